From an optimization exercise on the open Yosys and OpenROAD flow, aimed at small area and a short achievable clock period; shortcuts taken in it are not production practice. RTL that was checked went through simulation tests only; none was proved equivalent to the original. Order is by start time. A run may have started before the one above it ended, and the first run may already hold edits. The series may have gaps, and a smaller design here may also do less where the tests do not look. Only the layout flow was run in runs 3 to 7, 9, 10, 12, 13, 16 to 20, 26, 30 and 32; the RTL was not checked for function there.

==> design/flow/design.v <==
module BusMux2_1(out,data0,data1,select);
	output [15:0] out;
	input  [15:0] data0,data1;
	input select;
	reg [15:0] out;
always @ (select or data0 or data1)
        case (select)
                1'b0:  out <= data0;
                1'b1:  out <= data1;
                default: out <= data1; 
        endcase 
endmodule   
module shifter(dataout,datain,shift);
	output [15:0] dataout;
	input [15:0] datain;
	input [3:0] shift;
	assign dataout = datain >> shift;
endmodule
module CLA ( s, co, a, b, ci );
input ci;
input [15:0] a, b;
output [15:0] s;
output co;
reg [15:0] carrychain;
integer i;
wire [15:0] p = a ^ b;
wire [15:0] g = a & b;
wire [15+1:0] shiftedcarry = {carrychain, ci};
wire [15:0] s = p ^ shiftedcarry[15:0];
wire co = shiftedcarry[15+1];
always @ (a or b or ci or g or p)
begin
        carrychain[0] = g[0] | (p[0] & ci);
        for ( i = 1; i <= 15; i = i + 1)
                carrychain[i] = g[i] | (p[i] & carrychain[i-1]);
end
endmodule
module complement (dataout, datain, enable);
        output [15:0] dataout;
        input  [15:0] datain;
        input  enable;
        reg [15:0] Co, dataout, Enable;
        reg Cin;
        integer i,j;
always @ (enable)
        begin
        for(j=0;j<15+1;j=j+1)
                Enable[j] = enable;
        end
        wire [15:0] A = datain ^ Enable;
        always @ (enable)
                begin
                case (enable)
                        1'b0:  Cin = 1'b0;
                        1'b1:  Cin = 1'b1;
                        default:  Cin = 1'b1;
                endcase
                end
always @ (A or Cin )
        begin
           dataout[0] = A[0] ^ Cin;
           Co[0] = A[0] & Cin;
                for(i = 1; i <=15; i = i + 1)
                   begin
                        dataout[i] = A[i] ^ Co[i-1];
                        Co[i] = A[i] & Co[i-1];
                   end
        end
endmodule  
module Adder (S, sign, Asign, A, B, AS);
        output [15:0] S;
        output sign;
        input [15:0] A,B;
        input Asign,AS;
        wire [15:0] Atemp,Btemp,Btemp1,Stemp;
        reg [15:0] CIN;
        wire Y_1,Y_2,Y_3,Y_4;
        assign Y_1 = (~AS) & Asign;
        BusMux2_1 MUX_0 (Atemp,A,B,Y_1);  
        BusMux2_1 MUX_1 (Btemp,B,A,Y_1);
        assign Y_2 = Asign ^ AS;
        integer i;
always @ (Y_2)
        begin
                for(i=0;i<15+1;i=i+1)
                CIN[i] <= Y_2;
        end
        assign Btemp1 = Btemp ^ CIN;
        CLA Add (Stemp,Y_3,Atemp,Btemp1,Y_2);  
        assign Y_4 = (~Y_3) & (Asign ^ AS);
        complement Compl (S,Stemp,Y_4);   
        assign sign = (~Y_3 & AS) | (~Y_3 & Asign) | (AS & Asign);
endmodule  
module MEM (iteration, tanangle ) ;
    output [15:0] tanangle ;
    input [3:0] iteration ;
reg [15:0] tanangle ;
always @ (iteration)
  case (iteration)
    4'b0000: tanangle <= 16'b00101101_00000000 ;  
    4'b0001: tanangle <= 16'b00011010_10010001 ;  
    4'b0010: tanangle <= 16'b00001110_00001001 ;  
    4'b0011: tanangle <= 16'b00000111_00100000 ;  
    4'b0100: tanangle <= 16'b00000011_10010100 ;  
    4'b0101: tanangle <= 16'b00000001_11001010 ;  
    4'b0110: tanangle <= 16'b00000000_11100101 ;  
    4'b0111: tanangle <= 16'b00000000_01110011 ;  
    4'b1000: tanangle <= 16'b00000000_00111001 ;  
    4'b1001: tanangle <= 16'b00000000_00011101 ;  
    4'b1010: tanangle <= 16'b00000000_00001110 ;  
    4'b1011: tanangle <= 16'b00000000_00000111 ;  
    4'b1100: tanangle <= 16'b00000000_00000100 ;  
    4'b1101: tanangle <= 16'b00000000_00000010 ;  
    4'b1110: tanangle <= 16'b00000000_00000001 ;  
    4'b1111: tanangle <= 16'b00000000_00000000 ;  
   endcase
endmodule 
module cordic(CosX,SinX,theta,Sign,clock,reset);
	output [15+1:0] CosX,SinX;
	input [15:0] theta;
	input  Sign,clock,reset;
	reg AngleCin,Xsign,Ysign;
	reg [15:0] X,Y,Angle;
	reg [3:0] iteration;
	wire [15:0] tanangle;
	wire [15:0] BS1,BS2;
	wire [15:0] SumX,SumY,SumAngle;
	wire CarryX,CarryY,AngleCout;
MEM pla ( iteration, tanangle ) ;
        shifter SH1(BS1,Y,iteration); 
        Adder AddX(SumX,CarryX,Xsign,X,BS1,~AngleCin ^ Ysign);  
        shifter SH2(BS2,X,iteration);
        Adder AddY(SumY,CarryY,Ysign,Y,BS2,AngleCin ^ Xsign);
        Adder Add0(SumAngle,AngleCout,AngleCin,Angle,tanangle,~AngleCin);
        assign CosX={CarryX,SumX};
        assign SinX={CarryY,SumY};
	always @ (posedge clock)
		if (reset)
			begin
			iteration<=0;
			Angle <= theta ;
			X<=16'b1001101101110100;              
			Y<=16'b0000000000000000;
			Xsign<=0;
			Ysign<=0;
			AngleCin <= Sign ;
			end
		else
			begin
                        iteration <= iteration + 1;
                        Angle <= SumAngle;
                        X <= SumX;
                        Y <= SumY;
                        Xsign <= CarryX;
                        Ysign <= CarryY;
                        AngleCin <= AngleCout;
                        end
endmodule  
==> design/flow/run.sh <==
#!/bin/bash
# synth_recipe.tcl (not shown) runs the flow's synth.tcl, then flattens the netlist and writes it again
# the make line also repeats each setting of config.mk as NAME=value (left out here)
make -C /OpenROAD-flow-scripts/flow DESIGN_CONFIG=/design/flow/config.mk WORK_HOME=/design/flow/orfs CLKGATE_MAP_FILE= SYNTH_SCRIPT=/design/flow/synth_recipe.tcl finish
==> design/flow/config.mk <==
export PLATFORM = sky130hd
export DESIGN_NAME = cordic
export DESIGN_NICKNAME = cordic
export VERILOG_FILES = /design/flow/design.v
export SDC_FILE = /design/flow/constraint.sdc
export NUM_CORES = 4
export LEC_CHECK = 0
export CAP_MARGIN = 20
export CORE_MARGIN = 2
export CORE_UTILIZATION = 40
export SETUP_SLACK_MARGIN = 0.5
export SLEW_MARGIN = 20
==> design/flow/constraint.sdc <==
create_clock -name core_clock -period 15.0 [get_ports {clock}]
set_input_delay 3.0000 -clock core_clock [delete_from_list [all_inputs] [get_ports {clock}]]
set_output_delay 3.0000 -clock core_clock [all_outputs]
set_load 0.01 [all_outputs]
==> results of run 1 <==
layout make-up:
type	instances	area (sq um)	area share, %
repair buffers	141	1227	14.10
well taps	225	281.5	3.233
inverters	17	63.81	0.7329
flip-flops and latches	69	1395	16.02
multi-input cells	565	5451	62.61
clock buffers	11	252.7	2.903
clock inverters	5	35.03	0.4024
layer usage:
metal,up-vias,GRT usage [%]
li1,2672,-
met1,2769,25.95
met2,119,37.88
met3,27,4.362
met4,0,7.928
met5,-,0
stage by stage:
stage / setup WS, ns / utilization, %
finish: 0.8571 / 50.69
global route: 0.4841 / 50.69
CTS: 0.5172 / 50.24
detailed placement: -0.4156 / 47.75
global placement: -0.1679 / 47.75
floorplan: 0.4947 / -
layout by cell type, fill, tap and decap left out, types with 13 or more instances in the layout:
master	count
a21oi_1	22
buf_4	82
clkdlybuf4s50_1	47
dfxtp_1	64
fa_1	14
fa_2	28
ha_1	54
inv_1	13
mux2_2	36
mux2i_1	63
mux4_2	22
nand2_1	47
nor2_1	24
nor2b_1	34
nor3_1	13
o21ai_0	18
xnor2_1	62
xor2_1	23
kinds of logic after synthesis:
kind of cell,Yosys count
xor gates and xnor gates,85
buffers and inverters,71
adders and majority gates,98
muxes,126
AOI/OAI and AO/OA,89
and+or+nand+nor,167
DFF,69
sequential cells by signal, indices dropped and copies added, names as in the netlist:
name / flops
Y: 16
iteration: 4
Angle: 16
Add0.MUX_0.data1: 14
Xsign: 1
Ysign: 1
AngleCin: 1
X: 16
what timing repair did:
item	CTS	global route
setup buffers	1	1
cloned	0	0
pin swaps	4	14
endpoints found under the setup margin	13	7
gates resized for setup	56	19
hold endpoints to repair	0	0
final timing paths:
check | from | end | slack, ns | cells after the start
worst min-delay path | Ysign$_SDFF_PP0_ | Ysign$_SDFF_PP0_ | 0.71 | 3
worst min register to register | Ysign$_SDFF_PP0_ | Ysign$_SDFF_PP0_ | 0.71 | 3
worst max register to register | AngleCin$_DFF_P_ | Angle[15]$_DFF_P_ | 3.92 | 38
worst max-delay path | iteration[1]$_SDFF_PP0_ | CosX[15] | 0.86 | 41
critical path: cells and delay by family (launching register included):
kind	cells	cell delay (ns)
AOI/OAI and AO/OA	1	0.16
xor gates and xnor gates	3	0.49
adders and majority gates	29	8.35
buffers and inverters	3	0.40
DFF	1	0.37
muxes	3	0.80
and+or+nand+nor	2	0.22
==> summary.txt, run 1 <==
Clock network
  • Root buffer cell: clkbuf_16
  • Skew-Pair Late Insertion Delay: 0.35 ns
  • Clock-pin slew reported for the worst setup and hold paths after clock tree synthesis: 0.06 ns
  • CTS tree: done
  • Number of H-tree branching levels: 3
  • Total CTS buffers: 9
  • Hold-fix buffer count after cts: 0
  • TritonCTS sink count: 69
  • Clock buffer depth: 2

Synth
  • Number of nets in the synthesized netlist: 822
  • Ranking of synthesized cells by area: dfxtp_1 20%, fa_1 12%, ha_1 10%
  • Adder and majority gate portion of the synthesized area: 22.07%
  • Number of library cell types mapped by synthesis: 52
  • Syn_area_per_cell: 9.907 sq um
  • Share of the synthesized netlist area taken by xor and xnor gates: 10.66%
  • Compound-Gate Fraction of Synth Area: 8.062%
  • Yosys reg bits: 69
  • Fraction of post-synthesis cell area in the top cell type by area: 19.78%
  • Proportion of synthesized flip-flops having asynchronous set or reset: 0%
  • Main combinational cell family by area after synthesis: multiplexers
  • Cell area after synthesis: 6984 sq um
  • Top flip-flop cell by instance count after synthesis: dfxtp_1
  • Cell with the most instances after synthesis: dfxtp_1
  • Leading post-synthesis cells by instance count: 69 x dfxtp_1, 68 x mux2i_1, 62 x xnor2_1, 56 x ha_1, 47 x nand2_1
  • EDFF count, synth: 0
  • Cells after Synth: 705
  • Sequential-to-total area share from yosys stat: 19.78%
  • Dominant cell type by area after synthesis: dfxtp_1
  • Synth Area in Simple Gates: 12.15%
  • Proportion of synthesized area in mux cells: 22.64%
  • Total of warnings raised by yosys: 6

Worst setup path
  • Required time reported for the critical path endpoint: 12.00 ns
  • CP max FO: 17
  • Worst Setup Path Type: register to output pin
  • Nature of the critical path startpoint: register
  • Biggest cell delay along the critical path: 0.51 ns
  • Critical-path top delay cell: mux4_2
  • Arrival time worst endpoint: 11.14 ns
  • Type of destination of the critical path: output pin

Route
  • Via count: 5587
  • Top Metal Used: met4
  • Iteration count of the initial detailed-routing pass: 5
  • Vias per cell: 5.409
  • Met3 wire len: 793 um
  • Length of routed wiring on met1: 8326 um
  • Initial DRC Count: 382
  • DRC violations left: 0
  • Met2 layer wire length in the routed design: 9546 um
  • Final wirelength: 19130 um
  • Routed len/inst: 18.52 um
  • Post-route ant nets: 0

Outcome
  • Result of the run: no timing/DRC/antenna violations

Final layout
  • Ratio of cells with drive above 1 in the final layout: 28.84%
  • Area overhead of the layout relative to synthesis: 24.67%
  • Design area: 8707 sq um
  • Fillers: 1568
  • Antenna Cells: 0
  • Number of standard cells in the layout, taps in and fillers out: 1033
  • Final nets: 920

Worst hold path
  • Worst hold path class: register to register

Timing
  • Worst Hold Slack: 0.7093 ns
  • Part of the cycle the worst path needs: 94.29%
  • Setup repair after global routing missed its margin: no
  • Worst Skew: 0.009951 ns
  • Count of endpoints failing hold in the final timing report: 0
  • Number of endpoints failing setup at the final stage: 0
  • Shortest period the worst path allows: 14.14 ns
  • Slew at the pin with the worst max-slew slack: 0.6621 ns
  • Worst slew margin relative to its limit: 55.86%
  • Fmax: 70.71 MHz
  • Setup Total Neg Slack: 0 ns
  • Max-slew violation count: 0

Global routing
  • Vias in the first global route: 5846
  • Largest net degree at the start of global routing: 61
  • Congestion Overflow GR: 0
  • Global-route wire length before repair: 30660 um
  • Number of antenna violations at the first check in global routing: 0
  • GRT Overall Usage: 21.55%

Place
  • Post-detailed-placement cell area: 8202 sq um
  • Post-detail-place hpwl: 15070 um
  • Weighted congestion reported at the end of routability-driven placement: 0.9199
  • Count of buffers from port buffering: 52
  • Count of placed standard cells including taps: 1015

Run
  • MaxCap Viol Count: 0

Floorplanning
  • Floorplan core area: 17180 sq um
  • Die X-Extent: 136.1 um
  • Starting Density: 40.66%
  • Die footprint: 18530 sq um
  • Height of the die: 136.1 um
  • Row count: 48
  • Number of ports placed on the die boundary: 53
Power of run 1 is not shown: default switching activity piles up to over one toggle a cycle in this logic, so the estimate is an artifact.
==> run 2, diff against run 1 <==
==> design/flow/design.v (replaced) <==
module cordic(CosX,SinX,theta,Sign,clock,reset);
	output [16:0] CosX,SinX;
	input  [15:0] theta;
	input  Sign,clock,reset;
	reg [15:0] X;
	reg [16:0] Y;
	reg [14:0] Z;
	reg [3:0]  iteration;
	wire zs = Z[14];           
	reg [13:0] atan;
	always @* case (iteration)
		4'd0:  atan = 14'd11520; 4'd1:  atan = 14'd6801;
		4'd2:  atan = 14'd3593;  4'd3:  atan = 14'd1824;
		4'd4:  atan = 14'd916;   4'd5:  atan = 14'd458;
		4'd6:  atan = 14'd229;   4'd7:  atan = 14'd115;
		4'd8:  atan = 14'd57;    4'd9:  atan = 14'd29;
		4'd10: atan = 14'd14;    4'd11: atan = 14'd7;
		4'd12: atan = 14'd4;     4'd13: atan = 14'd2;
		4'd14: atan = 14'd1;     default: atan = 14'd0;
	endcase
	wire [32:0] yext = {{16{Y[16]}}, Y} >> iteration;
	wire [16:0] ysh = yext[16:0];
	wire [15:0] ylow = Y[15:0] & ~(16'hFFFF << iteration);
	wire yc = Y[16] & (|ylow);
	wire [15:0] xsh = X >> iteration;
	wire cx = yc ^ ~zs;
	wire cz = ~zs;
	wire [15:0] SumX = X + (ysh[15:0] ^ {16{~zs}}) + cx;
	wire [16:0] SumY = Y + ({1'b0, xsh} ^ {17{zs}}) + zs;
	wire [14:0] SumZ = Z + ({1'b0, atan} ^ {15{~zs}}) + cz;
	wire [14:0] Z0 = (theta[14:0] ^ {15{Sign}}) + (Sign ? 15'd11521 : -15'd11520);
	always @(posedge clock)
		if (reset) begin
			iteration <= 4'd1;
			X <= 16'h9B74;
			Y <= Sign ? -17'h09B74 : 17'h09B74;
			Z <= Z0;
		end else begin
			iteration <= iteration + 4'd1;
			X <= SumX;
			Y <= SumY;
			Z <= SumZ;
		end
	wire [15:0] ymag = (Y[15:0] ^ {16{Y[16]}}) + Y[16];
	assign CosX = {1'b0, X};
	assign SinX = {Y[16], ymag};
endmodule
==> run 2 against run 1 <==
  * Synthesized area is 4.7% higher
  * Register-to-register slack better by 6.2 ns
  * Utilization down 4.7 points
  * Global-route usage decreased by 2.3 points
  * Cell area shrank 5.1%
  * First-iteration DRC count rose by 20%
  * Still clean on timing, DRC and antenna
==> summary.txt, run 2 <==
Outcome
  • Result of the run: no timing/DRC/antenna violations

Synth
  • Ranking of synthesized cells by area: dfxtp_1 18%, ha_1 10%, xnor2_1 9.1%
  • Cell area after synthesis: 7316 sq um (+4.7%)
  • Number of nets in the synthesized netlist: 1045 (+27%)
  • Fraction of post-synthesis cell area in the top cell type by area: 18.06% (-1.7 points)
  • Leading post-synthesis cells by instance count: 96 x nand2_1, 82 x nor2_1, 76 x xnor2_1, 72 x o21ai_0, 70 x a21oi_1
  • Cells after Synth: 961 (+36%)
  • Sequential-to-total area share from yosys stat: 18.06% (-1.7 points)
  • Top flip-flop cell by instance count after synthesis: dfxtp_1
  • Proportion of synthesized flip-flops having asynchronous set or reset: 0% (unchanged)
  • Total of warnings raised by yosys: 1 (-5)
  • Number of library cell types mapped by synthesis: 70 (+35%)
  • Dominant cell type by area after synthesis: dfxtp_1
  • EDFF count, synth: 0 (unchanged)
  • Yosys reg bits: 66 (-4.3%)
  • Syn_area_per_cell: 7.613 sq um (-23%)
  • Cell with the most instances after synthesis: nand2_1

Route
  • Initial DRC Count: 459 (+20%)
  • Via count: 6766 (+21%)
  • Iteration count of the initial detailed-routing pass: 5 (unchanged)
  • Post-route ant nets: 0 (unchanged)
  • Final wirelength: 18920 um (-1.1%)
  • Routed len/inst: 15.73 um (-15%)
  • Vias per cell: 5.624 (+4.0%)
  • DRC violations left: 0 (unchanged)

Worst setup path
  • CP max FO: 30 (+13)
  • Worst Setup Path Type: register to output pin
  • Type of destination of the critical path: output pin
  • Source of the critical timing path: Y[16]$_DFF_P_
  • Required time reported for the critical path endpoint: 12.00 ns (about the same)
  • Worst R2R Start: iteration[1]$_SDFF_PP0_
  • Arrival time worst endpoint: 3.44 ns (-7.70 ns)
  • Worst path most repeated cell: ha_1
  • Critical-path top delay cell: dfxtp_1
  • Biggest cell delay along the critical path: 0.67 ns (+0.16 ns)
  • Nature of the critical path startpoint: register
  • Cell-by-cell trace of the critical path: buf_4 -> ha_1 -> ha_1 -> nand3_1 -> a21o_1 -> o21ai_0 -> o2bb2ai_1 -> xnor2_1 -> clkdlybuf4s50_1

Timing
  • Shortest period the worst path allows: 6.441 ns (-7.702 ns)
  • Worst Skew: 0.009473 ns (-0.0004788 ns)
  • Setup Total Neg Slack: 0 ns (unchanged)
  • Count of endpoints failing hold in the final timing report: 0 (unchanged)
  • Worst Hold Slack: 0.5649 ns (-0.1444 ns)
  • Fmax: 155.3 MHz (+120%)
  • Setup repair after global routing missed its margin: no
  • Part of the cycle the worst path needs: 42.94% (-51 points)
  • Max-slew violation count: 0 (unchanged)
  • Worst slew margin relative to its limit: 32.05% (-24 points)
  • Slew at the pin with the worst max-slew slack: 1.018 ns (+0.3561 ns)
  • Number of endpoints failing setup at the final stage: 0 (unchanged)

Place
  • Post-detail-place hpwl: 13660 um (-9.3%)
  • Count of placed standard cells including taps: 1187 (+17%)
  • Count of buffers from port buffering: 50 (-3.8%)
  • Weighted congestion reported at the end of routability-driven placement: 0.8580 (-6.7%)

Run
  • MaxCap Viol Count: 0 (unchanged)

Final layout
  • Largest Register: Y
  • Ratio of cells with drive above 1 in the final layout: 5.441% (-23 points)
  • Commonest cells after routing, fill and taps aside: 96 x nand2_1, 82 x nor2_1, 76 x xnor2_1
  • Most common cell after layout, fill and taps aside: nand2_1
  • Number of standard cells in the layout, taps in and fillers out: 1203 (+16%)
  • Area overhead of the layout relative to synthesis: 12.98%
  • Antenna Cells: 0 (unchanged)
  • Final nets: 1053 (+14%)
  • Largest register FFs: 17
  • Largest registers: Y: 17 flops, X: 16 flops, Z: 15 flops

Global routing
  • Vias in the first global route: 6257 (+7.0%)
  • GRT Overall Usage: 19.27% (-2.3 points)
  • Largest net degree at the start of global routing: 52 (-15%)
  • Number of antenna violations at the first check in global routing: 0 (unchanged)
  • Congestion Overflow GR: 0 (unchanged)
  • Global-route wire length before repair: 30840 um (+0.61%)

Clock network
  • Number of H-tree branching levels: 3 (unchanged)
  • Clock buffer depth: 2 (unchanged)
  • Root buffer cell: clkbuf_16
  • Hold-fix buffer count after cts: 0 (unchanged)
  • Skew-Pair Late Insertion Delay: 0.34 ns (about the same)
  • Post-CTS Setup Bufs: 0 (-1)
  • Clock-pin slew reported for the worst setup and hold paths after clock tree synthesis: 0.06 ns (about the same)
  • Cells resized by post-CTS repair: 0 (-100%)
  • CTS tree: done
  • TritonCTS sink count: 66 (-4.3%)
  • Total CTS buffers: 9 (unchanged)

Worst hold path
  • Worst hold path class: register to register
  • Worst min-delay path startpoint: Z[0]$_DFF_P_

Floorplanning
  • Starting Density: 40.73% (+0.064 points)
  • Die footprint: 19390 sq um (+4.6%)
  • Row count: 49 (+2.1%)
  • Floorplan core area: 17960 sq um (+4.6%)
  • Die X-Extent: 139.2 um (+2.3%)
  • Height of the die: 139.2 um (+2.3%)
  • Number of ports placed on the die boundary: 53 (unchanged)
==> run 2: cell types whose count changed in the layout (fill, tap and decap cells not counted), moves of 25 or more <==
| cell | delta |
|---|---|
| mux2_2 | -29 |
| nor2_1 | +58 |
| inv_1 | +25 |
| buf_4 | -73 |
| o21ai_0 | +54 |
| a21oi_1 | +48 |
| nand2_1 | +49 |
| fa_2 | -28 |
==> run 2: final timing paths <==
check	to	slack (ns)	cells after the start
min reg2reg	Z[0]$_DFF_P_	0.56	2
max reg2reg	X[15]$_SDFF_PP1_	10.07	16
max	SinX[14]	8.56	9
min	Z[0]$_DFF_P_	0.56	2
==> run 2: per-layer routing <==
layer	part of all wire (%)	GRT usage (%)	vias to the layer above
met5	0	0	-
met3	3.4	3.476	27
met1	48	25.23	3159
li1	-	-	3435
met4	2.0	5.369	0
met2	47	32.61	145
==> run 2: cells by family after synthesis <==
logic type	synth area share (%)
fa+ha+maj	11.53
mux	9.509
buf+inv	5.507
compound gates	23.62
xor+xnor	14.25
simple gates	17.48
other cells	0.05126
flops	18.06
==> run 2: critical path: cells and delay by family (launching register included) <==
| kind | cells | cell delay [ns] |
|---|---|---|
| buffers and inverters | 2 | 0.94 |
| flip-flops | 1 | 0.67 |
| AO/OA/AOI/OAI | 3 | 0.53 |
| AND/OR/NAND/NOR | 1 | 0.18 |
| adder cells (fa/ha/maj) | 2 | 0.63 |
| XOR/XNOR | 1 | 0.13 |
==> run 2: stage by stage <==
step           area (sq um)  utilization (%)  setup WS [ns]
6_report               8265            46.01          8.559
4_1_cts                8265            46.01          8.517
3_3_place_gp           7915            44.06          8.546
5_1_grt                8265            46.01          8.304
2_1_floorplan          7316                -          9.713
3_5_place_dp           7915            44.06          8.529
==> run 2: layout make-up <==
class	instances	area [sq um]
Clock buffer	10	239.0
Clock inverter	6	111.4
Fill cell	1829	9698
Inverter	40	150.1
Multi-Input combinational cell	793	5592
Sequential cell	66	1324
Tap cell	229	286.5
Timing Repair Buffer	59	563.0
Power of run 2 is not shown: the default activity estimate is doubtful for this run.
==> run 3, diff against run 2 <==
==> design/flow/design.v (replaced) <==
module cordic(CosX,SinX,theta,Sign,clock,reset);
	output [16:0] CosX,SinX;
	input  [15:0] theta;
	input  Sign,clock,reset;
	reg [15:0] X;
	reg [16:0] Y;
	reg [14:0] Z;
	reg        zsr;            
	reg [3:0]  iteration;
	wire zs = zsr;
	wire [14:0] zop =
		(iteration == 4'd1)  ? (Z[14] ? 15'd4720 : (zs ? -15'd4719 : -15'd18321)) :
		(iteration == 4'd2)  ? (zs ? 15'd3593 : -15'd3593) :
		(iteration == 4'd3)  ? (zs ? 15'd1824 : -15'd1824) :
		(iteration == 4'd4)  ? (zs ? 15'd916  : -15'd916)  :
		(iteration == 4'd5)  ? (zs ? 15'd458  : -15'd458)  :
		(iteration == 4'd6)  ? (zs ? 15'd229  : -15'd229)  :
		(iteration == 4'd7)  ? (zs ? 15'd115  : -15'd115)  :
		(iteration == 4'd8)  ? (zs ? 15'd57   : -15'd57)   :
		(iteration == 4'd9)  ? (zs ? 15'd29   : -15'd29)   :
		(iteration == 4'd10) ? (zs ? 15'd14   : -15'd14)   :
		(iteration == 4'd11) ? (zs ? 15'd7    : -15'd7)    :
		(iteration == 4'd12) ? (zs ? 15'd4    : -15'd4)    :
		(iteration == 4'd13) ? (zs ? 15'd2    : -15'd2)    :
		(iteration == 4'd14) ? (zs ? 15'd1    : -15'd1)    : 15'd0;
	wire [16:0] yx = Y ^ {17{~zs}};
	wire [32:0] yext = {{16{yx[16]}}, yx} >> iteration;
	wire [15:0] yop = yext[15:0];
	wire [15:0] xx = X ^ {16{zs}};
	wire [32:0] xext = {{17{zs}}, xx} >> iteration;
	wire [16:0] xop = xext[16:0];
	wire [15:0] ylow = Y[15:0] & ~(16'hFFFF << iteration);
	wire yc = Y[16] & (|ylow);
	wire cx = yc ^ ~zs;
	wire cy = zs;
	wire [15:0] SumX = X + yop + cx;
	wire [16:0] SumY = Y + xop + cy;
	wire [14:0] SumZ = Z + zop;
	always @(posedge clock)
		if (reset) begin
			iteration <= 4'd1;
			X <= 16'h9B74;
			Y <= Sign ? 17'h1648C : 17'h09B74;
			Z <= {Sign, theta[13:0] ^ {14{Sign}}};
			zsr <= ~Sign & (theta != 16'h2D00);
		end else begin
			iteration <= iteration + 4'd1;
			X <= SumX;
			Y <= SumY;
			Z <= SumZ;
			zsr <= SumZ[14];
		end
	wire [15:0] ymag = (Y[15:0] ^ {16{Y[16]}}) + Y[16];
	assign CosX = {1'b0, X};
	assign SinX = {Y[16], ymag};
endmodule
==> run 3 against run 2 <==
  * Final cell count shrank 2.4%
  * Sequential share of layout area shrank 2.2 points
  * Clock-buffer cell count shrank 5
  * Cell area shrank 6.4%
  * Critical path depth is the same
  * Register-to-register slack lost 0.55 ns
  * Synthesized area shrank 4.2%
  * Routed wire length grew 5.4%
  * Flip-flop and latch count shrank 13
  * Global-route usage grew 2.8 points
  * Hold slack gained 0.051 ns
==> summary.txt, run 3 <==
Place
  • Count of placed standard cells including taps: 1166 (-1.8%)
  • Post-detailed-placement cell area: 7594 sq um (-4.1%)
  • Count of buffers from port buffering: 51 (+2.0%)
  • Post-detail-place hpwl: 14360 um (+5.1%)
  • Weighted congestion reported at the end of routability-driven placement: 0.9159 (+6.7%)

Clock network
  • Hold-fix buffer count after cts: 0 (unchanged)
  • Root buffer cell: clkbuf_16
  • Clock buffer depth: 2 (unchanged)
  • Clock-pin slew reported for the worst setup and hold paths after clock tree synthesis: 0.08 ns (+0.02 ns)
  • Skew-Pair Late Insertion Delay: 0.31 ns (-0.03 ns)
  • Number of H-tree branching levels: 2 (-1)
  • Post-CTS Setup Bufs: 0 (unchanged)
  • Cells resized by post-CTS repair: 0 (unchanged)
  • CTS tree: done
  • Total CTS buffers: 5 (-4)
  • TritonCTS sink count: 53 (-20%)

Synth
  • Number of nets in the synthesized netlist: 1024 (-2.0%)
  • Yosys reg bits: 53 (-20%)
  • Cell with the most instances after synthesis: a21oi_1
  • Compound-Gate Fraction of Synth Area: 26.99% (+3.4 points)
  • Leading post-synthesis cells by instance count: 91 x a21oi_1, 89 x nand2_1, 85 x nor2_1, 78 x o21ai_0, 68 x xnor2_1
  • Cells after Synth: 950 (-1.1%)
  • Adder and majority gate portion of the synthesized area: 10.35% (-1.2 points)
  • Proportion of synthesized flip-flops having asynchronous set or reset: 0% (unchanged)
  • Syn_area_per_cell: 7.379 sq um (-3.1%)
  • Top flip-flop cell by instance count after synthesis: dfxtp_1
  • Ranking of synthesized cells by area: dfxtp_1 15%, ha_1 8.9%, xnor2_1 8.5%
  • Number of library cell types mapped by synthesis: 66 (-5.7%)
  • Fraction of post-synthesis cell area in the top cell type by area: 15.13% (-2.9 points)
  • Synth Area in Simple Gates: 19.19% (+1.7 points)
  • Total of warnings raised by yosys: 1 (unchanged)
  • Cell area after synthesis: 7010 sq um (-4.2%)
  • EDFF count, synth: 0 (unchanged)
  • Sequential-to-total area share from yosys stat: 15.13% (-2.9 points)
  • Proportion of synthesized area in mux cells: 9.977% (+0.47 points)
  • Share of the synthesized netlist area taken by xor and xnor gates: 12.74% (-1.5 points)
  • Main combinational cell family by area after synthesis: compound AO/OA/AOI/OAI gates
  • Dominant cell type by area after synthesis: dfxtp_1

Worst hold path
  • Worst min-delay path startpoint: Z[0]$_DFF_P_
  • Worst hold path class: register to register

Floorplanning
  • Starting Density: 40.67% (-0.054 points)
  • Die X-Extent: 136.4 um (-2.1%)
  • Floorplan core area: 17240 sq um (-4.0%)
  • Number of ports placed on the die boundary: 53 (unchanged)
  • Row count: 48 (-2.0%)
  • Die footprint: 18600 sq um (-4.1%)
  • Height of the die: 136.4 um (-2.1%)

Worst setup path
  • End of the worst register-to-register path: X[14]$_SDFF_PP0_
  • Worst R2R Start: iteration[1]$_SDFF_PP0_
  • Slack of the worst reg-to-reg path: 9.52 ns (-0.55 ns)
  • CP max FO: 41 (+37%)
  • Required time reported for the critical path endpoint: 12.00 ns (about the same)
  • Nature of the critical path startpoint: register
  • Endpoint of the worst setup timing path: SinX[15]
  • Source of the critical timing path: Y[16]$_DFF_P_
  • Worst Setup Path Type: register to output pin
  • Worst-case reg-to-reg path depth: 18 (+2)
  • Type of destination of the critical path: output pin
  • Arrival time worst endpoint: 3.15 ns (-0.29 ns)

Timing
  • Shortest period the worst path allows: 6.147 ns (-0.2941 ns)
  • Slew at the pin with the worst max-slew slack: 1.047 ns (+0.02888 ns)
  • Worst Skew: 0.01116 ns (+0.001691 ns)
  • Part of the cycle the worst path needs: 40.98% (-2.0 points)
  • Count of endpoints failing hold in the final timing report: 0 (unchanged)
  • Max-slew violation count: 0 (unchanged)
  • Worst slew margin relative to its limit: 30.20% (-1.9 points)
  • Setup Total Neg Slack: 0 ns (unchanged)
  • Number of endpoints failing setup at the final stage: 0 (unchanged)
  • Fmax: 162.7 MHz (+4.8%)
  • Setup repair after global routing missed its margin: no

Global routing
  • Congestion Overflow GR: 0 (unchanged)
  • Largest net degree at the start of global routing: 65 (+25%)
  • Global-route wire length before repair: 32830 um (+6.4%)
  • GRT Overall Usage: 22.11% (+2.8 points)
  • Vias in the first global route: 6258 (+0.016%)
  • Number of antenna violations at the first check in global routing: 0 (unchanged)

Final layout
  • Number of standard cells in the layout, taps in and fillers out: 1174 (-2.4%)
  • Largest Register: Y
  • Most common cell after layout, fill and taps aside: a21oi_1
  • Commonest cells after routing, fill and taps aside: 91 x a21oi_1, 89 x nand2_1, 85 x nor2_1
  • Area overhead of the layout relative to synthesis: 10.41%
  • Ratio of cells with drive above 1 in the final layout: 5.163% (-0.28 points)
  • Antenna Cells: 0 (unchanged)
  • Largest register FFs: 17 (unchanged)
  • Largest registers: Y: 17 flops, X: 16 flops, Z: 15 flops
  • Final nets: 1022 (-2.9%)
  • Design area: 7740 sq um (-6.4%)

Route
  • Iteration count of the initial detailed-routing pass: 6 (+1)
  • Vias per cell: 5.894 (+4.8%)
  • DRC violations left: 0 (unchanged)
  • Routed len/inst: 16.99 um (+8.0%)
  • Initial DRC Count: 600 (+31%)
  • Final wirelength: 19950 um (+5.4%)
  • Post-route ant nets: 0 (unchanged)
  • Via count: 6920 (+2.3%)

Run
  • MaxCap Viol Count: 0 (unchanged)

Outcome
  • Result of the run: no timing/DRC/antenna violations
==> run 3: cell count changes after synthesis, moves of 9 or more <==
cell	change
a21oi_1	+21
dfxtp_1	-13
ha_1	-11
inv_1	-11
mux2i_1	-15
mux4_2	+10
nor3_1	+10
xor2_1	-9
==> run 3: worst min path at each step <==
| stage | slack (ns) | cells past startpoint | end |
|---|---|---|---|
| floorplan | 0.56 | 3 | Z[0]$_DFF_P_ |
| global placement | 0.58 | 3 | Z[0]$_DFF_P_ |
| detailed placement | 0.59 | 3 | Z[0]$_DFF_P_ |
| CTS | 0.61 | 3 | Z[0]$_DFF_P_ |
| global route | 0.63 | 3 | Z[0]$_DFF_P_ |
| finish | 0.62 | 3 | Z[0]$_DFF_P_ |
==> run 3: stage by stage <==
stage                     utilization [%]  hold slack [ns]  setup WS (ns)
after floorplan                         -           0.5627          9.556
after global placement              44.05           0.5757          9.241
after detailed placement            44.05           0.5889          9.189
after CTS                           44.90           0.6082          8.850
after global routing                44.90           0.6289          8.611
final                               44.90           0.6160          8.853
==> run 3: metal layers <==
layer | GRT usage (%) | wire length [um] | up-vias
li1 | - | - | 3425
met1 | 31.64 | 9499 | 3239
met2 | 35.15 | 9078 | 231
met3 | 2.424 | 1011 | 25
met4 | 6.076 | 356 | 0
met5 | 0 | 0 | -
==> run 3: area by class of cell <==
class | instances | area, sq um
Fill cell | 1776 | 9497
Multi-Input combinational cell | 798 | 5559
Sequential cell | 53 | 1067
Inverter | 30 | 112.6
Tap cell | 225 | 281.5
Clock buffer | 5 | 125.1
Clock inverter | 3 | 21.27
Timing Repair Buffer | 60 | 573.1
==> run 3: logic make-up after synthesis <==
family	after synthesis
other cells	1
mux	47
xor+xnor	102
compound gates	305
fa+ha+maj	55
buf+inv	99
flops	53
simple gates	288
==> run 3: worst max-delay path, stage by stage (launching register included) <==
cell and delay [ns]:
dfxtp_1 0.31, buf_4 0.39, or3b_2 0.50, o21ai_0 0.22, nand4_1 0.20, nor2_1 0.22
a21oi_1 0.09, o22ai_1 0.19, xnor2_1 0.15, clkdlybuf4s50_1 0.55
Power of run 3 is not shown: the default activity estimate is doubtful for this run.
==> run 4, diff against run 3 <==
--- a/design/flow/config.mk
+++ b/design/flow/config.mk
@@ -5,8 +5,10 @@
 export SDC_FILE = /design/flow/constraint.sdc
 export NUM_CORES = 4
 export LEC_CHECK = 0
+export ABC_AREA = 1
 export CAP_MARGIN = 20
 export CORE_MARGIN = 2
-export CORE_UTILIZATION = 40
+export CORE_UTILIZATION = 60
+export CTS_BUF_LIST = sky130_fd_sc_hd__clkbuf_8
 export SETUP_SLACK_MARGIN = 0.5
 export SLEW_MARGIN = 20
==> run 4 against run 3 <==
  * Via count decreased by 0.32%
  * Flip-flop and latch count is the same
  * Routed wire length is 7.3% lower
  * Critical path depth increased by 1
  * Final cell count rose by 2.6%
  * Critical endpoint is now SinX[14]
  * Synthesized cell count is 9.7% higher
  * Clock skew decreased by 0.0052 ns
  * Register-to-register slack better by 0.21 ns
  * Synthesized area shrank 5.9%
  * Highest routed layer unchanged
  * Cell area down 6.5%
  * Hold slack worse by 0.0086 ns
  * Die area is 36% lower
  * Largest cell class unchanged
==> summary.txt, run 4 <==
Final layout
  • Most common cell after layout, fill and taps aside: nand2_1
  • Ratio of cells with drive above 1 in the final layout: 4.695% (-0.47 points)
  • Largest register FFs: 17 (unchanged)
  • Largest registers: Y: 17 flops, X: 16 flops, Z: 15 flops
  • Post-layout utilization of the core: 67.09% (+22 points)
  • Number of standard cells in the layout, taps in and fillers out: 1205 (+2.6%)
  • Largest Register: Y
  • Area overhead of the layout relative to synthesis: 9.810%
  • Fillers: 1037 (-42%)
  • Final nets: 1138 (+11%)
  • Antenna Cells: 0 (unchanged)
  • Commonest cells after routing, fill and taps aside: 230 x nand2_1, 119 x inv_1, 119 x o21ai_0

Place
  • Count of buffers from port buffering: 51 (unchanged)
  • Count of placed standard cells including taps: 1197 (+2.7%)
  • Weighted congestion reported at the end of routability-driven placement: 0.9408 (+2.7%)
  • Post-detail-place hpwl: 14230 um (-0.89%)

Clock network
  • Clock-pin slew reported for the worst setup and hold paths after clock tree synthesis: 0.11 ns (+0.03 ns)
  • Cells resized by post-CTS repair: 0 (unchanged)
  • TritonCTS sink count: 53 (unchanged)
  • Hold-fix buffer count after cts: 0 (unchanged)
  • Root buffer cell: clkbuf_8
  • Total CTS buffers: 5 (unchanged)
  • CTS tree: done
  • Skew-Pair Late Insertion Delay: 0.34 ns (+0.03 ns)
  • Clock buffer depth: 2 (unchanged)
  • Post-CTS Setup Bufs: 0 (unchanged)
  • Number of H-tree branching levels: 2 (unchanged)

Floorplanning
  • Floorplan core area: 10790 sq um (-37%)
  • Die X-Extent: 108.8 um (-20%)
  • Die footprint: 11840 sq um (-36%)
  • Height of the die: 108.8 um (-20%)
  • Number of ports placed on the die boundary: 53 (unchanged)
  • Row count: 38 (-21%)
  • Starting Density: 61.09% (+20 points)

Synth
  • Total of warnings raised by yosys: 1 (unchanged)
  • Proportion of synthesized flip-flops having asynchronous set or reset: 0% (unchanged)
  • Cells after Synth: 1042 (+9.7%)
  • Dominant cell type by area after synthesis: dfxtp_1
  • Cell area after synthesis: 6594 sq um (-5.9%)
  • Number of library cell types mapped by synthesis: 55 (-17%)
  • Leading post-synthesis cells by instance count: 230 x nand2_1, 119 x inv_1, 119 x o21ai_0, 82 x a21oi_1, 71 x nor2_1
  • Syn_area_per_cell: 6.328 sq um (-14%)
  • Fraction of post-synthesis cell area in the top cell type by area: 16.09% (+0.96 points)
  • EDFF count, synth: 0 (unchanged)
  • Cell with the most instances after synthesis: nand2_1
  • Number of nets in the synthesized netlist: 1116 (+9.0%)
  • Ranking of synthesized cells by area: dfxtp_1 16%, nand2_1 13%, ha_1 9.5%
  • Top flip-flop cell by instance count after synthesis: dfxtp_1
  • Sequential-to-total area share from yosys stat: 16.09% (+0.96 points)
  • Yosys reg bits: 53 (unchanged)

Worst setup path
  • Slack of the worst reg-to-reg path: 9.73 ns (+0.21 ns)
  • Nature of the critical path startpoint: register
  • Arrival time worst endpoint: 3.49 ns (+0.34 ns)
  • Required time reported for the critical path endpoint: 12.00 ns (about the same)
  • Worst Setup Path Type: register to output pin
  • CP max FO: 21 (-49%)
  • Type of destination of the critical path: output pin

Timing
  • Max-slew violation count: 0 (unchanged)
  • Worst Skew: 0.005917 ns (-0.005247 ns)
  • Setup repair after global routing missed its margin: no
  • Worst slew margin relative to its limit: 33.09% (+2.9 points)
  • Fmax: 154.0 MHz (-5.3%)
  • Count of endpoints failing hold in the final timing report: 0 (unchanged)
  • Number of endpoints failing setup at the final stage: 0 (unchanged)
  • Shortest period the worst path allows: 6.492 ns (+0.3453 ns)
  • Setup Total Neg Slack: 0 ns (unchanged)
  • Slew at the pin with the worst max-slew slack: 1.002 ns (-0.04472 ns)
  • Part of the cycle the worst path needs: 43.28% (+2.3 points)

Route
  • Routed len/inst: 15.34 um (-9.7%)
  • Initial DRC Count: 607 (+1.2%)
  • Post-route ant nets: 0 (unchanged)
  • Vias per cell: 5.724 (-2.9%)
  • DRC violations left: 0 (unchanged)
  • Final wirelength: 18490 um (-7.3%)
  • Via count: 6898 (-0.32%)
  • Iteration count of the initial detailed-routing pass: 7 (+1)

Worst hold path
  • Worst hold path class: register to register

Run
  • MaxCap Viol Count: 0 (unchanged)

Global routing
  • GRT Overall Usage: 32.31% (+10 points)
  • Largest net degree at the start of global routing: 53 (-18%)
  • Congestion Overflow GR: 0 (unchanged)
  • Vias in the first global route: 6049 (-3.3%)
  • Number of antenna violations at the first check in global routing: 0 (unchanged)
  • Global-route wire length before repair: 30090 um (-8.3%)

Outcome
  • Result of the run: no timing/DRC/antenna violations
==> run 4: cell count changes after synthesis, moves of 15 or more <==
cell	change
o21ai_0	+41
nand2_1	+141
nor2b_1	-18
inv_1	+92
clkbuf_1	-20
mux4_2	-18
o21a_1	-15
xnor2_1	-27
mux2i_1	-21
nand3_1	+25
==> run 4: cell families after synthesis <==
kind of cell             after synthesis  synth area share, %
adder cells (fa/ha/maj)               55                11.01
flip-flops                            53                16.09
buffers and inverters                169                10.28
AO/OA/AOI/OAI                        279                24.29
multiplexers                           5               0.7590
XOR/XNOR                              83                11.14
other                                  1              0.05687
AND/OR/NAND/NOR                      397                26.38
==> run 4: path summary, 6_finish.rpt <==
kind | cells after the start | endpoint | from
setup / recovery | 10 | SinX[14] | Y[16]$_DFF_P_
hold / removal | 3 | Z[0]$_DFF_P_ | Z[0]$_DFF_P_
setup reg to reg | 26 | zsr$_DFF_P_ | iteration[1]$_SDFF_PP0_
hold reg to reg | 3 | Z[0]$_DFF_P_ | Z[0]$_DFF_P_
==> run 4: cell type report <==
type	instances	area [sq um]	share of cell area (%)
clock buffers	5	68.82	0.9504
multi-input cells	820	4855	67.05
well taps	140	175.2	2.419
inverters	126	473.0	6.532
repair buffers	58	563.0	7.776
clock inverters	3	43.79	0.6048
flip-flops and latches	53	1062	14.67
==> run 4: worst max-delay path, stage by stage, from the launching register on <==
cell and delay, ns:
dfxtp_1 1.00, ha_1 0.31, ha_1 0.18, nand2_1 0.11, nor4_4 0.26, nand2_1 0.15
nor2_1 0.13, nand3b_1 0.15, nor3_2 0.16, xor2_1 0.15, clkdlybuf4s50_1 0.54
==> run 4: metrics by stage <==
step           worst slack (ns)  area [sq um]  hold slack, ns
2_1_floorplan             10.11          6594          0.5562
3_3_place_gp              8.546          7128          0.5670
3_5_place_dp              8.401          7128          0.5840
4_1_cts                   8.538          7241          0.6119
5_1_grt                   8.218          7241          0.6601
6_report                  8.508          7241          0.6073
==> run 4: per-layer routing <==
metal | track usage, % | part of all wire [%] | vias to the layer above
met5 | 0 | 0 | -
met4 | 11.72 | 2.9 | 0
met3 | 5.260 | 7.0 | 38
met2 | 49.02 | 43 | 270
met1 | 45.99 | 47 | 3051
li1 | - | - | 3539
Power of run 4 is not shown: the default activity estimate is doubtful for this run.
==> run 5, diff against run 4 <==
--- a/design/flow/design.v
+++ b/design/flow/design.v
@@ -8,6 +8,7 @@
 	reg        zsr;            
 	reg [3:0]  iteration;
 	wire zs = zsr;
+	wire last = (iteration == 4'd15);
 	wire [14:0] zop =
 		(iteration == 4'd1)  ? (Z[14] ? 15'd4720 : (zs ? -15'd4719 : -15'd18321)) :
 		(iteration == 4'd2)  ? (zs ? 15'd3593 : -15'd3593) :
@@ -23,34 +24,38 @@
 		(iteration == 4'd12) ? (zs ? 15'd4    : -15'd4)    :
 		(iteration == 4'd13) ? (zs ? 15'd2    : -15'd2)    :
 		(iteration == 4'd14) ? (zs ? 15'd1    : -15'd1)    : 15'd0;
+	wire b = X[15];
+	wire ysame = &(Y[15:0] ~^ {16{Y[16]}});      
+	wire neg = last & (Y[16] ^ (ysame & b & (Y[16] ^ zs)));
 	wire [16:0] yx = Y ^ {17{~zs}};
 	wire [32:0] yext = {{16{yx[16]}}, yx} >> iteration;
 	wire [15:0] yop = yext[15:0];
 	wire [15:0] xx = X ^ {16{zs}};
 	wire [32:0] xext = {{17{zs}}, xx} >> iteration;
-	wire [16:0] xop = xext[16:0];
+	wire [16:0] xop = neg ? {15'd0, zs & b, ~b} : xext[16:0];
 	wire [15:0] ylow = Y[15:0] & ~(16'hFFFF << iteration);
 	wire yc = Y[16] & (|ylow);
 	wire cx = yc ^ ~zs;
-	wire cy = zs;
+	wire cy = zs & ~neg;
+	wire [16:0] ya = Y ^ {17{neg}};
 	wire [15:0] SumX = X + yop + cx;
-	wire [16:0] SumY = Y + xop + cy;
+	wire [16:0] SumY = ya + xop + cy;
 	wire [14:0] SumZ = Z + zop;
+	wire t45 = theta[13] & theta[11] & theta[10] & theta[8];
 	always @(posedge clock)
 		if (reset) begin
 			iteration <= 4'd1;
 			X <= 16'h9B74;
 			Y <= Sign ? 17'h1648C : 17'h09B74;
 			Z <= {Sign, theta[13:0] ^ {14{Sign}}};
-			zsr <= ~Sign & (theta != 16'h2D00);
+			zsr <= ~Sign & ~t45;
 		end else begin
 			iteration <= iteration + 4'd1;
 			X <= SumX;
-			Y <= SumY;
+			Y <= {SumY[16] | neg, SumY[15:0]};
 			Z <= SumZ;
 			zsr <= SumZ[14];
 		end
-	wire [15:0] ymag = (Y[15:0] ^ {16{Y[16]}}) + Y[16];
 	assign CosX = {1'b0, X};
-	assign SinX = {Y[16], ymag};
+	assign SinX = Y;
 endmodule
==> design/flow/flow/run.sh (new file) <==
#!/bin/bash
set -euo pipefail
sed -e "s/SETUP_SLACK_MARGIN=[0-9.]*/SETUP_SLACK_MARGIN=9.5 'BUFFER_PORTS_ARGS=-buffer_cell sky130_fd_sc_hd__buf_2'/" standard.sh > my_standard.sh
bash my_standard.sh > flow_make.log 2>&1
==> design/flow/standard.sh (new file) <==
#!/bin/bash
# synth_recipe.tcl (not shown) runs the flow's synth.tcl, then flattens the netlist and writes it again
# the make line also repeats each setting of config.mk as NAME=value (left out here)
make -C /OpenROAD-flow-scripts/flow DESIGN_CONFIG=/design/flow/config.mk WORK_HOME=/design/flow/orfs CLKGATE_MAP_FILE= SYNTH_SCRIPT=/design/flow/synth_recipe.tcl "${@:-finish}"
removed: design/flow/run.sh
==> run 5 against run 4 <==
  * Register-to-register slack gained 0.32 ns
  * Flip-flop and latch count is the same
  * Synthesized area shrank 3.6%
  * Via count shrank 3.8%
  * Routed wire length shrank 4.0%
  * Hold slack lost 0.011 ns
  * Synthesized cell count shrank 3.9%
  * Critical path depth grew 17
  * Utilization shrank 2.1 points
  * Sequential share of layout area grew 1.2 points
  * Cell area shrank 7.4%
  * Highest routed layer unchanged
==> summary.txt, run 5 <==
Worst setup path
  • Biggest cell delay along the critical path: 0.53 ns (-0.47 ns)
  • Source of the critical timing path: iteration[1]$_SDFF_PP0_
  • Type of destination of the critical path: register
  • Total buffers and inverters traversed by the critical path: 5 (+4)
  • Worst R2R Start: iteration[1]$_SDFF_PP0_
  • Nature of the critical path startpoint: register
  • Worst path most repeated cell: nand2_1
  • Critical-path top delay cell: clkinvlp_4
  • CP max FO: 35 (+67%)
  • Arrival time worst endpoint: 5.21 ns (+1.72 ns)
  • Largest delay share family, worst path: compound AO/OA/AOI/OAI gates
  • Worst Setup Path Type: register to register
  • Required time reported for the critical path endpoint: 15.26 ns (+3.26 ns)

Synth
  • Cell area after synthesis: 6354 sq um (-3.6%)
  • Syn_area_per_cell: 6.347 sq um (+0.30%)
  • Number of library cell types mapped by synthesis: 52 (-5.5%)
  • Cell with the most instances after synthesis: nand2_1
  • Ranking of synthesized cells by area: dfxtp_1 17%, nand2_1 13%, ha_1 9.8%
  • Dominant cell type by area after synthesis: dfxtp_1
  • Sequential-to-total area share from yosys stat: 16.70% (+0.61 points)
  • Proportion of synthesized flip-flops having asynchronous set or reset: 0% (unchanged)
  • Cells after Synth: 1001 (-3.9%)
  • Fraction of post-synthesis cell area in the top cell type by area: 16.70% (+0.61 points)
  • EDFF count, synth: 0 (unchanged)
  • Top flip-flop cell by instance count after synthesis: dfxtp_1
  • Yosys reg bits: 53 (unchanged)
  • Total of warnings raised by yosys: 1 (unchanged)
  • Leading post-synthesis cells by instance count: 227 x nand2_1, 107 x o21ai_0, 104 x inv_1, 85 x a21oi_1, 64 x nor2_1
  • Number of nets in the synthesized netlist: 1075 (-3.7%)

Floorplanning
  • Floorplan core area: 10320 sq um (-4.3%)
  • Starting Density: 61.54% (+0.45 points)
  • Die footprint: 11430 sq um (-3.5%)
  • Die X-Extent: 106.9 um (-1.8%)
  • Number of ports placed on the die boundary: 53 (unchanged)
  • Row count: 37 (-2.6%)
  • Height of the die: 106.9 um (-1.8%)

Clock network
  • CTS tree: done
  • Root buffer cell: clkbuf_8
  • Total CTS buffers: 5 (unchanged)
  • Number of H-tree branching levels: 2 (unchanged)
  • TritonCTS sink count: 53 (unchanged)
  • Post-CTS Setup Bufs: 0 (unchanged)
  • Skew-Pair Late Insertion Delay: 0.36 ns (+0.02 ns)
  • Clock-pin slew reported for the worst setup and hold paths after clock tree synthesis: 0.12 ns (about the same)
  • Clock buffer depth: 2 (unchanged)

Final layout
  • Largest register FFs: 17 (unchanged)
  • Commonest cells after routing, fill and taps aside: 227 x nand2_1, 107 x o21ai_0, 103 x inv_1
  • Most common cell after layout, fill and taps aside: nand2_1
  • Antenna Cells: 0 (unchanged)
  • Largest Register: Y
  • Number of standard cells in the layout, taps in and fillers out: 1156 (-4.1%)
  • Largest registers: Y: 17 flops, X: 16 flops, Z: 15 flops
  • Ratio of cells with drive above 1 in the final layout: 10.49% (+5.8 points)
  • Area overhead of the layout relative to synthesis: 5.553%
  • Final nets: 1093 (-4.0%)

Route
  • Routed len/inst: 15.35 um (about the same)
  • Met3 wire len: 1197 um (-7.3%)
  • Vias per cell: 5.741 (+0.29%)
  • Post-route ant nets: 0 (unchanged)
  • Length of routed wiring on met1: 8459 um (-3.5%)
  • Iteration count of the initial detailed-routing pass: 5 (-2)
  • Via count: 6637 (-3.8%)
  • DRC violations left: 0 (unchanged)
  • Met2 layer wire length in the routed design: 7798 um (-1.0%)
  • Final wirelength: 17740 um (-4.0%)
  • Initial DRC Count: 610 (+0.49%)
  • Top Metal Used: met4

Global routing
  • GRT Overall Usage: 31.96% (-0.35 points)
  • Congestion Overflow GR: 0 (unchanged)
  • Number of antenna violations at the first check in global routing: 0 (unchanged)
  • Largest net degree at the start of global routing: 51 (-3.8%)
  • Vias in the first global route: 5848 (-3.3%)
  • Global-route wire length before repair: 29120 um (-3.2%)

Timing
  • Max-slew violation count: 0 (unchanged)
  • Worst slew margin relative to its limit: 27.53% (-5.6 points)
  • Count of endpoints failing hold in the final timing report: 0 (unchanged)
  • Number of endpoints failing setup at the final stage: 0 (unchanged)
  • Setup repair after global routing missed its margin: no
  • Worst Skew: 0.007338 ns (+0.001421 ns)
  • Slew at the pin with the worst max-slew slack: 1.086 ns (+0.08332 ns)
  • Fmax: 202.1 MHz (+31%)
  • Part of the cycle the worst path needs: 32.99% (-10 points)
  • Setup Total Neg Slack: 0 ns (unchanged)
  • Shortest period the worst path allows: 4.948 ns (-1.544 ns)

Outcome
  • Result of the run: no timing/DRC/antenna violations

Run
  • MaxCap Viol Count: 0 (unchanged)

Place
  • Weighted congestion reported at the end of routability-driven placement: 0.9491 (+0.88%)
  • Post-detail-place hpwl: 13180 um (-7.4%)
  • Count of buffers from port buffering: 49 (-3.9%)
  • Count of placed standard cells including taps: 1148 (-4.1%)

Worst hold path
  • Worst min-delay path startpoint: Z[0]$_DFF_P_
  • Worst hold path class: register to register
-- run 5: kinds of logic after synthesis --
logic type	Yosys count	share of synthesized area, %
buffers and inverters	161	10.38
adders and majority gates	55	11.42
muxes	6	0.9453
xor gates and xnor gates	72	10.04
AOI/OAI and AO/OA	274	24.50
DFF	53	16.70
and+or+nand+nor	379	25.96
other	1	0.05902
-- run 5: final cells by class --
type | instances | area (sq um)
flip-flops and latches | 53 | 1062
fillers | 1026 | 3617
repair buffers | 53 | 275.3
multi-input cells | 787 | 4636
well taps | 136 | 170.2
inverters | 119 | 450.4
clock buffers | 5 | 68.82
clock inverters | 3 | 43.79
-- run 5: metrics by stage --
step                hold slack (ns)  area (sq um)  utilization (%)  worst slack, ns
floorplan                    0.5563          6354                -            10.69
global placement             0.5699          6588            63.81            9.705
detailed placement           0.5727          6588            63.81            9.711
CTS                          0.6007          6700            64.90            9.970
global route                 0.6533          6706            64.96            9.625
finish                       0.5959          6706            64.96            10.05
-- run 5: routing by layer --
| metal | track usage, % | up-vias |
|---|---|---|
| met5 | 0 | - |
| li1 | - | 3398 |
| met4 | 8.442 | 0 |
| met1 | 45.85 | 2982 |
| met3 | 4.438 | 26 |
| met2 | 50.23 | 231 |
-- run 5: repair_timing --
item                                    4_1_cts  5_1_grt
resized for setup                             0        1
endpoints found under the setup margin        0        1
hold buffers                                  0        0
-- run 5: worst paths after layout --
check,endpoint,slack [ns],depth (start not counted)
setup / recovery,Z[12]$_DFF_P_,10.05,27
hold / removal,Z[0]$_DFF_P_,0.60,3
setup reg to reg,Z[12]$_DFF_P_,10.05,27
hold reg to reg,Z[0]$_DFF_P_,0.60,3
-- run 5: worst min-delay path, delay by kind of cell, from the launching register on --
| kind | cells | cell delay [ns] |
|---|---|---|
| AO/OA/AOI/OAI | 1 | 0.07 |
| adder cells (fa/ha/maj) | 1 | 0.12 |
| flip-flops | 1 | 0.33 |
| AND/OR/NAND/NOR | 1 | 0.05 |
Power of run 5 is not shown: the default activity estimate is doubtful for this run.
==> run 6, diff against run 5 <==
==> design/flow/flow/run.sh (replaced) <==
#!/bin/bash
set -euo pipefail
sed -e "s/SETUP_SLACK_MARGIN=[0-9.]*/SETUP_SLACK_MARGIN=10.5 'BUFFER_PORTS_ARGS=-buffer_cell sky130_fd_sc_hd__buf_2'/" standard.sh > my_standard.sh
bash my_standard.sh > flow_make.log 2>&1
==> run 6 against run 5 <==
  * Sequential share of layout area decreased by 0.23 points
  * Critical endpoint is now Y[16]$_DFF_P_
  * Largest cell class unchanged
  * Flip-flop and latch count unchanged
  * Via count increased by 1.6%
==> summary.txt, run 6 <==
Worst setup path
  • End of the worst register-to-register path: Z[12]$_DFF_P_
  • Worst R2R Start: iteration[2]$_SDFF_PP0_
  • Arrival time worst endpoint: 4.55 ns (-0.66 ns)
  • Worst Setup Path Type: input port to register
  • Nature of the critical path startpoint: input port
  • CP max FO: 28 (-20%)
  • Endpoint of the worst setup timing path: Y[16]$_DFF_P_
  • Required time reported for the critical path endpoint: 15.27 ns (about the same)
  • Slack of the worst reg-to-reg path: 10.79 ns (+0.74 ns)
  • Type of destination of the critical path: register
  • Worst-case reg-to-reg path depth: 24 (-11%)
  • Source of the critical timing path: reset

Global routing
  • GR met1 Demand/Resource: 46.67% (+0.82 points)
  • Vias in the first global route: 5942 (+1.6%)
  • Global-route wire length before repair: 29710 um (+2.0%)
  • Largest net degree at the start of global routing: 51 (unchanged)
  • Busiest layer in global routing: met2
  • GRT Overall Usage: 32.62% (+0.67 points)
  • Met3 routing resource usage after global routing: 4.681% (+0.24 points)
  • Number of antenna violations at the first check in global routing: 0 (unchanged)
  • Congestion Overflow GR: 0 (unchanged)
  • Met2 Resource Use GR: 51.27% (+1.0 points)

Timing
  • Max-slew violation count: 0 (unchanged)
  • Part of the cycle the worst path needs: 28.55% (-4.4 points)
  • Setup repair after global routing missed its margin: no
  • Worst slew margin relative to its limit: 47.42% (+20 points)
  • Slew at the pin with the worst max-slew slack: 0.7869 ns (-0.2988 ns)
  • Setup Total Neg Slack: 0 ns (unchanged)
  • Worst Skew: 0.01235 ns (+0.005012 ns)
  • Shortest period the worst path allows: 4.283 ns (-0.6655 ns)
  • Fmax: 233.5 MHz (+16%)
  • Count of endpoints failing hold in the final timing report: 0 (unchanged)
  • Number of endpoints failing setup at the final stage: 0 (unchanged)

Place
  • Count of buffers from port buffering: 49 (unchanged)
  • Weighted congestion reported at the end of routability-driven placement: 0.9491 (unchanged)
  • Post-detail-place hpwl: 13180 um (unchanged)

Synth
  • Ranking of synthesized cells by area: dfxtp_1 17%, nand2_1 13%, ha_1 9.8%
  • Total of warnings raised by yosys: 1 (unchanged)
  • Number of nets in the synthesized netlist: 1075 (unchanged)
  • Yosys reg bits: 53 (unchanged)
  • Cells after Synth: 1001 (unchanged)
  • Leading post-synthesis cells by instance count: 227 x nand2_1, 107 x o21ai_0, 104 x inv_1, 85 x a21oi_1, 64 x nor2_1
  • Fraction of post-synthesis cell area in the top cell type by area: 16.70% (unchanged)
  • EDFF count, synth: 0 (unchanged)
  • Dominant cell type by area after synthesis: dfxtp_1
  • Proportion of synthesized flip-flops having asynchronous set or reset: 0% (unchanged)
  • Sequential-to-total area share from yosys stat: 16.70% (unchanged)
  • Syn_area_per_cell: 6.347 sq um (unchanged)
  • Cell area after synthesis: 6354 sq um (unchanged)
  • Cell with the most instances after synthesis: nand2_1
  • Number of library cell types mapped by synthesis: 52 (unchanged)
  • Top flip-flop cell by instance count after synthesis: dfxtp_1

Route
  • Via count: 6740 (+1.6%)
  • Iteration count of the initial detailed-routing pass: 5 (unchanged)
  • Post-route ant nets: 0 (unchanged)
  • Vias per cell: 5.790 (+0.85%)
  • DRC violations left: 0 (unchanged)
  • Routed len/inst: 15.60 um (+1.6%)
  • Initial DRC Count: 591 (-3.1%)
  • Final wirelength: 18160 um (+2.3%)

Final layout
  • Final nets: 1101 (+0.73%)
  • Antenna Cells: 0 (unchanged)
  • Largest registers: Y: 17 flops, X: 16 flops, Z: 15 flops
  • Sequential cell area: 1069 sq um (+0.59%)
  • Area taken by multi-input logic gates: 4684 sq um (+1.1%)
  • Fillers: 1007 (-1.9%)
  • Most common cell after layout, fill and taps aside: nand2_1
  • Commonest cells after routing, fill and taps aside: 227 x nand2_1, 104 x o21ai_0, 101 x inv_1
  • Area overhead of the layout relative to synthesis: 7.739%
  • Ratio of cells with drive above 1 in the final layout: 12.35% (+1.9 points)
  • Largest register FFs: 17 (unchanged)
  • Largest Register: Y

Floorplanning
  • Height of the die: 106.9 um (unchanged)
  • Die footprint: 11430 sq um (unchanged)
  • Row count: 37 (unchanged)
  • Starting Density: 61.54% (unchanged)
  • Floorplan core area: 10320 sq um (unchanged)
  • Number of ports placed on the die boundary: 53 (unchanged)
  • Die X-Extent: 106.9 um (unchanged)

Outcome
  • Result of the run: no timing/DRC/antenna violations

Clock network
  • Root buffer cell: clkbuf_8
  • Number of H-tree branching levels: 2 (unchanged)
  • CTS tree: done
  • Skew-Pair Late Insertion Delay: 0.36 ns (about the same)
  • TritonCTS sink count: 53 (unchanged)
  • Clock buffer depth: 2 (unchanged)
  • Total CTS buffers: 5 (unchanged)
  • Clock-pin slew reported for the worst setup and hold paths after clock tree synthesis: 0.12 ns (about the same)

Run
  • MaxCap Viol Count: 0 (unchanged)

Worst hold path
  • Worst hold path class: register to register
[run 6: cell counts after synthesis]
Identical to the previous run, type by type.
[run 6: worst max-delay path, cell delays in order]
cell and delay (ns):
buf_2 0.50, clkinv_1 0.27, nor2_4 0.37, inv_1 0.25
nand2_1 0.12, inv_1 0.04
[run 6: routing by layer]
metal / vias up / routed length, um
li1: 3420 / -
met1: 3024 / 8554
met2: 260 / 7954
met3: 36 / 1299
met4: 0 / 348
met5: - / 0
[run 6: final cells by class]
cell class                 count  share of cell area (%)
sequential                    53                   15.61
timing repair inverter         2                  0.1828
clock buffer                   5                   1.005
clock inverter                 3                  0.6397
tap                          136                   2.486
inverter                     119                   6.726
timing repair buffer          58                   4.917
multi-input combinational    788                   68.43
[run 6: stage by stage]
step / util [%] / instance area, sq um / worst slack, ns / hold slack, ns / instances
after global routing: 66.31 / 6845 / 10.51 / 0.6534 / 1164
final: 66.31 / 6845 / 10.72 / 0.5968 / 1164
after global placement: 63.81 / 6588 / 9.705 / 0.5699 / 1148
after CTS: 65.64 / 6777 / 10.42 / 0.6007 / 1163
after floorplan: - / 6354 / 10.69 / 0.5563 / 1001
after detailed placement: 63.81 / 6588 / 9.711 / 0.5727 / 1148
[run 6: repair_timing]
| action | 4_1_cts | 5_1_grt |
|---|---|---|
| endpoints found under the hold margin | 0 | 0 |
| resized for setup | 8 | 22 |
| hold buffers | 0 | 0 |
| gates cloned | 2 | 1 |
| setup endpoints to repair | 32 | 15 |
| setup buffers | 5 | 0 |
| pin swaps | 0 | 1 |
[run 6: cells by family (layout without fill, tap and decap cells)]
logic type	Yosys count	count (layout)	synth area share [%]
flops	53	53	16.70
fa+ha+maj	55	55	11.42
buf+inv	161	187	10.38
other cells	1	1	0.05902
simple gates	379	380	25.96
compound gates	274	274	24.50
xor+xnor	72	72	10.04
mux	6	6	0.9453
[run 6: how the worst min path moves through the flow]
stage	startpoint	endpoint	slack, ns	depth (start not counted)
floorplan	Z[0]$_DFF_P_	Z[0]$_DFF_P_	0.56	3
global placement	Z[0]$_DFF_P_	Z[0]$_DFF_P_	0.57	3
detailed placement	Z[0]$_DFF_P_	Z[0]$_DFF_P_	0.57	3
CTS	Z[0]$_DFF_P_	Z[0]$_DFF_P_	0.60	3
global route	Z[0]$_DFF_P_	Z[0]$_DFF_P_	0.65	3
finish	Z[0]$_DFF_P_	Z[0]$_DFF_P_	0.60	3
Power of run 6 is not shown: the default activity estimate is doubtful for this run.
==> run 7, diff against run 6 <==
--- a/design/flow/design.v
+++ b/design/flow/design.v
@@ -38,9 +38,9 @@
 	wire cx = yc ^ ~zs;
 	wire cy = zs & ~neg;
 	wire [16:0] ya = Y ^ {17{neg}};
-	wire [15:0] SumX = X + yop + cx;
-	wire [16:0] SumY = ya + xop + cy;
-	wire [14:0] SumZ = Z + zop;
+	wire [15:0] SumX; addx ax(.a(X), .b(yop), .ci(cx), .s(SumX));
+	wire [16:0] SumY; addy ay(.a(ya), .b(xop), .ci(cy), .s(SumY));
+	wire [14:0] SumZ; addz az(.a(Z), .b(zop), .ci(1'b0), .s(SumZ));
 	wire t45 = theta[13] & theta[11] & theta[10] & theta[8];
 	always @(posedge clock)
 		if (reset) begin
@@ -59,3 +59,153 @@
 	assign CosX = {1'b0, X};
 	assign SinX = Y;
 endmodule
+module addx(input [15:0] a, input [15:0] b, input ci, output [15:0] s);
+  wire [15:0] p = a ^ b;
+  wire [15:0] g = a & b;
+  wire g0c = g[0] | (p[0] & ci);
+  wire gn1 = g[1] | (p[1] & g0c);
+  wire gn2 = g[3] | (p[3] & g[2]);
+  wire pn2 = p[3] & p[2];
+  wire gn3 = g[5] | (p[5] & g[4]);
+  wire pn3 = p[5] & p[4];
+  wire gn4 = g[7] | (p[7] & g[6]);
+  wire pn4 = p[7] & p[6];
+  wire gn5 = g[9] | (p[9] & g[8]);
+  wire pn5 = p[9] & p[8];
+  wire gn6 = g[11] | (p[11] & g[10]);
+  wire pn6 = p[11] & p[10];
+  wire gn7 = g[13] | (p[13] & g[12]);
+  wire pn7 = p[13] & p[12];
+  wire gn8 = g[15] | (p[15] & g[14]);
+  wire pn8 = p[15] & p[14];
+  wire gn9 = g[2] | (p[2] & gn1);
+  wire gn10 = gn2 | (pn2 & gn1);
+  wire gn11 = g[6] | (p[6] & gn3);
+  wire pn11 = p[6] & pn3;
+  wire gn12 = gn4 | (pn4 & gn3);
+  wire pn12 = pn4 & pn3;
+  wire gn13 = g[10] | (p[10] & gn5);
+  wire pn13 = p[10] & pn5;
+  wire gn14 = gn6 | (pn6 & gn5);
+  wire pn14 = pn6 & pn5;
+  wire gn15 = g[14] | (p[14] & gn7);
+  wire pn15 = p[14] & pn7;
+  wire gn16 = gn8 | (pn8 & gn7);
+  wire pn16 = pn8 & pn7;
+  wire gn17 = g[4] | (p[4] & gn10);
+  wire gn18 = gn3 | (pn3 & gn10);
+  wire gn19 = gn11 | (pn11 & gn10);
+  wire gn20 = gn12 | (pn12 & gn10);
+  wire gn21 = g[12] | (p[12] & gn14);
+  wire pn21 = p[12] & pn14;
+  wire gn22 = gn7 | (pn7 & gn14);
+  wire pn22 = pn7 & pn14;
+  wire gn23 = gn15 | (pn15 & gn14);
+  wire pn23 = pn15 & pn14;
+  wire gn24 = gn16 | (pn16 & gn14);
+  wire pn24 = pn16 & pn14;
+  wire gn25 = g[8] | (p[8] & gn20);
+  wire gn26 = gn5 | (pn5 & gn20);
+  wire gn27 = gn13 | (pn13 & gn20);
+  wire gn28 = gn14 | (pn14 & gn20);
+  wire gn29 = gn21 | (pn21 & gn20);
+  wire gn30 = gn22 | (pn22 & gn20);
+  wire gn31 = gn23 | (pn23 & gn20);
+  wire gn32 = gn24 | (pn24 & gn20);
+  wire [15:0] c = {gn31, gn30, gn29, gn28, gn27, gn26, gn25, gn20, gn19, gn18, gn17, gn10, gn9, gn1, g0c, ci};
+  assign s = p ^ c;
+endmodule
+module addy(input [16:0] a, input [16:0] b, input ci, output [16:0] s);
+  wire [16:0] p = a ^ b;
+  wire [16:0] g = a & b;
+  wire g0c = g[0] | (p[0] & ci);
+  wire gn1 = g[1] | (p[1] & g0c);
+  wire gn2 = g[3] | (p[3] & g[2]);
+  wire pn2 = p[3] & p[2];
+  wire gn3 = g[5] | (p[5] & g[4]);
+  wire pn3 = p[5] & p[4];
+  wire gn4 = g[7] | (p[7] & g[6]);
+  wire pn4 = p[7] & p[6];
+  wire gn5 = g[9] | (p[9] & g[8]);
+  wire pn5 = p[9] & p[8];
+  wire gn6 = g[11] | (p[11] & g[10]);
+  wire pn6 = p[11] & p[10];
+  wire gn7 = g[13] | (p[13] & g[12]);
+  wire pn7 = p[13] & p[12];
+  wire gn8 = g[15] | (p[15] & g[14]);
+  wire pn8 = p[15] & p[14];
+  wire gn9 = g[2] | (p[2] & gn1);
+  wire gn10 = gn2 | (pn2 & gn1);
+  wire gn11 = g[6] | (p[6] & gn3);
+  wire pn11 = p[6] & pn3;
+  wire gn12 = gn4 | (pn4 & gn3);
+  wire pn12 = pn4 & pn3;
+  wire gn13 = g[10] | (p[10] & gn5);
+  wire pn13 = p[10] & pn5;
+  wire gn14 = gn6 | (pn6 & gn5);
+  wire pn14 = pn6 & pn5;
+  wire gn15 = g[14] | (p[14] & gn7);
+  wire pn15 = p[14] & pn7;
+  wire gn16 = gn8 | (pn8 & gn7);
+  wire pn16 = pn8 & pn7;
+  wire gn17 = g[4] | (p[4] & gn10);
+  wire gn18 = gn3 | (pn3 & gn10);
+  wire gn19 = gn11 | (pn11 & gn10);
+  wire gn20 = gn12 | (pn12 & gn10);
+  wire gn21 = g[12] | (p[12] & gn14);
+  wire pn21 = p[12] & pn14;
+  wire gn22 = gn7 | (pn7 & gn14);
+  wire pn22 = pn7 & pn14;
+  wire gn23 = gn15 | (pn15 & gn14);
+  wire pn23 = pn15 & pn14;
+  wire gn24 = gn16 | (pn16 & gn14);
+  wire pn24 = pn16 & pn14;
+  wire gn25 = g[8] | (p[8] & gn20);
+  wire gn26 = gn5 | (pn5 & gn20);
+  wire gn27 = gn13 | (pn13 & gn20);
+  wire gn28 = gn14 | (pn14 & gn20);
+  wire gn29 = gn21 | (pn21 & gn20);
+  wire gn30 = gn22 | (pn22 & gn20);
+  wire gn31 = gn23 | (pn23 & gn20);
+  wire gn32 = gn24 | (pn24 & gn20);
+  wire gn33 = g[16] | (p[16] & gn32);
+  wire [16:0] c = {gn32, gn31, gn30, gn29, gn28, gn27, gn26, gn25, gn20, gn19, gn18, gn17, gn10, gn9, gn1, g0c, ci};
+  assign s = p ^ c;
+endmodule
+module addz(input [14:0] a, input [14:0] b, input ci, output [14:0] s);
+  wire [14:0] p = a ^ b;
+  wire [14:0] g = a & b;
+  wire g0c = g[0] | (p[0] & ci);
+  wire gn1 = g[1] | (p[1] & g0c);
+  wire gn2 = g[3] | (p[3] & g[2]);
+  wire pn2 = p[3] & p[2];
+  wire gn3 = g[5] | (p[5] & g[4]);
+  wire pn3 = p[5] & p[4];
+  wire gn4 = g[7] | (p[7] & g[6]);
+  wire pn4 = p[7] & p[6];
+  wire gn5 = g[9] | (p[9] & g[8]);
+  wire pn5 = p[9] & p[8];
+  wire gn6 = g[11] | (p[11] & g[10]);
+  wire pn6 = p[11] & p[10];
+  wire gn7 = g[13] | (p[13] & g[12]);
+  wire pn7 = p[13] & p[12];
+  wire gn8 = gn2 | (pn2 & gn1);
+  wire gn9 = gn4 | (pn4 & gn3);
+  wire pn9 = pn4 & pn3;
+  wire gn10 = gn6 | (pn6 & gn5);
+  wire pn10 = pn6 & pn5;
+  wire gn11 = gn9 | (pn9 & gn8);
+  wire gn12 = gn10 | (pn10 & gn11);
+  wire gn13 = gn3 | (pn3 & gn8);
+  wire gn14 = gn5 | (pn5 & gn11);
+  wire gn15 = gn7 | (pn7 & gn12);
+  wire gn16 = g[2] | (p[2] & gn1);
+  wire gn17 = g[4] | (p[4] & gn8);
+  wire gn18 = g[6] | (p[6] & gn13);
+  wire gn19 = g[8] | (p[8] & gn11);
+  wire gn20 = g[10] | (p[10] & gn14);
+  wire gn21 = g[12] | (p[12] & gn12);
+  wire gn22 = g[14] | (p[14] & gn15);
+  wire [14:0] c = {gn15, gn21, gn12, gn20, gn14, gn19, gn11, gn18, gn13, gn17, gn8, gn16, gn1, g0c, ci};
+  assign s = p ^ c;
+endmodule
==> design/flow/flow/run.sh (replaced) <==
#!/bin/bash
# The standard layout (standard.sh), with repair_timing aiming for a
# setup margin of 10.9 ns and buf_2 port buffers. make's output goes to
# flow_make.log here; each ORFS step logs under orfs/logs.
set -euo pipefail
sed -e "s/SETUP_SLACK_MARGIN=[0-9.]*/SETUP_SLACK_MARGIN=10.9 'BUFFER_PORTS_ARGS=-buffer_cell sky130_fd_sc_hd__buf_2'/" standard.sh > my_standard.sh
bash my_standard.sh > flow_make.log 2>&1
==> run 7 against run 6 <==
  * Clock skew down 0.0039 ns
  * Synthesized cell count down 6.4%
  * Critical path depth up 13
  * Still clean on timing, DRC and antenna
  * Via count down 0.53%
  * Final cell count down 1.6%
  * Flip-flop and latch count unchanged
  * Register-to-register slack better by 0.13 ns
  * Global-route usage up 0.53 points
  * Highest routed layer unchanged
==> summary.txt, run 7 <==
Outcome
  • Result of the run: no timing/DRC/antenna violations

Global routing
  • Met3 routing resource usage after global routing: 3.679% (-1.0 points)
  • GRT Overall Usage: 33.15% (+0.53 points)
  • Number of antenna violations at the first check in global routing: 0 (unchanged)
  • GR met1 Demand/Resource: 47.17% (+0.49 points)
  • Vias in the first global route: 6118 (+3.0%)
  • Global-route wire length before repair: 29900 um (+0.63%)
  • Busiest layer in global routing: met2
  • Congestion Overflow GR: 0 (unchanged)
  • Met2 Resource Use GR: 53.55% (+2.3 points)
  • Largest net degree at the start of global routing: 37 (-27%)

Route
  • Final wirelength: 19160 um (+5.5%)
  • Initial DRC Count: 723 (+22%)
  • Vias per cell: 5.855 (+1.1%)
  • Iteration count of the initial detailed-routing pass: 5 (unchanged)
  • DRC violations left: 0 (unchanged)
  • Via count: 6704 (-0.53%)
  • Post-route ant nets: 0 (unchanged)
  • Routed len/inst: 16.73 um (+7.3%)

Synth
  • Cell area after synthesis: 6237 sq um (-1.8%)
  • Dominant cell type by area after synthesis: dfxtp_1
  • Number of nets in the synthesized netlist: 1019 (-5.2%)
  • Fraction of post-synthesis cell area in the top cell type by area: 17.01% (+0.31 points)
  • Cells after Synth: 937 (-6.4%)
  • Number of library cell types mapped by synthesis: 52 (unchanged)
  • Sequential-to-total area share from yosys stat: 17.01% (+0.31 points)
  • Top flip-flop cell by instance count after synthesis: dfxtp_1
  • Yosys reg bits: 53 (unchanged)
  • Syn_area_per_cell: 6.657 sq um (+4.9%)
  • Cell with the most instances after synthesis: nand2_1
  • Ranking of synthesized cells by area: dfxtp_1 17%, nand2_1 13%, ha_1 9.2%
  • Leading post-synthesis cells by instance count: 209 x nand2_1, 123 x inv_1, 88 x o21ai_0, 61 x a21oi_1, 53 x dfxtp_1
  • Proportion of synthesized flip-flops having asynchronous set or reset: 0% (unchanged)
  • EDFF count, synth: 0 (unchanged)
  • Total of warnings raised by yosys: 1 (unchanged)

Timing
  • Worst slew margin relative to its limit: 62.13% (+15 points)
  • Shortest period the worst path allows: 4.082 ns (-0.2002 ns)
  • Worst Skew: 0.008495 ns (-0.003855 ns)
  • Count of endpoints failing hold in the final timing report: 0 (unchanged)
  • Part of the cycle the worst path needs: 27.22% (-1.3 points)
  • Setup Total Neg Slack: 0 ns (unchanged)
  • Setup repair after global routing missed its margin: yes
  • Slew at the pin with the worst max-slew slack: 0.5622 ns (-0.2247 ns)
  • Number of endpoints failing setup at the final stage: 0 (unchanged)
  • Max-slew violation count: 0 (unchanged)
  • Fmax: 245.0 MHz (+4.9%)

Clock network
  • CTS tree: done
  • Number of H-tree branching levels: 2 (unchanged)
  • Skew-Pair Late Insertion Delay: 0.32 ns (-0.04 ns)
  • Hold-fix buffer count after cts: 0 (unchanged)
  • TritonCTS sink count: 53 (unchanged)
  • Total CTS buffers: 5 (unchanged)
  • Clock buffer depth: 2 (unchanged)
  • Clock-pin slew reported for the worst setup and hold paths after clock tree synthesis: 0.10 ns (-0.02 ns)
  • Root buffer cell: clkbuf_8

Floorplanning
  • Die footprint: 11230 sq um (-1.8%)
  • Floorplan core area: 10180 sq um (-1.3%)
  • Height of the die: 106.0 um (-0.89%)
  • Row count: 37 (unchanged)
  • Die X-Extent: 106.0 um (-0.89%)
  • Starting Density: 61.24% (-0.30 points)
  • Number of ports placed on the die boundary: 53 (unchanged)

Final layout
  • Final nets: 1091 (-0.91%)
  • Area taken by multi-input logic gates: 4707 sq um (+0.48%)
  • Most common cell after layout, fill and taps aside: nand2_1
  • Largest register FFs: 17 (unchanged)
  • Antenna Cells: 0 (unchanged)
  • Design area: 7408 sq um (+8.2%)
  • Sequential cell area: 1080 sq um (+1.1%)
  • Area overhead of the layout relative to synthesis: 18.78%
  • Largest Register: Y
  • Fillers: 850 (-16%)
  • Largest registers: Y: 17 flops, X: 16 flops, Z: 15 flops
  • Ratio of cells with drive above 1 in the final layout: 22.50% (+10 points)
  • Commonest cells after routing, fill and taps aside: 200 x nand2_1, 113 x inv_1, 71 x o21ai_0

Worst setup path
  • Type of destination of the critical path: register
  • Worst-case reg-to-reg path depth: 19 (-21%)
  • End of the worst register-to-register path: X[8]$_SDFF_PP1_
  • Required time reported for the critical path endpoint: 15.22 ns (-0.05 ns)
  • Arrival time worst endpoint: 4.30 ns (-0.25 ns)
  • Worst Setup Path Type: register to register
  • Nature of the critical path startpoint: register
  • CP max FO: 5 (-82%)
  • Slack of the worst reg-to-reg path: 10.92 ns (+0.13 ns)
  • Worst R2R Start: iteration[0]$_SDFF_PP1_

Worst hold path
  • WHS Endpoint: Z[0]$_DFF_P_
  • Min-Delay Path Depth: 3 (unchanged)
  • Worst hold path class: register to register
  • Worst min-delay path startpoint: Z[0]$_DFF_P_

Run
  • MaxCap Viol Count: 0 (unchanged)

Place
  • Post-detailed-placement cell area: 6461 sq um (-1.9%)
  • Count of buffers from port buffering: 49 (unchanged)
  • Weighted congestion reported at the end of routability-driven placement: 0.9313 (-1.9%)
  • Post-detail-place hpwl: 13050 um (-0.97%)
run 7: cell count changes in the layout (fill, tap and decap cells not counted), moves of 6 or more:
cell / delta
a21oi_1: -26
buf_4: +37
fa_1: +8
ha_1: -6
inv_1: +12
nand2_1: -27
nand2_2: +11
nor2_1: -18
nor2_2: +8
o21ai_0: -33
xor2_1: -6
run 7: cells by family (layout without fill, tap and decap cells):
kind of cell               Yosys count  count (layout)  synth area share, %
DFF                                 53              53                17.01
xor gates and xnor gates            66              66                9.268
and+or+nand+nor                    355             356                25.60
adders and majority gates           63              63                14.68
buffers and inverters              173             244                11.82
other                                1               1              0.06012
muxes                                7               7                1.123
AOI/OAI and AO/OA                  219             219                20.44
run 7: repair_timing:
action,CTS,global route
gates cloned,5,1
setup buffers,23,23
pin swaps,7,28
setup endpoints to repair,45,29
gates resized for setup,39,83
run 7: worst max path at each step:
stage / from / endpoint / slack [ns] / depth (start not counted)
after floorplan: iteration[0]$_SDFF_PP1_ / X[8]$_SDFF_PP1_ / 10.91 / 21
after global placement: reset / Y[16]$_DFF_P_ / 9.23 / 6
after detailed placement: reset / Y[16]$_DFF_P_ / 9.19 / 6
after CTS: zsr$_DFF_P_ / Y[8]$_DFF_P_ / 10.90 / 25
after global routing: iteration[1]$_SDFF_PP0_ / X[8]$_SDFF_PP1_ / 10.78 / 20
final: iteration[0]$_SDFF_PP1_ / X[8]$_SDFF_PP1_ / 10.92 / 19
run 7: metal layers:
layer  vias to the layer above  part of all wire (%)
li1                       3235                     -
met1                      3095                    44
met2                       333                    45
met3                        41                   8.8
met4                         0                   2.1
met5                         -                     0
run 7: critical path, cell delays in order, from the launching register on:
cell	delay, ns
dfxtp_4	0.37
buf_12	0.14
buf_4	0.15
ha_4	0.16
nand2_2	0.08
o22ai_2	0.09
o41ai_2	0.38
a31oi_2	0.20
xor2_2	0.22
fa_2	0.38
fa_2	0.42
nor2_2	0.12
a211oi_2	0.06
o21ai_1	0.20
nand2_1	0.11
nand2_2	0.09
nand2_2	0.07
nand2_4	0.08
fa_1	0.38
or2_2	0.28
run 7: final cells by class:
| cell class | count | area share [%] |
|---|---|---|
| multi-input cells | 712 | 63.54 |
| well taps | 136 | 2.297 |
| repair buffers | 103 | 10.78 |
| clock inverters | 1 | 0.1013 |
| flip-flops and latches | 53 | 14.58 |
| repair inverters | 2 | 0.1689 |
| inverters | 132 | 7.431 |
| clock buffers | 6 | 1.115 |
run 7: per-stage QoR:
| step | cells | utilization [%] | setup WS (ns) | hold WS, ns |
|---|---|---|---|---|
| after floorplan | 937 | - | 10.91 | 0.5562 |
| after global placement | 1086 | 63.44 | 9.234 | 0.5668 |
| after detailed placement | 1086 | 63.44 | 9.194 | 0.5845 |
| after CTS | 1121 | 68.32 | 10.90 | 0.6074 |
| after global routing | 1145 | 72.74 | 10.78 | 0.6474 |
| final | 1145 | 72.74 | 10.92 | 0.6035 |
Power of run 7 is not shown: the default activity estimate is doubtful for this run.
==> run 8, diff against run 7 <==
--- a/design/flow/design.v
+++ b/design/flow/design.v
@@ -78,41 +78,29 @@
   wire pn7 = p[13] & p[12];
   wire gn8 = g[15] | (p[15] & g[14]);
   wire pn8 = p[15] & p[14];
-  wire gn9 = g[2] | (p[2] & gn1);
-  wire gn10 = gn2 | (pn2 & gn1);
-  wire gn11 = g[6] | (p[6] & gn3);
-  wire pn11 = p[6] & pn3;
-  wire gn12 = gn4 | (pn4 & gn3);
-  wire pn12 = pn4 & pn3;
-  wire gn13 = g[10] | (p[10] & gn5);
-  wire pn13 = p[10] & pn5;
-  wire gn14 = gn6 | (pn6 & gn5);
-  wire pn14 = pn6 & pn5;
-  wire gn15 = g[14] | (p[14] & gn7);
-  wire pn15 = p[14] & pn7;
-  wire gn16 = gn8 | (pn8 & gn7);
-  wire pn16 = pn8 & pn7;
-  wire gn17 = g[4] | (p[4] & gn10);
-  wire gn18 = gn3 | (pn3 & gn10);
-  wire gn19 = gn11 | (pn11 & gn10);
-  wire gn20 = gn12 | (pn12 & gn10);
-  wire gn21 = g[12] | (p[12] & gn14);
-  wire pn21 = p[12] & pn14;
-  wire gn22 = gn7 | (pn7 & gn14);
-  wire pn22 = pn7 & pn14;
-  wire gn23 = gn15 | (pn15 & gn14);
-  wire pn23 = pn15 & pn14;
-  wire gn24 = gn16 | (pn16 & gn14);
-  wire pn24 = pn16 & pn14;
-  wire gn25 = g[8] | (p[8] & gn20);
-  wire gn26 = gn5 | (pn5 & gn20);
-  wire gn27 = gn13 | (pn13 & gn20);
-  wire gn28 = gn14 | (pn14 & gn20);
-  wire gn29 = gn21 | (pn21 & gn20);
-  wire gn30 = gn22 | (pn22 & gn20);
-  wire gn31 = gn23 | (pn23 & gn20);
-  wire gn32 = gn24 | (pn24 & gn20);
-  wire [15:0] c = {gn31, gn30, gn29, gn28, gn27, gn26, gn25, gn20, gn19, gn18, gn17, gn10, gn9, gn1, g0c, ci};
+  wire gn9 = gn2 | (pn2 & gn1);
+  wire gn10 = gn4 | (pn4 & gn3);
+  wire pn10 = pn4 & pn3;
+  wire gn11 = gn6 | (pn6 & gn5);
+  wire pn11 = pn6 & pn5;
+  wire gn12 = gn8 | (pn8 & gn7);
+  wire pn12 = pn8 & pn7;
+  wire gn13 = gn10 | (pn10 & gn9);
+  wire gn14 = gn12 | (pn12 & gn11);
+  wire pn14 = pn12 & pn11;
+  wire gn15 = gn14 | (pn14 & gn13);
+  wire gn16 = gn11 | (pn11 & gn13);
+  wire gn17 = gn3 | (pn3 & gn9);
+  wire gn18 = gn5 | (pn5 & gn13);
+  wire gn19 = gn7 | (pn7 & gn16);
+  wire gn20 = g[2] | (p[2] & gn1);
+  wire gn21 = g[4] | (p[4] & gn9);
+  wire gn22 = g[6] | (p[6] & gn17);
+  wire gn23 = g[8] | (p[8] & gn13);
+  wire gn24 = g[10] | (p[10] & gn18);
+  wire gn25 = g[12] | (p[12] & gn16);
+  wire gn26 = g[14] | (p[14] & gn19);
+  wire [15:0] c = {gn26, gn19, gn25, gn16, gn24, gn18, gn23, gn13, gn22, gn17, gn21, gn9, gn20, gn1, g0c, ci};
   assign s = p ^ c;
 endmodule
 module addy(input [16:0] a, input [16:0] b, input ci, output [16:0] s);
@@ -134,42 +122,30 @@
   wire pn7 = p[13] & p[12];
   wire gn8 = g[15] | (p[15] & g[14]);
   wire pn8 = p[15] & p[14];
-  wire gn9 = g[2] | (p[2] & gn1);
-  wire gn10 = gn2 | (pn2 & gn1);
-  wire gn11 = g[6] | (p[6] & gn3);
-  wire pn11 = p[6] & pn3;
-  wire gn12 = gn4 | (pn4 & gn3);
-  wire pn12 = pn4 & pn3;
-  wire gn13 = g[10] | (p[10] & gn5);
-  wire pn13 = p[10] & pn5;
-  wire gn14 = gn6 | (pn6 & gn5);
-  wire pn14 = pn6 & pn5;
-  wire gn15 = g[14] | (p[14] & gn7);
-  wire pn15 = p[14] & pn7;
-  wire gn16 = gn8 | (pn8 & gn7);
-  wire pn16 = pn8 & pn7;
-  wire gn17 = g[4] | (p[4] & gn10);
-  wire gn18 = gn3 | (pn3 & gn10);
-  wire gn19 = gn11 | (pn11 & gn10);
-  wire gn20 = gn12 | (pn12 & gn10);
-  wire gn21 = g[12] | (p[12] & gn14);
-  wire pn21 = p[12] & pn14;
-  wire gn22 = gn7 | (pn7 & gn14);
-  wire pn22 = pn7 & pn14;
-  wire gn23 = gn15 | (pn15 & gn14);
-  wire pn23 = pn15 & pn14;
-  wire gn24 = gn16 | (pn16 & gn14);
-  wire pn24 = pn16 & pn14;
-  wire gn25 = g[8] | (p[8] & gn20);
-  wire gn26 = gn5 | (pn5 & gn20);
-  wire gn27 = gn13 | (pn13 & gn20);
-  wire gn28 = gn14 | (pn14 & gn20);
-  wire gn29 = gn21 | (pn21 & gn20);
-  wire gn30 = gn22 | (pn22 & gn20);
-  wire gn31 = gn23 | (pn23 & gn20);
-  wire gn32 = gn24 | (pn24 & gn20);
-  wire gn33 = g[16] | (p[16] & gn32);
-  wire [16:0] c = {gn32, gn31, gn30, gn29, gn28, gn27, gn26, gn25, gn20, gn19, gn18, gn17, gn10, gn9, gn1, g0c, ci};
+  wire gn9 = gn2 | (pn2 & gn1);
+  wire gn10 = gn4 | (pn4 & gn3);
+  wire pn10 = pn4 & pn3;
+  wire gn11 = gn6 | (pn6 & gn5);
+  wire pn11 = pn6 & pn5;
+  wire gn12 = gn8 | (pn8 & gn7);
+  wire pn12 = pn8 & pn7;
+  wire gn13 = gn10 | (pn10 & gn9);
+  wire gn14 = gn12 | (pn12 & gn11);
+  wire pn14 = pn12 & pn11;
+  wire gn15 = gn14 | (pn14 & gn13);
+  wire gn16 = gn11 | (pn11 & gn13);
+  wire gn17 = gn3 | (pn3 & gn9);
+  wire gn18 = gn5 | (pn5 & gn13);
+  wire gn19 = gn7 | (pn7 & gn16);
+  wire gn20 = g[2] | (p[2] & gn1);
+  wire gn21 = g[4] | (p[4] & gn9);
+  wire gn22 = g[6] | (p[6] & gn17);
+  wire gn23 = g[8] | (p[8] & gn13);
+  wire gn24 = g[10] | (p[10] & gn18);
+  wire gn25 = g[12] | (p[12] & gn16);
+  wire gn26 = g[14] | (p[14] & gn19);
+  wire gn27 = g[16] | (p[16] & gn15);
+  wire [16:0] c = {gn15, gn26, gn19, gn25, gn16, gn24, gn18, gn23, gn13, gn22, gn17, gn21, gn9, gn20, gn1, g0c, ci};
   assign s = p ^ c;
 endmodule
 module addz(input [14:0] a, input [14:0] b, input ci, output [14:0] s);
==> run 8 against run 7 <==
  * Still clean
  * Non-clock buffer count shrank 31
  * Setup slack better by 0.042 ns
  * Sequential share of layout area increased by 0.61 points
  * Final cell count shrank 3.3%
  * Clock-buffer cell count down 1
  * Synthesized cell count down 0.21%
  * Flip-flop and latch count did not move
  * Cell area down 3.2%
  * Register-to-register slack better by 0.10 ns
  * Routed wire length down 3.6%
  * Largest cell class unchanged
  * Highest routed layer unchanged
==> summary.txt, run 8 <==
Outcome
  • Result of the run: no timing/DRC/antenna violations

Place
  • Weighted congestion reported at the end of routability-driven placement: 0.9958 (+6.9%)
  • Worst setup timing slack at the placement stage: 9.242 ns (+0.04806 ns)
  • Post-detail-place hpwl: 13130 um (+0.62%)
  • Count of buffers from port buffering: 49 (unchanged)

Route
  • Initial DRC Count: 630 (-13%)
  • Via count: 6436 (-4.0%)
  • Post-route ant nets: 0 (unchanged)
  • DRC violations left: 0 (unchanged)
  • Final wirelength: 18470 um (-3.6%)
  • Routed len/inst: 16.69 um (-0.28%)
  • Vias per cell: 5.814 (-0.70%)
  • Iteration count of the initial detailed-routing pass: 6 (+1)

Synth
  • Leading post-synthesis cells by instance count: 220 x nand2_1, 114 x inv_1, 90 x o21ai_0, 58 x nor2_1, 53 x dfxtp_1
  • Number of library cell types mapped by synthesis: 48 (-7.7%)
  • Cell with the most instances after synthesis: nand2_1
  • Total of warnings raised by yosys: 1 (unchanged)
  • Cell area after synthesis: 6316 sq um (+1.3%)
  • EDFF count, synth: 0 (unchanged)
  • Dominant cell type by area after synthesis: dfxtp_1
  • Ranking of synthesized cells by area: dfxtp_1 17%, nand2_1 13%, ha_1 8.9%
  • Top flip-flop cell by instance count after synthesis: dfxtp_1
  • Sequential-to-total area share from yosys stat: 16.80% (-0.21 points)
  • Proportion of synthesized flip-flops having asynchronous set or reset: 0% (unchanged)
  • Number of nets in the synthesized netlist: 1024 (+0.49%)
  • Yosys reg bits: 53 (unchanged)
  • Cells after Synth: 935 (-0.21%)
  • Fraction of post-synthesis cell area in the top cell type by area: 16.80% (-0.21 points)
  • Syn_area_per_cell: 6.755 sq um (+1.5%)

Floorplanning
  • Number of ports placed on the die boundary: 53 (unchanged)
  • Floorplan core area: 10280 sq um (+0.91%)
  • Row count: 37 (unchanged)
  • Die footprint: 11360 sq um (+1.2%)
  • Die X-Extent: 106.6 um (+0.61%)
  • Height of the die: 106.6 um (+0.61%)
  • Starting Density: 61.46% (+0.22 points)

Worst setup path
  • Cell count along the critical path: 1 (-18)
  • Cell-by-cell trace of the critical path: buf_2
  • Nature of the critical path startpoint: register
  • Required time reported for the critical path endpoint: 12.00 ns (-3.22 ns)
  • Worst Setup Path Type: register to output pin
  • Type of destination of the critical path: output pin
  • Worst-case reg-to-reg path depth: 23 (+4)
  • Largest delay share family, worst path: flip-flops
  • Critical-path top delay cell: dfxtp_1
  • Total buffers and inverters traversed by the critical path: 1 (-1)
  • Arrival time worst endpoint: 1.04 ns (-3.26 ns)
  • CP max FO: 5 (unchanged)
  • Biggest cell delay along the critical path: 0.51 ns (+0.09 ns)

Timing
  • Count of endpoints failing hold in the final timing report: 0 (unchanged)
  • Shortest period the worst path allows: 4.040 ns (-0.04200 ns)
  • Fmax: 247.5 MHz (+1.0%)
  • Part of the cycle the worst path needs: 26.94% (-0.28 points)
  • Worst Hold Slack: 0.6127 ns (+0.009162 ns)
  • Setup slack after layout: 10.96 ns (+0.04200 ns)
  • Setup repair after global routing missed its margin: yes
  • Worst slew margin relative to its limit: 64.10% (+2.0 points)
  • Max-slew violation count: 0 (unchanged)
  • Slew at the pin with the worst max-slew slack: 0.5379 ns (-0.02430 ns)
  • Worst Skew: 0.01220 ns (+0.003704 ns)
  • Number of endpoints failing setup at the final stage: 0 (unchanged)
  • Setup Total Neg Slack: 0 ns (unchanged)

Global routing
  • GRT Overall Usage: 32.72% (-0.43 points)
  • Largest net degree at the start of global routing: 38 (+2.7%)
  • Congestion Overflow GR: 0 (unchanged)
  • Vias in the first global route: 5946 (-2.8%)
  • Global-route wire length before repair: 29800 um (-0.32%)
  • Number of antenna violations at the first check in global routing: 0 (unchanged)

Final layout
  • Area overhead of the layout relative to synthesis: 13.51%
  • Final nets: 1059 (-2.9%)
  • Largest register FFs: 17 (unchanged)
  • Most common cell after layout, fill and taps aside: nand2_1
  • Antenna Cells: 0 (unchanged)
  • Ratio of cells with drive above 1 in the final layout: 16.68% (-5.8 points)
  • Largest registers: Y: 17 flops, X: 16 flops, Z: 15 flops
  • Largest Register: Y
  • Commonest cells after routing, fill and taps aside: 215 x nand2_1, 112 x inv_1, 81 x o21ai_0
  • Post-layout utilization of the core: 69.76% (-3.0 points)

Clock network
  • TritonCTS sink count: 53 (unchanged)
  • Clock-pin slew reported for the worst setup and hold paths after clock tree synthesis: 0.11 ns (about the same)
  • Clock buffer depth: 2 (unchanged)
  • Skew-Pair Late Insertion Delay: 0.34 ns (+0.02 ns)
  • Root buffer cell: clkbuf_8
  • Hold-fix buffer count after cts: 0 (unchanged)
  • CTS tree: done
  • Number of H-tree branching levels: 2 (unchanged)
  • Total CTS buffers: 5 (unchanged)

Run
  • MaxCap Viol Count: 0 (unchanged)

Worst hold path
  • Min-Delay Path Depth: 3 (unchanged)
  • Worst hold path class: register to register
## run 8: tightest hold or removal path, delay by kind of cell (launching register included)
family	cells	cell delay [ns]
flip-flops	1	0.33
adder cells (fa/ha/maj)	1	0.12
AO/OA/AOI/OAI	1	0.08
AND/OR/NAND/NOR	1	0.05
## run 8: final cells by class
cell class                 count  area (sq um)
multi-input combinational    714          4722
timing repair buffer          72         576.8
tap                          136         170.2
sequential                    53          1089
fill                         945          3108
clock inverter                 3         26.28
clock buffer                   5         68.82
inverter                     124         516.7
## run 8: what timing repair did
action,CTS,global route
setup buffers,9,6
resized for setup,41,53
pin swaps,6,18
endpoints found under the setup margin,49,24
cloned,3,1
## run 8: path summary, 6_finish.rpt
path / to / startpoint / slack, ns
hold reg to reg: Z[0]$_DFF_P_ / Z[0]$_DFF_P_ / 0.61
hold / removal: Z[0]$_DFF_P_ / Z[0]$_DFF_P_ / 0.61
setup / recovery: SinX[15] / Y[15]$_DFF_P_ / 10.96
setup reg to reg: X[15]$_SDFF_PP1_ / iteration[1]$_SDFF_PP0_ / 11.02
## run 8: per-layer routing
layer / vias up / routed length (um) / GRT usage [%] / part of all wire, %
met4: 0 / 434 / 9.740 / 2.3
met1: 2992 / 8234 / 47.34 / 45
met2: 282 / 8367 / 51.36 / 45
met3: 33 / 1435 / 3.647 / 7.8
met5: - / 0 / 0 / 0
li1: 3129 / - / - / -
## run 8: through the flow
step / area, sq um / cells
after global placement: 6505 / 1080
after global routing: 7169 / 1107
after CTS: 6909 / 1100
final: 7169 / 1107
after floorplan: 6329 / 935
after detailed placement: 6505 / 1080
## run 8: cells by family (layout without fill, tap and decap cells)
logic type	after synthesis	after routing	share of synthesized area, %
AOI/OAI and AO/OA	208	208	18.80
xor gates and xnor gates	73	73	10.60
adders and majority gates	70	70	16.84
buffers and inverters	169	204	11.81
DFF	53	53	16.80
muxes	5	5	0.7924
other	1	1	0.05937
and+or+nand+nor	356	357	24.31
Power of run 8 is not shown: the default activity estimate is doubtful for this run.
==> run 9, diff against run 8 <==
--- a/design/flow/design.v
+++ b/design/flow/design.v
@@ -4,26 +4,27 @@
 	input  Sign,clock,reset;
 	reg [15:0] X;
 	reg [16:0] Y;
-	reg [14:0] Z;
+	reg [13:0] Z;
+	reg        S1;             
 	reg        zsr;            
 	reg [3:0]  iteration;
 	wire zs = zsr;
 	wire last = (iteration == 4'd15);
-	wire [14:0] zop =
-		(iteration == 4'd1)  ? (Z[14] ? 15'd4720 : (zs ? -15'd4719 : -15'd18321)) :
-		(iteration == 4'd2)  ? (zs ? 15'd3593 : -15'd3593) :
-		(iteration == 4'd3)  ? (zs ? 15'd1824 : -15'd1824) :
-		(iteration == 4'd4)  ? (zs ? 15'd916  : -15'd916)  :
-		(iteration == 4'd5)  ? (zs ? 15'd458  : -15'd458)  :
-		(iteration == 4'd6)  ? (zs ? 15'd229  : -15'd229)  :
-		(iteration == 4'd7)  ? (zs ? 15'd115  : -15'd115)  :
-		(iteration == 4'd8)  ? (zs ? 15'd57   : -15'd57)   :
-		(iteration == 4'd9)  ? (zs ? 15'd29   : -15'd29)   :
-		(iteration == 4'd10) ? (zs ? 15'd14   : -15'd14)   :
-		(iteration == 4'd11) ? (zs ? 15'd7    : -15'd7)    :
-		(iteration == 4'd12) ? (zs ? 15'd4    : -15'd4)    :
-		(iteration == 4'd13) ? (zs ? 15'd2    : -15'd2)    :
-		(iteration == 4'd14) ? (zs ? 15'd1    : -15'd1)    : 15'd0;
+	wire [13:0] zop =
+		(iteration == 4'd1)  ? (S1 ? 14'd4720 : (zs ? -14'd4719 : 14'd14447)) :
+		(iteration == 4'd2)  ? (zs ? 14'd3593 : -14'd3593) :
+		(iteration == 4'd3)  ? (zs ? 14'd1824 : -14'd1824) :
+		(iteration == 4'd4)  ? (zs ? 14'd916  : -14'd916)  :
+		(iteration == 4'd5)  ? (zs ? 14'd458  : -14'd458)  :
+		(iteration == 4'd6)  ? (zs ? 14'd229  : -14'd229)  :
+		(iteration == 4'd7)  ? (zs ? 14'd115  : -14'd115)  :
+		(iteration == 4'd8)  ? (zs ? 14'd57   : -14'd57)   :
+		(iteration == 4'd9)  ? (zs ? 14'd29   : -14'd29)   :
+		(iteration == 4'd10) ? (zs ? 14'd14   : -14'd14)   :
+		(iteration == 4'd11) ? (zs ? 14'd7    : -14'd7)    :
+		(iteration == 4'd12) ? (zs ? 14'd4    : -14'd4)    :
+		(iteration == 4'd13) ? (zs ? 14'd2    : -14'd2)    :
+		(iteration == 4'd14) ? (zs ? 14'd1    : -14'd1)    : 14'd0;
 	wire b = X[15];
 	wire ysame = &(Y[15:0] ~^ {16{Y[16]}});      
 	wire neg = last & (Y[16] ^ (ysame & b & (Y[16] ^ zs)));
@@ -40,21 +41,23 @@
 	wire [16:0] ya = Y ^ {17{neg}};
 	wire [15:0] SumX; addx ax(.a(X), .b(yop), .ci(cx), .s(SumX));
 	wire [16:0] SumY; addy ay(.a(ya), .b(xop), .ci(cy), .s(SumY));
-	wire [14:0] SumZ; addz az(.a(Z), .b(zop), .ci(1'b0), .s(SumZ));
+	wire [13:0] SumZ; addz az(.a(Z), .b(zop), .ci(1'b0), .s(SumZ));
 	wire t45 = theta[13] & theta[11] & theta[10] & theta[8];
 	always @(posedge clock)
 		if (reset) begin
 			iteration <= 4'd1;
 			X <= 16'h9B74;
 			Y <= Sign ? 17'h1648C : 17'h09B74;
-			Z <= {Sign, theta[13:0] ^ {14{Sign}}};
+			Z <= theta[13:0] ^ {14{Sign}};
+			S1 <= Sign;
 			zsr <= ~Sign & ~t45;
 		end else begin
 			iteration <= iteration + 4'd1;
 			X <= SumX;
 			Y <= {SumY[16] | neg, SumY[15:0]};
 			Z <= SumZ;
-			zsr <= SumZ[14];
+			S1 <= 1'b0;
+			zsr <= SumZ[13];
 		end
 	assign CosX = {1'b0, X};
 	assign SinX = Y;
@@ -148,9 +151,9 @@
   wire [16:0] c = {gn15, gn26, gn19, gn25, gn16, gn24, gn18, gn23, gn13, gn22, gn17, gn21, gn9, gn20, gn1, g0c, ci};
   assign s = p ^ c;
 endmodule
-module addz(input [14:0] a, input [14:0] b, input ci, output [14:0] s);
-  wire [14:0] p = a ^ b;
-  wire [14:0] g = a & b;
+module addz(input [13:0] a, input [13:0] b, input ci, output [13:0] s);
+  wire [13:0] p = a ^ b;
+  wire [13:0] g = a & b;
   wire g0c = g[0] | (p[0] & ci);
   wire gn1 = g[1] | (p[1] & g0c);
   wire gn2 = g[3] | (p[3] & g[2]);
@@ -181,7 +184,6 @@
   wire gn19 = g[8] | (p[8] & gn11);
   wire gn20 = g[10] | (p[10] & gn14);
   wire gn21 = g[12] | (p[12] & gn12);
-  wire gn22 = g[14] | (p[14] & gn15);
-  wire [14:0] c = {gn15, gn21, gn12, gn20, gn14, gn19, gn11, gn18, gn13, gn17, gn8, gn16, gn1, g0c, ci};
+  wire [13:0] c = {gn21, gn12, gn20, gn14, gn19, gn11, gn18, gn13, gn17, gn8, gn16, gn1, g0c, ci};
   assign s = p ^ c;
 endmodule
==> run 9 against run 8 <==
  * Die area fell by 2.6%
  * Critical path type is now register to register
  * Setup slack got worse by 0.26 ns
  * Critical path depth up 22
  * Still clean on timing, DRC and antenna
  * Critical endpoint is now X[15]$_SDFF_PP1_
  * Hold slack got worse by 0.040 ns
  * Final cell count rose by 1.4%
  * First-iteration DRC count increased by 30%
  * Synthesized area shrank 2.7%
  * Non-clock buffer count is 43 higher
==> summary.txt, run 9 <==
Route
  • Post-route ant nets: 0 (unchanged)
  • Routed len/inst: 17.85 um (+7.0%)
  • Initial DRC Count: 821 (+30%)
  • Via count: 6664 (+3.5%)
  • Vias per cell: 5.934 (+2.1%)
  • Iteration count of the initial detailed-routing pass: 5 (-1)
  • DRC violations left: 0 (unchanged)
  • Final wirelength: 20050 um (+8.5%)

Synth
  • Leading post-synthesis cells by instance count: 193 x nand2_1, 116 x inv_1, 104 x o21ai_0, 58 x nor2_1, 54 x xor2_1
  • Main combinational cell family by area after synthesis: simple AND/OR/NAND/NOR gates
  • Syn_area_per_cell: 6.760 sq um (about the same)
  • Number of library cell types mapped by synthesis: 50 (+4.2%)
  • Cell with the most instances after synthesis: nand2_1
  • Total of warnings raised by yosys: 1 (unchanged)
  • Ranking of synthesized cells by area: dfxtp_1 17%, nand2_1 12%, ha_1 8.8%
  • Synth Area in Simple Gates: 22.58% (-1.7 points)
  • Proportion of synthesized flip-flops having asynchronous set or reset: 0% (unchanged)
  • Cell area after synthesis: 6145 sq um (-2.7%)
  • Yosys reg bits: 53 (unchanged)
  • Number of nets in the synthesized netlist: 996 (-2.7%)
  • Sequential-to-total area share from yosys stat: 17.27% (+0.47 points)
  • Adder and majority gate portion of the synthesized area: 16.90% (+0.062 points)
  • Compound-Gate Fraction of Synth Area: 20.53% (+1.7 points)
  • Dominant cell type by area after synthesis: dfxtp_1
  • Share of the synthesized netlist area taken by xor and xnor gates: 10.26% (-0.34 points)
  • EDFF count, synth: 0 (unchanged)
  • Proportion of synthesized area in mux cells: 0.6516% (-0.14 points)
  • Top flip-flop cell by instance count after synthesis: dfxtp_1
  • Cells after Synth: 909 (-2.8%)
  • Fraction of post-synthesis cell area in the top cell type by area: 17.27% (+0.47 points)

Floorplanning
  • Number of ports placed on the die boundary: 53 (unchanged)
  • Die X-Extent: 105.2 um (-1.3%)
  • Starting Density: 62.29% (+0.83 points)
  • Row count: 36 (-2.7%)
  • Floorplan core area: 9864 sq um (-4.0%)
  • Height of the die: 105.2 um (-1.3%)
  • Die footprint: 11070 sq um (-2.6%)

Worst hold path
  • Worst hold path class: register to register

Global routing
  • GRT Overall Usage: 35.67% (+3.0 points)
  • Global-route wire length before repair: 31680 um (+6.3%)
  • Vias in the first global route: 6196 (+4.2%)
  • Congestion Overflow GR: 0 (unchanged)
  • Largest net degree at the start of global routing: 36 (-5.3%)
  • Number of antenna violations at the first check in global routing: 0 (unchanged)

Clock network
  • CTS tree: done
  • TritonCTS sink count: 53 (unchanged)
  • Root buffer cell: clkbuf_8
  • Total CTS buffers: 5 (unchanged)
  • Clock buffer depth: 2 (unchanged)
  • Hold-fix buffer count after cts: 0 (unchanged)
  • Number of H-tree branching levels: 2 (unchanged)
  • Clock-pin slew reported for the worst setup and hold paths after clock tree synthesis: 0.11 ns (about the same)
  • Skew-Pair Late Insertion Delay: 0.33 ns (about the same)

Final layout
  • Largest Register: Y
  • Fillers: 777 (-18%)
  • Largest register FFs: 17 (unchanged)
  • Most common cell after layout, fill and taps aside: nand2_1
  • Final nets: 1076 (+1.6%)
  • Antenna Cells: 0 (unchanged)
  • Ratio of cells with drive above 1 in the final layout: 26.77% (+10 points)
  • Area overhead of the layout relative to synthesis: 23.84%
  • Largest registers: Y: 17 flops, X: 16 flops, Z: 14 flops
  • Commonest cells after routing, fill and taps aside: 181 x nand2_1, 103 x inv_1, 80 x o21ai_0

Timing
  • Slew at the pin with the worst max-slew slack: 0.5187 ns (-0.01914 ns)
  • Worst slew margin relative to its limit: 65.23% (+1.1 points)
  • Worst Hold Slack: 0.5725 ns (-0.04017 ns)
  • Shortest period the worst path allows: 4.299 ns (+0.2586 ns)
  • Setup repair after global routing missed its margin: yes
  • Setup Total Neg Slack: 0 ns (unchanged)
  • Setup slack after layout: 10.70 ns (-0.2586 ns)
  • Count of endpoints failing hold in the final timing report: 0 (unchanged)
  • Worst Skew: 0.01167 ns (-0.0005251 ns)
  • Part of the cycle the worst path needs: 28.66% (+1.7 points)
  • Max-slew violation count: 0 (unchanged)
  • Number of endpoints failing setup at the final stage: 0 (unchanged)
  • Fmax: 232.6 MHz (-6.0%)

Worst setup path
  • Total buffers and inverters traversed by the critical path: 2 (+1)
  • Nature of the critical path startpoint: register
  • Critical-path top delay cell: fa_2
  • CP max FO: 4 (-1)
  • Type of destination of the critical path: register
  • Required time reported for the critical path endpoint: 15.21 ns (+3.21 ns)
  • Cell-by-cell trace of the critical path: buf_12 -> ha_4 -> nor2_4 -> buf_6 -> nor2_2 -> nor2_2 -> a31oi_2 -> o41ai_4 -> xor2_1 -> fa_2 -> fa_2 -> o21ai_4 -> a31oi_4 -> nor2_1 -> o21ai_1 -> nand2_1 -> a21boi_2 -> nor2_2 -> a211oi_2 -> fa_2 -> xnor2_2 -> a21oi_1 -> o21ai_1
  • Biggest cell delay along the critical path: 0.43 ns (-0.08 ns)
  • Largest delay share family, worst path: adder cells
  • Arrival time worst endpoint: 4.51 ns (+3.47 ns)
  • Worst Setup Path Type: register to register

Place
  • Post-detail-place hpwl: 12950 um (-1.4%)
  • Weighted congestion reported at the end of routability-driven placement: 0.9650 (-3.1%)
  • Count of buffers from port buffering: 49 (unchanged)
  • Worst setup timing slack at the placement stage: 9.370 ns (+0.1284 ns)

Run
  • MaxCap Viol Count: 0 (unchanged)

Outcome
  • Result of the run: no timing/DRC/antenna violations
==> run 9: through the flow <==
stage | util [%] | cells | instance area, sq um
finish | 77.14 | 1123 | 7610
global route | 77.14 | 1123 | 7610
CTS | 73.28 | 1106 | 7228
detailed placement | 64.89 | 1051 | 6401
global placement | 64.89 | 1051 | 6401
floorplan | - | 909 | 6251
==> run 9: worst paths after layout <==
| path | end | startpoint | cells after the start | slack (ns) |
|---|---|---|---|---|
| hold reg to reg | iteration[2]$_SDFF_PP0_ | iteration[2]$_SDFF_PP0_ | 2 | 0.57 |
| hold / removal | iteration[2]$_SDFF_PP0_ | iteration[2]$_SDFF_PP0_ | 2 | 0.57 |
| setup reg to reg | X[15]$_SDFF_PP1_ | iteration[0]$_SDFF_PP1_ | 23 | 10.70 |
| setup / recovery | X[15]$_SDFF_PP1_ | iteration[0]$_SDFF_PP1_ | 23 | 10.70 |
==> run 9: final cells by class <==
class / instances / area [sq um] / area share (%)
Multi-Input combinational cell: 686 / 4772 / 62.71
Sequential cell: 53 / 1096 / 14.40
Timing Repair Buffer: 115 / 942.2 / 12.38
Inverter: 125 / 519.2 / 6.823
Tap cell: 133 / 166.4 / 2.187
Clock buffer: 5 / 68.82 / 0.9043
Clock inverter: 3 / 26.28 / 0.3453
Timing Repair inverter: 3 / 18.77 / 0.2466
==> run 9: kinds of logic (layout without fill, tap and decap cells) <==
group / count (synthesis) / count (layout)
adder cells (fa/ha/maj): 68 / 68
other: 1 / 1
AO/OA/AOI/OAI: 218 / 218
buffers and inverters: 170 / 251
AND/OR/NAND/NOR: 323 / 323
XOR/XNOR: 72 / 72
multiplexers: 4 / 4
flip-flops: 53 / 53
==> run 9: timing repair <==
item / in CTS / in global routing
gates cloned: 8 / 0
gates resized for setup: 76 / 82
setup endpoints to repair: 46 / 19
pin swaps: 27 / 51
setup buffers: 39 / 17
hold endpoints to repair: 0 / 0
==> run 9: worst min-delay path, cell delays in order, from the launching register on <==
cell	delay, ns
dfxtp_4	0.41
nand2_1	0.08
a21oi_1	0.06
==> run 9: metal layers <==
layer  GRT usage (%)  wire length (um)
met1           48.94              8254
met2           57.37              9215
met3           4.928              1877
met4           12.10               704
met5               0                 0
Power of run 9 is not shown: the default activity estimate is doubtful for this run.
==> run 10, diff against run 9 <==
--- a/design/flow/design.v
+++ b/design/flow/design.v
@@ -7,37 +7,38 @@
 	reg [13:0] Z;
 	reg        S1;             
 	reg        zsr;            
-	reg [3:0]  iteration;
+	reg [3:0]  sh;             
 	wire zs = zsr;
-	wire last = (iteration == 4'd15);
+	wire last = (sh == 4'd14);
 	wire [13:0] zop =
-		(iteration == 4'd1)  ? (S1 ? 14'd4720 : (zs ? -14'd4719 : 14'd14447)) :
-		(iteration == 4'd2)  ? (zs ? 14'd3593 : -14'd3593) :
-		(iteration == 4'd3)  ? (zs ? 14'd1824 : -14'd1824) :
-		(iteration == 4'd4)  ? (zs ? 14'd916  : -14'd916)  :
-		(iteration == 4'd5)  ? (zs ? 14'd458  : -14'd458)  :
-		(iteration == 4'd6)  ? (zs ? 14'd229  : -14'd229)  :
-		(iteration == 4'd7)  ? (zs ? 14'd115  : -14'd115)  :
-		(iteration == 4'd8)  ? (zs ? 14'd57   : -14'd57)   :
-		(iteration == 4'd9)  ? (zs ? 14'd29   : -14'd29)   :
-		(iteration == 4'd10) ? (zs ? 14'd14   : -14'd14)   :
-		(iteration == 4'd11) ? (zs ? 14'd7    : -14'd7)    :
-		(iteration == 4'd12) ? (zs ? 14'd4    : -14'd4)    :
-		(iteration == 4'd13) ? (zs ? 14'd2    : -14'd2)    :
-		(iteration == 4'd14) ? (zs ? 14'd1    : -14'd1)    : 14'd0;
+		(sh == 4'd0)  ? (S1 ? 14'd4720 : (zs ? -14'd4719 : 14'd14447)) :
+		(sh == 4'd1)  ? (zs ? 14'd3593 : -14'd3593) :
+		(sh == 4'd2)  ? (zs ? 14'd1824 : -14'd1824) :
+		(sh == 4'd3)  ? (zs ? 14'd916  : -14'd916)  :
+		(sh == 4'd4)  ? (zs ? 14'd458  : -14'd458)  :
+		(sh == 4'd5)  ? (zs ? 14'd229  : -14'd229)  :
+		(sh == 4'd6)  ? (zs ? 14'd115  : -14'd115)  :
+		(sh == 4'd7)  ? (zs ? 14'd57   : -14'd57)   :
+		(sh == 4'd8)  ? (zs ? 14'd29   : -14'd29)   :
+		(sh == 4'd9) ? (zs ? 14'd14   : -14'd14)   :
+		(sh == 4'd10) ? (zs ? 14'd7    : -14'd7)    :
+		(sh == 4'd11) ? (zs ? 14'd4    : -14'd4)    :
+		(sh == 4'd12) ? (zs ? 14'd2    : -14'd2)    :
+		(sh == 4'd13) ? (zs ? 14'd1    : -14'd1)    : 14'd0;
 	wire b = X[15];
 	wire ysame = &(Y[15:0] ~^ {16{Y[16]}});      
 	wire neg = last & (Y[16] ^ (ysame & b & (Y[16] ^ zs)));
 	wire [16:0] yx = Y ^ {17{~zs}};
-	wire [32:0] yext = {{16{yx[16]}}, yx} >> iteration;
+	wire [32:0] yext = {{17{yx[16]}}, yx[16:1]} >> sh;
 	wire [15:0] yop = yext[15:0];
 	wire [15:0] xx = X ^ {16{zs}};
-	wire [32:0] xext = {{17{zs}}, xx} >> iteration;
-	wire [16:0] xop = neg ? {15'd0, zs & b, ~b} : xext[16:0];
-	wire [15:0] ylow = Y[15:0] & ~(16'hFFFF << iteration);
+	wire fillx = zs & ~neg;
+	wire [32:0] xext = {{18{fillx}}, xx[15:1] ^ {neg, 14'd0}} >> sh;
+	wire [16:0] xop = xext[16:0];
+	wire [15:0] ylow = Y[15:0] & ~(16'hFFFE << sh);
 	wire yc = Y[16] & (|ylow);
 	wire cx = yc ^ ~zs;
-	wire cy = zs & ~neg;
+	wire cy = zs;
 	wire [16:0] ya = Y ^ {17{neg}};
 	wire [15:0] SumX; addx ax(.a(X), .b(yop), .ci(cx), .s(SumX));
 	wire [16:0] SumY; addy ay(.a(ya), .b(xop), .ci(cy), .s(SumY));
@@ -45,14 +46,14 @@
 	wire t45 = theta[13] & theta[11] & theta[10] & theta[8];
 	always @(posedge clock)
 		if (reset) begin
-			iteration <= 4'd1;
+			sh <= 4'd0;
 			X <= 16'h9B74;
 			Y <= Sign ? 17'h1648C : 17'h09B74;
 			Z <= theta[13:0] ^ {14{Sign}};
 			S1 <= Sign;
 			zsr <= ~Sign & ~t45;
 		end else begin
-			iteration <= iteration + 4'd1;
+			sh <= sh + 4'd1;
 			X <= SumX;
 			Y <= {SumY[16] | neg, SumY[15:0]};
 			Z <= SumZ;
==> run 10 against run 9 <==
  * Flip-flop and latch count did not move
  * Clock-buffer cell count unchanged
  * Final cell count grew 1.4%
  * Largest cell class unchanged
==> summary.txt, run 10 <==
Outcome
  • Result of the run: no timing/DRC/antenna violations

Timing
  • Setup repair after global routing missed its margin: yes
  • Part of the cycle the worst path needs: 27.96% (-0.70 points)
  • Shortest period the worst path allows: 4.194 ns (-0.1047 ns)
  • Worst Skew: 0.01005 ns (-0.001629 ns)
  • Count of endpoints failing hold in the final timing report: 0 (unchanged)
  • Setup Total Neg Slack: 0 ns (unchanged)
  • Slew at the pin with the worst max-slew slack: 0.5642 ns (+0.04550 ns)
  • Max-slew violation count: 0 (unchanged)
  • Fmax: 238.4 MHz (+2.5%)
  • Number of endpoints failing setup at the final stage: 0 (unchanged)
  • Worst slew margin relative to its limit: 62.10% (-3.1 points)

Worst setup path
  • Biggest cell delay along the critical path: 0.41 ns (-0.02 ns)
  • Worst Setup Path Type: register to register
  • Critical-path top delay cell: dfxtp_4
  • Type of destination of the critical path: register
  • Nature of the critical path startpoint: register
  • Required time reported for the critical path endpoint: 15.24 ns (+0.03 ns)
  • CP max FO: 4 (unchanged)
  • Worst path most repeated cell: nand2_1
  • Arrival time worst endpoint: 4.43 ns (-0.08 ns)

Clock network
  • Clock-pin slew reported for the worst setup and hold paths after clock tree synthesis: 0.12 ns (about the same)
  • Clock buffer depth: 2 (unchanged)
  • TritonCTS sink count: 53 (unchanged)
  • Skew-Pair Late Insertion Delay: 0.34 ns (about the same)
  • CTS tree: done
  • Root buffer cell: clkbuf_8
  • Total CTS buffers: 5 (unchanged)
  • Number of H-tree branching levels: 2 (unchanged)
  • Hold-fix buffer count after cts: 0 (unchanged)

Floorplanning
  • Height of the die: 104.4 um (-0.75%)
  • Starting Density: 61.89% (-0.40 points)
  • Die footprint: 10900 sq um (-1.5%)
  • Number of ports placed on the die boundary: 53 (unchanged)
  • Floorplan core area: 9774 sq um (-0.91%)
  • Row count: 36 (unchanged)
  • Die X-Extent: 104.4 um (-0.75%)

Final layout
  • Fillers: 744 (-4.2%)
  • Final nets: 1091 (+1.4%)
  • Commonest cells after routing, fill and taps aside: 201 x nand2_1, 113 x inv_1, 64 x o21ai_0
  • Largest register FFs: 17 (unchanged)
  • Largest Register: Y
  • Ratio of cells with drive above 1 in the final layout: 28.23% (+1.5 points)
  • Most common cell after layout, fill and taps aside: nand2_1
  • Antenna Cells: 0 (unchanged)
  • Largest registers: Y: 17 flops, X: 16 flops, Z: 14 flops
  • Area overhead of the layout relative to synthesis: 26.27%
  • Area taken by multi-input logic gates: 4707 sq um (-1.4%)
  • Sequential cell area: 1136 sq um (+3.7%)

Global routing
  • GRT Overall Usage: 35.49% (-0.18 points)
  • Vias in the first global route: 6453 (+4.1%)
  • Largest net degree at the start of global routing: 38 (+5.6%)
  • Global-route wire length before repair: 31080 um (-1.9%)
  • Congestion Overflow GR: 0 (unchanged)
  • Number of antenna violations at the first check in global routing: 0 (unchanged)

Place
  • Count of buffers from port buffering: 49 (unchanged)
  • Post-detail-place hpwl: 12770 um (-1.4%)
  • Weighted congestion reported at the end of routability-driven placement: 0.9548 (-1.1%)

Route
  • Routed len/inst: 18.03 um (+0.99%)
  • DRC violations left: 0 (unchanged)
  • Initial DRC Count: 541 (-34%)
  • Iteration count of the initial detailed-routing pass: 5 (unchanged)
  • Via count: 6752 (+1.3%)
  • Post-route ant nets: 0 (unchanged)
  • Vias per cell: 5.928 (-0.10%)
  • Final wirelength: 20540 um (+2.4%)

Synth
  • Dominant cell type by area after synthesis: dfxtp_1
  • Cell area after synthesis: 6050 sq um (-1.5%)
  • Ranking of synthesized cells by area: dfxtp_1 18%, nand2_1 13%, ha_1 8.7%
  • Cells after Synth: 911 (+0.22%)
  • EDFF count, synth: 0 (unchanged)
  • Yosys reg bits: 53 (unchanged)
  • Syn_area_per_cell: 6.641 sq um (-1.8%)
  • Top flip-flop cell by instance count after synthesis: dfxtp_1
  • Leading post-synthesis cells by instance count: 210 x nand2_1, 121 x inv_1, 80 x o21ai_0, 66 x nor2_1, 59 x a21oi_1
  • Fraction of post-synthesis cell area in the top cell type by area: 17.54% (+0.27 points)
  • Proportion of synthesized flip-flops having asynchronous set or reset: 0% (unchanged)
  • Total of warnings raised by yosys: 1 (unchanged)
  • Number of library cell types mapped by synthesis: 51 (+2.0%)
  • Cell with the most instances after synthesis: nand2_1
  • Sequential-to-total area share from yosys stat: 17.54% (+0.27 points)
  • Number of nets in the synthesized netlist: 997 (+0.10%)

Run
  • MaxCap Viol Count: 0 (unchanged)

Worst hold path
  • Worst hold path class: register to register
-- run 10: worst paths after layout --
| check | startpoint | end | slack [ns] | cells past startpoint |
|---|---|---|---|---|
| max reg2reg | sh[0]$_SDFF_PP0_ | Z[13]$_DFF_P_ | 10.81 | 26 |
| max | sh[0]$_SDFF_PP0_ | Z[13]$_DFF_P_ | 10.81 | 26 |
| min | Z[0]$_DFF_P_ | Z[0]$_DFF_P_ | 0.61 | 3 |
| min reg2reg | Z[0]$_DFF_P_ | Z[0]$_DFF_P_ | 0.61 | 3 |
-- run 10: timing repair --
| action | in CTS | in global routing |
|---|---|---|
| setup buffers | 38 | 32 |
| cloned | 4 | 1 |
| pin swaps | 28 | 41 |
| resized for setup | 85 | 72 |
| setup endpoints to repair | 44 | 23 |
-- run 10: critical path: cells and delay by family (launching register included) --
kind                       cells  cell delay [ns]
buffers and inverters          3             0.31
DFF                            1             0.41
adders and majority gates      3             0.87
AOI/OAI and AO/OA             10             1.58
and+or+nand+nor                9             0.76
xor gates and xnor gates       1             0.16
-- run 10: kinds of logic after synthesis --
family | after synthesis | share of synthesized area [%]
and+or+nand+nor | 354 | 25.34
adders and majority gates | 67 | 16.96
other | 1 | 0.06199
buffers and inverters | 173 | 11.91
AOI/OAI and AO/OA | 202 | 19.32
xor gates and xnor gates | 59 | 8.542
DFF | 53 | 17.54
muxes | 2 | 0.3309
-- run 10: layout make-up --
class	count	area share, %
tap	133	2.179
timing repair inverter	2	0.2129
clock buffer	5	0.9009
sequential	53	14.87
timing repair buffer	125	12.69
inverter	133	7.142
clock inverter	3	0.3767
multi-input combinational	685	61.62
-- run 10: routing by layer --
| metal | track usage [%] | wire length, um |
|---|---|---|
| met3 | 5.827 | 1622 |
| met5 | 0 | 0 |
| met1 | 46.09 | 8657 |
| met2 | 59.06 | 9636 |
| met4 | 13.32 | 619 |
-- run 10: per-stage QoR --
| stage | setup WS [ns] | instances | hold WS [ns] | area (sq um) | utilization (%) |
|---|---|---|---|---|---|
| after floorplan | 10.90 | 911 | 0.5562 | 6192 | - |
| after global placement | 9.490 | 1056 | 0.5712 | 6359 | 65.05 |
| after detailed placement | 9.373 | 1056 | 0.5775 | 6359 | 65.05 |
| after CTS | 10.88 | 1106 | 0.6065 | 7119 | 72.84 |
| after global routing | 10.62 | 1139 | 0.6551 | 7639 | 78.15 |
| final | 10.81 | 1139 | 0.6085 | 7639 | 78.15 |
Power of run 10 is not shown: the default activity estimate is doubtful for this run.
==> run 11, diff against run 10 <==
--- a/design/flow/design.v
+++ b/design/flow/design.v
@@ -10,21 +10,17 @@
 	reg [3:0]  sh;             
 	wire zs = zsr;
 	wire last = (sh == 4'd14);
-	wire [13:0] zop =
-		(sh == 4'd0)  ? (S1 ? 14'd4720 : (zs ? -14'd4719 : 14'd14447)) :
-		(sh == 4'd1)  ? (zs ? 14'd3593 : -14'd3593) :
-		(sh == 4'd2)  ? (zs ? 14'd1824 : -14'd1824) :
-		(sh == 4'd3)  ? (zs ? 14'd916  : -14'd916)  :
-		(sh == 4'd4)  ? (zs ? 14'd458  : -14'd458)  :
-		(sh == 4'd5)  ? (zs ? 14'd229  : -14'd229)  :
-		(sh == 4'd6)  ? (zs ? 14'd115  : -14'd115)  :
-		(sh == 4'd7)  ? (zs ? 14'd57   : -14'd57)   :
-		(sh == 4'd8)  ? (zs ? 14'd29   : -14'd29)   :
-		(sh == 4'd9) ? (zs ? 14'd14   : -14'd14)   :
-		(sh == 4'd10) ? (zs ? 14'd7    : -14'd7)    :
-		(sh == 4'd11) ? (zs ? 14'd4    : -14'd4)    :
-		(sh == 4'd12) ? (zs ? 14'd2    : -14'd2)    :
-		(sh == 4'd13) ? (zs ? 14'd1    : -14'd1)    : 14'd0;
+	wire [13:0] atan =
+		(sh == 4'd1)  ? 14'd3593 : (sh == 4'd2)  ? 14'd1824 :
+		(sh == 4'd3)  ? 14'd916  : (sh == 4'd4)  ? 14'd458  :
+		(sh == 4'd5)  ? 14'd229  : (sh == 4'd6)  ? 14'd115  :
+		(sh == 4'd7)  ? 14'd57   : (sh == 4'd8)  ? 14'd29   :
+		(sh == 4'd9)  ? 14'd14   : (sh == 4'd10) ? 14'd7    :
+		(sh == 4'd11) ? 14'd4    : (sh == 4'd12) ? 14'd2    :
+		(sh == 4'd13) ? 14'd1    : 14'd0;
+	wire first = (sh == 4'd0);
+	wire [13:0] zop = first ? (S1 ? 14'd4720 : (zs ? -14'd4719 : 14'd14447)) : (atan ^ {14{~zs}});
+	wire zci = ~first & ~zs;
 	wire b = X[15];
 	wire ysame = &(Y[15:0] ~^ {16{Y[16]}});      
 	wire neg = last & (Y[16] ^ (ysame & b & (Y[16] ^ zs)));
@@ -42,7 +38,7 @@
 	wire [16:0] ya = Y ^ {17{neg}};
 	wire [15:0] SumX; addx ax(.a(X), .b(yop), .ci(cx), .s(SumX));
 	wire [16:0] SumY; addy ay(.a(ya), .b(xop), .ci(cy), .s(SumY));
-	wire [13:0] SumZ; addz az(.a(Z), .b(zop), .ci(1'b0), .s(SumZ));
+	wire [13:0] SumZ; addz az(.a(Z), .b(zop), .ci(zci), .s(SumZ));
 	wire t45 = theta[13] & theta[11] & theta[10] & theta[8];
 	always @(posedge clock)
 		if (reset) begin
==> run 11 against run 10 <==
  * Synthesized area down 4.6%
  * Clock-buffer cell count unchanged
  * Routed wire length down 6.4%
  * Global-route usage up 1.1 points
  * Die area down 4.4%
  * First-iteration DRC count up 23%
  * Fmax down 3.6%
  * Register-to-register slack worse by 0.15 ns
  * Utilization down 2.3 points
  * Non-clock buffer count down 14
  * Sequential share of layout area up 1.1 points
  * Critical path type unchanged
  * Critical endpoint unchanged
  * Highest routed layer unchanged
==> summary.txt, run 11 <==
Final layout
  • Largest register FFs: 17 (unchanged)
  • Largest Register: Y
  • Area overhead of the layout relative to synthesis: 22.02%
  • Largest registers: Y: 17 flops, X: 16 flops, Z: 14 flops
  • Commonest cells after routing, fill and taps aside: 172 x nand2_1, 94 x inv_1, 63 x nor2_1
  • Ratio of cells with drive above 1 in the final layout: 25.78% (-2.4 points)
  • Antenna Cells: 0 (unchanged)
  • Most common cell after layout, fill and taps aside: nand2_1
  • Final nets: 1012 (-7.2%)

Synth
  • Adder and majority gate portion of the synthesized area: 17.90% (+0.94 points)
  • Fraction of post-synthesis cell area in the top cell type by area: 18.38% (+0.84 points)
  • Yosys reg bits: 53 (unchanged)
  • Main combinational cell family by area after synthesis: simple AND/OR/NAND/NOR gates
  • Number of library cell types mapped by synthesis: 52 (+2.0%)
  • Dominant cell type by area after synthesis: dfxtp_1
  • Synth Area in Simple Gates: 22.82% (-2.5 points)
  • Compound-Gate Fraction of Synth Area: 19.53% (+0.21 points)
  • Proportion of synthesized area in mux cells: 1.040% (+0.71 points)
  • Top flip-flop cell by instance count after synthesis: dfxtp_1
  • Total of warnings raised by yosys: 1 (unchanged)
  • Ranking of synthesized cells by area: dfxtp_1 18%, nand2_1 12%, fa_1 9.0%
  • Leading post-synthesis cells by instance count: 181 x nand2_1, 107 x inv_1, 74 x nor2_1, 67 x o21ai_0, 53 x dfxtp_1
  • Syn_area_per_cell: 6.848 sq um (+3.1%)
  • Cells after Synth: 843 (-7.5%)
  • Sequential-to-total area share from yosys stat: 18.38% (+0.84 points)
  • Cell area after synthesis: 5773 sq um (-4.6%)
  • Share of the synthesized netlist area taken by xor and xnor gates: 8.951% (+0.41 points)
  • Number of nets in the synthesized netlist: 929 (-6.8%)
  • EDFF count, synth: 0 (unchanged)
  • Cell with the most instances after synthesis: nand2_1
  • Proportion of synthesized flip-flops having asynchronous set or reset: 0% (unchanged)

Timing
  • Shortest period the worst path allows: 4.349 ns (+0.1548 ns)
  • Fmax: 229.9 MHz (-3.6%)
  • Slew at the pin with the worst max-slew slack: 0.5056 ns (-0.05866 ns)
  • Count of endpoints failing hold in the final timing report: 0 (unchanged)
  • Part of the cycle the worst path needs: 28.99% (+1.0 points)
  • Setup repair after global routing missed its margin: yes
  • Worst slew margin relative to its limit: 65.94% (+3.8 points)
  • Number of endpoints failing setup at the final stage: 0 (unchanged)
  • Max-slew violation count: 0 (unchanged)
  • Worst Skew: 0.01639 ns (+0.006349 ns)
  • Setup Total Neg Slack: 0 ns (unchanged)

Place
  • Post-detail-place hpwl: 12230 um (-4.2%)
  • Count of buffers from port buffering: 49 (unchanged)
  • Weighted congestion reported at the end of routability-driven placement: 0.9411 (-1.4%)

Global routing
  • Global-route wire length before repair: 29400 um (-5.4%)
  • Vias in the first global route: 5827 (-9.7%)
  • Largest net degree at the start of global routing: 42 (+11%)
  • Number of antenna violations at the first check in global routing: 0 (unchanged)
  • GRT Overall Usage: 36.60% (+1.1 points)
  • Congestion Overflow GR: 0 (unchanged)

Floorplanning
  • Starting Density: 62.18% (+0.29 points)
  • Number of ports placed on the die boundary: 53 (unchanged)
  • Height of the die: 102.1 um (-2.2%)
  • Die X-Extent: 102.1 um (-2.2%)
  • Die footprint: 10420 sq um (-4.4%)
  • Row count: 35 (-2.8%)
  • Floorplan core area: 9284 sq um (-5.0%)

Outcome
  • Result of the run: no timing/DRC/antenna violations

Clock network
  • Total CTS buffers: 5 (unchanged)
  • CTS tree: done
  • Hold-fix buffer count after cts: 0 (unchanged)
  • Clock-pin slew reported for the worst setup and hold paths after clock tree synthesis: 0.12 ns (about the same)
  • TritonCTS sink count: 53 (unchanged)
  • Number of H-tree branching levels: 2 (unchanged)
  • Skew-Pair Late Insertion Delay: 0.33 ns (about the same)
  • Clock buffer depth: 2 (unchanged)
  • Root buffer cell: clkbuf_8

Route
  • Routed len/inst: 18.20 um (+0.94%)
  • Final wirelength: 19220 um (-6.4%)
  • Iteration count of the initial detailed-routing pass: 7 (+2)
  • DRC violations left: 0 (unchanged)
  • Vias per cell: 5.946 (+0.30%)
  • Via count: 6279 (-7.0%)
  • Initial DRC Count: 668 (+23%)
  • Post-route ant nets: 0 (unchanged)

Worst setup path
  • Nature of the critical path startpoint: register
  • Type of destination of the critical path: register
  • Arrival time worst endpoint: 4.56 ns (+0.13 ns)
  • CP max FO: 4 (unchanged)
  • Required time reported for the critical path endpoint: 15.21 ns (-0.03 ns)
  • Worst Setup Path Type: register to register

Run
  • MaxCap Viol Count: 0 (unchanged)

Worst hold path
  • Worst hold path class: register to register
==> run 11: cells by family (layout without fill, tap and decap cells) <==
| logic type | count (synthesis) | count (layout) |
|---|---|---|
| adder cells (fa/ha/maj) | 67 | 67 |
| AND/OR/NAND/NOR | 310 | 311 |
| multiplexers | 6 | 6 |
| AO/OA/AOI/OAI | 190 | 190 |
| flip-flops | 53 | 53 |
| XOR/XNOR | 59 | 59 |
| other | 1 | 1 |
| buffers and inverters | 157 | 240 |
==> run 11: cell type report <==
type	instances	area, sq um
clock inverters	3	21.27
repair buffers	111	765.7
multi-input cells	634	4404
repair inverters	2	16.27
flip-flops and latches	53	1124
fillers	723	2240
inverters	119	483.0
well taps	129	161.4
clock buffers	5	68.82
==> run 11: worst max-delay path: stages (launching register included) <==
cell      delay [ns]
dfxtp_4         0.42
buf_4           0.14
ha_2            0.20
inv_2           0.07
nor2_1          0.27
nor2_2          0.10
nand4_1         0.11
nand2_2         0.08
a211oi_2        0.24
fa_2            0.22
inv_1           0.05
fa_2            0.37
inv_2           0.08
a31oi_4         0.09
o311a_1         0.40
o21a_1          0.19
o21bai_1        0.18
a21oi_2         0.10
fa_2            0.36
xor2_1          0.18
nand3b_1        0.18
nand3_2         0.08
o211ai_1        0.10
==> run 11: path summary, 6_finish.rpt <==
path / start / end / slack (ns) / cells after the start
worst max register to register: sh[1]$_SDFF_PP0_ / Z[13]$_DFF_P_ / 10.65 / 22
worst min register to register: sh[0]$_SDFF_PP0_ / sh[0]$_SDFF_PP0_ / 0.67 / 2
worst min-delay path: sh[0]$_SDFF_PP0_ / sh[0]$_SDFF_PP0_ / 0.67 / 2
worst max-delay path: sh[1]$_SDFF_PP0_ / Z[13]$_DFF_P_ / 10.65 / 22
==> run 11: timing repair <==
item                                    in CTS  in global routing
setup buffers                               52                  8
resized for setup                          108                 22
cloned                                       3                  1
endpoints found under the setup margin      47                 20
pin swaps                                   38                 25
==> run 11: through the flow <==
step | setup WS (ns) | area (sq um) | util [%] | hold slack (ns) | instances
6_report | 10.65 | 7044 | 75.88 | 0.6696 | 1056
5_1_grt | 10.44 | 7044 | 75.88 | 0.6854 | 1056
4_1_cts | 10.73 | 6872 | 74.02 | 0.6688 | 1047
3_5_place_dp | 8.990 | 6021 | 64.85 | 0.6619 | 984
3_3_place_gp | 9.042 | 6021 | 64.85 | 0.6066 | 984
2_1_floorplan | 10.86 | 5839 | - | 0.5939 | 843
==> run 11: metal layers <==
layer | GRT usage (%) | vias to the layer above | routed length (um)
met1 | 47.15 | 2897 | 7547
li1 | - | 2926 | -
met3 | 5.198 | 82 | 1846
met2 | 62.50 | 374 | 9062
met5 | 0 | - | 0
met4 | 13.33 | 0 | 765
Power of run 11 is not shown: the default activity estimate is doubtful for this run.
==> run 12, diff against run 11 <==
==> design/flow/design.v (replaced) <==
module cordic(CosX,SinX,theta,Sign,clock,reset);
	output [16:0] CosX,SinX;
	input  [15:0] theta;
	input  Sign,clock,reset;
	reg [15:0] X;
	reg [16:0] Y;
	reg [13:0] Z;
	reg        S1;             
	reg        zsr;            
	reg [3:0]  sh;             
	wire zs = zsr;
	wire last = (sh == 4'd14);
	wire [13:0] atan =
		(sh == 4'd1)  ? 14'd3593 : (sh == 4'd2)  ? 14'd1824 :
		(sh == 4'd3)  ? 14'd916  : (sh == 4'd4)  ? 14'd458  :
		(sh == 4'd5)  ? 14'd229  : (sh == 4'd6)  ? 14'd115  :
		(sh == 4'd7)  ? 14'd57   : (sh == 4'd8)  ? 14'd29   :
		(sh == 4'd9)  ? 14'd14   : (sh == 4'd10) ? 14'd7    :
		(sh == 4'd11) ? 14'd4    : (sh == 4'd12) ? 14'd2    :
		(sh == 4'd13) ? 14'd1    : 14'd0;
	wire first = (sh == 4'd0);
	wire [13:0] zop = first ? (S1 ? 14'd4720 : (zs ? -14'd4719 : 14'd14447)) : (atan ^ {14{~zs}});
	wire zci = ~first & ~zs;
	wire b = X[15];
	wire ysame = &(Y[15:0] ~^ {16{Y[16]}});      
	wire neg = last & (Y[16] ^ (ysame & b & (Y[16] ^ zs)));
	wire [16:0] yx = Y ^ {17{~zs}};
	wire [32:0] yext = {{17{yx[16]}}, yx[16:1]} >> sh;
	wire [15:0] yop = yext[15:0];
	wire [15:0] xx = X ^ {16{zs}};
	wire fillx = zs & ~neg;
	wire [32:0] xext = {{18{fillx}}, xx[15:1] ^ {neg, 14'd0}} >> sh;
	wire [16:0] xop = xext[16:0];
	wire [15:0] ylow = Y[15:0] & ~(16'hFFFE << sh);
	wire yc = Y[16] & (|ylow);
	wire cx = yc ^ ~zs;
	wire cy = zs;
	wire [16:0] ya = Y ^ {17{neg}};
	wire [15:0] SumX; addx ax(.a(X), .b(yop), .ci(cx), .s(SumX));
	wire [16:0] SumY; addy ay(.a(ya), .b(xop), .ci(cy), .s(SumY));
	wire [13:0] SumZ; addz az(.a(Z), .b(zop), .ci(zci), .s(SumZ));
	wire t45 = theta[13] & theta[11] & theta[10] & theta[8];
	always @(posedge clock)
		if (reset) begin
			sh <= 4'd0;
			X <= 16'h9B74;
			Y <= Sign ? 17'h1648C : 17'h09B74;
			Z <= theta[13:0] ^ {14{Sign}};
			S1 <= Sign;
			zsr <= ~Sign & ~t45;
		end else begin
			sh <= sh + 4'd1;
			X <= SumX;
			Y <= {SumY[16] | neg, SumY[15:0]};
			Z <= SumZ;
			S1 <= 1'b0;
			zsr <= SumZ[13];
		end
	assign CosX = {1'b0, X};
	assign SinX = Y;
endmodule
module addx(input [15:0] a, input [15:0] b, input ci, output [15:0] s);
  wire [15:0] p = a ^ b;
  wire [15:0] g = a & b;
  wire [16:0] c;
  assign c[0] = ci;
  assign c[1] = g[0] | (p[0] & c[0]);
  assign c[2] = g[1] | (p[1] & c[1]);
  assign c[3] = g[2] | (p[2] & c[2]);
  assign c[4] = g[3] | (p[3] & c[3]);
  assign c[5] = g[4] | (p[4] & c[4]);
  assign c[6] = g[5] | (p[5] & c[5]);
  assign c[7] = g[6] | (p[6] & c[6]);
  assign c[8] = g[7] | (p[7] & c[7]);
  assign c[9] = g[8] | (p[8] & c[8]);
  assign c[10] = g[9] | (p[9] & c[9]);
  assign c[11] = g[10] | (p[10] & c[10]);
  assign c[12] = g[11] | (p[11] & c[11]);
  assign c[13] = g[12] | (p[12] & c[12]);
  assign c[14] = g[13] | (p[13] & c[13]);
  assign c[15] = g[14] | (p[14] & c[14]);
  assign c[16] = g[15] | (p[15] & c[15]);
  assign s = p ^ c[15:0];
endmodule
module addy(input [16:0] a, input [16:0] b, input ci, output [16:0] s);
  wire [16:0] p = a ^ b;
  wire [16:0] g = a & b;
  wire [17:0] c;
  assign c[0] = ci;
  assign c[1] = g[0] | (p[0] & c[0]);
  assign c[2] = g[1] | (p[1] & c[1]);
  assign c[3] = g[2] | (p[2] & c[2]);
  assign c[4] = g[3] | (p[3] & c[3]);
  assign c[5] = g[4] | (p[4] & c[4]);
  assign c[6] = g[5] | (p[5] & c[5]);
  assign c[7] = g[6] | (p[6] & c[6]);
  assign c[8] = g[7] | (p[7] & c[7]);
  assign c[9] = g[8] | (p[8] & c[8]);
  assign c[10] = g[9] | (p[9] & c[9]);
  assign c[11] = g[10] | (p[10] & c[10]);
  assign c[12] = g[11] | (p[11] & c[11]);
  assign c[13] = g[12] | (p[12] & c[12]);
  assign c[14] = g[13] | (p[13] & c[13]);
  assign c[15] = g[14] | (p[14] & c[14]);
  assign c[16] = g[15] | (p[15] & c[15]);
  assign c[17] = g[16] | (p[16] & c[16]);
  assign s = p ^ c[16:0];
endmodule
module addz(input [13:0] a, input [13:0] b, input ci, output [13:0] s);
  wire [13:0] p = a ^ b;
  wire [13:0] g = a & b;
  wire [14:0] c;
  assign c[0] = ci;
  assign c[1] = g[0] | (p[0] & c[0]);
  assign c[2] = g[1] | (p[1] & c[1]);
  assign c[3] = g[2] | (p[2] & c[2]);
  assign c[4] = g[3] | (p[3] & c[3]);
  assign c[5] = g[4] | (p[4] & c[4]);
  assign c[6] = g[5] | (p[5] & c[5]);
  assign c[7] = g[6] | (p[6] & c[6]);
  assign c[8] = g[7] | (p[7] & c[7]);
  assign c[9] = g[8] | (p[8] & c[8]);
  assign c[10] = g[9] | (p[9] & c[9]);
  assign c[11] = g[10] | (p[10] & c[10]);
  assign c[12] = g[11] | (p[11] & c[11]);
  assign c[13] = g[12] | (p[12] & c[12]);
  assign c[14] = g[13] | (p[13] & c[13]);
  assign s = p ^ c[13:0];
endmodule
==> design/flow/flow/run.sh (replaced) <==
#!/bin/bash
# The standard layout (standard.sh) with these changes:
# repair_timing aims for a setup margin of 10.9 ns, ports get buf_2
# buffers, and Yosys maps no full or half adder cells (ADDER_MAP_FILE is
# empty, so ABC maps the adders as plain logic).
# make's output goes to flow_make.log here; each ORFS step logs under orfs/logs.
set -euo pipefail

sed -e "s|SETUP_SLACK_MARGIN=[0-9.]*|SETUP_SLACK_MARGIN=10.9 'BUFFER_PORTS_ARGS=-buffer_cell sky130_fd_sc_hd__buf_2' ADDER_MAP_FILE=|" standard.sh > my_standard.sh
bash my_standard.sh > flow_make.log 2>&1
==> run 12 against run 11 <==
  * The run now fails in global routing (5_1_grt)
  * Synthesized cell count is 7.0% higher
  * Synthesized area is 4.4% lower
==> summary.txt, run 12 <==
Synth
  • Cell area after synthesis: 5517 sq um (-4.4%)
  • Main combinational cell family by area after synthesis: simple AND/OR/NAND/NOR gates
  • Proportion of synthesized flip-flops having asynchronous set or reset: 0% (unchanged)
  • Yosys reg bits: 53 (unchanged)
  • Dominant cell type by area after synthesis: dfxtp_1
  • Cell with the most instances after synthesis: nand2_1
  • EDFF count, synth: 0 (unchanged)
  • Share of the synthesized netlist area taken by xor and xnor gates: 14.77% (+5.8 points)
  • Top flip-flop cell by instance count after synthesis: dfxtp_1
  • Adder and majority gate portion of the synthesized area: 0% (-18 points)
  • Synth Area in Simple Gates: 35.45% (+13 points)
  • Fraction of post-synthesis cell area in the top cell type by area: 19.23% (+0.85 points)
  • Leading post-synthesis cells by instance count: 258 x nand2_1, 88 x inv_1, 63 x nand3_1, 61 x nor2_1, 60 x o21ai_0
  • Number of library cell types mapped by synthesis: 53 (+1.9%)
  • Ranking of synthesized cells by area: dfxtp_1 19%, nand2_1 18%, xor2_1 8.1%
  • Cells after Synth: 902 (+7.0%)
  • Syn_area_per_cell: 6.116 sq um (-11%)
  • Sequential-to-total area share from yosys stat: 19.23% (+0.85 points)
  • Total of warnings raised by yosys: 1 (unchanged)
  • Number of nets in the synthesized netlist: 921 (-0.86%)
  • Proportion of synthesized area in mux cells: 1.270% (+0.23 points)
  • Compound-Gate Fraction of Synth Area: 17.62% (-1.9 points)

Timing
  • Worst EP post-GRT repair: Y[16]$_DFF_P_/D
  • Type of the worst endpoint after the last repair: sequential cell input

Outcome
  • Stage where the flow stopped: global routing (5_1_grt)
  • Error text reported by the tool: [ERROR GRT-0232] Routing congestion too high. Check the congestion heatmap in the GUI.
  • Result of the run: did not finish

Place
  • Count of buffers from port buffering: 49 (unchanged)
  • Post-detail-place hpwl: 11820 um (-3.4%)
  • Post-detailed-placement cell area: 5707 sq um (-5.2%)
  • Weighted congestion reported at the end of routability-driven placement: 1.010 (+7.3%)

Floorplanning
  • Height of the die: 99.89 um (-2.2%)
  • Row count: 34 (-2.9%)
  • Die X-Extent: 99.89 um (-2.2%)
  • Starting Density: 62.65% (+0.46 points)
  • Number of ports placed on the die boundary: 53 (unchanged)

Clock network
  • Clock buffer depth: 2 (unchanged)
  • Hold-fix buffer count after cts: 0 (unchanged)
  • TritonCTS sink count: 53 (unchanged)
  • Number of H-tree branching levels: 2 (unchanged)
  • Total CTS buffers: 5 (unchanged)
  • Root buffer cell: clkbuf_8

Global routing
  • Largest net degree at the start of global routing: 47
  • GRT Overall Usage: 74.02%
  • Congestion Overflow GR: 14
[run 12: worst max-delay path by stage]
stage               slack (ns)  cells after the start         from                to
CTS                      10.85                     41  zsr$_DFF_P_  X[15]$_SDFF_PP1_
floorplan                11.03                      6        reset       zsr$_DFF_P_
global placement          9.94                     44  zsr$_DFF_P_     Y[16]$_DFF_P_
detailed placement        9.79                     45  zsr$_DFF_P_     Y[16]$_DFF_P_
[run 12: metal layers]
metal / overflow / GRT usage, %
met5: 0 / 11.79
met4: 6 / 76.29
met3: 0 / 56.69
met2: 8 / 92.57
met1: 0 / 73.68
[run 12: cell families after synthesis]
logic type      Yosys count
simple gates            445
compound gates          161
flops                    53
mux                       7
other cells               1
buf+inv                 142
xor+xnor                 93
[run 12: through the flow]
stage	hold WS (ns)	util [%]	worst slack (ns)	instances
floorplan	0.6035	-	11.03	902
detailed placement	0.5534	64.81	9.790	1028
global placement	0.5307	64.81	9.939	1028
CTS	0.6638	85.25	10.85	1168
[run 12: what timing repair did]
action | 4_1_cts
pin swaps | 62
cloned | 9
resized for setup | 155
setup endpoints to repair | 34
buffers inserted | 123
==> run 13, diff against run 12 <==
==> design/flow/design.v (replaced) <==
module cordic(CosX,SinX,theta,Sign,clock,reset);
	output [16:0] CosX,SinX;
	input  [15:0] theta;
	input  Sign,clock,reset;
	reg [15:0] X;
	reg [16:0] Y;
	reg [13:0] Z;
	reg        S1;             
	reg        zsr;            
	reg [3:0]  sh;             
	wire zs = zsr;
	wire last = (sh == 4'd14);
	wire [13:0] atan =
		(sh == 4'd1)  ? 14'd3593 : (sh == 4'd2)  ? 14'd1824 :
		(sh == 4'd3)  ? 14'd916  : (sh == 4'd4)  ? 14'd458  :
		(sh == 4'd5)  ? 14'd229  : (sh == 4'd6)  ? 14'd115  :
		(sh == 4'd7)  ? 14'd57   : (sh == 4'd8)  ? 14'd29   :
		(sh == 4'd9)  ? 14'd14   : (sh == 4'd10) ? 14'd7    :
		(sh == 4'd11) ? 14'd4    : (sh == 4'd12) ? 14'd2    :
		(sh == 4'd13) ? 14'd1    : 14'd0;
	wire first = (sh == 4'd0);
	wire [13:0] zop = first ? (S1 ? 14'd4720 : (zs ? -14'd4719 : 14'd14447)) : (atan ^ {14{~zs}});
	wire zci = ~first & ~zs;
	wire b = X[15];
	wire ysame = &(Y[15:0] ~^ {16{Y[16]}});      
	wire neg = last & (Y[16] ^ (ysame & b & (Y[16] ^ zs)));
	wire [16:0] yx = Y ^ {17{~zs}};
	wire [32:0] yext = {{17{yx[16]}}, yx[16:1]} >> sh;
	wire [15:0] yop = yext[15:0];
	wire [15:0] xx = X ^ {16{zs}};
	wire fillx = zs & ~neg;
	wire [32:0] xext = {{18{fillx}}, xx[15:1] ^ {neg, 14'd0}} >> sh;
	wire [16:0] xop = xext[16:0];
	wire [15:0] ylow = Y[15:0] & ~(16'hFFFE << sh);
	wire yc = Y[16] & (|ylow);
	wire cx = yc ^ ~zs;
	wire cy = zs;
	wire [16:0] ya = Y ^ {17{neg}};
	wire [15:0] SumX; addx ax(.a(X), .b(yop), .ci(cx), .s(SumX));
	wire [16:0] SumY; addy ay(.a(ya), .b(xop), .ci(cy), .s(SumY));
	wire [13:0] SumZ; addz az(.a(Z), .b(zop), .ci(zci), .s(SumZ));
	wire t45 = theta[13] & theta[11] & theta[10] & theta[8];
	always @(posedge clock)
		if (reset) begin
			sh <= 4'd0;
			X <= 16'h9B74;
			Y <= Sign ? 17'h1648C : 17'h09B74;
			Z <= theta[13:0] ^ {14{Sign}};
			S1 <= Sign;
			zsr <= ~Sign & ~t45;
		end else begin
			sh <= sh + 4'd1;
			X <= SumX;
			Y <= {SumY[16] | neg, SumY[15:0]};
			Z <= SumZ;
			S1 <= 1'b0;
			zsr <= SumZ[13];
		end
	assign CosX = {1'b0, X};
	assign SinX = Y;
endmodule
module addx(input [15:0] a, input [15:0] b, input ci, output [15:0] s);
  wire [15:0] p = a ^ b;
  wire [15:0] g = a & b;
  wire g0c = g[0] | (p[0] & ci);
  wire gn1 = g[1] | (p[1] & g0c);
  wire gn2 = g[3] | (p[3] & g[2]);
  wire pn2 = p[3] & p[2];
  wire gn3 = g[5] | (p[5] & g[4]);
  wire pn3 = p[5] & p[4];
  wire gn4 = g[7] | (p[7] & g[6]);
  wire pn4 = p[7] & p[6];
  wire gn5 = g[9] | (p[9] & g[8]);
  wire pn5 = p[9] & p[8];
  wire gn6 = g[11] | (p[11] & g[10]);
  wire pn6 = p[11] & p[10];
  wire gn7 = g[13] | (p[13] & g[12]);
  wire pn7 = p[13] & p[12];
  wire gn8 = g[15] | (p[15] & g[14]);
  wire pn8 = p[15] & p[14];
  wire gn9 = g[2] | (p[2] & gn1);
  wire gn10 = gn2 | (pn2 & gn1);
  wire gn11 = g[6] | (p[6] & gn3);
  wire pn11 = p[6] & pn3;
  wire gn12 = gn4 | (pn4 & gn3);
  wire pn12 = pn4 & pn3;
  wire gn13 = g[10] | (p[10] & gn5);
  wire pn13 = p[10] & pn5;
  wire gn14 = gn6 | (pn6 & gn5);
  wire pn14 = pn6 & pn5;
  wire gn15 = g[14] | (p[14] & gn7);
  wire pn15 = p[14] & pn7;
  wire gn16 = gn8 | (pn8 & gn7);
  wire pn16 = pn8 & pn7;
  wire gn17 = g[4] | (p[4] & gn10);
  wire gn18 = gn3 | (pn3 & gn10);
  wire gn19 = gn11 | (pn11 & gn10);
  wire gn20 = gn12 | (pn12 & gn10);
  wire gn21 = g[12] | (p[12] & gn14);
  wire pn21 = p[12] & pn14;
  wire gn22 = gn7 | (pn7 & gn14);
  wire pn22 = pn7 & pn14;
  wire gn23 = gn15 | (pn15 & gn14);
  wire pn23 = pn15 & pn14;
  wire gn24 = gn16 | (pn16 & gn14);
  wire pn24 = pn16 & pn14;
  wire gn25 = g[8] | (p[8] & gn20);
  wire gn26 = gn5 | (pn5 & gn20);
  wire gn27 = gn13 | (pn13 & gn20);
  wire gn28 = gn14 | (pn14 & gn20);
  wire gn29 = gn21 | (pn21 & gn20);
  wire gn30 = gn22 | (pn22 & gn20);
  wire gn31 = gn23 | (pn23 & gn20);
  wire gn32 = gn24 | (pn24 & gn20);
  wire [15:0] c = {gn31, gn30, gn29, gn28, gn27, gn26, gn25, gn20, gn19, gn18, gn17, gn10, gn9, gn1, g0c, ci};
  assign s = p ^ c;
endmodule
module addy(input [16:0] a, input [16:0] b, input ci, output [16:0] s);
  wire [16:0] p = a ^ b;
  wire [16:0] g = a & b;
  wire g0c = g[0] | (p[0] & ci);
  wire gn1 = g[1] | (p[1] & g0c);
  wire gn2 = g[3] | (p[3] & g[2]);
  wire pn2 = p[3] & p[2];
  wire gn3 = g[5] | (p[5] & g[4]);
  wire pn3 = p[5] & p[4];
  wire gn4 = g[7] | (p[7] & g[6]);
  wire pn4 = p[7] & p[6];
  wire gn5 = g[9] | (p[9] & g[8]);
  wire pn5 = p[9] & p[8];
  wire gn6 = g[11] | (p[11] & g[10]);
  wire pn6 = p[11] & p[10];
  wire gn7 = g[13] | (p[13] & g[12]);
  wire pn7 = p[13] & p[12];
  wire gn8 = g[15] | (p[15] & g[14]);
  wire pn8 = p[15] & p[14];
  wire gn9 = g[2] | (p[2] & gn1);
  wire gn10 = gn2 | (pn2 & gn1);
  wire gn11 = g[6] | (p[6] & gn3);
  wire pn11 = p[6] & pn3;
  wire gn12 = gn4 | (pn4 & gn3);
  wire pn12 = pn4 & pn3;
  wire gn13 = g[10] | (p[10] & gn5);
  wire pn13 = p[10] & pn5;
  wire gn14 = gn6 | (pn6 & gn5);
  wire pn14 = pn6 & pn5;
  wire gn15 = g[14] | (p[14] & gn7);
  wire pn15 = p[14] & pn7;
  wire gn16 = gn8 | (pn8 & gn7);
  wire pn16 = pn8 & pn7;
  wire gn17 = g[4] | (p[4] & gn10);
  wire gn18 = gn3 | (pn3 & gn10);
  wire gn19 = gn11 | (pn11 & gn10);
  wire gn20 = gn12 | (pn12 & gn10);
  wire gn21 = g[12] | (p[12] & gn14);
  wire pn21 = p[12] & pn14;
  wire gn22 = gn7 | (pn7 & gn14);
  wire pn22 = pn7 & pn14;
  wire gn23 = gn15 | (pn15 & gn14);
  wire pn23 = pn15 & pn14;
  wire gn24 = gn16 | (pn16 & gn14);
  wire pn24 = pn16 & pn14;
  wire gn25 = g[8] | (p[8] & gn20);
  wire gn26 = gn5 | (pn5 & gn20);
  wire gn27 = gn13 | (pn13 & gn20);
  wire gn28 = gn14 | (pn14 & gn20);
  wire gn29 = gn21 | (pn21 & gn20);
  wire gn30 = gn22 | (pn22 & gn20);
  wire gn31 = gn23 | (pn23 & gn20);
  wire gn32 = gn24 | (pn24 & gn20);
  wire gn33 = g[16] | (p[16] & gn32);
  wire [16:0] c = {gn32, gn31, gn30, gn29, gn28, gn27, gn26, gn25, gn20, gn19, gn18, gn17, gn10, gn9, gn1, g0c, ci};
  assign s = p ^ c;
endmodule
module addz(input [13:0] a, input [13:0] b, input ci, output [13:0] s);
  wire [13:0] p = a ^ b;
  wire [13:0] g = a & b;
  wire g0c = g[0] | (p[0] & ci);
  wire gn1 = g[1] | (p[1] & g0c);
  wire gn2 = g[3] | (p[3] & g[2]);
  wire pn2 = p[3] & p[2];
  wire gn3 = g[5] | (p[5] & g[4]);
  wire pn3 = p[5] & p[4];
  wire gn4 = g[7] | (p[7] & g[6]);
  wire pn4 = p[7] & p[6];
  wire gn5 = g[9] | (p[9] & g[8]);
  wire pn5 = p[9] & p[8];
  wire gn6 = g[11] | (p[11] & g[10]);
  wire pn6 = p[11] & p[10];
  wire gn7 = g[13] | (p[13] & g[12]);
  wire pn7 = p[13] & p[12];
  wire gn8 = g[2] | (p[2] & gn1);
  wire gn9 = gn2 | (pn2 & gn1);
  wire gn10 = g[6] | (p[6] & gn3);
  wire pn10 = p[6] & pn3;
  wire gn11 = gn4 | (pn4 & gn3);
  wire pn11 = pn4 & pn3;
  wire gn12 = g[10] | (p[10] & gn5);
  wire pn12 = p[10] & pn5;
  wire gn13 = gn6 | (pn6 & gn5);
  wire pn13 = pn6 & pn5;
  wire gn14 = g[4] | (p[4] & gn9);
  wire gn15 = gn3 | (pn3 & gn9);
  wire gn16 = gn10 | (pn10 & gn9);
  wire gn17 = gn11 | (pn11 & gn9);
  wire gn18 = g[12] | (p[12] & gn13);
  wire pn18 = p[12] & pn13;
  wire gn19 = gn7 | (pn7 & gn13);
  wire pn19 = pn7 & pn13;
  wire gn20 = g[8] | (p[8] & gn17);
  wire gn21 = gn5 | (pn5 & gn17);
  wire gn22 = gn12 | (pn12 & gn17);
  wire gn23 = gn13 | (pn13 & gn17);
  wire gn24 = gn18 | (pn18 & gn17);
  wire gn25 = gn19 | (pn19 & gn17);
  wire [13:0] c = {gn24, gn23, gn22, gn21, gn20, gn17, gn16, gn15, gn14, gn9, gn8, gn1, g0c, ci};
  assign s = p ^ c;
endmodule
==> design/flow/flow/run.sh (replaced) <==
#!/bin/bash
# The standard layout (standard.sh) with these changes:
# repair_timing aims for a setup margin of 10.9 ns, ports get buf_2
# buffers, and Yosys maps no full or half adder cells (ADDER_MAP_FILE is
# empty, so ABC maps the adders as plain logic). ABC maps with
# flow/abc_area.script (a copy of ORFS's scripts folder is made here and
# only that file replaced).
# make's output goes to flow_make.log here; each ORFS step logs under orfs/logs.
set -euo pipefail
rm -rf scripts_copy
cp -r "$FLOW_HOME/scripts" scripts_copy
cp flow/abc_area.script scripts_copy/abc_area.script
sed -e "s|SETUP_SLACK_MARGIN=[0-9.]*|SETUP_SLACK_MARGIN=10.9 'BUFFER_PORTS_ARGS=-buffer_cell sky130_fd_sc_hd__buf_2' ADDER_MAP_FILE= SCRIPTS_DIR=$PWD/scripts_copy|" standard.sh > my_standard.sh
bash my_standard.sh > flow_make.log 2>&1
==> design/flow/flow/abc_area.script (new file) <==
strash
balance
rewrite
refactor
balance
rewrite
rewrite -z
balance
refactor -z
rewrite -z
balance
dch
map -a
topo
stime -c
buffer -c
upsize -c
dnsize -c
--- a/design/flow/config.mk
+++ b/design/flow/config.mk
@@ -8,7 +8,7 @@
 export ABC_AREA = 1
 export CAP_MARGIN = 20
 export CORE_MARGIN = 2
-export CORE_UTILIZATION = 60
+export CORE_UTILIZATION = 50
 export CTS_BUF_LIST = sky130_fd_sc_hd__clkbuf_8
 export SETUP_SLACK_MARGIN = 0.5
 export SLEW_MARGIN = 20
==> run 13 against run 12 <==
  * Now clean on timing, DRC and antenna
  * Synthesized cell count up 1.6%
  * Synthesized area down 1.0%
==> summary.txt, run 13 <==
Route
  • Initial DRC Count: 708
  • Final wirelength: 18670 um
  • Routed len/inst: 16.74 um
  • DRC violations left: 0
  • Top Metal Used: met5
  • Post-route ant nets: 0
  • Length of routed wiring on met1: 7993 um
  • Via count: 6429
  • Met3 wire len: 1624 um
  • Vias per cell: 5.766
  • Iteration count of the initial detailed-routing pass: 6
  • Met2 layer wire length in the routed design: 8349 um

Global routing
  • Congestion Overflow GR: 0
  • Vias in the first global route: 5650
  • Number of antenna violations at the first check in global routing: 0
  • Global-route wire length before repair: 28430 um
  • GRT Overall Usage: 31.07%
  • Largest net degree at the start of global routing: 36

Synth
  • Dominant cell type by area after synthesis: dfxtp_1
  • Leading post-synthesis cells by instance count: 198 x nand2_1, 135 x nor2_1, 97 x inv_1, 59 x xor2_1
  • EDFF count, synth: 0 (unchanged)
  • Ranking of synthesized cells by area: dfxtp_1 19%, nand2_1 14%, xor2_1 9.5%
  • Cell with the most instances after synthesis: nand2_1
  • Cells after Synth: 916 (+1.6%)
  • Number of nets in the synthesized netlist: 935 (+1.5%)
  • Sequential-to-total area share from yosys stat: 19.44% (+0.20 points)
  • Fraction of post-synthesis cell area in the top cell type by area: 19.44% (+0.20 points)
  • Top flip-flop cell by instance count after synthesis: dfxtp_1
  • Syn_area_per_cell: 5.960 sq um (-2.6%)
  • Number of library cell types mapped by synthesis: 55 (+3.8%)
  • Yosys reg bits: 53 (unchanged)
  • Cell area after synthesis: 5459 sq um (-1.0%)
  • Total of warnings raised by yosys: 1 (unchanged)
  • Proportion of synthesized flip-flops having asynchronous set or reset: 0% (unchanged)

Floorplanning
  • Row count: 38 (+12%)
  • Starting Density: 50.80% (-12 points)
  • Floorplan core area: 10750 sq um
  • Die X-Extent: 108.5 um (+8.6%)
  • Die footprint: 11770 sq um
  • Number of ports placed on the die boundary: 53 (unchanged)
  • Height of the die: 108.5 um (+8.6%)

Clock network
  • Number of H-tree branching levels: 2 (unchanged)
  • Clock-pin slew reported for the worst setup and hold paths after clock tree synthesis: 0.11 ns
  • Root buffer cell: clkbuf_8
  • CTS tree: done
  • Skew-Pair Late Insertion Delay: 0.35 ns
  • Total CTS buffers: 5 (unchanged)
  • Clock buffer depth: 2 (unchanged)
  • Hold-fix buffer count after cts: 0 (unchanged)
  • TritonCTS sink count: 53 (unchanged)

Final layout
  • Most common cell after layout, fill and taps aside: nand2_1
  • Design area: 6753 sq um
  • Largest register FFs: 17
  • Final nets: 993
  • Area taken by multi-input logic gates: 4190 sq um
  • Largest registers: Y: 17 flops, X: 16 flops, Z: 14 flops
  • Fillers: 1005
  • Commonest cells after routing, fill and taps aside: 194 x nand2_1, 120 x nor2_1, 94 x inv_1
  • Post-layout utilization of the core: 62.84%
  • Area overhead of the layout relative to synthesis: 23.70%
  • Largest Register: Y
  • Antenna Cells: 0
  • Sequential cell area: 1095 sq um
  • Ratio of cells with drive above 1 in the final layout: 23.28%

Worst setup path
  • Arrival time worst endpoint: 4.48 ns
  • Worst-case reg-to-reg path depth: 31
  • Worst Setup Path Type: register to register
  • Required time reported for the critical path endpoint: 15.25 ns
  • Nature of the critical path startpoint: register
  • Biggest cell delay along the critical path: 0.34 ns
  • End of the worst register-to-register path: X[15]$_SDFF_PP1_
  • Critical-path top delay cell: dfxtp_1
  • Type of destination of the critical path: register
  • Slack of the worst reg-to-reg path: 10.76 ns
  • CP max FO: 21
  • Largest delay share family, worst path: simple AND/OR/NAND/NOR gates
  • Worst R2R Start: sh[1]$_SDFF_PP0_
  • Worst path most repeated cell: nor2_4
  • Total buffers and inverters traversed by the critical path: 6

Place
  • Weighted congestion reported at the end of routability-driven placement: 0.9858 (-2.3%)
  • Count of buffers from port buffering: 49 (unchanged)
  • Post-detail-place hpwl: 12760 um (+8.0%)
  • Post-detailed-placement cell area: 5739 sq um (+0.57%)

Worst hold path
  • Worst hold path class: register to register
  • Worst min-delay path startpoint: sh[3]$_SDFF_PP0_
  • Min-Delay Path Depth: 2
  • WHS Endpoint: sh[3]$_SDFF_PP0_

Timing
  • Count of endpoints failing hold in the final timing report: 0
  • Number of endpoints failing setup at the final stage: 0
  • Shortest period the worst path allows: 4.235 ns
  • Max-slew violation count: 0
  • Setup Total Neg Slack: 0 ns
  • Worst Skew: 0.01031 ns
  • Setup repair after global routing missed its margin: yes
  • Part of the cycle the worst path needs: 28.24%
  • Fmax: 236.1 MHz

Outcome
  • Result of the run: no timing/DRC/antenna violations

Run
  • MaxCap Viol Count: 0
## run 13: changes by cell type after synthesis, sizes merged, moves of 15 or more
cell,delta
nor2,+81
a21oi,+19
nand3,-42
nand2,-86
o21ai,+15
xnor2,-18
a31oi,+15
## run 13: worst max-delay path by stage
stage	to	slack [ns]	depth (start not counted)	from
4_1_cts	X[15]$_SDFF_PP1_	10.90	32	zsr$_DFF_P_
3_5_place_dp	Z[2]$_DFF_P_	9.62	5	reset
3_3_place_gp	Z[10]$_DFF_P_	9.66	5	reset
6_report	X[15]$_SDFF_PP1_	10.76	31	sh[1]$_SDFF_PP0_
2_1_floorplan	Z[5]$_DFF_P_	10.97	5	Sign
5_1_grt	X[15]$_SDFF_PP1_	10.54	30	zsr$_DFF_P_
## run 13: per-layer routing
| metal | GRT usage [%] | vias to the layer above |
|---|---|---|
| met4 | 11.72 | 2 |
| li1 | - | 3107 |
| met2 | 48.97 | 324 |
| met1 | 41.08 | 2929 |
| met3 | 6.872 | 67 |
| met5 | 2.679 | - |
## run 13: stage by stage
step | instances | setup WS [ns] | hold WS (ns)
after floorplan | 916 | 10.97 | 0.5904
after global placement | 1072 | 9.661 | 0.5875
after detailed placement | 1072 | 9.623 | 0.6201
after CTS | 1101 | 10.90 | 0.6224
after global routing | 1115 | 10.54 | 0.6563
final | 1115 | 10.76 | 0.6265
## run 13: cell type report
cell class              instances  share of cell area (%)
clock buffers                   6                   1.223
clock inverters                 2                  0.5559
inverters                     114                   7.115
multi-input cells             711                   62.05
flip-flops and latches         53                   16.21
well taps                     140                   2.594
repair buffers                 87                   10.04
repair inverters                2                  0.2038
## run 13: kinds of logic (layout without fill, tap and decap cells)
| kind of cell | Yosys count | after routing | synth area share [%] |
|---|---|---|---|
| AND/OR/NAND/NOR | 412 | 412 | 32.07 |
| AO/OA/AOI/OAI | 212 | 212 | 23.01 |
| buffers and inverters | 152 | 211 | 11.21 |
| XOR/XNOR | 84 | 84 | 13.82 |
| flip-flops | 53 | 53 | 19.44 |
| adder cells (fa/ha/maj) | 2 | 2 | 0.3896 |
| other | 1 | 1 | 0.06869 |
## run 13: repair_timing
item	4_1_cts	5_1_grt
gates resized for setup	56	82
setup buffers	16	13
pin swaps	8	28
setup endpoints to repair	40	29
gates cloned	5	1
## run 13: worst min-delay path, cell delays in order, from the launching register on
cell	delay, ns
dfxtp_4	0.39
nor2_1	0.14
nor3_1	0.06
Power of run 13 is not shown: the default activity estimate is doubtful for this run.
==> run 14, diff against run 13 <==
==> design/flow/design.v: back to that of run 11 <==
==> design/flow/flow/run.sh (replaced) <==
#!/bin/bash
# The standard layout (standard.sh) with these changes:
# repair_timing aims for a setup margin of 10.9 ns, ports get buf_2
# buffers, and Yosys maps no full or half adder cells (ADDER_MAP_FILE is
# empty, so ABC maps the adders as plain logic).
# make's output goes to flow_make.log here; each ORFS step logs under orfs/logs.
set -euo pipefail

sed -e "s|SETUP_SLACK_MARGIN=[0-9.]*|SETUP_SLACK_MARGIN=10.9 'BUFFER_PORTS_ARGS=-buffer_cell sky130_fd_sc_hd__buf_2' ADDER_MAP_FILE=|" standard.sh > my_standard.sh
bash my_standard.sh > flow_make.log 2>&1
removed: design/flow/flow/abc_area.script
==> run 14 against run 13 <==
  * Still clean
  * Synthesized area grew 6.9%
  * Hold slack worse by 0.20 ns
  * Fmax grew 3.9%
  * Via count fell by 3.8%
  * Non-clock buffer count down 31
  * Global-route usage fell by 3.9 points
  * First-iteration DRC count decreased by 30%
  * Clock-buffer cell count shrank 1
  * Sequential share of layout area is 1.2 points higher
  * Utilization decreased by 8.2 points
  * Cell area decreased by 7.6%
  * Critical path type is now register to output pin
  * Highest routed layer is now met4
==> summary.txt, run 14 <==
Outcome
  • Result of the run: no timing/DRC/antenna violations

Synth
  • Yosys reg bits: 53 (unchanged)
  • Number of nets in the synthesized netlist: 1023 (+9.4%)
  • Cells after Synth: 1004 (+9.6%)
  • Number of library cell types mapped by synthesis: 55 (unchanged)
  • Leading post-synthesis cells by instance count: 290 x nand2_1, 116 x inv_1, 97 x nor2_1, 71 x o21ai_0, 57 x nand3_1
  • EDFF count, synth: 0 (unchanged)
  • Top flip-flop cell by instance count after synthesis: dfxtp_1
  • Dominant cell type by area after synthesis: nand2_1
  • Cell area after synthesis: 5838 sq um (+6.9%)
  • Ranking of synthesized cells by area: nand2_1 19%, dfxtp_1 18%, inv_1 7.5%
  • Sequential-to-total area share from yosys stat: 18.17% (-1.3 points)
  • Total of warnings raised by yosys: 1 (unchanged)
  • Cell with the most instances after synthesis: nand2_1
  • Fraction of post-synthesis cell area in the top cell type by area: 18.65% (-0.79 points)
  • Syn_area_per_cell: 5.815 sq um (-2.4%)
  • Proportion of synthesized flip-flops having asynchronous set or reset: 0% (unchanged)

Clock network
  • Root buffer cell: clkbuf_8
  • Total CTS buffers: 5 (unchanged)
  • TritonCTS sink count: 53 (unchanged)
  • Number of H-tree branching levels: 2 (unchanged)
  • CTS tree: done
  • Skew-Pair Late Insertion Delay: 0.35 ns (about the same)
  • Clock buffer depth: 2 (unchanged)
  • Hold-fix buffer count after cts: 0 (unchanged)
  • Clock-pin slew reported for the worst setup and hold paths after clock tree synthesis: 0.11 ns (about the same)

Worst setup path
  • Required time reported for the critical path endpoint: 12.00 ns (-3.25 ns)
  • Cell count along the critical path: 1 (-97%)
  • Worst Setup Path Type: register to output pin
  • Critical-path top delay cell: dfxtp_1
  • Largest delay share family, worst path: flip-flops
  • Biggest cell delay along the critical path: 0.54 ns (+0.20 ns)
  • Arrival time worst endpoint: 1.08 ns (-3.40 ns)
  • Slack of the worst reg-to-reg path: 11.25 ns (+0.49 ns)
  • Type of destination of the critical path: output pin
  • Total buffers and inverters traversed by the critical path: 1 (-5)
  • Cell-by-cell trace of the critical path: buf_2
  • Nature of the critical path startpoint: register
  • Worst-case reg-to-reg path depth: 25 (-19%)
  • CP max FO: 6 (-71%)

Floorplanning
  • Floorplan core area: 11420 sq um (+6.3%)
  • Starting Density: 51.13% (+0.33 points)
  • Row count: 39 (+2.6%)
  • Die footprint: 12560 sq um (+6.7%)
  • Height of the die: 112.1 um (+3.3%)
  • Die X-Extent: 112.1 um (+3.3%)
  • Number of ports placed on the die boundary: 53 (unchanged)

Final layout
  • Largest register FFs: 17 (unchanged)
  • Commonest cells after routing, fill and taps aside: 290 x nand2_1, 114 x inv_1, 96 x nor2_1
  • Most common cell after layout, fill and taps aside: nand2_1
  • Antenna Cells: 0 (unchanged)
  • Largest Register: Y
  • Final nets: 1048 (+5.5%)
  • Largest registers: Y: 17 flops, X: 16 flops, Z: 14 flops
  • Design area: 6240 sq um (-7.6%)
  • Number of standard cells in the layout, taps in and fillers out: 1173 (+5.2%)
  • Area overhead of the layout relative to synthesis: 6.879%
  • Ratio of cells with drive above 1 in the final layout: 14.76% (-8.5 points)

Timing
  • Worst Hold Slack: 0.4242 ns (-0.2024 ns)
  • Max-slew violation count: 0 (unchanged)
  • Shortest period the worst path allows: 4.077 ns (-0.1583 ns)
  • Part of the cycle the worst path needs: 27.18% (-1.1 points)
  • Count of endpoints failing hold in the final timing report: 0 (unchanged)
  • Slew at the pin with the worst max-slew slack: 0.6069 ns
  • Setup repair after global routing missed its margin: no
  • Worst Skew: 0.01173 ns (+0.001422 ns)
  • Number of endpoints failing setup at the final stage: 0 (unchanged)
  • Fmax: 245.3 MHz (+3.9%)
  • Setup Total Neg Slack: 0 ns (unchanged)
  • Worst slew margin relative to its limit: 59.50%

Route
  • DRC violations left: 0 (unchanged)
  • Iteration count of the initial detailed-routing pass: 5 (-1)
  • Vias per cell: 5.271 (-8.6%)
  • Initial DRC Count: 496 (-30%)
  • Final wirelength: 16810 um (-9.9%)
  • Routed len/inst: 14.33 um (-14%)
  • Via count: 6183 (-3.8%)
  • Post-route ant nets: 0 (unchanged)

Global routing
  • Vias in the first global route: 5564 (-1.5%)
  • Met2 Resource Use GR: 46.18% (-2.8 points)
  • Congestion Overflow GR: 0 (unchanged)
  • Met3 routing resource usage after global routing: 3.942% (-2.9 points)
  • Global-route wire length before repair: 27460 um (-3.4%)
  • Largest net degree at the start of global routing: 47 (+31%)
  • GRT Overall Usage: 27.15% (-3.9 points)
  • Number of antenna violations at the first check in global routing: 0 (unchanged)
  • Busiest layer in global routing: met2
  • GR met1 Demand/Resource: 36.63% (-4.5 points)

Worst hold path
  • Min-Delay Path Depth: 1 (-1)
  • Worst hold path class: register to register

Place
  • Count of placed standard cells including taps: 1161 (+8.3%)
  • Post-detail-place hpwl: 12540 um (-1.7%)
  • Count of buffers from port buffering: 49 (unchanged)
  • Post-detailed-placement cell area: 6061 sq um (+5.6%)
  • Weighted congestion reported at the end of routability-driven placement: 0.9205 (-6.6%)

Run
  • MaxCap Viol Count: 0 (unchanged)
run 14: cell count changes after synthesis, sizes merged, moves of 7 or more:
cell	previous run	this run
or2	7	20
nand3	23	66
o21ai	89	96
xor2	60	45
nor2	149	101
inv	113	126
nand2	201	312
a21oi	59	46
a31oi	16	2
o221ai	12	3
run 14: final cells by class:
type | instances | area (sq um)
multi-input cells | 785 | 4078
clock buffers | 5 | 68.82
clock inverters | 3 | 21.27
flip-flops and latches | 53 | 1085
fillers | 1233 | 5179
well taps | 143 | 178.9
repair buffers | 56 | 312.8
repair inverters | 1 | 5.005
inverters | 127 | 490.5
run 14: layer usage:
metal  wire (um)  up-vias  part of all wire (%)
li1            -     3262                     -
met1        8022     2746                    48
met2        7740      162                    46
met3         856       13                   5.1
met4         194        0                   1.2
met5           0        -                     0
run 14: per-stage QoR:
stage,worst slack (ns),utilization (%)
2_1_floorplan,11.05,-
3_3_place_gp,10.41,53.08
3_5_place_dp,10.41,53.08
4_1_cts,10.90,54.10
5_1_grt,10.90,54.65
6_report,10.92,54.65
run 14: kinds of logic after synthesis:
family,Yosys count,share of synthesized area (%)
multiplexers,6,1.029
XOR/XNOR,74,11.36
AO/OA/AOI/OAI,186,18.15
other,1,0.06423
AND/OR/NAND/NOR,517,38.90
flip-flops,53,18.17
buffers and inverters,167,12.32
run 14: final timing paths:
check | startpoint | to
worst min register to register | sh[0]$_SDFF_PP0_ | sh[0]$_SDFF_PP0_
worst max register to register | sh[3]$_SDFF_PP0_ | X[15]$_SDFF_PP1_
worst min-delay path | sh[0]$_SDFF_PP0_ | sh[0]$_SDFF_PP0_
worst max-delay path | Y[4]$_DFF_P_ | SinX[4]
run 14: timing repair:
item,CTS,global route
hold endpoints to repair,0,0
pin swaps,0,2
setup buffers,0,2
resized for setup,9,17
cloned,1,1
endpoints found under the setup margin,18,34
Power of run 14 is not shown: the default activity estimate is doubtful for this run.
==> run 15, diff against run 14 <==
==> design/flow/flow/run.sh (replaced) <==
#!/bin/bash
# The standard layout (standard.sh) with these changes:
# repair_timing aims for a setup margin of 11.2 ns, ports get buf_2
# buffers, and Yosys maps no full or half adder cells (ADDER_MAP_FILE is
# empty, so ABC maps the adders as plain logic).
# make's output goes to flow_make.log here; each ORFS step logs under orfs/logs.
set -euo pipefail

sed -e "s|SETUP_SLACK_MARGIN=[0-9.]*|SETUP_SLACK_MARGIN=11.2 'BUFFER_PORTS_ARGS=-buffer_cell sky130_fd_sc_hd__buf_2' ADDER_MAP_FILE=|" standard.sh > my_standard.sh
bash my_standard.sh > flow_make.log 2>&1
==> run 15 against run 14 <==
  * Via count up 2.1%
  * Critical endpoint is now SinX[1]
  * Clock-buffer cell count up 1
  * Critical path type unchanged
  * Die area unchanged
  * Clock skew up 0.0011 ns
  * Utilization up 5.8 points
  * Register-to-register slack better by 0.26 ns
  * Critical path depth unchanged
  * Largest cell class unchanged
==> summary.txt, run 15 <==
Worst setup path
  • CP max FO: 2 (-4)
  • Worst R2R Start: zsr$_DFF_P_
  • Required time reported for the critical path endpoint: 12.00 ns (about the same)
  • Total buffers and inverters traversed by the critical path: 1 (unchanged)
  • Biggest cell delay along the critical path: 0.37 ns (-0.17 ns)
  • Cell-by-cell trace of the critical path: buf_6
  • Source of the critical timing path: Y[1]$_SDFF_PP0_
  • Worst Setup Path Type: register to output pin
  • Nature of the critical path startpoint: register
  • Largest delay share family, worst path: flip-flops
  • Arrival time worst endpoint: 0.83 ns (-0.25 ns)
  • Critical-path top delay cell: dfxtp_4
  • Type of destination of the critical path: output pin
  • Slack of the worst reg-to-reg path: 11.51 ns (+0.26 ns)

Timing
  • Count of endpoints failing hold in the final timing report: 0 (unchanged)
  • Worst Skew: 0.01287 ns (+0.001138 ns)
  • Fmax: 260.8 MHz (+6.3%)
  • Part of the cycle the worst path needs: 25.56% (-1.6 points)
  • Shortest period the worst path allows: 3.835 ns (-0.2423 ns)
  • Setup repair after global routing missed its margin: yes
  • Worst slew margin relative to its limit: 59.47% (about the same)
  • Worst Hold Slack: 0.5465 ns (+0.1224 ns)
  • Number of endpoints failing setup at the final stage: 0 (unchanged)
  • Setup Total Neg Slack: 0 ns (unchanged)
  • Slew at the pin with the worst max-slew slack: 0.6072 ns (+0.0003484 ns)
  • Max-slew violation count: 0 (unchanged)

Final layout
  • Final nets: 1089 (+3.9%)
  • Fillers: 1181 (-4.2%)
  • Area overhead of the layout relative to synthesis: 18.13%
  • Ratio of cells with drive above 1 in the final layout: 20.17% (+5.4 points)
  • Most common cell after layout, fill and taps aside: nand2_1
  • Commonest cells after routing, fill and taps aside: 288 x nand2_1, 115 x inv_1, 96 x nor2_1
  • Largest registers: Y: 17 flops, X: 16 flops, Z: 14 flops
  • Antenna Cells: 0 (unchanged)
  • Largest Register: Y
  • Largest register FFs: 17 (unchanged)

Synth
  • Yosys reg bits: 53 (unchanged)
  • Ranking of synthesized cells by area: nand2_1 19%, dfxtp_1 18%, inv_1 7.5%
  • Top flip-flop cell by instance count after synthesis: dfxtp_1
  • Sequential-to-total area share from yosys stat: 18.17% (unchanged)
  • Cell with the most instances after synthesis: nand2_1
  • EDFF count, synth: 0 (unchanged)
  • Total of warnings raised by yosys: 1 (unchanged)
  • Cell area after synthesis: 5838 sq um (unchanged)
  • Dominant cell type by area after synthesis: nand2_1
  • Leading post-synthesis cells by instance count: 290 x nand2_1, 116 x inv_1, 97 x nor2_1, 71 x o21ai_0, 57 x nand3_1
  • Fraction of post-synthesis cell area in the top cell type by area: 18.65% (unchanged)
  • Proportion of synthesized flip-flops having asynchronous set or reset: 0% (unchanged)
  • Number of library cell types mapped by synthesis: 55 (unchanged)
  • Cells after Synth: 1004 (unchanged)
  • Syn_area_per_cell: 5.815 sq um (unchanged)
  • Number of nets in the synthesized netlist: 1023 (unchanged)

Route
  • Via count: 6313 (+2.1%)
  • Post-route ant nets: 0 (unchanged)
  • DRC violations left: 0 (unchanged)
  • Vias per cell: 5.200 (-1.3%)
  • Routed len/inst: 14.18 um (-1.1%)
  • Final wirelength: 17210 um (+2.4%)
  • Initial DRC Count: 476 (-4.0%)
  • Iteration count of the initial detailed-routing pass: 5 (unchanged)

Worst hold path
  • Worst hold path class: register to register
  • Worst min-delay path startpoint: sh[0]$_SDFF_PP0_

Floorplanning
  • Row count: 39 (unchanged)
  • Die footprint: 12560 sq um (unchanged)
  • Floorplan core area: 11420 sq um (unchanged)
  • Height of the die: 112.1 um (unchanged)
  • Starting Density: 51.13% (unchanged)
  • Die X-Extent: 112.1 um (unchanged)
  • Number of ports placed on the die boundary: 53 (unchanged)

Place
  • Weighted congestion reported at the end of routability-driven placement: 0.9046 (-1.7%)
  • Post-detail-place hpwl: 12470 um (-0.54%)
  • Count of buffers from port buffering: 49 (unchanged)

Clock network
  • Clock-pin slew reported for the worst setup and hold paths after clock tree synthesis: 0.11 ns (about the same)
  • Number of H-tree branching levels: 2 (unchanged)
  • Clock buffer depth: 2 (unchanged)
  • Root buffer cell: clkbuf_8
  • CTS tree: done
  • Total CTS buffers: 5 (unchanged)
  • Hold-fix buffer count after cts: 0 (unchanged)
  • TritonCTS sink count: 53 (unchanged)
  • Skew-Pair Late Insertion Delay: 0.34 ns (about the same)

Global routing
  • Global-route wire length before repair: 28280 um (+3.0%)
  • GRT Overall Usage: 27.84% (+0.69 points)
  • Congestion Overflow GR: 0 (unchanged)
  • Vias in the first global route: 5818 (+4.6%)
  • Largest net degree at the start of global routing: 47 (unchanged)
  • Number of antenna violations at the first check in global routing: 0 (unchanged)

Run
  • MaxCap Viol Count: 0 (unchanged)

Outcome
  • Result of the run: no timing/DRC/antenna violations
## run 15: cell counts after synthesis
No cell type changed its count.
## run 15: routing by layer
metal,global-route usage [%],routed length (um),vias up
li1,-,-,3341
met1,37.10,7903,2767
met2,47.15,7961,169
met3,3.942,915,36
met4,8.130,429,0
met5,0,0,-
## run 15: layout make-up
type	count	area, sq um	share of cell area, %
inverter	127	491.7	7.130
clock inverter	2	33.78	0.4898
multi-input combinational	785	4083	59.20
timing repair buffer	97	854.6	12.39
tap	143	178.9	2.594
timing repair inverter	1	5.005	0.07257
clock buffer	6	82.58	1.197
sequential	53	1167	16.93
## run 15: kinds of logic (layout without fill, tap and decap cells)
logic type	Yosys count	count (layout)	share of synthesized area [%]
AO/OA/AOI/OAI	186	186	18.15
XOR/XNOR	74	74	11.36
buffers and inverters	167	233	12.32
flip-flops	53	53	18.17
multiplexers	6	6	1.029
other	1	1	0.06423
AND/OR/NAND/NOR	517	518	38.90
## run 15: through the flow
step | setup WS [ns] | instance area (sq um) | std cells | util (%)
final | 11.17 | 6897 | 1214 | 60.40
after global routing | 11.14 | 6897 | 1214 | 60.40
after CTS | 11.16 | 6718 | 1203 | 58.83
after detailed placement | 10.48 | 6062 | 1161 | 53.09
after global placement | 10.49 | 6062 | 1161 | 53.09
after floorplan | 11.21 | 5844 | 1004 | -
## run 15: final timing paths
kind	to	cells past startpoint
setup / recovery	SinX[1]	1
hold / removal	sh[0]$_SDFF_PP0_	1
setup reg to reg	X[15]$_SDFF_PP1_	27
hold reg to reg	sh[0]$_SDFF_PP0_	1
## run 15: repair_timing
item	CTS	global route
resized for setup	90	20
endpoints found under the setup margin	68	60
pin swaps	0	2
setup buffers	33	10
cloned	1	1
Power of run 15 is not shown: the default activity estimate is doubtful for this run.
==> run 16, diff against run 15 <==
--- a/design/flow/design.v
+++ b/design/flow/design.v
@@ -5,7 +5,6 @@
 	reg [15:0] X;
 	reg [16:0] Y;
 	reg [13:0] Z;
-	reg        S1;             
 	reg        zsr;            
 	reg [3:0]  sh;             
 	wire zs = zsr;
@@ -19,7 +18,7 @@
 		(sh == 4'd11) ? 14'd4    : (sh == 4'd12) ? 14'd2    :
 		(sh == 4'd13) ? 14'd1    : 14'd0;
 	wire first = (sh == 4'd0);
-	wire [13:0] zop = first ? (S1 ? 14'd4720 : (zs ? -14'd4719 : 14'd14447)) : (atan ^ {14{~zs}});
+	wire [13:0] zop = first ? (Y[16] ? 14'd4720 : (zs ? -14'd4719 : 14'd14447)) : (atan ^ {14{~zs}});
 	wire zci = ~first & ~zs;
 	wire b = X[15];
 	wire ysame = &(Y[15:0] ~^ {16{Y[16]}});      
@@ -46,14 +45,12 @@
 			X <= 16'h9B74;
 			Y <= Sign ? 17'h1648C : 17'h09B74;
 			Z <= theta[13:0] ^ {14{Sign}};
-			S1 <= Sign;
 			zsr <= ~Sign & ~t45;
 		end else begin
 			sh <= sh + 4'd1;
 			X <= SumX;
 			Y <= {SumY[16] | neg, SumY[15:0]};
 			Z <= SumZ;
-			S1 <= 1'b0;
 			zsr <= SumZ[13];
 		end
 	assign CosX = {1'b0, X};
==> design/flow/flow/run.sh (replaced) <==
#!/bin/bash
# The standard layout (standard.sh) with these changes:
# repair_timing aims for a setup margin of 10.9 ns, ports get buf_2
# buffers, and Yosys maps no full or half adder cells (ADDER_MAP_FILE is
# empty, so ABC maps the adders as plain logic).
# make's output goes to flow_make.log here; each ORFS step logs under orfs/logs.
set -euo pipefail

sed -e "s|SETUP_SLACK_MARGIN=[0-9.]*|SETUP_SLACK_MARGIN=10.9 'BUFFER_PORTS_ARGS=-buffer_cell sky130_fd_sc_hd__buf_2' ADDER_MAP_FILE=|" standard.sh > my_standard.sh
bash my_standard.sh > flow_make.log 2>&1
==> run 16 against run 15 <==
  * Global-route usage down 0.099 points
  * Fmax decreased by 6.0%
  * Synthesized cell count shrank 2.8%
  * Still clean
  * Final cell count down 5.6%
==> summary.txt, run 16 <==
Floorplanning
  • Number of ports placed on the die boundary: 53 (unchanged)
  • Row count: 39 (unchanged)
  • Height of the die: 111.6 um (-0.45%)
  • Die X-Extent: 111.6 um (-0.45%)
  • Die footprint: 12440 sq um (-0.89%)
  • Floorplan core area: 11370 sq um (-0.43%)
  • Starting Density: 50.87% (-0.25 points)

Synth
  • Cell area after synthesis: 5784 sq um (-0.92%)
  • Top flip-flop cell by instance count after synthesis: dfxtp_1
  • EDFF count, synth: 0 (unchanged)
  • Cells after Synth: 976 (-2.8%)
  • Proportion of synthesized flip-flops having asynchronous set or reset: 0% (unchanged)
  • Number of nets in the synthesized netlist: 995 (-2.7%)
  • Syn_area_per_cell: 5.927 sq um (+1.9%)
  • Total of warnings raised by yosys: 1 (unchanged)
  • Sequential-to-total area share from yosys stat: 18.00% (-0.18 points)
  • Dominant cell type by area after synthesis: nand2_1
  • Number of library cell types mapped by synthesis: 54 (-1.8%)
  • Leading post-synthesis cells by instance count: 288 x nand2_1, 94 x inv_1, 86 x nor2_1, 71 x o21ai_0, 57 x nand3_1
  • Yosys reg bits: 52 (-1.9%)
  • Fraction of post-synthesis cell area in the top cell type by area: 18.69% (+0.044 points)
  • Ranking of synthesized cells by area: nand2_1 19%, dfxtp_1 18%, xor2_1 6.2%
  • Cell with the most instances after synthesis: nand2_1

Run
  • MaxCap Viol Count: 0 (unchanged)

Timing
  • Max-slew violation count: 0 (unchanged)
  • Fmax: 245.2 MHz (-6.0%)
  • Number of endpoints failing setup at the final stage: 0 (unchanged)
  • Shortest period the worst path allows: 4.078 ns (+0.2430 ns)
  • Setup repair after global routing missed its margin: no
  • Slew at the pin with the worst max-slew slack: 0.6985 ns (+0.09129 ns)
  • Setup Total Neg Slack: 0 ns (unchanged)
  • Worst Skew: 0.009075 ns (-0.003796 ns)
  • Part of the cycle the worst path needs: 27.18% (+1.6 points)
  • Count of endpoints failing hold in the final timing report: 0 (unchanged)
  • Worst slew margin relative to its limit: 52.84% (-6.6 points)

Clock network
  • Hold-fix buffer count after cts: 0 (unchanged)
  • TritonCTS sink count: 52 (-1.9%)
  • Clock-pin slew reported for the worst setup and hold paths after clock tree synthesis: 0.11 ns (about the same)
  • Clock buffer depth: 2 (unchanged)
  • Number of H-tree branching levels: 2 (unchanged)
  • Root buffer cell: clkbuf_8
  • CTS tree: done
  • Total CTS buffers: 5 (unchanged)
  • Skew-Pair Late Insertion Delay: 0.34 ns (about the same)

Global routing
  • Vias in the first global route: 5703 (-2.0%)
  • GRT Overall Usage: 27.74% (-0.099 points)
  • Congestion Overflow GR: 0 (unchanged)
  • Number of antenna violations at the first check in global routing: 0 (unchanged)
  • Largest net degree at the start of global routing: 52 (+11%)
  • Global-route wire length before repair: 28310 um (about the same)

Place
  • Count of buffers from port buffering: 49 (unchanged)
  • Post-detail-place hpwl: 12950 um (+3.9%)
  • Weighted congestion reported at the end of routability-driven placement: 0.9070 (+0.27%)

Final layout
  • Area overhead of the layout relative to synthesis: 7.419%
  • Fillers: 1192 (+0.93%)
  • Ratio of cells with drive above 1 in the final layout: 15.85% (-4.3 points)
  • Largest Register: Y
  • Largest register FFs: 17 (unchanged)
  • Final nets: 1021 (-6.2%)
  • Largest registers: Y: 17 flops, X: 16 flops, Z: 14 flops
  • Commonest cells after routing, fill and taps aside: 288 x nand2_1, 94 x inv_1, 85 x nor2_1
  • Antenna Cells: 0 (unchanged)
  • Most common cell after layout, fill and taps aside: nand2_1

Worst setup path
  • Type of destination of the critical path: output pin
  • Nature of the critical path startpoint: register
  • Total buffers and inverters traversed by the critical path: 1 (unchanged)
  • Cell-by-cell trace of the critical path: buf_2
  • Biggest cell delay along the critical path: 0.54 ns (+0.17 ns)
  • Worst Setup Path Type: register to output pin
  • Required time reported for the critical path endpoint: 12.00 ns (about the same)
  • Largest delay share family, worst path: flip-flops
  • Arrival time worst endpoint: 1.08 ns (+0.25 ns)
  • CP max FO: 6 (+4)
  • Critical-path top delay cell: dfxtp_1

Route
  • Post-route ant nets: 0 (unchanged)
  • Initial DRC Count: 437 (-8.2%)
  • DRC violations left: 0 (unchanged)
  • Iteration count of the initial detailed-routing pass: 5 (unchanged)
  • Via count: 6354 (+0.65%)
  • Vias per cell: 5.545 (+6.6%)
  • Final wirelength: 17450 um (+1.4%)
  • Routed len/inst: 15.23 um (+7.4%)

Outcome
  • Result of the run: no timing/DRC/antenna violations

Worst hold path
  • Worst hold path class: register to register
## run 16: cell types whose count changed in the layout (fill, tap and decap cells not counted), sizes merged, moves of 4 or more
cell	delta
o22ai	-4
a21oi	-9
nor2	-7
xor2	-4
buf	-40
a21o	+4
or2	-4
nand2	+4
inv	-16
o221ai	+5
## run 16: layer usage
layer | vias up | wire length [um] | track usage [%]
li1 | 3202 | - | -
met1 | 2881 | 8143 | 38.16
met2 | 231 | 7831 | 45.12
met3 | 40 | 1049 | 3.865
met4 | 0 | 425 | 8.807
met5 | - | 0 | 0
## run 16: final timing paths
| path | from | end | slack (ns) | cells after the start |
|---|---|---|---|---|
| max reg2reg | zsr$_DFF_P_ | X[15]$_SDFF_PP1_ | 11.33 | 28 |
| max | Y[9]$_DFF_P_ | SinX[9] | 10.92 | 1 |
| min | X[0]$_SDFF_PP0_ | X[0]$_SDFF_PP0_ | 0.63 | 3 |
| min reg2reg | X[0]$_SDFF_PP0_ | X[0]$_SDFF_PP0_ | 0.63 | 3 |
## run 16: logic make-up after synthesis
kind of cell / after synthesis / synth area share, %
xor+xnor: 73 / 11.18
buf+inv: 150 / 11.98
simple gates: 507 / 38.35
flops: 52 / 18.00
compound gates: 187 / 19.38
other cells: 1 / 0.06483
mux: 6 / 1.038
## run 16: worst reg2reg max path: cells and delay by family, from the launching register on
family | cells | cell delay, ns
buffers and inverters | 3 | 0.51
AND/OR/NAND/NOR | 17 | 1.60
flip-flops | 1 | 0.37
AO/OA/AOI/OAI | 7 | 0.96
XOR/XNOR | 1 | 0.14
## run 16: layout make-up
cell class                      count  area, sq um  area share [%]
Sequential cell                    52         1060           17.06
Multi-Input combinational cell    775         4086           65.77
Clock inverter                      2        11.26          0.1812
Tap cell                          143        178.9           2.880
Clock buffer                        6        82.58           1.329
Timing Repair Buffer               58        365.4           5.880
Inverter                          110        429.2           6.907
## run 16: stage by stage
stage	area (sq um)	hold slack (ns)	worst slack (ns)	instances	util [%]
after floorplan	5784	0.6057	11.02	976	-
after global placement	5969	0.5923	9.678	1132	52.50
after detailed placement	5969	0.6220	9.653	1132	52.50
after CTS	6088	0.6392	10.82	1140	53.55
after global routing	6213	0.6878	10.90	1146	54.65
final	6213	0.6304	10.92	1146	54.65
## run 16: repair_timing
action,in CTS,in global routing
pin swaps,0,1
endpoints found under the setup margin,29,35
resized for setup,8,19
gates cloned,0,2
endpoints found under the hold margin,0,0
setup buffers,0,4
Power of run 16 is not shown: the default activity estimate is doubtful for this run.
==> run 17, diff against run 16 <==
==> design/flow/flow/run.sh (replaced) <==
#!/bin/bash
# The standard layout (standard.sh) with these changes:
# repair_timing aims for a setup margin of 11.05 ns, ports get buf_2
# buffers, and Yosys maps no full or half adder cells (ADDER_MAP_FILE is
# empty, so ABC maps the adders as plain logic).
# make's output goes to flow_make.log here; each ORFS step logs under orfs/logs.
set -euo pipefail

sed -e "s|SETUP_SLACK_MARGIN=[0-9.]*|SETUP_SLACK_MARGIN=11.05 'BUFFER_PORTS_ARGS=-buffer_cell sky130_fd_sc_hd__buf_2' ADDER_MAP_FILE=|" standard.sh > my_standard.sh
bash my_standard.sh > flow_make.log 2>&1
==> run 17 against run 16 <==
  * Register-to-register slack improved by 0.09 ns
  * Die area is the same
  * Flip-flop and latch count unchanged
  * First-iteration DRC count is 32% higher
  * Critical endpoint is now CosX[14]
  * Highest routed layer unchanged
==> summary.txt, run 17 <==
Outcome
  • Result of the run: no timing/DRC/antenna violations

Worst setup path
  • Largest delay share family, worst path: flip-flops
  • End of the worst register-to-register path: X[15]$_SDFF_PP1_
  • Slack of the worst reg-to-reg path: 11.42 ns (+0.09 ns)
  • Nature of the critical path startpoint: register
  • Worst-case reg-to-reg path depth: 28 (unchanged)
  • Critical-path top delay cell: dfxtp_1
  • Worst Setup Path Type: register to output pin
  • Source of the critical timing path: X[14]$_SDFF_PP0_
  • Worst R2R Start: zsr$_DFF_P_
  • Total buffers and inverters traversed by the critical path: 1 (unchanged)
  • Type of destination of the critical path: output pin
  • Arrival time worst endpoint: 0.92 ns (-0.16 ns)
  • CP max FO: 4 (-2)
  • Biggest cell delay along the critical path: 0.42 ns (-0.12 ns)
  • Required time reported for the critical path endpoint: 12.00 ns (about the same)
  • Cell-by-cell trace of the critical path: buf_2

Floorplanning
  • Starting Density: 50.87% (unchanged)
  • Die X-Extent: 111.6 um (unchanged)
  • Row count: 39 (unchanged)
  • Die footprint: 12440 sq um (unchanged)
  • Number of ports placed on the die boundary: 53 (unchanged)
  • Floorplan core area: 11370 sq um (unchanged)
  • Height of the die: 111.6 um (unchanged)

Place
  • Count of buffers from port buffering: 49 (unchanged)
  • Post-detail-place hpwl: 13050 um (+0.74%)
  • Worst setup timing slack at the placement stage: 10.38 ns (+0.7301 ns)
  • Weighted congestion reported at the end of routability-driven placement: 0.9151 (+0.89%)
  • Post-detailed-placement cell area: 5984 sq um (+0.25%)

Final layout
  • Area taken by multi-input logic gates: 4093 sq um (+0.15%)
  • Sequential cell area: 1107 sq um (+4.5%)
  • Post-layout utilization of the core: 54.85% (+0.20 points)
  • Largest Register: Y
  • Ratio of cells with drive above 1 in the final layout: 17.10% (+1.2 points)
  • Fillers: 1187 (-0.42%)
  • Area overhead of the layout relative to synthesis: 7.809%
  • Design area: 6236 sq um (+0.36%)
  • Antenna Cells: 0 (unchanged)
  • Final nets: 1019 (-0.20%)
  • Commonest cells after routing, fill and taps aside: 286 x nand2_1, 94 x inv_1, 86 x nor2_1
  • Largest register FFs: 17 (unchanged)
  • Most common cell after layout, fill and taps aside: nand2_1
  • Largest registers: Y: 17 flops, X: 16 flops, Z: 14 flops

Synth
  • Cells after Synth: 976 (unchanged)
  • Number of nets in the synthesized netlist: 995 (unchanged)
  • Leading post-synthesis cells by instance count: 288 x nand2_1, 94 x inv_1, 86 x nor2_1, 71 x o21ai_0, 57 x nand3_1
  • Yosys reg bits: 52 (unchanged)
  • Cell area after synthesis: 5784 sq um (unchanged)
  • Sequential-to-total area share from yosys stat: 18.00% (unchanged)
  • Number of library cell types mapped by synthesis: 54 (unchanged)
  • EDFF count, synth: 0 (unchanged)
  • Ranking of synthesized cells by area: nand2_1 19%, dfxtp_1 18%, xor2_1 6.2%
  • Total of warnings raised by yosys: 1 (unchanged)
  • Top flip-flop cell by instance count after synthesis: dfxtp_1
  • Dominant cell type by area after synthesis: nand2_1
  • Cell with the most instances after synthesis: nand2_1
  • Fraction of post-synthesis cell area in the top cell type by area: 18.69% (unchanged)
  • Proportion of synthesized flip-flops having asynchronous set or reset: 0% (unchanged)
  • Syn_area_per_cell: 5.927 sq um (unchanged)

Clock network
  • Clock-pin slew reported for the worst setup and hold paths after clock tree synthesis: 0.10 ns (about the same)
  • Hold-fix buffer count after cts: 0 (unchanged)
  • Skew-Pair Late Insertion Delay: 0.34 ns (about the same)
  • Root buffer cell: clkbuf_8
  • Clock buffer depth: 2 (unchanged)
  • TritonCTS sink count: 52 (unchanged)
  • Post-CTS Setup Bufs: 0 (unchanged)
  • Total CTS buffers: 5 (unchanged)
  • CTS tree: done
  • Number of H-tree branching levels: 2 (unchanged)

Timing
  • Number of endpoints failing setup at the final stage: 0 (unchanged)
  • Worst Skew: 0.008901 ns (-0.0001747 ns)
  • Worst slew margin relative to its limit: 65.31% (+12 points)
  • Fmax: 255.3 MHz (+4.1%)
  • Part of the cycle the worst path needs: 26.11% (-1.1 points)
  • Setup Total Neg Slack: 0 ns (unchanged)
  • Shortest period the worst path allows: 3.917 ns (-0.1606 ns)
  • Setup repair after global routing missed its margin: no
  • Setup slack after layout: 11.08 ns (+0.1606 ns)
  • Max-slew violation count: 0 (unchanged)
  • Slew at the pin with the worst max-slew slack: 0.5149 ns (-0.1836 ns)
  • Count of endpoints failing hold in the final timing report: 0 (unchanged)

Route
  • Via count: 6347 (-0.11%)
  • Vias per cell: 5.553 (+0.15%)
  • Final wirelength: 17470 um (+0.14%)
  • DRC violations left: 0 (unchanged)
  • Post-route ant nets: 0 (unchanged)
  • Routed len/inst: 15.29 um (+0.40%)
  • Initial DRC Count: 578 (+32%)
  • Iteration count of the initial detailed-routing pass: 5 (unchanged)

Global routing
  • Busiest layer in global routing: met2
  • Largest net degree at the start of global routing: 52 (unchanged)
  • Met3 routing resource usage after global routing: 3.430% (-0.44 points)
  • Vias in the first global route: 5655 (-0.84%)
  • Congestion Overflow GR: 0 (unchanged)
  • Global-route wire length before repair: 27460 um (-3.0%)
  • GRT Overall Usage: 27.18% (-0.56 points)
  • Number of antenna violations at the first check in global routing: 0 (unchanged)
  • Met2 Resource Use GR: 46.38% (+1.3 points)
  • GR met1 Demand/Resource: 36.06% (-2.1 points)

Worst hold path
  • Worst min-delay path startpoint: X[0]$_SDFF_PP0_
  • Worst hold path class: register to register
  • Min-Delay Path Depth: 3 (unchanged)
  • WHS Endpoint: X[0]$_SDFF_PP0_

Run
  • MaxCap Viol Count: 0 (unchanged)
## run 17: cell counts after synthesis
No cell type changed its count.
## run 17: what timing repair did
item | 4_1_cts | 5_1_grt
cloned | 0 | 2
gates resized for setup | 28 | 31
endpoints found under the setup margin | 50 | 42
pin swaps | 0 | 1
## run 17: worst max path at each step
stage | cells after the start | end
after CTS | 1 | SinX[7]
final | 1 | CosX[14]
after floorplan | 6 | zsr$_DFF_P_
after global placement | 24 | Y[15]$_DFF_P_
after global routing | 28 | X[15]$_SDFF_PP1_
after detailed placement | 24 | Y[15]$_DFF_P_
## run 17: cell families after synthesis
kind of cell              after synthesis  synth area share, %
DFF                                    52                18.00
AOI/OAI and AO/OA                     187                19.38
muxes                                   6                1.038
xor gates and xnor gates               73                11.18
and+or+nand+nor                       507                38.35
buffers and inverters                 150                11.98
other                                   1              0.06483
## run 17: cell type report
| cell class | instances | area share (%) |
|---|---|---|
| inverter | 110 | 6.902 |
| timing repair buffer | 56 | 5.538 |
| tap | 143 | 2.869 |
| sequential | 52 | 17.76 |
| clock inverter | 2 | 0.2006 |
| multi-input combinational | 775 | 65.63 |
| clock buffer | 5 | 1.104 |
## run 17: worst register-to-register path, delay by kind of cell, from the launching register on
kind	cells	cell delay, ns
and+or+nand+nor	17	1.51
buffers and inverters	3	0.50
DFF	1	0.37
AOI/OAI and AO/OA	7	0.97
xor gates and xnor gates	1	0.15
## run 17: routing by layer
metal  routed length (um)  vias to the layer above
met1                 8038                     2913
met3                 1015                       27
li1                     -                     3201
met2                 8089                      206
met5                    0                        -
met4                  329                        0
## run 17: metrics by stage
stage                     hold WS [ns]  cells
after floorplan                 0.6057    976
after global placement          0.6109   1134
after detailed placement        0.6133   1134
after CTS                       0.6341   1141
after global routing            0.6690   1143
final                           0.6206   1143
Power of run 17 is not shown: the default activity estimate is doubtful for this run.
==> run 18, diff against run 17 <==
--- a/design/flow/design.v
+++ b/design/flow/design.v
@@ -3,9 +3,10 @@
 	input  [15:0] theta;
 	input  Sign,clock,reset;
 	reg [15:0] X;
-	reg [16:0] Y;
-	reg [13:0] Z;
+	reg [16:0] Y;              
+	reg [13:0] Z;              
 	reg        zsr;            
+	reg        S;              
 	reg [3:0]  sh;             
 	wire zs = zsr;
 	wire last = (sh == 4'd14);
@@ -18,11 +19,14 @@
 		(sh == 4'd11) ? 14'd4    : (sh == 4'd12) ? 14'd2    :
 		(sh == 4'd13) ? 14'd1    : 14'd0;
 	wire first = (sh == 4'd0);
-	wire [13:0] zop = first ? (Y[16] ? 14'd4720 : (zs ? -14'd4719 : 14'd14447)) : (atan ^ {14{~zs}});
-	wire zci = ~first & ~zs;
+	wire [13:0] zop = first ? (zs ? -14'd4720 : -14'd18322) : (atan ^ {14{~zs}});
+	wire zci = first ? ~S : ~zs;
 	wire b = X[15];
 	wire ysame = &(Y[15:0] ~^ {16{Y[16]}});      
-	wire neg = last & (Y[16] ^ (ysame & b & (Y[16] ^ zs)));
+	wire yneg = Y[16] ^ (ysame & b & (Y[16] ^ zs));
+	wire yzero = ysame & (Y[16] ? (b & ~zs) : ~b);
+	wire neg = last & yneg;
+	wire ssign = (yneg ^ S) & ~yzero;
 	wire [16:0] yx = Y ^ {17{~zs}};
 	wire [32:0] yext = {{17{yx[16]}}, yx[16:1]} >> sh;
 	wire [15:0] yop = yext[15:0];
@@ -43,13 +47,14 @@
 		if (reset) begin
 			sh <= 4'd0;
 			X <= 16'h9B74;
-			Y <= Sign ? 17'h1648C : 17'h09B74;
-			Z <= theta[13:0] ^ {14{Sign}};
-			zsr <= ~Sign & ~t45;
+			Y <= 17'h09B74;
+			Z <= theta[13:0];
+			zsr <= Sign | ~t45;
+			S <= Sign;
 		end else begin
 			sh <= sh + 4'd1;
 			X <= SumX;
-			Y <= {SumY[16] | neg, SumY[15:0]};
+			Y <= {last ? ssign : SumY[16], SumY[15:0]};
 			Z <= SumZ;
 			zsr <= SumZ[13];
 		end
==> design/flow/flow/run.sh (replaced) <==
#!/bin/bash
# The standard layout (standard.sh) with these changes:
# repair_timing aims for a setup margin of 11.12 ns, ports get buf_2
# buffers, and Yosys maps no full or half adder cells (ADDER_MAP_FILE is
# empty, so ABC maps the adders as plain logic).
# make's output goes to flow_make.log here; each ORFS step logs under orfs/logs.
set -euo pipefail

sed -e "s|SETUP_SLACK_MARGIN=[0-9.]*|SETUP_SLACK_MARGIN=11.12 'BUFFER_PORTS_ARGS=-buffer_cell sky130_fd_sc_hd__buf_2' ADDER_MAP_FILE=|" standard.sh > my_standard.sh
bash my_standard.sh > flow_make.log 2>&1
==> run 18 against run 17 <==
  * Flip-flop and latch count rose by 1
  * Critical path type unchanged
  * Routed wire length rose by 0.14%
  * Setup slack improved by 0.058 ns
==> summary.txt, run 18 <==
Route
  • Iteration count of the initial detailed-routing pass: 5 (unchanged)
  • Via count: 6255 (-1.4%)
  • Met2 layer wire length in the routed design: 8140 um (+0.63%)
  • Length of routed wiring on met1: 8124 um (+1.1%)
  • Top Metal Used: met4
  • Final wirelength: 17500 um (+0.14%)
  • Vias per cell: 5.301 (-4.5%)
  • Routed len/inst: 14.83 um (-3.0%)
  • Initial DRC Count: 586 (+1.4%)
  • DRC violations left: 0 (unchanged)
  • Post-route ant nets: 0 (unchanged)
  • Met3 wire len: 905 um (-11%)

Timing
  • Part of the cycle the worst path needs: 25.73% (-0.39 points)
  • Worst slew margin relative to its limit: 50.38% (-15 points)
  • Count of endpoints failing hold in the final timing report: 0 (unchanged)
  • Worst Skew: 0.01212 ns (+0.003224 ns)
  • Slew at the pin with the worst max-slew slack: 0.7416 ns (+0.2266 ns)
  • Fmax: 259.1 MHz (+1.5%)
  • Setup repair after global routing missed its margin: yes
  • Setup slack after layout: 11.14 ns (+0.05780 ns)
  • Shortest period the worst path allows: 3.859 ns (-0.05780 ns)
  • Setup Total Neg Slack: 0 ns (unchanged)
  • Number of endpoints failing setup at the final stage: 0 (unchanged)
  • Max-slew violation count: 0 (unchanged)

Synth
  • Fraction of post-synthesis cell area in the top cell type by area: 20.31% (+1.6 points)
  • Cell with the most instances after synthesis: nand2_1
  • Syn_area_per_cell: 5.822 sq um (-1.8%)
  • Number of nets in the synthesized netlist: 1003 (+0.80%)
  • Sequential-to-total area share from yosys stat: 18.69% (+0.70 points)
  • Top flip-flop cell by instance count after synthesis: dfxtp_1
  • Proportion of synthesized flip-flops having asynchronous set or reset: 0% (unchanged)
  • EDFF count, synth: 1 (+1)
  • Leading post-synthesis cells by instance count: 310 x nand2_1, 102 x inv_1, 80 x nor2_1, 74 x o21ai_0, 52 x dfxtp_1
  • Total of warnings raised by yosys: 2 (+1)
  • Dominant cell type by area after synthesis: nand2_1
  • Ranking of synthesized cells by area: nand2_1 20%, dfxtp_1 18%, inv_1 6.7%
  • Cells after Synth: 984 (+0.82%)
  • Number of library cell types mapped by synthesis: 53 (-1.9%)
  • Cell area after synthesis: 5729 sq um (-0.95%)
  • Yosys reg bits: 53 (+1.9%)

Worst setup path
  • Biggest cell delay along the critical path: 0.38 ns (-0.04 ns)
  • CP max FO: 3 (-1)
  • Slack of the worst reg-to-reg path: 11.42 ns (about the same)
  • Largest delay share family, worst path: flip-flops
  • Total buffers and inverters traversed by the critical path: 1 (unchanged)
  • End of the worst register-to-register path: X[15]$_SDFF_PP1_
  • Worst-case reg-to-reg path depth: 24 (-14%)
  • Critical-path top delay cell: dfxtp_1
  • Worst R2R Start: sh[3]$_SDFF_PP0_
  • Worst Setup Path Type: register to output pin
  • Cell-by-cell trace of the critical path: buf_2
  • Arrival time worst endpoint: 0.86 ns (-0.06 ns)
  • Nature of the critical path startpoint: register
  • Required time reported for the critical path endpoint: 12.00 ns (about the same)
  • Type of destination of the critical path: output pin

Final layout
  • Most common cell after layout, fill and taps aside: nand2_1
  • Final nets: 1055 (+3.5%)
  • Largest Register: Y
  • Largest register FFs: 17 (unchanged)
  • Ratio of cells with drive above 1 in the final layout: 19.96% (+2.9 points)
  • Area overhead of the layout relative to synthesis: 12.71%
  • Commonest cells after routing, fill and taps aside: 310 x nand2_1, 101 x inv_1, 79 x nor2_1
  • Post-layout utilization of the core: 57.04% (+2.2 points)
  • Largest registers: Y: 17 flops, X: 16 flops, Z: 14 flops
  • Antenna Cells: 0 (unchanged)

Global routing
  • Global-route wire length before repair: 27790 um (+1.2%)
  • GRT Overall Usage: 27.63% (+0.46 points)
  • Number of antenna violations at the first check in global routing: 0 (unchanged)
  • Vias in the first global route: 5669 (+0.25%)
  • Congestion Overflow GR: 0 (unchanged)
  • Largest net degree at the start of global routing: 51 (-1.9%)

Run
  • MaxCap Viol Count: 0 (unchanged)

Worst hold path
  • Min-Delay Path Depth: 3 (unchanged)
  • Worst min-delay path startpoint: X[14]$_SDFF_PP0_
  • WHS Endpoint: X[15]$_SDFF_PP1_
  • Worst hold path class: register to register

Floorplanning
  • Die footprint: 12330 sq um (-0.91%)
  • Row count: 39 (unchanged)
  • Floorplan core area: 11320 sq um (-0.43%)
  • Height of the die: 111.0 um (-0.46%)
  • Number of ports placed on the die boundary: 53 (unchanged)
  • Die X-Extent: 111.0 um (-0.46%)
  • Starting Density: 50.61% (-0.27 points)

Place
  • Weighted congestion reported at the end of routability-driven placement: 0.9141 (-0.11%)
  • Post-detail-place hpwl: 12600 um (-3.5%)
  • Count of buffers from port buffering: 49 (unchanged)
  • Worst setup timing slack at the placement stage: 10.26 ns (-0.1248 ns)

Clock network
  • Clock-pin slew reported for the worst setup and hold paths after clock tree synthesis: 0.11 ns (about the same)
  • Skew-Pair Late Insertion Delay: 0.34 ns (about the same)
  • TritonCTS sink count: 53 (+1.9%)
  • Total CTS buffers: 5 (unchanged)
  • CTS tree: done
  • Hold-fix buffer count after cts: 0 (unchanged)
  • Root buffer cell: clkbuf_8
  • Number of H-tree branching levels: 2 (unchanged)
  • Clock buffer depth: 2 (unchanged)

Outcome
  • Result of the run: no timing/DRC/antenna violations
-- run 18: how the worst max path moves through the flow --
stage	startpoint	to	cells past startpoint	slack, ns
2_1_floorplan	reset	Y[15]$_SDFF_PP1_	5	11.18
3_3_place_gp	reset	zsr$_DFF_P_	5	10.32
3_5_place_dp	reset	zsr$_DFF_P_	5	10.26
4_1_cts	Y[6]$_SDFF_PP1_	SinX[6]	1	11.12
5_1_grt	zsr$_DFF_P_	X[15]$_SDFF_PP1_	32	11.12
6_report	X[13]$_SDFF_PP0_	CosX[13]	1	11.14
-- run 18: final cells by class --
type | count | area, sq um
Fill cell | 1200 | 4863
Multi-Input combinational cell | 770 | 3986
Sequential cell | 53 | 1164
Timing Repair Buffer | 80 | 548.0
Inverter | 124 | 478.0
Tap cell | 143 | 178.9
Clock buffer | 5 | 68.82
Clock inverter | 3 | 18.77
Timing Repair inverter | 2 | 15.01
-- run 18: cell families after synthesis --
kind of cell | synth area share (%)
other cells | 0.06545
xor+xnor | 10.24
buf+inv | 11.90
compound gates | 18.50
simple gates | 39.90
flops | 18.69
mux | 0.6989
-- run 18: repair_timing --
item,in CTS,in global routing
buffers inserted,13,9
pin swaps,0,1
setup endpoints to repair,65,42
cloned,1,3
gates resized for setup,44,28
-- run 18: metal layers --
layer,global-route usage (%),up-vias
met5,0,-
met4,8.313,0
met3,3.007,22
met2,46.50,173
met1,37.42,2816
li1,-,3244
-- run 18: stage by stage --
| step | hold slack (ns) | instance area [sq um] | instances |
|---|---|---|---|
| 3_5_place_dp | 0.6088 | 5991 | 1146 |
| 5_1_grt | 0.6418 | 6457 | 1180 |
| 2_1_floorplan | 0.5743 | 5732 | 984 |
| 3_3_place_gp | 0.5996 | 5991 | 1146 |
| 6_report | 0.6106 | 6457 | 1180 |
| 4_1_cts | 0.6148 | 6262 | 1168 |
Power of run 18 is not shown: the default activity estimate is doubtful for this run.
==> run 19, diff against run 18 <==
==> design/flow/flow/run.sh (replaced) <==
#!/bin/bash
# The standard layout (standard.sh) with these changes:
# repair_timing aims for a setup margin of 11.05 ns, ports get buf_2
# buffers, and Yosys maps no full or half adder cells (ADDER_MAP_FILE is
# empty, so ABC maps the adders as plain logic).
# make's output goes to flow_make.log here; each ORFS step logs under orfs/logs.
set -euo pipefail

sed -e "s|SETUP_SLACK_MARGIN=[0-9.]*|SETUP_SLACK_MARGIN=11.05 'BUFFER_PORTS_ARGS=-buffer_cell sky130_fd_sc_hd__buf_2' ADDER_MAP_FILE=|" standard.sh > my_standard.sh
bash my_standard.sh > flow_make.log 2>&1
==> run 19 against run 18 <==
  * Still clean
  * Die area stayed put
  * Clock skew is 0.00062 ns lower
  * Hold slack better by 0.012 ns
==> summary.txt, run 19 <==
Global routing
  • GRT Overall Usage: 27.50% (-0.13 points)
  • Vias in the first global route: 5614 (-0.97%)
  • Number of antenna violations at the first check in global routing: 0 (unchanged)
  • Congestion Overflow GR: 0 (unchanged)
  • Largest net degree at the start of global routing: 51 (unchanged)
  • Global-route wire length before repair: 27820 um (+0.12%)

Final layout
  • Area overhead of the layout relative to synthesis: 9.194%
  • Commonest cells after routing, fill and taps aside: 310 x nand2_1, 101 x inv_1, 80 x nor2_1
  • Antenna Cells: 0 (unchanged)
  • Largest registers: Y: 17 flops, X: 16 flops, Z: 14 flops
  • Most common cell after layout, fill and taps aside: nand2_1
  • Design area: 6256 sq um (-3.1%)
  • Largest Register: Y
  • Post-layout utilization of the core: 55.26% (-1.8 points)
  • Area taken by multi-input logic gates: 3988 sq um (about the same)
  • Fillers: 1206 (+0.50%)
  • Sequential cell area: 1121 sq um (-3.7%)
  • Largest register FFs: 17 (unchanged)
  • Final nets: 1038 (-1.6%)
  • Ratio of cells with drive above 1 in the final layout: 17.55% (-2.4 points)

Synth
  • Cell area after synthesis: 5729 sq um (unchanged)
  • Sequential-to-total area share from yosys stat: 18.69% (unchanged)
  • Ranking of synthesized cells by area: nand2_1 20%, dfxtp_1 18%, inv_1 6.7%
  • Fraction of post-synthesis cell area in the top cell type by area: 20.31% (unchanged)
  • Leading post-synthesis cells by instance count: 310 x nand2_1, 102 x inv_1, 80 x nor2_1, 74 x o21ai_0, 52 x dfxtp_1
  • Proportion of synthesized flip-flops having asynchronous set or reset: 0% (unchanged)
  • Number of nets in the synthesized netlist: 1003 (unchanged)
  • EDFF count, synth: 1 (unchanged)
  • Yosys reg bits: 53 (unchanged)
  • Number of library cell types mapped by synthesis: 53 (unchanged)
  • Syn_area_per_cell: 5.822 sq um (unchanged)
  • Cell with the most instances after synthesis: nand2_1
  • Top flip-flop cell by instance count after synthesis: dfxtp_1
  • Dominant cell type by area after synthesis: nand2_1
  • Total of warnings raised by yosys: 2 (unchanged)
  • Cells after Synth: 984 (unchanged)

Route
  • Vias per cell: 5.312 (+0.21%)
  • Routed len/inst: 14.60 um (-1.5%)
  • Post-route ant nets: 0 (unchanged)
  • Via count: 6178 (-1.2%)
  • Iteration count of the initial detailed-routing pass: 5 (unchanged)
  • Final wirelength: 16980 um (-2.9%)
  • DRC violations left: 0 (unchanged)
  • Initial DRC Count: 531 (-9.4%)

Timing
  • Max-slew violation count: 0 (unchanged)
  • Count of endpoints failing hold in the final timing report: 0 (unchanged)
  • Worst slew margin relative to its limit: 49.89% (-0.49 points)
  • Setup repair after global routing missed its margin: no
  • Number of endpoints failing setup at the final stage: 0 (unchanged)
  • Shortest period the worst path allows: 3.919 ns (+0.06000 ns)
  • Worst Skew: 0.01151 ns (-0.0006180 ns)
  • Slew at the pin with the worst max-slew slack: 0.7488 ns (+0.007261 ns)
  • Setup Total Neg Slack: 0 ns (unchanged)
  • Fmax: 255.1 MHz (-1.5%)
  • Part of the cycle the worst path needs: 26.13% (+0.40 points)

Worst setup path
  • Type of destination of the critical path: output pin
  • Slack of the worst reg-to-reg path: 11.41 ns (about the same)
  • Cell-by-cell trace of the critical path: buf_2
  • End of the worst register-to-register path: X[15]$_SDFF_PP1_
  • Biggest cell delay along the critical path: 0.42 ns (+0.04 ns)
  • Required time reported for the critical path endpoint: 12.00 ns (about the same)
  • Nature of the critical path startpoint: register
  • Worst R2R Start: sh[3]$_SDFF_PP0_
  • CP max FO: 6 (+3)
  • Critical-path top delay cell: dfxtp_4
  • Arrival time worst endpoint: 0.92 ns (+0.06 ns)
  • Worst-case reg-to-reg path depth: 24 (unchanged)
  • Worst Setup Path Type: register to output pin
  • Total buffers and inverters traversed by the critical path: 1 (unchanged)
  • Largest delay share family, worst path: flip-flops

Worst hold path
  • Min-Delay Path Depth: 3 (unchanged)
  • Worst min-delay path startpoint: X[14]$_SDFF_PP0_
  • WHS Endpoint: X[15]$_SDFF_PP1_
  • Worst hold path class: register to register

Clock network
  • Clock buffer depth: 2 (unchanged)
  • Number of H-tree branching levels: 2 (unchanged)
  • Root buffer cell: clkbuf_8
  • Skew-Pair Late Insertion Delay: 0.34 ns (about the same)
  • Total CTS buffers: 5 (unchanged)
  • CTS tree: done
  • TritonCTS sink count: 53 (unchanged)
  • Clock-pin slew reported for the worst setup and hold paths after clock tree synthesis: 0.11 ns (about the same)

Place
  • Weighted congestion reported at the end of routability-driven placement: 0.9079 (-0.68%)
  • Post-detailed-placement cell area: 5991 sq um (unchanged)
  • Count of buffers from port buffering: 49 (unchanged)
  • Post-detail-place hpwl: 12640 um (+0.35%)

Floorplanning
  • Row count: 39 (unchanged)
  • Die X-Extent: 111.0 um (unchanged)
  • Starting Density: 50.61% (unchanged)
  • Number of ports placed on the die boundary: 53 (unchanged)
  • Floorplan core area: 11320 sq um (unchanged)
  • Die footprint: 12330 sq um (unchanged)
  • Height of the die: 111.0 um (unchanged)

Outcome
  • Result of the run: no timing/DRC/antenna violations

Run
  • MaxCap Viol Count: 0 (unchanged)
==> run 19: cell types whose count changed in the layout (fill, tap and decap cells not counted), moves of 2 or more <==
| cell | change |
|---|---|
| dfxtp_4 | -12 |
| buf_4 | -13 |
| dfxtp_1 | +10 |
| dfxtp_2 | +2 |
| buf_6 | -2 |
==> run 19: worst reg2reg max path, stage by stage, from the launching register on <==
cell and delay [ns]:
dfxtp_1 0.31, buf_4 0.24, nor2_1 0.64, inv_1 0.37, o22ai_1 0.24, o21bai_2 0.16
nor2_1 0.06, inv_1 0.07, nand2_1 0.07, inv_2 0.07, nand2_1 0.04, nand2_1 0.09
nand2_1 0.07, nand2_1 0.08, nand3_1 0.09, nand2_2 0.11, nand3_2 0.09, nand2_2 0.08
nand3_1 0.10, nand2_1 0.10, nand2_1 0.05, nand2_1 0.10, nand2_1 0.08, nand3b_1 0.08
nand3_1 0.07
==> run 19: what timing repair did <==
| item | 4_1_cts | 5_1_grt |
|---|---|---|
| gates resized for setup | 26 | 18 |
| setup endpoints to repair | 50 | 26 |
| pin swaps | 0 | 1 |
| hold buffers | 0 | 0 |
| buffers inserted | 1 | 6 |
| gates cloned | 0 | 2 |
==> run 19: cells by family (layout without fill, tap and decap cells) <==
family	Yosys count	count (layout)	share of synthesized area [%]
flip-flops	53	53	18.69
XOR/XNOR	67	67	10.24
other	1	1	0.06545
buffers and inverters	161	197	11.90
AO/OA/AOI/OAI	186	186	18.50
AND/OR/NAND/NOR	512	512	39.90
multiplexers	4	4	0.6989
==> run 19: worst max path at each step <==
stage	start	endpoint	slack [ns]	depth (start not counted)
3_3_place_gp	reset	zsr$_DFF_P_	10.34	5
3_5_place_dp	reset	Z[10]$_DFF_P_	10.27	5
2_1_floorplan	reset	Y[15]$_SDFF_PP1_	11.08	5
4_1_cts	Y[3]$_SDFF_PP0_	SinX[3]	11.06	1
5_1_grt	X[15]$_SDFF_PP1_	CosX[15]	11.05	1
6_report	Y[12]$_SDFF_PP1_	SinX[12]	11.08	1
==> run 19: layer usage <==
metal	track usage [%]	share of wire, %
met5	0	0
met1	38.58	48
met3	3.609	5.1
met2	45.77	46
met4	5.103	1.1
==> run 19: final cells by class <==
type / count / area share, %
Sequential cell: 53 / 17.92
Timing Repair Buffer: 64 / 6.360
Multi-Input combinational cell: 770 / 63.74
Clock inverter: 3 / 0.3000
Timing Repair inverter: 1 / 0.1200
Inverter: 124 / 7.600
Clock buffer: 5 / 1.100
Tap cell: 143 / 2.860
==> run 19: per-stage QoR <==
step | instances | setup slack (ns) | hold slack (ns)
6_report | 1163 | 11.08 | 0.6225
5_1_grt | 1163 | 11.05 | 0.6786
4_1_cts | 1155 | 11.06 | 0.6450
3_5_place_dp | 1146 | 10.27 | 0.6194
3_3_place_gp | 1146 | 10.34 | 0.6018
2_1_floorplan | 984 | 11.08 | 0.5743
Power of run 19 is not shown: the default activity estimate is doubtful for this run.
==> run 20, diff against run 19 <==
--- a/design/flow/design.v
+++ b/design/flow/design.v
@@ -22,7 +22,7 @@
 	wire [13:0] zop = first ? (zs ? -14'd4720 : -14'd18322) : (atan ^ {14{~zs}});
 	wire zci = first ? ~S : ~zs;
 	wire b = X[15];
-	wire ysame = &(Y[15:0] ~^ {16{Y[16]}});      
+	wire ysame = Y[16] ? &Y[2:0] : ~|Y[15:0];   
 	wire yneg = Y[16] ^ (ysame & b & (Y[16] ^ zs));
 	wire yzero = ysame & (Y[16] ? (b & ~zs) : ~b);
 	wire neg = last & yneg;
@@ -34,11 +34,11 @@
 	wire fillx = zs & ~neg;
 	wire [32:0] xext = {{18{fillx}}, xx[15:1] ^ {neg, 14'd0}} >> sh;
 	wire [16:0] xop = xext[16:0];
-	wire [15:0] ylow = Y[15:0] & ~(16'hFFFE << sh);
-	wire yc = Y[16] & (|ylow);
+	wire [5:0] ylow = Y[5:0] & ~(6'h3E << sh);
+	wire yc = Y[16] & ((sh >= 4'd6) | (|ylow));
 	wire cx = yc ^ ~zs;
 	wire cy = zs;
-	wire [16:0] ya = Y ^ {17{neg}};
+	wire [16:0] ya = {Y[16:3], Y[2:0] ^ {3{neg}}};
 	wire [15:0] SumX; addx ax(.a(X), .b(yop), .ci(cx), .s(SumX));
 	wire [16:0] SumY; addy ay(.a(ya), .b(xop), .ci(cy), .s(SumY));
 	wire [13:0] SumZ; addz az(.a(Z), .b(zop), .ci(zci), .s(SumZ));
@@ -54,7 +54,7 @@
 		end else begin
 			sh <= sh + 4'd1;
 			X <= SumX;
-			Y <= {last ? ssign : SumY[16], SumY[15:0]};
+			Y <= {last ? ssign : SumY[16], SumY[15:3] & {13{~neg}}, SumY[2:0]};
 			Z <= SumZ;
 			zsr <= SumZ[13];
 		end
==> run 20 against run 19 <==
  * Hold slack lost 0.0012 ns
  * Global-route usage grew 0.15 points
  * Critical path depth is the same
  * Final cell count shrank 5.8%
  * Routed wire length shrank 4.6%
  * Still clean on timing, DRC and antenna
  * Sequential share of layout area grew 0.69 points
  * Via count shrank 5.3%
  * Fmax grew 0.11%
  * First-iteration DRC count shrank 30%
  * Clock skew is essentially flat
  * Die area shrank 2.9%
==> summary.txt, run 20 <==
Final layout
  • Antenna Cells: 0 (unchanged)
  • Post-layout utilization of the core: 55.57% (+0.31 points)
  • Area taken by multi-input logic gates: 3859 sq um (-3.2%)
  • Area overhead of the layout relative to synthesis: 8.397%
  • Largest Register: Y
  • Commonest cells after routing, fill and taps aside: 266 x nand2_1, 93 x inv_1, 75 x o21ai_0, 75 x nor2_1, 59 x nand3_1
  • Largest registers: Y: 17 flops, X: 16 flops, Z: 14 flops
  • Sequential cell area: 1121 sq um (unchanged)
  • Final nets: 973 (-6.3%)
  • Most common cell after layout, fill and taps aside: nand2_1
  • Fillers: 1155 (-4.2%)
  • Largest register FFs: 17 (unchanged)
  • Ratio of cells with drive above 1 in the final layout: 19.90% (+2.3 points)

Worst setup path
  • Cell-by-cell trace of the critical path: buf_2
  • Worst Setup Path Type: register to output pin
  • Arrival time worst endpoint: 0.91 ns (about the same)
  • Nature of the critical path startpoint: register
  • Total buffers and inverters traversed by the critical path: 1 (unchanged)
  • Type of destination of the critical path: output pin
  • Biggest cell delay along the critical path: 0.43 ns (about the same)
  • Required time reported for the critical path endpoint: 12.00 ns (about the same)
  • Critical-path top delay cell: dfxtp_4
  • Largest delay share family, worst path: flip-flops
  • CP max FO: 7 (+1)

Floorplanning
  • Starting Density: 51.27% (+0.66 points)
  • Die footprint: 11970 sq um (-2.9%)
  • Number of ports placed on the die boundary: 53 (unchanged)
  • Floorplan core area: 10840 sq um (-4.2%)
  • Height of the die: 109.4 um (-1.5%)
  • Row count: 38 (-2.6%)
  • Die X-Extent: 109.4 um (-1.5%)

Synth
  • Top flip-flop cell by instance count after synthesis: dfxtp_1
  • Fraction of post-synthesis cell area in the top cell type by area: 18.73% (-1.6 points)
  • Ranking of synthesized cells by area: dfxtp_1 19%, nand2_1 18%, o21ai_0 6.8%
  • Cell area after synthesis: 5558 sq um (-3.0%)
  • Syn_area_per_cell: 6.008 sq um (+3.2%)
  • Dominant cell type by area after synthesis: dfxtp_1
  • Leading post-synthesis cells by instance count: 267 x nand2_1, 94 x inv_1, 76 x nor2_1, 75 x o21ai_0, 59 x nand3_1
  • Cell with the most instances after synthesis: nand2_1
  • Yosys reg bits: 53 (unchanged)
  • Number of library cell types mapped by synthesis: 61 (+15%)
  • Total of warnings raised by yosys: 2 (unchanged)
  • EDFF count, synth: 1 (unchanged)
  • Cells after Synth: 925 (-6.0%)
  • Number of nets in the synthesized netlist: 944 (-5.9%)
  • Proportion of synthesized flip-flops having asynchronous set or reset: 0% (unchanged)
  • Sequential-to-total area share from yosys stat: 19.27% (+0.58 points)

Global routing
  • Met2 Resource Use GR: 47.00% (+1.2 points)
  • Largest net degree at the start of global routing: 49 (-3.9%)
  • Number of antenna violations at the first check in global routing: 0 (unchanged)
  • GR met1 Demand/Resource: 35.18% (-3.4 points)
  • Congestion Overflow GR: 0 (unchanged)
  • Met3 routing resource usage after global routing: 4.149% (+0.54 points)
  • Vias in the first global route: 5317 (-5.3%)
  • GRT Overall Usage: 27.65% (+0.15 points)
  • Busiest layer in global routing: met2
  • Global-route wire length before repair: 25630 um (-7.9%)

Route
  • Iteration count of the initial detailed-routing pass: 5 (unchanged)
  • Routed len/inst: 14.80 um (+1.4%)
  • Final wirelength: 16210 um (-4.6%)
  • Vias per cell: 5.344 (+0.61%)
  • Initial DRC Count: 372 (-30%)
  • Via count: 5852 (-5.3%)
  • Post-route ant nets: 0 (unchanged)
  • DRC violations left: 0 (unchanged)

Timing
  • Part of the cycle the worst path needs: 26.10% (-0.030 points)
  • Count of endpoints failing hold in the final timing report: 0 (unchanged)
  • Max-slew violation count: 0 (unchanged)
  • Number of endpoints failing setup at the final stage: 0 (unchanged)
  • Worst Skew: 0.01124 ns (-0.0002692 ns)
  • Setup repair after global routing missed its margin: yes
  • Fmax: 255.4 MHz (+0.11%)
  • Setup Total Neg Slack: 0 ns (unchanged)
  • Slew at the pin with the worst max-slew slack: 0.6196 ns (-0.1292 ns)
  • Shortest period the worst path allows: 3.915 ns (-0.004500 ns)
  • Worst slew margin relative to its limit: 58.25% (+8.4 points)
  • Worst Hold Slack: 0.6213 ns (-0.001168 ns)

Place
  • Weighted congestion reported at the end of routability-driven placement: 0.9320 (+2.7%)
  • Count of buffers from port buffering: 49 (unchanged)
  • Post-detail-place hpwl: 12470 um (-1.4%)

Clock network
  • TritonCTS sink count: 53 (unchanged)
  • Number of H-tree branching levels: 2 (unchanged)
  • Total CTS buffers: 5 (unchanged)
  • Skew-Pair Late Insertion Delay: 0.34 ns (about the same)
  • Root buffer cell: clkbuf_8
  • Clock-pin slew reported for the worst setup and hold paths after clock tree synthesis: 0.11 ns (about the same)
  • CTS tree: done
  • Clock buffer depth: 2 (unchanged)

Outcome
  • Result of the run: no timing/DRC/antenna violations

Run
  • MaxCap Viol Count: 0 (unchanged)

Worst hold path
  • Worst hold path class: register to register
-- run 20: changes by cell type after synthesis, sizes merged, moves of 4 or more --
cell,delta
a21oi,-13
buf,+5
clkbuf,-6
inv,-14
mux2i,+5
nand2,-30
nand3,+10
nand3b,-4
o21ai,-4
o22ai,-4
xor2,-6
-- run 20: cells by family after synthesis --
logic type	synth area share, %
compound gates	17.65
xor+xnor	9.883
buf+inv	11.71
flops	19.27
simple gates	39.62
mux	1.621
fa+ha+maj	0.1801
other cells	0.06747
-- run 20: cell type report --
| type | instances | share of cell area, % |
|---|---|---|
| clock inverters | 2 | 0.5607 |
| inverters | 111 | 7.124 |
| well taps | 140 | 2.908 |
| clock buffers | 6 | 1.371 |
| multi-input cells | 724 | 64.05 |
| repair inverters | 1 | 0.08307 |
| repair buffers | 58 | 5.296 |
| flip-flops and latches | 53 | 18.61 |
-- run 20: repair_timing --
action / in CTS / in global routing
resized for setup: 25 / 19
cloned: 0 / 1
endpoints found under the setup margin: 54 / 31
hold buffers: 0 / 0
buffers inserted: 1 / 4
-- run 20: path summary, 6_finish.rpt --
path	from	end	slack, ns	cells past startpoint
worst max-delay path	Y[16]$_SDFF_PP0_	SinX[16]	11.09	1
worst min-delay path	X[14]$_SDFF_PP0_	X[15]$_SDFF_PP1_	0.62	3
worst min register to register	X[14]$_SDFF_PP0_	X[15]$_SDFF_PP1_	0.62	3
worst max register to register	sh[2]$_SDFF_PP0_	Z[13]$_DFF_P_	11.42	31
-- run 20: layer usage --
metal,up-vias,part of all wire [%]
li1,3023,-
met1,2650,46
met2,151,46
met3,28,5.1
met4,0,3.2
met5,-,0
-- run 20: stage by stage --
step / instance area (sq um) / cells / worst slack, ns
after floorplan: 5558 / 925 / 11.27
after global placement: 5776 / 1081 / 10.28
after detailed placement: 5776 / 1081 / 10.20
after CTS: 5941 / 1090 / 11.05
after global routing: 6025 / 1095 / 11.05
final: 6025 / 1095 / 11.09
Power of run 20 is not shown: the default activity estimate is doubtful for this run.
==> run 21, diff against run 20 <==
--- a/design/flow/design.v
+++ b/design/flow/design.v
@@ -34,8 +34,8 @@
 	wire fillx = zs & ~neg;
 	wire [32:0] xext = {{18{fillx}}, xx[15:1] ^ {neg, 14'd0}} >> sh;
 	wire [16:0] xop = xext[16:0];
-	wire [5:0] ylow = Y[5:0] & ~(6'h3E << sh);
-	wire yc = Y[16] & ((sh >= 4'd6) | (|ylow));
+	wire [15:0] ylow = Y[15:0] & ~(16'hFFFE << sh);
+	wire yc = Y[16] & (|ylow);
 	wire cx = yc ^ ~zs;
 	wire cy = zs;
 	wire [16:0] ya = {Y[16:3], Y[2:0] ^ {3{neg}}};
==> run 21 against run 20 <==
  * Largest cell class unchanged
  * Via count increased by 1.4%
  * Final cell count grew 1.9%
  * Highest routed layer unchanged
  * Fmax fell by 0.89%
  * Critical endpoint is now SinX[9]
==> summary.txt, run 21 <==
Outcome
  • Result of the run: no timing/DRC/antenna violations

Worst setup path
  • Biggest cell delay along the critical path: 0.44 ns (about the same)
  • Total buffers and inverters traversed by the critical path: 1 (unchanged)
  • Worst Setup Path Type: register to output pin
  • Type of destination of the critical path: output pin
  • Nature of the critical path startpoint: register
  • Arrival time worst endpoint: 0.95 ns (+0.04 ns)
  • Required time reported for the critical path endpoint: 12.00 ns (about the same)
  • CP max FO: 6 (-1)
  • Largest delay share family, worst path: flip-flops
  • Critical-path top delay cell: dfxtp_2
  • Cell-by-cell trace of the critical path: buf_2

Synth
  • Leading post-synthesis cells by instance count: 301 x nand2_1, 85 x inv_1, 84 x nor2_1, 55 x nand3_1, 52 x dfxtp_1
  • Fraction of post-synthesis cell area in the top cell type by area: 20.24% (+1.5 points)
  • Ranking of synthesized cells by area: nand2_1 20%, dfxtp_1 19%, inv_1 5.7%
  • Top flip-flop cell by instance count after synthesis: dfxtp_1
  • Yosys reg bits: 53 (unchanged)
  • EDFF count, synth: 1 (unchanged)
  • Syn_area_per_cell: 5.863 sq um (-2.4%)
  • Sequential-to-total area share from yosys stat: 19.19% (-0.082 points)
  • Total of warnings raised by yosys: 2 (unchanged)
  • Cell with the most instances after synthesis: nand2_1
  • Proportion of synthesized flip-flops having asynchronous set or reset: 0% (unchanged)
  • Cells after Synth: 952 (+2.9%)
  • Cell area after synthesis: 5582 sq um (+0.43%)
  • Number of nets in the synthesized netlist: 971 (+2.9%)
  • Number of library cell types mapped by synthesis: 56 (-8.2%)
  • Dominant cell type by area after synthesis: nand2_1

Route
  • Iteration count of the initial detailed-routing pass: 5 (unchanged)
  • Final wirelength: 16090 um (-0.73%)
  • Vias per cell: 5.315 (-0.54%)
  • Routed len/inst: 14.42 um (-2.6%)
  • Via count: 5932 (+1.4%)
  • Post-route ant nets: 0 (unchanged)
  • DRC violations left: 0 (unchanged)
  • Initial DRC Count: 317 (-15%)

Final layout
  • Ratio of cells with drive above 1 in the final layout: 18.55% (-1.4 points)
  • Largest Register: Y
  • Final nets: 994 (+2.2%)
  • Largest register FFs: 17 (unchanged)
  • Fillers: 1164 (+0.78%)
  • Largest registers: Y: 17 flops, X: 16 flops, Z: 14 flops
  • Antenna Cells: 0 (unchanged)
  • Most common cell after layout, fill and taps aside: nand2_1
  • Area overhead of the layout relative to synthesis: 7.218%
  • Commonest cells after routing, fill and taps aside: 301 x nand2_1, 85 x inv_1, 84 x nor2_1

Timing
  • Number of endpoints failing setup at the final stage: 0 (unchanged)
  • Setup repair after global routing missed its margin: yes
  • Shortest period the worst path allows: 3.950 ns (+0.03530 ns)
  • Part of the cycle the worst path needs: 26.33% (+0.24 points)
  • Setup Total Neg Slack: 0 ns (unchanged)
  • Count of endpoints failing hold in the final timing report: 0 (unchanged)
  • Fmax: 253.2 MHz (-0.89%)
  • Slew at the pin with the worst max-slew slack: 0.7341 ns (+0.1145 ns)
  • Max-slew violation count: 0 (unchanged)
  • Worst slew margin relative to its limit: 51.01% (-7.2 points)
  • Worst Skew: 0.01200 ns (+0.0007600 ns)

Floorplanning
  • Die footprint: 12020 sq um (+0.41%)
  • Number of ports placed on the die boundary: 53 (unchanged)
  • Row count: 38 (unchanged)
  • Height of the die: 109.7 um (+0.21%)
  • Floorplan core area: 10890 sq um (+0.44%)
  • Die X-Extent: 109.7 um (+0.21%)
  • Starting Density: 51.26% (about the same)

Global routing
  • Global-route wire length before repair: 25900 um (+1.1%)
  • GRT Overall Usage: 27.78% (+0.13 points)
  • Congestion Overflow GR: 0 (unchanged)
  • Number of antenna violations at the first check in global routing: 0 (unchanged)
  • Largest net degree at the start of global routing: 48 (-2.0%)
  • Vias in the first global route: 5479 (+3.0%)

Clock network
  • Hold-fix buffer count after cts: 0 (unchanged)
  • TritonCTS sink count: 53 (unchanged)
  • Total CTS buffers: 5 (unchanged)
  • Skew-Pair Late Insertion Delay: 0.35 ns (about the same)
  • Clock-pin slew reported for the worst setup and hold paths after clock tree synthesis: 0.11 ns (about the same)
  • CTS tree: done
  • Number of H-tree branching levels: 2 (unchanged)
  • Root buffer cell: clkbuf_8
  • Clock buffer depth: 2 (unchanged)

Run
  • MaxCap Viol Count: 0 (unchanged)

Worst hold path
  • Worst hold path class: register to register

Place
  • Post-detail-place hpwl: 12270 um (-1.6%)
  • Count of buffers from port buffering: 49 (unchanged)
  • Weighted congestion reported at the end of routability-driven placement: 0.9429 (+1.2%)
run 21: kinds of logic (layout without fill, tap and decap cells):
group / count (synthesis) / count (layout) / share of synthesized area [%]
muxes: 4 / 4 / 0.7174
and+or+nand+nor: 528 / 528 / 41.78
AOI/OAI and AO/OA: 160 / 160 / 16.57
adders and majority gates: 1 / 1 / 0.1793
other: 1 / 1 / 0.06718
DFF: 53 / 53 / 19.19
xor gates and xnor gates: 59 / 59 / 9.796
buffers and inverters: 146 / 170 / 11.70
run 21: worst paths after layout:
path | slack, ns | endpoint | cells past startpoint | start
worst min register to register | 0.62 | X[15]$_SDFF_PP1_ | 3 | X[14]$_SDFF_PP0_
worst min-delay path | 0.62 | X[15]$_SDFF_PP1_ | 3 | X[14]$_SDFF_PP0_
worst max register to register | 11.41 | Y[15]$_SDFF_PP1_ | 30 | sh[1]$_SDFF_PP0_
worst max-delay path | 11.05 | SinX[9] | 1 | Y[9]$_SDFF_PP1_
run 21: stage by stage:
stage                     utilization [%]  hold WS [ns]  std cells  setup WS [ns]  instance area [sq um]
after global placement              53.23        0.5964       1108          9.916                   5796
after global routing                54.96        0.6449       1116          10.98                   5984
after floorplan                         -        0.5832        952          11.24                   5582
final                               54.96        0.6214       1116          11.05                   5984
after detailed placement            53.23        0.6158       1108          9.896                   5796
after CTS                           54.76        0.6307       1116          11.05                   5962
run 21: cell type report:
cell class	instances	area (sq um)	area share, %
inverter	108	415.4	6.941
multi-input combinational	753	3857	64.46
tap	140	175.2	2.927
timing repair buffer	54	296.5	4.955
clock inverter	2	37.54	0.6272
clock buffer	6	82.58	1.380
sequential	53	1120	18.71
run 21: routing by layer:
| layer | share of wire [%] | wire length (um) | GRT usage (%) |
|---|---|---|---|
| met1 | 46 | 7436 | 35.35 |
| met2 | 47 | 7593 | 47.49 |
| met3 | 4.4 | 705 | 4.149 |
| met4 | 2.2 | 354 | 10.04 |
| met5 | 0 | 0 | 0 |
run 21: what timing repair did:
item,4_1_cts,5_1_grt
endpoints found under the setup margin,60,21
hold endpoints to repair,0,0
buffers inserted,0,0
resized for setup,29,10
Power of run 21 is not shown: the default activity estimate is doubtful for this run.
==> run 22, diff against run 21 <==
--- a/design/flow/config.mk
+++ b/design/flow/config.mk
@@ -12,3 +12,4 @@
 export CTS_BUF_LIST = sky130_fd_sc_hd__clkbuf_8
 export SETUP_SLACK_MARGIN = 0.5
 export SLEW_MARGIN = 20
+export TNS_END_PERCENT = 10
==> run 22 against run 21 <==
  * Clock-buffer cell count unchanged
  * Routed wire length is essentially flat
  * Utilization down 0.36 points
  * First-iteration DRC count rose by 12%
  * Hold slack gained 0.021 ns
  * Fmax is 1.7% lower
  * Final cell count is the same
  * Register-to-register slack about the same
  * Global-route usage about the same
  * Critical path type unchanged
  * Largest cell class unchanged
==> summary.txt, run 22 <==
Synth
  • Number of library cell types mapped by synthesis: 56 (unchanged)
  • Total of warnings raised by yosys: 2 (unchanged)
  • Number of nets in the synthesized netlist: 971 (unchanged)
  • Cells after Synth: 952 (unchanged)
  • Sequential-to-total area share from yosys stat: 19.19% (unchanged)
  • Dominant cell type by area after synthesis: nand2_1
  • Proportion of synthesized flip-flops having asynchronous set or reset: 0% (unchanged)
  • Fraction of post-synthesis cell area in the top cell type by area: 20.24% (unchanged)
  • Yosys reg bits: 53 (unchanged)
  • Ranking of synthesized cells by area: nand2_1 20%, dfxtp_1 19%, inv_1 5.7%
  • Leading post-synthesis cells by instance count: 301 x nand2_1, 85 x inv_1, 84 x nor2_1, 55 x nand3_1, 52 x dfxtp_1
  • EDFF count, synth: 1 (unchanged)
  • Cell with the most instances after synthesis: nand2_1
  • Syn_area_per_cell: 5.863 sq um (unchanged)
  • Top flip-flop cell by instance count after synthesis: dfxtp_1
  • Cell area after synthesis: 5582 sq um (unchanged)

Final layout
  • Largest registers: Y: 17 flops, X: 16 flops, Z: 14 flops
  • Fillers: 1175 (+0.95%)
  • Ratio of cells with drive above 1 in the final layout: 17.11% (-1.4 points)
  • Design area: 5946 sq um (-0.65%)
  • Commonest cells after routing, fill and taps aside: 301 x nand2_1, 85 x inv_1, 84 x nor2_1
  • Number of standard cells in the layout, taps in and fillers out: 1116 (unchanged)
  • Area taken by multi-input logic gates: 3857 sq um (unchanged)
  • Largest register FFs: 17 (unchanged)
  • Final nets: 994 (unchanged)
  • Area overhead of the layout relative to synthesis: 6.523%
  • Largest Register: Y
  • Antenna Cells: 0 (unchanged)
  • Most common cell after layout, fill and taps aside: nand2_1
  • Sequential cell area: 1085 sq um (-3.1%)

Worst hold path
  • Worst hold path class: register to register

Route
  • Vias per cell: 5.299 (-0.30%)
  • Post-route ant nets: 0 (unchanged)
  • Routed len/inst: 14.42 um (about the same)
  • DRC violations left: 0 (unchanged)
  • Via count: 5914 (-0.30%)
  • Iteration count of the initial detailed-routing pass: 5 (unchanged)
  • Final wirelength: 16090 um (about the same)
  • Initial DRC Count: 354 (+12%)

Worst setup path
  • Type of destination of the critical path: output pin
  • Critical-path top delay cell: dfxtp_1
  • CP max FO: 5 (-1)
  • Cell-by-cell trace of the critical path: buf_2
  • Slack of the worst reg-to-reg path: 11.41 ns (about the same)
  • Arrival time worst endpoint: 1.02 ns (+0.07 ns)
  • Required time reported for the critical path endpoint: 12.00 ns (about the same)
  • Biggest cell delay along the critical path: 0.48 ns (+0.04 ns)
  • Worst Setup Path Type: register to output pin
  • Nature of the critical path startpoint: register
  • Largest delay share family, worst path: flip-flops
  • Total buffers and inverters traversed by the critical path: 1 (unchanged)

Global routing
  • Global-route wire length before repair: 25880 um (about the same)
  • Number of antenna violations at the first check in global routing: 0 (unchanged)
  • Largest net degree at the start of global routing: 48 (unchanged)
  • Congestion Overflow GR: 0 (unchanged)
  • Vias in the first global route: 5475 (-0.073%)
  • GRT Overall Usage: 27.77% (about the same)

Floorplanning
  • Die X-Extent: 109.7 um (unchanged)
  • Die footprint: 12020 sq um (unchanged)
  • Number of ports placed on the die boundary: 53 (unchanged)
  • Row count: 38 (unchanged)
  • Starting Density: 51.26% (unchanged)
  • Floorplan core area: 10890 sq um (unchanged)
  • Height of the die: 109.7 um (unchanged)

Clock network
  • Skew-Pair Late Insertion Delay: 0.35 ns (about the same)
  • Post-CTS Setup Bufs: 0 (unchanged)
  • Number of H-tree branching levels: 2 (unchanged)
  • Total CTS buffers: 5 (unchanged)
  • Clock-pin slew reported for the worst setup and hold paths after clock tree synthesis: 0.11 ns (about the same)
  • CTS tree: done
  • Root buffer cell: clkbuf_8
  • Clock buffer depth: 2 (unchanged)
  • TritonCTS sink count: 53 (unchanged)

Timing
  • Worst slew margin relative to its limit: 51.85% (+0.84 points)
  • Worst Skew: 0.01071 ns (-0.001285 ns)
  • Max-slew violation count: 0 (unchanged)
  • Number of endpoints failing setup at the final stage: 0 (unchanged)
  • Setup Total Neg Slack: 0 ns (unchanged)
  • Slew at the pin with the worst max-slew slack: 0.7215 ns (-0.01266 ns)
  • Fmax: 248.8 MHz (-1.7%)
  • Setup repair after global routing missed its margin: yes
  • Count of endpoints failing hold in the final timing report: 0 (unchanged)
  • Shortest period the worst path allows: 4.019 ns (+0.06910 ns)
  • Part of the cycle the worst path needs: 26.79% (+0.46 points)
  • Setup slack after layout: 10.98 ns (-0.06910 ns)

Place
  • Post-detailed-placement cell area: 5796 sq um (unchanged)
  • Weighted congestion reported at the end of routability-driven placement: 0.9429 (unchanged)
  • Worst setup timing slack at the placement stage: 9.896 ns (unchanged)
  • Post-detail-place hpwl: 12270 um (unchanged)
  • Count of buffers from port buffering: 49 (unchanged)
  • Count of placed standard cells including taps: 1108 (unchanged)

Outcome
  • Result of the run: no timing/DRC/antenna violations

Run
  • MaxCap Viol Count: 0 (unchanged)
[run 22: cell types whose count changed in the layout (fill, tap and decap cells not counted)]
cell,change
buf_4,+1
buf_6,-1
dfxtp_1,+14
dfxtp_2,-7
dfxtp_4,-7
[run 22: final timing paths]
path                                        from                to  cells after the start
worst max register to register  sh[1]$_SDFF_PP0_  Y[15]$_SDFF_PP1_                     30
worst min-delay path            X[14]$_SDFF_PP0_  X[15]$_SDFF_PP1_                      3
worst max-delay path            Y[11]$_SDFF_PP1_          SinX[11]                      1
worst min register to register  X[14]$_SDFF_PP0_  X[15]$_SDFF_PP1_                      3
[run 22: worst min-delay path, delay by kind of cell (launching register included)]
kind | cells | cell delay (ns)
AND/OR/NAND/NOR | 3 | 0.26
flip-flops | 1 | 0.36
[run 22: kinds of logic after synthesis]
group	synth area share, %
simple gates	41.78
compound gates	16.57
buf+inv	11.70
xor+xnor	9.796
flops	19.19
mux	0.7174
fa+ha+maj	0.1793
other cells	0.06718
[run 22: routing by layer]
layer | global-route usage [%] | routed length [um]
met1 | 35.40 | 7443
met2 | 47.40 | 7561
met3 | 4.149 | 725
met4 | 10.04 | 364
met5 | 0 | 0
[run 22: per-stage QoR]
stage               hold slack, ns  util (%)
floorplan                   0.5832         -
global placement            0.5964     53.23
detailed placement          0.6158     53.23
CTS                         0.6434     54.47
global route                0.6722     54.61
finish                      0.6428     54.61
[run 22: area by class of cell]
| class | instances | area share [%] |
|---|---|---|
| timing repair buffer | 54 | 4.924 |
| clock buffer | 6 | 1.389 |
| clock inverter | 2 | 0.6313 |
| sequential | 53 | 18.24 |
| multi-input combinational | 753 | 64.88 |
| tap | 140 | 2.946 |
| inverter | 108 | 6.987 |
[run 22: timing repair]
| action | 4_1_cts | 5_1_grt |
|---|---|---|
| setup endpoints to repair | 60 | 39 |
| gates resized for setup | 9 | 8 |
| hold buffers | 0 | 0 |
Power of run 22 is not shown: the default activity estimate is doubtful for this run.
==> run 23, diff against run 22 <==
--- a/design/flow/config.mk
+++ b/design/flow/config.mk
@@ -8,8 +8,7 @@
 export ABC_AREA = 1
 export CAP_MARGIN = 20
 export CORE_MARGIN = 2
-export CORE_UTILIZATION = 50
+export CORE_UTILIZATION = 55
 export CTS_BUF_LIST = sky130_fd_sc_hd__clkbuf_8
 export SETUP_SLACK_MARGIN = 0.5
 export SLEW_MARGIN = 20
-export TNS_END_PERCENT = 10
==> run 23 against run 22 <==
  * Clock-buffer cell count down 1
  * Utilization rose by 6.0 points
  * Critical path type unchanged
  * Routed wire length decreased by 3.7%
  * Final cell count down 0.63%
  * Via count up 2.0%
  * Highest routed layer unchanged
  * Die area down 8.8%
  * Global-route usage up 0.88 points
  * Flip-flop and latch count is the same
==> summary.txt, run 23 <==
Synth
  • EDFF count, synth: 1 (unchanged)
  • Syn_area_per_cell: 5.863 sq um (unchanged)
  • Total of warnings raised by yosys: 2 (unchanged)
  • Cells after Synth: 952 (unchanged)
  • Fraction of post-synthesis cell area in the top cell type by area: 20.24% (unchanged)
  • Sequential-to-total area share from yosys stat: 19.19% (unchanged)
  • Cell with the most instances after synthesis: nand2_1
  • Compound-Gate Fraction of Synth Area: 16.57% (unchanged)
  • Yosys reg bits: 53 (unchanged)
  • Dominant cell type by area after synthesis: nand2_1
  • Proportion of synthesized area in mux cells: 0.7173% (unchanged)
  • Leading post-synthesis cells by instance count: 301 x nand2_1, 85 x inv_1, 84 x nor2_1, 55 x nand3_1, 52 x dfxtp_1
  • Synth Area in Simple Gates: 41.78% (unchanged)
  • Number of nets in the synthesized netlist: 971 (unchanged)
  • Top flip-flop cell by instance count after synthesis: dfxtp_1
  • Main combinational cell family by area after synthesis: simple AND/OR/NAND/NOR gates
  • Adder and majority gate portion of the synthesized area: 0.1793% (unchanged)
  • Number of library cell types mapped by synthesis: 56 (unchanged)
  • Ranking of synthesized cells by area: nand2_1 20%, dfxtp_1 19%, inv_1 5.7%
  • Share of the synthesized netlist area taken by xor and xnor gates: 9.796% (unchanged)
  • Proportion of synthesized flip-flops having asynchronous set or reset: 0% (unchanged)
  • Cell area after synthesis: 5582 sq um (unchanged)

Timing
  • Setup slack after layout: 11.07 ns (+0.09100 ns)
  • Worst slew margin relative to its limit: 55.04% (+3.2 points)
  • Setup repair after global routing missed its margin: yes
  • Count of endpoints failing hold in the final timing report: 0 (unchanged)
  • Setup Total Neg Slack: 0 ns (unchanged)
  • Number of endpoints failing setup at the final stage: 0 (unchanged)
  • Slew at the pin with the worst max-slew slack: 0.6737 ns (-0.04773 ns)
  • Worst Skew: 0.009561 ns (-0.001152 ns)
  • Max-slew violation count: 0 (unchanged)
  • Part of the cycle the worst path needs: 26.19% (-0.61 points)
  • Fmax: 254.6 MHz (+2.3%)
  • Shortest period the worst path allows: 3.928 ns (-0.09100 ns)

Clock network
  • Clock-pin slew reported for the worst setup and hold paths after clock tree synthesis: 0.10 ns (about the same)
  • Skew-Pair Late Insertion Delay: 0.33 ns (-0.02 ns)
  • TritonCTS sink count: 53 (unchanged)
  • Clock buffer depth: 2 (unchanged)
  • CTS tree: done
  • Number of H-tree branching levels: 2 (unchanged)
  • Total CTS buffers: 5 (unchanged)
  • Root buffer cell: clkbuf_8

Place
  • Count of buffers from port buffering: 49 (unchanged)
  • Weighted congestion reported at the end of routability-driven placement: 0.9572 (+1.5%)
  • Post-detail-place hpwl: 12020 um (-2.1%)
  • Worst setup timing slack at the placement stage: 9.915 ns (+0.01921 ns)

Worst setup path
  • Nature of the critical path startpoint: register
  • Type of destination of the critical path: output pin
  • Source of the critical timing path: Y[13]$_SDFF_PP0_
  • Biggest cell delay along the critical path: 0.44 ns (-0.04 ns)
  • Arrival time worst endpoint: 0.93 ns (-0.09 ns)
  • Worst Setup Path Type: register to output pin
  • Required time reported for the critical path endpoint: 12.00 ns (about the same)
  • Slack of the worst reg-to-reg path: 11.45 ns (+0.04 ns)
  • CP max FO: 6 (+1)
  • Worst-case reg-to-reg path depth: 30 (unchanged)
  • Largest delay share family, worst path: flip-flops
  • Critical-path top delay cell: dfxtp_2
  • End of the worst register-to-register path: Y[15]$_SDFF_PP1_
  • Cell-by-cell trace of the critical path: buf_2
  • Total buffers and inverters traversed by the critical path: 1 (unchanged)
  • Worst R2R Start: sh[1]$_SDFF_PP0_

Run
  • MaxCap Viol Count: 0 (unchanged)

Floorplanning
  • Height of the die: 104.7 um (-4.5%)
  • Die footprint: 10970 sq um (-8.8%)
  • Floorplan core area: 9819 sq um (-9.8%)
  • Row count: 36 (-5.3%)
  • Die X-Extent: 104.7 um (-4.5%)
  • Starting Density: 56.84% (+5.6 points)
  • Number of ports placed on the die boundary: 53 (unchanged)

Route
  • Post-route ant nets: 0 (unchanged)
  • Routed len/inst: 13.97 um (-3.1%)
  • Initial DRC Count: 388 (+9.6%)
  • Iteration count of the initial detailed-routing pass: 5 (unchanged)
  • DRC violations left: 0 (unchanged)
  • Vias per cell: 5.442 (+2.7%)
  • Final wirelength: 15500 um (-3.7%)
  • Via count: 6035 (+2.0%)

Final layout
  • Largest register FFs: 17 (unchanged)
  • Final nets: 994 (unchanged)
  • Largest registers: Y: 17 flops, X: 16 flops, Z: 14 flops
  • Ratio of cells with drive above 1 in the final layout: 18.03% (+0.92 points)
  • Most common cell after layout, fill and taps aside: nand2_1
  • Antenna Cells: 0 (unchanged)
  • Area overhead of the layout relative to synthesis: 6.568% (about the same)
  • Commonest cells after routing, fill and taps aside: 300 x nand2_1, 86 x inv_1, 84 x nor2_1
  • Largest Register: Y

Global routing
  • Number of antenna violations at the first check in global routing: 0 (unchanged)
  • Largest net degree at the start of global routing: 48 (unchanged)
  • Global-route wire length before repair: 25800 um (-0.32%)
  • Congestion Overflow GR: 0 (unchanged)
  • GRT Overall Usage: 28.65% (+0.88 points)
  • Vias in the first global route: 5562 (+1.6%)

Worst hold path
  • Worst hold path class: register to register
  • Min-Delay Path Depth: 3 (unchanged)
  • Worst min-delay path startpoint: Z[13]$_DFF_P_
  • WHS Endpoint: zsr$_DFF_P_

Outcome
  • Result of the run: no timing/DRC/antenna violations
## run 23: worst max-delay path by stage
stage / end / slack [ns] / cells past startpoint
finish: SinX[13] / 11.07 / 1
global route: Y[15]$_SDFF_PP1_ / 11.03 / 30
CTS: SinX[14] / 11.05 / 1
detailed placement: Y[10]$_SDFF_PP0_ / 9.92 / 5
global placement: Y[10]$_SDFF_PP0_ / 10.01 / 5
floorplan: X[4]$_SDFF_PP1_ / 11.24 / 4
## run 23: per-stage QoR
stage,instance area (sq um),hold WS (ns),util (%),cells
floorplan,5582,0.5832,-,952
global placement,5787,0.5977,58.93,1101
detailed placement,5787,0.6065,58.93,1101
CTS,5923,0.6246,60.32,1109
global route,5948,0.6659,60.58,1109
finish,5948,0.6176,60.58,1109
## run 23: logic make-up (layout without fill, tap and decap cells)
| kind of cell | after synthesis | count (layout) |
|---|---|---|
| buffers and inverters | 146 | 170 |
| other | 1 | 1 |
| adders and majority gates | 1 | 1 |
| and+or+nand+nor | 528 | 528 |
| xor gates and xnor gates | 59 | 59 |
| AOI/OAI and AO/OA | 160 | 160 |
| muxes | 4 | 4 |
| DFF | 53 | 53 |
## run 23: layout make-up
| class | count | area [sq um] |
|---|---|---|
| timing repair buffer | 54 | 300.3 |
| clock buffer | 5 | 68.82 |
| multi-input combinational | 753 | 3860 |
| clock inverter | 3 | 38.79 |
| fill | 1032 | 3871 |
| sequential | 53 | 1101 |
| inverter | 108 | 412.9 |
| tap | 133 | 166.4 |
## run 23: timing repair
action | 4_1_cts | 5_1_grt
resized for setup | 18 | 11
gates cloned | 0 | 0
setup buffers | 0 | 0
setup endpoints to repair | 53 | 25
hold buffers | 0 | 0
## run 23: layer usage
layer	share of wire, %	global-route usage, %	up-vias
li1	-	-	3082
met3	5.9	4.055	31
met5	0	0	-
met1	44	36.51	2725
met2	48	49.68	197
met4	2.1	9.143	0
Power of run 23 is not shown: the default activity estimate is doubtful for this run.
==> run 24, diff against run 23 <==
--- a/design/flow/config.mk
+++ b/design/flow/config.mk
@@ -8,7 +8,7 @@
 export ABC_AREA = 1
 export CAP_MARGIN = 20
 export CORE_MARGIN = 2
-export CORE_UTILIZATION = 55
+export CORE_UTILIZATION = 45
 export CTS_BUF_LIST = sky130_fd_sc_hd__clkbuf_8
 export SETUP_SLACK_MARGIN = 0.5
 export SLEW_MARGIN = 20
==> run 24 against run 23 <==
  * Register-to-register slack better by 0.04 ns
  * Still clean
  * Setup slack gained 0.011 ns
  * Via count decreased by 4.6%
==> summary.txt, run 24 <==
Clock network
  • TritonCTS sink count: 53 (unchanged)
  • Clock buffer depth: 2 (unchanged)
  • Skew-Pair Late Insertion Delay: 0.34 ns (about the same)
  • Clock-pin slew reported for the worst setup and hold paths after clock tree synthesis: 0.10 ns (about the same)
  • Total CTS buffers: 5 (unchanged)
  • Hold-fix buffer count after cts: 0 (unchanged)
  • Number of H-tree branching levels: 2 (unchanged)
  • Root buffer cell: clkbuf_8
  • CTS tree: done

Timing
  • Slew at the pin with the worst max-slew slack: 0.7155 ns (+0.04177 ns)
  • Setup repair after global routing missed its margin: no
  • Fmax: 255.3 MHz (+0.29%)
  • Setup Total Neg Slack: 0 ns (unchanged)
  • Max-slew violation count: 0 (unchanged)
  • Worst Skew: 0.01066 ns (+0.001103 ns)
  • Count of endpoints failing hold in the final timing report: 0 (unchanged)
  • Worst slew margin relative to its limit: 52.25% (-2.8 points)
  • Part of the cycle the worst path needs: 26.11% (-0.076 points)
  • Number of endpoints failing setup at the final stage: 0 (unchanged)
  • Shortest period the worst path allows: 3.917 ns (-0.01140 ns)

Synth
  • Yosys reg bits: 53 (unchanged)
  • Leading post-synthesis cells by instance count: 301 x nand2_1, 85 x inv_1, 84 x nor2_1, 55 x nand3_1, 52 x dfxtp_1
  • Top flip-flop cell by instance count after synthesis: dfxtp_1
  • Cell area after synthesis: 5582 sq um (unchanged)
  • Dominant cell type by area after synthesis: nand2_1
  • Syn_area_per_cell: 5.863 sq um (unchanged)
  • Proportion of synthesized flip-flops having asynchronous set or reset: 0% (unchanged)
  • EDFF count, synth: 1 (unchanged)
  • Cell with the most instances after synthesis: nand2_1
  • Number of nets in the synthesized netlist: 971 (unchanged)
  • Cells after Synth: 952 (unchanged)
  • Number of library cell types mapped by synthesis: 56 (unchanged)
  • Sequential-to-total area share from yosys stat: 19.19% (unchanged)
  • Fraction of post-synthesis cell area in the top cell type by area: 20.24% (unchanged)
  • Ranking of synthesized cells by area: nand2_1 20%, dfxtp_1 19%, inv_1 5.7%
  • Total of warnings raised by yosys: 2 (unchanged)

Final layout
  • Largest registers: Y: 17 flops, X: 16 flops, Z: 14 flops
  • Commonest cells after routing, fill and taps aside: 301 x nand2_1, 85 x inv_1, 84 x nor2_1
  • Most common cell after layout, fill and taps aside: nand2_1
  • Sequential cell area: 1125 sq um (+2.2%)
  • Ratio of cells with drive above 1 in the final layout: 18.78% (+0.74 points)
  • Area overhead of the layout relative to synthesis: 7.801%
  • Largest Register: Y
  • Antenna Cells: 0 (unchanged)
  • Fillers: 1365 (+32%)
  • Largest register FFs: 17 (unchanged)
  • Area taken by multi-input logic gates: 3857 sq um (about the same)
  • Final nets: 998 (+0.40%)

Floorplanning
  • Starting Density: 46.28% (-11 points)
  • Die footprint: 13310 sq um (+21%)
  • Row count: 40 (+11%)
  • Floorplan core area: 12060 sq um (+23%)
  • Die X-Extent: 115.4 um (+10%)
  • Height of the die: 115.4 um (+10%)
  • Number of ports placed on the die boundary: 53 (unchanged)

Global routing
  • Congestion Overflow GR: 0 (unchanged)
  • GRT Overall Usage: 23.52% (-5.1 points)
  • Global-route wire length before repair: 24770 um (-4.0%)
  • Number of antenna violations at the first check in global routing: 0 (unchanged)
  • Largest net degree at the start of global routing: 48 (unchanged)
  • Vias in the first global route: 5169 (-7.1%)

Route
  • Via count: 5760 (-4.6%)
  • Iteration count of the initial detailed-routing pass: 5 (unchanged)
  • Routed len/inst: 13.23 um (-5.3%)
  • DRC violations left: 0 (unchanged)
  • Initial DRC Count: 326 (-16%)
  • Final wirelength: 15190 um (-2.0%)
  • Vias per cell: 5.017 (-7.8%)
  • Post-route ant nets: 0 (unchanged)

Worst setup path
  • Largest delay share family, worst path: flip-flops
  • Total buffers and inverters traversed by the critical path: 1 (unchanged)
  • Required time reported for the critical path endpoint: 12.00 ns (about the same)
  • Cell-by-cell trace of the critical path: buf_2
  • Biggest cell delay along the critical path: 0.42 ns (-0.02 ns)
  • Worst Setup Path Type: register to output pin
  • CP max FO: 6 (unchanged)
  • Critical-path top delay cell: dfxtp_2
  • Arrival time worst endpoint: 0.92 ns (about the same)
  • Nature of the critical path startpoint: register
  • Type of destination of the critical path: output pin

Place
  • Weighted congestion reported at the end of routability-driven placement: 0.8969 (-6.3%)
  • Post-detail-place hpwl: 11540 um (-4.0%)
  • Count of buffers from port buffering: 49 (unchanged)

Run
  • MaxCap Viol Count: 0 (unchanged)

Outcome
  • Result of the run: no timing/DRC/antenna violations

Worst hold path
  • Worst hold path class: register to register
-- run 24: changes by cell type in the layout (fill, tap and decap cells not counted), sizes merged --
cell	before	now
buf	54	58
clkinvlp	0	1
bufinv	1	0
-- run 24: worst paths after layout --
kind,startpoint,endpoint,slack [ns],cells after the start
max,Y[8]$_SDFF_PP1_,SinX[8],11.08,1
min,Z[13]$_DFF_P_,zsr$_DFF_P_,0.61,3
max reg2reg,sh[3]$_SDFF_PP0_,Z[13]$_DFF_P_,11.49,30
min reg2reg,Z[13]$_DFF_P_,zsr$_DFF_P_,0.61,3
-- run 24: final cells by class --
| type | count | area share, % |
|---|---|---|
| inverter | 108 | 6.779 |
| multi-input combinational | 753 | 64.11 |
| clock inverter | 3 | 0.3535 |
| clock buffer | 5 | 1.144 |
| tap | 168 | 3.493 |
| timing repair buffer | 58 | 5.427 |
| sequential | 53 | 18.69 |
-- run 24: worst reg2reg max path, delay by kind of cell, from the launching register on --
family	cells	cell delay, ns
buffers and inverters	2	0.73
XOR/XNOR	1	0.19
AND/OR/NAND/NOR	24	1.71
AO/OA/AOI/OAI	3	0.45
flip-flops	1	0.32
-- run 24: stage by stage --
step / hold slack (ns) / instances / area (sq um) / util [%] / worst slack (ns)
3_3_place_gp: 0.6029 / 1136 / 5831 / 48.34 / 10.60
2_1_floorplan: 0.5832 / 952 / 5582 / - / 11.24
3_5_place_dp: 0.6031 / 1136 / 5831 / 48.34 / 10.60
6_report: 0.6136 / 1148 / 6017 / 49.89 / 11.08
5_1_grt: 0.6688 / 1148 / 6017 / 49.89 / 11.05
4_1_cts: 0.6211 / 1144 / 5954 / 49.37 / 11.03
-- run 24: logic make-up after synthesis --
family	Yosys count	synth area share [%]
multiplexers	4	0.7174
flip-flops	53	19.19
buffers and inverters	146	11.70
other	1	0.06718
adder cells (fa/ha/maj)	1	0.1793
AO/OA/AOI/OAI	160	16.57
XOR/XNOR	59	9.796
AND/OR/NAND/NOR	528	41.78
-- run 24: per-layer routing --
metal  share of wire [%]  up-vias  GRT usage (%)  wire (um)
met5                   0        -              0          0
met4                 2.8        0          9.237        431
met3                 5.0       31          3.374        766
met2                  44      132          37.70       6643
met1                  48     2504          31.84       7344
li1                    -     3093              -          -
-- run 24: what timing repair did --
| action | CTS | global route |
|---|---|---|
| cloned | 0 | 0 |
| pin swaps | 0 | 0 |
| resized for setup | 23 | 14 |
| endpoints found under the setup margin | 24 | 26 |
| setup buffers | 0 | 4 |
Power of run 24 is not shown: the default activity estimate is doubtful for this run.
==> run 25, diff against run 24 <==
==> design/flow/flow/run.sh (replaced) <==
#!/bin/bash
# The standard layout (standard.sh) with these changes:
# repair_timing aims for a setup margin of 11.05 ns, ports get buf_2
# buffers, and Yosys maps no full or half adder cells (ADDER_MAP_FILE is
# empty, so ABC maps the adders as plain logic). ABC maps with
# flow/abc_area.script (a copy of ORFS's scripts folder is made here and
# only that file replaced).
# make's output goes to flow_make.log here; each ORFS step logs under orfs/logs.
set -euo pipefail
rm -rf scripts_copy
cp -r "$FLOW_HOME/scripts" scripts_copy
cp flow/abc_area.script scripts_copy/abc_area.script
sed -e "s|SETUP_SLACK_MARGIN=[0-9.]*|SETUP_SLACK_MARGIN=11.05 'BUFFER_PORTS_ARGS=-buffer_cell sky130_fd_sc_hd__buf_2' ADDER_MAP_FILE= SCRIPTS_DIR=$PWD/scripts_copy|" standard.sh > my_standard.sh
bash my_standard.sh > flow_make.log 2>&1
==> design/flow/flow/abc_area.script (new file) <==
strash
dch
map -a -B 0.9
topo
stime -c
buffer -c
upsize -c
dnsize -c
--- a/design/flow/config.mk
+++ b/design/flow/config.mk
@@ -8,7 +8,7 @@
 export ABC_AREA = 1
 export CAP_MARGIN = 20
 export CORE_MARGIN = 2
-export CORE_UTILIZATION = 45
+export CORE_UTILIZATION = 50
 export CTS_BUF_LIST = sky130_fd_sc_hd__clkbuf_8
 export SETUP_SLACK_MARGIN = 0.5
 export SLEW_MARGIN = 20
==> run 25 against run 24 <==
  * Critical path type is now register to register
  * Synthesized area fell by 7.0%
  * Hold slack improved by 0.0068 ns
  * Still clean on timing, DRC and antenna
  * Routed wire length rose by 23%
  * Die area fell by 16%
  * Critical path depth rose by 34
  * Sequential share of layout area fell by 3.2 points
  * Flip-flop and latch count did not move
  * Highest routed layer unchanged
  * Cell area rose by 22%
  * Clock-buffer cell count rose by 1
  * Synthesized cell count fell by 12%
  * Clock skew barely moved
==> summary.txt, run 25 <==
Final layout
  • Largest register FFs: 17 (unchanged)
  • Antenna Cells: 0 (unchanged)
  • Most common cell after layout, fill and taps aside: nand2_1
  • Ratio of cells with drive above 1 in the final layout: 36.00% (+17 points)
  • Area overhead of the layout relative to synthesis: 41.57%
  • Largest Register: Y
  • Commonest cells after routing, fill and taps aside: 178 x nand2_1, 101 x nor2_1, 98 x buf_4
  • Largest registers: Y: 17 flops, X: 16 flops, Z: 14 flops
  • Final nets: 1018 (+2.0%)

Clock network
  • Clock buffer depth: 2 (unchanged)
  • Hold-fix buffer count after cts: 0 (unchanged)
  • TritonCTS sink count: 53 (unchanged)
  • Clock-pin slew reported for the worst setup and hold paths after clock tree synthesis: 0.10 ns (about the same)
  • CTS tree: done
  • Total CTS buffers: 5 (unchanged)
  • Number of H-tree branching levels: 2 (unchanged)
  • Skew-Pair Late Insertion Delay: 0.33 ns (about the same)
  • Root buffer cell: clkbuf_8

Floorplanning
  • Starting Density: 50.98% (+4.7 points)
  • Floorplan core area: 10180 sq um (-16%)
  • Number of ports placed on the die boundary: 53 (unchanged)
  • Row count: 37 (-7.5%)
  • Die footprint: 11220 sq um (-16%)
  • Die X-Extent: 105.9 um (-8.2%)
  • Height of the die: 105.9 um (-8.2%)

Place
  • Weighted congestion reported at the end of routability-driven placement: 0.9102 (+1.5%)
  • Count of buffers from port buffering: 49 (unchanged)
  • Post-detail-place hpwl: 11410 um (-1.1%)

Worst setup path
  • Critical-path top delay cell: dfxtp_2
  • Worst-case reg-to-reg path depth: 35 (+17%)
  • Type of destination of the critical path: register
  • End of the worst register-to-register path: Y[15]$_SDFF_PP1_
  • Required time reported for the critical path endpoint: 15.21 ns (+3.21 ns)
  • CP max FO: 3 (-3)
  • Worst path most repeated cell: o21ai_2
  • Biggest cell delay along the critical path: 0.35 ns (-0.07 ns)
  • Arrival time worst endpoint: 4.57 ns (+3.65 ns)
  • Nature of the critical path startpoint: register
  • Worst R2R Start: Y[0]$_SDFF_PP0_
  • Slack of the worst reg-to-reg path: 10.65 ns (-0.84 ns)
  • Worst Setup Path Type: register to register

Synth
  • Number of library cell types mapped by synthesis: 59 (+5.4%)
  • Ranking of synthesized cells by area: dfxtp_1 20%, nand2_1 14%, xor2_1 8.3%
  • Sequential-to-total area share from yosys stat: 20.63% (+1.4 points)
  • Fraction of post-synthesis cell area in the top cell type by area: 20.05% (-0.19 points)
  • Top flip-flop cell by instance count after synthesis: dfxtp_1
  • Proportion of synthesized flip-flops having asynchronous set or reset: 0% (unchanged)
  • Syn_area_per_cell: 6.167 sq um (+5.2%)
  • Total of warnings raised by yosys: 2 (unchanged)
  • Cells after Synth: 842 (-12%)
  • Cell with the most instances after synthesis: nand2_1
  • Cell area after synthesis: 5192 sq um (-7.0%)
  • Leading post-synthesis cells by instance count: 191 x nand2_1, 114 x nor2_1, 96 x inv_1, 80 x o21ai_0, 52 x dfxtp_1
  • EDFF count, synth: 1 (unchanged)
  • Number of nets in the synthesized netlist: 861 (-11%)
  • Yosys reg bits: 53 (unchanged)
  • Dominant cell type by area after synthesis: dfxtp_1

Route
  • Iteration count of the initial detailed-routing pass: 5 (unchanged)
  • Routed len/inst: 16.44 um (+24%)
  • Via count: 6292 (+9.2%)
  • Initial DRC Count: 678 (+110%)
  • Vias per cell: 5.539 (+10%)
  • Final wirelength: 18680 um (+23%)
  • DRC violations left: 0 (unchanged)
  • Post-route ant nets: 0 (unchanged)

Outcome
  • Result of the run: no timing/DRC/antenna violations

Global routing
  • Vias in the first global route: 5688 (+10%)
  • GRT Overall Usage: 31.39% (+7.9 points)
  • Global-route wire length before repair: 27950 um (+13%)
  • Number of antenna violations at the first check in global routing: 0 (unchanged)
  • Largest net degree at the start of global routing: 41 (-15%)
  • Congestion Overflow GR: 0 (unchanged)

Timing
  • Max-slew violation count: 0 (unchanged)
  • Shortest period the worst path allows: 4.353 ns (+0.4361 ns)
  • Setup repair after global routing missed its margin: yes
  • Setup Total Neg Slack: 0 ns (unchanged)
  • Number of endpoints failing setup at the final stage: 0 (unchanged)
  • Count of endpoints failing hold in the final timing report: 0 (unchanged)
  • Part of the cycle the worst path needs: 29.02% (+2.9 points)
  • Fmax: 229.7 MHz (-10%)
  • Worst Skew: 0.01097 ns (+0.0003038 ns)

Worst hold path
  • Worst min-delay path startpoint: X[0]$_SDFF_PP0_
  • Min-Delay Path Depth: 2 (-1)
  • WHS Endpoint: X[0]$_SDFF_PP0_
  • Worst hold path class: register to register

Run
  • MaxCap Viol Count: 0 (unchanged)
-- run 25: timing repair --
action                     4_1_cts  5_1_grt
setup buffers                   81       44
setup endpoints to repair       46       37
gates cloned                     5        1
pin swaps                       20       44
gates resized for setup        113      102
-- run 25: cell type report --
class | instances | area [sq um]
multi-input cells | 647 | 3915
clock inverters | 2 | 33.78
clock buffers | 6 | 82.58
fillers | 855 | 2834
inverters | 107 | 454.2
flip-flops and latches | 53 | 1141
well taps | 136 | 170.2
repair buffers | 183 | 1540
repair inverters | 2 | 13.76
-- run 25: cell families after synthesis --
group	after synthesis	share of synthesized area (%)
xor gates and xnor gates	73	12.46
DFF	53	20.63
buffers and inverters	142	11.45
and+or+nand+nor	377	31.30
muxes	8	1.542
adders and majority gates	2	0.4337
other	1	0.07222
AOI/OAI and AO/OA	186	22.12
-- run 25: layer usage --
metal | up-vias | share of wire (%) | GRT usage (%)
met4 | 0 | 3.9 | 9.962
met3 | 72 | 8.8 | 4.721
met2 | 310 | 48 | 54.56
met5 | - | 0 | 0
li1 | 3032 | - | -
met1 | 2878 | 40 | 39.96
-- run 25: metrics by stage --
step	area (sq um)	util, %	instances	hold slack [ns]	setup WS [ns]
6_report	7351	72.17	1136	0.6204	10.65
5_1_grt	7351	72.17	1136	0.6986	10.19
4_1_cts	6648	65.27	1091	0.6203	10.76
3_5_place_dp	5454	53.55	997	0.5881	9.740
3_3_place_gp	5454	53.55	997	0.5629	9.896
2_1_floorplan	5192	-	842	0.5839	11.13
-- run 25: worst max-delay path by stage --
stage | startpoint | to | slack, ns
global placement | sh[1]$_SDFF_PP0_ | X[15]$_SDFF_PP1_ | 9.90
global route | sh[3]$_SDFF_PP0_ | X[15]$_SDFF_PP1_ | 10.19
CTS | sh[3]$_SDFF_PP0_ | zsr$_DFF_P_ | 10.76
floorplan | sh[1]$_SDFF_PP0_ | X[15]$_SDFF_PP1_ | 11.13
finish | Y[0]$_SDFF_PP0_ | Y[15]$_SDFF_PP1_ | 10.65
detailed placement | sh[1]$_SDFF_PP0_ | zsr$_DFF_P_ | 9.74
-- run 25: worst max-delay path, delay by kind of cell, from the launching register on --
| kind | cells | cell delay, ns |
|---|---|---|
| flip-flops | 1 | 0.35 |
| buffers and inverters | 5 | 0.33 |
| AO/OA/AOI/OAI | 9 | 1.34 |
| XOR/XNOR | 2 | 0.25 |
| AND/OR/NAND/NOR | 19 | 1.97 |
Power of run 25 is not shown: the default activity estimate is doubtful for this run.
==> run 26, diff against run 25 <==
--- a/design/flow/design.v
+++ b/design/flow/design.v
@@ -3,12 +3,14 @@
 	input  [15:0] theta;
 	input  Sign,clock,reset;
 	reg [15:0] X;
-	reg [16:0] Y;              
+	reg [15:0] Y;              
+	reg        Ys;             
 	reg [13:0] Z;              
 	reg        zsr;            
 	reg        S;              
 	reg [3:0]  sh;             
 	wire zs = zsr;
+	wire yn = &Y[15:12];
 	wire last = (sh == 4'd14);
 	wire [13:0] atan =
 		(sh == 4'd1)  ? 14'd3593 : (sh == 4'd2)  ? 14'd1824 :
@@ -21,45 +23,44 @@
 	wire first = (sh == 4'd0);
 	wire [13:0] zop = first ? (zs ? -14'd4720 : -14'd18322) : (atan ^ {14{~zs}});
 	wire zci = first ? ~S : ~zs;
-	wire b = X[15];
-	wire ysame = Y[16] ? &Y[2:0] : ~|Y[15:0];   
-	wire yneg = Y[16] ^ (ysame & b & (Y[16] ^ zs));
-	wire yzero = ysame & (Y[16] ? (b & ~zs) : ~b);
-	wire neg = last & yneg;
-	wire ssign = (yneg ^ S) & ~yzero;
-	wire [16:0] yx = Y ^ {17{~zs}};
-	wire [32:0] yext = {{17{yx[16]}}, yx[16:1]} >> sh;
+	wire neg = last & yn;
+	wire ssign = yn ^ S;
+	wire [15:0] yx = Y ^ {16{~zs}};
+	wire yfill = yn ^ ~zs;
+	wire [32:0] yext = {{18{yfill}}, yx[15:1]} >> sh;
 	wire [15:0] yop = yext[15:0];
 	wire [15:0] xx = X ^ {16{zs}};
 	wire fillx = zs & ~neg;
 	wire [32:0] xext = {{18{fillx}}, xx[15:1] ^ {neg, 14'd0}} >> sh;
 	wire [16:0] xop = xext[16:0];
-	wire [15:0] ylow = Y[15:0] & ~(16'hFFFE << sh);
-	wire yc = Y[16] & (|ylow);
+	wire [5:0] ylow = Y[5:0] & ~(6'h3E << sh);
+	wire yc = yn & ((sh >= 4'd6) | (|ylow));
 	wire cx = yc ^ ~zs;
 	wire cy = zs;
-	wire [16:0] ya = {Y[16:3], Y[2:0] ^ {3{neg}}};
+	wire [15:0] ya = {Y[15:3], Y[2:0] ^ {3{neg}}};
 	wire [15:0] SumX; addx ax(.a(X), .b(yop), .ci(cx), .s(SumX));
-	wire [16:0] SumY; addy ay(.a(ya), .b(xop), .ci(cy), .s(SumY));
+	wire [15:0] SumY; addy ay(.a(ya), .b(xop[15:0]), .ci(cy), .s(SumY));
 	wire [13:0] SumZ; addz az(.a(Z), .b(zop), .ci(zci), .s(SumZ));
 	wire t45 = theta[13] & theta[11] & theta[10] & theta[8];
+	always @(posedge clock)
+		Ys <= ssign;
 	always @(posedge clock)
 		if (reset) begin
 			sh <= 4'd0;
 			X <= 16'h9B74;
-			Y <= 17'h09B74;
+			Y <= 16'h9B74;
 			Z <= theta[13:0];
 			zsr <= Sign | ~t45;
 			S <= Sign;
 		end else begin
 			sh <= sh + 4'd1;
 			X <= SumX;
-			Y <= {last ? ssign : SumY[16], SumY[15:3] & {13{~neg}}, SumY[2:0]};
+			Y <= {SumY[15:3] & {13{~neg}}, SumY[2:0]};
 			Z <= SumZ;
 			zsr <= SumZ[13];
 		end
 	assign CosX = {1'b0, X};
-	assign SinX = Y;
+	assign SinX = {Ys, Y};
 endmodule
 module addx(input [15:0] a, input [15:0] b, input ci, output [15:0] s);
   wire [15:0] p = a ^ b;
@@ -105,9 +106,9 @@
   wire [15:0] c = {gn26, gn19, gn25, gn16, gn24, gn18, gn23, gn13, gn22, gn17, gn21, gn9, gn20, gn1, g0c, ci};
   assign s = p ^ c;
 endmodule
-module addy(input [16:0] a, input [16:0] b, input ci, output [16:0] s);
-  wire [16:0] p = a ^ b;
-  wire [16:0] g = a & b;
+module addy(input [15:0] a, input [15:0] b, input ci, output [15:0] s);
+  wire [15:0] p = a ^ b;
+  wire [15:0] g = a & b;
   wire g0c = g[0] | (p[0] & ci);
   wire gn1 = g[1] | (p[1] & g0c);
   wire gn2 = g[3] | (p[3] & g[2]);
@@ -146,8 +147,7 @@
   wire gn24 = g[10] | (p[10] & gn18);
   wire gn25 = g[12] | (p[12] & gn16);
   wire gn26 = g[14] | (p[14] & gn19);
-  wire gn27 = g[16] | (p[16] & gn15);
-  wire [16:0] c = {gn15, gn26, gn19, gn25, gn16, gn24, gn18, gn23, gn13, gn22, gn17, gn21, gn9, gn20, gn1, g0c, ci};
+  wire [15:0] c = {gn26, gn19, gn25, gn16, gn24, gn18, gn23, gn13, gn22, gn17, gn21, gn9, gn20, gn1, g0c, ci};
   assign s = p ^ c;
 endmodule
 module addz(input [13:0] a, input [13:0] b, input ci, output [13:0] s);
==> design/flow/flow/run.sh (replaced) <==
#!/bin/bash
# The standard layout (standard.sh) with these changes:
# repair_timing aims for a setup margin of 11.05 ns, ports get buf_2
# buffers, and Yosys maps no full or half adder cells (ADDER_MAP_FILE is
# empty, so ABC maps the adders as plain logic).
# make's output goes to flow_make.log here; each ORFS step logs under orfs/logs.
set -euo pipefail

sed -e "s|SETUP_SLACK_MARGIN=[0-9.]*|SETUP_SLACK_MARGIN=11.05 'BUFFER_PORTS_ARGS=-buffer_cell sky130_fd_sc_hd__buf_2' ADDER_MAP_FILE=|" standard.sh > my_standard.sh
bash my_standard.sh > flow_make.log 2>&1
removed: design/flow/flow/abc_area.script
==> run 26 against run 25 <==
  * Still clean
  * Via count decreased by 11%
  * Register-to-register slack better by 0.84 ns
  * Cell area fell by 20%
  * Non-clock buffer count decreased by 131
  * Clock skew up 0.0075 ns
  * Flip-flop and latch count unchanged
  * Die area grew 6.9%
  * Sequential share of layout area up 3.4 points
  * Fmax increased by 11%
  * Critical path type is now register to output pin
==> summary.txt, run 26 <==
Synth
  • Proportion of synthesized flip-flops having asynchronous set or reset: 0% (unchanged)
  • Cell with the most instances after synthesis: nand2_1
  • Fraction of post-synthesis cell area in the top cell type by area: 19.03% (-1.0 points)
  • Leading post-synthesis cells by instance count: 282 x nand2_1, 73 x nand3_1, 67 x inv_1, 54 x nor2_1, 52 x dfxtp_1
  • Dominant cell type by area after synthesis: nand2_1
  • Yosys reg bits: 53 (unchanged)
  • Cells after Synth: 896 (+6.4%)
  • Sequential-to-total area share from yosys stat: 19.25% (-1.4 points)
  • Cell area after synthesis: 5563 sq um (+7.1%)
  • Syn_area_per_cell: 6.209 sq um (+0.68%)
  • Total of warnings raised by yosys: 2 (unchanged)
  • Number of nets in the synthesized netlist: 915 (+6.3%)
  • Number of library cell types mapped by synthesis: 56 (-5.1%)
  • Ranking of synthesized cells by area: nand2_1 19%, dfxtp_1 19%, nand3_1 6.6%
  • Top flip-flop cell by instance count after synthesis: dfxtp_1
  • EDFF count, synth: 1 (unchanged)

Clock network
  • Clock buffer depth: 2 (unchanged)
  • Number of H-tree branching levels: 2 (unchanged)
  • CTS tree: done
  • Clock-pin slew reported for the worst setup and hold paths after clock tree synthesis: 0.11 ns (about the same)
  • TritonCTS sink count: 53 (unchanged)
  • Post-CTS Setup Bufs: 0 (-100%)
  • Skew-Pair Late Insertion Delay: 0.35 ns (+0.02 ns)
  • Cells resized by post-CTS repair: 15 (-87%)
  • Total CTS buffers: 5 (unchanged)
  • Hold-fix buffer count after cts: 0 (unchanged)
  • Root buffer cell: clkbuf_8

Worst setup path
  • Slack of the worst reg-to-reg path: 11.49 ns (+0.84 ns)
  • Worst Setup Path Type: register to output pin
  • Worst R2R Start: sh[1]$_SDFF_PP0_
  • Arrival time worst endpoint: 0.91 ns (-3.66 ns)
  • CP max FO: 4 (+1)
  • Critical-path top delay cell: dfxtp_2
  • Largest delay share family, worst path: flip-flops
  • Nature of the critical path startpoint: register
  • End of the worst register-to-register path: Z[13]$_DFF_P_
  • Type of destination of the critical path: output pin
  • Source of the critical timing path: X[3]$_SDFF_PP0_
  • Cell-by-cell trace of the critical path: buf_2
  • Biggest cell delay along the critical path: 0.41 ns (+0.06 ns)
  • Total buffers and inverters traversed by the critical path: 1 (-4)
  • Worst-case reg-to-reg path depth: 24 (-31%)
  • Required time reported for the critical path endpoint: 12.00 ns (-3.21 ns)

Place
  • Count of buffers from port buffering: 49 (unchanged)
  • Worst setup timing slack at the placement stage: 10.46 ns (+0.7239 ns)
  • Weighted congestion reported at the end of routability-driven placement: 0.8672 (-4.7%)
  • Post-detail-place hpwl: 11240 um (-1.5%)
  • Count of placed standard cells including taps: 1051 (+5.4%)

Route
  • Final wirelength: 15020 um (-20%)
  • DRC violations left: 0 (unchanged)
  • Initial DRC Count: 388 (-43%)
  • Iteration count of the initial detailed-routing pass: 5 (unchanged)
  • Via count: 5587 (-11%)
  • Vias per cell: 5.276 (-4.7%)
  • Routed len/inst: 14.18 um (-14%)
  • Post-route ant nets: 0 (unchanged)

Floorplanning
  • Starting Density: 51.32% (+0.33 points)
  • Die X-Extent: 109.5 um (+3.4%)
  • Height of the die: 109.5 um (+3.4%)
  • Floorplan core area: 10840 sq um (+6.4%)
  • Number of ports placed on the die boundary: 53 (unchanged)
  • Die footprint: 11990 sq um (+6.9%)
  • Row count: 38 (+2.7%)

Outcome
  • Result of the run: no timing/DRC/antenna violations

Timing
  • Max-slew violation count: 0 (unchanged)
  • Setup slack after layout: 11.09 ns (+0.4428 ns)
  • Worst slew margin relative to its limit: 63.43%
  • Slew at the pin with the worst max-slew slack: 0.5478 ns
  • Fmax: 255.7 MHz (+11%)
  • Setup repair after global routing missed its margin: no
  • Number of endpoints failing setup at the final stage: 0 (unchanged)
  • Worst Skew: 0.01848 ns (+0.007516 ns)
  • Setup Total Neg Slack: 0 ns (unchanged)
  • Count of endpoints failing hold in the final timing report: 0 (unchanged)
  • Shortest period the worst path allows: 3.910 ns (-0.4428 ns)
  • Part of the cycle the worst path needs: 26.07% (-3.0 points)

Final layout
  • Antenna Cells: 0 (unchanged)
  • Number of standard cells in the layout, taps in and fillers out: 1059 (-6.8%)
  • Final nets: 937 (-8.0%)
  • Largest registers: X: 16 flops, Y: 16 flops, Z: 14 flops
  • Ratio of cells with drive above 1 in the final layout: 21.22% (-15 points)
  • Commonest cells after routing, fill and taps aside: 282 x nand2_1, 73 x nand3_1, 68 x inv_1
  • Most common cell after layout, fill and taps aside: nand2_1
  • Area overhead of the layout relative to synthesis: 5.308%
  • Post-layout utilization of the core: 54.04% (-18 points)

Global routing
  • Vias in the first global route: 5027 (-12%)
  • Number of antenna violations at the first check in global routing: 0 (unchanged)
  • Congestion Overflow GR: 0 (unchanged)
  • Largest net degree at the start of global routing: 46 (+12%)
  • GRT Overall Usage: 26.09% (-5.3 points)
  • Global-route wire length before repair: 24480 um (-12%)

Worst hold path
  • Worst min-delay path startpoint: S$_DFFE_PP_
  • Min-Delay Path Depth: 1 (-1)
  • Worst hold path class: register to register
  • WHS Endpoint: Ys$_DFF_P_

Run
  • MaxCap Viol Count: 0 (unchanged)
-- run 26: kinds of logic (layout without fill, tap and decap cells) --
family | count (synthesis) | in the layout | synth area share [%]
AND/OR/NAND/NOR | 508 | 508 | 42.80
multiplexers | 3 | 3 | 0.5398
AO/OA/AOI/OAI | 151 | 151 | 15.72
XOR/XNOR | 57 | 57 | 10.19
other | 1 | 1 | 0.06741
flip-flops | 53 | 53 | 19.25
buffers and inverters | 123 | 146 | 11.43
-- run 26: per-stage QoR --
| step | hold WS [ns] | instance area (sq um) |
|---|---|---|
| floorplan | 0.4512 | 5562 |
| global placement | 0.5213 | 5718 |
| detailed placement | 0.5291 | 5718 |
| CTS | 0.5454 | 5827 |
| global route | 0.5617 | 5858 |
| finish | 0.5390 | 5858 |
-- run 26: layout make-up --
class	count	area (sq um)
inverter	86	354.1
sequential	53	1111
multi-input combinational	720	3856
clock buffer	5	68.82
clock inverter	3	18.77
timing repair buffer	52	274.0
tap	140	175.2
fill	1179	4982
-- run 26: worst max-delay path by stage --
| stage | to | slack [ns] | cells past startpoint |
|---|---|---|---|
| 6_report | CosX[3] | 11.09 | 1 |
| 3_5_place_dp | Y[13]$_SDFF_PP0_ | 10.46 | 6 |
| 4_1_cts | CosX[10] | 11.05 | 1 |
| 5_1_grt | SinX[8] | 11.04 | 1 |
| 2_1_floorplan | Y[12]$_SDFF_PP1_ | 11.13 | 4 |
| 3_3_place_gp | Y[13]$_SDFF_PP0_ | 10.45 | 6 |
-- run 26: metal layers --
metal / track usage [%] / up-vias / wire length, um / share of wire, %
li1: - / 2934 / - / -
met1: 36.17 / 2518 / 7619 / 51
met2: 40.70 / 116 / 6452 / 43
met3: 4.624 / 19 / 643 / 4.3
met4: 8.861 / 0 / 301 / 2.0
met5: 0 / - / 0 / 0
Power of run 26 is not shown: the default activity estimate is doubtful for this run.
==> run 27, diff against run 26 <==
--- a/design/flow/design.v
+++ b/design/flow/design.v
@@ -3,14 +3,12 @@
 	input  [15:0] theta;
 	input  Sign,clock,reset;
 	reg [15:0] X;
-	reg [15:0] Y;              
-	reg        Ys;             
+	reg [16:0] Y;              
 	reg [13:0] Z;              
 	reg        zsr;            
 	reg        S;              
 	reg [3:0]  sh;             
 	wire zs = zsr;
-	wire yn = &Y[15:12];
 	wire last = (sh == 4'd14);
 	wire [13:0] atan =
 		(sh == 4'd1)  ? 14'd3593 : (sh == 4'd2)  ? 14'd1824 :
@@ -23,44 +21,41 @@
 	wire first = (sh == 4'd0);
 	wire [13:0] zop = first ? (zs ? -14'd4720 : -14'd18322) : (atan ^ {14{~zs}});
 	wire zci = first ? ~S : ~zs;
-	wire neg = last & yn;
-	wire ssign = yn ^ S;
-	wire [15:0] yx = Y ^ {16{~zs}};
-	wire yfill = yn ^ ~zs;
-	wire [32:0] yext = {{18{yfill}}, yx[15:1]} >> sh;
+	wire neg = last & Y[16];
+	wire ssign = Y[16] ^ S;
+	wire [16:0] yx = Y ^ {17{~zs}};
+	wire [32:0] yext = {{17{yx[16]}}, yx[16:1]} >> sh;
 	wire [15:0] yop = yext[15:0];
 	wire [15:0] xx = X ^ {16{zs}};
 	wire fillx = zs & ~neg;
 	wire [32:0] xext = {{18{fillx}}, xx[15:1] ^ {neg, 14'd0}} >> sh;
 	wire [16:0] xop = xext[16:0];
 	wire [5:0] ylow = Y[5:0] & ~(6'h3E << sh);
-	wire yc = yn & ((sh >= 4'd6) | (|ylow));
+	wire yc = Y[16] & ((sh >= 4'd6) | (|ylow));
 	wire cx = yc ^ ~zs;
 	wire cy = zs;
-	wire [15:0] ya = {Y[15:3], Y[2:0] ^ {3{neg}}};
+	wire [16:0] ya = {Y[16:3], Y[2:0] ^ {3{neg}}};
 	wire [15:0] SumX; addx ax(.a(X), .b(yop), .ci(cx), .s(SumX));
-	wire [15:0] SumY; addy ay(.a(ya), .b(xop[15:0]), .ci(cy), .s(SumY));
+	wire [16:0] SumY; addy ay(.a(ya), .b(xop), .ci(cy), .s(SumY));
 	wire [13:0] SumZ; addz az(.a(Z), .b(zop), .ci(zci), .s(SumZ));
 	wire t45 = theta[13] & theta[11] & theta[10] & theta[8];
-	always @(posedge clock)
-		Ys <= ssign;
 	always @(posedge clock)
 		if (reset) begin
 			sh <= 4'd0;
 			X <= 16'h9B74;
-			Y <= 16'h9B74;
+			Y <= 17'h09B74;
 			Z <= theta[13:0];
 			zsr <= Sign | ~t45;
 			S <= Sign;
 		end else begin
 			sh <= sh + 4'd1;
 			X <= SumX;
-			Y <= {SumY[15:3] & {13{~neg}}, SumY[2:0]};
+			Y <= {last ? ssign : SumY[16], SumY[15:3] & {13{~neg}}, SumY[2:0]};
 			Z <= SumZ;
 			zsr <= SumZ[13];
 		end
 	assign CosX = {1'b0, X};
-	assign SinX = {Ys, Y};
+	assign SinX = Y;
 endmodule
 module addx(input [15:0] a, input [15:0] b, input ci, output [15:0] s);
   wire [15:0] p = a ^ b;
@@ -106,9 +101,9 @@
   wire [15:0] c = {gn26, gn19, gn25, gn16, gn24, gn18, gn23, gn13, gn22, gn17, gn21, gn9, gn20, gn1, g0c, ci};
   assign s = p ^ c;
 endmodule
-module addy(input [15:0] a, input [15:0] b, input ci, output [15:0] s);
-  wire [15:0] p = a ^ b;
-  wire [15:0] g = a & b;
+module addy(input [16:0] a, input [16:0] b, input ci, output [16:0] s);
+  wire [16:0] p = a ^ b;
+  wire [16:0] g = a & b;
   wire g0c = g[0] | (p[0] & ci);
   wire gn1 = g[1] | (p[1] & g0c);
   wire gn2 = g[3] | (p[3] & g[2]);
@@ -147,7 +142,8 @@
   wire gn24 = g[10] | (p[10] & gn18);
   wire gn25 = g[12] | (p[12] & gn16);
   wire gn26 = g[14] | (p[14] & gn19);
-  wire [15:0] c = {gn26, gn19, gn25, gn16, gn24, gn18, gn23, gn13, gn22, gn17, gn21, gn9, gn20, gn1, g0c, ci};
+  wire gn27 = g[16] | (p[16] & gn15);
+  wire [16:0] c = {gn15, gn26, gn19, gn25, gn16, gn24, gn18, gn23, gn13, gn22, gn17, gn21, gn9, gn20, gn1, g0c, ci};
   assign s = p ^ c;
 endmodule
 module addz(input [13:0] a, input [13:0] b, input ci, output [13:0] s);
==> run 27 against run 26 <==
  * Cell area down 1.1%
  * First-iteration DRC count down 8.0%
  * Clock-buffer cell count up 1
  * Routed wire length down 1.3%
  * Highest routed layer unchanged
  * Largest cell class unchanged
  * Critical path depth unchanged
  * Critical path type unchanged
  * Synthesized cell count up 2.3%
==> summary.txt, run 27 <==
Outcome
  • Result of the run: no timing/DRC/antenna violations

Synth
  • EDFF count, synth: 1 (unchanged)
  • Ranking of synthesized cells by area: nand2_1 20%, dfxtp_1 19%, inv_1 6.0%
  • Syn_area_per_cell: 5.899 sq um (-5.0%)
  • Number of library cell types mapped by synthesis: 55 (-1.8%)
  • Top flip-flop cell by instance count after synthesis: dfxtp_1
  • Cells after Synth: 917 (+2.3%)
  • Cell area after synthesis: 5409 sq um (-2.8%)
  • Yosys reg bits: 53 (unchanged)
  • Cell with the most instances after synthesis: nand2_1
  • Fraction of post-synthesis cell area in the top cell type by area: 20.47% (+1.4 points)
  • Number of nets in the synthesized netlist: 936 (+2.3%)
  • Dominant cell type by area after synthesis: nand2_1
  • Leading post-synthesis cells by instance count: 295 x nand2_1, 86 x inv_1, 72 x nor2_1, 61 x nand3_1, 55 x o21ai_0
  • Proportion of synthesized flip-flops having asynchronous set or reset: 0% (unchanged)
  • Sequential-to-total area share from yosys stat: 19.80% (+0.55 points)
  • Total of warnings raised by yosys: 2 (unchanged)

Final layout
  • Area taken by multi-input logic gates: 3721 sq um (-3.5%)
  • Antenna Cells: 0 (unchanged)
  • Final nets: 962 (+2.7%)
  • Sequential cell area: 1099 sq um (-1.1%)
  • Commonest cells after routing, fill and taps aside: 295 x nand2_1, 86 x inv_1, 71 x nor2_1
  • Fillers: 1113 (-5.6%)
  • Largest register FFs: 17
  • Largest Register: Y
  • Most common cell after layout, fill and taps aside: nand2_1
  • Largest registers: Y: 17 flops, X: 16 flops, Z: 14 flops
  • Area overhead of the layout relative to synthesis: 7.125%
  • Ratio of cells with drive above 1 in the final layout: 16.95% (-4.3 points)

Clock network
  • Skew-Pair Late Insertion Delay: 0.33 ns (-0.02 ns)
  • Clock buffer depth: 2 (unchanged)
  • Root buffer cell: clkbuf_8
  • Total CTS buffers: 5 (unchanged)
  • Number of H-tree branching levels: 2 (unchanged)
  • Clock-pin slew reported for the worst setup and hold paths after clock tree synthesis: 0.11 ns (about the same)
  • CTS tree: done
  • TritonCTS sink count: 53 (unchanged)
  • Hold-fix buffer count after cts: 0 (unchanged)

Worst setup path
  • Worst Setup Path Type: register to output pin
  • Type of destination of the critical path: output pin
  • Biggest cell delay along the critical path: 0.43 ns (+0.02 ns)
  • Source of the critical timing path: Y[11]$_SDFF_PP1_
  • Total buffers and inverters traversed by the critical path: 1 (unchanged)
  • Cell-by-cell trace of the critical path: buf_2
  • Arrival time worst endpoint: 0.92 ns (about the same)
  • CP max FO: 4 (unchanged)
  • Worst R2R Start: zsr$_DFF_P_
  • Slack of the worst reg-to-reg path: 11.43 ns (-0.06 ns)
  • Required time reported for the critical path endpoint: 12.00 ns (about the same)
  • Critical-path top delay cell: dfxtp_1
  • Nature of the critical path startpoint: register
  • Largest delay share family, worst path: flip-flops

Place
  • Post-detail-place hpwl: 11230 um (about the same)
  • Count of buffers from port buffering: 49 (unchanged)
  • Weighted congestion reported at the end of routability-driven placement: 0.9080 (+4.7%)

Floorplanning
  • Row count: 37 (-2.6%)
  • Height of the die: 108.0 um (-1.3%)
  • Die footprint: 11670 sq um (-2.7%)
  • Die X-Extent: 108.0 um (-1.3%)
  • Number of ports placed on the die boundary: 53 (unchanged)
  • Floorplan core area: 10420 sq um (-3.9%)
  • Starting Density: 51.93% (+0.61 points)

Timing
  • Part of the cycle the worst path needs: 26.16% (+0.090 points)
  • Setup repair after global routing missed its margin: yes
  • Number of endpoints failing setup at the final stage: 0 (unchanged)
  • Worst Skew: 0.007648 ns (-0.01084 ns)
  • Slew at the pin with the worst max-slew slack: 0.5809 ns (+0.03304 ns)
  • Count of endpoints failing hold in the final timing report: 0 (unchanged)
  • Setup Total Neg Slack: 0 ns (unchanged)
  • Max-slew violation count: 0 (unchanged)
  • Shortest period the worst path allows: 3.924 ns (+0.01350 ns)
  • Fmax: 254.9 MHz (-0.34%)
  • Worst slew margin relative to its limit: 61.23% (-2.2 points)

Global routing
  • Congestion Overflow GR: 0 (unchanged)
  • Vias in the first global route: 5271 (+4.9%)
  • GRT Overall Usage: 26.33% (+0.25 points)
  • Largest net degree at the start of global routing: 53 (+15%)
  • Number of antenna violations at the first check in global routing: 0 (unchanged)
  • Global-route wire length before repair: 24670 um (+0.76%)

Route
  • Iteration count of the initial detailed-routing pass: 6 (+1)
  • Routed len/inst: 13.72 um (-3.3%)
  • Final wirelength: 14820 um (-1.3%)
  • Vias per cell: 5.314 (+0.72%)
  • Via count: 5739 (+2.7%)
  • Initial DRC Count: 357 (-8.0%)
  • DRC violations left: 0 (unchanged)
  • Post-route ant nets: 0 (unchanged)

Worst hold path
  • Worst min-delay path startpoint: sh[0]$_SDFF_PP0_
  • Worst hold path class: register to register

Run
  • MaxCap Viol Count: 0 (unchanged)
## run 27: cell types whose count changed after synthesis, moves of 8 or more
cell / delta
nand2_1: +13
nand2_2: -8
nor2_1: +18
nand3_1: -12
o21ai_0: +8
inv_1: +19
## run 27: logic make-up after synthesis
family / Yosys count / synth area share, %
DFF: 53 / 19.80
and+or+nand+nor: 496 / 40.32
AOI/OAI and AO/OA: 175 / 18.69
xor gates and xnor gates: 52 / 9.114
muxes: 3 / 0.5552
buffers and inverters: 137 / 11.45
other: 1 / 0.06933
## run 27: worst paths after layout
path / to / depth (start not counted)
max: SinX[11] / 1
min: sh[0]$_SDFF_PP0_ / 1
max reg2reg: X[15]$_SDFF_PP1_ / 24
min reg2reg: sh[0]$_SDFF_PP0_ / 1
## run 27: area by class of cell
class	count	area share (%)
flip-flops and latches	53	18.96
well taps	136	2.937
clock buffers	6	1.425
inverters	102	6.694
clock inverters	2	0.6478
repair buffers	54	5.118
multi-input cells	727	64.22
## run 27: metal layers
layer / global-route usage, % / routed length [um] / vias to the layer above / part of all wire (%)
li1: - / - / 3002 / -
met1: 33.68 / 6523 / 2579 / 44
met2: 46.81 / 7208 / 140 / 49
met3: 3.195 / 818 / 18 / 5.5
met4: 6.960 / 265 / 0 / 1.8
met5: 0 / 0 / - / 0
## run 27: through the flow
| stage | utilization (%) | setup WS, ns | hold WS, ns | cells | instance area [sq um] |
|---|---|---|---|---|---|
| after detailed placement | 54.02 | 9.889 | 0.4023 | 1072 | 5627 |
| after global placement | 54.02 | 9.909 | 0.4016 | 1072 | 5627 |
| final | 55.63 | 11.08 | 0.4187 | 1080 | 5794 |
| after CTS | 55.36 | 11.05 | 0.4178 | 1080 | 5767 |
| after floorplan | - | 11.09 | 0.5599 | 917 | 5409 |
| after global routing | 55.63 | 11.03 | 0.4591 | 1080 | 5794 |
## run 27: what timing repair did
item	CTS	global route
endpoints found under the setup margin	48	36
setup buffers	0	0
gates resized for setup	11	16
Power of run 27 is not shown: the default activity estimate is doubtful for this run.
==> run 28, diff against run 27 <==
--- a/design/flow/config.mk
+++ b/design/flow/config.mk
@@ -10,5 +10,7 @@
 export CORE_MARGIN = 2
 export CORE_UTILIZATION = 50
 export CTS_BUF_LIST = sky130_fd_sc_hd__clkbuf_8
+export CTS_CLUSTER_DIAMETER = 100
+export CTS_CLUSTER_SIZE = 30
 export SETUP_SLACK_MARGIN = 0.5
 export SLEW_MARGIN = 20
==> run 28 against run 27 <==
  * Register-to-register slack is essentially flat
  * First-iteration DRC count is the same
  * Final cell count is the same
  * Sequential share of layout area is the same
  * Synthesized area is the same
  * Cell area is the same
==> summary.txt, run 28 <==
Worst setup path
  • Total buffers and inverters traversed by the critical path: 1 (unchanged)
  • Worst Setup Path Type: register to output pin
  • Largest delay share family, worst path: flip-flops
  • Critical-path top delay cell: dfxtp_1
  • Nature of the critical path startpoint: register
  • Worst-case reg-to-reg path depth: 24 (unchanged)
  • Arrival time worst endpoint: 0.92 ns (about the same)
  • Biggest cell delay along the critical path: 0.43 ns (about the same)
  • CP max FO: 4 (unchanged)
  • Cell count along the critical path: 1 (unchanged)
  • Required time reported for the critical path endpoint: 12.00 ns (about the same)
  • Cell-by-cell trace of the critical path: buf_2
  • Type of destination of the critical path: output pin

Place
  • Count of placed standard cells including taps: 1072 (unchanged)
  • Post-detail-place hpwl: 11230 um (unchanged)
  • Count of buffers from port buffering: 49 (unchanged)
  • Worst setup timing slack at the placement stage: 9.889 ns (unchanged)
  • Weighted congestion reported at the end of routability-driven placement: 0.9080 (unchanged)

Route
  • Initial DRC Count: 357 (unchanged)
  • Iteration count of the initial detailed-routing pass: 6 (unchanged)
  • Routed len/inst: 13.72 um (unchanged)
  • Final wirelength: 14820 um (unchanged)
  • Via count: 5739 (unchanged)
  • Post-route ant nets: 0 (unchanged)
  • DRC violations left: 0 (unchanged)
  • Vias per cell: 5.314 (unchanged)

Clock network
  • Skew-Pair Late Insertion Delay: 0.33 ns (about the same)
  • Clock-pin slew reported for the worst setup and hold paths after clock tree synthesis: 0.11 ns (about the same)
  • Number of H-tree branching levels: 2 (unchanged)
  • TritonCTS sink count: 53 (unchanged)
  • Hold-fix buffer count after cts: 0 (unchanged)
  • Total CTS buffers: 5 (unchanged)
  • Root buffer cell: clkbuf_8
  • CTS tree: done
  • Clock buffer depth: 2 (unchanged)

Final layout
  • Most common cell after layout, fill and taps aside: nand2_1
  • Area overhead of the layout relative to synthesis: 7.125% (unchanged)
  • Largest registers: Y: 17 flops, X: 16 flops, Z: 14 flops
  • Ratio of cells with drive above 1 in the final layout: 16.95% (unchanged)
  • Commonest cells after routing, fill and taps aside: 295 x nand2_1, 86 x inv_1, 71 x nor2_1
  • Final nets: 962 (unchanged)
  • Number of standard cells in the layout, taps in and fillers out: 1080 (unchanged)
  • Largest register FFs: 17 (unchanged)
  • Antenna Cells: 0 (unchanged)
  • Largest Register: Y

Floorplanning
  • Die X-Extent: 108.0 um (unchanged)
  • Starting Density: 51.93% (unchanged)
  • Die footprint: 11670 sq um (unchanged)
  • Row count: 37 (unchanged)
  • Height of the die: 108.0 um (unchanged)
  • Floorplan core area: 10420 sq um (unchanged)
  • Number of ports placed on the die boundary: 53 (unchanged)

Synth
  • EDFF count, synth: 1 (unchanged)
  • Leading post-synthesis cells by instance count: 295 x nand2_1, 86 x inv_1, 72 x nor2_1, 61 x nand3_1, 55 x o21ai_0
  • Ranking of synthesized cells by area: nand2_1 20%, dfxtp_1 19%, inv_1 6.0%
  • Proportion of synthesized flip-flops having asynchronous set or reset: 0% (unchanged)
  • Syn_area_per_cell: 5.899 sq um (unchanged)
  • Fraction of post-synthesis cell area in the top cell type by area: 20.47% (unchanged)
  • Total of warnings raised by yosys: 2 (unchanged)
  • Number of library cell types mapped by synthesis: 55 (unchanged)
  • Cells after Synth: 917 (unchanged)
  • Yosys reg bits: 53 (unchanged)
  • Cell with the most instances after synthesis: nand2_1
  • Top flip-flop cell by instance count after synthesis: dfxtp_1
  • Cell area after synthesis: 5409 sq um (unchanged)
  • Sequential-to-total area share from yosys stat: 19.80% (unchanged)
  • Dominant cell type by area after synthesis: nand2_1
  • Number of nets in the synthesized netlist: 936 (unchanged)

Timing
  • Worst slew margin relative to its limit: 61.23% (unchanged)
  • Shortest period the worst path allows: 3.924 ns (unchanged)
  • Slew at the pin with the worst max-slew slack: 0.5809 ns (unchanged)
  • Number of endpoints failing setup at the final stage: 0 (unchanged)
  • Fmax: 254.9 MHz (unchanged)
  • Worst Skew: 0.007648 ns (unchanged)
  • Max-slew violation count: 0 (unchanged)
  • Part of the cycle the worst path needs: 26.16% (unchanged)
  • Setup slack after layout: 11.08 ns (unchanged)
  • Worst Hold Slack: 0.4187 ns (unchanged)
  • Count of endpoints failing hold in the final timing report: 0 (unchanged)
  • Setup repair after global routing missed its margin: yes
  • Setup Total Neg Slack: 0 ns (unchanged)

Worst hold path
  • Min-Delay Path Depth: 1 (unchanged)
  • Worst hold path class: register to register

Global routing
  • Largest net degree at the start of global routing: 53 (unchanged)
  • Vias in the first global route: 5271 (unchanged)
  • Global-route wire length before repair: 24670 um (unchanged)
  • Congestion Overflow GR: 0 (unchanged)
  • Number of antenna violations at the first check in global routing: 0 (unchanged)
  • GRT Overall Usage: 26.33% (unchanged)

Outcome
  • Result of the run: no timing/DRC/antenna violations

Run
  • MaxCap Viol Count: 0 (unchanged)
## run 28: cell counts in the layout (fill, tap and decap cells not counted)
No cell type changed its count.
## run 28: final cells by class
type                    instances  area (sq um)
fillers                      1113          4622
multi-input cells             727          3721
flip-flops and latches         53          1099
inverters                     102         387.9
repair buffers                 54         296.5
well taps                     136         170.2
clock buffers                   6         82.58
clock inverters                 2         37.54
## run 28: logic make-up after synthesis
kind of cell,Yosys count,share of synthesized area (%)
AO/OA/AOI/OAI,175,18.69
other,1,0.06933
buffers and inverters,137,11.45
flip-flops,53,19.80
XOR/XNOR,52,9.114
multiplexers,3,0.5552
AND/OR/NAND/NOR,496,40.32
## run 28: per-stage QoR
stage | instance area, sq um | utilization [%]
floorplan | 5409 | -
global route | 5794 | 55.63
CTS | 5767 | 55.36
global placement | 5627 | 54.02
detailed placement | 5627 | 54.02
finish | 5794 | 55.63
## run 28: worst paths after layout
| kind | start | end | slack (ns) |
|---|---|---|---|
| worst max register to register | zsr$_DFF_P_ | X[15]$_SDFF_PP1_ | 11.43 |
| worst max-delay path | Y[11]$_SDFF_PP1_ | SinX[11] | 11.08 |
| worst min register to register | sh[0]$_SDFF_PP0_ | sh[0]$_SDFF_PP0_ | 0.42 |
| worst min-delay path | sh[0]$_SDFF_PP0_ | sh[0]$_SDFF_PP0_ | 0.42 |
## run 28: routing by layer
layer	part of all wire (%)	GRT usage, %
met5	0	0
met1	44	33.68
met4	1.8	6.960
met2	49	46.81
met3	5.5	3.195
## run 28: timing repair
action,4_1_cts,5_1_grt
endpoints found under the setup margin,48,36
setup buffers,0,0
gates resized for setup,11,16
Power of run 28 is not shown: the default activity estimate is doubtful for this run.
==> run 29, diff against run 28 <==
==> design/flow/flow/run.sh (replaced) <==
#!/bin/bash
# The standard layout (standard.sh) with these changes:
# repair_timing aims for a setup margin of 11.12 ns, ports get buf_2
# buffers, and Yosys maps no full or half adder cells (ADDER_MAP_FILE is
# empty, so ABC maps the adders as plain logic).
# make's output goes to flow_make.log here; each ORFS step logs under orfs/logs.
set -euo pipefail

sed -e "s|SETUP_SLACK_MARGIN=[0-9.]*|SETUP_SLACK_MARGIN=11.12 'BUFFER_PORTS_ARGS=-buffer_cell sky130_fd_sc_hd__buf_2' ADDER_MAP_FILE=|" standard.sh > my_standard.sh
bash my_standard.sh > flow_make.log 2>&1
--- a/design/flow/config.mk
+++ b/design/flow/config.mk
@@ -10,7 +10,5 @@
 export CORE_MARGIN = 2
 export CORE_UTILIZATION = 50
 export CTS_BUF_LIST = sky130_fd_sc_hd__clkbuf_8
-export CTS_CLUSTER_DIAMETER = 100
-export CTS_CLUSTER_SIZE = 30
 export SETUP_SLACK_MARGIN = 0.5
 export SLEW_MARGIN = 20
==> run 29 against run 28 <==
  * Still clean on timing, DRC and antenna
  * Utilization up 1.8 points
  * Final cell count increased by 1.7%
  * Die area stayed put
  * Synthesized area unchanged
  * Critical path depth unchanged
  * Flip-flop and latch count stayed put
  * First-iteration DRC count rose by 13%
  * Highest routed layer unchanged
==> summary.txt, run 29 <==
Synth
  • Proportion of synthesized flip-flops having asynchronous set or reset: 0% (unchanged)
  • Adder and majority gate portion of the synthesized area: 0% (unchanged)
  • Share of the synthesized netlist area taken by xor and xnor gates: 9.114% (unchanged)
  • Synth Area in Simple Gates: 40.32% (unchanged)
  • Syn_area_per_cell: 5.899 sq um (unchanged)
  • Total of warnings raised by yosys: 2 (unchanged)
  • Leading post-synthesis cells by instance count: 295 x nand2_1, 86 x inv_1, 72 x nor2_1, 61 x nand3_1, 55 x o21ai_0
  • Compound-Gate Fraction of Synth Area: 18.69% (unchanged)
  • Fraction of post-synthesis cell area in the top cell type by area: 20.47% (unchanged)
  • Cells after Synth: 917 (unchanged)
  • Cell area after synthesis: 5409 sq um (unchanged)
  • Cell with the most instances after synthesis: nand2_1
  • Number of nets in the synthesized netlist: 936 (unchanged)
  • Number of library cell types mapped by synthesis: 55 (unchanged)
  • Top flip-flop cell by instance count after synthesis: dfxtp_1
  • EDFF count, synth: 1 (unchanged)
  • Yosys reg bits: 53 (unchanged)
  • Main combinational cell family by area after synthesis: simple AND/OR/NAND/NOR gates
  • Ranking of synthesized cells by area: nand2_1 20%, dfxtp_1 19%, inv_1 6.0%
  • Sequential-to-total area share from yosys stat: 19.80% (unchanged)
  • Dominant cell type by area after synthesis: nand2_1
  • Proportion of synthesized area in mux cells: 0.5552% (unchanged)

Final layout
  • Largest Register: Y
  • Sequential cell area: 1171 sq um (+6.6%)
  • Post-layout utilization of the core: 57.47% (+1.8 points)
  • Commonest cells after routing, fill and taps aside: 295 x nand2_1, 86 x inv_1, 71 x nor2_1
  • Ratio of cells with drive above 1 in the final layout: 20.17% (+3.2 points)
  • Most common cell after layout, fill and taps aside: nand2_1
  • Antenna Cells: 0 (unchanged)
  • Final nets: 980 (+1.9%)
  • Largest register FFs: 17 (unchanged)
  • Fillers: 1082 (-2.8%)
  • Area taken by multi-input logic gates: 3729 sq um (+0.20%)
  • Area overhead of the layout relative to synthesis: 10.66%
  • Largest registers: Y: 17 flops, X: 16 flops, Z: 14 flops

Route
  • Initial DRC Count: 402 (+13%)
  • DRC violations left: 0 (unchanged)
  • Final wirelength: 14860 um (+0.33%)
  • Iteration count of the initial detailed-routing pass: 6 (unchanged)
  • Via count: 5853 (+2.0%)
  • Post-route ant nets: 0 (unchanged)
  • Routed len/inst: 13.54 um (-1.3%)
  • Vias per cell: 5.331 (+0.31%)

Worst setup path
  • CP max FO: 4 (unchanged)
  • Total buffers and inverters traversed by the critical path: 1 (unchanged)
  • Required time reported for the critical path endpoint: 12.00 ns (about the same)
  • Type of destination of the critical path: output pin
  • Critical-path top delay cell: dfxtp_2
  • Biggest cell delay along the critical path: 0.38 ns (-0.05 ns)
  • Slack of the worst reg-to-reg path: 11.57 ns (+0.14 ns)
  • Arrival time worst endpoint: 0.84 ns (-0.08 ns)
  • Largest delay share family, worst path: flip-flops
  • Cell-by-cell trace of the critical path: buf_2
  • Worst Setup Path Type: register to output pin
  • Nature of the critical path startpoint: register

Global routing
  • GRT Overall Usage: 25.83% (-0.50 points)
  • Largest net degree at the start of global routing: 53 (unchanged)
  • Congestion Overflow GR: 0 (unchanged)
  • Number of antenna violations at the first check in global routing: 0 (unchanged)
  • Global-route wire length before repair: 23910 um (-3.1%)
  • Vias in the first global route: 5266 (-0.095%)

Place
  • Worst setup timing slack at the placement stage: 10.16 ns (+0.2703 ns)
  • Count of buffers from port buffering: 49 (unchanged)
  • Weighted congestion reported at the end of routability-driven placement: 0.9284 (+2.2%)
  • Post-detail-place hpwl: 11200 um (-0.30%)

Outcome
  • Result of the run: no timing/DRC/antenna violations

Clock network
  • Number of H-tree branching levels: 2 (unchanged)
  • Total CTS buffers: 5 (unchanged)
  • CTS tree: done
  • Root buffer cell: clkbuf_8
  • Skew-Pair Late Insertion Delay: 0.33 ns (about the same)
  • TritonCTS sink count: 53 (unchanged)
  • Hold-fix buffer count after cts: 0 (unchanged)
  • Clock-pin slew reported for the worst setup and hold paths after clock tree synthesis: 0.10 ns (about the same)
  • Clock buffer depth: 2 (unchanged)

Timing
  • Setup slack after layout: 11.16 ns (+0.08060 ns)
  • Fmax: 260.2 MHz (+2.1%)
  • Slew at the pin with the worst max-slew slack: 0.6443 ns (+0.06339 ns)
  • Shortest period the worst path allows: 3.843 ns (-0.08060 ns)
  • Worst Skew: 0.005561 ns (-0.002087 ns)
  • Max-slew violation count: 0 (unchanged)
  • Worst slew margin relative to its limit: 57.00% (-4.2 points)
  • Setup Total Neg Slack: 0 ns (unchanged)
  • Part of the cycle the worst path needs: 25.62% (-0.54 points)
  • Setup repair after global routing missed its margin: no
  • Count of endpoints failing hold in the final timing report: 0 (unchanged)
  • Number of endpoints failing setup at the final stage: 0 (unchanged)

Floorplanning
  • Floorplan core area: 10420 sq um (unchanged)
  • Die footprint: 11670 sq um (unchanged)
  • Die X-Extent: 108.0 um (unchanged)
  • Row count: 37 (unchanged)
  • Number of ports placed on the die boundary: 53 (unchanged)
  • Starting Density: 51.93% (unchanged)
  • Height of the die: 108.0 um (unchanged)

Worst hold path
  • Worst hold path class: register to register

Run
  • MaxCap Viol Count: 0 (unchanged)
[run 29: cell types whose count changed in the layout (fill, tap and decap cells not counted), sizes merged]
cell	change
buf	+18
clkinv	+2
bufinv	-1
clkbuf	-1
[run 29: cells by family after synthesis]
family | after synthesis
simple gates | 496
flops | 53
xor+xnor | 52
compound gates | 175
buf+inv | 137
other cells | 1
mux | 3
[run 29: final cells by class]
cell class / count / area share, %
Clock inverter: 3 / 0.2299
Tap cell: 136 / 2.843
Sequential cell: 53 / 19.57
Clock buffer: 5 / 1.150
Timing Repair Buffer: 72 / 7.253
Inverter: 102 / 6.668
Multi-Input combinational cell: 727 / 62.29
[run 29: metal layers]
| layer | track usage [%] | vias to the layer above | wire length [um] |
|---|---|---|---|
| met2 | 46.86 | 136 | 7248 |
| met4 | 7.234 | 0 | 288 |
| met3 | 4.219 | 23 | 731 |
| met5 | 0 | - | 0 |
| li1 | - | 3039 | - |
| met1 | 31.44 | 2655 | 6595 |
[run 29: worst paths after layout]
path                            depth (start not counted)               end             start
worst max register to register                         23     Z[13]$_DFF_P_  sh[2]$_SDFF_PP0_
worst max-delay path                                    1          CosX[11]  X[11]$_SDFF_PP1_
worst min-delay path                                    3  X[15]$_SDFF_PP1_  X[14]$_SDFF_PP0_
worst min register to register                          3  X[15]$_SDFF_PP1_  X[14]$_SDFF_PP0_
[run 29: metrics by stage]
stage / instance area, sq um / cells / hold WS [ns]
2_1_floorplan: 5410 / 917 / 0.5599
3_5_place_dp: 5620 / 1071 / 0.6009
6_report: 5986 / 1098 / 0.6084
3_3_place_gp: 5620 / 1071 / 0.5829
4_1_cts: 5796 / 1080 / 0.6182
5_1_grt: 5986 / 1098 / 0.6367
[run 29: what timing repair did]
action	4_1_cts	5_1_grt
endpoints found under the setup margin	72	49
setup buffers	1	18
gates resized for setup	47	19
Power of run 29 is not shown: the default activity estimate is doubtful for this run.
==> run 30, diff against run 29 <==
--- a/design/flow/design.v
+++ b/design/flow/design.v
@@ -8,6 +8,7 @@
 	reg        zsr;            
 	reg        S;              
 	reg [3:0]  sh;             
+	reg        r1;             
 	wire zs = zsr;
 	wire last = (sh == 4'd14);
 	wire [13:0] atan =
@@ -42,18 +43,24 @@
 	always @(posedge clock)
 		if (reset) begin
 			sh <= 4'd0;
-			X <= 16'h9B74;
-			Y <= 17'h09B74;
 			Z <= theta[13:0];
 			zsr <= Sign | ~t45;
 			S <= Sign;
 		end else begin
 			sh <= sh + 4'd1;
-			X <= SumX;
-			Y <= {last ? ssign : SumY[16], SumY[15:3] & {13{~neg}}, SumY[2:0]};
 			Z <= SumZ;
 			zsr <= SumZ[13];
 		end
+	always @(posedge clock) begin
+		r1 <= reset;
+		if (r1) begin
+			X <= zs ? 16'hE92E : 16'h4DBA;
+			Y <= zs ? 17'h04DBA : 17'h0E92E;
+		end else begin
+			X <= SumX;
+			Y <= {last ? ssign : SumY[16], SumY[15:3] & {13{~neg}}, SumY[2:0]};
+		end
+	end
 	assign CosX = {1'b0, X};
 	assign SinX = Y;
 endmodule
==> design/flow/flow/run.sh (replaced) <==
#!/bin/bash
# The standard layout (standard.sh) with these changes:
# repair_timing aims for a setup margin of 11.05 ns, ports get buf_2
# buffers, and Yosys maps no full or half adder cells (ADDER_MAP_FILE is
# empty, so ABC maps the adders as plain logic).
# make's output goes to flow_make.log here; each ORFS step logs under orfs/logs.
set -euo pipefail

sed -e "s|SETUP_SLACK_MARGIN=[0-9.]*|SETUP_SLACK_MARGIN=11.05 'BUFFER_PORTS_ARGS=-buffer_cell sky130_fd_sc_hd__buf_2' ADDER_MAP_FILE=|" standard.sh > my_standard.sh
bash my_standard.sh > flow_make.log 2>&1
==> run 30 against run 29 <==
  * Still clean
  * Synthesized cell count is 3.2% higher
  * Register-to-register slack worse by 0.25 ns
  * Global-route usage up 0.41 points
  * Via count rose by 0.77%
  * Hold slack better by 0.027 ns
  * Utilization down 2.5 points
  * Critical path type unchanged
  * Critical endpoint is now SinX[1]
  * Highest routed layer unchanged
==> summary.txt, run 30 <==
Global routing
  • Number of antenna violations at the first check in global routing: 0 (unchanged)
  • Global-route wire length before repair: 24850 um (+3.9%)
  • Largest net degree at the start of global routing: 51 (-3.8%)
  • Congestion Overflow GR: 0 (unchanged)
  • GRT Overall Usage: 26.25% (+0.41 points)
  • Vias in the first global route: 5067 (-3.8%)

Clock network
  • Clock-pin slew reported for the worst setup and hold paths after clock tree synthesis: 0.12 ns (+0.02 ns)
  • TritonCTS sink count: 54 (+1.9%)
  • Root buffer cell: clkbuf_8
  • CTS tree: done
  • Number of H-tree branching levels: 2 (unchanged)
  • Clock buffer depth: 2 (unchanged)
  • Hold-fix buffer count after cts: 0 (unchanged)
  • Total CTS buffers: 5 (unchanged)
  • Skew-Pair Late Insertion Delay: 0.35 ns (+0.02 ns)

Timing
  • Shortest period the worst path allows: 3.917 ns (+0.07380 ns)
  • Setup repair after global routing missed its margin: no
  • Worst Skew: 0.01235 ns (+0.006790 ns)
  • Worst slew margin relative to its limit: 42.96% (-14 points)
  • Number of endpoints failing setup at the final stage: 0 (unchanged)
  • Setup slack after layout: 11.08 ns (-0.07380 ns)
  • Setup Total Neg Slack: 0 ns (unchanged)
  • Count of endpoints failing hold in the final timing report: 0 (unchanged)
  • Part of the cycle the worst path needs: 26.11% (+0.49 points)
  • Fmax: 255.3 MHz (-1.9%)
  • Slew at the pin with the worst max-slew slack: 0.8557 ns (+0.2114 ns)
  • Max-slew violation count: 0 (unchanged)

Worst setup path
  • Total buffers and inverters traversed by the critical path: 1 (unchanged)
  • Type of destination of the critical path: output pin
  • Arrival time worst endpoint: 0.92 ns (+0.08 ns)
  • Cell-by-cell trace of the critical path: buf_2
  • CP max FO: 5 (+1)
  • Slack of the worst reg-to-reg path: 11.32 ns (-0.25 ns)
  • Worst R2R Start: sh[3]$_SDFF_PP0_
  • Worst Setup Path Type: register to output pin
  • Worst-case reg-to-reg path depth: 24 (+4.3%)
  • Source of the critical timing path: Y[1]$_SDFF_PP1_
  • Largest delay share family, worst path: flip-flops
  • End of the worst register-to-register path: Z[13]$_DFF_P_
  • Nature of the critical path startpoint: register
  • Cell count along the critical path: 1 (unchanged)
  • Biggest cell delay along the critical path: 0.42 ns (+0.04 ns)
  • Critical-path top delay cell: dfxtp_2
  • Required time reported for the critical path endpoint: 12.00 ns (about the same)

Worst hold path
  • WHS Endpoint: X[13]$_DFF_P_
  • Worst hold path class: register to register
  • Min-Delay Path Depth: 1 (-2)
  • Worst min-delay path startpoint: r1$_DFF_P_

Route
  • Post-route ant nets: 0 (unchanged)
  • Vias per cell: 5.309 (-0.41%)
  • Via count: 5898 (+0.77%)
  • Final wirelength: 15330 um (+3.1%)
  • DRC violations left: 0 (unchanged)
  • Routed len/inst: 13.80 um (+1.9%)
  • Initial DRC Count: 451 (+12%)
  • Iteration count of the initial detailed-routing pass: 5 (-1)

Floorplanning
  • Die footprint: 12170 sq um (+4.3%)
  • Die X-Extent: 110.3 um (+2.1%)
  • Starting Density: 51.66% (-0.27 points)
  • Height of the die: 110.3 um (+2.1%)
  • Row count: 38 (+2.7%)
  • Number of ports placed on the die boundary: 53 (unchanged)
  • Floorplan core area: 10940 sq um (+5.0%)

Final layout
  • Most common cell after layout, fill and taps aside: nand2_1
  • Antenna Cells: 0 (unchanged)
  • Commonest cells after routing, fill and taps aside: 308 x nand2_1, 97 x inv_1, 71 x nand3_1
  • Final nets: 989 (+0.92%)
  • Fillers: 1158 (+7.0%)
  • Largest Register: Y
  • Ratio of cells with drive above 1 in the final layout: 19.88% (-0.29 points)
  • Largest registers: Y: 17 flops, X: 16 flops, Z: 14 flops
  • Area overhead of the layout relative to synthesis: 6.379%
  • Largest register FFs: 17 (unchanged)

Place
  • Weighted congestion reported at the end of routability-driven placement: 0.9393 (+1.2%)
  • Count of buffers from port buffering: 49 (unchanged)
  • Post-detail-place hpwl: 11580 um (+3.4%)
  • Worst setup timing slack at the placement stage: 10.66 ns (+0.4975 ns)

Synth
  • Leading post-synthesis cells by instance count: 308 x nand2_1, 98 x inv_1, 71 x nand3_1, 62 x nor2_1, 53 x dfxtp_1
  • Number of nets in the synthesized netlist: 965 (+3.1%)
  • Cell area after synthesis: 5649 sq um (+4.4%)
  • Number of library cell types mapped by synthesis: 53 (-3.6%)
  • EDFF count, synth: 1 (unchanged)
  • Syn_area_per_cell: 5.972 sq um (+1.2%)
  • Sequential-to-total area share from yosys stat: 19.31% (-0.49 points)
  • Total of warnings raised by yosys: 2 (unchanged)
  • Cells after Synth: 946 (+3.2%)
  • Fraction of post-synthesis cell area in the top cell type by area: 20.47% (about the same)
  • Top flip-flop cell by instance count after synthesis: dfxtp_1
  • Proportion of synthesized flip-flops having asynchronous set or reset: 0% (unchanged)
  • Dominant cell type by area after synthesis: nand2_1
  • Ranking of synthesized cells by area: nand2_1 20%, dfxtp_1 19%, inv_1 6.5%
  • Yosys reg bits: 54 (+1.9%)
  • Cell with the most instances after synthesis: nand2_1

Run
  • MaxCap Viol Count: 0 (unchanged)

Outcome
  • Result of the run: no timing/DRC/antenna violations
-- run 30: metrics by stage --
| step | instances | util (%) | area (sq um) | hold slack, ns |
|---|---|---|---|---|
| floorplan | 946 | - | 5649 | 0.5868 |
| global placement | 1100 | 53.22 | 5819 | 0.5968 |
| detailed placement | 1100 | 53.22 | 5819 | 0.6232 |
| CTS | 1108 | 54.51 | 5961 | 0.6368 |
| global route | 1111 | 54.95 | 6010 | 0.6793 |
| finish | 1111 | 54.95 | 6010 | 0.6355 |
-- run 30: cell families after synthesis --
group           Yosys count  synth area share (%)
mux                       2                0.3544
other cells               1               0.06638
simple gates            514                 40.33
buf+inv                 153                 12.56
flops                    54                 19.31
xor+xnor                 60                 10.50
compound gates          162                 16.88
-- run 30: layout make-up --
class	count	area (sq um)	share of cell area (%)
multi-input combinational	739	3849	64.04
sequential	54	1140	18.97
inverter	116	449.2	7.475
timing repair buffer	53	275.3	4.580
tap	140	175.2	2.915
clock buffer	5	68.82	1.145
clock inverter	3	47.55	0.7912
timing repair inverter	1	5.005	0.08328
-- run 30: layer usage --
| metal | wire (um) | vias to the layer above | share of wire, % | track usage [%] |
|---|---|---|---|---|
| li1 | - | 3053 | - | - |
| met1 | 7739 | 2679 | 50 | 38.00 |
| met2 | 6619 | 150 | 43 | 40.97 |
| met3 | 718 | 16 | 4.7 | 2.704 |
| met4 | 254 | 0 | 1.7 | 7.857 |
| met5 | 0 | - | 0 | 0 |
-- run 30: timing repair --
action                     CTS  global route
setup endpoints to repair   37            37
gates resized for setup     19            19
cloned                       0             1
buffers inserted             0             2
-- run 30: how the worst max path moves through the flow --
| stage | slack (ns) | endpoint |
|---|---|---|
| detailed placement | 10.66 | Z[13]$_DFF_P_ |
| global placement | 10.80 | sh[3]$_SDFF_PP0_ |
| global route | 11.05 | SinX[4] |
| floorplan | 11.50 | sh[3]$_SDFF_PP0_ |
| finish | 11.08 | SinX[1] |
| CTS | 11.05 | SinX[15] |
Power of run 30 is not shown: the default activity estimate is doubtful for this run.
==> run 31, diff against run 30 <==
--- a/design/flow/design.v
+++ b/design/flow/design.v
@@ -8,7 +8,6 @@
 	reg        zsr;            
 	reg        S;              
 	reg [3:0]  sh;             
-	reg        r1;             
 	wire zs = zsr;
 	wire last = (sh == 4'd14);
 	wire [13:0] atan =
@@ -43,24 +42,18 @@
 	always @(posedge clock)
 		if (reset) begin
 			sh <= 4'd0;
+			X <= 16'h9B74;
+			Y <= 17'h09B74;
 			Z <= theta[13:0];
 			zsr <= Sign | ~t45;
 			S <= Sign;
 		end else begin
 			sh <= sh + 4'd1;
+			X <= SumX;
+			Y <= {last ? ssign : SumY[16], SumY[15:3] & {13{~neg}}, SumY[2:0]};
 			Z <= SumZ;
 			zsr <= SumZ[13];
 		end
-	always @(posedge clock) begin
-		r1 <= reset;
-		if (r1) begin
-			X <= zs ? 16'hE92E : 16'h4DBA;
-			Y <= zs ? 17'h04DBA : 17'h0E92E;
-		end else begin
-			X <= SumX;
-			Y <= {last ? ssign : SumY[16], SumY[15:3] & {13{~neg}}, SumY[2:0]};
-		end
-	end
 	assign CosX = {1'b0, X};
 	assign SinX = Y;
 endmodule
@@ -156,36 +149,21 @@
 module addz(input [13:0] a, input [13:0] b, input ci, output [13:0] s);
   wire [13:0] p = a ^ b;
   wire [13:0] g = a & b;
-  wire g0c = g[0] | (p[0] & ci);
-  wire gn1 = g[1] | (p[1] & g0c);
-  wire gn2 = g[3] | (p[3] & g[2]);
-  wire pn2 = p[3] & p[2];
-  wire gn3 = g[5] | (p[5] & g[4]);
-  wire pn3 = p[5] & p[4];
-  wire gn4 = g[7] | (p[7] & g[6]);
-  wire pn4 = p[7] & p[6];
-  wire gn5 = g[9] | (p[9] & g[8]);
-  wire pn5 = p[9] & p[8];
-  wire gn6 = g[11] | (p[11] & g[10]);
-  wire pn6 = p[11] & p[10];
-  wire gn7 = g[13] | (p[13] & g[12]);
-  wire pn7 = p[13] & p[12];
-  wire gn8 = gn2 | (pn2 & gn1);
-  wire gn9 = gn4 | (pn4 & gn3);
-  wire pn9 = pn4 & pn3;
-  wire gn10 = gn6 | (pn6 & gn5);
-  wire pn10 = pn6 & pn5;
-  wire gn11 = gn9 | (pn9 & gn8);
-  wire gn12 = gn10 | (pn10 & gn11);
-  wire gn13 = gn3 | (pn3 & gn8);
-  wire gn14 = gn5 | (pn5 & gn11);
-  wire gn15 = gn7 | (pn7 & gn12);
-  wire gn16 = g[2] | (p[2] & gn1);
-  wire gn17 = g[4] | (p[4] & gn8);
-  wire gn18 = g[6] | (p[6] & gn13);
-  wire gn19 = g[8] | (p[8] & gn11);
-  wire gn20 = g[10] | (p[10] & gn14);
-  wire gn21 = g[12] | (p[12] & gn12);
-  wire [13:0] c = {gn21, gn12, gn20, gn14, gn19, gn11, gn18, gn13, gn17, gn8, gn16, gn1, g0c, ci};
-  assign s = p ^ c;
+  wire [14:0] c;
+  assign c[0] = ci;
+  assign c[1] = g[0] | (p[0] & c[0]);
+  assign c[2] = g[1] | (p[1] & c[1]);
+  assign c[3] = g[2] | (p[2] & c[2]);
+  assign c[4] = g[3] | (p[3] & c[3]);
+  assign c[5] = g[4] | (p[4] & c[4]);
+  assign c[6] = g[5] | (p[5] & c[5]);
+  assign c[7] = g[6] | (p[6] & c[6]);
+  assign c[8] = g[7] | (p[7] & c[7]);
+  assign c[9] = g[8] | (p[8] & c[8]);
+  assign c[10] = g[9] | (p[9] & c[9]);
+  assign c[11] = g[10] | (p[10] & c[10]);
+  assign c[12] = g[11] | (p[11] & c[11]);
+  assign c[13] = g[12] | (p[12] & c[12]);
+  assign c[14] = g[13] | (p[13] & c[13]);
+  assign s = p ^ c[13:0];
 endmodule
==> run 31 against run 30 <==
  * Still clean
  * Hold slack got worse by 0.037 ns
  * Utilization increased by 1.2 points
  * Via count decreased by 5.5%
  * First-iteration DRC count decreased by 27%
  * Final cell count decreased by 7.4%
  * Synthesized area decreased by 7.3%
  * Cell area decreased by 4.3%
  * Critical path type unchanged
  * Highest routed layer unchanged
==> summary.txt, run 31 <==
Outcome
  • Result of the run: no timing/DRC/antenna violations

Final layout
  • Fillers: 1063 (-8.2%)
  • Largest register FFs: 17 (unchanged)
  • Largest Register: Y
  • Antenna Cells: 0 (unchanged)
  • Ratio of cells with drive above 1 in the final layout: 19.15% (-0.73 points)
  • Area overhead of the layout relative to synthesis: 9.823%
  • Largest registers: Y: 17 flops, X: 16 flops, Z: 14 flops
  • Most common cell after layout, fill and taps aside: nand2_1
  • Commonest cells after routing, fill and taps aside: 243 x nand2_1, 89 x inv_1, 72 x o21ai_0
  • Final nets: 911 (-7.9%)

Timing
  • Shortest period the worst path allows: 3.904 ns (-0.01290 ns)
  • Part of the cycle the worst path needs: 26.03% (-0.086 points)
  • Setup slack after layout: 11.10 ns (+0.01290 ns)
  • Worst Skew: 0.009465 ns (-0.002887 ns)
  • Number of endpoints failing setup at the final stage: 0 (unchanged)
  • Count of endpoints failing hold in the final timing report: 0 (unchanged)
  • Worst slew margin relative to its limit: 65.46% (+23 points)
  • Max-slew violation count: 0 (unchanged)
  • Setup Total Neg Slack: 0 ns (unchanged)
  • Setup repair after global routing missed its margin: yes
  • Slew at the pin with the worst max-slew slack: 0.5182 ns (-0.3375 ns)
  • Fmax: 256.2 MHz (+0.33%)

Clock network
  • Total CTS buffers: 5 (unchanged)
  • Skew-Pair Late Insertion Delay: 0.35 ns (about the same)
  • Clock buffer depth: 2 (unchanged)
  • Root buffer cell: clkbuf_8
  • TritonCTS sink count: 53 (-1.9%)
  • Clock-pin slew reported for the worst setup and hold paths after clock tree synthesis: 0.11 ns (about the same)
  • Hold-fix buffer count after cts: 0 (unchanged)
  • Number of H-tree branching levels: 2 (unchanged)
  • CTS tree: done

Worst setup path
  • Nature of the critical path startpoint: register
  • CP max FO: 4 (-1)
  • Worst Setup Path Type: register to output pin
  • Biggest cell delay along the critical path: 0.41 ns (about the same)
  • Type of destination of the critical path: output pin
  • Arrival time worst endpoint: 0.90 ns (-0.02 ns)
  • Cell-by-cell trace of the critical path: buf_2
  • Largest delay share family, worst path: flip-flops
  • Required time reported for the critical path endpoint: 12.00 ns (about the same)
  • Total buffers and inverters traversed by the critical path: 1 (unchanged)
  • Critical-path top delay cell: dfxtp_1

Synth
  • Total of warnings raised by yosys: 2 (unchanged)
  • Sequential-to-total area share from yosys stat: 20.46% (+1.1 points)
  • Cell area after synthesis: 5235 sq um (-7.3%)
  • Fraction of post-synthesis cell area in the top cell type by area: 19.89% (-0.58 points)
  • Top flip-flop cell by instance count after synthesis: dfxtp_1
  • Yosys reg bits: 53 (-1.9%)
  • Synth Area in Simple Gates: 35.44% (-4.9 points)
  • Number of library cell types mapped by synthesis: 59 (+11%)
  • EDFF count, synth: 1 (unchanged)
  • Cells after Synth: 856 (-9.5%)
  • Proportion of synthesized area in mux cells: 2.175% (+1.8 points)
  • Leading post-synthesis cells by instance count: 244 x nand2_1, 92 x inv_1, 72 x o21ai_0, 56 x nor2_1, 52 x dfxtp_1
  • Cell with the most instances after synthesis: nand2_1
  • Proportion of synthesized flip-flops having asynchronous set or reset: 0% (unchanged)
  • Compound-Gate Fraction of Synth Area: 18.62% (+1.7 points)
  • Ranking of synthesized cells by area: dfxtp_1 20%, nand2_1 17%, o21ai_0 6.9%
  • Share of the synthesized netlist area taken by xor and xnor gates: 11.64% (+1.1 points)
  • Adder and majority gate portion of the synthesized area: 0% (unchanged)
  • Syn_area_per_cell: 6.116 sq um (+2.4%)
  • Dominant cell type by area after synthesis: dfxtp_1
  • Main combinational cell family by area after synthesis: simple AND/OR/NAND/NOR gates
  • Number of nets in the synthesized netlist: 875 (-9.3%)

Route
  • Initial DRC Count: 329 (-27%)
  • Final wirelength: 15050 um (-1.8%)
  • Post-route ant nets: 0 (unchanged)
  • Routed len/inst: 14.63 um (+6.0%)
  • Iteration count of the initial detailed-routing pass: 5 (unchanged)
  • Via count: 5573 (-5.5%)
  • Vias per cell: 5.416 (+2.0%)
  • DRC violations left: 0 (unchanged)

Place
  • Count of buffers from port buffering: 49 (unchanged)
  • Weighted congestion reported at the end of routability-driven placement: 0.8940 (-4.8%)
  • Worst setup timing slack at the placement stage: 9.917 ns (-0.7398 ns)
  • Post-detail-place hpwl: 11110 um (-4.0%)

Floorplanning
  • Height of the die: 106.3 um (-3.6%)
  • Starting Density: 51.17% (-0.49 points)
  • Floorplan core area: 10230 sq um (-6.4%)
  • Row count: 37 (-2.6%)
  • Die footprint: 11310 sq um (-7.1%)
  • Number of ports placed on the die boundary: 53 (unchanged)
  • Die X-Extent: 106.3 um (-3.6%)

Global routing
  • Number of antenna violations at the first check in global routing: 0 (unchanged)
  • Congestion Overflow GR: 0 (unchanged)
  • GRT Overall Usage: 26.60% (+0.35 points)
  • GR met1 Demand/Resource: 33.72% (-4.3 points)
  • Global-route wire length before repair: 24030 um (-3.3%)
  • Busiest layer in global routing: met2
  • Largest net degree at the start of global routing: 48 (-5.9%)
  • Met2 Resource Use GR: 46.47% (+5.5 points)
  • Met3 routing resource usage after global routing: 3.188% (+0.48 points)
  • Vias in the first global route: 5082 (+0.30%)

Run
  • MaxCap Viol Count: 0 (unchanged)

Worst hold path
  • Worst hold path class: register to register
## run 31: cell count changes after synthesis, sizes merged, moves of 9 or more
cell   change
nor2      -10
nand2     -67
nand3     -34
inv       -17
mux2i      +9
## run 31: logic make-up after synthesis
group                     after synthesis
buffers and inverters                 136
and+or+nand+nor                       420
DFF                                    53
other                                   1
muxes                                  11
AOI/OAI and AO/OA                     168
xor gates and xnor gates               67
## run 31: worst paths after layout
kind	startpoint	end	slack, ns	cells past startpoint
setup reg to reg	sh[3]$_SDFF_PP0_	Y[16]$_SDFF_PP0_	11.43	22
hold reg to reg	X[14]$_SDFF_PP0_	X[15]$_SDFF_PP1_	0.60	3
hold / removal	X[14]$_SDFF_PP0_	X[15]$_SDFF_PP1_	0.60	3
setup / recovery	Y[7]$_SDFF_PP0_	SinX[7]	11.10	1
## run 31: final cells by class
class                   instances  area (sq um)  share of cell area [%]
clock inverters                 2         37.54                  0.6529
multi-input cells             667          3565                   62.00
repair buffers                 63         370.4                   6.442
flip-flops and latches         53          1107                   19.26
clock buffers                   6         82.58                   1.436
repair inverters                2         10.01                  0.1741
inverters                     100         406.6                   7.073
well taps                     136         170.2                   2.960
## run 31: stage by stage
stage               area (sq um)  util [%]  std cells  hold WS [ns]
finish                      5749     56.19       1029        0.5987
global route                5749     56.19       1029        0.6352
CTS                         5598     54.71       1016        0.6305
floorplan                   5235         -        856        0.5218
detailed placement          5438     53.15       1007        0.6113
global placement            5438     53.15       1007        0.5717
## run 31: metal layers
metal	share of wire [%]	routed length [um]	vias up
li1	-	-	2827
met4	2.4	358	0
met5	0	0	-
met1	45	6777	2573
met2	48	7210	148
met3	4.7	706	25
## run 31: timing repair
action | 4_1_cts | 5_1_grt
pin swaps | 0 | 1
endpoints found under the setup margin | 53 | 32
gates resized for setup | 19 | 18
setup buffers | 0 | 12
cloned | 1 | 1
Power of run 31 is not shown: the default activity estimate is doubtful for this run.
==> run 32, diff against run 31 <==
--- a/design/flow/design.v
+++ b/design/flow/design.v
@@ -8,6 +8,7 @@
 	reg        zsr;            
 	reg        S;              
 	reg [3:0]  sh;             
+	reg        r1;             
 	wire zs = zsr;
 	wire last = (sh == 4'd14);
 	wire [13:0] atan =
@@ -42,18 +43,24 @@
 	always @(posedge clock)
 		if (reset) begin
 			sh <= 4'd0;
-			X <= 16'h9B74;
-			Y <= 17'h09B74;
 			Z <= theta[13:0];
 			zsr <= Sign | ~t45;
 			S <= Sign;
 		end else begin
 			sh <= sh + 4'd1;
-			X <= SumX;
-			Y <= {last ? ssign : SumY[16], SumY[15:3] & {13{~neg}}, SumY[2:0]};
 			Z <= SumZ;
 			zsr <= SumZ[13];
 		end
+	always @(posedge clock) begin
+		r1 <= reset;
+		if (r1) begin
+			X <= zs ? 16'hE92E : 16'h4DBA;
+			Y <= zs ? 17'h04DBA : 17'h0E92E;
+		end else begin
+			X <= SumX;
+			Y <= {last ? ssign : SumY[16], SumY[15:3] & {13{~neg}}, SumY[2:0]};
+		end
+	end
 	assign CosX = {1'b0, X};
 	assign SinX = Y;
 endmodule
==> design/flow/flow/run.sh (replaced) <==
#!/bin/bash
# The standard layout (standard.sh) with these changes:
# repair_timing aims for a setup margin of 11.15 ns, ports get buf_2
# buffers, and Yosys maps no full or half adder cells (ADDER_MAP_FILE is
# empty, so ABC maps the adders as plain logic).
# make's output goes to flow_make.log here; each ORFS step logs under orfs/logs.
set -euo pipefail

sed -e "s|SETUP_SLACK_MARGIN=[0-9.]*|SETUP_SLACK_MARGIN=11.15 'BUFFER_PORTS_ARGS=-buffer_cell sky130_fd_sc_hd__buf_2' ADDER_MAP_FILE=|" standard.sh > my_standard.sh
bash my_standard.sh > flow_make.log 2>&1
==> run 32 against run 31 <==
  * Synthesized cell count rose by 1.4%
  * Sequential share of layout area barely moved
  * Fmax rose by 2.0%
  * Still clean
  * Critical path type unchanged
==> summary.txt, run 32 <==
Worst hold path
  • Worst min-delay path startpoint: Z[4]$_DFF_P_
  • WHS Endpoint: Z[5]$_DFF_P_
  • Worst hold path class: register to register
  • Min-Delay Path Depth: 4 (+1)

Timing
  • Worst slew margin relative to its limit: 61.65% (-3.8 points)
  • Setup repair after global routing missed its margin: yes
  • Part of the cycle the worst path needs: 25.52% (-0.50 points)
  • Setup Total Neg Slack: 0 ns (unchanged)
  • Setup slack after layout: 11.17 ns (+0.07560 ns)
  • Count of endpoints failing hold in the final timing report: 0 (unchanged)
  • Number of endpoints failing setup at the final stage: 0 (unchanged)
  • Worst Skew: 0.008318 ns (-0.001147 ns)
  • Shortest period the worst path allows: 3.828 ns (-0.07560 ns)
  • Slew at the pin with the worst max-slew slack: 0.5692 ns (+0.05105 ns)
  • Fmax: 261.2 MHz (+2.0%)
  • Max-slew violation count: 0 (unchanged)

Worst setup path
  • Worst R2R Start: sh[2]$_SDFF_PP0_
  • Required time reported for the critical path endpoint: 12.00 ns (about the same)
  • CP max FO: 2 (-2)
  • End of the worst register-to-register path: X[15]$_DFF_P_
  • Type of destination of the critical path: output pin
  • Total buffers and inverters traversed by the critical path: 1 (unchanged)
  • Nature of the critical path startpoint: register
  • Cell-by-cell trace of the critical path: buf_6
  • Slack of the worst reg-to-reg path: 11.42 ns (about the same)
  • Worst Setup Path Type: register to output pin
  • Arrival time worst endpoint: 0.83 ns (-0.07 ns)
  • Largest delay share family, worst path: flip-flops
  • Critical-path top delay cell: dfxtp_4
  • Worst-case reg-to-reg path depth: 25 (+14%)
  • Biggest cell delay along the critical path: 0.37 ns (-0.04 ns)

Floorplanning
  • Row count: 37 (unchanged)
  • Floorplan core area: 10370 sq um (+1.4%)
  • Die X-Extent: 107.4 um (+1.0%)
  • Die footprint: 11540 sq um (+2.1%)
  • Starting Density: 51.58% (+0.41 points)
  • Height of the die: 107.4 um (+1.0%)
  • Number of ports placed on the die boundary: 53 (unchanged)

Synth
  • Cells after Synth: 868 (+1.4%)
  • Cell area after synthesis: 5349 sq um (+2.2%)
  • Ranking of synthesized cells by area: dfxtp_1 20%, nand2_1 18%, xor2_1 7.7%
  • Sequential-to-total area share from yosys stat: 20.40% (-0.061 points)
  • Number of nets in the synthesized netlist: 887 (+1.4%)
  • Number of library cell types mapped by synthesis: 60 (+1.7%)
  • Cell with the most instances after synthesis: nand2_1
  • Fraction of post-synthesis cell area in the top cell type by area: 19.84% (-0.049 points)
  • Leading post-synthesis cells by instance count: 251 x nand2_1, 93 x inv_1, 54 x o21ai_0, 53 x dfxtp_1
  • Syn_area_per_cell: 6.162 sq um (+0.76%)
  • Top flip-flop cell by instance count after synthesis: dfxtp_1
  • Total of warnings raised by yosys: 2 (unchanged)
  • Yosys reg bits: 54 (+1.9%)
  • Proportion of synthesized flip-flops having asynchronous set or reset: 0% (unchanged)
  • EDFF count, synth: 1 (unchanged)
  • Dominant cell type by area after synthesis: dfxtp_1

Final layout
  • Number of standard cells in the layout, taps in and fillers out: 1063 (+3.3%)
  • Largest register FFs: 17 (unchanged)
  • Design area: 6113 sq um (+6.3%)
  • Final nets: 945 (+3.7%)
  • Most common cell after layout, fill and taps aside: nand2_1
  • Ratio of cells with drive above 1 in the final layout: 23.41% (+4.3 points)
  • Largest Register: Y
  • Area overhead of the layout relative to synthesis: 14.29%
  • Commonest cells after routing, fill and taps aside: 249 x nand2_1, 92 x inv_1, 54 x o21ai_0
  • Antenna Cells: 0 (unchanged)
  • Largest registers: Y: 17 flops, X: 16 flops, Z: 14 flops

Global routing
  • GRT Overall Usage: 26.78% (+0.18 points)
  • Global-route wire length before repair: 24540 um (+2.1%)
  • Largest net degree at the start of global routing: 52 (+8.3%)
  • Congestion Overflow GR: 0 (unchanged)
  • Number of antenna violations at the first check in global routing: 0 (unchanged)
  • Vias in the first global route: 5224 (+2.8%)

Route
  • Top Metal Used: met4
  • Routed len/inst: 14.19 um (-3.0%)
  • Post-route ant nets: 0 (unchanged)
  • Length of routed wiring on met1: 6527 um (-3.7%)
  • Met3 wire len: 787 um (+11%)
  • Met2 layer wire length in the routed design: 7366 um (+2.2%)
  • DRC violations left: 0 (unchanged)
  • Initial DRC Count: 291 (-12%)
  • Final wirelength: 15090 um (+0.24%)
  • Iteration count of the initial detailed-routing pass: 5 (unchanged)
  • Via count: 5646 (+1.3%)
  • Vias per cell: 5.311 (-1.9%)

Clock network
  • CTS tree: done
  • Clock-pin slew reported for the worst setup and hold paths after clock tree synthesis: 0.10 ns (about the same)
  • Number of H-tree branching levels: 2 (unchanged)
  • Clock buffer depth: 2 (unchanged)
  • Total CTS buffers: 5 (unchanged)
  • Skew-Pair Late Insertion Delay: 0.35 ns (about the same)
  • TritonCTS sink count: 54 (+1.9%)
  • Root buffer cell: clkbuf_8

Run
  • MaxCap Viol Count: 0 (unchanged)

Place
  • Post-detailed-placement cell area: 5542 sq um (+1.9%)
  • Worst setup timing slack at the placement stage: 10.24 ns (+0.3182 ns)
  • Count of placed standard cells including taps: 1022 (+1.5%)
  • Count of buffers from port buffering: 49 (unchanged)
  • Weighted congestion reported at the end of routability-driven placement: 0.9150 (+2.3%)
  • Post-detail-place hpwl: 11020 um (-0.78%)

Outcome
  • Result of the run: no timing/DRC/antenna violations
## run 32: changes by cell type after synthesis, moves of 5 or more
cell and change:
o21ai_1 +9, nand2_2 +5, xor2_1 +6, o21ai_0 -18
nor2_1 -6, nand3_1 +7, buf_2 +5, nand2_1 +7
clkbuf_1 -10, inv_2 +6
## run 32: layer usage
metal	GRT usage, %	up-vias
li1	-	2898
met5	0	-
met2	47.60	168
met3	5.145	32
met4	9.158	0
met1	32.17	2548
## run 32: what timing repair did
action,4_1_cts,5_1_grt
resized for setup,53,31
setup endpoints to repair,59,44
hold buffers,0,0
buffers inserted,28,5
## run 32: kinds of logic (layout without fill, tap and decap cells)
kind of cell | count (synthesis) | count (layout) | synth area share, %
buffers and inverters | 140 | 199 | 12.07
XOR/XNOR | 72 | 72 | 12.21
multiplexers | 8 | 8 | 1.567
AO/OA/AOI/OAI | 166 | 166 | 18.32
flip-flops | 54 | 54 | 20.40
AND/OR/NAND/NOR | 426 | 426 | 35.18
adder cells (fa/ha/maj) | 1 | 1 | 0.1871
other | 1 | 1 | 0.07011
## run 32: how the worst max path moves through the flow
| stage | start | to | slack (ns) | cells past startpoint |
|---|---|---|---|---|
| 5_1_grt | zsr$_DFF_P_ | X[15]$_DFF_P_ | 11.04 | 28 |
| 6_report | Y[12]$_SDFF_PP0_ | SinX[12] | 11.17 | 1 |
| 3_3_place_gp | sh[0]$_SDFF_PP0_ | Y[15]$_DFF_P_ | 10.32 | 28 |
| 4_1_cts | Y[10]$_DFF_P_ | SinX[10] | 11.15 | 1 |
| 2_1_floorplan | reset | zsr$_DFF_P_ | 11.45 | 3 |
| 3_5_place_dp | sh[0]$_SDFF_PP0_ | Y[15]$_DFF_P_ | 10.24 | 28 |
## run 32: through the flow
step / hold slack (ns) / utilization, %
6_report: 0.6224 / 58.95
5_1_grt: 0.6745 / 58.95
4_1_cts: 0.6177 / 57.26
3_5_place_dp: 0.6077 / 53.44
3_3_place_gp: 0.5775 / 53.44
2_1_floorplan: 0.4921 / -
## run 32: cell type report
cell class | instances | area [sq um]
clock buffers | 6 | 82.58
well taps | 136 | 170.2
clock inverters | 2 | 12.51
inverters | 107 | 420.4
multi-input cells | 674 | 3640
repair buffers | 84 | 609.3
fillers | 1054 | 4257
flip-flops and latches | 54 | 1179
Power of run 32 is not shown: the default activity estimate is doubtful for this run.
==> run 33, diff against run 32 <==
--- a/design/flow/design.v
+++ b/design/flow/design.v
@@ -3,13 +3,14 @@
 	input  [15:0] theta;
 	input  Sign,clock,reset;
 	reg [15:0] X;
-	reg [16:0] Y;              
+	reg [15:0] Y;              
+	reg        Ys;             
 	reg [13:0] Z;              
 	reg        zsr;            
 	reg        S;              
 	reg [3:0]  sh;             
-	reg        r1;             
 	wire zs = zsr;
+	wire yn = &Y[15:12];
 	wire last = (sh == 4'd14);
 	wire [13:0] atan =
 		(sh == 4'd1)  ? 14'd3593 : (sh == 4'd2)  ? 14'd1824 :
@@ -22,47 +23,44 @@
 	wire first = (sh == 4'd0);
 	wire [13:0] zop = first ? (zs ? -14'd4720 : -14'd18322) : (atan ^ {14{~zs}});
 	wire zci = first ? ~S : ~zs;
-	wire neg = last & Y[16];
-	wire ssign = Y[16] ^ S;
-	wire [16:0] yx = Y ^ {17{~zs}};
-	wire [32:0] yext = {{17{yx[16]}}, yx[16:1]} >> sh;
+	wire neg = last & yn;
+	wire ssign = yn ^ S;
+	wire [15:0] yx = Y ^ {16{~zs}};
+	wire yfill = yn ^ ~zs;
+	wire [32:0] yext = {{18{yfill}}, yx[15:1]} >> sh;
 	wire [15:0] yop = yext[15:0];
 	wire [15:0] xx = X ^ {16{zs}};
 	wire fillx = zs & ~neg;
 	wire [32:0] xext = {{18{fillx}}, xx[15:1] ^ {neg, 14'd0}} >> sh;
 	wire [16:0] xop = xext[16:0];
 	wire [5:0] ylow = Y[5:0] & ~(6'h3E << sh);
-	wire yc = Y[16] & ((sh >= 4'd6) | (|ylow));
+	wire yc = yn & ((sh >= 4'd6) | (|ylow));
 	wire cx = yc ^ ~zs;
 	wire cy = zs;
-	wire [16:0] ya = {Y[16:3], Y[2:0] ^ {3{neg}}};
+	wire [15:0] ya = {Y[15:3], Y[2:0] ^ {3{neg}}};
 	wire [15:0] SumX; addx ax(.a(X), .b(yop), .ci(cx), .s(SumX));
-	wire [16:0] SumY; addy ay(.a(ya), .b(xop), .ci(cy), .s(SumY));
+	wire [15:0] SumY; addy ay(.a(ya), .b(xop[15:0]), .ci(cy), .s(SumY));
 	wire [13:0] SumZ; addz az(.a(Z), .b(zop), .ci(zci), .s(SumZ));
 	wire t45 = theta[13] & theta[11] & theta[10] & theta[8];
 	always @(posedge clock)
+		Ys <= ssign;
+	always @(posedge clock)
 		if (reset) begin
 			sh <= 4'd0;
+			X <= 16'h9B74;
+			Y <= 16'h9B74;
 			Z <= theta[13:0];
 			zsr <= Sign | ~t45;
 			S <= Sign;
 		end else begin
 			sh <= sh + 4'd1;
+			X <= SumX;
+			Y <= {SumY[15:3] & {13{~neg}}, SumY[2:0]};
 			Z <= SumZ;
 			zsr <= SumZ[13];
 		end
-	always @(posedge clock) begin
-		r1 <= reset;
-		if (r1) begin
-			X <= zs ? 16'hE92E : 16'h4DBA;
-			Y <= zs ? 17'h04DBA : 17'h0E92E;
-		end else begin
-			X <= SumX;
-			Y <= {last ? ssign : SumY[16], SumY[15:3] & {13{~neg}}, SumY[2:0]};
-		end
-	end
 	assign CosX = {1'b0, X};
-	assign SinX = Y;
+	assign SinX = {Ys, Y};
 endmodule
 module addx(input [15:0] a, input [15:0] b, input ci, output [15:0] s);
   wire [15:0] p = a ^ b;
@@ -108,9 +106,9 @@
   wire [15:0] c = {gn26, gn19, gn25, gn16, gn24, gn18, gn23, gn13, gn22, gn17, gn21, gn9, gn20, gn1, g0c, ci};
   assign s = p ^ c;
 endmodule
-module addy(input [16:0] a, input [16:0] b, input ci, output [16:0] s);
-  wire [16:0] p = a ^ b;
-  wire [16:0] g = a & b;
+module addy(input [15:0] a, input [15:0] b, input ci, output [15:0] s);
+  wire [15:0] p = a ^ b;
+  wire [15:0] g = a & b;
   wire g0c = g[0] | (p[0] & ci);
   wire gn1 = g[1] | (p[1] & g0c);
   wire gn2 = g[3] | (p[3] & g[2]);
@@ -149,8 +147,7 @@
   wire gn24 = g[10] | (p[10] & gn18);
   wire gn25 = g[12] | (p[12] & gn16);
   wire gn26 = g[14] | (p[14] & gn19);
-  wire gn27 = g[16] | (p[16] & gn15);
-  wire [16:0] c = {gn15, gn26, gn19, gn25, gn16, gn24, gn18, gn23, gn13, gn22, gn17, gn21, gn9, gn20, gn1, g0c, ci};
+  wire [15:0] c = {gn26, gn19, gn25, gn16, gn24, gn18, gn23, gn13, gn22, gn17, gn21, gn9, gn20, gn1, g0c, ci};
   assign s = p ^ c;
 endmodule
 module addz(input [13:0] a, input [13:0] b, input ci, output [13:0] s);
==> run 33 against run 32 <==
  * Hold slack worse by 0.046 ns
  * Via count grew 0.27%
  * Synthesized cell count shrank 1.2%
  * First-iteration DRC count increased by 58%
  * Utilization rose by 1.8 points
  * Die area down 3.0%
  * Final cell count increased by 0.56%
  * Synthesized area fell by 3.1%
  * Sequential share of layout area is 0.79 points lower
==> summary.txt, run 33 <==
Clock network
  • Total CTS buffers: 5 (unchanged)
  • Hold-fix buffer count after cts: 0 (unchanged)
  • CTS tree: done
  • Clock-pin slew reported for the worst setup and hold paths after clock tree synthesis: 0.10 ns (about the same)
  • Clock buffer depth: 2 (unchanged)
  • Root buffer cell: clkbuf_8
  • TritonCTS sink count: 53 (-1.9%)
  • Number of H-tree branching levels: 2 (unchanged)
  • Skew-Pair Late Insertion Delay: 0.34 ns (about the same)

Worst hold path
  • Min-Delay Path Depth: 2 (-2)
  • WHS Endpoint: Ys$_DFF_P_
  • Worst hold path class: register to register
  • Worst min-delay path startpoint: S$_DFFE_PP_

Synth
  • Proportion of synthesized flip-flops having asynchronous set or reset: 0% (unchanged)
  • Yosys reg bits: 53 (-1.9%)
  • Proportion of synthesized area in mux cells: 2.317% (+0.75 points)
  • Dominant cell type by area after synthesis: dfxtp_1
  • Adder and majority gate portion of the synthesized area: 0% (-0.19 points)
  • EDFF count, synth: 1 (unchanged)
  • Fraction of post-synthesis cell area in the top cell type by area: 20.08% (+0.24 points)
  • Share of the synthesized netlist area taken by xor and xnor gates: 11.63% (-0.58 points)
  • Cell with the most instances after synthesis: nand2_1
  • Syn_area_per_cell: 6.043 sq um (-1.9%)
  • Compound-Gate Fraction of Synth Area: 17.18% (-1.1 points)
  • Main combinational cell family by area after synthesis: simple AND/OR/NAND/NOR gates
  • Total of warnings raised by yosys: 2 (unchanged)
  • Cells after Synth: 858 (-1.2%)
  • Number of nets in the synthesized netlist: 877 (-1.1%)
  • Leading post-synthesis cells by instance count: 250 x nand2_1, 89 x inv_1, 57 x nor2_1, 53 x o21ai_0
  • Ranking of synthesized cells by area: dfxtp_1 20%, nand2_1 18%, xor2_1 7.8%
  • Top flip-flop cell by instance count after synthesis: dfxtp_1
  • Cell area after synthesis: 5185 sq um (-3.1%)
  • Synth Area in Simple Gates: 36.63% (+1.4 points)
  • Number of library cell types mapped by synthesis: 53 (-12%)
  • Sequential-to-total area share from yosys stat: 20.66% (+0.26 points)

Global routing
  • Number of antenna violations at the first check in global routing: 0 (unchanged)
  • Congestion Overflow GR: 0 (unchanged)
  • Largest net degree at the start of global routing: 49 (-5.8%)
  • GRT Overall Usage: 27.49% (+0.71 points)
  • Vias in the first global route: 5294 (+1.3%)
  • Global-route wire length before repair: 24670 um (+0.53%)

Floorplanning
  • Die X-Extent: 105.8 um (-1.5%)
  • Height of the die: 105.8 um (-1.5%)
  • Starting Density: 50.91% (-0.67 points)
  • Floorplan core area: 10180 sq um (-1.8%)
  • Number of ports placed on the die boundary: 53 (unchanged)
  • Row count: 37 (unchanged)
  • Die footprint: 11200 sq um (-3.0%)

Worst setup path
  • Arrival time worst endpoint: 0.82 ns (about the same)
  • Nature of the critical path startpoint: register
  • Slack of the worst reg-to-reg path: 11.53 ns (+0.11 ns)
  • Cell-by-cell trace of the critical path: buf_2
  • Worst-case reg-to-reg path depth: 35 (+40%)
  • Biggest cell delay along the critical path: 0.35 ns (-0.02 ns)
  • End of the worst register-to-register path: zsr$_DFF_P_
  • CP max FO: 2 (unchanged)
  • Worst R2R Start: sh[1]$_SDFF_PP0_
  • Worst Setup Path Type: register to output pin
  • Required time reported for the critical path endpoint: 12.00 ns (about the same)
  • Type of destination of the critical path: output pin
  • Critical-path top delay cell: dfxtp_2
  • Total buffers and inverters traversed by the critical path: 1 (unchanged)
  • Largest delay share family, worst path: flip-flops

Place
  • Post-detailed-placement cell area: 5438 sq um (-1.9%)
  • Post-detail-place hpwl: 10930 um (-0.82%)
  • Count of buffers from port buffering: 49 (unchanged)
  • Worst setup timing slack at the placement stage: 10.30 ns (+0.06230 ns)
  • Weighted congestion reported at the end of routability-driven placement: 0.9272 (+1.3%)

Timing
  • Setup repair after global routing missed its margin: no
  • Fmax: 261.9 MHz (+0.28%)
  • Setup Total Neg Slack: 0 ns (unchanged)
  • Shortest period the worst path allows: 3.818 ns (-0.01060 ns)
  • Worst Hold Slack: 0.5765 ns (-0.04588 ns)
  • Part of the cycle the worst path needs: 25.45% (-0.071 points)
  • Worst Skew: 0.01144 ns (+0.003124 ns)
  • Count of endpoints failing hold in the final timing report: 0 (unchanged)
  • Number of endpoints failing setup at the final stage: 0 (unchanged)
  • Setup slack after layout: 11.18 ns (+0.01060 ns)
  • Max-slew violation count: 0 (unchanged)

Route
  • Final wirelength: 15650 um (+3.7%)
  • Initial DRC Count: 461 (+58%)
  • Vias per cell: 5.296 (-0.30%)
  • Routed len/inst: 14.64 um (+3.1%)
  • Via count: 5661 (+0.27%)
  • DRC violations left: 0 (unchanged)
  • Post-route ant nets: 0 (unchanged)
  • Iteration count of the initial detailed-routing pass: 5 (unchanged)

Final layout
  • Largest registers: X: 16 flops, Y: 16 flops, Z: 14 flops
  • Most common cell after layout, fill and taps aside: nand2_1
  • Ratio of cells with drive above 1 in the final layout: 23.90% (+0.49 points)
  • Antenna Cells: 0 (unchanged)
  • Area overhead of the layout relative to synthesis: 19.28%
  • Fillers: 989 (-6.2%)
  • Design area: 6185 sq um (+1.2%)
  • Final nets: 951 (+0.63%)
  • Commonest cells after routing, fill and taps aside: 249 x nand2_1, 88 x inv_1, 56 x nor2_1

Outcome
  • Result of the run: no timing/DRC/antenna violations

Run
  • MaxCap Viol Count: 0 (unchanged)
==> run 33: cell types whose count changed after synthesis, moves of 4 or more <==
cell      previous run  this run
nor2_1              50        57
clkbuf_1             4        10
nand2_2             32        26
mux2i_1              7        12
inv_1               93        89
inv_2               12        16
==> run 33: layout make-up <==
cell class                      count  area, sq um  share of cell area (%)
Clock buffer                        5        68.82                   1.113
Timing Repair Buffer               99        758.2                   12.26
Tap cell                          136        170.2                   2.751
Sequential cell                    53         1144                   18.49
Clock inverter                      3        38.79                  0.6271
Inverter                          107        425.4                   6.878
Multi-Input combinational cell    665         3575                   57.80
Timing Repair inverter              1        5.005                 0.08092
==> run 33: repair_timing <==
action,in CTS,in global routing
gates cloned,1,3
buffers inserted,18,25
gates resized for setup,48,36
pin swaps,0,3
endpoints found under the setup margin,73,44
==> run 33: stage by stage <==
step                      std cells  util, %
after floorplan                 858        -
after global placement         1014    53.39
after detailed placement       1014    53.39
after CTS                      1041    56.67
after global routing           1069    60.72
final                          1069    60.72
==> run 33: worst max-delay path by stage <==
stage | from | to | slack (ns) | depth (start not counted)
after detailed placement | reset | zsr$_DFF_P_ | 10.30 | 4
final | X[11]$_SDFF_PP1_ | CosX[11] | 11.18 | 1
after CTS | X[5]$_SDFF_PP1_ | CosX[5] | 11.15 | 1
after global placement | reset | Z[13]$_DFF_P_ | 10.32 | 4
after floorplan | reset | Z[11]$_DFF_P_ | 11.15 | 5
after global routing | sh[1]$_SDFF_PP0_ | zsr$_DFF_P_ | 11.15 | 35
==> run 33: cells by family after synthesis <==
| family | Yosys count |
|---|---|
| simple gates | 430 |
| other cells | 1 |
| buf+inv | 140 |
| flops | 53 |
| xor+xnor | 68 |
| mux | 12 |
| compound gates | 154 |
==> run 33: per-layer routing <==
metal | vias to the layer above | routed length (um) | global-route usage, %
li1 | 2896 | - | -
met5 | - | 0 | 0
met3 | 28 | 856 | 4.267
met2 | 160 | 7547 | 47.74
met4 | 0 | 392 | 9.305
met1 | 2577 | 6853 | 34.59
Power of run 33 is not shown: the default activity estimate is doubtful for this run.
==> run 34, diff against run 33 <==
==> design/flow/flow/run.sh (replaced) <==
#!/bin/bash
# The standard layout (standard.sh) with these changes:
# repair_timing aims for a setup margin of 11.05 ns, ports get buf_2
# buffers, and Yosys maps no full or half adder cells (ADDER_MAP_FILE is
# empty, so ABC maps the adders as plain logic).
# make's output goes to flow_make.log here; each ORFS step logs under orfs/logs.
set -euo pipefail

sed -e "s|SETUP_SLACK_MARGIN=[0-9.]*|SETUP_SLACK_MARGIN=11.05 'BUFFER_PORTS_ARGS=-buffer_cell sky130_fd_sc_hd__buf_2' ADDER_MAP_FILE=|" standard.sh > my_standard.sh
bash my_standard.sh > flow_make.log 2>&1
==> run 34 against run 33 <==
  * First-iteration DRC count fell by 20%
  * Still clean on timing, DRC and antenna
  * Largest cell class unchanged
  * Critical path type unchanged
  * Clock-buffer cell count did not move
  * Setup slack got worse by 0.090 ns
  * Critical endpoint is now CosX[2]
  * Clock skew fell by 0.0011 ns
  * Hold slack got worse by 0.0063 ns
  * Cell area fell by 7.8%
  * Die area did not move
==> summary.txt, run 34 <==
Timing
  • Part of the cycle the worst path needs: 26.05% (+0.60 points)
  • Worst slew margin relative to its limit: 61.72%
  • Fmax: 255.9 MHz (-2.3%)
  • Setup repair after global routing missed its margin: yes
  • Number of endpoints failing setup at the final stage: 0 (unchanged)
  • Worst Skew: 0.01029 ns (-0.001149 ns)
  • Slew at the pin with the worst max-slew slack: 0.5723 ns
  • Count of endpoints failing hold in the final timing report: 0 (unchanged)
  • Setup Total Neg Slack: 0 ns (unchanged)
  • Shortest period the worst path allows: 3.908 ns (+0.09040 ns)
  • Max-slew violation count: 0 (unchanged)

Route
  • Iteration count of the initial detailed-routing pass: 5 (unchanged)
  • Routed len/inst: 14.75 um (+0.75%)
  • Initial DRC Count: 371 (-20%)
  • Post-route ant nets: 0 (unchanged)
  • Vias per cell: 5.303 (+0.14%)
  • DRC violations left: 0 (unchanged)
  • Via count: 5457 (-3.6%)
  • Final wirelength: 15180 um (-3.0%)

Synth
  • Proportion of synthesized flip-flops having asynchronous set or reset: 0% (unchanged)
  • Sequential-to-total area share from yosys stat: 20.66% (unchanged)
  • Number of nets in the synthesized netlist: 877 (unchanged)
  • Ranking of synthesized cells by area: dfxtp_1 20%, nand2_1 18%, xor2_1 7.8%
  • Cell with the most instances after synthesis: nand2_1
  • Dominant cell type by area after synthesis: dfxtp_1
  • Leading post-synthesis cells by instance count: 250 x nand2_1, 89 x inv_1, 57 x nor2_1, 53 x o21ai_0
  • Number of library cell types mapped by synthesis: 53 (unchanged)
  • Top flip-flop cell by instance count after synthesis: dfxtp_1
  • Total of warnings raised by yosys: 2 (unchanged)
  • Cells after Synth: 858 (unchanged)
  • Syn_area_per_cell: 6.043 sq um (unchanged)
  • Cell area after synthesis: 5185 sq um (unchanged)
  • Yosys reg bits: 53 (unchanged)
  • Fraction of post-synthesis cell area in the top cell type by area: 20.08% (unchanged)
  • EDFF count, synth: 1 (unchanged)

Clock network
  • TritonCTS sink count: 53 (unchanged)
  • Number of H-tree branching levels: 2 (unchanged)
  • CTS tree: done
  • Clock buffer depth: 2 (unchanged)
  • Hold-fix buffer count after cts: 0 (unchanged)
  • Skew-Pair Late Insertion Delay: 0.34 ns (about the same)
  • Root buffer cell: clkbuf_8
  • Clock-pin slew reported for the worst setup and hold paths after clock tree synthesis: 0.11 ns (about the same)
  • Total CTS buffers: 5 (unchanged)

Worst setup path
  • Nature of the critical path startpoint: register
  • CP max FO: 4 (+2)
  • Total buffers and inverters traversed by the critical path: 1 (unchanged)
  • Largest delay share family, worst path: flip-flops
  • Cell-by-cell trace of the critical path: buf_2
  • Required time reported for the critical path endpoint: 12.00 ns (about the same)
  • Arrival time worst endpoint: 0.91 ns (+0.09 ns)
  • Biggest cell delay along the critical path: 0.42 ns (+0.07 ns)
  • Critical-path top delay cell: dfxtp_1
  • Worst Setup Path Type: register to output pin
  • Type of destination of the critical path: output pin

Global routing
  • Number of antenna violations at the first check in global routing: 0 (unchanged)
  • Congestion Overflow GR: 0 (unchanged)
  • Largest net degree at the start of global routing: 49 (unchanged)
  • Vias in the first global route: 5116 (-3.4%)
  • Global-route wire length before repair: 23960 um (-2.9%)
  • GRT Overall Usage: 26.64% (-0.85 points)

Place
  • Count of buffers from port buffering: 49 (unchanged)
  • Weighted congestion reported at the end of routability-driven placement: 0.9040 (-2.5%)
  • Post-detail-place hpwl: 11010 um (+0.73%)
  • Count of placed standard cells including taps: 1013 (-0.099%)

Run
  • MaxCap Viol Count: 0 (unchanged)

Outcome
  • Result of the run: no timing/DRC/antenna violations

Worst hold path
  • Worst hold path class: register to register

Floorplanning
  • Number of ports placed on the die boundary: 53 (unchanged)
  • Starting Density: 50.91% (unchanged)
  • Floorplan core area: 10180 sq um (unchanged)
  • Die X-Extent: 105.8 um (unchanged)
  • Die footprint: 11200 sq um (unchanged)
  • Height of the die: 105.8 um (unchanged)
  • Row count: 37 (unchanged)

Final layout
  • Most common cell after layout, fill and taps aside: nand2_1
  • Antenna Cells: 0 (unchanged)
  • Area overhead of the layout relative to synthesis: 10.01%
  • Ratio of cells with drive above 1 in the final layout: 17.36% (-6.5 points)
  • Number of standard cells in the layout, taps in and fillers out: 1029 (-3.7%)
  • Largest registers: X: 16 flops, Y: 16 flops, Z: 14 flops
  • Final nets: 911 (-4.2%)
  • Commonest cells after routing, fill and taps aside: 250 x nand2_1, 89 x inv_1, 57 x nor2_1
## run 34: cell count changes in the layout (fill, tap and decap cells not counted), sizes merged
cell    before  now
buf         96   57
clkbuf       8    7
clkinv       2    3
inv        106  105
## run 34: cell type report
class	instances	area [sq um]
repair inverters	1	5.005
inverters	107	420.4
clock inverters	3	38.79
fillers	1099	4481
well taps	136	170.2
multi-input cells	665	3525
repair buffers	59	377.9
flip-flops and latches	53	1099
clock buffers	5	68.82
## run 34: layer usage
metal	GRT usage (%)	routed length, um	share of wire [%]	up-vias
li1	-	-	-	2808
met1	33.42	6858	45	2499
met2	47.83	7330	48	132
met3	3.030	719	4.7	18
met4	7.707	266	1.8	0
met5	0	0	0	-
## run 34: cells by family after synthesis
| group | count (synthesis) | synth area share [%] |
|---|---|---|
| buffers and inverters | 140 | 11.51 |
| other | 1 | 0.07232 |
| muxes | 12 | 2.317 |
| DFF | 53 | 20.66 |
| xor gates and xnor gates | 68 | 11.63 |
| and+or+nand+nor | 430 | 36.63 |
| AOI/OAI and AO/OA | 154 | 17.18 |
## run 34: tightest hold or removal path, stage by stage (launching register included)
cell and delay, ns:
edfxtp_1 0.34, inv_1 0.06, xor2_1 0.14
## run 34: timing repair
action / 4_1_cts / 5_1_grt
buffers inserted: 0 / 5
resized for setup: 15 / 17
cloned: 0 / 3
setup endpoints to repair: 48 / 22
pin swaps: 0 / 1
## run 34: through the flow
step / worst slack (ns) / hold WS [ns] / area [sq um] / utilization (%)
final: 11.09 / 0.5703 / 5704 / 56.01
after global routing: 11.02 / 0.6192 / 5704 / 56.01
after CTS: 11.05 / 0.5634 / 5564 / 54.63
after detailed placement: 9.743 / 0.5355 / 5429 / 53.30
after global placement: 9.747 / 0.5425 / 5429 / 53.30
after floorplan: 11.10 / 0.5053 / 5185 / -
## run 34: path summary, 6_finish.rpt
kind	startpoint	endpoint	slack [ns]	cells past startpoint
worst min-delay path	S$_DFFE_PP_	Ys$_DFF_P_	0.57	2
worst max register to register	sh[0]$_SDFF_PP0_	Y[15]$_SDFF_PP1_	11.35	27
worst max-delay path	X[2]$_SDFF_PP1_	CosX[2]	11.09	1
worst min register to register	S$_DFFE_PP_	Ys$_DFF_P_	0.57	2
Power of run 34 is not shown: the default activity estimate is doubtful for this run.
==> run 35, diff against run 34 <==
==> design/flow/flow/run.sh (replaced) <==
#!/bin/bash
# The standard layout (standard.sh) with these changes:
# repair_timing aims for a setup margin of 11.0 ns, ports get buf_2
# buffers, and Yosys maps no full or half adder cells (ADDER_MAP_FILE is
# empty, so ABC maps the adders as plain logic).
# make's output goes to flow_make.log here; each ORFS step logs under orfs/logs.
set -euo pipefail

sed -e "s|SETUP_SLACK_MARGIN=[0-9.]*|SETUP_SLACK_MARGIN=11.0 'BUFFER_PORTS_ARGS=-buffer_cell sky130_fd_sc_hd__buf_2' ADDER_MAP_FILE=|" standard.sh > my_standard.sh
bash my_standard.sh > flow_make.log 2>&1
==> run 35 against run 34 <==
  * Still clean
  * First-iteration DRC count up 15%
  * Largest cell class unchanged
  * Highest routed layer unchanged
  * Synthesized cell count unchanged
  * Hold slack worse by 0.0041 ns
  * Clock-buffer cell count did not move
  * Final cell count is essentially flat
  * Register-to-register slack about the same
  * Critical path type unchanged
==> summary.txt, run 35 <==
Place
  • Worst setup timing slack at the placement stage: 9.743 ns (unchanged)
  • Count of buffers from port buffering: 49 (unchanged)
  • Weighted congestion reported at the end of routability-driven placement: 0.9040 (unchanged)
  • Count of placed standard cells including taps: 1013 (unchanged)
  • Post-detail-place hpwl: 11010 um (unchanged)

Final layout
  • Commonest cells after routing, fill and taps aside: 250 x nand2_1, 89 x inv_1, 57 x nor2_1
  • Number of standard cells in the layout, taps in and fillers out: 1028 (-0.097%)
  • Final nets: 910 (-0.11%)
  • Antenna Cells: 0 (unchanged)
  • Post-layout utilization of the core: 55.61% (-0.39 points)
  • Fillers: 1099 (unchanged)
  • Ratio of cells with drive above 1 in the final layout: 16.59% (-0.77 points)
  • Largest registers: X: 16 flops, Y: 16 flops, Z: 14 flops
  • Area overhead of the layout relative to synthesis: 9.242%
  • Most common cell after layout, fill and taps aside: nand2_1

Synth
  • Leading post-synthesis cells by instance count: 250 x nand2_1, 89 x inv_1, 57 x nor2_1, 53 x o21ai_0
  • Cell area after synthesis: 5185 sq um (unchanged)
  • Ranking of synthesized cells by area: dfxtp_1 20%, nand2_1 18%, xor2_1 7.8%
  • Cell with the most instances after synthesis: nand2_1
  • Number of library cell types mapped by synthesis: 53 (unchanged)
  • Cells after Synth: 858 (unchanged)
  • Number of nets in the synthesized netlist: 877 (unchanged)
  • EDFF count, synth: 1 (unchanged)
  • Total of warnings raised by yosys: 2 (unchanged)
  • Yosys reg bits: 53 (unchanged)
  • Syn_area_per_cell: 6.043 sq um (unchanged)
  • Proportion of synthesized flip-flops having asynchronous set or reset: 0% (unchanged)
  • Fraction of post-synthesis cell area in the top cell type by area: 20.08% (unchanged)
  • Top flip-flop cell by instance count after synthesis: dfxtp_1
  • Sequential-to-total area share from yosys stat: 20.66% (unchanged)
  • Dominant cell type by area after synthesis: dfxtp_1

Timing
  • Setup repair after global routing missed its margin: no
  • Shortest period the worst path allows: 3.953 ns (+0.04460 ns)
  • Setup slack after layout: 11.05 ns (-0.04460 ns)
  • Number of endpoints failing setup at the final stage: 0 (unchanged)
  • Setup Total Neg Slack: 0 ns (unchanged)
  • Count of endpoints failing hold in the final timing report: 0 (unchanged)
  • Worst slew margin relative to its limit: 61.07% (-0.65 points)
  • Worst Skew: 0.01002 ns (-0.0002680 ns)
  • Slew at the pin with the worst max-slew slack: 0.5820 ns (+0.009710 ns)
  • Max-slew violation count: 0 (unchanged)
  • Part of the cycle the worst path needs: 26.35% (+0.30 points)
  • Fmax: 253.0 MHz (-1.1%)

Clock network
  • Clock-pin slew reported for the worst setup and hold paths after clock tree synthesis: 0.11 ns (about the same)
  • Skew-Pair Late Insertion Delay: 0.34 ns (about the same)
  • TritonCTS sink count: 53 (unchanged)
  • Clock buffer depth: 2 (unchanged)
  • Root buffer cell: clkbuf_8
  • Number of H-tree branching levels: 2 (unchanged)
  • CTS tree: done
  • Total CTS buffers: 5 (unchanged)

Worst setup path
  • Cell-by-cell trace of the critical path: buf_2
  • Slack of the worst reg-to-reg path: 11.34 ns (about the same)
  • Total buffers and inverters traversed by the critical path: 1 (unchanged)
  • CP max FO: 4 (unchanged)
  • Worst Setup Path Type: register to output pin
  • End of the worst register-to-register path: Y[15]$_SDFF_PP1_
  • Nature of the critical path startpoint: register
  • Worst R2R Start: sh[0]$_SDFF_PP0_
  • Arrival time worst endpoint: 0.95 ns (+0.04 ns)
  • Biggest cell delay along the critical path: 0.44 ns (+0.02 ns)
  • Required time reported for the critical path endpoint: 12.00 ns (about the same)
  • Critical-path top delay cell: dfxtp_1
  • Type of destination of the critical path: output pin
  • Worst-case reg-to-reg path depth: 27 (unchanged)
  • Largest delay share family, worst path: flip-flops

Global routing
  • Number of antenna violations at the first check in global routing: 0 (unchanged)
  • Global-route wire length before repair: 23950 um (about the same)
  • Vias in the first global route: 5118 (+0.039%)
  • GRT Overall Usage: 26.59% (-0.042 points)
  • Largest net degree at the start of global routing: 49 (unchanged)
  • Congestion Overflow GR: 0 (unchanged)

Run
  • MaxCap Viol Count: 0 (unchanged)

Worst hold path
  • WHS Endpoint: Ys$_DFF_P_
  • Worst hold path class: register to register
  • Worst min-delay path startpoint: S$_DFFE_PP_
  • Min-Delay Path Depth: 2 (unchanged)

Route
  • Routed len/inst: 14.76 um (+0.11%)
  • Vias per cell: 5.308 (about the same)
  • DRC violations left: 0 (unchanged)
  • Via count: 5457 (unchanged)
  • Final wirelength: 15180 um (about the same)
  • Post-route ant nets: 0 (unchanged)
  • Initial DRC Count: 428 (+15%)
  • Iteration count of the initial detailed-routing pass: 6 (+1)

Floorplanning
  • Starting Density: 50.91% (unchanged)
  • Die X-Extent: 105.8 um (unchanged)
  • Row count: 37 (unchanged)
  • Height of the die: 105.8 um (unchanged)
  • Number of ports placed on the die boundary: 53 (unchanged)
  • Floorplan core area: 10180 sq um (unchanged)
  • Die footprint: 11200 sq um (unchanged)

Outcome
  • Result of the run: no timing/DRC/antenna violations
run 35: layout make-up:
class | instances | area [sq um] | area share, %
Timing Repair inverter | 1 | 5.005 | 0.08836
Sequential cell | 53 | 1086 | 19.17
Tap cell | 136 | 170.2 | 3.004
Multi-Input combinational cell | 665 | 3525 | 62.23
Inverter | 107 | 417.9 | 7.378
Clock buffer | 5 | 68.82 | 1.215
Clock inverter | 3 | 38.79 | 0.6848
Timing Repair Buffer | 58 | 352.8 | 6.229
run 35: worst max-delay path by stage:
stage | endpoint | depth (start not counted) | startpoint | slack [ns]
after floorplan | Z[11]$_DFF_P_ | 5 | reset | 11.10
after global placement | Z[13]$_DFF_P_ | 4 | reset | 9.75
after detailed placement | zsr$_DFF_P_ | 4 | reset | 9.74
after CTS | SinX[1] | 1 | Y[1]$_SDFF_PP0_ | 11.02
after global routing | X[15]$_SDFF_PP1_ | 27 | zsr$_DFF_P_ | 11.00
final | SinX[2] | 1 | Y[2]$_SDFF_PP1_ | 11.05
run 35: logic make-up (layout without fill, tap and decap cells):
| logic type | Yosys count | after routing | share of synthesized area [%] |
|---|---|---|---|
| flip-flops | 53 | 53 | 20.66 |
| XOR/XNOR | 68 | 68 | 11.63 |
| multiplexers | 12 | 12 | 2.317 |
| AND/OR/NAND/NOR | 430 | 430 | 36.63 |
| AO/OA/AOI/OAI | 154 | 154 | 17.18 |
| other | 1 | 1 | 0.07232 |
| buffers and inverters | 140 | 174 | 11.51 |
run 35: layer usage:
metal	routed length [um]	GRT usage [%]	vias to the layer above
met5	0	0	-
met4	290	7.895	0
met3	586	3.092	22
met2	7234	47.83	129
met1	7065	33.18	2501
li1	-	-	2805
run 35: per-stage QoR:
step,hold slack [ns],instance area [sq um]
floorplan,0.5053,5185
CTS,0.5634,5558
global placement,0.5425,5429
finish,0.5662,5664
detailed placement,0.5355,5429
global route,0.6192,5664
run 35: what timing repair did:
action / 4_1_cts / 5_1_grt
hold buffers: 0 / 0
endpoints found under the hold margin: 0 / 0
cloned: 0 / 2
resized for setup: 10 / 13
setup endpoints to repair: 43 / 17
pin swaps: 0 / 1
buffers inserted: 0 / 5
run 35: worst min-delay path, stage by stage, from the launching register on:
cell      delay, ns
edfxtp_1       0.34
inv_1          0.06
xor2_1         0.14
Power of run 35 is not shown: the default activity estimate is doubtful for this run.
==> run 36, diff against run 35 <==
==> design/flow/flow/run.sh (replaced) <==
#!/bin/bash
# The standard layout (standard.sh) with these changes:
# repair_timing aims for a setup margin of 11.05 ns, ports get buf_2
# buffers, and Yosys maps no full or half adder cells (ADDER_MAP_FILE is
# empty, so ABC maps the adders as plain logic).
# make's output goes to flow_make.log here; each ORFS step logs under orfs/logs.
set -euo pipefail

sed -e "s|SETUP_SLACK_MARGIN=[0-9.]*|SETUP_SLACK_MARGIN=11.05 'BUFFER_PORTS_ARGS=-buffer_cell sky130_fd_sc_hd__buf_2' ADDER_MAP_FILE=|" standard.sh > my_standard.sh
bash my_standard.sh > flow_make.log 2>&1
--- a/design/flow/config.mk
+++ b/design/flow/config.mk
@@ -9,6 +9,6 @@
 export CAP_MARGIN = 20
 export CORE_MARGIN = 2
 export CORE_UTILIZATION = 50
-export CTS_BUF_LIST = sky130_fd_sc_hd__clkbuf_8
+export CTS_BUF_LIST = sky130_fd_sc_hd__clkbuf_16
 export SETUP_SLACK_MARGIN = 0.5
 export SLEW_MARGIN = 20
==> run 36 against run 35 <==
  * Setup slack better by 0.053 ns
  * Hold slack worse by 0.0067 ns
  * Routed wire length is 0.76% higher
  * Final cell count hardly changed
  * Cell area is 1.6% higher
  * First-iteration DRC count is 4.2% lower
==> summary.txt, run 36 <==
Timing
  • Slew at the pin with the worst max-slew slack: 0.5697 ns (-0.01234 ns)
  • Number of endpoints failing setup at the final stage: 0 (unchanged)
  • Worst slew margin relative to its limit: 61.90% (+0.83 points)
  • Setup Total Neg Slack: 0 ns (unchanged)
  • Max-slew violation count: 0 (unchanged)
  • Part of the cycle the worst path needs: 26.00% (-0.35 points)
  • Count of endpoints failing hold in the final timing report: 0 (unchanged)
  • Worst Skew: 0.008643 ns (-0.001381 ns)
  • Fmax: 256.4 MHz (+1.3%)
  • Shortest period the worst path allows: 3.900 ns (-0.05260 ns)
  • Setup repair after global routing missed its margin: yes
  • Setup slack after layout: 11.10 ns (+0.05260 ns)

Clock network
  • TritonCTS sink count: 53 (unchanged)
  • CTS tree: done
  • Clock-pin slew reported for the worst setup and hold paths after clock tree synthesis: 0.07 ns (-0.04 ns)
  • Root buffer cell: clkbuf_16
  • Clock buffer depth: 2 (unchanged)
  • Skew-Pair Late Insertion Delay: 0.30 ns (-0.04 ns)
  • Number of H-tree branching levels: 2 (unchanged)
  • Hold-fix buffer count after cts: 0 (unchanged)
  • Total CTS buffers: 5 (unchanged)

Floorplanning
  • Height of the die: 105.8 um (unchanged)
  • Row count: 37 (unchanged)
  • Floorplan core area: 10180 sq um (unchanged)
  • Die footprint: 11200 sq um (unchanged)
  • Starting Density: 50.91% (unchanged)
  • Number of ports placed on the die boundary: 53 (unchanged)
  • Die X-Extent: 105.8 um (unchanged)

Synth
  • Ranking of synthesized cells by area: dfxtp_1 20%, nand2_1 18%, xor2_1 7.8%
  • EDFF count, synth: 1 (unchanged)
  • Leading post-synthesis cells by instance count: 250 x nand2_1, 89 x inv_1, 57 x nor2_1, 53 x o21ai_0
  • Cells after Synth: 858 (unchanged)
  • Sequential-to-total area share from yosys stat: 20.66% (unchanged)
  • Cell area after synthesis: 5185 sq um (unchanged)
  • Fraction of post-synthesis cell area in the top cell type by area: 20.08% (unchanged)
  • Total of warnings raised by yosys: 2 (unchanged)
  • Number of library cell types mapped by synthesis: 53 (unchanged)
  • Dominant cell type by area after synthesis: dfxtp_1
  • Cell with the most instances after synthesis: nand2_1
  • Top flip-flop cell by instance count after synthesis: dfxtp_1
  • Proportion of synthesized flip-flops having asynchronous set or reset: 0% (unchanged)
  • Syn_area_per_cell: 6.043 sq um (unchanged)
  • Number of nets in the synthesized netlist: 877 (unchanged)
  • Yosys reg bits: 53 (unchanged)

Global routing
  • GRT Overall Usage: 26.71% (+0.12 points)
  • Congestion Overflow GR: 0 (unchanged)
  • Vias in the first global route: 5122 (+0.078%)
  • Global-route wire length before repair: 24050 um (+0.43%)
  • Largest net degree at the start of global routing: 49 (unchanged)
  • Number of antenna violations at the first check in global routing: 0 (unchanged)

Final layout
  • Final nets: 911 (+0.11%)
  • Commonest cells after routing, fill and taps aside: 250 x nand2_1, 89 x inv_1, 57 x nor2_1
  • Antenna Cells: 0 (unchanged)
  • Most common cell after layout, fill and taps aside: nand2_1
  • Area overhead of the layout relative to synthesis: 10.96%
  • Ratio of cells with drive above 1 in the final layout: 16.91% (+0.32 points)
  • Largest registers: X: 16 flops, Y: 16 flops, Z: 14 flops

Outcome
  • Result of the run: no timing/DRC/antenna violations

Worst setup path
  • Worst Setup Path Type: register to output pin
  • Biggest cell delay along the critical path: 0.43 ns (about the same)
  • Largest delay share family, worst path: flip-flops
  • Type of destination of the critical path: output pin
  • Nature of the critical path startpoint: register
  • CP max FO: 5 (+1)
  • Required time reported for the critical path endpoint: 12.00 ns (about the same)
  • Critical-path top delay cell: dfxtp_1
  • Total buffers and inverters traversed by the critical path: 1 (unchanged)
  • Cell-by-cell trace of the critical path: buf_2
  • Arrival time worst endpoint: 0.90 ns (-0.05 ns)

Worst hold path
  • Worst hold path class: register to register

Route
  • Final wirelength: 15290 um (+0.76%)
  • DRC violations left: 0 (unchanged)
  • Routed len/inst: 14.86 um (+0.67%)
  • Post-route ant nets: 0 (unchanged)
  • Initial DRC Count: 410 (-4.2%)
  • Via count: 5475 (+0.33%)
  • Iteration count of the initial detailed-routing pass: 5 (-1)
  • Vias per cell: 5.321 (+0.23%)

Place
  • Count of buffers from port buffering: 49 (unchanged)
  • Worst setup timing slack at the placement stage: 9.743 ns (unchanged)
  • Weighted congestion reported at the end of routability-driven placement: 0.9040 (unchanged)
  • Post-detail-place hpwl: 11010 um (unchanged)

Run
  • MaxCap Viol Count: 0 (unchanged)
run 36: kinds of logic after synthesis:
family	share of synthesized area (%)
multiplexers	2.317
XOR/XNOR	11.63
buffers and inverters	11.51
flip-flops	20.66
other	0.07232
AO/OA/AOI/OAI	17.18
AND/OR/NAND/NOR	36.63
run 36: final cells by class:
class,instances,area (sq um)
inverter,107,420.4
timing repair inverter,1,5.005
tap,136,170.2
clock inverter,3,38.79
fill,1091,4432
timing repair buffer,59,377.9
sequential,53,1091
multi-input combinational,665,3525
clock buffer,5,125.1
run 36: what timing repair did:
item / 4_1_cts / 5_1_grt
cloned: 0 / 3
pin swaps: 0 / 1
setup buffers: 0 / 5
endpoints found under the setup margin: 43 / 22
gates resized for setup: 10 / 17
hold endpoints to repair: 0 / 0
run 36: final timing paths:
check                           depth (start not counted)             start          endpoint  slack [ns]
worst max register to register                         27  sh[0]$_SDFF_PP0_  Y[15]$_SDFF_PP1_       11.35
worst min-delay path                                    2       S$_DFFE_PP_        Ys$_DFF_P_        0.56
worst max-delay path                                    1  Y[13]$_SDFF_PP0_          SinX[13]       11.10
worst min register to register                          2       S$_DFFE_PP_        Ys$_DFF_P_        0.56
run 36: stage by stage:
stage          hold WS (ns)  utilization (%)  area, sq um  instances
3_3_place_gp         0.5425            53.30         5429       1013
3_5_place_dp         0.5355            53.30         5429       1013
5_1_grt              0.6120            56.49         5753       1029
2_1_floorplan        0.5053                -         5185        858
4_1_cts              0.5553            55.12         5614       1021
6_report             0.5596            56.49         5753       1029
run 36: per-layer routing:
layer	vias to the layer above	share of wire (%)	GRT usage (%)
met5	-	0	0
met4	0	1.9	7.801
met3	24	3.9	3.463
met2	136	48	47.74
met1	2511	47	33.41
li1	2804	-	-
Power of run 36 is not shown: the default activity estimate is doubtful for this run.

==> re-timing with driven ports <==
In the flow no input, the clock included, has a driving cell. The finished layouts below were timed again as built, in two steps.
Step 1 (the two cells are an assumption about what drives the block):
set clk [get_ports {clock}]
set_driving_cell -lib_cell sky130_fd_sc_hd__clkbuf_16 $clk
set_driving_cell -lib_cell sky130_fd_sc_hd__buf_2 [delete_from_list [all_inputs] $clk]
Step 2, shift: input delay + t, output delay - t, t = (earliest + latest rising clock arrival at the registers) / 2. This alone moves slack from input paths to output paths.
a / b / c = no drivers / after step 1 / after step 2; a / b = the first two.
run	t (ns)	setup slack, ns	worst hold slack (ns)	clock arrival spread, ns	slew at the worst register clock pin (ns)
run 1	0.391	0.857 / 0.809 / 1.200	0.709 / 0.709 / 0.709	0.010 / 0.010	0.06 / 0.06
run 2	0.385	8.559 / 8.515 / 8.527	0.565 / 0.565 / 0.565	0.010 / 0.009	0.06 / 0.06
run 3	0.349	8.853 / 8.812 / 9.161	0.616 / 0.616 / 0.616	0.011 / 0.011	0.08 / 0.08
run 4	0.376	8.508 / 8.471 / 8.404	0.607 / 0.607 / 0.607	0.006 / 0.006	0.11 / 0.11
run 5	0.388	10.052 / 10.052 / 10.052	0.596 / 0.596 / 0.596	0.007 / 0.007	0.12 / 0.12
run 6	0.388	10.717 / 10.731 / 10.343	0.597 / 0.597 / 0.597	0.013 / 0.012	0.12 / 0.12
run 7	0.351	10.918 / 10.888 / 10.759	0.604 / 0.604 / 0.604	0.008 / 0.008	0.11 / 0.11
run 8	0.371	10.960 / 10.924 / 10.771	0.613 / 0.613 / 0.613	0.012 / 0.012	0.11 / 0.11
run 9	0.359	10.701 / 10.701 / 10.650	0.573 / 0.573 / 0.573	0.011 / 0.012	0.11 / 0.11
run 10	0.372	10.806 / 10.806 / 10.591	0.609 / 0.609 / 0.609	0.010 / 0.010	0.12 / 0.12
run 11	0.357	10.651 / 10.651 / 10.651	0.670 / 0.670 / 0.670	0.016 / 0.016	0.12 / 0.12
run 13	0.379	10.765 / 10.765 / 10.674	0.627 / 0.627 / 0.627	0.010 / 0.011	0.11 / 0.11
run 14	0.380	10.923 / 10.884 / 10.729	0.424 / 0.424 / 0.424	0.012 / 0.012	0.11 / 0.11
run 15	0.371	11.165 / 11.131 / 10.947	0.547 / 0.547 / 0.547	0.013 / 0.013	0.11 / 0.11
run 16	0.371	10.922 / 10.887 / 10.679	0.630 / 0.630 / 0.630	0.009 / 0.009	0.11 / 0.11
run 17	0.371	11.083 / 11.043 / 10.794	0.621 / 0.621 / 0.621	0.009 / 0.009	0.10 / 0.10
run 18	0.370	11.141 / 11.101 / 10.959	0.611 / 0.611 / 0.611	0.013 / 0.013	0.11 / 0.11
run 19	0.376	11.081 / 11.044 / 10.923	0.622 / 0.622 / 0.622	0.012 / 0.011	0.11 / 0.11
run 20	0.368	11.085 / 11.047 / 10.819	0.621 / 0.621 / 0.621	0.011 / 0.011	0.11 / 0.11
run 21	0.385	11.050 / 11.014 / 10.761	0.621 / 0.621 / 0.621	0.012 / 0.013	0.11 / 0.11
run 22	0.385	10.981 / 10.945 / 10.657	0.643 / 0.643 / 0.643	0.011 / 0.011	0.11 / 0.11
run 23	0.358	11.072 / 11.035 / 10.878	0.618 / 0.618 / 0.618	0.010 / 0.009	0.10 / 0.10
run 24	0.373	11.083 / 11.049 / 10.843	0.614 / 0.614 / 0.614	0.011 / 0.011	0.11 / 0.11
run 25	0.360	10.647 / 10.647 / 10.647	0.620 / 0.620 / 0.620	0.011 / 0.011	0.10 / 0.10
run 26	0.376	11.090 / 11.055 / 10.867	0.539 / 0.539 / 0.539	0.019 / 0.018	0.11 / 0.11
run 27	0.358	11.076 / 11.040 / 10.794	0.419 / 0.419 / 0.419	0.007 / 0.007	0.11 / 0.11
run 28	0.358	11.076 / 11.040 / 10.794	0.419 / 0.419 / 0.419	0.007 / 0.007	0.11 / 0.11
run 29	0.364	11.157 / 11.121 / 10.928	0.608 / 0.608 / 0.608	0.005 / 0.006	0.10 / 0.10
run 30	0.379	11.083 / 11.046 / 10.802	0.635 / 0.635 / 0.635	0.012 / 0.012	0.12 / 0.12
run 31	0.378	11.096 / 11.059 / 10.852	0.599 / 0.599 / 0.599	0.009 / 0.009	0.11 / 0.11
run 32	0.382	11.172 / 11.133 / 10.915	0.622 / 0.622 / 0.622	0.008 / 0.008	0.10 / 0.10
run 33	0.369	11.182 / 11.148 / 11.089	0.577 / 0.577 / 0.577	0.012 / 0.012	0.10 / 0.10
run 34	0.367	11.092 / 11.058 / 10.903	0.570 / 0.570 / 0.570	0.011 / 0.010	0.11 / 0.11
run 35	0.365	11.047 / 11.013 / 10.912	0.566 / 0.566 / 0.566	0.010 / 0.011	0.11 / 0.11
run 36	0.340	11.100 / 11.060 / 10.905	0.560 / 0.560 / 0.560	0.009 / 0.009	0.07 / 0.07
After both steps every run listed still meets setup and hold. For run 6, which loses most, drivers alone change the setup slack by +0.014 ns; drivers and shift together by -0.374 ns.
